Source: an optimization exercise on an open RTL-to-GDS flow (aim: small area and a short achievable clock period). Production flows keep margins and buffers that such runs may drop. At most, simulation tests tie the RTL to the original design; equivalence was not proved. The runs stand in the order in which they began. Some may have run side by side, so a run need not build on the results above it, and the first need not be the original design. Some runs may be left out. An edit can pass the tests and still lose a function that they never use. For runs 1 to 3, only the layout was checked, not whether the RTL still works. No activity file was given, so power comes from the tool's default toggle rates.

==> design.v <==
module mkbitmanip(CLK,
		  RST_N,
		  mav_putvalue_instr,
		  mav_putvalue_src1,
		  mav_putvalue_src2,
		  mav_putvalue_src3,
		  EN_mav_putvalue,
		  mav_putvalue,
		  RDY_mav_putvalue,
		  mv_scopbusy,
		  RDY_mv_scopbusy);
  input  CLK;
  input  RST_N;
  input  [31 : 0] mav_putvalue_instr;
  input  [31 : 0] mav_putvalue_src1;
  input  [31 : 0] mav_putvalue_src2;
  input  [31 : 0] mav_putvalue_src3;
  input  EN_mav_putvalue;
  output [32 : 0] mav_putvalue;
  output RDY_mav_putvalue;
  output mv_scopbusy;
  output RDY_mv_scopbusy;
  wire [32 : 0] mav_putvalue;
  wire RDY_mav_putvalue, RDY_mv_scopbusy, mv_scopbusy;
  wire CAN_FIRE_mav_putvalue, WILL_FIRE_mav_putvalue;
  reg [31 : 0] CASE_regdest03_0b110000001000010010011_field13_ETC__q4,
	       IF_mav_putvalue_instr_BITS_21_TO_20_66_EQ_0b0__ETC___d2277;
  wire [63 : 0] IF_IF_mav_putvalue_instr_BIT_14_2_THEN_IF_NOT__ETC___d260,
		data__h3408,
		data__h3409,
		data__h3410,
		data__h3411,
		data__h3412,
		inpdata__h3339,
		t__h3414,
		t__h3711,
		t__h3759,
		t__h3807,
		t__h3855,
		t__h3903;
  wire [31 : 0] IF_NOT_mav_putvalue_instr_BITS_14_TO_12_CONCAT_ETC___d2279,
		IF_mav_putvalue_instr_BITS_26_TO_25_65_EQ_0b11_ETC___d2246,
		IF_mav_putvalue_instr_BITS_31_TO_25_CONCAT_mav_ETC___d2264,
		IF_mav_putvalue_instr_BITS_31_TO_25_CONCAT_mav_ETC___d2265,
		IF_mav_putvalue_instr_BITS_31_TO_25_CONCAT_mav_ETC___d2266,
		IF_mav_putvalue_instr_BITS_31_TO_25_EQ_0b10000_ETC___d2272,
		IF_mav_putvalue_instr_BITS_31_TO_25_EQ_0b10000_ETC___d2273,
		IF_mav_putvalue_instr_BITS_31_TO_25_EQ_0b10010_ETC___d2247,
		IF_mav_putvalue_instr_BITS_31_TO_25_EQ_0b10010_ETC___d2259,
		IF_mav_putvalue_instr_BITS_31_TO_25_EQ_0b10010_ETC___d2269,
		IF_mav_putvalue_instr_BITS_31_TO_25_EQ_0b100_9_ETC___d2255,
		IF_mav_putvalue_instr_BITS_31_TO_25_EQ_0b100_9_ETC___d2256,
		IF_mav_putvalue_instr_BITS_31_TO_25_EQ_0b100_9_ETC___d2260,
		IF_mav_putvalue_instr_BITS_31_TO_25_EQ_0b100_9_ETC___d2268,
		IF_mav_putvalue_instr_BITS_31_TO_25_EQ_0b100_9_ETC___d2270,
		IF_mav_putvalue_instr_BITS_31_TO_25_EQ_0b10100_ETC___d2257,
		IF_mav_putvalue_instr_BITS_31_TO_25_EQ_0b101_0_ETC___d2248,
		IF_mav_putvalue_instr_BITS_31_TO_25_EQ_0b101_0_ETC___d2249,
		IF_mav_putvalue_instr_BITS_31_TO_25_EQ_0b101_0_ETC___d2250,
		IF_mav_putvalue_instr_BITS_31_TO_25_EQ_0b11010_ETC___d2258,
		IF_mav_putvalue_instr_BITS_31_TO_26_44_EQ_0b10_ETC___d2251,
		IF_mav_putvalue_instr_BITS_31_TO_26_44_EQ_0b10_ETC___d2252,
		IF_mav_putvalue_instr_BITS_31_TO_26_44_EQ_0b10_ETC___d2253,
		IF_mav_putvalue_instr_BITS_31_TO_26_44_EQ_0b11_ETC___d2254,
		IF_mav_putvalue_instr_BIT_29_04_THEN_IF_mav_pu_ETC___d314,
		IF_mav_putvalue_src2_BITS_27_TO_24_EQ_0_THEN_1_ETC__q3,
		IF_mav_putvalue_src2_BIT_0_05_THEN_IF_mav_putv_ETC___d807,
		IF_mav_putvalue_src2_BIT_10_95_THEN_IF_mav_put_ETC___d1106,
		IF_mav_putvalue_src2_BIT_10_95_THEN_IF_mav_put_ETC___d1957,
		IF_mav_putvalue_src2_BIT_10_95_THEN_IF_mav_put_ETC___d2080,
		IF_mav_putvalue_src2_BIT_10_95_THEN_IF_mav_put_ETC___d2179,
		IF_mav_putvalue_src2_BIT_10_95_THEN_IF_mav_put_ETC___d886,
		IF_mav_putvalue_src2_BIT_11_94_THEN_IF_mav_put_ETC___d1111,
		IF_mav_putvalue_src2_BIT_11_94_THEN_IF_mav_put_ETC___d1961,
		IF_mav_putvalue_src2_BIT_11_94_THEN_IF_mav_put_ETC___d2084,
		IF_mav_putvalue_src2_BIT_11_94_THEN_IF_mav_put_ETC___d2181,
		IF_mav_putvalue_src2_BIT_11_94_THEN_IF_mav_put_ETC___d894,
		IF_mav_putvalue_src2_BIT_12_93_THEN_IF_mav_put_ETC___d1116,
		IF_mav_putvalue_src2_BIT_12_93_THEN_IF_mav_put_ETC___d1965,
		IF_mav_putvalue_src2_BIT_12_93_THEN_IF_mav_put_ETC___d2088,
		IF_mav_putvalue_src2_BIT_12_93_THEN_IF_mav_put_ETC___d2183,
		IF_mav_putvalue_src2_BIT_12_93_THEN_IF_mav_put_ETC___d902,
		IF_mav_putvalue_src2_BIT_13_92_THEN_IF_mav_put_ETC___d1121,
		IF_mav_putvalue_src2_BIT_13_92_THEN_IF_mav_put_ETC___d1969,
		IF_mav_putvalue_src2_BIT_13_92_THEN_IF_mav_put_ETC___d2092,
		IF_mav_putvalue_src2_BIT_13_92_THEN_IF_mav_put_ETC___d2185,
		IF_mav_putvalue_src2_BIT_13_92_THEN_IF_mav_put_ETC___d910,
		IF_mav_putvalue_src2_BIT_14_91_THEN_IF_mav_put_ETC___d1126,
		IF_mav_putvalue_src2_BIT_14_91_THEN_IF_mav_put_ETC___d1973,
		IF_mav_putvalue_src2_BIT_14_91_THEN_IF_mav_put_ETC___d2096,
		IF_mav_putvalue_src2_BIT_14_91_THEN_IF_mav_put_ETC___d2187,
		IF_mav_putvalue_src2_BIT_14_91_THEN_IF_mav_put_ETC___d918,
		IF_mav_putvalue_src2_BIT_15_90_THEN_IF_mav_put_ETC___d1131,
		IF_mav_putvalue_src2_BIT_15_90_THEN_IF_mav_put_ETC___d1977,
		IF_mav_putvalue_src2_BIT_15_90_THEN_IF_mav_put_ETC___d2099,
		IF_mav_putvalue_src2_BIT_15_90_THEN_IF_mav_put_ETC___d2189,
		IF_mav_putvalue_src2_BIT_15_90_THEN_IF_mav_put_ETC___d926,
		IF_mav_putvalue_src2_BIT_16_89_THEN_IF_mav_put_ETC___d1136,
		IF_mav_putvalue_src2_BIT_16_89_THEN_IF_mav_put_ETC___d1980,
		IF_mav_putvalue_src2_BIT_16_89_THEN_IF_mav_put_ETC___d2103,
		IF_mav_putvalue_src2_BIT_16_89_THEN_IF_mav_put_ETC___d2191,
		IF_mav_putvalue_src2_BIT_16_89_THEN_IF_mav_put_ETC___d934,
		IF_mav_putvalue_src2_BIT_17_88_THEN_IF_mav_put_ETC___d1141,
		IF_mav_putvalue_src2_BIT_17_88_THEN_IF_mav_put_ETC___d1984,
		IF_mav_putvalue_src2_BIT_17_88_THEN_IF_mav_put_ETC___d2107,
		IF_mav_putvalue_src2_BIT_17_88_THEN_IF_mav_put_ETC___d2193,
		IF_mav_putvalue_src2_BIT_17_88_THEN_IF_mav_put_ETC___d942,
		IF_mav_putvalue_src2_BIT_18_87_THEN_IF_mav_put_ETC___d1146,
		IF_mav_putvalue_src2_BIT_18_87_THEN_IF_mav_put_ETC___d1988,
		IF_mav_putvalue_src2_BIT_18_87_THEN_IF_mav_put_ETC___d2111,
		IF_mav_putvalue_src2_BIT_18_87_THEN_IF_mav_put_ETC___d2195,
		IF_mav_putvalue_src2_BIT_18_87_THEN_IF_mav_put_ETC___d950,
		IF_mav_putvalue_src2_BIT_19_86_THEN_IF_mav_put_ETC___d1151,
		IF_mav_putvalue_src2_BIT_19_86_THEN_IF_mav_put_ETC___d1992,
		IF_mav_putvalue_src2_BIT_19_86_THEN_IF_mav_put_ETC___d2115,
		IF_mav_putvalue_src2_BIT_19_86_THEN_IF_mav_put_ETC___d2197,
		IF_mav_putvalue_src2_BIT_19_86_THEN_IF_mav_put_ETC___d958,
		IF_mav_putvalue_src2_BIT_1_04_THEN_IF_mav_putv_ETC___d1061,
		IF_mav_putvalue_src2_BIT_1_04_THEN_IF_mav_putv_ETC___d1921,
		IF_mav_putvalue_src2_BIT_1_04_THEN_IF_mav_putv_ETC___d2045,
		IF_mav_putvalue_src2_BIT_1_04_THEN_IF_mav_putv_ETC___d814,
		IF_mav_putvalue_src2_BIT_20_85_THEN_IF_mav_put_ETC___d1156,
		IF_mav_putvalue_src2_BIT_20_85_THEN_IF_mav_put_ETC___d1996,
		IF_mav_putvalue_src2_BIT_20_85_THEN_IF_mav_put_ETC___d2119,
		IF_mav_putvalue_src2_BIT_20_85_THEN_IF_mav_put_ETC___d2199,
		IF_mav_putvalue_src2_BIT_20_85_THEN_IF_mav_put_ETC___d966,
		IF_mav_putvalue_src2_BIT_21_84_THEN_IF_mav_put_ETC___d1161,
		IF_mav_putvalue_src2_BIT_21_84_THEN_IF_mav_put_ETC___d2000,
		IF_mav_putvalue_src2_BIT_21_84_THEN_IF_mav_put_ETC___d2123,
		IF_mav_putvalue_src2_BIT_21_84_THEN_IF_mav_put_ETC___d2201,
		IF_mav_putvalue_src2_BIT_21_84_THEN_IF_mav_put_ETC___d974,
		IF_mav_putvalue_src2_BIT_22_83_THEN_IF_mav_put_ETC___d1166,
		IF_mav_putvalue_src2_BIT_22_83_THEN_IF_mav_put_ETC___d2004,
		IF_mav_putvalue_src2_BIT_22_83_THEN_IF_mav_put_ETC___d2127,
		IF_mav_putvalue_src2_BIT_22_83_THEN_IF_mav_put_ETC___d2203,
		IF_mav_putvalue_src2_BIT_22_83_THEN_IF_mav_put_ETC___d982,
		IF_mav_putvalue_src2_BIT_23_82_THEN_IF_mav_put_ETC___d1171,
		IF_mav_putvalue_src2_BIT_23_82_THEN_IF_mav_put_ETC___d2008,
		IF_mav_putvalue_src2_BIT_23_82_THEN_IF_mav_put_ETC___d2131,
		IF_mav_putvalue_src2_BIT_23_82_THEN_IF_mav_put_ETC___d2205,
		IF_mav_putvalue_src2_BIT_23_82_THEN_IF_mav_put_ETC___d990,
		IF_mav_putvalue_src2_BIT_24_81_THEN_IF_mav_put_ETC___d1176,
		IF_mav_putvalue_src2_BIT_24_81_THEN_IF_mav_put_ETC___d2011,
		IF_mav_putvalue_src2_BIT_24_81_THEN_IF_mav_put_ETC___d2135,
		IF_mav_putvalue_src2_BIT_24_81_THEN_IF_mav_put_ETC___d2207,
		IF_mav_putvalue_src2_BIT_24_81_THEN_IF_mav_put_ETC___d998,
		IF_mav_putvalue_src2_BIT_25_80_THEN_IF_mav_put_ETC___d1006,
		IF_mav_putvalue_src2_BIT_25_80_THEN_IF_mav_put_ETC___d1181,
		IF_mav_putvalue_src2_BIT_25_80_THEN_IF_mav_put_ETC___d2015,
		IF_mav_putvalue_src2_BIT_25_80_THEN_IF_mav_put_ETC___d2139,
		IF_mav_putvalue_src2_BIT_25_80_THEN_IF_mav_put_ETC___d2209,
		IF_mav_putvalue_src2_BIT_26_79_THEN_IF_mav_put_ETC___d1014,
		IF_mav_putvalue_src2_BIT_26_79_THEN_IF_mav_put_ETC___d1186,
		IF_mav_putvalue_src2_BIT_26_79_THEN_IF_mav_put_ETC___d2019,
		IF_mav_putvalue_src2_BIT_26_79_THEN_IF_mav_put_ETC___d2143,
		IF_mav_putvalue_src2_BIT_26_79_THEN_IF_mav_put_ETC___d2211,
		IF_mav_putvalue_src2_BIT_27_78_THEN_IF_mav_put_ETC___d1022,
		IF_mav_putvalue_src2_BIT_27_78_THEN_IF_mav_put_ETC___d1191,
		IF_mav_putvalue_src2_BIT_27_78_THEN_IF_mav_put_ETC___d2023,
		IF_mav_putvalue_src2_BIT_27_78_THEN_IF_mav_put_ETC___d2147,
		IF_mav_putvalue_src2_BIT_27_78_THEN_IF_mav_put_ETC___d2213,
		IF_mav_putvalue_src2_BIT_28_77_THEN_IF_mav_put_ETC___d1030,
		IF_mav_putvalue_src2_BIT_28_77_THEN_IF_mav_put_ETC___d1196,
		IF_mav_putvalue_src2_BIT_28_77_THEN_IF_mav_put_ETC___d2027,
		IF_mav_putvalue_src2_BIT_28_77_THEN_IF_mav_put_ETC___d2151,
		IF_mav_putvalue_src2_BIT_28_77_THEN_IF_mav_put_ETC___d2215,
		IF_mav_putvalue_src2_BIT_29_76_THEN_IF_mav_put_ETC___d1038,
		IF_mav_putvalue_src2_BIT_29_76_THEN_IF_mav_put_ETC___d1201,
		IF_mav_putvalue_src2_BIT_29_76_THEN_IF_mav_put_ETC___d2031,
		IF_mav_putvalue_src2_BIT_29_76_THEN_IF_mav_put_ETC___d2155,
		IF_mav_putvalue_src2_BIT_29_76_THEN_IF_mav_put_ETC___d2217,
		IF_mav_putvalue_src2_BIT_2_03_THEN_IF_mav_putv_ETC___d1066,
		IF_mav_putvalue_src2_BIT_2_03_THEN_IF_mav_putv_ETC___d1925,
		IF_mav_putvalue_src2_BIT_2_03_THEN_IF_mav_putv_ETC___d2049,
		IF_mav_putvalue_src2_BIT_2_03_THEN_IF_mav_putv_ETC___d2163,
		IF_mav_putvalue_src2_BIT_2_03_THEN_IF_mav_putv_ETC___d822,
		IF_mav_putvalue_src2_BIT_30_75_THEN_IF_mav_put_ETC___d1046,
		IF_mav_putvalue_src2_BIT_30_75_THEN_IF_mav_put_ETC___d1206,
		IF_mav_putvalue_src2_BIT_30_75_THEN_IF_mav_put_ETC___d2035,
		IF_mav_putvalue_src2_BIT_30_75_THEN_IF_mav_put_ETC___d2157,
		IF_mav_putvalue_src2_BIT_30_75_THEN_IF_mav_put_ETC___d2219,
		IF_mav_putvalue_src2_BIT_3_02_THEN_IF_mav_putv_ETC___d1071,
		IF_mav_putvalue_src2_BIT_3_02_THEN_IF_mav_putv_ETC___d1929,
		IF_mav_putvalue_src2_BIT_3_02_THEN_IF_mav_putv_ETC___d2053,
		IF_mav_putvalue_src2_BIT_3_02_THEN_IF_mav_putv_ETC___d2165,
		IF_mav_putvalue_src2_BIT_3_02_THEN_IF_mav_putv_ETC___d830,
		IF_mav_putvalue_src2_BIT_4_01_THEN_IF_mav_putv_ETC___d1076,
		IF_mav_putvalue_src2_BIT_4_01_THEN_IF_mav_putv_ETC___d1933,
		IF_mav_putvalue_src2_BIT_4_01_THEN_IF_mav_putv_ETC___d2057,
		IF_mav_putvalue_src2_BIT_4_01_THEN_IF_mav_putv_ETC___d2167,
		IF_mav_putvalue_src2_BIT_4_01_THEN_IF_mav_putv_ETC___d838,
		IF_mav_putvalue_src2_BIT_5_00_THEN_IF_mav_putv_ETC___d1081,
		IF_mav_putvalue_src2_BIT_5_00_THEN_IF_mav_putv_ETC___d1937,
		IF_mav_putvalue_src2_BIT_5_00_THEN_IF_mav_putv_ETC___d2061,
		IF_mav_putvalue_src2_BIT_5_00_THEN_IF_mav_putv_ETC___d2169,
		IF_mav_putvalue_src2_BIT_5_00_THEN_IF_mav_putv_ETC___d846,
		IF_mav_putvalue_src2_BIT_6_99_THEN_IF_mav_putv_ETC___d1086,
		IF_mav_putvalue_src2_BIT_6_99_THEN_IF_mav_putv_ETC___d1941,
		IF_mav_putvalue_src2_BIT_6_99_THEN_IF_mav_putv_ETC___d2065,
		IF_mav_putvalue_src2_BIT_6_99_THEN_IF_mav_putv_ETC___d2171,
		IF_mav_putvalue_src2_BIT_6_99_THEN_IF_mav_putv_ETC___d854,
		IF_mav_putvalue_src2_BIT_7_98_THEN_IF_mav_putv_ETC___d1091,
		IF_mav_putvalue_src2_BIT_7_98_THEN_IF_mav_putv_ETC___d1945,
		IF_mav_putvalue_src2_BIT_7_98_THEN_IF_mav_putv_ETC___d2068,
		IF_mav_putvalue_src2_BIT_7_98_THEN_IF_mav_putv_ETC___d2173,
		IF_mav_putvalue_src2_BIT_7_98_THEN_IF_mav_putv_ETC___d862,
		IF_mav_putvalue_src2_BIT_8_97_THEN_IF_mav_putv_ETC___d1096,
		IF_mav_putvalue_src2_BIT_8_97_THEN_IF_mav_putv_ETC___d1949,
		IF_mav_putvalue_src2_BIT_8_97_THEN_IF_mav_putv_ETC___d2072,
		IF_mav_putvalue_src2_BIT_8_97_THEN_IF_mav_putv_ETC___d2175,
		IF_mav_putvalue_src2_BIT_8_97_THEN_IF_mav_putv_ETC___d870,
		IF_mav_putvalue_src2_BIT_9_96_THEN_IF_mav_putv_ETC___d1101,
		IF_mav_putvalue_src2_BIT_9_96_THEN_IF_mav_putv_ETC___d1953,
		IF_mav_putvalue_src2_BIT_9_96_THEN_IF_mav_putv_ETC___d2076,
		IF_mav_putvalue_src2_BIT_9_96_THEN_IF_mav_putv_ETC___d2177,
		IF_mav_putvalue_src2_BIT_9_96_THEN_IF_mav_putv_ETC___d878,
		_0_CONCAT_0_CONCAT_0_CONCAT_0_CONCAT_0_CONCAT_0_ETC___d405,
		_0_CONCAT_0_CONCAT_0_CONCAT_0_CONCAT_0_CONCAT_0_ETC___d411,
		_0_CONCAT_0_CONCAT_0_CONCAT_0_CONCAT_0_CONCAT_0_ETC___d417,
		_0_CONCAT_0_CONCAT_0_CONCAT_0_CONCAT_0_CONCAT_0_ETC___d424,
		_0_CONCAT_0_CONCAT_0_CONCAT_0_CONCAT_0_CONCAT_0_ETC___d430,
		_0_CONCAT_0_CONCAT_0_CONCAT_0_CONCAT_0_CONCAT_0_ETC___d436,
		_0_CONCAT_0_CONCAT_0_CONCAT_0_CONCAT_0_CONCAT_0_ETC___d442,
		_0_CONCAT_0_CONCAT_0_CONCAT_0_CONCAT_0_CONCAT_0_ETC___d448,
		_0_CONCAT_0_CONCAT_0_CONCAT_0_CONCAT_0_CONCAT_0_ETC___d454,
		_0_CONCAT_0_CONCAT_0_CONCAT_0_CONCAT_0_CONCAT_0_ETC___d460,
		_0_CONCAT_0_CONCAT_0_CONCAT_0_CONCAT_0_CONCAT_0_ETC___d466,
		_0_CONCAT_0_CONCAT_0_CONCAT_0_CONCAT_0_CONCAT_0_ETC___d473,
		_0_CONCAT_0_CONCAT_0_CONCAT_0_CONCAT_0_CONCAT_0_ETC___d479,
		_0_CONCAT_0_CONCAT_0_CONCAT_0_CONCAT_0_CONCAT_0_ETC___d485,
		_0_CONCAT_0_CONCAT_0_CONCAT_0_CONCAT_0_CONCAT_0_ETC___d491,
		_0_CONCAT_0_CONCAT_0_CONCAT_0_CONCAT_0_CONCAT_0_ETC___d497,
		_0_CONCAT_0_CONCAT_0_CONCAT_0_CONCAT_0_CONCAT_0_ETC___d503,
		_0_CONCAT_0_CONCAT_0_CONCAT_0_CONCAT_0_CONCAT_0_ETC___d509,
		_0_CONCAT_0_CONCAT_0_CONCAT_0_CONCAT_0_CONCAT_0_ETC___d515,
		_0_CONCAT_0_CONCAT_0_CONCAT_0_CONCAT_0_CONCAT_0_ETC___d521,
		_0_CONCAT_0_CONCAT_0_CONCAT_0_CONCAT_0_CONCAT_0_ETC___d527,
		_0_CONCAT_0_CONCAT_0_CONCAT_0_CONCAT_0_CONCAT_0_ETC___d533,
		_0_CONCAT_0_CONCAT_0_CONCAT_0_CONCAT_0_CONCAT_0_ETC___d539,
		_0_CONCAT_0_CONCAT_0_CONCAT_0_CONCAT_0_CONCAT_0_ETC___d545,
		_0_CONCAT_0_CONCAT_0_CONCAT_0_CONCAT_0_CONCAT_0_ETC___d551,
		_0_CONCAT_0_CONCAT_0_CONCAT_0_CONCAT_0_CONCAT_0_ETC___d557,
		_0_CONCAT_0_CONCAT_0_CONCAT_0_CONCAT_0_CONCAT_m_ETC___d399,
		_0_CONCAT_0_CONCAT_0_CONCAT_0_CONCAT_mav_putval_ETC___d393,
		_0_CONCAT_0_CONCAT_0_CONCAT_mav_putvalue_src1_B_ETC___d387,
		_0_CONCAT_0_CONCAT_mav_putvalue_src1_BITS_31_TO_ETC___d381,
		_0_CONCAT_mav_putvalue_src1_BITS_31_TO_1_68_69__ETC___d375,
		_theResult_____1__h32267,
		_theResult_____1__h32509,
		_theResult_____1__h32745,
		_theResult_____1__h33012,
		_theResult_____1__h33273,
		_theResult_____1__h3338,
		_theResult_____1__h33525,
		_theResult_____1__h33781,
		_theResult_____1__h34060,
		_theResult_____2__h32266,
		_theResult_____2__h32508,
		_theResult_____2__h32744,
		_theResult_____2__h33011,
		_theResult_____2__h33272,
		_theResult_____2__h33524,
		_theResult_____2__h33780,
		_theResult_____2__h34059,
		_theResult_____3__h32265,
		_theResult_____3__h32507,
		_theResult_____3__h33271,
		_theResult_____3__h33523,
		_theResult____h32264,
		_theResult____h32506,
		_theResult____h32743,
		_theResult____h33010,
		_theResult____h33270,
		_theResult____h33522,
		_theResult____h33779,
		_theResult____h34058,
		_theResult___fst__h25061,
		_theResult___fst__h25112,
		_theResult___fst__h25153,
		_theResult___fst__h25194,
		_theResult___fst__h25235,
		_theResult___fst__h25276,
		_theResult___fst__h25317,
		_theResult___fst__h25358,
		_theResult___fst__h25399,
		_theResult___fst__h25440,
		_theResult___fst__h25481,
		_theResult___fst__h25522,
		_theResult___fst__h25563,
		_theResult___fst__h25604,
		_theResult___fst__h25645,
		_theResult___fst__h25686,
		_theResult___fst__h25727,
		_theResult___fst__h25768,
		_theResult___fst__h25809,
		_theResult___fst__h25850,
		_theResult___fst__h25891,
		_theResult___fst__h25932,
		_theResult___fst__h25973,
		_theResult___fst__h26014,
		_theResult___fst__h26055,
		_theResult___fst__h26096,
		_theResult___fst__h26137,
		_theResult___fst__h26178,
		_theResult___fst__h26219,
		_theResult___fst__h26260,
		_theResult___fst__h26301,
		_theResult___fst__h29128,
		_theResult___fst__h29177,
		_theResult___fst__h29226,
		_theResult___fst__h29275,
		_theResult___fst__h29324,
		_theResult___fst__h29373,
		_theResult___fst__h29422,
		_theResult___fst__h29471,
		_theResult___fst__h29520,
		_theResult___fst__h29569,
		_theResult___fst__h29618,
		_theResult___fst__h29667,
		_theResult___fst__h29716,
		_theResult___fst__h29765,
		_theResult___fst__h29814,
		_theResult___fst__h29863,
		_theResult___fst__h29912,
		_theResult___fst__h29961,
		_theResult___fst__h30010,
		_theResult___fst__h30059,
		_theResult___fst__h30108,
		_theResult___fst__h30157,
		_theResult___fst__h30206,
		_theResult___fst__h30255,
		_theResult___fst__h30304,
		_theResult___fst__h30353,
		_theResult___fst__h30402,
		_theResult___fst__h30451,
		_theResult___fst__h30500,
		_theResult___fst__h30549,
		_theResult___fst__h30598,
		_theResult___fst__h30647,
		data__h39658,
		field1___1__h3327,
		field1___1__h4164,
		field1___1__h4621,
		field1___1__h6358,
		field1__h1075,
		field1__h109,
		field1__h1126,
		field1__h1205,
		field1__h1260,
		field1__h1312,
		field1__h1364,
		field1__h1373,
		field1__h1379,
		field1__h2241,
		field1__h2292,
		field1__h2343,
		field1__h2394,
		field1__h2445,
		field1__h2496,
		field1__h2547,
		field1__h2598,
		field1__h2649,
		field1__h2700,
		field1__h2751,
		field1__h2802,
		field1__h2853,
		field1__h2904,
		field1__h2958,
		field1__h3009,
		field1__h331,
		field1__h382,
		field1__h999,
		len__h39654,
		mask___1__h3967,
		mask__h3337,
		mask__h39657,
		mav_putvalue_src1_BIT_30_02_CONCAT_0_219_CONCA_ETC___d1251,
		off__h39655,
		result__h4403,
		result__h4476,
		result__h4553,
		rs1__h8682,
		rs2__h8683,
		shamt__h39728,
		x___1__h33955,
		x___1__h34234,
		x__h25068,
		x__h26419,
		x__h26467,
		x__h26515,
		x__h26563,
		x__h26611,
		x__h26659,
		x__h26707,
		x__h26755,
		x__h26803,
		x__h26851,
		x__h26899,
		x__h26947,
		x__h26995,
		x__h27043,
		x__h27091,
		x__h27139,
		x__h27187,
		x__h27235,
		x__h27283,
		x__h27331,
		x__h27379,
		x__h27427,
		x__h27475,
		x__h27523,
		x__h27571,
		x__h27619,
		x__h27667,
		x__h27715,
		x__h27763,
		x__h27811,
		x__h32333,
		x__h32363,
		x__h32393,
		x__h32668,
		x__h32687,
		x__h32706,
		x__h32762,
		x__h32808,
		x__h32854,
		x__h33,
		x__h33030,
		x__h33076,
		x__h33122,
		x__h33358,
		x__h33388,
		x__h33418,
		x__h33580,
		x__h33608,
		x__h33636,
		x__h33664,
		x__h33691,
		x__h33817,
		x__h33863,
		x__h33909,
		x__h34097,
		x__h34143,
		x__h34189,
		x__h34662,
		x__h34702,
		x__h34742,
		x__h34782,
		x__h34822,
		x__h34862,
		x__h34902,
		x__h34942,
		x__h34982,
		x__h35022,
		x__h35062,
		x__h35102,
		x__h35142,
		x__h35182,
		x__h35222,
		x__h35262,
		x__h35302,
		x__h35342,
		x__h35382,
		x__h35422,
		x__h35462,
		x__h35502,
		x__h35542,
		x__h35582,
		x__h35622,
		x__h35662,
		x__h35702,
		x__h35742,
		x__h35782,
		x__h35822,
		x__h35862,
		x__h35874,
		x__h36370,
		x__h36410,
		x__h36450,
		x__h36490,
		x__h36530,
		x__h36570,
		x__h36610,
		x__h36650,
		x__h36690,
		x__h36730,
		x__h36770,
		x__h36810,
		x__h36850,
		x__h36890,
		x__h36930,
		x__h36970,
		x__h37010,
		x__h37050,
		x__h37090,
		x__h37130,
		x__h37170,
		x__h37210,
		x__h37250,
		x__h37290,
		x__h37330,
		x__h37370,
		x__h37410,
		x__h37450,
		x__h37490,
		x__h37530,
		x__h37570,
		x__h37582,
		x__h38206,
		x__h38246,
		x__h38286,
		x__h38326,
		x__h38366,
		x__h38406,
		x__h38446,
		x__h38486,
		x__h38526,
		x__h38566,
		x__h38606,
		x__h38646,
		x__h38686,
		x__h38726,
		x__h38766,
		x__h38806,
		x__h38846,
		x__h38886,
		x__h38926,
		x__h38966,
		x__h39006,
		x__h39046,
		x__h39086,
		x__h39126,
		x__h39166,
		x__h39206,
		x__h39246,
		x__h39286,
		x__h39326,
		x__h39366,
		x__h39378,
		x__h39406,
		x__h39669,
		x__h39722,
		x__h39744,
		x__h39889,
		x__h39889_local,
		x__h4402,
		x__h4625,
		x__h6800,
		x__h6816,
		x__h6832,
		x__h6848,
		x__h6864,
		x__h6880,
		x__h6896,
		x__h6912,
		x__h6928,
		x__h6944,
		x__h6960,
		x__h6976,
		x__h6992,
		x__h7008,
		x__h7024,
		x__h7040,
		x__h7056,
		x__h7072,
		x__h7088,
		x__h7104,
		x__h7120,
		x__h7136,
		x__h7152,
		x__h7168,
		x__h7184,
		x__h7200,
		x__h7216,
		x__h7232,
		x__h7248,
		x__h7264,
		x__h7280,
		x__h8406,
		y__h27941,
		y__h27966,
		y__h27991,
		y__h28016,
		y__h28041,
		y__h28066,
		y__h28091,
		y__h28116,
		y__h28141,
		y__h28166,
		y__h28191,
		y__h28216,
		y__h28241,
		y__h28266,
		y__h28291,
		y__h28316,
		y__h28341,
		y__h28366,
		y__h28391,
		y__h28416,
		y__h28441,
		y__h28466,
		y__h28491,
		y__h28516,
		y__h28541,
		y__h28566,
		y__h28591,
		y__h28616,
		y__h28641,
		y__h28666,
		y__h28691,
		y__h32334,
		y__h32364,
		y__h32394,
		y__h32545,
		y__h32571,
		y__h32597,
		y__h32623,
		y__h32669,
		y__h32688,
		y__h32707,
		y__h33359,
		y__h33389,
		y__h33419,
		y__h33581,
		y__h33582,
		y__h33609,
		y__h33610,
		y__h33637,
		y__h33638,
		y__h33665,
		y__h33666,
		y__h33692,
		y__h33693,
		y__h34675,
		y__h34715,
		y__h34755,
		y__h34795,
		y__h34835,
		y__h34875,
		y__h34915,
		y__h34955,
		y__h34995,
		y__h35035,
		y__h35075,
		y__h35115,
		y__h35155,
		y__h35195,
		y__h35235,
		y__h35275,
		y__h35315,
		y__h35355,
		y__h35395,
		y__h35435,
		y__h35475,
		y__h35515,
		y__h35555,
		y__h35595,
		y__h35635,
		y__h35675,
		y__h35715,
		y__h35755,
		y__h35795,
		y__h35835,
		y__h35875,
		y__h38219,
		y__h38259,
		y__h38299,
		y__h38339,
		y__h38379,
		y__h38419,
		y__h38459,
		y__h38499,
		y__h38539,
		y__h38579,
		y__h38619,
		y__h38659,
		y__h38699,
		y__h38739,
		y__h38779,
		y__h38819,
		y__h38859,
		y__h38899,
		y__h38939,
		y__h38979,
		y__h39019,
		y__h39059,
		y__h39099,
		y__h39139,
		y__h39179,
		y__h39219,
		y__h39259,
		y__h39299,
		y__h39339,
		y__h39379,
		y__h39670,
		y__h39877,
		y__h39890,
		y__h39891,
		y__h4496,
		y__h6801,
		y__h6817,
		y__h6833,
		y__h6849,
		y__h6865,
		y__h6881,
		y__h6897,
		y__h6913,
		y__h6929,
		y__h6945,
		y__h6961,
		y__h6977,
		y__h6993,
		y__h7009,
		y__h7025,
		y__h7041,
		y__h7057,
		y__h7073,
		y__h7089,
		y__h7105,
		y__h7121,
		y__h7137,
		y__h7153,
		y__h7169,
		y__h7185,
		y__h7201,
		y__h7217,
		y__h7233,
		y__h7249,
		y__h7265,
		y__h7281,
		y__h7297,
		y__h7304,
		y__h7357,
		y__h7392,
		y__h7427,
		y__h7462,
		y__h7497,
		y__h7532,
		y__h7567,
		y__h7602,
		y__h7637,
		y__h7672,
		y__h7707,
		y__h7742,
		y__h7777,
		y__h7812,
		y__h7847,
		y__h7882,
		y__h7917,
		y__h7952,
		y__h7987,
		y__h8022,
		y__h8057,
		y__h8092,
		y__h8127,
		y__h8162,
		y__h8197,
		y__h8232,
		y__h8267,
		y__h8302,
		y__h8337,
		y__h8372,
		y__h8407;
  wire [21 : 0] regdest__h103;
  wire [17 : 0] x__h1209;
  wire [15 : 0] mav_putvalue_src1_BITS_15_TO_0__q2, rs__h8634;
  wire [9 : 0] x__h254;
  wire [7 : 0] mav_putvalue_src1_BITS_7_TO_0__q1;
  wire [5 : 0] IF_mav_putvalue_instr_BIT_14_2_THEN_IF_NOT_mav_ETC___d217,
	       _theResult_____2__h3336,
	       shamt___1__h3631,
	       shamt__h3335,
	       x__h13442,
	       x__h20124,
	       x__h23461,
	       x__h23478,
	       x__h23490,
	       x__h23502,
	       x__h23514,
	       x__h23526,
	       x__h23538,
	       x__h23550,
	       x__h23562,
	       x__h23574,
	       x__h23586,
	       x__h23598,
	       x__h23610,
	       x__h23622,
	       x__h23634,
	       x__h23646,
	       x__h23658,
	       x__h23670,
	       x__h23682,
	       x__h23694,
	       x__h23706,
	       x__h23718,
	       x__h23730,
	       x__h23742,
	       x__h23754,
	       x__h23766,
	       x__h23778,
	       x__h23790,
	       x__h23802,
	       x__h23814,
	       x__h23826,
	       x__h23838,
	       x__h410,
	       y__h23479,
	       y__h23491,
	       y__h23503,
	       y__h23515,
	       y__h23527,
	       y__h23539,
	       y__h23551,
	       y__h23563,
	       y__h23575,
	       y__h23587,
	       y__h23599,
	       y__h23611,
	       y__h23623,
	       y__h23635,
	       y__h23647,
	       y__h23659,
	       y__h23671,
	       y__h23683,
	       y__h23695,
	       y__h23707,
	       y__h23719,
	       y__h23731,
	       y__h23743,
	       y__h23755,
	       y__h23767,
	       y__h23779,
	       y__h23791,
	       y__h23803,
	       y__h23815,
	       y__h23827,
	       y__h23839;
  wire [4 : 0] IF_mav_putvalue_src2_BIT_10_95_THEN_IF_mav_put_ETC___d888,
	       IF_mav_putvalue_src2_BIT_11_94_THEN_IF_mav_put_ETC___d896,
	       IF_mav_putvalue_src2_BIT_12_93_THEN_IF_mav_put_ETC___d904,
	       IF_mav_putvalue_src2_BIT_13_92_THEN_IF_mav_put_ETC___d912,
	       IF_mav_putvalue_src2_BIT_14_91_THEN_IF_mav_put_ETC___d920,
	       IF_mav_putvalue_src2_BIT_15_90_THEN_IF_mav_put_ETC___d928,
	       IF_mav_putvalue_src2_BIT_16_89_THEN_IF_mav_put_ETC___d936,
	       IF_mav_putvalue_src2_BIT_17_88_THEN_IF_mav_put_ETC___d944,
	       IF_mav_putvalue_src2_BIT_18_87_THEN_IF_mav_put_ETC___d952,
	       IF_mav_putvalue_src2_BIT_19_86_THEN_IF_mav_put_ETC___d960,
	       IF_mav_putvalue_src2_BIT_1_04_THEN_IF_mav_putv_ETC___d816,
	       IF_mav_putvalue_src2_BIT_20_85_THEN_IF_mav_put_ETC___d968,
	       IF_mav_putvalue_src2_BIT_21_84_THEN_IF_mav_put_ETC___d976,
	       IF_mav_putvalue_src2_BIT_22_83_THEN_IF_mav_put_ETC___d984,
	       IF_mav_putvalue_src2_BIT_23_82_THEN_IF_mav_put_ETC___d992,
	       IF_mav_putvalue_src2_BIT_24_81_THEN_IF_mav_put_ETC___d1000,
	       IF_mav_putvalue_src2_BIT_25_80_THEN_IF_mav_put_ETC___d1008,
	       IF_mav_putvalue_src2_BIT_26_79_THEN_IF_mav_put_ETC___d1016,
	       IF_mav_putvalue_src2_BIT_27_78_THEN_IF_mav_put_ETC___d1024,
	       IF_mav_putvalue_src2_BIT_28_77_THEN_IF_mav_put_ETC___d1032,
	       IF_mav_putvalue_src2_BIT_29_76_THEN_IF_mav_put_ETC___d1040,
	       IF_mav_putvalue_src2_BIT_2_03_THEN_IF_mav_putv_ETC___d824,
	       IF_mav_putvalue_src2_BIT_3_02_THEN_IF_mav_putv_ETC___d832,
	       IF_mav_putvalue_src2_BIT_4_01_THEN_IF_mav_putv_ETC___d840,
	       IF_mav_putvalue_src2_BIT_5_00_THEN_IF_mav_putv_ETC___d848,
	       IF_mav_putvalue_src2_BIT_6_99_THEN_IF_mav_putv_ETC___d856,
	       IF_mav_putvalue_src2_BIT_7_98_THEN_IF_mav_putv_ETC___d864,
	       IF_mav_putvalue_src2_BIT_8_97_THEN_IF_mav_putv_ETC___d872,
	       IF_mav_putvalue_src2_BIT_9_96_THEN_IF_mav_putv_ETC___d880,
	       count__h29176,
	       count__h29225,
	       count__h29274,
	       count__h29323,
	       count__h29372,
	       count__h29421,
	       count__h29470,
	       count__h29519,
	       count__h29568,
	       count__h29617,
	       count__h29666,
	       count__h29715,
	       count__h29764,
	       count__h29813,
	       count__h29862,
	       count__h29911,
	       count__h29960,
	       count__h30009,
	       count__h30058,
	       count__h30107,
	       count__h30156,
	       count__h30205,
	       count__h30254,
	       count__h30303,
	       count__h30352,
	       count__h30401,
	       count__h30450,
	       count__h30499,
	       count__h30548,
	       count__h30597,
	       i__h30718,
	       i__h32218,
	       x__h4425;
  wire NOT_mav_putvalue_instr_BITS_14_TO_12_CONCAT_ma_ETC___d339,
       NOT_mav_putvalue_instr_BITS_26_TO_25_65_EQ_0b1_ETC___d359,
       NOT_mav_putvalue_instr_BITS_31_TO_25_CONCAT_ma_ETC___d338,
       NOT_mav_putvalue_instr_BITS_31_TO_25_EQ_0b1000_ETC___d133,
       NOT_mav_putvalue_instr_BITS_31_TO_25_EQ_0b1000_ETC___d196,
       NOT_mav_putvalue_instr_BITS_31_TO_25_EQ_0b1000_ETC___d281,
       NOT_mav_putvalue_instr_BITS_31_TO_25_EQ_0b1000_ETC___d299,
       NOT_mav_putvalue_instr_BITS_31_TO_25_EQ_0b1000_ETC___d365,
       NOT_mav_putvalue_instr_BITS_31_TO_25_EQ_0b1001_ETC___d122,
       NOT_mav_putvalue_instr_BITS_31_TO_25_EQ_0b1001_ETC___d124,
       NOT_mav_putvalue_instr_BITS_31_TO_25_EQ_0b100__ETC___d183,
       NOT_mav_putvalue_instr_BITS_31_TO_25_EQ_0b100__ETC___d194,
       NOT_mav_putvalue_instr_BITS_31_TO_25_EQ_0b100__ETC___d91,
       NOT_mav_putvalue_instr_BITS_31_TO_25_EQ_0b101__ETC___d88,
       mav_putvalue_instr_BITS_26_TO_25_65_EQ_0b11_66_ETC___d2291,
       mav_putvalue_instr_BITS_31_TO_25_CONCAT_mav_pu_ETC___d2320,
       mav_putvalue_instr_BITS_31_TO_25_EQ_0b100000_A_ETC___d2336,
       mav_putvalue_instr_BITS_31_TO_25_EQ_0b10000_9__ETC___d2307,
       mav_putvalue_instr_BITS_31_TO_25_EQ_0b10000_9__ETC___d2331,
       mav_putvalue_instr_BITS_31_TO_25_EQ_0b100100_6_ETC___d2325,
       mav_putvalue_instr_BITS_31_TO_25_EQ_0b100100_6_ETC___d294,
       mav_putvalue_instr_BITS_31_TO_25_EQ_0b100_9_AN_ETC___d2301,
       mav_putvalue_instr_BITS_31_TO_25_EQ_0b101_0_AN_ETC___d2296,
       mav_putvalue_instr_BITS_31_TO_25_EQ_0b110000_8_ETC___d2328,
       mav_putvalue_instr_BITS_31_TO_25_EQ_0b110100_0_ETC___d2313,
       mav_putvalue_instr_BITS_31_TO_27_7_EQ_0b1001_5_ETC___d2316,
       mav_putvalue_instr_BITS_31_TO_27_7_EQ_0b101_15_ETC___d2310,
       x__h4309,
       x__h8685,
       y__h8804;
  assign mav_putvalue =
	     { x__h33,
	       (mav_putvalue_instr[6:0] == 7'b0110011 ||
		mav_putvalue_instr[6:0] == 7'b0010011) &&
	       mav_putvalue_instr_BITS_31_TO_25_EQ_0b100000_A_ETC___d2336 } ;
  assign RDY_mav_putvalue = 1'd1 ;
  assign CAN_FIRE_mav_putvalue = 1'd1 ;
  assign WILL_FIRE_mav_putvalue = EN_mav_putvalue ;
  assign mv_scopbusy = 1'd0 ;
  assign RDY_mv_scopbusy = 1'd1 ;
  assign IF_IF_mav_putvalue_instr_BIT_14_2_THEN_IF_NOT__ETC___d260 =
	     IF_mav_putvalue_instr_BIT_14_2_THEN_IF_NOT_mav_ETC___d217[0] ?
	       t__h3414 :
	       data__h3412 ;
  assign IF_NOT_mav_putvalue_instr_BITS_14_TO_12_CONCAT_ETC___d2279 =
	     NOT_mav_putvalue_instr_BITS_14_TO_12_CONCAT_ma_ETC___d339 ?
	       field1___1__h4621 :
	       (NOT_mav_putvalue_instr_BITS_31_TO_25_EQ_0b1000_ETC___d365 ?
		  IF_mav_putvalue_instr_BITS_21_TO_20_66_EQ_0b0__ETC___d2277 :
		  field1__h109) ;
  assign IF_mav_putvalue_instr_BITS_26_TO_25_65_EQ_0b11_ETC___d2246 =
	     (mav_putvalue_instr[26:25] == 2'b11 &&
	      x__h254 == 10'b0010110011) ?
	       field1__h2958 :
	       field1__h3009 ;
  assign IF_mav_putvalue_instr_BITS_31_TO_25_CONCAT_mav_ETC___d2264 =
	     (x__h1209 == 18'b011000000010001001 &&
	      mav_putvalue_instr[2:0] == 3'b011) ?
	       field1__h1364 :
	       CASE_regdest03_0b110000001000010010011_field13_ETC__q4 ;
  assign IF_mav_putvalue_instr_BITS_31_TO_25_CONCAT_mav_ETC___d2265 =
	     (x__h1209 == 18'b011000000001001001 &&
	      mav_putvalue_instr[2:0] == 3'b011) ?
	       field1__h1312 :
	       IF_mav_putvalue_instr_BITS_31_TO_25_CONCAT_mav_ETC___d2264 ;
  assign IF_mav_putvalue_instr_BITS_31_TO_25_CONCAT_mav_ETC___d2266 =
	     (x__h1209 == 18'b011000000000001001 &&
	      mav_putvalue_instr[2:0] == 3'b011) ?
	       field1__h1260 :
	       IF_mav_putvalue_instr_BITS_31_TO_25_CONCAT_mav_ETC___d2265 ;
  assign IF_mav_putvalue_instr_BITS_31_TO_25_EQ_0b10000_ETC___d2272 =
	     (mav_putvalue_instr[31:25] == 7'b0100000 &&
	      x__h254 == 10'b1000110011) ?
	       field1__h382 :
	       IF_mav_putvalue_instr_BITS_31_TO_25_EQ_0b100_9_ETC___d2270 ;
  assign IF_mav_putvalue_instr_BITS_31_TO_25_EQ_0b10000_ETC___d2273 =
	     (mav_putvalue_instr[31:25] == 7'b0100000 &&
	      x__h254 == 10'b1100110011) ?
	       field1__h331 :
	       IF_mav_putvalue_instr_BITS_31_TO_25_EQ_0b10000_ETC___d2272 ;
  assign IF_mav_putvalue_instr_BITS_31_TO_25_EQ_0b10010_ETC___d2247 =
	     (mav_putvalue_instr[31:25] == 7'b0100100 &&
	      x__h254 == 10'b1110110011) ?
	       field1__h2904 :
	       IF_mav_putvalue_instr_BITS_26_TO_25_65_EQ_0b11_ETC___d2246 ;
  assign IF_mav_putvalue_instr_BITS_31_TO_25_EQ_0b10010_ETC___d2259 =
	     (mav_putvalue_instr[31:25] == 7'b0100100 &&
	      x__h254 == 10'b1100110011) ?
	       field1__h2292 :
	       IF_mav_putvalue_instr_BITS_31_TO_25_EQ_0b11010_ETC___d2258 ;
  assign IF_mav_putvalue_instr_BITS_31_TO_25_EQ_0b10010_ETC___d2269 =
	     (mav_putvalue_instr[31:25] == 7'b0100100 &&
	      x__h410 == 6'b100011 &&
	      mav_putvalue_instr[2:0] == 3'b011) ?
	       field1__h1075 :
	       IF_mav_putvalue_instr_BITS_31_TO_25_EQ_0b100_9_ETC___d2268 ;
  assign IF_mav_putvalue_instr_BITS_31_TO_25_EQ_0b100_9_ETC___d2255 =
	     (mav_putvalue_instr[31:25] == 7'b0000100 &&
	      x__h254 == 10'b1010110011) ?
	       field1__h2496 :
	       IF_mav_putvalue_instr_BITS_31_TO_26_44_EQ_0b11_ETC___d2254 ;
  assign IF_mav_putvalue_instr_BITS_31_TO_25_EQ_0b100_9_ETC___d2256 =
	     (mav_putvalue_instr[31:25] == 7'b0000100 &&
	      x__h254 == 10'b0010110011) ?
	       field1__h2445 :
	       IF_mav_putvalue_instr_BITS_31_TO_25_EQ_0b100_9_ETC___d2255 ;
  assign IF_mav_putvalue_instr_BITS_31_TO_25_EQ_0b100_9_ETC___d2260 =
	     (mav_putvalue_instr[31:25] == 7'b0000100 &&
	      x__h254 == 10'b1100110011) ?
	       field1__h2241 :
	       IF_mav_putvalue_instr_BITS_31_TO_25_EQ_0b10010_ETC___d2259 ;
  assign IF_mav_putvalue_instr_BITS_31_TO_25_EQ_0b100_9_ETC___d2268 =
	     (mav_putvalue_instr[31:25] == 7'b0000100 &&
	      x__h254 == 10'b1110110011) ?
	       field1__h1126 :
	       ((mav_putvalue_instr[31:25] == 7'b0000101 &&
		 mav_putvalue_instr[14] &&
		 mav_putvalue_instr[6:0] == 7'b0110011) ?
		  field1__h1205 :
		  IF_mav_putvalue_instr_BITS_31_TO_25_CONCAT_mav_ETC___d2266) ;
  assign IF_mav_putvalue_instr_BITS_31_TO_25_EQ_0b100_9_ETC___d2270 =
	     (mav_putvalue_instr[31:25] == 7'b0000100 &&
	      x__h410 == 6'b100011 &&
	      mav_putvalue_instr[2:0] == 3'b011) ?
	       field1__h999 :
	       IF_mav_putvalue_instr_BITS_31_TO_25_EQ_0b10010_ETC___d2269 ;
  assign IF_mav_putvalue_instr_BITS_31_TO_25_EQ_0b10100_ETC___d2257 =
	     (mav_putvalue_instr[31:25] == 7'b0010100 &&
	      x__h254 == 10'b1010110011) ?
	       field1__h2394 :
	       IF_mav_putvalue_instr_BITS_31_TO_25_EQ_0b100_9_ETC___d2256 ;
  assign IF_mav_putvalue_instr_BITS_31_TO_25_EQ_0b101_0_ETC___d2248 =
	     (mav_putvalue_instr[31:25] == 7'b0000101 &&
	      x__h254 == 10'b0110110011) ?
	       field1__h2853 :
	       IF_mav_putvalue_instr_BITS_31_TO_25_EQ_0b10010_ETC___d2247 ;
  assign IF_mav_putvalue_instr_BITS_31_TO_25_EQ_0b101_0_ETC___d2249 =
	     (mav_putvalue_instr[31:25] == 7'b0000101 &&
	      x__h254 == 10'b0100110011) ?
	       field1__h2802 :
	       IF_mav_putvalue_instr_BITS_31_TO_25_EQ_0b101_0_ETC___d2248 ;
  assign IF_mav_putvalue_instr_BITS_31_TO_25_EQ_0b101_0_ETC___d2250 =
	     (mav_putvalue_instr[31:25] == 7'b0000101 &&
	      x__h254 == 10'b0010110011) ?
	       field1__h2751 :
	       IF_mav_putvalue_instr_BITS_31_TO_25_EQ_0b101_0_ETC___d2249 ;
  assign IF_mav_putvalue_instr_BITS_31_TO_25_EQ_0b11010_ETC___d2258 =
	     (mav_putvalue_instr[31:25] == 7'b0110100 &&
	      x__h254 == 10'b1010110011) ?
	       field1__h2343 :
	       IF_mav_putvalue_instr_BITS_31_TO_25_EQ_0b10100_ETC___d2257 ;
  assign IF_mav_putvalue_instr_BITS_31_TO_26_44_EQ_0b10_ETC___d2251 =
	     (mav_putvalue_instr[31:26] == 6'b000010 &&
	      x__h254 == 10'b1010010011) ?
	       field1__h2700 :
	       IF_mav_putvalue_instr_BITS_31_TO_25_EQ_0b101_0_ETC___d2250 ;
  assign IF_mav_putvalue_instr_BITS_31_TO_26_44_EQ_0b10_ETC___d2252 =
	     (mav_putvalue_instr[31:26] == 6'b000010 &&
	      x__h254 == 10'b0010010011) ?
	       field1__h2649 :
	       IF_mav_putvalue_instr_BITS_31_TO_26_44_EQ_0b10_ETC___d2251 ;
  assign IF_mav_putvalue_instr_BITS_31_TO_26_44_EQ_0b10_ETC___d2253 =
	     (mav_putvalue_instr[31:26] == 6'b001010 &&
	      x__h254 == 10'b1010010011) ?
	       field1__h2598 :
	       IF_mav_putvalue_instr_BITS_31_TO_26_44_EQ_0b10_ETC___d2252 ;
  assign IF_mav_putvalue_instr_BITS_31_TO_26_44_EQ_0b11_ETC___d2254 =
	     (mav_putvalue_instr[31:26] == 6'b011010 &&
	      x__h254 == 10'b1010010011) ?
	       field1__h2547 :
	       IF_mav_putvalue_instr_BITS_31_TO_26_44_EQ_0b10_ETC___d2253 ;
  assign IF_mav_putvalue_instr_BIT_14_2_THEN_IF_NOT_mav_ETC___d217 =
	     mav_putvalue_instr[14] ?
	       _theResult_____2__h3336 :
	       -_theResult_____2__h3336 ;
  assign IF_mav_putvalue_instr_BIT_29_04_THEN_IF_mav_pu_ETC___d314 =
	     mav_putvalue_instr[29] ?
	       ((mav_putvalue_instr[30:29] == 2'b11) ?
		  result__h4553 :
		  mav_putvalue_src1) :
	       result__h4476 ;
  assign IF_mav_putvalue_src2_BITS_27_TO_24_EQ_0_THEN_1_ETC__q3 =
	     (mav_putvalue_src2[27:24] == 4'd0) ? 32'd16 : len__h39654 ;
  assign IF_mav_putvalue_src2_BIT_0_05_THEN_IF_mav_putv_ETC___d807 =
	     mav_putvalue_src2[0] ? _theResult___fst__h30647 : 32'd0 ;
  assign IF_mav_putvalue_src2_BIT_10_95_THEN_IF_mav_put_ETC___d1106 =
	     mav_putvalue_src2[10] ?
	       _theResult___fst__h30157 :
	       IF_mav_putvalue_src2_BIT_9_96_THEN_IF_mav_putv_ETC___d1101 ;
  assign IF_mav_putvalue_src2_BIT_10_95_THEN_IF_mav_put_ETC___d1957 =
	     mav_putvalue_src2[10] ?
	       x__h35502 :
	       IF_mav_putvalue_src2_BIT_9_96_THEN_IF_mav_putv_ETC___d1953 ;
  assign IF_mav_putvalue_src2_BIT_10_95_THEN_IF_mav_put_ETC___d2080 =
	     mav_putvalue_src2[10] ?
	       x__h37210 :
	       IF_mav_putvalue_src2_BIT_9_96_THEN_IF_mav_putv_ETC___d2076 ;
  assign IF_mav_putvalue_src2_BIT_10_95_THEN_IF_mav_put_ETC___d2179 =
	     mav_putvalue_src2[10] ?
	       x__h39046 :
	       IF_mav_putvalue_src2_BIT_9_96_THEN_IF_mav_putv_ETC___d2177 ;
  assign IF_mav_putvalue_src2_BIT_10_95_THEN_IF_mav_put_ETC___d886 =
	     mav_putvalue_src2[10] ?
	       _theResult___fst__h25932 :
	       IF_mav_putvalue_src2_BIT_9_96_THEN_IF_mav_putv_ETC___d878 ;
  assign IF_mav_putvalue_src2_BIT_10_95_THEN_IF_mav_put_ETC___d888 =
	     mav_putvalue_src2[10] ?
	       count__h30156 :
	       IF_mav_putvalue_src2_BIT_9_96_THEN_IF_mav_putv_ETC___d880 ;
  assign IF_mav_putvalue_src2_BIT_11_94_THEN_IF_mav_put_ETC___d1111 =
	     mav_putvalue_src2[11] ?
	       _theResult___fst__h30108 :
	       IF_mav_putvalue_src2_BIT_10_95_THEN_IF_mav_put_ETC___d1106 ;
  assign IF_mav_putvalue_src2_BIT_11_94_THEN_IF_mav_put_ETC___d1961 =
	     mav_putvalue_src2[11] ?
	       x__h35462 :
	       IF_mav_putvalue_src2_BIT_10_95_THEN_IF_mav_put_ETC___d1957 ;
  assign IF_mav_putvalue_src2_BIT_11_94_THEN_IF_mav_put_ETC___d2084 =
	     mav_putvalue_src2[11] ?
	       x__h37170 :
	       IF_mav_putvalue_src2_BIT_10_95_THEN_IF_mav_put_ETC___d2080 ;
  assign IF_mav_putvalue_src2_BIT_11_94_THEN_IF_mav_put_ETC___d2181 =
	     mav_putvalue_src2[11] ?
	       x__h39006 :
	       IF_mav_putvalue_src2_BIT_10_95_THEN_IF_mav_put_ETC___d2179 ;
  assign IF_mav_putvalue_src2_BIT_11_94_THEN_IF_mav_put_ETC___d894 =
	     mav_putvalue_src2[11] ?
	       _theResult___fst__h25891 :
	       IF_mav_putvalue_src2_BIT_10_95_THEN_IF_mav_put_ETC___d886 ;
  assign IF_mav_putvalue_src2_BIT_11_94_THEN_IF_mav_put_ETC___d896 =
	     mav_putvalue_src2[11] ?
	       count__h30107 :
	       IF_mav_putvalue_src2_BIT_10_95_THEN_IF_mav_put_ETC___d888 ;
  assign IF_mav_putvalue_src2_BIT_12_93_THEN_IF_mav_put_ETC___d1116 =
	     mav_putvalue_src2[12] ?
	       _theResult___fst__h30059 :
	       IF_mav_putvalue_src2_BIT_11_94_THEN_IF_mav_put_ETC___d1111 ;
  assign IF_mav_putvalue_src2_BIT_12_93_THEN_IF_mav_put_ETC___d1965 =
	     mav_putvalue_src2[12] ?
	       x__h35422 :
	       IF_mav_putvalue_src2_BIT_11_94_THEN_IF_mav_put_ETC___d1961 ;
  assign IF_mav_putvalue_src2_BIT_12_93_THEN_IF_mav_put_ETC___d2088 =
	     mav_putvalue_src2[12] ?
	       x__h37130 :
	       IF_mav_putvalue_src2_BIT_11_94_THEN_IF_mav_put_ETC___d2084 ;
  assign IF_mav_putvalue_src2_BIT_12_93_THEN_IF_mav_put_ETC___d2183 =
	     mav_putvalue_src2[12] ?
	       x__h38966 :
	       IF_mav_putvalue_src2_BIT_11_94_THEN_IF_mav_put_ETC___d2181 ;
  assign IF_mav_putvalue_src2_BIT_12_93_THEN_IF_mav_put_ETC___d902 =
	     mav_putvalue_src2[12] ?
	       _theResult___fst__h25850 :
	       IF_mav_putvalue_src2_BIT_11_94_THEN_IF_mav_put_ETC___d894 ;
  assign IF_mav_putvalue_src2_BIT_12_93_THEN_IF_mav_put_ETC___d904 =
	     mav_putvalue_src2[12] ?
	       count__h30058 :
	       IF_mav_putvalue_src2_BIT_11_94_THEN_IF_mav_put_ETC___d896 ;
  assign IF_mav_putvalue_src2_BIT_13_92_THEN_IF_mav_put_ETC___d1121 =
	     mav_putvalue_src2[13] ?
	       _theResult___fst__h30010 :
	       IF_mav_putvalue_src2_BIT_12_93_THEN_IF_mav_put_ETC___d1116 ;
  assign IF_mav_putvalue_src2_BIT_13_92_THEN_IF_mav_put_ETC___d1969 =
	     mav_putvalue_src2[13] ?
	       x__h35382 :
	       IF_mav_putvalue_src2_BIT_12_93_THEN_IF_mav_put_ETC___d1965 ;
  assign IF_mav_putvalue_src2_BIT_13_92_THEN_IF_mav_put_ETC___d2092 =
	     mav_putvalue_src2[13] ?
	       x__h37090 :
	       IF_mav_putvalue_src2_BIT_12_93_THEN_IF_mav_put_ETC___d2088 ;
  assign IF_mav_putvalue_src2_BIT_13_92_THEN_IF_mav_put_ETC___d2185 =
	     mav_putvalue_src2[13] ?
	       x__h38926 :
	       IF_mav_putvalue_src2_BIT_12_93_THEN_IF_mav_put_ETC___d2183 ;
  assign IF_mav_putvalue_src2_BIT_13_92_THEN_IF_mav_put_ETC___d910 =
	     mav_putvalue_src2[13] ?
	       _theResult___fst__h25809 :
	       IF_mav_putvalue_src2_BIT_12_93_THEN_IF_mav_put_ETC___d902 ;
  assign IF_mav_putvalue_src2_BIT_13_92_THEN_IF_mav_put_ETC___d912 =
	     mav_putvalue_src2[13] ?
	       count__h30009 :
	       IF_mav_putvalue_src2_BIT_12_93_THEN_IF_mav_put_ETC___d904 ;
  assign IF_mav_putvalue_src2_BIT_14_91_THEN_IF_mav_put_ETC___d1126 =
	     mav_putvalue_src2[14] ?
	       _theResult___fst__h29961 :
	       IF_mav_putvalue_src2_BIT_13_92_THEN_IF_mav_put_ETC___d1121 ;
  assign IF_mav_putvalue_src2_BIT_14_91_THEN_IF_mav_put_ETC___d1973 =
	     mav_putvalue_src2[14] ?
	       x__h35342 :
	       IF_mav_putvalue_src2_BIT_13_92_THEN_IF_mav_put_ETC___d1969 ;
  assign IF_mav_putvalue_src2_BIT_14_91_THEN_IF_mav_put_ETC___d2096 =
	     mav_putvalue_src2[14] ?
	       x__h37050 :
	       IF_mav_putvalue_src2_BIT_13_92_THEN_IF_mav_put_ETC___d2092 ;
  assign IF_mav_putvalue_src2_BIT_14_91_THEN_IF_mav_put_ETC___d2187 =
	     mav_putvalue_src2[14] ?
	       x__h38886 :
	       IF_mav_putvalue_src2_BIT_13_92_THEN_IF_mav_put_ETC___d2185 ;
  assign IF_mav_putvalue_src2_BIT_14_91_THEN_IF_mav_put_ETC___d918 =
	     mav_putvalue_src2[14] ?
	       _theResult___fst__h25768 :
	       IF_mav_putvalue_src2_BIT_13_92_THEN_IF_mav_put_ETC___d910 ;
  assign IF_mav_putvalue_src2_BIT_14_91_THEN_IF_mav_put_ETC___d920 =
	     mav_putvalue_src2[14] ?
	       count__h29960 :
	       IF_mav_putvalue_src2_BIT_13_92_THEN_IF_mav_put_ETC___d912 ;
  assign IF_mav_putvalue_src2_BIT_15_90_THEN_IF_mav_put_ETC___d1131 =
	     mav_putvalue_src2[15] ?
	       _theResult___fst__h29912 :
	       IF_mav_putvalue_src2_BIT_14_91_THEN_IF_mav_put_ETC___d1126 ;
  assign IF_mav_putvalue_src2_BIT_15_90_THEN_IF_mav_put_ETC___d1977 =
	     mav_putvalue_src2[15] ?
	       x__h35302 :
	       IF_mav_putvalue_src2_BIT_14_91_THEN_IF_mav_put_ETC___d1973 ;
  assign IF_mav_putvalue_src2_BIT_15_90_THEN_IF_mav_put_ETC___d2099 =
	     mav_putvalue_src2[15] ?
	       x__h37010 :
	       IF_mav_putvalue_src2_BIT_14_91_THEN_IF_mav_put_ETC___d2096 ;
  assign IF_mav_putvalue_src2_BIT_15_90_THEN_IF_mav_put_ETC___d2189 =
	     mav_putvalue_src2[15] ?
	       x__h38846 :
	       IF_mav_putvalue_src2_BIT_14_91_THEN_IF_mav_put_ETC___d2187 ;
  assign IF_mav_putvalue_src2_BIT_15_90_THEN_IF_mav_put_ETC___d926 =
	     mav_putvalue_src2[15] ?
	       _theResult___fst__h25727 :
	       IF_mav_putvalue_src2_BIT_14_91_THEN_IF_mav_put_ETC___d918 ;
  assign IF_mav_putvalue_src2_BIT_15_90_THEN_IF_mav_put_ETC___d928 =
	     mav_putvalue_src2[15] ?
	       count__h29911 :
	       IF_mav_putvalue_src2_BIT_14_91_THEN_IF_mav_put_ETC___d920 ;
  assign IF_mav_putvalue_src2_BIT_16_89_THEN_IF_mav_put_ETC___d1136 =
	     mav_putvalue_src2[16] ?
	       _theResult___fst__h29863 :
	       IF_mav_putvalue_src2_BIT_15_90_THEN_IF_mav_put_ETC___d1131 ;
  assign IF_mav_putvalue_src2_BIT_16_89_THEN_IF_mav_put_ETC___d1980 =
	     mav_putvalue_src2[16] ?
	       x__h35262 :
	       IF_mav_putvalue_src2_BIT_15_90_THEN_IF_mav_put_ETC___d1977 ;
  assign IF_mav_putvalue_src2_BIT_16_89_THEN_IF_mav_put_ETC___d2103 =
	     mav_putvalue_src2[16] ?
	       x__h36970 :
	       IF_mav_putvalue_src2_BIT_15_90_THEN_IF_mav_put_ETC___d2099 ;
  assign IF_mav_putvalue_src2_BIT_16_89_THEN_IF_mav_put_ETC___d2191 =
	     mav_putvalue_src2[16] ?
	       x__h38806 :
	       IF_mav_putvalue_src2_BIT_15_90_THEN_IF_mav_put_ETC___d2189 ;
  assign IF_mav_putvalue_src2_BIT_16_89_THEN_IF_mav_put_ETC___d934 =
	     mav_putvalue_src2[16] ?
	       _theResult___fst__h25686 :
	       IF_mav_putvalue_src2_BIT_15_90_THEN_IF_mav_put_ETC___d926 ;
  assign IF_mav_putvalue_src2_BIT_16_89_THEN_IF_mav_put_ETC___d936 =
	     mav_putvalue_src2[16] ?
	       count__h29862 :
	       IF_mav_putvalue_src2_BIT_15_90_THEN_IF_mav_put_ETC___d928 ;
  assign IF_mav_putvalue_src2_BIT_17_88_THEN_IF_mav_put_ETC___d1141 =
	     mav_putvalue_src2[17] ?
	       _theResult___fst__h29814 :
	       IF_mav_putvalue_src2_BIT_16_89_THEN_IF_mav_put_ETC___d1136 ;
  assign IF_mav_putvalue_src2_BIT_17_88_THEN_IF_mav_put_ETC___d1984 =
	     mav_putvalue_src2[17] ?
	       x__h35222 :
	       IF_mav_putvalue_src2_BIT_16_89_THEN_IF_mav_put_ETC___d1980 ;
  assign IF_mav_putvalue_src2_BIT_17_88_THEN_IF_mav_put_ETC___d2107 =
	     mav_putvalue_src2[17] ?
	       x__h36930 :
	       IF_mav_putvalue_src2_BIT_16_89_THEN_IF_mav_put_ETC___d2103 ;
  assign IF_mav_putvalue_src2_BIT_17_88_THEN_IF_mav_put_ETC___d2193 =
	     mav_putvalue_src2[17] ?
	       x__h38766 :
	       IF_mav_putvalue_src2_BIT_16_89_THEN_IF_mav_put_ETC___d2191 ;
  assign IF_mav_putvalue_src2_BIT_17_88_THEN_IF_mav_put_ETC___d942 =
	     mav_putvalue_src2[17] ?
	       _theResult___fst__h25645 :
	       IF_mav_putvalue_src2_BIT_16_89_THEN_IF_mav_put_ETC___d934 ;
  assign IF_mav_putvalue_src2_BIT_17_88_THEN_IF_mav_put_ETC___d944 =
	     mav_putvalue_src2[17] ?
	       count__h29813 :
	       IF_mav_putvalue_src2_BIT_16_89_THEN_IF_mav_put_ETC___d936 ;
  assign IF_mav_putvalue_src2_BIT_18_87_THEN_IF_mav_put_ETC___d1146 =
	     mav_putvalue_src2[18] ?
	       _theResult___fst__h29765 :
	       IF_mav_putvalue_src2_BIT_17_88_THEN_IF_mav_put_ETC___d1141 ;
  assign IF_mav_putvalue_src2_BIT_18_87_THEN_IF_mav_put_ETC___d1988 =
	     mav_putvalue_src2[18] ?
	       x__h35182 :
	       IF_mav_putvalue_src2_BIT_17_88_THEN_IF_mav_put_ETC___d1984 ;
  assign IF_mav_putvalue_src2_BIT_18_87_THEN_IF_mav_put_ETC___d2111 =
	     mav_putvalue_src2[18] ?
	       x__h36890 :
	       IF_mav_putvalue_src2_BIT_17_88_THEN_IF_mav_put_ETC___d2107 ;
  assign IF_mav_putvalue_src2_BIT_18_87_THEN_IF_mav_put_ETC___d2195 =
	     mav_putvalue_src2[18] ?
	       x__h38726 :
	       IF_mav_putvalue_src2_BIT_17_88_THEN_IF_mav_put_ETC___d2193 ;
  assign IF_mav_putvalue_src2_BIT_18_87_THEN_IF_mav_put_ETC___d950 =
	     mav_putvalue_src2[18] ?
	       _theResult___fst__h25604 :
	       IF_mav_putvalue_src2_BIT_17_88_THEN_IF_mav_put_ETC___d942 ;
  assign IF_mav_putvalue_src2_BIT_18_87_THEN_IF_mav_put_ETC___d952 =
	     mav_putvalue_src2[18] ?
	       count__h29764 :
	       IF_mav_putvalue_src2_BIT_17_88_THEN_IF_mav_put_ETC___d944 ;
  assign IF_mav_putvalue_src2_BIT_19_86_THEN_IF_mav_put_ETC___d1151 =
	     mav_putvalue_src2[19] ?
	       _theResult___fst__h29716 :
	       IF_mav_putvalue_src2_BIT_18_87_THEN_IF_mav_put_ETC___d1146 ;
  assign IF_mav_putvalue_src2_BIT_19_86_THEN_IF_mav_put_ETC___d1992 =
	     mav_putvalue_src2[19] ?
	       x__h35142 :
	       IF_mav_putvalue_src2_BIT_18_87_THEN_IF_mav_put_ETC___d1988 ;
  assign IF_mav_putvalue_src2_BIT_19_86_THEN_IF_mav_put_ETC___d2115 =
	     mav_putvalue_src2[19] ?
	       x__h36850 :
	       IF_mav_putvalue_src2_BIT_18_87_THEN_IF_mav_put_ETC___d2111 ;
  assign IF_mav_putvalue_src2_BIT_19_86_THEN_IF_mav_put_ETC___d2197 =
	     mav_putvalue_src2[19] ?
	       x__h38686 :
	       IF_mav_putvalue_src2_BIT_18_87_THEN_IF_mav_put_ETC___d2195 ;
  assign IF_mav_putvalue_src2_BIT_19_86_THEN_IF_mav_put_ETC___d958 =
	     mav_putvalue_src2[19] ?
	       _theResult___fst__h25563 :
	       IF_mav_putvalue_src2_BIT_18_87_THEN_IF_mav_put_ETC___d950 ;
  assign IF_mav_putvalue_src2_BIT_19_86_THEN_IF_mav_put_ETC___d960 =
	     mav_putvalue_src2[19] ?
	       count__h29715 :
	       IF_mav_putvalue_src2_BIT_18_87_THEN_IF_mav_put_ETC___d952 ;
  assign IF_mav_putvalue_src2_BIT_1_04_THEN_IF_mav_putv_ETC___d1061 =
	     mav_putvalue_src2[1] ?
	       _theResult___fst__h30598 :
	       IF_mav_putvalue_src2_BIT_0_05_THEN_IF_mav_putv_ETC___d807 ;
  assign IF_mav_putvalue_src2_BIT_1_04_THEN_IF_mav_putv_ETC___d1921 =
	     mav_putvalue_src2[1] ? x__h35862 : x__h35874 ;
  assign IF_mav_putvalue_src2_BIT_1_04_THEN_IF_mav_putv_ETC___d2045 =
	     mav_putvalue_src2[1] ? x__h37570 : x__h37582 ;
  assign IF_mav_putvalue_src2_BIT_1_04_THEN_IF_mav_putv_ETC___d814 =
	     mav_putvalue_src2[1] ?
	       _theResult___fst__h26301 :
	       IF_mav_putvalue_src2_BIT_0_05_THEN_IF_mav_putv_ETC___d807 ;
  assign IF_mav_putvalue_src2_BIT_1_04_THEN_IF_mav_putv_ETC___d816 =
	     mav_putvalue_src2[1] ? count__h30597 : i__h30718 ;
  assign IF_mav_putvalue_src2_BIT_20_85_THEN_IF_mav_put_ETC___d1156 =
	     mav_putvalue_src2[20] ?
	       _theResult___fst__h29667 :
	       IF_mav_putvalue_src2_BIT_19_86_THEN_IF_mav_put_ETC___d1151 ;
  assign IF_mav_putvalue_src2_BIT_20_85_THEN_IF_mav_put_ETC___d1996 =
	     mav_putvalue_src2[20] ?
	       x__h35102 :
	       IF_mav_putvalue_src2_BIT_19_86_THEN_IF_mav_put_ETC___d1992 ;
  assign IF_mav_putvalue_src2_BIT_20_85_THEN_IF_mav_put_ETC___d2119 =
	     mav_putvalue_src2[20] ?
	       x__h36810 :
	       IF_mav_putvalue_src2_BIT_19_86_THEN_IF_mav_put_ETC___d2115 ;
  assign IF_mav_putvalue_src2_BIT_20_85_THEN_IF_mav_put_ETC___d2199 =
	     mav_putvalue_src2[20] ?
	       x__h38646 :
	       IF_mav_putvalue_src2_BIT_19_86_THEN_IF_mav_put_ETC___d2197 ;
  assign IF_mav_putvalue_src2_BIT_20_85_THEN_IF_mav_put_ETC___d966 =
	     mav_putvalue_src2[20] ?
	       _theResult___fst__h25522 :
	       IF_mav_putvalue_src2_BIT_19_86_THEN_IF_mav_put_ETC___d958 ;
  assign IF_mav_putvalue_src2_BIT_20_85_THEN_IF_mav_put_ETC___d968 =
	     mav_putvalue_src2[20] ?
	       count__h29666 :
	       IF_mav_putvalue_src2_BIT_19_86_THEN_IF_mav_put_ETC___d960 ;
  assign IF_mav_putvalue_src2_BIT_21_84_THEN_IF_mav_put_ETC___d1161 =
	     mav_putvalue_src2[21] ?
	       _theResult___fst__h29618 :
	       IF_mav_putvalue_src2_BIT_20_85_THEN_IF_mav_put_ETC___d1156 ;
  assign IF_mav_putvalue_src2_BIT_21_84_THEN_IF_mav_put_ETC___d2000 =
	     mav_putvalue_src2[21] ?
	       x__h35062 :
	       IF_mav_putvalue_src2_BIT_20_85_THEN_IF_mav_put_ETC___d1996 ;
  assign IF_mav_putvalue_src2_BIT_21_84_THEN_IF_mav_put_ETC___d2123 =
	     mav_putvalue_src2[21] ?
	       x__h36770 :
	       IF_mav_putvalue_src2_BIT_20_85_THEN_IF_mav_put_ETC___d2119 ;
  assign IF_mav_putvalue_src2_BIT_21_84_THEN_IF_mav_put_ETC___d2201 =
	     mav_putvalue_src2[21] ?
	       x__h38606 :
	       IF_mav_putvalue_src2_BIT_20_85_THEN_IF_mav_put_ETC___d2199 ;
  assign IF_mav_putvalue_src2_BIT_21_84_THEN_IF_mav_put_ETC___d974 =
	     mav_putvalue_src2[21] ?
	       _theResult___fst__h25481 :
	       IF_mav_putvalue_src2_BIT_20_85_THEN_IF_mav_put_ETC___d966 ;
  assign IF_mav_putvalue_src2_BIT_21_84_THEN_IF_mav_put_ETC___d976 =
	     mav_putvalue_src2[21] ?
	       count__h29617 :
	       IF_mav_putvalue_src2_BIT_20_85_THEN_IF_mav_put_ETC___d968 ;
  assign IF_mav_putvalue_src2_BIT_22_83_THEN_IF_mav_put_ETC___d1166 =
	     mav_putvalue_src2[22] ?
	       _theResult___fst__h29569 :
	       IF_mav_putvalue_src2_BIT_21_84_THEN_IF_mav_put_ETC___d1161 ;
  assign IF_mav_putvalue_src2_BIT_22_83_THEN_IF_mav_put_ETC___d2004 =
	     mav_putvalue_src2[22] ?
	       x__h35022 :
	       IF_mav_putvalue_src2_BIT_21_84_THEN_IF_mav_put_ETC___d2000 ;
  assign IF_mav_putvalue_src2_BIT_22_83_THEN_IF_mav_put_ETC___d2127 =
	     mav_putvalue_src2[22] ?
	       x__h36730 :
	       IF_mav_putvalue_src2_BIT_21_84_THEN_IF_mav_put_ETC___d2123 ;
  assign IF_mav_putvalue_src2_BIT_22_83_THEN_IF_mav_put_ETC___d2203 =
	     mav_putvalue_src2[22] ?
	       x__h38566 :
	       IF_mav_putvalue_src2_BIT_21_84_THEN_IF_mav_put_ETC___d2201 ;
  assign IF_mav_putvalue_src2_BIT_22_83_THEN_IF_mav_put_ETC___d982 =
	     mav_putvalue_src2[22] ?
	       _theResult___fst__h25440 :
	       IF_mav_putvalue_src2_BIT_21_84_THEN_IF_mav_put_ETC___d974 ;
  assign IF_mav_putvalue_src2_BIT_22_83_THEN_IF_mav_put_ETC___d984 =
	     mav_putvalue_src2[22] ?
	       count__h29568 :
	       IF_mav_putvalue_src2_BIT_21_84_THEN_IF_mav_put_ETC___d976 ;
  assign IF_mav_putvalue_src2_BIT_23_82_THEN_IF_mav_put_ETC___d1171 =
	     mav_putvalue_src2[23] ?
	       _theResult___fst__h29520 :
	       IF_mav_putvalue_src2_BIT_22_83_THEN_IF_mav_put_ETC___d1166 ;
  assign IF_mav_putvalue_src2_BIT_23_82_THEN_IF_mav_put_ETC___d2008 =
	     mav_putvalue_src2[23] ?
	       x__h34982 :
	       IF_mav_putvalue_src2_BIT_22_83_THEN_IF_mav_put_ETC___d2004 ;
  assign IF_mav_putvalue_src2_BIT_23_82_THEN_IF_mav_put_ETC___d2131 =
	     mav_putvalue_src2[23] ?
	       x__h36690 :
	       IF_mav_putvalue_src2_BIT_22_83_THEN_IF_mav_put_ETC___d2127 ;
  assign IF_mav_putvalue_src2_BIT_23_82_THEN_IF_mav_put_ETC___d2205 =
	     mav_putvalue_src2[23] ?
	       x__h38526 :
	       IF_mav_putvalue_src2_BIT_22_83_THEN_IF_mav_put_ETC___d2203 ;
  assign IF_mav_putvalue_src2_BIT_23_82_THEN_IF_mav_put_ETC___d990 =
	     mav_putvalue_src2[23] ?
	       _theResult___fst__h25399 :
	       IF_mav_putvalue_src2_BIT_22_83_THEN_IF_mav_put_ETC___d982 ;
  assign IF_mav_putvalue_src2_BIT_23_82_THEN_IF_mav_put_ETC___d992 =
	     mav_putvalue_src2[23] ?
	       count__h29519 :
	       IF_mav_putvalue_src2_BIT_22_83_THEN_IF_mav_put_ETC___d984 ;
  assign IF_mav_putvalue_src2_BIT_24_81_THEN_IF_mav_put_ETC___d1000 =
	     mav_putvalue_src2[24] ?
	       count__h29470 :
	       IF_mav_putvalue_src2_BIT_23_82_THEN_IF_mav_put_ETC___d992 ;
  assign IF_mav_putvalue_src2_BIT_24_81_THEN_IF_mav_put_ETC___d1176 =
	     mav_putvalue_src2[24] ?
	       _theResult___fst__h29471 :
	       IF_mav_putvalue_src2_BIT_23_82_THEN_IF_mav_put_ETC___d1171 ;
  assign IF_mav_putvalue_src2_BIT_24_81_THEN_IF_mav_put_ETC___d2011 =
	     mav_putvalue_src2[24] ?
	       x__h34942 :
	       IF_mav_putvalue_src2_BIT_23_82_THEN_IF_mav_put_ETC___d2008 ;
  assign IF_mav_putvalue_src2_BIT_24_81_THEN_IF_mav_put_ETC___d2135 =
	     mav_putvalue_src2[24] ?
	       x__h36650 :
	       IF_mav_putvalue_src2_BIT_23_82_THEN_IF_mav_put_ETC___d2131 ;
  assign IF_mav_putvalue_src2_BIT_24_81_THEN_IF_mav_put_ETC___d2207 =
	     mav_putvalue_src2[24] ?
	       x__h38486 :
	       IF_mav_putvalue_src2_BIT_23_82_THEN_IF_mav_put_ETC___d2205 ;
  assign IF_mav_putvalue_src2_BIT_24_81_THEN_IF_mav_put_ETC___d998 =
	     mav_putvalue_src2[24] ?
	       _theResult___fst__h25358 :
	       IF_mav_putvalue_src2_BIT_23_82_THEN_IF_mav_put_ETC___d990 ;
  assign IF_mav_putvalue_src2_BIT_25_80_THEN_IF_mav_put_ETC___d1006 =
	     mav_putvalue_src2[25] ?
	       _theResult___fst__h25317 :
	       IF_mav_putvalue_src2_BIT_24_81_THEN_IF_mav_put_ETC___d998 ;
  assign IF_mav_putvalue_src2_BIT_25_80_THEN_IF_mav_put_ETC___d1008 =
	     mav_putvalue_src2[25] ?
	       count__h29421 :
	       IF_mav_putvalue_src2_BIT_24_81_THEN_IF_mav_put_ETC___d1000 ;
  assign IF_mav_putvalue_src2_BIT_25_80_THEN_IF_mav_put_ETC___d1181 =
	     mav_putvalue_src2[25] ?
	       _theResult___fst__h29422 :
	       IF_mav_putvalue_src2_BIT_24_81_THEN_IF_mav_put_ETC___d1176 ;
  assign IF_mav_putvalue_src2_BIT_25_80_THEN_IF_mav_put_ETC___d2015 =
	     mav_putvalue_src2[25] ?
	       x__h34902 :
	       IF_mav_putvalue_src2_BIT_24_81_THEN_IF_mav_put_ETC___d2011 ;
  assign IF_mav_putvalue_src2_BIT_25_80_THEN_IF_mav_put_ETC___d2139 =
	     mav_putvalue_src2[25] ?
	       x__h36610 :
	       IF_mav_putvalue_src2_BIT_24_81_THEN_IF_mav_put_ETC___d2135 ;
  assign IF_mav_putvalue_src2_BIT_25_80_THEN_IF_mav_put_ETC___d2209 =
	     mav_putvalue_src2[25] ?
	       x__h38446 :
	       IF_mav_putvalue_src2_BIT_24_81_THEN_IF_mav_put_ETC___d2207 ;
  assign IF_mav_putvalue_src2_BIT_26_79_THEN_IF_mav_put_ETC___d1014 =
	     mav_putvalue_src2[26] ?
	       _theResult___fst__h25276 :
	       IF_mav_putvalue_src2_BIT_25_80_THEN_IF_mav_put_ETC___d1006 ;
  assign IF_mav_putvalue_src2_BIT_26_79_THEN_IF_mav_put_ETC___d1016 =
	     mav_putvalue_src2[26] ?
	       count__h29372 :
	       IF_mav_putvalue_src2_BIT_25_80_THEN_IF_mav_put_ETC___d1008 ;
  assign IF_mav_putvalue_src2_BIT_26_79_THEN_IF_mav_put_ETC___d1186 =
	     mav_putvalue_src2[26] ?
	       _theResult___fst__h29373 :
	       IF_mav_putvalue_src2_BIT_25_80_THEN_IF_mav_put_ETC___d1181 ;
  assign IF_mav_putvalue_src2_BIT_26_79_THEN_IF_mav_put_ETC___d2019 =
	     mav_putvalue_src2[26] ?
	       x__h34862 :
	       IF_mav_putvalue_src2_BIT_25_80_THEN_IF_mav_put_ETC___d2015 ;
  assign IF_mav_putvalue_src2_BIT_26_79_THEN_IF_mav_put_ETC___d2143 =
	     mav_putvalue_src2[26] ?
	       x__h36570 :
	       IF_mav_putvalue_src2_BIT_25_80_THEN_IF_mav_put_ETC___d2139 ;
  assign IF_mav_putvalue_src2_BIT_26_79_THEN_IF_mav_put_ETC___d2211 =
	     mav_putvalue_src2[26] ?
	       x__h38406 :
	       IF_mav_putvalue_src2_BIT_25_80_THEN_IF_mav_put_ETC___d2209 ;
  assign IF_mav_putvalue_src2_BIT_27_78_THEN_IF_mav_put_ETC___d1022 =
	     mav_putvalue_src2[27] ?
	       _theResult___fst__h25235 :
	       IF_mav_putvalue_src2_BIT_26_79_THEN_IF_mav_put_ETC___d1014 ;
  assign IF_mav_putvalue_src2_BIT_27_78_THEN_IF_mav_put_ETC___d1024 =
	     mav_putvalue_src2[27] ?
	       count__h29323 :
	       IF_mav_putvalue_src2_BIT_26_79_THEN_IF_mav_put_ETC___d1016 ;
  assign IF_mav_putvalue_src2_BIT_27_78_THEN_IF_mav_put_ETC___d1191 =
	     mav_putvalue_src2[27] ?
	       _theResult___fst__h29324 :
	       IF_mav_putvalue_src2_BIT_26_79_THEN_IF_mav_put_ETC___d1186 ;
  assign IF_mav_putvalue_src2_BIT_27_78_THEN_IF_mav_put_ETC___d2023 =
	     mav_putvalue_src2[27] ?
	       x__h34822 :
	       IF_mav_putvalue_src2_BIT_26_79_THEN_IF_mav_put_ETC___d2019 ;
  assign IF_mav_putvalue_src2_BIT_27_78_THEN_IF_mav_put_ETC___d2147 =
	     mav_putvalue_src2[27] ?
	       x__h36530 :
	       IF_mav_putvalue_src2_BIT_26_79_THEN_IF_mav_put_ETC___d2143 ;
  assign IF_mav_putvalue_src2_BIT_27_78_THEN_IF_mav_put_ETC___d2213 =
	     mav_putvalue_src2[27] ?
	       x__h38366 :
	       IF_mav_putvalue_src2_BIT_26_79_THEN_IF_mav_put_ETC___d2211 ;
  assign IF_mav_putvalue_src2_BIT_28_77_THEN_IF_mav_put_ETC___d1030 =
	     mav_putvalue_src2[28] ?
	       _theResult___fst__h25194 :
	       IF_mav_putvalue_src2_BIT_27_78_THEN_IF_mav_put_ETC___d1022 ;
  assign IF_mav_putvalue_src2_BIT_28_77_THEN_IF_mav_put_ETC___d1032 =
	     mav_putvalue_src2[28] ?
	       count__h29274 :
	       IF_mav_putvalue_src2_BIT_27_78_THEN_IF_mav_put_ETC___d1024 ;
  assign IF_mav_putvalue_src2_BIT_28_77_THEN_IF_mav_put_ETC___d1196 =
	     mav_putvalue_src2[28] ?
	       _theResult___fst__h29275 :
	       IF_mav_putvalue_src2_BIT_27_78_THEN_IF_mav_put_ETC___d1191 ;
  assign IF_mav_putvalue_src2_BIT_28_77_THEN_IF_mav_put_ETC___d2027 =
	     mav_putvalue_src2[28] ?
	       x__h34782 :
	       IF_mav_putvalue_src2_BIT_27_78_THEN_IF_mav_put_ETC___d2023 ;
  assign IF_mav_putvalue_src2_BIT_28_77_THEN_IF_mav_put_ETC___d2151 =
	     mav_putvalue_src2[28] ?
	       x__h36490 :
	       IF_mav_putvalue_src2_BIT_27_78_THEN_IF_mav_put_ETC___d2147 ;
  assign IF_mav_putvalue_src2_BIT_28_77_THEN_IF_mav_put_ETC___d2215 =
	     mav_putvalue_src2[28] ?
	       x__h38326 :
	       IF_mav_putvalue_src2_BIT_27_78_THEN_IF_mav_put_ETC___d2213 ;
  assign IF_mav_putvalue_src2_BIT_29_76_THEN_IF_mav_put_ETC___d1038 =
	     mav_putvalue_src2[29] ?
	       _theResult___fst__h25153 :
	       IF_mav_putvalue_src2_BIT_28_77_THEN_IF_mav_put_ETC___d1030 ;
  assign IF_mav_putvalue_src2_BIT_29_76_THEN_IF_mav_put_ETC___d1040 =
	     mav_putvalue_src2[29] ?
	       count__h29225 :
	       IF_mav_putvalue_src2_BIT_28_77_THEN_IF_mav_put_ETC___d1032 ;
  assign IF_mav_putvalue_src2_BIT_29_76_THEN_IF_mav_put_ETC___d1201 =
	     mav_putvalue_src2[29] ?
	       _theResult___fst__h29226 :
	       IF_mav_putvalue_src2_BIT_28_77_THEN_IF_mav_put_ETC___d1196 ;
  assign IF_mav_putvalue_src2_BIT_29_76_THEN_IF_mav_put_ETC___d2031 =
	     mav_putvalue_src2[29] ?
	       x__h34742 :
	       IF_mav_putvalue_src2_BIT_28_77_THEN_IF_mav_put_ETC___d2027 ;
  assign IF_mav_putvalue_src2_BIT_29_76_THEN_IF_mav_put_ETC___d2155 =
	     mav_putvalue_src2[29] ?
	       x__h36450 :
	       IF_mav_putvalue_src2_BIT_28_77_THEN_IF_mav_put_ETC___d2151 ;
  assign IF_mav_putvalue_src2_BIT_29_76_THEN_IF_mav_put_ETC___d2217 =
	     mav_putvalue_src2[29] ?
	       x__h38286 :
	       IF_mav_putvalue_src2_BIT_28_77_THEN_IF_mav_put_ETC___d2215 ;
  assign IF_mav_putvalue_src2_BIT_2_03_THEN_IF_mav_putv_ETC___d1066 =
	     mav_putvalue_src2[2] ?
	       _theResult___fst__h30549 :
	       IF_mav_putvalue_src2_BIT_1_04_THEN_IF_mav_putv_ETC___d1061 ;
  assign IF_mav_putvalue_src2_BIT_2_03_THEN_IF_mav_putv_ETC___d1925 =
	     mav_putvalue_src2[2] ?
	       x__h35822 :
	       IF_mav_putvalue_src2_BIT_1_04_THEN_IF_mav_putv_ETC___d1921 ;
  assign IF_mav_putvalue_src2_BIT_2_03_THEN_IF_mav_putv_ETC___d2049 =
	     mav_putvalue_src2[2] ?
	       x__h37530 :
	       IF_mav_putvalue_src2_BIT_1_04_THEN_IF_mav_putv_ETC___d2045 ;
  assign IF_mav_putvalue_src2_BIT_2_03_THEN_IF_mav_putv_ETC___d2163 =
	     mav_putvalue_src2[2] ? x__h39366 : x__h39378 ;
  assign IF_mav_putvalue_src2_BIT_2_03_THEN_IF_mav_putv_ETC___d822 =
	     mav_putvalue_src2[2] ?
	       _theResult___fst__h26260 :
	       IF_mav_putvalue_src2_BIT_1_04_THEN_IF_mav_putv_ETC___d814 ;
  assign IF_mav_putvalue_src2_BIT_2_03_THEN_IF_mav_putv_ETC___d824 =
	     mav_putvalue_src2[2] ?
	       count__h30548 :
	       IF_mav_putvalue_src2_BIT_1_04_THEN_IF_mav_putv_ETC___d816 ;
  assign IF_mav_putvalue_src2_BIT_30_75_THEN_IF_mav_put_ETC___d1046 =
	     mav_putvalue_src2[30] ?
	       _theResult___fst__h25112 :
	       IF_mav_putvalue_src2_BIT_29_76_THEN_IF_mav_put_ETC___d1038 ;
  assign IF_mav_putvalue_src2_BIT_30_75_THEN_IF_mav_put_ETC___d1206 =
	     mav_putvalue_src2[30] ?
	       _theResult___fst__h29177 :
	       IF_mav_putvalue_src2_BIT_29_76_THEN_IF_mav_put_ETC___d1201 ;
  assign IF_mav_putvalue_src2_BIT_30_75_THEN_IF_mav_put_ETC___d2035 =
	     mav_putvalue_src2[30] ?
	       x__h34702 :
	       IF_mav_putvalue_src2_BIT_29_76_THEN_IF_mav_put_ETC___d2031 ;
  assign IF_mav_putvalue_src2_BIT_30_75_THEN_IF_mav_put_ETC___d2157 =
	     mav_putvalue_src2[30] ?
	       x__h36410 :
	       IF_mav_putvalue_src2_BIT_29_76_THEN_IF_mav_put_ETC___d2155 ;
  assign IF_mav_putvalue_src2_BIT_30_75_THEN_IF_mav_put_ETC___d2219 =
	     mav_putvalue_src2[30] ?
	       x__h38246 :
	       IF_mav_putvalue_src2_BIT_29_76_THEN_IF_mav_put_ETC___d2217 ;
  assign IF_mav_putvalue_src2_BIT_3_02_THEN_IF_mav_putv_ETC___d1071 =
	     mav_putvalue_src2[3] ?
	       _theResult___fst__h30500 :
	       IF_mav_putvalue_src2_BIT_2_03_THEN_IF_mav_putv_ETC___d1066 ;
  assign IF_mav_putvalue_src2_BIT_3_02_THEN_IF_mav_putv_ETC___d1929 =
	     mav_putvalue_src2[3] ?
	       x__h35782 :
	       IF_mav_putvalue_src2_BIT_2_03_THEN_IF_mav_putv_ETC___d1925 ;
  assign IF_mav_putvalue_src2_BIT_3_02_THEN_IF_mav_putv_ETC___d2053 =
	     mav_putvalue_src2[3] ?
	       x__h37490 :
	       IF_mav_putvalue_src2_BIT_2_03_THEN_IF_mav_putv_ETC___d2049 ;
  assign IF_mav_putvalue_src2_BIT_3_02_THEN_IF_mav_putv_ETC___d2165 =
	     mav_putvalue_src2[3] ?
	       x__h39326 :
	       IF_mav_putvalue_src2_BIT_2_03_THEN_IF_mav_putv_ETC___d2163 ;
  assign IF_mav_putvalue_src2_BIT_3_02_THEN_IF_mav_putv_ETC___d830 =
	     mav_putvalue_src2[3] ?
	       _theResult___fst__h26219 :
	       IF_mav_putvalue_src2_BIT_2_03_THEN_IF_mav_putv_ETC___d822 ;
  assign IF_mav_putvalue_src2_BIT_3_02_THEN_IF_mav_putv_ETC___d832 =
	     mav_putvalue_src2[3] ?
	       count__h30499 :
	       IF_mav_putvalue_src2_BIT_2_03_THEN_IF_mav_putv_ETC___d824 ;
  assign IF_mav_putvalue_src2_BIT_4_01_THEN_IF_mav_putv_ETC___d1076 =
	     mav_putvalue_src2[4] ?
	       _theResult___fst__h30451 :
	       IF_mav_putvalue_src2_BIT_3_02_THEN_IF_mav_putv_ETC___d1071 ;
  assign IF_mav_putvalue_src2_BIT_4_01_THEN_IF_mav_putv_ETC___d1933 =
	     mav_putvalue_src2[4] ?
	       x__h35742 :
	       IF_mav_putvalue_src2_BIT_3_02_THEN_IF_mav_putv_ETC___d1929 ;
  assign IF_mav_putvalue_src2_BIT_4_01_THEN_IF_mav_putv_ETC___d2057 =
	     mav_putvalue_src2[4] ?
	       x__h37450 :
	       IF_mav_putvalue_src2_BIT_3_02_THEN_IF_mav_putv_ETC___d2053 ;
  assign IF_mav_putvalue_src2_BIT_4_01_THEN_IF_mav_putv_ETC___d2167 =
	     mav_putvalue_src2[4] ?
	       x__h39286 :
	       IF_mav_putvalue_src2_BIT_3_02_THEN_IF_mav_putv_ETC___d2165 ;
  assign IF_mav_putvalue_src2_BIT_4_01_THEN_IF_mav_putv_ETC___d838 =
	     mav_putvalue_src2[4] ?
	       _theResult___fst__h26178 :
	       IF_mav_putvalue_src2_BIT_3_02_THEN_IF_mav_putv_ETC___d830 ;
  assign IF_mav_putvalue_src2_BIT_4_01_THEN_IF_mav_putv_ETC___d840 =
	     mav_putvalue_src2[4] ?
	       count__h30450 :
	       IF_mav_putvalue_src2_BIT_3_02_THEN_IF_mav_putv_ETC___d832 ;
  assign IF_mav_putvalue_src2_BIT_5_00_THEN_IF_mav_putv_ETC___d1081 =
	     mav_putvalue_src2[5] ?
	       _theResult___fst__h30402 :
	       IF_mav_putvalue_src2_BIT_4_01_THEN_IF_mav_putv_ETC___d1076 ;
  assign IF_mav_putvalue_src2_BIT_5_00_THEN_IF_mav_putv_ETC___d1937 =
	     mav_putvalue_src2[5] ?
	       x__h35702 :
	       IF_mav_putvalue_src2_BIT_4_01_THEN_IF_mav_putv_ETC___d1933 ;
  assign IF_mav_putvalue_src2_BIT_5_00_THEN_IF_mav_putv_ETC___d2061 =
	     mav_putvalue_src2[5] ?
	       x__h37410 :
	       IF_mav_putvalue_src2_BIT_4_01_THEN_IF_mav_putv_ETC___d2057 ;
  assign IF_mav_putvalue_src2_BIT_5_00_THEN_IF_mav_putv_ETC___d2169 =
	     mav_putvalue_src2[5] ?
	       x__h39246 :
	       IF_mav_putvalue_src2_BIT_4_01_THEN_IF_mav_putv_ETC___d2167 ;
  assign IF_mav_putvalue_src2_BIT_5_00_THEN_IF_mav_putv_ETC___d846 =
	     mav_putvalue_src2[5] ?
	       _theResult___fst__h26137 :
	       IF_mav_putvalue_src2_BIT_4_01_THEN_IF_mav_putv_ETC___d838 ;
  assign IF_mav_putvalue_src2_BIT_5_00_THEN_IF_mav_putv_ETC___d848 =
	     mav_putvalue_src2[5] ?
	       count__h30401 :
	       IF_mav_putvalue_src2_BIT_4_01_THEN_IF_mav_putv_ETC___d840 ;
  assign IF_mav_putvalue_src2_BIT_6_99_THEN_IF_mav_putv_ETC___d1086 =
	     mav_putvalue_src2[6] ?
	       _theResult___fst__h30353 :
	       IF_mav_putvalue_src2_BIT_5_00_THEN_IF_mav_putv_ETC___d1081 ;
  assign IF_mav_putvalue_src2_BIT_6_99_THEN_IF_mav_putv_ETC___d1941 =
	     mav_putvalue_src2[6] ?
	       x__h35662 :
	       IF_mav_putvalue_src2_BIT_5_00_THEN_IF_mav_putv_ETC___d1937 ;
  assign IF_mav_putvalue_src2_BIT_6_99_THEN_IF_mav_putv_ETC___d2065 =
	     mav_putvalue_src2[6] ?
	       x__h37370 :
	       IF_mav_putvalue_src2_BIT_5_00_THEN_IF_mav_putv_ETC___d2061 ;
  assign IF_mav_putvalue_src2_BIT_6_99_THEN_IF_mav_putv_ETC___d2171 =
	     mav_putvalue_src2[6] ?
	       x__h39206 :
	       IF_mav_putvalue_src2_BIT_5_00_THEN_IF_mav_putv_ETC___d2169 ;
  assign IF_mav_putvalue_src2_BIT_6_99_THEN_IF_mav_putv_ETC___d854 =
	     mav_putvalue_src2[6] ?
	       _theResult___fst__h26096 :
	       IF_mav_putvalue_src2_BIT_5_00_THEN_IF_mav_putv_ETC___d846 ;
  assign IF_mav_putvalue_src2_BIT_6_99_THEN_IF_mav_putv_ETC___d856 =
	     mav_putvalue_src2[6] ?
	       count__h30352 :
	       IF_mav_putvalue_src2_BIT_5_00_THEN_IF_mav_putv_ETC___d848 ;
  assign IF_mav_putvalue_src2_BIT_7_98_THEN_IF_mav_putv_ETC___d1091 =
	     mav_putvalue_src2[7] ?
	       _theResult___fst__h30304 :
	       IF_mav_putvalue_src2_BIT_6_99_THEN_IF_mav_putv_ETC___d1086 ;
  assign IF_mav_putvalue_src2_BIT_7_98_THEN_IF_mav_putv_ETC___d1945 =
	     mav_putvalue_src2[7] ?
	       x__h35622 :
	       IF_mav_putvalue_src2_BIT_6_99_THEN_IF_mav_putv_ETC___d1941 ;
  assign IF_mav_putvalue_src2_BIT_7_98_THEN_IF_mav_putv_ETC___d2068 =
	     mav_putvalue_src2[7] ?
	       x__h37330 :
	       IF_mav_putvalue_src2_BIT_6_99_THEN_IF_mav_putv_ETC___d2065 ;
  assign IF_mav_putvalue_src2_BIT_7_98_THEN_IF_mav_putv_ETC___d2173 =
	     mav_putvalue_src2[7] ?
	       x__h39166 :
	       IF_mav_putvalue_src2_BIT_6_99_THEN_IF_mav_putv_ETC___d2171 ;
  assign IF_mav_putvalue_src2_BIT_7_98_THEN_IF_mav_putv_ETC___d862 =
	     mav_putvalue_src2[7] ?
	       _theResult___fst__h26055 :
	       IF_mav_putvalue_src2_BIT_6_99_THEN_IF_mav_putv_ETC___d854 ;
  assign IF_mav_putvalue_src2_BIT_7_98_THEN_IF_mav_putv_ETC___d864 =
	     mav_putvalue_src2[7] ?
	       count__h30303 :
	       IF_mav_putvalue_src2_BIT_6_99_THEN_IF_mav_putv_ETC___d856 ;
  assign IF_mav_putvalue_src2_BIT_8_97_THEN_IF_mav_putv_ETC___d1096 =
	     mav_putvalue_src2[8] ?
	       _theResult___fst__h30255 :
	       IF_mav_putvalue_src2_BIT_7_98_THEN_IF_mav_putv_ETC___d1091 ;
  assign IF_mav_putvalue_src2_BIT_8_97_THEN_IF_mav_putv_ETC___d1949 =
	     mav_putvalue_src2[8] ?
	       x__h35582 :
	       IF_mav_putvalue_src2_BIT_7_98_THEN_IF_mav_putv_ETC___d1945 ;
  assign IF_mav_putvalue_src2_BIT_8_97_THEN_IF_mav_putv_ETC___d2072 =
	     mav_putvalue_src2[8] ?
	       x__h37290 :
	       IF_mav_putvalue_src2_BIT_7_98_THEN_IF_mav_putv_ETC___d2068 ;
  assign IF_mav_putvalue_src2_BIT_8_97_THEN_IF_mav_putv_ETC___d2175 =
	     mav_putvalue_src2[8] ?
	       x__h39126 :
	       IF_mav_putvalue_src2_BIT_7_98_THEN_IF_mav_putv_ETC___d2173 ;
  assign IF_mav_putvalue_src2_BIT_8_97_THEN_IF_mav_putv_ETC___d870 =
	     mav_putvalue_src2[8] ?
	       _theResult___fst__h26014 :
	       IF_mav_putvalue_src2_BIT_7_98_THEN_IF_mav_putv_ETC___d862 ;
  assign IF_mav_putvalue_src2_BIT_8_97_THEN_IF_mav_putv_ETC___d872 =
	     mav_putvalue_src2[8] ?
	       count__h30254 :
	       IF_mav_putvalue_src2_BIT_7_98_THEN_IF_mav_putv_ETC___d864 ;
  assign IF_mav_putvalue_src2_BIT_9_96_THEN_IF_mav_putv_ETC___d1101 =
	     mav_putvalue_src2[9] ?
	       _theResult___fst__h30206 :
	       IF_mav_putvalue_src2_BIT_8_97_THEN_IF_mav_putv_ETC___d1096 ;
  assign IF_mav_putvalue_src2_BIT_9_96_THEN_IF_mav_putv_ETC___d1953 =
	     mav_putvalue_src2[9] ?
	       x__h35542 :
	       IF_mav_putvalue_src2_BIT_8_97_THEN_IF_mav_putv_ETC___d1949 ;
  assign IF_mav_putvalue_src2_BIT_9_96_THEN_IF_mav_putv_ETC___d2076 =
	     mav_putvalue_src2[9] ?
	       x__h37250 :
	       IF_mav_putvalue_src2_BIT_8_97_THEN_IF_mav_putv_ETC___d2072 ;
  assign IF_mav_putvalue_src2_BIT_9_96_THEN_IF_mav_putv_ETC___d2177 =
	     mav_putvalue_src2[9] ?
	       x__h39086 :
	       IF_mav_putvalue_src2_BIT_8_97_THEN_IF_mav_putv_ETC___d2175 ;
  assign IF_mav_putvalue_src2_BIT_9_96_THEN_IF_mav_putv_ETC___d878 =
	     mav_putvalue_src2[9] ?
	       _theResult___fst__h25973 :
	       IF_mav_putvalue_src2_BIT_8_97_THEN_IF_mav_putv_ETC___d870 ;
  assign IF_mav_putvalue_src2_BIT_9_96_THEN_IF_mav_putv_ETC___d880 =
	     mav_putvalue_src2[9] ?
	       count__h30205 :
	       IF_mav_putvalue_src2_BIT_8_97_THEN_IF_mav_putv_ETC___d872 ;
  assign NOT_mav_putvalue_instr_BITS_14_TO_12_CONCAT_ma_ETC___d339 =
	     x__h410 != 6'b001011 &&
	     (mav_putvalue_instr[31:27] != 5'b00100 ||
	      x__h410 != 6'b001001) &&
	     x__h410 != 6'b101011 &&
	     (mav_putvalue_instr[31:27] != 5'b00100 ||
	      x__h410 != 6'b101001) &&
	     (mav_putvalue_instr[31:27] != 5'b01100 ||
	      x__h410 != 6'b101001) &&
	     NOT_mav_putvalue_instr_BITS_31_TO_25_CONCAT_ma_ETC___d338 ;
  assign NOT_mav_putvalue_instr_BITS_26_TO_25_65_EQ_0b1_ETC___d359 =
	     (mav_putvalue_instr[26:25] != 2'b10 ||
	      x__h254 != 10'b0010110011) &&
	     (mav_putvalue_instr[26:25] != 2'b10 ||
	      x__h254 != 10'b1010110011) &&
	     (!mav_putvalue_instr[26] || x__h254 != 10'b1010010011) &&
	     (regdest__h103 == 22'b0110000100000010010011 ||
	      regdest__h103 == 22'b0110000100010010010011 ||
	      regdest__h103 == 22'b0110000100100010010011 ||
	      regdest__h103 == 22'b0110000110000010010011 ||
	      regdest__h103 == 22'b0110000110010010010011 ||
	      regdest__h103 == 22'b0110000110100010010011) ;
  assign NOT_mav_putvalue_instr_BITS_31_TO_25_CONCAT_ma_ETC___d338 =
	     x__h1209 != 18'b011000000000001001 &&
	     x__h1209 != 18'b011000000001001001 &&
	     x__h1209 != 18'b011000000010001001 &&
	     regdest__h103 != 22'b0110000001000010010011 &&
	     regdest__h103 != 22'b0110000001010010010011 &&
	     mav_putvalue_instr[31:25] == 7'b0010000 &&
	     (x__h410 == 6'b010011 || x__h410 == 6'b100011 ||
	      x__h410 == 6'b110011) &&
	     mav_putvalue_instr[2:0] == 3'b011 ;
  assign NOT_mav_putvalue_instr_BITS_31_TO_25_EQ_0b1000_ETC___d133 =
	     mav_putvalue_instr[31:25] != 7'b0010000 ||
	     x__h410 != 6'b010011 && x__h410 != 6'b100011 &&
	     x__h410 != 6'b110011 ||
	     mav_putvalue_instr[2:0] != 3'b011 ;
  assign NOT_mav_putvalue_instr_BITS_31_TO_25_EQ_0b1000_ETC___d196 =
	     (mav_putvalue_instr[31:25] != 7'b0100000 ||
	      x__h254 != 10'b1110110011 && x__h254 != 10'b1100110011 &&
	      x__h254 != 10'b1000110011) &&
	     (mav_putvalue_instr[31:25] == 7'b0010000 &&
	      x__h410 == 6'b001011 &&
	      mav_putvalue_instr[2:0] == 3'b011 ||
	      mav_putvalue_instr[31:27] == 5'b00100 && x__h410 == 6'b001001 &&
	      mav_putvalue_instr[2:0] == 3'b011 ||
	      mav_putvalue_instr[31:25] == 7'b0010000 &&
	      x__h410 == 6'b101011 &&
	      mav_putvalue_instr[2:0] == 3'b011 ||
	      mav_putvalue_instr[31:27] == 5'b00100 && x__h410 == 6'b101001 &&
	      mav_putvalue_instr[2:0] == 3'b011 ||
	      mav_putvalue_instr[31:25] == 7'b0110000 &&
	      x__h410 == 6'b001011 &&
	      mav_putvalue_instr[2:0] == 3'b011 ||
	      mav_putvalue_instr[31:25] == 7'b0110000 &&
	      x__h410 == 6'b101011 &&
	      mav_putvalue_instr[2:0] == 3'b011 ||
	      mav_putvalue_instr[31:27] == 5'b01100 && x__h410 == 6'b101001 &&
	      mav_putvalue_instr[2:0] == 3'b011 ||
	      NOT_mav_putvalue_instr_BITS_31_TO_25_EQ_0b100__ETC___d194) ;
  assign NOT_mav_putvalue_instr_BITS_31_TO_25_EQ_0b1000_ETC___d281 =
	     (mav_putvalue_instr[31:25] != 7'b0010000 ||
	      x__h410 != 6'b001011 ||
	      mav_putvalue_instr[2:0] != 3'b011) &&
	     (mav_putvalue_instr[31:27] != 5'b00100 || x__h410 != 6'b001001 ||
	      mav_putvalue_instr[2:0] != 3'b011) &&
	     (mav_putvalue_instr[31:25] != 7'b0010000 ||
	      x__h410 != 6'b101011 ||
	      mav_putvalue_instr[2:0] != 3'b011) &&
	     (mav_putvalue_instr[31:27] != 5'b00100 || x__h410 != 6'b101001 ||
	      mav_putvalue_instr[2:0] != 3'b011) &&
	     (mav_putvalue_instr[31:25] != 7'b0110000 ||
	      x__h410 != 6'b001011 ||
	      mav_putvalue_instr[2:0] != 3'b011) &&
	     (mav_putvalue_instr[31:25] != 7'b0110000 ||
	      x__h410 != 6'b101011 ||
	      mav_putvalue_instr[2:0] != 3'b011) &&
	     (mav_putvalue_instr[31:27] != 5'b01100 || x__h410 != 6'b101001 ||
	      mav_putvalue_instr[2:0] != 3'b011) ;
  assign NOT_mav_putvalue_instr_BITS_31_TO_25_EQ_0b1000_ETC___d299 =
	     (mav_putvalue_instr[31:25] != 7'b0100000 ||
	      x__h254 != 10'b1110110011 && x__h254 != 10'b1100110011 &&
	      x__h254 != 10'b1000110011) &&
	     NOT_mav_putvalue_instr_BITS_31_TO_25_EQ_0b1000_ETC___d281 &&
	     NOT_mav_putvalue_instr_BITS_31_TO_25_EQ_0b100__ETC___d91 &&
	     (mav_putvalue_instr[31:25] == 7'b0100100 &&
	      x__h410 == 6'b001011 &&
	      mav_putvalue_instr[2:0] == 3'b011 ||
	      mav_putvalue_instr[31:27] == 5'b01001 && x__h410 == 6'b001001 &&
	      mav_putvalue_instr[2:0] == 3'b011 ||
	      mav_putvalue_instr_BITS_31_TO_25_EQ_0b100100_6_ETC___d294) ;
  assign NOT_mav_putvalue_instr_BITS_31_TO_25_EQ_0b1000_ETC___d365 =
	     (mav_putvalue_instr[31:25] != 7'b0100000 ||
	      x__h254 != 10'b1110110011 && x__h254 != 10'b1100110011 &&
	      x__h254 != 10'b1000110011) &&
	     NOT_mav_putvalue_instr_BITS_31_TO_25_EQ_0b1000_ETC___d281 &&
	     NOT_mav_putvalue_instr_BITS_31_TO_25_EQ_0b100__ETC___d91 &&
	     NOT_mav_putvalue_instr_BITS_31_TO_25_EQ_0b1001_ETC___d124 &&
	     NOT_mav_putvalue_instr_BITS_31_TO_25_EQ_0b1000_ETC___d133 &&
	     NOT_mav_putvalue_instr_BITS_31_TO_25_EQ_0b100__ETC___d183 &&
	     NOT_mav_putvalue_instr_BITS_26_TO_25_65_EQ_0b1_ETC___d359 ;
  assign NOT_mav_putvalue_instr_BITS_31_TO_25_EQ_0b1001_ETC___d122 =
	     (mav_putvalue_instr[31:25] != 7'b0100100 ||
	      x__h410 != 6'b101011 ||
	      mav_putvalue_instr[2:0] != 3'b011) &&
	     (mav_putvalue_instr[31:27] != 5'b01001 ||
	      x__h254 != 10'b1010010011) &&
	     (mav_putvalue_instr[31:25] != 7'b0110100 ||
	      x__h410 != 6'b001011 ||
	      mav_putvalue_instr[2:0] != 3'b011) &&
	     (mav_putvalue_instr[31:27] != 5'b01101 || x__h410 != 6'b001001 ||
	      mav_putvalue_instr[2:0] != 3'b011) &&
	     (mav_putvalue_instr[31:25] != 7'b0010100 ||
	      x__h410 != 6'b001011 ||
	      mav_putvalue_instr[2:0] != 3'b011) &&
	     (mav_putvalue_instr[31:27] != 5'b00101 || x__h410 != 6'b001001 ||
	      mav_putvalue_instr[2:0] != 3'b011) ;
  assign NOT_mav_putvalue_instr_BITS_31_TO_25_EQ_0b1001_ETC___d124 =
	     (mav_putvalue_instr[31:25] != 7'b0100100 ||
	      x__h410 != 6'b001011 ||
	      mav_putvalue_instr[2:0] != 3'b011) &&
	     (mav_putvalue_instr[31:27] != 5'b01001 || x__h410 != 6'b001001 ||
	      mav_putvalue_instr[2:0] != 3'b011) &&
	     NOT_mav_putvalue_instr_BITS_31_TO_25_EQ_0b1001_ETC___d122 ;
  assign NOT_mav_putvalue_instr_BITS_31_TO_25_EQ_0b100__ETC___d183 =
	     (mav_putvalue_instr[31:25] != 7'b0000100 ||
	      x__h254 != 10'b1100110011) &&
	     (mav_putvalue_instr[31:25] != 7'b0100100 ||
	      x__h254 != 10'b1100110011) &&
	     (mav_putvalue_instr[31:25] != 7'b0110100 ||
	      x__h254 != 10'b1010110011) &&
	     (mav_putvalue_instr[31:25] != 7'b0010100 ||
	      x__h254 != 10'b1010110011) &&
	     (mav_putvalue_instr[31:25] != 7'b0000100 ||
	      x__h254 != 10'b0010110011) &&
	     (mav_putvalue_instr[31:25] != 7'b0000100 ||
	      x__h254 != 10'b1010110011) &&
	     (mav_putvalue_instr[31:26] != 6'b011010 ||
	      x__h254 != 10'b1010010011) &&
	     (mav_putvalue_instr[31:26] != 6'b001010 ||
	      x__h254 != 10'b1010010011) &&
	     (mav_putvalue_instr[31:26] != 6'b000010 ||
	      x__h254 != 10'b0010010011) &&
	     (mav_putvalue_instr[31:26] != 6'b000010 ||
	      x__h254 != 10'b1010010011) &&
	     (mav_putvalue_instr[31:25] != 7'b0000101 ||
	      x__h254 != 10'b0010110011) &&
	     (mav_putvalue_instr[31:25] != 7'b0000101 ||
	      x__h254 != 10'b0100110011) &&
	     (mav_putvalue_instr[31:25] != 7'b0000101 ||
	      x__h254 != 10'b0110110011) &&
	     (mav_putvalue_instr[31:25] != 7'b0100100 ||
	      x__h254 != 10'b1110110011) &&
	     (mav_putvalue_instr[26:25] != 2'b11 ||
	      x__h254 != 10'b0010110011 && x__h254 != 10'b1010110011) ;
  assign NOT_mav_putvalue_instr_BITS_31_TO_25_EQ_0b100__ETC___d194 =
	     NOT_mav_putvalue_instr_BITS_31_TO_25_EQ_0b100__ETC___d91 &&
	     NOT_mav_putvalue_instr_BITS_31_TO_25_EQ_0b1001_ETC___d124 &&
	     NOT_mav_putvalue_instr_BITS_31_TO_25_EQ_0b1000_ETC___d133 &&
	     NOT_mav_putvalue_instr_BITS_31_TO_25_EQ_0b100__ETC___d183 &&
	     (mav_putvalue_instr[26:25] == 2'b10 &&
	      x__h254 == 10'b0010110011 ||
	      mav_putvalue_instr[26:25] == 2'b10 &&
	      x__h254 == 10'b1010110011 ||
	      mav_putvalue_instr[26] && x__h254 == 10'b1010010011) ;
  assign NOT_mav_putvalue_instr_BITS_31_TO_25_EQ_0b100__ETC___d91 =
	     (mav_putvalue_instr[31:25] != 7'b0000100 ||
	      x__h410 != 6'b100011 ||
	      mav_putvalue_instr[2:0] != 3'b011) &&
	     (mav_putvalue_instr[31:25] != 7'b0100100 ||
	      x__h410 != 6'b100011 ||
	      mav_putvalue_instr[2:0] != 3'b011) &&
	     (mav_putvalue_instr[31:25] != 7'b0000100 ||
	      x__h254 != 10'b1110110011) &&
	     NOT_mav_putvalue_instr_BITS_31_TO_25_EQ_0b101__ETC___d88 ;
  assign NOT_mav_putvalue_instr_BITS_31_TO_25_EQ_0b101__ETC___d88 =
	     (mav_putvalue_instr[31:25] != 7'b0000101 ||
	      !mav_putvalue_instr[14] ||
	      mav_putvalue_instr[6:0] != 7'b0110011) &&
	     (x__h1209 != 18'b011000000000001001 ||
	      mav_putvalue_instr[2:0] != 3'b011) &&
	     (x__h1209 != 18'b011000000001001001 ||
	      mav_putvalue_instr[2:0] != 3'b011) &&
	     (x__h1209 != 18'b011000000010001001 ||
	      mav_putvalue_instr[2:0] != 3'b011) &&
	     regdest__h103 != 22'b0110000001000010010011 &&
	     regdest__h103 != 22'b0110000001010010010011 ;
  assign _0_CONCAT_0_CONCAT_0_CONCAT_0_CONCAT_0_CONCAT_0_ETC___d405 =
	     x__h7216 ^ y__h7217 ;
  assign _0_CONCAT_0_CONCAT_0_CONCAT_0_CONCAT_0_CONCAT_0_ETC___d411 =
	     x__h7200 ^ y__h7201 ;
  assign _0_CONCAT_0_CONCAT_0_CONCAT_0_CONCAT_0_CONCAT_0_ETC___d417 =
	     x__h7184 ^ y__h7185 ;
  assign _0_CONCAT_0_CONCAT_0_CONCAT_0_CONCAT_0_CONCAT_0_ETC___d424 =
	     x__h7168 ^ y__h7169 ;
  assign _0_CONCAT_0_CONCAT_0_CONCAT_0_CONCAT_0_CONCAT_0_ETC___d430 =
	     x__h7152 ^ y__h7153 ;
  assign _0_CONCAT_0_CONCAT_0_CONCAT_0_CONCAT_0_CONCAT_0_ETC___d436 =
	     x__h7136 ^ y__h7137 ;
  assign _0_CONCAT_0_CONCAT_0_CONCAT_0_CONCAT_0_CONCAT_0_ETC___d442 =
	     x__h7120 ^ y__h7121 ;
  assign _0_CONCAT_0_CONCAT_0_CONCAT_0_CONCAT_0_CONCAT_0_ETC___d448 =
	     x__h7104 ^ y__h7105 ;
  assign _0_CONCAT_0_CONCAT_0_CONCAT_0_CONCAT_0_CONCAT_0_ETC___d454 =
	     x__h7088 ^ y__h7089 ;
  assign _0_CONCAT_0_CONCAT_0_CONCAT_0_CONCAT_0_CONCAT_0_ETC___d460 =
	     x__h7072 ^ y__h7073 ;
  assign _0_CONCAT_0_CONCAT_0_CONCAT_0_CONCAT_0_CONCAT_0_ETC___d466 =
	     x__h7056 ^ y__h7057 ;
  assign _0_CONCAT_0_CONCAT_0_CONCAT_0_CONCAT_0_CONCAT_0_ETC___d473 =
	     x__h7040 ^ y__h7041 ;
  assign _0_CONCAT_0_CONCAT_0_CONCAT_0_CONCAT_0_CONCAT_0_ETC___d479 =
	     x__h7024 ^ y__h7025 ;
  assign _0_CONCAT_0_CONCAT_0_CONCAT_0_CONCAT_0_CONCAT_0_ETC___d485 =
	     x__h7008 ^ y__h7009 ;
  assign _0_CONCAT_0_CONCAT_0_CONCAT_0_CONCAT_0_CONCAT_0_ETC___d491 =
	     x__h6992 ^ y__h6993 ;
  assign _0_CONCAT_0_CONCAT_0_CONCAT_0_CONCAT_0_CONCAT_0_ETC___d497 =
	     x__h6976 ^ y__h6977 ;
  assign _0_CONCAT_0_CONCAT_0_CONCAT_0_CONCAT_0_CONCAT_0_ETC___d503 =
	     x__h6960 ^ y__h6961 ;
  assign _0_CONCAT_0_CONCAT_0_CONCAT_0_CONCAT_0_CONCAT_0_ETC___d509 =
	     x__h6944 ^ y__h6945 ;
  assign _0_CONCAT_0_CONCAT_0_CONCAT_0_CONCAT_0_CONCAT_0_ETC___d515 =
	     x__h6928 ^ y__h6929 ;
  assign _0_CONCAT_0_CONCAT_0_CONCAT_0_CONCAT_0_CONCAT_0_ETC___d521 =
	     x__h6912 ^ y__h6913 ;
  assign _0_CONCAT_0_CONCAT_0_CONCAT_0_CONCAT_0_CONCAT_0_ETC___d527 =
	     x__h6896 ^ y__h6897 ;
  assign _0_CONCAT_0_CONCAT_0_CONCAT_0_CONCAT_0_CONCAT_0_ETC___d533 =
	     x__h6880 ^ y__h6881 ;
  assign _0_CONCAT_0_CONCAT_0_CONCAT_0_CONCAT_0_CONCAT_0_ETC___d539 =
	     x__h6864 ^ y__h6865 ;
  assign _0_CONCAT_0_CONCAT_0_CONCAT_0_CONCAT_0_CONCAT_0_ETC___d545 =
	     x__h6848 ^ y__h6849 ;
  assign _0_CONCAT_0_CONCAT_0_CONCAT_0_CONCAT_0_CONCAT_0_ETC___d551 =
	     x__h6832 ^ y__h6833 ;
  assign _0_CONCAT_0_CONCAT_0_CONCAT_0_CONCAT_0_CONCAT_0_ETC___d557 =
	     x__h6816 ^ y__h6817 ;
  assign _0_CONCAT_0_CONCAT_0_CONCAT_0_CONCAT_0_CONCAT_m_ETC___d399 =
	     x__h7232 ^ y__h7233 ;
  assign _0_CONCAT_0_CONCAT_0_CONCAT_0_CONCAT_mav_putval_ETC___d393 =
	     x__h7248 ^ y__h7249 ;
  assign _0_CONCAT_0_CONCAT_0_CONCAT_mav_putvalue_src1_B_ETC___d387 =
	     x__h7264 ^ y__h7265 ;
  assign _0_CONCAT_0_CONCAT_mav_putvalue_src1_BITS_31_TO_ETC___d381 =
	     x__h7280 ^ y__h7281 ;
  assign _0_CONCAT_mav_putvalue_src1_BITS_31_TO_1_68_69__ETC___d375 =
	     y__h38219 ^ y__h7297 ;
  assign _theResult_____1__h32267 =
	     ({ 28'd0, mav_putvalue_src2[3] } == 29'd0) ?
	       _theResult_____2__h32266 :
	       x__h32333 | y__h32334 ;
  assign _theResult_____1__h32509 =
	     ({ 28'd0, mav_putvalue_src2[3] } == 29'd0) ?
	       _theResult_____2__h32508 :
	       _theResult_____2__h32508 | y__h32571 ;
  assign _theResult_____1__h32745 =
	     ({ 30'd0, mav_putvalue_src2[1] } == 31'd0) ?
	       _theResult_____2__h32744 :
	       x__h32808 ;
  assign _theResult_____1__h33012 =
	     ({ 29'd0, mav_putvalue_src2[2] } == 30'd0) ?
	       _theResult_____2__h33011 :
	       x__h33076 ;
  assign _theResult_____1__h33273 =
	     ({ 3'd0, mav_putvalue_instr[23] } == 4'd0) ?
	       _theResult_____2__h33272 :
	       x__h33358 | y__h33359 ;
  assign _theResult_____1__h3338 =
	     (mav_putvalue_instr[26:25] == 2'b10 && mav_putvalue_instr[5] &&
	      !mav_putvalue_instr[14] ||
	      (mav_putvalue_instr[26:25] == 2'b10 && mav_putvalue_instr[5] ||
	       mav_putvalue_instr[26] && !mav_putvalue_instr[5]) &&
	      mav_putvalue_instr[14]) ?
	       mask___1__h3967 :
	       mask__h3337 ;
  assign _theResult_____1__h33525 =
	     ({ 3'd0, mav_putvalue_instr[23] } == 4'd0) ?
	       _theResult_____2__h33524 :
	       x__h33608 | y__h33609 ;
  assign _theResult_____1__h33781 =
	     ({ 4'd0, mav_putvalue_instr[21] } == 5'd0) ?
	       _theResult_____2__h33780 :
	       x__h33863 ;
  assign _theResult_____1__h34060 =
	     ({ 3'd0, mav_putvalue_instr[22] } == 4'd0) ?
	       _theResult_____2__h34059 :
	       x__h34143 ;
  assign _theResult_____2__h32266 =
	     ({ 29'd0, mav_putvalue_src2[2] } == 30'd0) ?
	       _theResult_____3__h32265 :
	       x__h32363 | y__h32364 ;
  assign _theResult_____2__h32508 =
	     ({ 29'd0, mav_putvalue_src2[2] } == 30'd0) ?
	       _theResult_____3__h32507 :
	       _theResult_____3__h32507 | y__h32597 ;
  assign _theResult_____2__h32744 =
	     ({ 29'd0, mav_putvalue_src2[2] } == 30'd0) ?
	       _theResult____h32743 :
	       x__h32854 ;
  assign _theResult_____2__h33011 =
	     ({ 30'd0, mav_putvalue_src2[1] } == 31'd0) ?
	       _theResult____h33010 :
	       x__h33122 ;
  assign _theResult_____2__h33272 =
	     ({ 4'd0, mav_putvalue_instr[22] } == 5'd0) ?
	       _theResult_____3__h33271 :
	       x__h33388 | y__h33389 ;
  assign _theResult_____2__h3336 =
	     (((mav_putvalue_instr[26:25] != 2'b10 ||
		!mav_putvalue_instr[5]) &&
	       (!mav_putvalue_instr[26] || mav_putvalue_instr[5]) ||
	       !mav_putvalue_instr[14]) &&
	      (mav_putvalue_instr[26:25] != 2'b10 || !mav_putvalue_instr[5] ||
	       mav_putvalue_instr[14]) &&
	      !mav_putvalue_instr[3]) ?
	       shamt___1__h3631 :
	       shamt__h3335 ;
  assign _theResult_____2__h33524 =
	     ({ 4'd0, mav_putvalue_instr[22] } == 5'd0) ?
	       _theResult_____3__h33523 :
	       x__h33636 | y__h33637 ;
  assign _theResult_____2__h33780 =
	     ({ 3'd0, mav_putvalue_instr[22] } == 4'd0) ?
	       _theResult____h33779 :
	       x__h33909 ;
  assign _theResult_____2__h34059 =
	     ({ 4'd0, mav_putvalue_instr[21] } == 5'd0) ?
	       _theResult____h34058 :
	       x__h34189 ;
  assign _theResult_____3__h32265 =
	     ({ 30'd0, mav_putvalue_src2[1] } == 31'd0) ?
	       _theResult____h32264 :
	       x__h32393 | y__h32394 ;
  assign _theResult_____3__h32507 =
	     ({ 30'd0, mav_putvalue_src2[1] } == 31'd0) ?
	       _theResult____h32506 :
	       _theResult____h32506 | y__h32623 ;
  assign _theResult_____3__h33271 =
	     ({ 5'd0, mav_putvalue_instr[21] } == 6'd0) ?
	       _theResult____h33270 :
	       x__h33418 | y__h33419 ;
  assign _theResult_____3__h33523 =
	     ({ 5'd0, mav_putvalue_instr[21] } == 6'd0) ?
	       _theResult____h33522 :
	       x__h33664 | y__h33665 ;
  assign _theResult____h32264 =
	     mav_putvalue_src2[0] ?
	       mav_putvalue_src1_BIT_30_02_CONCAT_0_219_CONCA_ETC___d1251 :
	       mav_putvalue_src1 ;
  assign _theResult____h32506 =
	     mav_putvalue_src2[0] ?
	       mav_putvalue_src1 |
	       mav_putvalue_src1_BIT_30_02_CONCAT_0_219_CONCA_ETC___d1251 :
	       mav_putvalue_src1 ;
  assign _theResult____h32743 =
	     ({ 28'd0, mav_putvalue_src2[3] } == 29'd0) ?
	       mav_putvalue_src1 :
	       x___1__h33955 ;
  assign _theResult____h33010 =
	     mav_putvalue_src2[0] ? x___1__h34234 : mav_putvalue_src1 ;
  assign _theResult____h33270 =
	     mav_putvalue_instr[20] ?
	       mav_putvalue_src1_BIT_30_02_CONCAT_0_219_CONCA_ETC___d1251 :
	       mav_putvalue_src1 ;
  assign _theResult____h33522 =
	     mav_putvalue_instr[20] ?
	       x__h33691 | y__h33692 :
	       mav_putvalue_src1 ;
  assign _theResult____h33779 =
	     ({ 2'd0, mav_putvalue_instr[23] } == 3'd0) ?
	       mav_putvalue_src1 :
	       x___1__h33955 ;
  assign _theResult____h34058 =
	     mav_putvalue_instr[20] ? x___1__h34234 : mav_putvalue_src1 ;
  assign _theResult___fst__h25061 =
	     mav_putvalue_src1[31] ?
	       IF_mav_putvalue_src2_BIT_30_75_THEN_IF_mav_put_ETC___d1046 |
	       x__h25068 :
	       IF_mav_putvalue_src2_BIT_30_75_THEN_IF_mav_put_ETC___d1046 &
	       y__h28691 ;
  assign _theResult___fst__h25112 =
	     mav_putvalue_src1[30] ?
	       IF_mav_putvalue_src2_BIT_29_76_THEN_IF_mav_put_ETC___d1038 |
	       x__h26419 :
	       IF_mav_putvalue_src2_BIT_29_76_THEN_IF_mav_put_ETC___d1038 &
	       y__h28666 ;
  assign _theResult___fst__h25153 =
	     mav_putvalue_src1[29] ?
	       IF_mav_putvalue_src2_BIT_28_77_THEN_IF_mav_put_ETC___d1030 |
	       x__h26467 :
	       IF_mav_putvalue_src2_BIT_28_77_THEN_IF_mav_put_ETC___d1030 &
	       y__h28641 ;
  assign _theResult___fst__h25194 =
	     mav_putvalue_src1[28] ?
	       IF_mav_putvalue_src2_BIT_27_78_THEN_IF_mav_put_ETC___d1022 |
	       x__h26515 :
	       IF_mav_putvalue_src2_BIT_27_78_THEN_IF_mav_put_ETC___d1022 &
	       y__h28616 ;
  assign _theResult___fst__h25235 =
	     mav_putvalue_src1[27] ?
	       IF_mav_putvalue_src2_BIT_26_79_THEN_IF_mav_put_ETC___d1014 |
	       x__h26563 :
	       IF_mav_putvalue_src2_BIT_26_79_THEN_IF_mav_put_ETC___d1014 &
	       y__h28591 ;
  assign _theResult___fst__h25276 =
	     mav_putvalue_src1[26] ?
	       IF_mav_putvalue_src2_BIT_25_80_THEN_IF_mav_put_ETC___d1006 |
	       x__h26611 :
	       IF_mav_putvalue_src2_BIT_25_80_THEN_IF_mav_put_ETC___d1006 &
	       y__h28566 ;
  assign _theResult___fst__h25317 =
	     mav_putvalue_src1[25] ?
	       IF_mav_putvalue_src2_BIT_24_81_THEN_IF_mav_put_ETC___d998 |
	       x__h26659 :
	       IF_mav_putvalue_src2_BIT_24_81_THEN_IF_mav_put_ETC___d998 &
	       y__h28541 ;
  assign _theResult___fst__h25358 =
	     mav_putvalue_src1[24] ?
	       IF_mav_putvalue_src2_BIT_23_82_THEN_IF_mav_put_ETC___d990 |
	       x__h26707 :
	       IF_mav_putvalue_src2_BIT_23_82_THEN_IF_mav_put_ETC___d990 &
	       y__h28516 ;
  assign _theResult___fst__h25399 =
	     mav_putvalue_src1[23] ?
	       IF_mav_putvalue_src2_BIT_22_83_THEN_IF_mav_put_ETC___d982 |
	       x__h26755 :
	       IF_mav_putvalue_src2_BIT_22_83_THEN_IF_mav_put_ETC___d982 &
	       y__h28491 ;
  assign _theResult___fst__h25440 =
	     mav_putvalue_src1[22] ?
	       IF_mav_putvalue_src2_BIT_21_84_THEN_IF_mav_put_ETC___d974 |
	       x__h26803 :
	       IF_mav_putvalue_src2_BIT_21_84_THEN_IF_mav_put_ETC___d974 &
	       y__h28466 ;
  assign _theResult___fst__h25481 =
	     mav_putvalue_src1[21] ?
	       IF_mav_putvalue_src2_BIT_20_85_THEN_IF_mav_put_ETC___d966 |
	       x__h26851 :
	       IF_mav_putvalue_src2_BIT_20_85_THEN_IF_mav_put_ETC___d966 &
	       y__h28441 ;
  assign _theResult___fst__h25522 =
	     mav_putvalue_src1[20] ?
	       IF_mav_putvalue_src2_BIT_19_86_THEN_IF_mav_put_ETC___d958 |
	       x__h26899 :
	       IF_mav_putvalue_src2_BIT_19_86_THEN_IF_mav_put_ETC___d958 &
	       y__h28416 ;
  assign _theResult___fst__h25563 =
	     mav_putvalue_src1[19] ?
	       IF_mav_putvalue_src2_BIT_18_87_THEN_IF_mav_put_ETC___d950 |
	       x__h26947 :
	       IF_mav_putvalue_src2_BIT_18_87_THEN_IF_mav_put_ETC___d950 &
	       y__h28391 ;
  assign _theResult___fst__h25604 =
	     mav_putvalue_src1[18] ?
	       IF_mav_putvalue_src2_BIT_17_88_THEN_IF_mav_put_ETC___d942 |
	       x__h26995 :
	       IF_mav_putvalue_src2_BIT_17_88_THEN_IF_mav_put_ETC___d942 &
	       y__h28366 ;
  assign _theResult___fst__h25645 =
	     mav_putvalue_src1[17] ?
	       IF_mav_putvalue_src2_BIT_16_89_THEN_IF_mav_put_ETC___d934 |
	       x__h27043 :
	       IF_mav_putvalue_src2_BIT_16_89_THEN_IF_mav_put_ETC___d934 &
	       y__h28341 ;
  assign _theResult___fst__h25686 =
	     mav_putvalue_src1[16] ?
	       IF_mav_putvalue_src2_BIT_15_90_THEN_IF_mav_put_ETC___d926 |
	       x__h27091 :
	       IF_mav_putvalue_src2_BIT_15_90_THEN_IF_mav_put_ETC___d926 &
	       y__h28316 ;
  assign _theResult___fst__h25727 =
	     mav_putvalue_src1[15] ?
	       IF_mav_putvalue_src2_BIT_14_91_THEN_IF_mav_put_ETC___d918 |
	       x__h27139 :
	       IF_mav_putvalue_src2_BIT_14_91_THEN_IF_mav_put_ETC___d918 &
	       y__h28291 ;
  assign _theResult___fst__h25768 =
	     mav_putvalue_src1[14] ?
	       IF_mav_putvalue_src2_BIT_13_92_THEN_IF_mav_put_ETC___d910 |
	       x__h27187 :
	       IF_mav_putvalue_src2_BIT_13_92_THEN_IF_mav_put_ETC___d910 &
	       y__h28266 ;
  assign _theResult___fst__h25809 =
	     mav_putvalue_src1[13] ?
	       IF_mav_putvalue_src2_BIT_12_93_THEN_IF_mav_put_ETC___d902 |
	       x__h27235 :
	       IF_mav_putvalue_src2_BIT_12_93_THEN_IF_mav_put_ETC___d902 &
	       y__h28241 ;
  assign _theResult___fst__h25850 =
	     mav_putvalue_src1[12] ?
	       IF_mav_putvalue_src2_BIT_11_94_THEN_IF_mav_put_ETC___d894 |
	       x__h27283 :
	       IF_mav_putvalue_src2_BIT_11_94_THEN_IF_mav_put_ETC___d894 &
	       y__h28216 ;
  assign _theResult___fst__h25891 =
	     mav_putvalue_src1[11] ?
	       IF_mav_putvalue_src2_BIT_10_95_THEN_IF_mav_put_ETC___d886 |
	       x__h27331 :
	       IF_mav_putvalue_src2_BIT_10_95_THEN_IF_mav_put_ETC___d886 &
	       y__h28191 ;
  assign _theResult___fst__h25932 =
	     mav_putvalue_src1[10] ?
	       IF_mav_putvalue_src2_BIT_9_96_THEN_IF_mav_putv_ETC___d878 |
	       x__h27379 :
	       IF_mav_putvalue_src2_BIT_9_96_THEN_IF_mav_putv_ETC___d878 &
	       y__h28166 ;
  assign _theResult___fst__h25973 =
	     mav_putvalue_src1[9] ?
	       IF_mav_putvalue_src2_BIT_8_97_THEN_IF_mav_putv_ETC___d870 |
	       x__h27427 :
	       IF_mav_putvalue_src2_BIT_8_97_THEN_IF_mav_putv_ETC___d870 &
	       y__h28141 ;
  assign _theResult___fst__h26014 =
	     mav_putvalue_src1[8] ?
	       IF_mav_putvalue_src2_BIT_7_98_THEN_IF_mav_putv_ETC___d862 |
	       x__h27475 :
	       IF_mav_putvalue_src2_BIT_7_98_THEN_IF_mav_putv_ETC___d862 &
	       y__h28116 ;
  assign _theResult___fst__h26055 =
	     mav_putvalue_src1[7] ?
	       IF_mav_putvalue_src2_BIT_6_99_THEN_IF_mav_putv_ETC___d854 |
	       x__h27523 :
	       IF_mav_putvalue_src2_BIT_6_99_THEN_IF_mav_putv_ETC___d854 &
	       y__h28091 ;
  assign _theResult___fst__h26096 =
	     mav_putvalue_src1[6] ?
	       IF_mav_putvalue_src2_BIT_5_00_THEN_IF_mav_putv_ETC___d846 |
	       x__h27571 :
	       IF_mav_putvalue_src2_BIT_5_00_THEN_IF_mav_putv_ETC___d846 &
	       y__h28066 ;
  assign _theResult___fst__h26137 =
	     mav_putvalue_src1[5] ?
	       IF_mav_putvalue_src2_BIT_4_01_THEN_IF_mav_putv_ETC___d838 |
	       x__h27619 :
	       IF_mav_putvalue_src2_BIT_4_01_THEN_IF_mav_putv_ETC___d838 &
	       y__h28041 ;
  assign _theResult___fst__h26178 =
	     mav_putvalue_src1[4] ?
	       IF_mav_putvalue_src2_BIT_3_02_THEN_IF_mav_putv_ETC___d830 |
	       x__h27667 :
	       IF_mav_putvalue_src2_BIT_3_02_THEN_IF_mav_putv_ETC___d830 &
	       y__h28016 ;
  assign _theResult___fst__h26219 =
	     mav_putvalue_src1[3] ?
	       IF_mav_putvalue_src2_BIT_2_03_THEN_IF_mav_putv_ETC___d822 |
	       x__h27715 :
	       IF_mav_putvalue_src2_BIT_2_03_THEN_IF_mav_putv_ETC___d822 &
	       y__h27991 ;
  assign _theResult___fst__h26260 =
	     mav_putvalue_src1[2] ?
	       IF_mav_putvalue_src2_BIT_1_04_THEN_IF_mav_putv_ETC___d814 |
	       x__h27763 :
	       IF_mav_putvalue_src2_BIT_1_04_THEN_IF_mav_putv_ETC___d814 &
	       y__h27966 ;
  assign _theResult___fst__h26301 =
	     mav_putvalue_src1[1] ?
	       IF_mav_putvalue_src2_BIT_0_05_THEN_IF_mav_putv_ETC___d807 |
	       x__h27811 :
	       IF_mav_putvalue_src2_BIT_0_05_THEN_IF_mav_putv_ETC___d807 &
	       y__h27941 ;
  assign _theResult___fst__h29128 =
	     { mav_putvalue_src1[i__h32218],
	       IF_mav_putvalue_src2_BIT_30_75_THEN_IF_mav_put_ETC___d1206[30:0] } ;
  assign _theResult___fst__h29177 =
	     { IF_mav_putvalue_src2_BIT_29_76_THEN_IF_mav_put_ETC___d1201[31],
	       mav_putvalue_src1[IF_mav_putvalue_src2_BIT_29_76_THEN_IF_mav_put_ETC___d1040],
	       IF_mav_putvalue_src2_BIT_29_76_THEN_IF_mav_put_ETC___d1201[29:0] } ;
  assign _theResult___fst__h29226 =
	     { IF_mav_putvalue_src2_BIT_28_77_THEN_IF_mav_put_ETC___d1196[31:30],
	       mav_putvalue_src1[IF_mav_putvalue_src2_BIT_28_77_THEN_IF_mav_put_ETC___d1032],
	       IF_mav_putvalue_src2_BIT_28_77_THEN_IF_mav_put_ETC___d1196[28:0] } ;
  assign _theResult___fst__h29275 =
	     { IF_mav_putvalue_src2_BIT_27_78_THEN_IF_mav_put_ETC___d1191[31:29],
	       mav_putvalue_src1[IF_mav_putvalue_src2_BIT_27_78_THEN_IF_mav_put_ETC___d1024],
	       IF_mav_putvalue_src2_BIT_27_78_THEN_IF_mav_put_ETC___d1191[27:0] } ;
  assign _theResult___fst__h29324 =
	     { IF_mav_putvalue_src2_BIT_26_79_THEN_IF_mav_put_ETC___d1186[31:28],
	       mav_putvalue_src1[IF_mav_putvalue_src2_BIT_26_79_THEN_IF_mav_put_ETC___d1016],
	       IF_mav_putvalue_src2_BIT_26_79_THEN_IF_mav_put_ETC___d1186[26:0] } ;
  assign _theResult___fst__h29373 =
	     { IF_mav_putvalue_src2_BIT_25_80_THEN_IF_mav_put_ETC___d1181[31:27],
	       mav_putvalue_src1[IF_mav_putvalue_src2_BIT_25_80_THEN_IF_mav_put_ETC___d1008],
	       IF_mav_putvalue_src2_BIT_25_80_THEN_IF_mav_put_ETC___d1181[25:0] } ;
  assign _theResult___fst__h29422 =
	     { IF_mav_putvalue_src2_BIT_24_81_THEN_IF_mav_put_ETC___d1176[31:26],
	       mav_putvalue_src1[IF_mav_putvalue_src2_BIT_24_81_THEN_IF_mav_put_ETC___d1000],
	       IF_mav_putvalue_src2_BIT_24_81_THEN_IF_mav_put_ETC___d1176[24:0] } ;
  assign _theResult___fst__h29471 =
	     { IF_mav_putvalue_src2_BIT_23_82_THEN_IF_mav_put_ETC___d1171[31:25],
	       mav_putvalue_src1[IF_mav_putvalue_src2_BIT_23_82_THEN_IF_mav_put_ETC___d992],
	       IF_mav_putvalue_src2_BIT_23_82_THEN_IF_mav_put_ETC___d1171[23:0] } ;
  assign _theResult___fst__h29520 =
	     { IF_mav_putvalue_src2_BIT_22_83_THEN_IF_mav_put_ETC___d1166[31:24],
	       mav_putvalue_src1[IF_mav_putvalue_src2_BIT_22_83_THEN_IF_mav_put_ETC___d984],
	       IF_mav_putvalue_src2_BIT_22_83_THEN_IF_mav_put_ETC___d1166[22:0] } ;
  assign _theResult___fst__h29569 =
	     { IF_mav_putvalue_src2_BIT_21_84_THEN_IF_mav_put_ETC___d1161[31:23],
	       mav_putvalue_src1[IF_mav_putvalue_src2_BIT_21_84_THEN_IF_mav_put_ETC___d976],
	       IF_mav_putvalue_src2_BIT_21_84_THEN_IF_mav_put_ETC___d1161[21:0] } ;
  assign _theResult___fst__h29618 =
	     { IF_mav_putvalue_src2_BIT_20_85_THEN_IF_mav_put_ETC___d1156[31:22],
	       mav_putvalue_src1[IF_mav_putvalue_src2_BIT_20_85_THEN_IF_mav_put_ETC___d968],
	       IF_mav_putvalue_src2_BIT_20_85_THEN_IF_mav_put_ETC___d1156[20:0] } ;
  assign _theResult___fst__h29667 =
	     { IF_mav_putvalue_src2_BIT_19_86_THEN_IF_mav_put_ETC___d1151[31:21],
	       mav_putvalue_src1[IF_mav_putvalue_src2_BIT_19_86_THEN_IF_mav_put_ETC___d960],
	       IF_mav_putvalue_src2_BIT_19_86_THEN_IF_mav_put_ETC___d1151[19:0] } ;
  assign _theResult___fst__h29716 =
	     { IF_mav_putvalue_src2_BIT_18_87_THEN_IF_mav_put_ETC___d1146[31:20],
	       mav_putvalue_src1[IF_mav_putvalue_src2_BIT_18_87_THEN_IF_mav_put_ETC___d952],
	       IF_mav_putvalue_src2_BIT_18_87_THEN_IF_mav_put_ETC___d1146[18:0] } ;
  assign _theResult___fst__h29765 =
	     { IF_mav_putvalue_src2_BIT_17_88_THEN_IF_mav_put_ETC___d1141[31:19],
	       mav_putvalue_src1[IF_mav_putvalue_src2_BIT_17_88_THEN_IF_mav_put_ETC___d944],
	       IF_mav_putvalue_src2_BIT_17_88_THEN_IF_mav_put_ETC___d1141[17:0] } ;
  assign _theResult___fst__h29814 =
	     { IF_mav_putvalue_src2_BIT_16_89_THEN_IF_mav_put_ETC___d1136[31:18],
	       mav_putvalue_src1[IF_mav_putvalue_src2_BIT_16_89_THEN_IF_mav_put_ETC___d936],
	       IF_mav_putvalue_src2_BIT_16_89_THEN_IF_mav_put_ETC___d1136[16:0] } ;
  assign _theResult___fst__h29863 =
	     { IF_mav_putvalue_src2_BIT_15_90_THEN_IF_mav_put_ETC___d1131[31:17],
	       mav_putvalue_src1[IF_mav_putvalue_src2_BIT_15_90_THEN_IF_mav_put_ETC___d928],
	       IF_mav_putvalue_src2_BIT_15_90_THEN_IF_mav_put_ETC___d1131[15:0] } ;
  assign _theResult___fst__h29912 =
	     { IF_mav_putvalue_src2_BIT_14_91_THEN_IF_mav_put_ETC___d1126[31:16],
	       mav_putvalue_src1[IF_mav_putvalue_src2_BIT_14_91_THEN_IF_mav_put_ETC___d920],
	       IF_mav_putvalue_src2_BIT_14_91_THEN_IF_mav_put_ETC___d1126[14:0] } ;
  assign _theResult___fst__h29961 =
	     { IF_mav_putvalue_src2_BIT_13_92_THEN_IF_mav_put_ETC___d1121[31:15],
	       mav_putvalue_src1[IF_mav_putvalue_src2_BIT_13_92_THEN_IF_mav_put_ETC___d912],
	       IF_mav_putvalue_src2_BIT_13_92_THEN_IF_mav_put_ETC___d1121[13:0] } ;
  assign _theResult___fst__h30010 =
	     { IF_mav_putvalue_src2_BIT_12_93_THEN_IF_mav_put_ETC___d1116[31:14],
	       mav_putvalue_src1[IF_mav_putvalue_src2_BIT_12_93_THEN_IF_mav_put_ETC___d904],
	       IF_mav_putvalue_src2_BIT_12_93_THEN_IF_mav_put_ETC___d1116[12:0] } ;
  assign _theResult___fst__h30059 =
	     { IF_mav_putvalue_src2_BIT_11_94_THEN_IF_mav_put_ETC___d1111[31:13],
	       mav_putvalue_src1[IF_mav_putvalue_src2_BIT_11_94_THEN_IF_mav_put_ETC___d896],
	       IF_mav_putvalue_src2_BIT_11_94_THEN_IF_mav_put_ETC___d1111[11:0] } ;
  assign _theResult___fst__h30108 =
	     { IF_mav_putvalue_src2_BIT_10_95_THEN_IF_mav_put_ETC___d1106[31:12],
	       mav_putvalue_src1[IF_mav_putvalue_src2_BIT_10_95_THEN_IF_mav_put_ETC___d888],
	       IF_mav_putvalue_src2_BIT_10_95_THEN_IF_mav_put_ETC___d1106[10:0] } ;
  assign _theResult___fst__h30157 =
	     { IF_mav_putvalue_src2_BIT_9_96_THEN_IF_mav_putv_ETC___d1101[31:11],
	       mav_putvalue_src1[IF_mav_putvalue_src2_BIT_9_96_THEN_IF_mav_putv_ETC___d880],
	       IF_mav_putvalue_src2_BIT_9_96_THEN_IF_mav_putv_ETC___d1101[9:0] } ;
  assign _theResult___fst__h30206 =
	     { IF_mav_putvalue_src2_BIT_8_97_THEN_IF_mav_putv_ETC___d1096[31:10],
	       mav_putvalue_src1[IF_mav_putvalue_src2_BIT_8_97_THEN_IF_mav_putv_ETC___d872],
	       IF_mav_putvalue_src2_BIT_8_97_THEN_IF_mav_putv_ETC___d1096[8:0] } ;
  assign _theResult___fst__h30255 =
	     { IF_mav_putvalue_src2_BIT_7_98_THEN_IF_mav_putv_ETC___d1091[31:9],
	       mav_putvalue_src1[IF_mav_putvalue_src2_BIT_7_98_THEN_IF_mav_putv_ETC___d864],
	       IF_mav_putvalue_src2_BIT_7_98_THEN_IF_mav_putv_ETC___d1091[7:0] } ;
  assign _theResult___fst__h30304 =
	     { IF_mav_putvalue_src2_BIT_6_99_THEN_IF_mav_putv_ETC___d1086[31:8],
	       mav_putvalue_src1[IF_mav_putvalue_src2_BIT_6_99_THEN_IF_mav_putv_ETC___d856],
	       IF_mav_putvalue_src2_BIT_6_99_THEN_IF_mav_putv_ETC___d1086[6:0] } ;
  assign _theResult___fst__h30353 =
	     { IF_mav_putvalue_src2_BIT_5_00_THEN_IF_mav_putv_ETC___d1081[31:7],
	       mav_putvalue_src1[IF_mav_putvalue_src2_BIT_5_00_THEN_IF_mav_putv_ETC___d848],
	       IF_mav_putvalue_src2_BIT_5_00_THEN_IF_mav_putv_ETC___d1081[5:0] } ;
  assign _theResult___fst__h30402 =
	     { IF_mav_putvalue_src2_BIT_4_01_THEN_IF_mav_putv_ETC___d1076[31:6],
	       mav_putvalue_src1[IF_mav_putvalue_src2_BIT_4_01_THEN_IF_mav_putv_ETC___d840],
	       IF_mav_putvalue_src2_BIT_4_01_THEN_IF_mav_putv_ETC___d1076[4:0] } ;
  assign _theResult___fst__h30451 =
	     { IF_mav_putvalue_src2_BIT_3_02_THEN_IF_mav_putv_ETC___d1071[31:5],
	       mav_putvalue_src1[IF_mav_putvalue_src2_BIT_3_02_THEN_IF_mav_putv_ETC___d832],
	       IF_mav_putvalue_src2_BIT_3_02_THEN_IF_mav_putv_ETC___d1071[3:0] } ;
  assign _theResult___fst__h30500 =
	     { IF_mav_putvalue_src2_BIT_2_03_THEN_IF_mav_putv_ETC___d1066[31:4],
	       mav_putvalue_src1[IF_mav_putvalue_src2_BIT_2_03_THEN_IF_mav_putv_ETC___d824],
	       IF_mav_putvalue_src2_BIT_2_03_THEN_IF_mav_putv_ETC___d1066[2:0] } ;
  assign _theResult___fst__h30549 =
	     { IF_mav_putvalue_src2_BIT_1_04_THEN_IF_mav_putv_ETC___d1061[31:3],
	       mav_putvalue_src1[IF_mav_putvalue_src2_BIT_1_04_THEN_IF_mav_putv_ETC___d816],
	       IF_mav_putvalue_src2_BIT_1_04_THEN_IF_mav_putv_ETC___d1061[1:0] } ;
  assign _theResult___fst__h30598 =
	     { IF_mav_putvalue_src2_BIT_0_05_THEN_IF_mav_putv_ETC___d807[31:2],
	       mav_putvalue_src1[i__h30718],
	       IF_mav_putvalue_src2_BIT_0_05_THEN_IF_mav_putv_ETC___d807[0] } ;
  assign _theResult___fst__h30647 = mav_putvalue_src1[0] ? 32'd1 : 32'd0 ;
  assign count__h29176 =
	     IF_mav_putvalue_src2_BIT_29_76_THEN_IF_mav_put_ETC___d1040 +
	     5'd1 ;
  assign count__h29225 =
	     IF_mav_putvalue_src2_BIT_28_77_THEN_IF_mav_put_ETC___d1032 +
	     5'd1 ;
  assign count__h29274 =
	     IF_mav_putvalue_src2_BIT_27_78_THEN_IF_mav_put_ETC___d1024 +
	     5'd1 ;
  assign count__h29323 =
	     IF_mav_putvalue_src2_BIT_26_79_THEN_IF_mav_put_ETC___d1016 +
	     5'd1 ;
  assign count__h29372 =
	     IF_mav_putvalue_src2_BIT_25_80_THEN_IF_mav_put_ETC___d1008 +
	     5'd1 ;
  assign count__h29421 =
	     IF_mav_putvalue_src2_BIT_24_81_THEN_IF_mav_put_ETC___d1000 +
	     5'd1 ;
  assign count__h29470 =
	     IF_mav_putvalue_src2_BIT_23_82_THEN_IF_mav_put_ETC___d992 +
	     5'd1 ;
  assign count__h29519 =
	     IF_mav_putvalue_src2_BIT_22_83_THEN_IF_mav_put_ETC___d984 +
	     5'd1 ;
  assign count__h29568 =
	     IF_mav_putvalue_src2_BIT_21_84_THEN_IF_mav_put_ETC___d976 +
	     5'd1 ;
  assign count__h29617 =
	     IF_mav_putvalue_src2_BIT_20_85_THEN_IF_mav_put_ETC___d968 +
	     5'd1 ;
  assign count__h29666 =
	     IF_mav_putvalue_src2_BIT_19_86_THEN_IF_mav_put_ETC___d960 +
	     5'd1 ;
  assign count__h29715 =
	     IF_mav_putvalue_src2_BIT_18_87_THEN_IF_mav_put_ETC___d952 +
	     5'd1 ;
  assign count__h29764 =
	     IF_mav_putvalue_src2_BIT_17_88_THEN_IF_mav_put_ETC___d944 +
	     5'd1 ;
  assign count__h29813 =
	     IF_mav_putvalue_src2_BIT_16_89_THEN_IF_mav_put_ETC___d936 +
	     5'd1 ;
  assign count__h29862 =
	     IF_mav_putvalue_src2_BIT_15_90_THEN_IF_mav_put_ETC___d928 +
	     5'd1 ;
  assign count__h29911 =
	     IF_mav_putvalue_src2_BIT_14_91_THEN_IF_mav_put_ETC___d920 +
	     5'd1 ;
  assign count__h29960 =
	     IF_mav_putvalue_src2_BIT_13_92_THEN_IF_mav_put_ETC___d912 +
	     5'd1 ;
  assign count__h30009 =
	     IF_mav_putvalue_src2_BIT_12_93_THEN_IF_mav_put_ETC___d904 +
	     5'd1 ;
  assign count__h30058 =
	     IF_mav_putvalue_src2_BIT_11_94_THEN_IF_mav_put_ETC___d896 +
	     5'd1 ;
  assign count__h30107 =
	     IF_mav_putvalue_src2_BIT_10_95_THEN_IF_mav_put_ETC___d888 +
	     5'd1 ;
  assign count__h30156 =
	     IF_mav_putvalue_src2_BIT_9_96_THEN_IF_mav_putv_ETC___d880 +
	     5'd1 ;
  assign count__h30205 =
	     IF_mav_putvalue_src2_BIT_8_97_THEN_IF_mav_putv_ETC___d872 +
	     5'd1 ;
  assign count__h30254 =
	     IF_mav_putvalue_src2_BIT_7_98_THEN_IF_mav_putv_ETC___d864 +
	     5'd1 ;
  assign count__h30303 =
	     IF_mav_putvalue_src2_BIT_6_99_THEN_IF_mav_putv_ETC___d856 +
	     5'd1 ;
  assign count__h30352 =
	     IF_mav_putvalue_src2_BIT_5_00_THEN_IF_mav_putv_ETC___d848 +
	     5'd1 ;
  assign count__h30401 =
	     IF_mav_putvalue_src2_BIT_4_01_THEN_IF_mav_putv_ETC___d840 +
	     5'd1 ;
  assign count__h30450 =
	     IF_mav_putvalue_src2_BIT_3_02_THEN_IF_mav_putv_ETC___d832 +
	     5'd1 ;
  assign count__h30499 =
	     IF_mav_putvalue_src2_BIT_2_03_THEN_IF_mav_putv_ETC___d824 +
	     5'd1 ;
  assign count__h30548 =
	     IF_mav_putvalue_src2_BIT_1_04_THEN_IF_mav_putv_ETC___d816 +
	     5'd1 ;
  assign count__h30597 = i__h30718 + 5'd1 ;
  assign data__h3408 =
	     IF_mav_putvalue_instr_BIT_14_2_THEN_IF_NOT_mav_ETC___d217[5] ?
	       t__h3903 :
	       inpdata__h3339 ;
  assign data__h3409 =
	     IF_mav_putvalue_instr_BIT_14_2_THEN_IF_NOT_mav_ETC___d217[4] ?
	       t__h3855 :
	       data__h3408 ;
  assign data__h3410 =
	     IF_mav_putvalue_instr_BIT_14_2_THEN_IF_NOT_mav_ETC___d217[3] ?
	       t__h3807 :
	       data__h3409 ;
  assign data__h3411 =
	     IF_mav_putvalue_instr_BIT_14_2_THEN_IF_NOT_mav_ETC___d217[2] ?
	       t__h3759 :
	       data__h3410 ;
  assign data__h3412 =
	     IF_mav_putvalue_instr_BIT_14_2_THEN_IF_NOT_mav_ETC___d217[1] ?
	       t__h3711 :
	       data__h3411 ;
  assign data__h39658 = mav_putvalue_src2 << off__h39655 ;
  assign field1___1__h3327 =
	     mav_putvalue_instr[14] ?
	       IF_IF_mav_putvalue_instr_BIT_14_2_THEN_IF_NOT__ETC___d260[31:0] :
	       IF_IF_mav_putvalue_instr_BIT_14_2_THEN_IF_NOT__ETC___d260[63:32] ;
  assign field1___1__h4164 =
	     mav_putvalue_instr[14] ?
	       { 31'd0, x__h4309 } :
	       (mav_putvalue_instr[30] ?
		  IF_mav_putvalue_instr_BIT_29_04_THEN_IF_mav_pu_ETC___d314 :
		  result__h4403) ;
  assign field1___1__h4621 = x__h4625 + mav_putvalue_src2 ;
  assign field1___1__h6358 = x__h6800 ^ y__h6801 ;
  assign field1__h1075 =
	     { mav_putvalue_src2[31:16], mav_putvalue_src1[31:16] } ;
  assign field1__h109 =
	     (mav_putvalue_instr[31:25] == 7'b0100000 &&
	      x__h254 == 10'b1110110011) ?
	       x__h39889_local :
	       IF_mav_putvalue_instr_BITS_31_TO_25_EQ_0b10000_ETC___d2273 ;
  assign field1__h1126 = { 16'd0, rs__h8634 } ;
  assign field1__h1205 =
	     (x__h8685 ^ mav_putvalue_instr[12]) ?
	       mav_putvalue_src1 :
	       mav_putvalue_src2 ;
  assign field1__h1260 = { 26'd0, x__h13442 } ;
  assign field1__h1312 = { 26'd0, x__h20124 } ;
  assign field1__h1364 = { 26'd0, x__h23461 } ;
  assign field1__h1373 =
	     { {24{mav_putvalue_src1_BITS_7_TO_0__q1[7]}},
	       mav_putvalue_src1_BITS_7_TO_0__q1 } ;
  assign field1__h1379 =
	     { {16{mav_putvalue_src1_BITS_15_TO_0__q2[15]}},
	       mav_putvalue_src1_BITS_15_TO_0__q2 } ;
  assign field1__h2241 =
	     mav_putvalue_src2[31] ?
	       _theResult___fst__h25061 :
	       IF_mav_putvalue_src2_BIT_30_75_THEN_IF_mav_put_ETC___d1046 ;
  assign field1__h2292 =
	     mav_putvalue_src2[31] ?
	       _theResult___fst__h29128 :
	       IF_mav_putvalue_src2_BIT_30_75_THEN_IF_mav_put_ETC___d1206 ;
  assign field1__h2343 =
	     ({ 27'd0, mav_putvalue_src2[4] } == 28'd0) ?
	       _theResult_____1__h32267 :
	       { _theResult_____1__h32267[15:0],
		 _theResult_____1__h32267[31:16] } ;
  assign field1__h2394 =
	     ({ 27'd0, mav_putvalue_src2[4] } == 28'd0) ?
	       _theResult_____1__h32509 :
	       _theResult_____1__h32509 | y__h32545 ;
  assign field1__h2445 =
	     mav_putvalue_src2[0] ? x__h32762 : _theResult_____1__h32745 ;
  assign field1__h2496 =
	     ({ 28'd0, mav_putvalue_src2[3] } == 29'd0) ?
	       _theResult_____1__h33012 :
	       x__h33030 ;
  assign field1__h2547 =
	     ({ 2'd0, mav_putvalue_instr[24] } == 3'd0) ?
	       _theResult_____1__h33273 :
	       { _theResult_____1__h33273[15:0],
		 _theResult_____1__h33273[31:16] } ;
  assign field1__h2598 =
	     ({ 2'd0, mav_putvalue_instr[24] } == 3'd0) ?
	       _theResult_____1__h33525 :
	       x__h33580 | y__h33581 ;
  assign field1__h2649 =
	     mav_putvalue_instr[20] ? x__h33817 : _theResult_____1__h33781 ;
  assign field1__h2700 =
	     ({ 2'd0, mav_putvalue_instr[23] } == 3'd0) ?
	       _theResult_____1__h34060 :
	       x__h34097 ;
  assign field1__h2751 =
	     mav_putvalue_src2[31] ?
	       x__h34662 :
	       IF_mav_putvalue_src2_BIT_30_75_THEN_IF_mav_put_ETC___d2035 ;
  assign field1__h2802 =
	     mav_putvalue_src2[31] ?
	       x__h36370 :
	       IF_mav_putvalue_src2_BIT_30_75_THEN_IF_mav_put_ETC___d2157 ;
  assign field1__h2853 =
	     mav_putvalue_src2[31] ?
	       x__h38206 :
	       IF_mav_putvalue_src2_BIT_30_75_THEN_IF_mav_put_ETC___d2219 ;
  assign field1__h2904 = x__h39669 | y__h39670 ;
  assign field1__h2958 = x__h39889 | y__h39890 ;
  assign field1__h3009 =
	     (mav_putvalue_src2 == 32'd0) ?
	       mav_putvalue_src3 :
	       mav_putvalue_src1 ;
  assign field1__h331 = mav_putvalue_src1 | y__h39891 ;
  assign field1__h382 = mav_putvalue_src1 ^ y__h39891 ;
  assign field1__h999 = { mav_putvalue_src2[15:0], mav_putvalue_src1[15:0] } ;
  assign i__h30718 = mav_putvalue_src2[0] ? 5'd1 : 5'd0 ;
  assign i__h32218 =
	     mav_putvalue_src2[30] ?
	       count__h29176 :
	       IF_mav_putvalue_src2_BIT_29_76_THEN_IF_mav_put_ETC___d1040 ;
  assign inpdata__h3339 =
	     mav_putvalue_instr[14] ?
	       { _theResult_____1__h3338, mav_putvalue_src1 } :
	       { mav_putvalue_src1, _theResult_____1__h3338 } ;
  assign len__h39654 = { 28'd0, mav_putvalue_src2[27:24] } ;
  assign mask___1__h3967 =
	     mav_putvalue_instr[3] ? mav_putvalue_src1 : mav_putvalue_src3 ;
  assign mask__h3337 =
	     mav_putvalue_instr[30] ? mav_putvalue_src1 : 32'hFFFFFFFF ;
  assign mask__h39657 = x__h39722 << off__h39655 ;
  assign mav_putvalue_instr_BITS_26_TO_25_65_EQ_0b11_66_ETC___d2291 =
	     mav_putvalue_instr[26:25] == 2'b11 &&
	     x__h254 == 10'b1010110011 ||
	     mav_putvalue_instr[26:25] == 2'b10 &&
	     x__h254 == 10'b0010110011 ||
	     mav_putvalue_instr[26:25] == 2'b10 &&
	     x__h254 == 10'b1010110011 ||
	     mav_putvalue_instr[26] && x__h254 == 10'b1010010011 ||
	     regdest__h103 == 22'b0110000100000010010011 ||
	     regdest__h103 == 22'b0110000100010010010011 ||
	     regdest__h103 == 22'b0110000100100010010011 ||
	     regdest__h103 == 22'b0110000110000010010011 ||
	     regdest__h103 == 22'b0110000110010010010011 ||
	     regdest__h103 == 22'b0110000110100010010011 ;
  assign mav_putvalue_instr_BITS_31_TO_25_CONCAT_mav_pu_ETC___d2320 =
	     x__h1209 == 18'b011000000010001001 &&
	     mav_putvalue_instr[2:0] == 3'b011 ||
	     regdest__h103 == 22'b0110000001000010010011 ||
	     regdest__h103 == 22'b0110000001010010010011 ||
	     mav_putvalue_instr[31:25] == 7'b0100100 &&
	     x__h410 == 6'b001011 &&
	     mav_putvalue_instr[2:0] == 3'b011 ||
	     mav_putvalue_instr_BITS_31_TO_27_7_EQ_0b1001_5_ETC___d2316 ;
  assign mav_putvalue_instr_BITS_31_TO_25_EQ_0b100000_A_ETC___d2336 =
	     mav_putvalue_instr[31:25] == 7'b0100000 &&
	     x__h254 == 10'b1110110011 ||
	     mav_putvalue_instr[31:25] == 7'b0100000 &&
	     x__h254 == 10'b1100110011 ||
	     mav_putvalue_instr[31:25] == 7'b0100000 &&
	     x__h254 == 10'b1000110011 ||
	     mav_putvalue_instr[31:25] == 7'b0010000 &&
	     x__h410 == 6'b001011 &&
	     mav_putvalue_instr[2:0] == 3'b011 ||
	     mav_putvalue_instr[31:27] == 5'b00100 && x__h410 == 6'b001001 &&
	     mav_putvalue_instr[2:0] == 3'b011 ||
	     mav_putvalue_instr_BITS_31_TO_25_EQ_0b10000_9__ETC___d2331 ;
  assign mav_putvalue_instr_BITS_31_TO_25_EQ_0b10000_9__ETC___d2307 =
	     mav_putvalue_instr[31:25] == 7'b0010000 &&
	     x__h410 == 6'b110011 &&
	     mav_putvalue_instr[2:0] == 3'b011 ||
	     mav_putvalue_instr[31:25] == 7'b0000100 &&
	     x__h254 == 10'b1100110011 ||
	     mav_putvalue_instr[31:25] == 7'b0100100 &&
	     x__h254 == 10'b1100110011 ||
	     mav_putvalue_instr[31:25] == 7'b0110100 &&
	     x__h254 == 10'b1010110011 ||
	     mav_putvalue_instr[31:25] == 7'b0010100 &&
	     x__h254 == 10'b1010110011 ||
	     mav_putvalue_instr[31:25] == 7'b0000100 &&
	     x__h254 == 10'b0010110011 ||
	     mav_putvalue_instr_BITS_31_TO_25_EQ_0b100_9_AN_ETC___d2301 ;
  assign mav_putvalue_instr_BITS_31_TO_25_EQ_0b10000_9__ETC___d2331 =
	     mav_putvalue_instr[31:25] == 7'b0010000 &&
	     x__h410 == 6'b101011 &&
	     mav_putvalue_instr[2:0] == 3'b011 ||
	     mav_putvalue_instr[31:27] == 5'b00100 && x__h410 == 6'b101001 &&
	     mav_putvalue_instr[2:0] == 3'b011 ||
	     mav_putvalue_instr[31:25] == 7'b0110000 &&
	     x__h410 == 6'b001011 &&
	     mav_putvalue_instr[2:0] == 3'b011 ||
	     mav_putvalue_instr_BITS_31_TO_25_EQ_0b110000_8_ETC___d2328 ;
  assign mav_putvalue_instr_BITS_31_TO_25_EQ_0b100100_6_ETC___d2325 =
	     mav_putvalue_instr[31:25] == 7'b0100100 &&
	     x__h410 == 6'b100011 &&
	     mav_putvalue_instr[2:0] == 3'b011 ||
	     mav_putvalue_instr[31:25] == 7'b0000100 &&
	     x__h254 == 10'b1110110011 ||
	     mav_putvalue_instr[31:25] == 7'b0000101 &&
	     mav_putvalue_instr[14] &&
	     mav_putvalue_instr[6:0] == 7'b0110011 ||
	     x__h1209 == 18'b011000000000001001 &&
	     mav_putvalue_instr[2:0] == 3'b011 ||
	     x__h1209 == 18'b011000000001001001 &&
	     mav_putvalue_instr[2:0] == 3'b011 ||
	     mav_putvalue_instr_BITS_31_TO_25_CONCAT_mav_pu_ETC___d2320 ;
  assign mav_putvalue_instr_BITS_31_TO_25_EQ_0b100100_6_ETC___d294 =
	     mav_putvalue_instr[31:25] == 7'b0100100 &&
	     x__h410 == 6'b101011 &&
	     mav_putvalue_instr[2:0] == 3'b011 ||
	     mav_putvalue_instr[31:27] == 5'b01001 &&
	     x__h254 == 10'b1010010011 ||
	     mav_putvalue_instr[31:25] == 7'b0110100 &&
	     x__h410 == 6'b001011 &&
	     mav_putvalue_instr[2:0] == 3'b011 ||
	     mav_putvalue_instr[31:27] == 5'b01101 && x__h410 == 6'b001001 &&
	     mav_putvalue_instr[2:0] == 3'b011 ||
	     mav_putvalue_instr[31:25] == 7'b0010100 &&
	     x__h410 == 6'b001011 &&
	     mav_putvalue_instr[2:0] == 3'b011 ||
	     mav_putvalue_instr[31:27] == 5'b00101 && x__h410 == 6'b001001 &&
	     mav_putvalue_instr[2:0] == 3'b011 ;
  assign mav_putvalue_instr_BITS_31_TO_25_EQ_0b100_9_AN_ETC___d2301 =
	     mav_putvalue_instr[31:25] == 7'b0000100 &&
	     x__h254 == 10'b1010110011 ||
	     mav_putvalue_instr[31:26] == 6'b011010 &&
	     x__h254 == 10'b1010010011 ||
	     mav_putvalue_instr[31:26] == 6'b001010 &&
	     x__h254 == 10'b1010010011 ||
	     mav_putvalue_instr[31:26] == 6'b000010 &&
	     x__h254 == 10'b0010010011 ||
	     mav_putvalue_instr[31:26] == 6'b000010 &&
	     x__h254 == 10'b1010010011 ||
	     mav_putvalue_instr_BITS_31_TO_25_EQ_0b101_0_AN_ETC___d2296 ;
  assign mav_putvalue_instr_BITS_31_TO_25_EQ_0b101_0_AN_ETC___d2296 =
	     mav_putvalue_instr[31:25] == 7'b0000101 &&
	     x__h254 == 10'b0010110011 ||
	     mav_putvalue_instr[31:25] == 7'b0000101 &&
	     x__h254 == 10'b0100110011 ||
	     mav_putvalue_instr[31:25] == 7'b0000101 &&
	     x__h254 == 10'b0110110011 ||
	     mav_putvalue_instr[31:25] == 7'b0100100 &&
	     x__h254 == 10'b1110110011 ||
	     mav_putvalue_instr[26:25] == 2'b11 &&
	     x__h254 == 10'b0010110011 ||
	     mav_putvalue_instr_BITS_26_TO_25_65_EQ_0b11_66_ETC___d2291 ;
  assign mav_putvalue_instr_BITS_31_TO_25_EQ_0b110000_8_ETC___d2328 =
	     mav_putvalue_instr[31:25] == 7'b0110000 &&
	     x__h410 == 6'b101011 &&
	     mav_putvalue_instr[2:0] == 3'b011 ||
	     mav_putvalue_instr[31:27] == 5'b01100 && x__h410 == 6'b101001 &&
	     mav_putvalue_instr[2:0] == 3'b011 ||
	     mav_putvalue_instr[31:25] == 7'b0000100 &&
	     x__h410 == 6'b100011 &&
	     mav_putvalue_instr[2:0] == 3'b011 ||
	     mav_putvalue_instr_BITS_31_TO_25_EQ_0b100100_6_ETC___d2325 ;
  assign mav_putvalue_instr_BITS_31_TO_25_EQ_0b110100_0_ETC___d2313 =
	     mav_putvalue_instr[31:25] == 7'b0110100 &&
	     x__h410 == 6'b001011 &&
	     mav_putvalue_instr[2:0] == 3'b011 ||
	     mav_putvalue_instr[31:27] == 5'b01101 && x__h410 == 6'b001001 &&
	     mav_putvalue_instr[2:0] == 3'b011 ||
	     mav_putvalue_instr[31:25] == 7'b0010100 &&
	     x__h410 == 6'b001011 &&
	     mav_putvalue_instr[2:0] == 3'b011 ||
	     mav_putvalue_instr_BITS_31_TO_27_7_EQ_0b101_15_ETC___d2310 ;
  assign mav_putvalue_instr_BITS_31_TO_27_7_EQ_0b1001_5_ETC___d2316 =
	     mav_putvalue_instr[31:27] == 5'b01001 && x__h410 == 6'b001001 &&
	     mav_putvalue_instr[2:0] == 3'b011 ||
	     mav_putvalue_instr[31:25] == 7'b0100100 &&
	     x__h410 == 6'b101011 &&
	     mav_putvalue_instr[2:0] == 3'b011 ||
	     mav_putvalue_instr[31:27] == 5'b01001 &&
	     x__h254 == 10'b1010010011 ||
	     mav_putvalue_instr_BITS_31_TO_25_EQ_0b110100_0_ETC___d2313 ;
  assign mav_putvalue_instr_BITS_31_TO_27_7_EQ_0b101_15_ETC___d2310 =
	     mav_putvalue_instr[31:27] == 5'b00101 && x__h410 == 6'b001001 &&
	     mav_putvalue_instr[2:0] == 3'b011 ||
	     mav_putvalue_instr[31:25] == 7'b0010000 &&
	     x__h410 == 6'b010011 &&
	     mav_putvalue_instr[2:0] == 3'b011 ||
	     mav_putvalue_instr[31:25] == 7'b0010000 &&
	     x__h410 == 6'b100011 &&
	     mav_putvalue_instr[2:0] == 3'b011 ||
	     mav_putvalue_instr_BITS_31_TO_25_EQ_0b10000_9__ETC___d2307 ;
  assign mav_putvalue_src1_BITS_15_TO_0__q2 = mav_putvalue_src1[15:0] ;
  assign mav_putvalue_src1_BITS_7_TO_0__q1 = mav_putvalue_src1[7:0] ;
  assign mav_putvalue_src1_BIT_30_02_CONCAT_0_219_CONCA_ETC___d1251 =
	     y__h33693 | y__h33692 ;
  assign off__h39655 = { 27'd0, mav_putvalue_src2[20:16] } ;
  assign regdest__h103 =
	     { mav_putvalue_instr[31:20],
	       mav_putvalue_instr[14:12],
	       mav_putvalue_instr[6:0] } ;
  assign result__h4403 = mav_putvalue_src1 | x__h4402 ;
  assign result__h4476 = mav_putvalue_src1 & y__h4496 ;
  assign result__h4553 = (~x__h4309) ? result__h4403 : result__h4476 ;
  assign rs1__h8682 =
	     { mav_putvalue_src1[31] ^ y__h8804, mav_putvalue_src1[30:0] } ;
  assign rs2__h8683 =
	     { mav_putvalue_src2[31] ^ y__h8804, mav_putvalue_src2[30:0] } ;
  assign rs__h8634 = { mav_putvalue_src2[7:0], mav_putvalue_src1[7:0] } ;
  assign shamt___1__h3631 = { 1'b0, shamt__h3335[4:0] } ;
  assign shamt__h3335 =
	     mav_putvalue_instr[5] ?
	       mav_putvalue_src2[5:0] :
	       mav_putvalue_instr[25:20] ;
  assign shamt__h39728 =
	     { 27'd0,
	       IF_mav_putvalue_src2_BITS_27_TO_24_EQ_0_THEN_1_ETC__q3[4:0] } ;
  assign t__h3414 = { data__h3412[0], data__h3412[63:1] } ;
  assign t__h3711 = { data__h3411[1:0], data__h3411[63:2] } ;
  assign t__h3759 = { data__h3410[3:0], data__h3410[63:4] } ;
  assign t__h3807 = { data__h3409[7:0], data__h3409[63:8] } ;
  assign t__h3855 = { data__h3408[15:0], data__h3408[63:16] } ;
  assign t__h3903 = { inpdata__h3339[31:0], inpdata__h3339[63:32] } ;
  assign x___1__h33955 =
	     { { mav_putvalue_src1[31:24], 16'd0 } |
	       { 8'd0, mav_putvalue_src1[15:8], 8'd0 } |
	       { 16'd0, mav_putvalue_src1[23:16] },
	       mav_putvalue_src1[7:0] } ;
  assign x___1__h34234 =
	     { { mav_putvalue_src1[31],
		 2'd0,
		 mav_putvalue_src1[28:27],
		 2'd0,
		 mav_putvalue_src1[24:23],
		 2'd0,
		 mav_putvalue_src1[20:19],
		 2'd0,
		 mav_putvalue_src1[16:15],
		 2'd0,
		 mav_putvalue_src1[12:11],
		 2'd0,
		 mav_putvalue_src1[8:7],
		 2'd0,
		 mav_putvalue_src1[4:3],
		 2'd0 } |
	       { 1'd0,
		 mav_putvalue_src1[29],
		 3'd0,
		 mav_putvalue_src1[25],
		 3'd0,
		 mav_putvalue_src1[21],
		 3'd0,
		 mav_putvalue_src1[17],
		 3'd0,
		 mav_putvalue_src1[13],
		 3'd0,
		 mav_putvalue_src1[9],
		 3'd0,
		 mav_putvalue_src1[5],
		 3'd0,
		 mav_putvalue_src1[1],
		 1'd0 } |
	       { 2'd0,
		 mav_putvalue_src1[30],
		 3'd0,
		 mav_putvalue_src1[26],
		 3'd0,
		 mav_putvalue_src1[22],
		 3'd0,
		 mav_putvalue_src1[18],
		 3'd0,
		 mav_putvalue_src1[14],
		 3'd0,
		 mav_putvalue_src1[10],
		 3'd0,
		 mav_putvalue_src1[6],
		 3'd0,
		 mav_putvalue_src1[2] },
	       mav_putvalue_src1[0] } ;
  assign x__h1209 =
	     { mav_putvalue_instr[31:20],
	       mav_putvalue_instr[14:12],
	       mav_putvalue_instr[6:4] } ;
  assign x__h13442 =
	     mav_putvalue_src1[31] ?
	       6'd0 :
	       (mav_putvalue_src1[30] ?
		  6'd1 :
		  (mav_putvalue_src1[29] ?
		     6'd2 :
		     (mav_putvalue_src1[28] ?
			6'd3 :
			(mav_putvalue_src1[27] ?
			   6'd4 :
			   (mav_putvalue_src1[26] ?
			      6'd5 :
			      (mav_putvalue_src1[25] ?
				 6'd6 :
				 (mav_putvalue_src1[24] ?
				    6'd7 :
				    (mav_putvalue_src1[23] ?
				       6'd8 :
				       (mav_putvalue_src1[22] ?
					  6'd9 :
					  (mav_putvalue_src1[21] ?
					     6'd10 :
					     (mav_putvalue_src1[20] ?
						6'd11 :
						(mav_putvalue_src1[19] ?
						   6'd12 :
						   (mav_putvalue_src1[18] ?
						      6'd13 :
						      (mav_putvalue_src1[17] ?
							 6'd14 :
							 (mav_putvalue_src1[16] ?
							    6'd15 :
							    (mav_putvalue_src1[15] ?
							       6'd16 :
							       (mav_putvalue_src1[14] ?
								  6'd17 :
								  (mav_putvalue_src1[13] ?
								     6'd18 :
								     (mav_putvalue_src1[12] ?
									6'd19 :
									(mav_putvalue_src1[11] ?
									   6'd20 :
									   (mav_putvalue_src1[10] ?
									      6'd21 :
									      (mav_putvalue_src1[9] ?
										 6'd22 :
										 (mav_putvalue_src1[8] ?
										    6'd23 :
										    (mav_putvalue_src1[7] ?
										       6'd24 :
										       (mav_putvalue_src1[6] ?
											  6'd25 :
											  (mav_putvalue_src1[5] ?
											     6'd26 :
											     (mav_putvalue_src1[4] ?
												6'd27 :
												(mav_putvalue_src1[3] ?
												   6'd28 :
												   (mav_putvalue_src1[2] ?
												      6'd29 :
												      (mav_putvalue_src1[1] ?
													 6'd30 :
													 (mav_putvalue_src1[0] ?
													    6'd31 :
													    6'd32))))))))))))))))))))))))))))))) ;
  assign x__h20124 =
	     mav_putvalue_src1[0] ?
	       6'd0 :
	       (mav_putvalue_src1[1] ?
		  6'd1 :
		  (mav_putvalue_src1[2] ?
		     6'd2 :
		     (mav_putvalue_src1[3] ?
			6'd3 :
			(mav_putvalue_src1[4] ?
			   6'd4 :
			   (mav_putvalue_src1[5] ?
			      6'd5 :
			      (mav_putvalue_src1[6] ?
				 6'd6 :
				 (mav_putvalue_src1[7] ?
				    6'd7 :
				    (mav_putvalue_src1[8] ?
				       6'd8 :
				       (mav_putvalue_src1[9] ?
					  6'd9 :
					  (mav_putvalue_src1[10] ?
					     6'd10 :
					     (mav_putvalue_src1[11] ?
						6'd11 :
						(mav_putvalue_src1[12] ?
						   6'd12 :
						   (mav_putvalue_src1[13] ?
						      6'd13 :
						      (mav_putvalue_src1[14] ?
							 6'd14 :
							 (mav_putvalue_src1[15] ?
							    6'd15 :
							    (mav_putvalue_src1[16] ?
							       6'd16 :
							       (mav_putvalue_src1[17] ?
								  6'd17 :
								  (mav_putvalue_src1[18] ?
								     6'd18 :
								     (mav_putvalue_src1[19] ?
									6'd19 :
									(mav_putvalue_src1[20] ?
									   6'd20 :
									   (mav_putvalue_src1[21] ?
									      6'd21 :
									      (mav_putvalue_src1[22] ?
										 6'd22 :
										 (mav_putvalue_src1[23] ?
										    6'd23 :
										    (mav_putvalue_src1[24] ?
										       6'd24 :
										       (mav_putvalue_src1[25] ?
											  6'd25 :
											  (mav_putvalue_src1[26] ?
											     6'd26 :
											     (mav_putvalue_src1[27] ?
												6'd27 :
												(mav_putvalue_src1[28] ?
												   6'd28 :
												   (mav_putvalue_src1[29] ?
												      6'd29 :
												      (mav_putvalue_src1[30] ?
													 6'd30 :
													 (mav_putvalue_src1[31] ?
													    6'd31 :
													    6'd32))))))))))))))))))))))))))))))) ;
  assign x__h23461 = x__h23478 + y__h23479 ;
  assign x__h23478 = x__h23490 + y__h23491 ;
  assign x__h23490 = x__h23502 + y__h23503 ;
  assign x__h23502 = x__h23514 + y__h23515 ;
  assign x__h23514 = x__h23526 + y__h23527 ;
  assign x__h23526 = x__h23538 + y__h23539 ;
  assign x__h23538 = x__h23550 + y__h23551 ;
  assign x__h23550 = x__h23562 + y__h23563 ;
  assign x__h23562 = x__h23574 + y__h23575 ;
  assign x__h23574 = x__h23586 + y__h23587 ;
  assign x__h23586 = x__h23598 + y__h23599 ;
  assign x__h23598 = x__h23610 + y__h23611 ;
  assign x__h23610 = x__h23622 + y__h23623 ;
  assign x__h23622 = x__h23634 + y__h23635 ;
  assign x__h23634 = x__h23646 + y__h23647 ;
  assign x__h23646 = x__h23658 + y__h23659 ;
  assign x__h23658 = x__h23670 + y__h23671 ;
  assign x__h23670 = x__h23682 + y__h23683 ;
  assign x__h23682 = x__h23694 + y__h23695 ;
  assign x__h23694 = x__h23706 + y__h23707 ;
  assign x__h23706 = x__h23718 + y__h23719 ;
  assign x__h23718 = x__h23730 + y__h23731 ;
  assign x__h23730 = x__h23742 + y__h23743 ;
  assign x__h23742 = x__h23754 + y__h23755 ;
  assign x__h23754 = x__h23766 + y__h23767 ;
  assign x__h23766 = x__h23778 + y__h23779 ;
  assign x__h23778 = x__h23790 + y__h23791 ;
  assign x__h23790 = x__h23802 + y__h23803 ;
  assign x__h23802 = x__h23814 + y__h23815 ;
  assign x__h23814 = x__h23826 + y__h23827 ;
  assign x__h23826 = x__h23838 + y__h23839 ;
  assign x__h23838 = { 5'd0, mav_putvalue_src1[31] } ;
  assign x__h25068 = 32'd1 << i__h32218 ;
  assign x__h254 = { mav_putvalue_instr[14:12], mav_putvalue_instr[6:0] } ;
  assign x__h26419 =
	     32'd1 <<
	     IF_mav_putvalue_src2_BIT_29_76_THEN_IF_mav_put_ETC___d1040 ;
  assign x__h26467 =
	     32'd1 <<
	     IF_mav_putvalue_src2_BIT_28_77_THEN_IF_mav_put_ETC___d1032 ;
  assign x__h26515 =
	     32'd1 <<
	     IF_mav_putvalue_src2_BIT_27_78_THEN_IF_mav_put_ETC___d1024 ;
  assign x__h26563 =
	     32'd1 <<
	     IF_mav_putvalue_src2_BIT_26_79_THEN_IF_mav_put_ETC___d1016 ;
  assign x__h26611 =
	     32'd1 <<
	     IF_mav_putvalue_src2_BIT_25_80_THEN_IF_mav_put_ETC___d1008 ;
  assign x__h26659 =
	     32'd1 <<
	     IF_mav_putvalue_src2_BIT_24_81_THEN_IF_mav_put_ETC___d1000 ;
  assign x__h26707 =
	     32'd1 <<
	     IF_mav_putvalue_src2_BIT_23_82_THEN_IF_mav_put_ETC___d992 ;
  assign x__h26755 =
	     32'd1 <<
	     IF_mav_putvalue_src2_BIT_22_83_THEN_IF_mav_put_ETC___d984 ;
  assign x__h26803 =
	     32'd1 <<
	     IF_mav_putvalue_src2_BIT_21_84_THEN_IF_mav_put_ETC___d976 ;
  assign x__h26851 =
	     32'd1 <<
	     IF_mav_putvalue_src2_BIT_20_85_THEN_IF_mav_put_ETC___d968 ;
  assign x__h26899 =
	     32'd1 <<
	     IF_mav_putvalue_src2_BIT_19_86_THEN_IF_mav_put_ETC___d960 ;
  assign x__h26947 =
	     32'd1 <<
	     IF_mav_putvalue_src2_BIT_18_87_THEN_IF_mav_put_ETC___d952 ;
  assign x__h26995 =
	     32'd1 <<
	     IF_mav_putvalue_src2_BIT_17_88_THEN_IF_mav_put_ETC___d944 ;
  assign x__h27043 =
	     32'd1 <<
	     IF_mav_putvalue_src2_BIT_16_89_THEN_IF_mav_put_ETC___d936 ;
  assign x__h27091 =
	     32'd1 <<
	     IF_mav_putvalue_src2_BIT_15_90_THEN_IF_mav_put_ETC___d928 ;
  assign x__h27139 =
	     32'd1 <<
	     IF_mav_putvalue_src2_BIT_14_91_THEN_IF_mav_put_ETC___d920 ;
  assign x__h27187 =
	     32'd1 <<
	     IF_mav_putvalue_src2_BIT_13_92_THEN_IF_mav_put_ETC___d912 ;
  assign x__h27235 =
	     32'd1 <<
	     IF_mav_putvalue_src2_BIT_12_93_THEN_IF_mav_put_ETC___d904 ;
  assign x__h27283 =
	     32'd1 <<
	     IF_mav_putvalue_src2_BIT_11_94_THEN_IF_mav_put_ETC___d896 ;
  assign x__h27331 =
	     32'd1 <<
	     IF_mav_putvalue_src2_BIT_10_95_THEN_IF_mav_put_ETC___d888 ;
  assign x__h27379 =
	     32'd1 <<
	     IF_mav_putvalue_src2_BIT_9_96_THEN_IF_mav_putv_ETC___d880 ;
  assign x__h27427 =
	     32'd1 <<
	     IF_mav_putvalue_src2_BIT_8_97_THEN_IF_mav_putv_ETC___d872 ;
  assign x__h27475 =
	     32'd1 <<
	     IF_mav_putvalue_src2_BIT_7_98_THEN_IF_mav_putv_ETC___d864 ;
  assign x__h27523 =
	     32'd1 <<
	     IF_mav_putvalue_src2_BIT_6_99_THEN_IF_mav_putv_ETC___d856 ;
  assign x__h27571 =
	     32'd1 <<
	     IF_mav_putvalue_src2_BIT_5_00_THEN_IF_mav_putv_ETC___d848 ;
  assign x__h27619 =
	     32'd1 <<
	     IF_mav_putvalue_src2_BIT_4_01_THEN_IF_mav_putv_ETC___d840 ;
  assign x__h27667 =
	     32'd1 <<
	     IF_mav_putvalue_src2_BIT_3_02_THEN_IF_mav_putv_ETC___d832 ;
  assign x__h27715 =
	     32'd1 <<
	     IF_mav_putvalue_src2_BIT_2_03_THEN_IF_mav_putv_ETC___d824 ;
  assign x__h27763 =
	     32'd1 <<
	     IF_mav_putvalue_src2_BIT_1_04_THEN_IF_mav_putv_ETC___d816 ;
  assign x__h27811 = 32'd1 << i__h30718 ;
  assign x__h32333 =
	     { _theResult_____2__h32266[23:16],
	       8'd0,
	       _theResult_____2__h32266[7:0],
	       8'd0 } ;
  assign x__h32363 =
	     { _theResult_____3__h32265[27:24],
	       4'd0,
	       _theResult_____3__h32265[19:16],
	       4'd0,
	       _theResult_____3__h32265[11:8],
	       4'd0,
	       _theResult_____3__h32265[3:0],
	       4'd0 } ;
  assign x__h32393 =
	     { _theResult____h32264[29:28],
	       2'd0,
	       _theResult____h32264[25:24],
	       2'd0,
	       _theResult____h32264[21:20],
	       2'd0,
	       _theResult____h32264[17:16],
	       2'd0,
	       _theResult____h32264[13:12],
	       2'd0,
	       _theResult____h32264[9:8],
	       2'd0,
	       _theResult____h32264[5:4],
	       2'd0,
	       _theResult____h32264[1:0],
	       2'd0 } ;
  assign x__h32668 =
	     { _theResult____h32506[29:28],
	       2'd0,
	       _theResult____h32506[25:24],
	       2'd0,
	       _theResult____h32506[21:20],
	       2'd0,
	       _theResult____h32506[17:16],
	       2'd0,
	       _theResult____h32506[13:12],
	       2'd0,
	       _theResult____h32506[9:8],
	       2'd0,
	       _theResult____h32506[5:4],
	       2'd0,
	       _theResult____h32506[1:0],
	       2'd0 } ;
  assign x__h32687 =
	     { _theResult_____3__h32507[27:24],
	       4'd0,
	       _theResult_____3__h32507[19:16],
	       4'd0,
	       _theResult_____3__h32507[11:8],
	       4'd0,
	       _theResult_____3__h32507[3:0],
	       4'd0 } ;
  assign x__h32706 =
	     { _theResult_____2__h32508[23:16],
	       8'd0,
	       _theResult_____2__h32508[7:0],
	       8'd0 } ;
  assign x__h32762 =
	     { { _theResult_____1__h32745[31],
		 2'd0,
		 _theResult_____1__h32745[28:27],
		 2'd0,
		 _theResult_____1__h32745[24:23],
		 2'd0,
		 _theResult_____1__h32745[20:19],
		 2'd0,
		 _theResult_____1__h32745[16:15],
		 2'd0,
		 _theResult_____1__h32745[12:11],
		 2'd0,
		 _theResult_____1__h32745[8:7],
		 2'd0,
		 _theResult_____1__h32745[4:3],
		 2'd0 } |
	       { 1'd0,
		 _theResult_____1__h32745[29],
		 3'd0,
		 _theResult_____1__h32745[25],
		 3'd0,
		 _theResult_____1__h32745[21],
		 3'd0,
		 _theResult_____1__h32745[17],
		 3'd0,
		 _theResult_____1__h32745[13],
		 3'd0,
		 _theResult_____1__h32745[9],
		 3'd0,
		 _theResult_____1__h32745[5],
		 3'd0,
		 _theResult_____1__h32745[1],
		 1'd0 } |
	       { 2'd0,
		 _theResult_____1__h32745[30],
		 3'd0,
		 _theResult_____1__h32745[26],
		 3'd0,
		 _theResult_____1__h32745[22],
		 3'd0,
		 _theResult_____1__h32745[18],
		 3'd0,
		 _theResult_____1__h32745[14],
		 3'd0,
		 _theResult_____1__h32745[10],
		 3'd0,
		 _theResult_____1__h32745[6],
		 3'd0,
		 _theResult_____1__h32745[2] },
	       _theResult_____1__h32745[0] } ;
  assign x__h32808 =
	     { { _theResult_____2__h32744[31:30],
		 4'd0,
		 _theResult_____2__h32744[25:22],
		 4'd0,
		 _theResult_____2__h32744[17:14],
		 4'd0,
		 _theResult_____2__h32744[9:6],
		 4'd0 } |
	       { 2'd0,
		 _theResult_____2__h32744[27:26],
		 6'd0,
		 _theResult_____2__h32744[19:18],
		 6'd0,
		 _theResult_____2__h32744[11:10],
		 6'd0,
		 _theResult_____2__h32744[3:2],
		 2'd0 } |
	       { 4'd0,
		 _theResult_____2__h32744[29:28],
		 6'd0,
		 _theResult_____2__h32744[21:20],
		 6'd0,
		 _theResult_____2__h32744[13:12],
		 6'd0,
		 _theResult_____2__h32744[5:4] },
	       _theResult_____2__h32744[1:0] } ;
  assign x__h32854 =
	     { { _theResult____h32743[31:28],
		 8'd0,
		 _theResult____h32743[19:12],
		 8'd0 } |
	       { 4'd0,
		 _theResult____h32743[23:20],
		 12'd0,
		 _theResult____h32743[7:4],
		 4'd0 } |
	       { 8'd0,
		 _theResult____h32743[27:24],
		 12'd0,
		 _theResult____h32743[11:8] },
	       _theResult____h32743[3:0] } ;
  assign x__h33 =
	     NOT_mav_putvalue_instr_BITS_31_TO_25_EQ_0b1000_ETC___d196 ?
	       field1___1__h3327 :
	       (NOT_mav_putvalue_instr_BITS_31_TO_25_EQ_0b1000_ETC___d299 ?
		  field1___1__h4164 :
		  IF_NOT_mav_putvalue_instr_BITS_14_TO_12_CONCAT_ETC___d2279) ;
  assign x__h33030 =
	     { { _theResult_____1__h33012[31:24], 16'd0 } |
	       { 8'd0, _theResult_____1__h33012[15:8], 8'd0 } |
	       { 16'd0, _theResult_____1__h33012[23:16] },
	       _theResult_____1__h33012[7:0] } ;
  assign x__h33076 =
	     { { _theResult_____2__h33011[31:28],
		 8'd0,
		 _theResult_____2__h33011[19:12],
		 8'd0 } |
	       { 4'd0,
		 _theResult_____2__h33011[23:20],
		 12'd0,
		 _theResult_____2__h33011[7:4],
		 4'd0 } |
	       { 8'd0,
		 _theResult_____2__h33011[27:24],
		 12'd0,
		 _theResult_____2__h33011[11:8] },
	       _theResult_____2__h33011[3:0] } ;
  assign x__h33122 =
	     { { _theResult____h33010[31:30],
		 4'd0,
		 _theResult____h33010[25:22],
		 4'd0,
		 _theResult____h33010[17:14],
		 4'd0,
		 _theResult____h33010[9:6],
		 4'd0 } |
	       { 2'd0,
		 _theResult____h33010[27:26],
		 6'd0,
		 _theResult____h33010[19:18],
		 6'd0,
		 _theResult____h33010[11:10],
		 6'd0,
		 _theResult____h33010[3:2],
		 2'd0 } |
	       { 4'd0,
		 _theResult____h33010[29:28],
		 6'd0,
		 _theResult____h33010[21:20],
		 6'd0,
		 _theResult____h33010[13:12],
		 6'd0,
		 _theResult____h33010[5:4] },
	       _theResult____h33010[1:0] } ;
  assign x__h33358 =
	     { _theResult_____2__h33272[23:16],
	       8'd0,
	       _theResult_____2__h33272[7:0],
	       8'd0 } ;
  assign x__h33388 =
	     { _theResult_____3__h33271[27:24],
	       4'd0,
	       _theResult_____3__h33271[19:16],
	       4'd0,
	       _theResult_____3__h33271[11:8],
	       4'd0,
	       _theResult_____3__h33271[3:0],
	       4'd0 } ;
  assign x__h33418 =
	     { _theResult____h33270[29:28],
	       2'd0,
	       _theResult____h33270[25:24],
	       2'd0,
	       _theResult____h33270[21:20],
	       2'd0,
	       _theResult____h33270[17:16],
	       2'd0,
	       _theResult____h33270[13:12],
	       2'd0,
	       _theResult____h33270[9:8],
	       2'd0,
	       _theResult____h33270[5:4],
	       2'd0,
	       _theResult____h33270[1:0],
	       2'd0 } ;
  assign x__h33580 = _theResult_____1__h33525 | y__h33582 ;
  assign x__h33608 = _theResult_____2__h33524 | y__h33610 ;
  assign x__h33636 = _theResult_____3__h33523 | y__h33638 ;
  assign x__h33664 = _theResult____h33522 | y__h33666 ;
  assign x__h33691 = mav_putvalue_src1 | y__h33693 ;
  assign x__h33817 =
	     { { _theResult_____1__h33781[31],
		 2'd0,
		 _theResult_____1__h33781[28:27],
		 2'd0,
		 _theResult_____1__h33781[24:23],
		 2'd0,
		 _theResult_____1__h33781[20:19],
		 2'd0,
		 _theResult_____1__h33781[16:15],
		 2'd0,
		 _theResult_____1__h33781[12:11],
		 2'd0,
		 _theResult_____1__h33781[8:7],
		 2'd0,
		 _theResult_____1__h33781[4:3],
		 2'd0 } |
	       { 1'd0,
		 _theResult_____1__h33781[29],
		 3'd0,
		 _theResult_____1__h33781[25],
		 3'd0,
		 _theResult_____1__h33781[21],
		 3'd0,
		 _theResult_____1__h33781[17],
		 3'd0,
		 _theResult_____1__h33781[13],
		 3'd0,
		 _theResult_____1__h33781[9],
		 3'd0,
		 _theResult_____1__h33781[5],
		 3'd0,
		 _theResult_____1__h33781[1],
		 1'd0 } |
	       { 2'd0,
		 _theResult_____1__h33781[30],
		 3'd0,
		 _theResult_____1__h33781[26],
		 3'd0,
		 _theResult_____1__h33781[22],
		 3'd0,
		 _theResult_____1__h33781[18],
		 3'd0,
		 _theResult_____1__h33781[14],
		 3'd0,
		 _theResult_____1__h33781[10],
		 3'd0,
		 _theResult_____1__h33781[6],
		 3'd0,
		 _theResult_____1__h33781[2] },
	       _theResult_____1__h33781[0] } ;
  assign x__h33863 =
	     { { _theResult_____2__h33780[31:30],
		 4'd0,
		 _theResult_____2__h33780[25:22],
		 4'd0,
		 _theResult_____2__h33780[17:14],
		 4'd0,
		 _theResult_____2__h33780[9:6],
		 4'd0 } |
	       { 2'd0,
		 _theResult_____2__h33780[27:26],
		 6'd0,
		 _theResult_____2__h33780[19:18],
		 6'd0,
		 _theResult_____2__h33780[11:10],
		 6'd0,
		 _theResult_____2__h33780[3:2],
		 2'd0 } |
	       { 4'd0,
		 _theResult_____2__h33780[29:28],
		 6'd0,
		 _theResult_____2__h33780[21:20],
		 6'd0,
		 _theResult_____2__h33780[13:12],
		 6'd0,
		 _theResult_____2__h33780[5:4] },
	       _theResult_____2__h33780[1:0] } ;
  assign x__h33909 =
	     { { _theResult____h33779[31:28],
		 8'd0,
		 _theResult____h33779[19:12],
		 8'd0 } |
	       { 4'd0,
		 _theResult____h33779[23:20],
		 12'd0,
		 _theResult____h33779[7:4],
		 4'd0 } |
	       { 8'd0,
		 _theResult____h33779[27:24],
		 12'd0,
		 _theResult____h33779[11:8] },
	       _theResult____h33779[3:0] } ;
  assign x__h34097 =
	     { { _theResult_____1__h34060[31:24], 16'd0 } |
	       { 8'd0, _theResult_____1__h34060[15:8], 8'd0 } |
	       { 16'd0, _theResult_____1__h34060[23:16] },
	       _theResult_____1__h34060[7:0] } ;
  assign x__h34143 =
	     { { _theResult_____2__h34059[31:28],
		 8'd0,
		 _theResult_____2__h34059[19:12],
		 8'd0 } |
	       { 4'd0,
		 _theResult_____2__h34059[23:20],
		 12'd0,
		 _theResult_____2__h34059[7:4],
		 4'd0 } |
	       { 8'd0,
		 _theResult_____2__h34059[27:24],
		 12'd0,
		 _theResult_____2__h34059[11:8] },
	       _theResult_____2__h34059[3:0] } ;
  assign x__h34189 =
	     { { _theResult____h34058[31:30],
		 4'd0,
		 _theResult____h34058[25:22],
		 4'd0,
		 _theResult____h34058[17:14],
		 4'd0,
		 _theResult____h34058[9:6],
		 4'd0 } |
	       { 2'd0,
		 _theResult____h34058[27:26],
		 6'd0,
		 _theResult____h34058[19:18],
		 6'd0,
		 _theResult____h34058[11:10],
		 6'd0,
		 _theResult____h34058[3:2],
		 2'd0 } |
	       { 4'd0,
		 _theResult____h34058[29:28],
		 6'd0,
		 _theResult____h34058[21:20],
		 6'd0,
		 _theResult____h34058[13:12],
		 6'd0,
		 _theResult____h34058[5:4] },
	       _theResult____h34058[1:0] } ;
  assign x__h34662 =
	     IF_mav_putvalue_src2_BIT_30_75_THEN_IF_mav_put_ETC___d2035 ^
	     y__h34675 ;
  assign x__h34702 =
	     IF_mav_putvalue_src2_BIT_29_76_THEN_IF_mav_put_ETC___d2031 ^
	     y__h34715 ;
  assign x__h34742 =
	     IF_mav_putvalue_src2_BIT_28_77_THEN_IF_mav_put_ETC___d2027 ^
	     y__h34755 ;
  assign x__h34782 =
	     IF_mav_putvalue_src2_BIT_27_78_THEN_IF_mav_put_ETC___d2023 ^
	     y__h34795 ;
  assign x__h34822 =
	     IF_mav_putvalue_src2_BIT_26_79_THEN_IF_mav_put_ETC___d2019 ^
	     y__h34835 ;
  assign x__h34862 =
	     IF_mav_putvalue_src2_BIT_25_80_THEN_IF_mav_put_ETC___d2015 ^
	     y__h34875 ;
  assign x__h34902 =
	     IF_mav_putvalue_src2_BIT_24_81_THEN_IF_mav_put_ETC___d2011 ^
	     y__h34915 ;
  assign x__h34942 =
	     IF_mav_putvalue_src2_BIT_23_82_THEN_IF_mav_put_ETC___d2008 ^
	     y__h34955 ;
  assign x__h34982 =
	     IF_mav_putvalue_src2_BIT_22_83_THEN_IF_mav_put_ETC___d2004 ^
	     y__h34995 ;
  assign x__h35022 =
	     IF_mav_putvalue_src2_BIT_21_84_THEN_IF_mav_put_ETC___d2000 ^
	     y__h35035 ;
  assign x__h35062 =
	     IF_mav_putvalue_src2_BIT_20_85_THEN_IF_mav_put_ETC___d1996 ^
	     y__h35075 ;
  assign x__h35102 =
	     IF_mav_putvalue_src2_BIT_19_86_THEN_IF_mav_put_ETC___d1992 ^
	     y__h35115 ;
  assign x__h35142 =
	     IF_mav_putvalue_src2_BIT_18_87_THEN_IF_mav_put_ETC___d1988 ^
	     y__h35155 ;
  assign x__h35182 =
	     IF_mav_putvalue_src2_BIT_17_88_THEN_IF_mav_put_ETC___d1984 ^
	     y__h35195 ;
  assign x__h35222 =
	     IF_mav_putvalue_src2_BIT_16_89_THEN_IF_mav_put_ETC___d1980 ^
	     y__h35235 ;
  assign x__h35262 =
	     IF_mav_putvalue_src2_BIT_15_90_THEN_IF_mav_put_ETC___d1977 ^
	     y__h35275 ;
  assign x__h35302 =
	     IF_mav_putvalue_src2_BIT_14_91_THEN_IF_mav_put_ETC___d1973 ^
	     y__h35315 ;
  assign x__h35342 =
	     IF_mav_putvalue_src2_BIT_13_92_THEN_IF_mav_put_ETC___d1969 ^
	     y__h35355 ;
  assign x__h35382 =
	     IF_mav_putvalue_src2_BIT_12_93_THEN_IF_mav_put_ETC___d1965 ^
	     y__h35395 ;
  assign x__h35422 =
	     IF_mav_putvalue_src2_BIT_11_94_THEN_IF_mav_put_ETC___d1961 ^
	     y__h35435 ;
  assign x__h35462 =
	     IF_mav_putvalue_src2_BIT_10_95_THEN_IF_mav_put_ETC___d1957 ^
	     y__h35475 ;
  assign x__h35502 =
	     IF_mav_putvalue_src2_BIT_9_96_THEN_IF_mav_putv_ETC___d1953 ^
	     y__h35515 ;
  assign x__h35542 =
	     IF_mav_putvalue_src2_BIT_8_97_THEN_IF_mav_putv_ETC___d1949 ^
	     y__h35555 ;
  assign x__h35582 =
	     IF_mav_putvalue_src2_BIT_7_98_THEN_IF_mav_putv_ETC___d1945 ^
	     y__h35595 ;
  assign x__h35622 =
	     IF_mav_putvalue_src2_BIT_6_99_THEN_IF_mav_putv_ETC___d1941 ^
	     y__h35635 ;
  assign x__h35662 =
	     IF_mav_putvalue_src2_BIT_5_00_THEN_IF_mav_putv_ETC___d1937 ^
	     y__h35675 ;
  assign x__h35702 =
	     IF_mav_putvalue_src2_BIT_4_01_THEN_IF_mav_putv_ETC___d1933 ^
	     y__h35715 ;
  assign x__h35742 =
	     IF_mav_putvalue_src2_BIT_3_02_THEN_IF_mav_putv_ETC___d1929 ^
	     y__h35755 ;
  assign x__h35782 =
	     IF_mav_putvalue_src2_BIT_2_03_THEN_IF_mav_putv_ETC___d1925 ^
	     y__h35795 ;
  assign x__h35822 =
	     IF_mav_putvalue_src2_BIT_1_04_THEN_IF_mav_putv_ETC___d1921 ^
	     y__h35835 ;
  assign x__h35862 = x__h35874 ^ y__h35875 ;
  assign x__h35874 = mav_putvalue_src2[0] ? mav_putvalue_src1 : 32'd0 ;
  assign x__h36370 =
	     IF_mav_putvalue_src2_BIT_30_75_THEN_IF_mav_put_ETC___d2157 ^
	     mav_putvalue_src1 ;
  assign x__h36410 =
	     IF_mav_putvalue_src2_BIT_29_76_THEN_IF_mav_put_ETC___d2155 ^
	     y__h38219 ;
  assign x__h36450 =
	     IF_mav_putvalue_src2_BIT_28_77_THEN_IF_mav_put_ETC___d2151 ^
	     y__h38259 ;
  assign x__h36490 =
	     IF_mav_putvalue_src2_BIT_27_78_THEN_IF_mav_put_ETC___d2147 ^
	     y__h38299 ;
  assign x__h36530 =
	     IF_mav_putvalue_src2_BIT_26_79_THEN_IF_mav_put_ETC___d2143 ^
	     y__h38339 ;
  assign x__h36570 =
	     IF_mav_putvalue_src2_BIT_25_80_THEN_IF_mav_put_ETC___d2139 ^
	     y__h38379 ;
  assign x__h36610 =
	     IF_mav_putvalue_src2_BIT_24_81_THEN_IF_mav_put_ETC___d2135 ^
	     y__h38419 ;
  assign x__h36650 =
	     IF_mav_putvalue_src2_BIT_23_82_THEN_IF_mav_put_ETC___d2131 ^
	     y__h38459 ;
  assign x__h36690 =
	     IF_mav_putvalue_src2_BIT_22_83_THEN_IF_mav_put_ETC___d2127 ^
	     y__h38499 ;
  assign x__h36730 =
	     IF_mav_putvalue_src2_BIT_21_84_THEN_IF_mav_put_ETC___d2123 ^
	     y__h38539 ;
  assign x__h36770 =
	     IF_mav_putvalue_src2_BIT_20_85_THEN_IF_mav_put_ETC___d2119 ^
	     y__h38579 ;
  assign x__h36810 =
	     IF_mav_putvalue_src2_BIT_19_86_THEN_IF_mav_put_ETC___d2115 ^
	     y__h38619 ;
  assign x__h36850 =
	     IF_mav_putvalue_src2_BIT_18_87_THEN_IF_mav_put_ETC___d2111 ^
	     y__h38659 ;
  assign x__h36890 =
	     IF_mav_putvalue_src2_BIT_17_88_THEN_IF_mav_put_ETC___d2107 ^
	     y__h38699 ;
  assign x__h36930 =
	     IF_mav_putvalue_src2_BIT_16_89_THEN_IF_mav_put_ETC___d2103 ^
	     y__h38739 ;
  assign x__h36970 =
	     IF_mav_putvalue_src2_BIT_15_90_THEN_IF_mav_put_ETC___d2099 ^
	     y__h38779 ;
  assign x__h37010 =
	     IF_mav_putvalue_src2_BIT_14_91_THEN_IF_mav_put_ETC___d2096 ^
	     y__h38819 ;
  assign x__h37050 =
	     IF_mav_putvalue_src2_BIT_13_92_THEN_IF_mav_put_ETC___d2092 ^
	     y__h38859 ;
  assign x__h37090 =
	     IF_mav_putvalue_src2_BIT_12_93_THEN_IF_mav_put_ETC___d2088 ^
	     y__h38899 ;
  assign x__h37130 =
	     IF_mav_putvalue_src2_BIT_11_94_THEN_IF_mav_put_ETC___d2084 ^
	     y__h38939 ;
  assign x__h37170 =
	     IF_mav_putvalue_src2_BIT_10_95_THEN_IF_mav_put_ETC___d2080 ^
	     y__h38979 ;
  assign x__h37210 =
	     IF_mav_putvalue_src2_BIT_9_96_THEN_IF_mav_putv_ETC___d2076 ^
	     y__h39019 ;
  assign x__h37250 =
	     IF_mav_putvalue_src2_BIT_8_97_THEN_IF_mav_putv_ETC___d2072 ^
	     y__h39059 ;
  assign x__h37290 =
	     IF_mav_putvalue_src2_BIT_7_98_THEN_IF_mav_putv_ETC___d2068 ^
	     y__h39099 ;
  assign x__h37330 =
	     IF_mav_putvalue_src2_BIT_6_99_THEN_IF_mav_putv_ETC___d2065 ^
	     y__h39139 ;
  assign x__h37370 =
	     IF_mav_putvalue_src2_BIT_5_00_THEN_IF_mav_putv_ETC___d2061 ^
	     y__h39179 ;
  assign x__h37410 =
	     IF_mav_putvalue_src2_BIT_4_01_THEN_IF_mav_putv_ETC___d2057 ^
	     y__h39219 ;
  assign x__h37450 =
	     IF_mav_putvalue_src2_BIT_3_02_THEN_IF_mav_putv_ETC___d2053 ^
	     y__h39259 ;
  assign x__h37490 =
	     IF_mav_putvalue_src2_BIT_2_03_THEN_IF_mav_putv_ETC___d2049 ^
	     y__h39299 ;
  assign x__h37530 =
	     IF_mav_putvalue_src2_BIT_1_04_THEN_IF_mav_putv_ETC___d2045 ^
	     y__h39339 ;
  assign x__h37570 = x__h37582 ^ y__h39379 ;
  assign x__h37582 = mav_putvalue_src2[0] ? x__h39406 : 32'd0 ;
  assign x__h38206 =
	     IF_mav_putvalue_src2_BIT_30_75_THEN_IF_mav_put_ETC___d2219 ^
	     y__h38219 ;
  assign x__h38246 =
	     IF_mav_putvalue_src2_BIT_29_76_THEN_IF_mav_put_ETC___d2217 ^
	     y__h38259 ;
  assign x__h38286 =
	     IF_mav_putvalue_src2_BIT_28_77_THEN_IF_mav_put_ETC___d2215 ^
	     y__h38299 ;
  assign x__h38326 =
	     IF_mav_putvalue_src2_BIT_27_78_THEN_IF_mav_put_ETC___d2213 ^
	     y__h38339 ;
  assign x__h38366 =
	     IF_mav_putvalue_src2_BIT_26_79_THEN_IF_mav_put_ETC___d2211 ^
	     y__h38379 ;
  assign x__h38406 =
	     IF_mav_putvalue_src2_BIT_25_80_THEN_IF_mav_put_ETC___d2209 ^
	     y__h38419 ;
  assign x__h38446 =
	     IF_mav_putvalue_src2_BIT_24_81_THEN_IF_mav_put_ETC___d2207 ^
	     y__h38459 ;
  assign x__h38486 =
	     IF_mav_putvalue_src2_BIT_23_82_THEN_IF_mav_put_ETC___d2205 ^
	     y__h38499 ;
  assign x__h38526 =
	     IF_mav_putvalue_src2_BIT_22_83_THEN_IF_mav_put_ETC___d2203 ^
	     y__h38539 ;
  assign x__h38566 =
	     IF_mav_putvalue_src2_BIT_21_84_THEN_IF_mav_put_ETC___d2201 ^
	     y__h38579 ;
  assign x__h38606 =
	     IF_mav_putvalue_src2_BIT_20_85_THEN_IF_mav_put_ETC___d2199 ^
	     y__h38619 ;
  assign x__h38646 =
	     IF_mav_putvalue_src2_BIT_19_86_THEN_IF_mav_put_ETC___d2197 ^
	     y__h38659 ;
  assign x__h38686 =
	     IF_mav_putvalue_src2_BIT_18_87_THEN_IF_mav_put_ETC___d2195 ^
	     y__h38699 ;
  assign x__h38726 =
	     IF_mav_putvalue_src2_BIT_17_88_THEN_IF_mav_put_ETC___d2193 ^
	     y__h38739 ;
  assign x__h38766 =
	     IF_mav_putvalue_src2_BIT_16_89_THEN_IF_mav_put_ETC___d2191 ^
	     y__h38779 ;
  assign x__h38806 =
	     IF_mav_putvalue_src2_BIT_15_90_THEN_IF_mav_put_ETC___d2189 ^
	     y__h38819 ;
  assign x__h38846 =
	     IF_mav_putvalue_src2_BIT_14_91_THEN_IF_mav_put_ETC___d2187 ^
	     y__h38859 ;
  assign x__h38886 =
	     IF_mav_putvalue_src2_BIT_13_92_THEN_IF_mav_put_ETC___d2185 ^
	     y__h38899 ;
  assign x__h38926 =
	     IF_mav_putvalue_src2_BIT_12_93_THEN_IF_mav_put_ETC___d2183 ^
	     y__h38939 ;
  assign x__h38966 =
	     IF_mav_putvalue_src2_BIT_11_94_THEN_IF_mav_put_ETC___d2181 ^
	     y__h38979 ;
  assign x__h39006 =
	     IF_mav_putvalue_src2_BIT_10_95_THEN_IF_mav_put_ETC___d2179 ^
	     y__h39019 ;
  assign x__h39046 =
	     IF_mav_putvalue_src2_BIT_9_96_THEN_IF_mav_putv_ETC___d2177 ^
	     y__h39059 ;
  assign x__h39086 =
	     IF_mav_putvalue_src2_BIT_8_97_THEN_IF_mav_putv_ETC___d2175 ^
	     y__h39099 ;
  assign x__h39126 =
	     IF_mav_putvalue_src2_BIT_7_98_THEN_IF_mav_putv_ETC___d2173 ^
	     y__h39139 ;
  assign x__h39166 =
	     IF_mav_putvalue_src2_BIT_6_99_THEN_IF_mav_putv_ETC___d2171 ^
	     y__h39179 ;
  assign x__h39206 =
	     IF_mav_putvalue_src2_BIT_5_00_THEN_IF_mav_putv_ETC___d2169 ^
	     y__h39219 ;
  assign x__h39246 =
	     IF_mav_putvalue_src2_BIT_4_01_THEN_IF_mav_putv_ETC___d2167 ^
	     y__h39259 ;
  assign x__h39286 =
	     IF_mav_putvalue_src2_BIT_3_02_THEN_IF_mav_putv_ETC___d2165 ^
	     y__h39299 ;
  assign x__h39326 =
	     IF_mav_putvalue_src2_BIT_2_03_THEN_IF_mav_putv_ETC___d2163 ^
	     y__h39339 ;
  assign x__h39366 = x__h39378 ^ y__h39379 ;
  assign x__h39378 = mav_putvalue_src2[1] ? x__h39406 : 32'd0 ;
  assign x__h39406 = { 31'd0, mav_putvalue_src1[31] } ;
  assign x__h39669 = data__h39658 & mask__h39657 ;
  assign x__h39722 = ~x__h39744 ;
  assign x__h39744 = 32'hFFFFFFFF << shamt__h39728 ;
  assign x__h39889 = mav_putvalue_src1 & mav_putvalue_src2 ;
  assign x__h39889_local = mav_putvalue_src1 & (~mav_putvalue_src2) ;
  assign x__h410 = { mav_putvalue_instr[14:12], mav_putvalue_instr[6:4] } ;
  assign x__h4309 = mav_putvalue_src1[x__h4425] ;
  assign x__h4402 = 32'd1 << x__h4425 ;
  assign x__h4425 =
	     mav_putvalue_instr[5] ?
	       mav_putvalue_src2[4:0] :
	       mav_putvalue_instr[24:20] ;
  assign x__h4625 = mav_putvalue_src1 << mav_putvalue_instr[14:13] ;
  assign x__h6800 =
	     { 1'd0,
	       _0_CONCAT_0_CONCAT_0_CONCAT_0_CONCAT_0_CONCAT_0_ETC___d557[31:1] } ;
  assign x__h6816 =
	     { 1'd0,
	       _0_CONCAT_0_CONCAT_0_CONCAT_0_CONCAT_0_CONCAT_0_ETC___d551[31:1] } ;
  assign x__h6832 =
	     { 1'd0,
	       _0_CONCAT_0_CONCAT_0_CONCAT_0_CONCAT_0_CONCAT_0_ETC___d545[31:1] } ;
  assign x__h6848 =
	     { 1'd0,
	       _0_CONCAT_0_CONCAT_0_CONCAT_0_CONCAT_0_CONCAT_0_ETC___d539[31:1] } ;
  assign x__h6864 =
	     { 1'd0,
	       _0_CONCAT_0_CONCAT_0_CONCAT_0_CONCAT_0_CONCAT_0_ETC___d533[31:1] } ;
  assign x__h6880 =
	     { 1'd0,
	       _0_CONCAT_0_CONCAT_0_CONCAT_0_CONCAT_0_CONCAT_0_ETC___d527[31:1] } ;
  assign x__h6896 =
	     { 1'd0,
	       _0_CONCAT_0_CONCAT_0_CONCAT_0_CONCAT_0_CONCAT_0_ETC___d521[31:1] } ;
  assign x__h6912 =
	     { 1'd0,
	       _0_CONCAT_0_CONCAT_0_CONCAT_0_CONCAT_0_CONCAT_0_ETC___d515[31:1] } ;
  assign x__h6928 =
	     { 1'd0,
	       _0_CONCAT_0_CONCAT_0_CONCAT_0_CONCAT_0_CONCAT_0_ETC___d509[31:1] } ;
  assign x__h6944 =
	     { 1'd0,
	       _0_CONCAT_0_CONCAT_0_CONCAT_0_CONCAT_0_CONCAT_0_ETC___d503[31:1] } ;
  assign x__h6960 =
	     { 1'd0,
	       _0_CONCAT_0_CONCAT_0_CONCAT_0_CONCAT_0_CONCAT_0_ETC___d497[31:1] } ;
  assign x__h6976 =
	     { 1'd0,
	       _0_CONCAT_0_CONCAT_0_CONCAT_0_CONCAT_0_CONCAT_0_ETC___d491[31:1] } ;
  assign x__h6992 =
	     { 1'd0,
	       _0_CONCAT_0_CONCAT_0_CONCAT_0_CONCAT_0_CONCAT_0_ETC___d485[31:1] } ;
  assign x__h7008 =
	     { 1'd0,
	       _0_CONCAT_0_CONCAT_0_CONCAT_0_CONCAT_0_CONCAT_0_ETC___d479[31:1] } ;
  assign x__h7024 =
	     { 1'd0,
	       _0_CONCAT_0_CONCAT_0_CONCAT_0_CONCAT_0_CONCAT_0_ETC___d473[31:1] } ;
  assign x__h7040 =
	     { 1'd0,
	       _0_CONCAT_0_CONCAT_0_CONCAT_0_CONCAT_0_CONCAT_0_ETC___d466[31:1] } ;
  assign x__h7056 =
	     { 1'd0,
	       _0_CONCAT_0_CONCAT_0_CONCAT_0_CONCAT_0_CONCAT_0_ETC___d460[31:1] } ;
  assign x__h7072 =
	     { 1'd0,
	       _0_CONCAT_0_CONCAT_0_CONCAT_0_CONCAT_0_CONCAT_0_ETC___d454[31:1] } ;
  assign x__h7088 =
	     { 1'd0,
	       _0_CONCAT_0_CONCAT_0_CONCAT_0_CONCAT_0_CONCAT_0_ETC___d448[31:1] } ;
  assign x__h7104 =
	     { 1'd0,
	       _0_CONCAT_0_CONCAT_0_CONCAT_0_CONCAT_0_CONCAT_0_ETC___d442[31:1] } ;
  assign x__h7120 =
	     { 1'd0,
	       _0_CONCAT_0_CONCAT_0_CONCAT_0_CONCAT_0_CONCAT_0_ETC___d436[31:1] } ;
  assign x__h7136 =
	     { 1'd0,
	       _0_CONCAT_0_CONCAT_0_CONCAT_0_CONCAT_0_CONCAT_0_ETC___d430[31:1] } ;
  assign x__h7152 =
	     { 1'd0,
	       _0_CONCAT_0_CONCAT_0_CONCAT_0_CONCAT_0_CONCAT_0_ETC___d424[31:1] } ;
  assign x__h7168 =
	     { 1'd0,
	       _0_CONCAT_0_CONCAT_0_CONCAT_0_CONCAT_0_CONCAT_0_ETC___d417[31:1] } ;
  assign x__h7184 =
	     { 1'd0,
	       _0_CONCAT_0_CONCAT_0_CONCAT_0_CONCAT_0_CONCAT_0_ETC___d411[31:1] } ;
  assign x__h7200 =
	     { 1'd0,
	       _0_CONCAT_0_CONCAT_0_CONCAT_0_CONCAT_0_CONCAT_0_ETC___d405[31:1] } ;
  assign x__h7216 =
	     { 1'd0,
	       _0_CONCAT_0_CONCAT_0_CONCAT_0_CONCAT_0_CONCAT_m_ETC___d399[31:1] } ;
  assign x__h7232 =
	     { 1'd0,
	       _0_CONCAT_0_CONCAT_0_CONCAT_0_CONCAT_mav_putval_ETC___d393[31:1] } ;
  assign x__h7248 =
	     { 1'd0,
	       _0_CONCAT_0_CONCAT_0_CONCAT_mav_putvalue_src1_B_ETC___d387[31:1] } ;
  assign x__h7264 =
	     { 1'd0,
	       _0_CONCAT_0_CONCAT_mav_putvalue_src1_BITS_31_TO_ETC___d381[31:1] } ;
  assign x__h7280 =
	     { 1'd0,
	       _0_CONCAT_mav_putvalue_src1_BITS_31_TO_1_68_69__ETC___d375[31:1] } ;
  assign x__h8406 = mav_putvalue_instr[23] ? 32'h82F63B78 : 32'hEDB88320 ;
  assign x__h8685 = rs1__h8682 < rs2__h8683 ;
  assign y__h23479 = { 5'd0, mav_putvalue_src1[0] } ;
  assign y__h23491 = { 5'd0, mav_putvalue_src1[1] } ;
  assign y__h23503 = { 5'd0, mav_putvalue_src1[2] } ;
  assign y__h23515 = { 5'd0, mav_putvalue_src1[3] } ;
  assign y__h23527 = { 5'd0, mav_putvalue_src1[4] } ;
  assign y__h23539 = { 5'd0, mav_putvalue_src1[5] } ;
  assign y__h23551 = { 5'd0, mav_putvalue_src1[6] } ;
  assign y__h23563 = { 5'd0, mav_putvalue_src1[7] } ;
  assign y__h23575 = { 5'd0, mav_putvalue_src1[8] } ;
  assign y__h23587 = { 5'd0, mav_putvalue_src1[9] } ;
  assign y__h23599 = { 5'd0, mav_putvalue_src1[10] } ;
  assign y__h23611 = { 5'd0, mav_putvalue_src1[11] } ;
  assign y__h23623 = { 5'd0, mav_putvalue_src1[12] } ;
  assign y__h23635 = { 5'd0, mav_putvalue_src1[13] } ;
  assign y__h23647 = { 5'd0, mav_putvalue_src1[14] } ;
  assign y__h23659 = { 5'd0, mav_putvalue_src1[15] } ;
  assign y__h23671 = { 5'd0, mav_putvalue_src1[16] } ;
  assign y__h23683 = { 5'd0, mav_putvalue_src1[17] } ;
  assign y__h23695 = { 5'd0, mav_putvalue_src1[18] } ;
  assign y__h23707 = { 5'd0, mav_putvalue_src1[19] } ;
  assign y__h23719 = { 5'd0, mav_putvalue_src1[20] } ;
  assign y__h23731 = { 5'd0, mav_putvalue_src1[21] } ;
  assign y__h23743 = { 5'd0, mav_putvalue_src1[22] } ;
  assign y__h23755 = { 5'd0, mav_putvalue_src1[23] } ;
  assign y__h23767 = { 5'd0, mav_putvalue_src1[24] } ;
  assign y__h23779 = { 5'd0, mav_putvalue_src1[25] } ;
  assign y__h23791 = { 5'd0, mav_putvalue_src1[26] } ;
  assign y__h23803 = { 5'd0, mav_putvalue_src1[27] } ;
  assign y__h23815 = { 5'd0, mav_putvalue_src1[28] } ;
  assign y__h23827 = { 5'd0, mav_putvalue_src1[29] } ;
  assign y__h23839 = { 5'd0, mav_putvalue_src1[30] } ;
  assign y__h27941 = ~x__h27811 ;
  assign y__h27966 = ~x__h27763 ;
  assign y__h27991 = ~x__h27715 ;
  assign y__h28016 = ~x__h27667 ;
  assign y__h28041 = ~x__h27619 ;
  assign y__h28066 = ~x__h27571 ;
  assign y__h28091 = ~x__h27523 ;
  assign y__h28116 = ~x__h27475 ;
  assign y__h28141 = ~x__h27427 ;
  assign y__h28166 = ~x__h27379 ;
  assign y__h28191 = ~x__h27331 ;
  assign y__h28216 = ~x__h27283 ;
  assign y__h28241 = ~x__h27235 ;
  assign y__h28266 = ~x__h27187 ;
  assign y__h28291 = ~x__h27139 ;
  assign y__h28316 = ~x__h27091 ;
  assign y__h28341 = ~x__h27043 ;
  assign y__h28366 = ~x__h26995 ;
  assign y__h28391 = ~x__h26947 ;
  assign y__h28416 = ~x__h26899 ;
  assign y__h28441 = ~x__h26851 ;
  assign y__h28466 = ~x__h26803 ;
  assign y__h28491 = ~x__h26755 ;
  assign y__h28516 = ~x__h26707 ;
  assign y__h28541 = ~x__h26659 ;
  assign y__h28566 = ~x__h26611 ;
  assign y__h28591 = ~x__h26563 ;
  assign y__h28616 = ~x__h26515 ;
  assign y__h28641 = ~x__h26467 ;
  assign y__h28666 = ~x__h26419 ;
  assign y__h28691 = ~x__h25068 ;
  assign y__h32334 =
	     { 8'd0,
	       _theResult_____2__h32266[31:24],
	       8'd0,
	       _theResult_____2__h32266[15:8] } ;
  assign y__h32364 =
	     { 4'd0,
	       _theResult_____3__h32265[31:28],
	       4'd0,
	       _theResult_____3__h32265[23:20],
	       4'd0,
	       _theResult_____3__h32265[15:12],
	       4'd0,
	       _theResult_____3__h32265[7:4] } ;
  assign y__h32394 =
	     { 2'd0,
	       _theResult____h32264[31:30],
	       2'd0,
	       _theResult____h32264[27:26],
	       2'd0,
	       _theResult____h32264[23:22],
	       2'd0,
	       _theResult____h32264[19:18],
	       2'd0,
	       _theResult____h32264[15:14],
	       2'd0,
	       _theResult____h32264[11:10],
	       2'd0,
	       _theResult____h32264[7:6],
	       2'd0,
	       _theResult____h32264[3:2] } ;
  assign y__h32545 =
	     { _theResult_____1__h32509[15:0],
	       _theResult_____1__h32509[31:16] } ;
  assign y__h32571 = x__h32706 | y__h32707 ;
  assign y__h32597 = x__h32687 | y__h32688 ;
  assign y__h32623 = x__h32668 | y__h32669 ;
  assign y__h32669 =
	     { 2'd0,
	       _theResult____h32506[31:30],
	       2'd0,
	       _theResult____h32506[27:26],
	       2'd0,
	       _theResult____h32506[23:22],
	       2'd0,
	       _theResult____h32506[19:18],
	       2'd0,
	       _theResult____h32506[15:14],
	       2'd0,
	       _theResult____h32506[11:10],
	       2'd0,
	       _theResult____h32506[7:6],
	       2'd0,
	       _theResult____h32506[3:2] } ;
  assign y__h32688 =
	     { 4'd0,
	       _theResult_____3__h32507[31:28],
	       4'd0,
	       _theResult_____3__h32507[23:20],
	       4'd0,
	       _theResult_____3__h32507[15:12],
	       4'd0,
	       _theResult_____3__h32507[7:4] } ;
  assign y__h32707 =
	     { 8'd0,
	       _theResult_____2__h32508[31:24],
	       8'd0,
	       _theResult_____2__h32508[15:8] } ;
  assign y__h33359 =
	     { 8'd0,
	       _theResult_____2__h33272[31:24],
	       8'd0,
	       _theResult_____2__h33272[15:8] } ;
  assign y__h33389 =
	     { 4'd0,
	       _theResult_____3__h33271[31:28],
	       4'd0,
	       _theResult_____3__h33271[23:20],
	       4'd0,
	       _theResult_____3__h33271[15:12],
	       4'd0,
	       _theResult_____3__h33271[7:4] } ;
  assign y__h33419 =
	     { 2'd0,
	       _theResult____h33270[31:30],
	       2'd0,
	       _theResult____h33270[27:26],
	       2'd0,
	       _theResult____h33270[23:22],
	       2'd0,
	       _theResult____h33270[19:18],
	       2'd0,
	       _theResult____h33270[15:14],
	       2'd0,
	       _theResult____h33270[11:10],
	       2'd0,
	       _theResult____h33270[7:6],
	       2'd0,
	       _theResult____h33270[3:2] } ;
  assign y__h33581 = { 16'd0, _theResult_____1__h33525[31:16] } ;
  assign y__h33582 = { _theResult_____1__h33525[15:0], 16'd0 } ;
  assign y__h33609 =
	     { 8'd0,
	       _theResult_____2__h33524[31:24],
	       8'd0,
	       _theResult_____2__h33524[15:8] } ;
  assign y__h33610 =
	     { _theResult_____2__h33524[23:16],
	       8'd0,
	       _theResult_____2__h33524[7:0],
	       8'd0 } ;
  assign y__h33637 =
	     { 4'd0,
	       _theResult_____3__h33523[31:28],
	       4'd0,
	       _theResult_____3__h33523[23:20],
	       4'd0,
	       _theResult_____3__h33523[15:12],
	       4'd0,
	       _theResult_____3__h33523[7:4] } ;
  assign y__h33638 =
	     { _theResult_____3__h33523[27:24],
	       4'd0,
	       _theResult_____3__h33523[19:16],
	       4'd0,
	       _theResult_____3__h33523[11:8],
	       4'd0,
	       _theResult_____3__h33523[3:0],
	       4'd0 } ;
  assign y__h33665 =
	     { 2'd0,
	       _theResult____h33522[31:30],
	       2'd0,
	       _theResult____h33522[27:26],
	       2'd0,
	       _theResult____h33522[23:22],
	       2'd0,
	       _theResult____h33522[19:18],
	       2'd0,
	       _theResult____h33522[15:14],
	       2'd0,
	       _theResult____h33522[11:10],
	       2'd0,
	       _theResult____h33522[7:6],
	       2'd0,
	       _theResult____h33522[3:2] } ;
  assign y__h33666 =
	     { _theResult____h33522[29:28],
	       2'd0,
	       _theResult____h33522[25:24],
	       2'd0,
	       _theResult____h33522[21:20],
	       2'd0,
	       _theResult____h33522[17:16],
	       2'd0,
	       _theResult____h33522[13:12],
	       2'd0,
	       _theResult____h33522[9:8],
	       2'd0,
	       _theResult____h33522[5:4],
	       2'd0,
	       _theResult____h33522[1:0],
	       2'd0 } ;
  assign y__h33692 =
	     { 1'd0,
	       mav_putvalue_src1[31],
	       1'd0,
	       mav_putvalue_src1[29],
	       1'd0,
	       mav_putvalue_src1[27],
	       1'd0,
	       mav_putvalue_src1[25],
	       1'd0,
	       mav_putvalue_src1[23],
	       1'd0,
	       mav_putvalue_src1[21],
	       1'd0,
	       mav_putvalue_src1[19],
	       1'd0,
	       mav_putvalue_src1[17],
	       1'd0,
	       mav_putvalue_src1[15],
	       1'd0,
	       mav_putvalue_src1[13],
	       1'd0,
	       mav_putvalue_src1[11],
	       1'd0,
	       mav_putvalue_src1[9],
	       1'd0,
	       mav_putvalue_src1[7],
	       1'd0,
	       mav_putvalue_src1[5],
	       1'd0,
	       mav_putvalue_src1[3],
	       1'd0,
	       mav_putvalue_src1[1] } ;
  assign y__h33693 =
	     { mav_putvalue_src1[30],
	       1'd0,
	       mav_putvalue_src1[28],
	       1'd0,
	       mav_putvalue_src1[26],
	       1'd0,
	       mav_putvalue_src1[24],
	       1'd0,
	       mav_putvalue_src1[22],
	       1'd0,
	       mav_putvalue_src1[20],
	       1'd0,
	       mav_putvalue_src1[18],
	       1'd0,
	       mav_putvalue_src1[16],
	       1'd0,
	       mav_putvalue_src1[14],
	       1'd0,
	       mav_putvalue_src1[12],
	       1'd0,
	       mav_putvalue_src1[10],
	       1'd0,
	       mav_putvalue_src1[8],
	       1'd0,
	       mav_putvalue_src1[6],
	       1'd0,
	       mav_putvalue_src1[4],
	       1'd0,
	       mav_putvalue_src1[2],
	       1'd0,
	       mav_putvalue_src1[0],
	       1'd0 } ;
  assign y__h34675 = { mav_putvalue_src1[0], 31'd0 } ;
  assign y__h34715 = { mav_putvalue_src1[1:0], 30'd0 } ;
  assign y__h34755 = { mav_putvalue_src1[2:0], 29'd0 } ;
  assign y__h34795 = { mav_putvalue_src1[3:0], 28'd0 } ;
  assign y__h34835 = { mav_putvalue_src1[4:0], 27'd0 } ;
  assign y__h34875 = { mav_putvalue_src1[5:0], 26'd0 } ;
  assign y__h34915 = { mav_putvalue_src1[6:0], 25'd0 } ;
  assign y__h34955 = { mav_putvalue_src1[7:0], 24'd0 } ;
  assign y__h34995 = { mav_putvalue_src1[8:0], 23'd0 } ;
  assign y__h35035 = { mav_putvalue_src1[9:0], 22'd0 } ;
  assign y__h35075 = { mav_putvalue_src1[10:0], 21'd0 } ;
  assign y__h35115 = { mav_putvalue_src1[11:0], 20'd0 } ;
  assign y__h35155 = { mav_putvalue_src1[12:0], 19'd0 } ;
  assign y__h35195 = { mav_putvalue_src1[13:0], 18'd0 } ;
  assign y__h35235 = { mav_putvalue_src1[14:0], 17'd0 } ;
  assign y__h35275 = { mav_putvalue_src1[15:0], 16'd0 } ;
  assign y__h35315 = { mav_putvalue_src1[16:0], 15'd0 } ;
  assign y__h35355 = { mav_putvalue_src1[17:0], 14'd0 } ;
  assign y__h35395 = { mav_putvalue_src1[18:0], 13'd0 } ;
  assign y__h35435 = { mav_putvalue_src1[19:0], 12'd0 } ;
  assign y__h35475 = { mav_putvalue_src1[20:0], 11'd0 } ;
  assign y__h35515 = { mav_putvalue_src1[21:0], 10'd0 } ;
  assign y__h35555 = { mav_putvalue_src1[22:0], 9'd0 } ;
  assign y__h35595 = { mav_putvalue_src1[23:0], 8'd0 } ;
  assign y__h35635 = { mav_putvalue_src1[24:0], 7'd0 } ;
  assign y__h35675 = { mav_putvalue_src1[25:0], 6'd0 } ;
  assign y__h35715 = { mav_putvalue_src1[26:0], 5'd0 } ;
  assign y__h35755 = { mav_putvalue_src1[27:0], 4'd0 } ;
  assign y__h35795 = { mav_putvalue_src1[28:0], 3'd0 } ;
  assign y__h35835 = { mav_putvalue_src1[29:0], 2'd0 } ;
  assign y__h35875 = { mav_putvalue_src1[30:0], 1'd0 } ;
  assign y__h38219 = { 1'd0, mav_putvalue_src1[31:1] } ;
  assign y__h38259 = { 2'd0, mav_putvalue_src1[31:2] } ;
  assign y__h38299 = { 3'd0, mav_putvalue_src1[31:3] } ;
  assign y__h38339 = { 4'd0, mav_putvalue_src1[31:4] } ;
  assign y__h38379 = { 5'd0, mav_putvalue_src1[31:5] } ;
  assign y__h38419 = { 6'd0, mav_putvalue_src1[31:6] } ;
  assign y__h38459 = { 7'd0, mav_putvalue_src1[31:7] } ;
  assign y__h38499 = { 8'd0, mav_putvalue_src1[31:8] } ;
  assign y__h38539 = { 9'd0, mav_putvalue_src1[31:9] } ;
  assign y__h38579 = { 10'd0, mav_putvalue_src1[31:10] } ;
  assign y__h38619 = { 11'd0, mav_putvalue_src1[31:11] } ;
  assign y__h38659 = { 12'd0, mav_putvalue_src1[31:12] } ;
  assign y__h38699 = { 13'd0, mav_putvalue_src1[31:13] } ;
  assign y__h38739 = { 14'd0, mav_putvalue_src1[31:14] } ;
  assign y__h38779 = { 15'd0, mav_putvalue_src1[31:15] } ;
  assign y__h38819 = { 16'd0, mav_putvalue_src1[31:16] } ;
  assign y__h38859 = { 17'd0, mav_putvalue_src1[31:17] } ;
  assign y__h38899 = { 18'd0, mav_putvalue_src1[31:18] } ;
  assign y__h38939 = { 19'd0, mav_putvalue_src1[31:19] } ;
  assign y__h38979 = { 20'd0, mav_putvalue_src1[31:20] } ;
  assign y__h39019 = { 21'd0, mav_putvalue_src1[31:21] } ;
  assign y__h39059 = { 22'd0, mav_putvalue_src1[31:22] } ;
  assign y__h39099 = { 23'd0, mav_putvalue_src1[31:23] } ;
  assign y__h39139 = { 24'd0, mav_putvalue_src1[31:24] } ;
  assign y__h39179 = { 25'd0, mav_putvalue_src1[31:25] } ;
  assign y__h39219 = { 26'd0, mav_putvalue_src1[31:26] } ;
  assign y__h39259 = { 27'd0, mav_putvalue_src1[31:27] } ;
  assign y__h39299 = { 28'd0, mav_putvalue_src1[31:28] } ;
  assign y__h39339 = { 29'd0, mav_putvalue_src1[31:29] } ;
  assign y__h39379 = { 30'd0, mav_putvalue_src1[31:30] } ;
  assign y__h39670 = mav_putvalue_src1 & y__h39877 ;
  assign y__h39877 = ~mask__h39657 ;
  assign y__h39890 = mav_putvalue_src3 & y__h39891 ;
  assign y__h39891 = ~mav_putvalue_src2 ;
  assign y__h4496 = ~x__h4402 ;
  assign y__h6801 = x__h8406 & y__h8407 ;
  assign y__h6817 = x__h8406 & y__h8372 ;
  assign y__h6833 = x__h8406 & y__h8337 ;
  assign y__h6849 = x__h8406 & y__h8302 ;
  assign y__h6865 = x__h8406 & y__h8267 ;
  assign y__h6881 = x__h8406 & y__h8232 ;
  assign y__h6897 = x__h8406 & y__h8197 ;
  assign y__h6913 = x__h8406 & y__h8162 ;
  assign y__h6929 = x__h8406 & y__h8127 ;
  assign y__h6945 = x__h8406 & y__h8092 ;
  assign y__h6961 = x__h8406 & y__h8057 ;
  assign y__h6977 = x__h8406 & y__h8022 ;
  assign y__h6993 = x__h8406 & y__h7987 ;
  assign y__h7009 = x__h8406 & y__h7952 ;
  assign y__h7025 = x__h8406 & y__h7917 ;
  assign y__h7041 = x__h8406 & y__h7882 ;
  assign y__h7057 = x__h8406 & y__h7847 ;
  assign y__h7073 = x__h8406 & y__h7812 ;
  assign y__h7089 = x__h8406 & y__h7777 ;
  assign y__h7105 = x__h8406 & y__h7742 ;
  assign y__h7121 = x__h8406 & y__h7707 ;
  assign y__h7137 = x__h8406 & y__h7672 ;
  assign y__h7153 = x__h8406 & y__h7637 ;
  assign y__h7169 = x__h8406 & y__h7602 ;
  assign y__h7185 = x__h8406 & y__h7567 ;
  assign y__h7201 = x__h8406 & y__h7532 ;
  assign y__h7217 = x__h8406 & y__h7497 ;
  assign y__h7233 = x__h8406 & y__h7462 ;
  assign y__h7249 = x__h8406 & y__h7427 ;
  assign y__h7265 = x__h8406 & y__h7392 ;
  assign y__h7281 = x__h8406 & y__h7357 ;
  assign y__h7297 = x__h8406 & y__h7304 ;
  assign y__h7304 = {32{mav_putvalue_src1[0]}} ;
  assign y__h7357 =
	     {32{_0_CONCAT_mav_putvalue_src1_BITS_31_TO_1_68_69__ETC___d375[0]}} ;
  assign y__h7392 =
	     {32{_0_CONCAT_0_CONCAT_mav_putvalue_src1_BITS_31_TO_ETC___d381[0]}} ;
  assign y__h7427 =
	     {32{_0_CONCAT_0_CONCAT_0_CONCAT_mav_putvalue_src1_B_ETC___d387[0]}} ;
  assign y__h7462 =
	     {32{_0_CONCAT_0_CONCAT_0_CONCAT_0_CONCAT_mav_putval_ETC___d393[0]}} ;
  assign y__h7497 =
	     {32{_0_CONCAT_0_CONCAT_0_CONCAT_0_CONCAT_0_CONCAT_m_ETC___d399[0]}} ;
  assign y__h7532 =
	     {32{_0_CONCAT_0_CONCAT_0_CONCAT_0_CONCAT_0_CONCAT_0_ETC___d405[0]}} ;
  assign y__h7567 =
	     {32{_0_CONCAT_0_CONCAT_0_CONCAT_0_CONCAT_0_CONCAT_0_ETC___d411[0]}} ;
  assign y__h7602 =
	     {32{_0_CONCAT_0_CONCAT_0_CONCAT_0_CONCAT_0_CONCAT_0_ETC___d417[0]}} ;
  assign y__h7637 =
	     {32{_0_CONCAT_0_CONCAT_0_CONCAT_0_CONCAT_0_CONCAT_0_ETC___d424[0]}} ;
  assign y__h7672 =
	     {32{_0_CONCAT_0_CONCAT_0_CONCAT_0_CONCAT_0_CONCAT_0_ETC___d430[0]}} ;
  assign y__h7707 =
	     {32{_0_CONCAT_0_CONCAT_0_CONCAT_0_CONCAT_0_CONCAT_0_ETC___d436[0]}} ;
  assign y__h7742 =
	     {32{_0_CONCAT_0_CONCAT_0_CONCAT_0_CONCAT_0_CONCAT_0_ETC___d442[0]}} ;
  assign y__h7777 =
	     {32{_0_CONCAT_0_CONCAT_0_CONCAT_0_CONCAT_0_CONCAT_0_ETC___d448[0]}} ;
  assign y__h7812 =
	     {32{_0_CONCAT_0_CONCAT_0_CONCAT_0_CONCAT_0_CONCAT_0_ETC___d454[0]}} ;
  assign y__h7847 =
	     {32{_0_CONCAT_0_CONCAT_0_CONCAT_0_CONCAT_0_CONCAT_0_ETC___d460[0]}} ;
  assign y__h7882 =
	     {32{_0_CONCAT_0_CONCAT_0_CONCAT_0_CONCAT_0_CONCAT_0_ETC___d466[0]}} ;
  assign y__h7917 =
	     {32{_0_CONCAT_0_CONCAT_0_CONCAT_0_CONCAT_0_CONCAT_0_ETC___d473[0]}} ;
  assign y__h7952 =
	     {32{_0_CONCAT_0_CONCAT_0_CONCAT_0_CONCAT_0_CONCAT_0_ETC___d479[0]}} ;
  assign y__h7987 =
	     {32{_0_CONCAT_0_CONCAT_0_CONCAT_0_CONCAT_0_CONCAT_0_ETC___d485[0]}} ;
  assign y__h8022 =
	     {32{_0_CONCAT_0_CONCAT_0_CONCAT_0_CONCAT_0_CONCAT_0_ETC___d491[0]}} ;
  assign y__h8057 =
	     {32{_0_CONCAT_0_CONCAT_0_CONCAT_0_CONCAT_0_CONCAT_0_ETC___d497[0]}} ;
  assign y__h8092 =
	     {32{_0_CONCAT_0_CONCAT_0_CONCAT_0_CONCAT_0_CONCAT_0_ETC___d503[0]}} ;
  assign y__h8127 =
	     {32{_0_CONCAT_0_CONCAT_0_CONCAT_0_CONCAT_0_CONCAT_0_ETC___d509[0]}} ;
  assign y__h8162 =
	     {32{_0_CONCAT_0_CONCAT_0_CONCAT_0_CONCAT_0_CONCAT_0_ETC___d515[0]}} ;
  assign y__h8197 =
	     {32{_0_CONCAT_0_CONCAT_0_CONCAT_0_CONCAT_0_CONCAT_0_ETC___d521[0]}} ;
  assign y__h8232 =
	     {32{_0_CONCAT_0_CONCAT_0_CONCAT_0_CONCAT_0_CONCAT_0_ETC___d527[0]}} ;
  assign y__h8267 =
	     {32{_0_CONCAT_0_CONCAT_0_CONCAT_0_CONCAT_0_CONCAT_0_ETC___d533[0]}} ;
  assign y__h8302 =
	     {32{_0_CONCAT_0_CONCAT_0_CONCAT_0_CONCAT_0_CONCAT_0_ETC___d539[0]}} ;
  assign y__h8337 =
	     {32{_0_CONCAT_0_CONCAT_0_CONCAT_0_CONCAT_0_CONCAT_0_ETC___d545[0]}} ;
  assign y__h8372 =
	     {32{_0_CONCAT_0_CONCAT_0_CONCAT_0_CONCAT_0_CONCAT_0_ETC___d551[0]}} ;
  assign y__h8407 =
	     {32{_0_CONCAT_0_CONCAT_0_CONCAT_0_CONCAT_0_CONCAT_0_ETC___d557[0]}} ;
  assign y__h8804 = ~mav_putvalue_instr[13] ;
  always@(regdest__h103 or
	  IF_mav_putvalue_instr_BITS_31_TO_25_EQ_0b100_9_ETC___d2260 or
	  field1__h1373 or field1__h1379)
  begin
    case (regdest__h103)
      22'b0110000001000010010011:
	  CASE_regdest03_0b110000001000010010011_field13_ETC__q4 =
	      field1__h1373;
      22'b0110000001010010010011:
	  CASE_regdest03_0b110000001000010010011_field13_ETC__q4 =
	      field1__h1379;
      default: CASE_regdest03_0b110000001000010010011_field13_ETC__q4 =
		   IF_mav_putvalue_instr_BITS_31_TO_25_EQ_0b100_9_ETC___d2260;
    endcase
  end
  always@(mav_putvalue_instr or
	  field1__h109 or
	  _0_CONCAT_0_CONCAT_0_CONCAT_0_CONCAT_0_CONCAT_0_ETC___d417 or
	  _0_CONCAT_0_CONCAT_0_CONCAT_0_CONCAT_0_CONCAT_0_ETC___d466 or
	  field1___1__h6358)
  begin
    case (mav_putvalue_instr[21:20])
      2'b0:
	  IF_mav_putvalue_instr_BITS_21_TO_20_66_EQ_0b0__ETC___d2277 =
	      _0_CONCAT_0_CONCAT_0_CONCAT_0_CONCAT_0_CONCAT_0_ETC___d417;
      2'b01:
	  IF_mav_putvalue_instr_BITS_21_TO_20_66_EQ_0b0__ETC___d2277 =
	      _0_CONCAT_0_CONCAT_0_CONCAT_0_CONCAT_0_CONCAT_0_ETC___d466;
      2'b10:
	  IF_mav_putvalue_instr_BITS_21_TO_20_66_EQ_0b0__ETC___d2277 =
	      field1___1__h6358;
      2'd3:
	  IF_mav_putvalue_instr_BITS_21_TO_20_66_EQ_0b0__ETC___d2277 =
	      field1__h109;
    endcase
  end
endmodule   
module bitmanip_pipe(CLK,
                     RST_N,
                     mav_putvalue_instr,
                     mav_putvalue_src1,
                     mav_putvalue_src2,
                     mav_putvalue_src3,
                     EN_mav_putvalue,
                     mav_putvalue,
                     RDY_mav_putvalue,
                     mv_scopbusy,
                     RDY_mv_scopbusy);
  input  CLK;
  input  RST_N;
  input  [31 : 0] mav_putvalue_instr;
  input  [31 : 0] mav_putvalue_src1;
  input  [31 : 0] mav_putvalue_src2;
  input  [31 : 0] mav_putvalue_src3;
  input  EN_mav_putvalue;
  output [32 : 0] mav_putvalue;
  output RDY_mav_putvalue;
  output mv_scopbusy;
  output RDY_mv_scopbusy;
  reg [32 : 0] result_q;
  wire [32 : 0] result_d;
  wire rdy_put, busy, rdy_busy;
  mkbitmanip u_bitmanip(.CLK(CLK),
                        .RST_N(RST_N),
                        .mav_putvalue_instr(mav_putvalue_instr),
                        .mav_putvalue_src1(mav_putvalue_src1),
                        .mav_putvalue_src2(mav_putvalue_src2),
                        .mav_putvalue_src3(mav_putvalue_src3),
                        .EN_mav_putvalue(EN_mav_putvalue),
                        .mav_putvalue(result_d),
                        .RDY_mav_putvalue(rdy_put),
                        .mv_scopbusy(busy),
                        .RDY_mv_scopbusy(rdy_busy));
  always @(posedge CLK) begin
    result_q <= result_d;
  end
  assign mav_putvalue     = result_q;
  assign RDY_mav_putvalue = rdy_put;
  assign mv_scopbusy      = busy;
  assign RDY_mv_scopbusy  = rdy_busy;
endmodule
==> run.sh <==
#!/bin/bash
# synth_recipe.tcl (not shown) runs the flow's synth.tcl, then flattens the netlist and writes it again
# the make line also repeats each setting of config.mk as NAME=value (left out here)
make -C /OpenROAD-flow-scripts/flow DESIGN_CONFIG=/design/flow/config.mk WORK_HOME=/design/flow/orfs CLKGATE_MAP_FILE= SYNTH_SCRIPT=/design/flow/synth_recipe.tcl finish
==> config.mk <==
export PLATFORM = sky130hd
export DESIGN_NAME = bitmanip_pipe
export DESIGN_NICKNAME = bitmanip_pipe
export VERILOG_FILES = /design/flow/design.v
export SDC_FILE = /design/flow/constraint.sdc
export NUM_CORES = 8
export LEC_CHECK = 0
export CAP_MARGIN = 30
export CORE_MARGIN = 2
export CORE_UTILIZATION = 40
export SLEW_MARGIN = 30
==> constraint.sdc <==
create_clock -name core_clock -period 26.0 [get_ports {CLK}]
set_input_delay 5.2000 -clock core_clock [delete_from_list [all_inputs] [get_ports {CLK}]]
set_output_delay 5.2000 -clock core_clock [all_outputs]
set_load 0.01 [all_outputs]
==> results of run 1 <==
worst paths after layout:
kind | startpoint | to | slack [ns] | cells past startpoint
worst max-delay path | mav_putvalue_src2[0] | result_q[32]$_DFF_P_ | 0.67 | 104
worst min-delay path | mav_putvalue_src1[23] | result_q[8]$_DFF_P_ | 5.58 | 3
final cells by class:
| cell class | instances | area share |
|---|---|---|
| multi-input combinational | 10700 | 0.875 |
| clock buffer | 6 | 0.00154 |
| sequential | 33 | 0.00790 |
| timing repair buffer | 665 | 0.0638 |
| clock inverter | 2 | 0.000120 |
| antenna | 106 | 0.00317 |
| tap | 2542 | 0.0380 |
| inverter | 234 | 0.0106 |
logic make-up (layout without fill, tap and decap cells):
kind of cell / count (synthesis) / after routing
compound gates: 3549 / 3549
xor+xnor: 1622 / 1622
fa+ha+maj: 297 / 297
buf+inv: 1448 / 907
flops: 33 / 33
mux: 847 / 847
other cells: 2 / 109
simple gates: 4361 / 4361
critical path, delay by kind of cell:
family                   cells  cell delay [ns]
XOR/XNOR                     1             0.17
buffers and inverters       10             1.71
AND/OR/NAND/NOR             30             4.06
AO/OA/AOI/OAI               35             6.21
multiplexers                 3             0.87
adder cells (fa/ha/maj)     25             7.20
placed cells by master, fill, tap and decap left out, drive strengths merged, types with 109 or more instances in the layout:
cell type  instances
nand2           2260
mux2i            532
mux2             109
a31oi            160
nor3             265
inv              193
a211oi           206
nand3            326
buf              584
o21ai            907
o22ai            211
xnor2           1229
and2             126
mux4             206
a21oi            864
ha               269
nor2             944
xor2             342
o211ai           234
layer usage:
| layer | global-route usage | share of wire | vias up |
|---|---|---|---|
| met2 | 0.741 | 0.39 | 10400 |
| met5 | 0 | 0.00045 | - |
| met3 | 0.215 | 0.16 | 2831 |
| met1 | 0.667 | 0.36 | 50900 |
| met4 | 0.399 | 0.094 | 36 |
| li1 | - | - | 42800 |
timing repair:
action / in CTS / in global routing
hold buffers: 0 / 0
setup buffers: 0 / 17
setup endpoints to repair: 0 / 32
resized for setup: 0 / 26
metrics by stage:
step | std cells | util | hold WS, ns
after floorplan | 12200 | - | 5.38
after global placement | 14100 | 0.425 | 5.89
after detailed placement | 14100 | 0.426 | 5.84
after CTS | 14100 | 0.426 | 5.52
after global routing | 14200 | 0.429 | 5.56
final | 14300 | 0.430 | 5.58
==> impl_metrics.csv, run 1 <==
group,metric,value,unit
outcome,status,"no timing/DRC/antenna violations",
place,dp_slack,0.00141,ns
logic_synthesis,ys_types,121,
place,dpl_cell_area,82800,µm²
place,io_buffers,151,
clock_network,ctsHtreeMaxLevel,2,
setup_path,path_max_fanout,18,
grt,grt.total_usage,0.538,
setup_path,crit_path_end_kind,"register",
cells_and_area,seq_area,661,µm²
setup_path,path_class,"in -> reg",
route,avgRoutedWirePerCell,39.6,µm
logic_synthesis,seq_area_frac_synth,0.00844,
logic_synthesis,synth_edf_count,0,
route,drt_iter0_drc,20700,
setup_path,crit_path_start_kind,"input pin",
grt,overflow,0,
route,vias_per_cell,7.50,
logic_synthesis,synth_compound_area_frac,0.293,
timing,tightest_slew,1.29,ns
min_path,hp-class,"in -> reg",
cells_and_area,largest_reg_flops,33,
die,fp.coreArea,195000,µm²
timing,hold_violations,0,
die,die_area,199000,µm²
timing,clock.fmax,0.0395,GHz
logic_synthesis,synthSimpleGateAreaFrac,0.239,
logic_synthesis,yosys-top-cells-area,"xnor2_1, nand2_1, mux2i_1",
route,drcViolationCount,0,
grt,grt_pass1_vias,94400,
logic_synthesis,netlist_area,78300,µm²
route,num_vias,107000,
setup_path,critPathSlowestCell,"a222oi_1",
place,post-dp-hpwl,408,mm
clock_network,cts_buffers,5,
setup_path,crit_top_cell,"ha_1",
route,ant_nets,0,
cells_and_area,regMostFlops,"result_q",
setup_path,crit_path_max_incr_delay,0.43,ns
logic_synthesis,synthTopCellsByCount,"nand2_1, xnor2_1, nor2_1",
clock_network,cts.clk_slew.worst_paths,0.07,ns
timing,setup_ws,0.668,ns
timing,drv_slew,0,
logic_synthesis,synth_top_family_by_area,"compound AO/OA/AOI/OAI gates",
cells_and_area,drive_above_1_share,0.105,
cells_and_area,nets,12000,
timing,setup_tns,0,ns
grt,grt_antenna_before_repair,103,
logic_synthesis,yosys_register_bits,33,
clock_network,cts_tree,"built",
run,maxCapViolations,0,
logic_synthesis,synth_fa_ha_area_frac,0.0498,
timing,final_period_minus_worst_setup_slack,25.33,ns
grt,grt_max_degree,137,
place,place.gp.congestion,1.13,
timing,finalCritPeriodShare,0.974,
logic_synthesis,async_flop_share,0,
cells_and_area,postLayoutCellArea,83600,µm²
die,num_rows,162,
route,wirelength,565,mm
route,firstDrtPassIters,10,
clock_network,root_buffer,"clkbuf_16",
die,io_pins,167,
logic_synthesis,synth.largest_area_cell,"xnor2_1",
logic_synthesis,synth_xor_area_frac,0.196,
clock_network,clock_path_buffers,2,
cells_and_area,area_delta_synth_final,6.84,%
logic_synthesis,synth_cells,12200,
die,die_h,446,µm
grt,grt_pass1_wl,766,mm
logic_synthesis,synth_top_area_frac,0.134,
logic_synthesis,synthFlopType,"dfxtp_1",
cells_and_area,fillers,20700,
setup_path,cp.arrival,25.55,ns
cells_and_area,multi_input_area,73200,µm²
logic_synthesis,synth.most_common_cell,"nand2_1",
timing,maxSlewHeadroom,0.138,
die,die_x,446,µm
logic_synthesis,synth_area_per_cell,6.44,µm²
setup_path,worst_ep_required_time,26.22,ns
cells_and_area,reg_top3,"result_q: 33 flops",
logic_synthesis,yosysWarnings,2,
timing,finalSetupViolCount,0,
die,start_util,0.402,
logic_synthesis,synthMuxAreaShare,0.143,
clock_network,clock-sinks,33,
Power of run 1 is left out: the tool's default activity adds up to more than one toggle a clock period on the data nets, which glitch-free logic cannot reach.
==> inputs of run 2 (changes only) <==
==> design.v (replaced) <==
module mkbitmanip(CLK,
		  RST_N,
		  mav_putvalue_instr,
		  mav_putvalue_src1,
		  mav_putvalue_src2,
		  mav_putvalue_src3,
		  EN_mav_putvalue,
		  mav_putvalue,
		  RDY_mav_putvalue,
		  mv_scopbusy,
		  RDY_mv_scopbusy);
  input  CLK;
  input  RST_N;
  input  [31 : 0] mav_putvalue_instr;
  input  [31 : 0] mav_putvalue_src1;
  input  [31 : 0] mav_putvalue_src2;
  input  [31 : 0] mav_putvalue_src3;
  input  EN_mav_putvalue;
  output [32 : 0] mav_putvalue;
  output RDY_mav_putvalue;
  output mv_scopbusy;
  output RDY_mv_scopbusy;
  assign RDY_mav_putvalue = 1'b1;
  assign mv_scopbusy      = 1'b0;
  assign RDY_mv_scopbusy  = 1'b1;
  wire [31:0] in = mav_putvalue_instr;
  wire [31:0] a  = mav_putvalue_src1;
  wire [31:0] b  = mav_putvalue_src2;
  wire [31:0] c  = mav_putvalue_src3;
  integer q, j;
  wire [2:0] f3 = in[14:12];
  wire [6:0] f7 = in[31:25];
  wire isOP  = in[6:0] == 7'b0110011;
  wire isIMM = in[6:0] == 7'b0010011;
  wire f3_001 = f3 == 3'b001;
  wire f3_101 = f3 == 3'b101;
  wire d_andn   = isOP & f7 == 7'b0100000 & f3 == 3'b111;
  wire d_orn    = isOP & f7 == 7'b0100000 & f3 == 3'b110;
  wire d_xnor   = isOP & f7 == 7'b0100000 & f3 == 3'b100;
  wire d_slo    = isOP & f7 == 7'b0010000 & f3_001;
  wire d_sro    = isOP & f7 == 7'b0010000 & f3_101;
  wire d_shadd  = isOP & f7 == 7'b0010000 & (f3 == 3'b010 | f3 == 3'b100 | f3 == 3'b110);
  wire d_rol    = isOP & f7 == 7'b0110000 & f3_001;
  wire d_ror    = isOP & f7 == 7'b0110000 & f3_101;
  wire d_pack   = isOP & f7 == 7'b0000100 & f3 == 3'b100;
  wire d_bext   = isOP & f7 == 7'b0000100 & f3 == 3'b110;
  wire d_packh  = isOP & f7 == 7'b0000100 & f3 == 3'b111;
  wire d_shfl   = isOP & f7 == 7'b0000100 & f3_001;
  wire d_unshfl = isOP & f7 == 7'b0000100 & f3_101;
  wire d_packu  = isOP & f7 == 7'b0100100 & f3 == 3'b100;
  wire d_sbclr  = isOP & f7 == 7'b0100100 & f3_001;
  wire d_sbext  = isOP & f7 == 7'b0100100 & f3_101;
  wire d_bdep   = isOP & f7 == 7'b0100100 & f3 == 3'b110;
  wire d_bfp    = isOP & f7 == 7'b0100100 & f3 == 3'b111;
  wire d_minmax = isOP & f7 == 7'b0000101 & f3[2];
  wire d_clmul  = isOP & f7 == 7'b0000101 & (f3 == 3'b001 | f3 == 3'b010 | f3 == 3'b011);
  wire d_sbinv  = isOP & f7 == 7'b0110100 & f3_001;
  wire d_grev   = isOP & f7 == 7'b0110100 & f3_101;
  wire d_sbset  = isOP & f7 == 7'b0010100 & f3_001;
  wire d_gorc   = isOP & f7 == 7'b0010100 & f3_101;
  wire d_cmix   = isOP & in[26:25] == 2'b11 & f3_001;
  wire d_cmov   = isOP & in[26:25] == 2'b11 & f3_101;
  wire d_fsl    = isOP & in[26:25] == 2'b10 & f3_001;
  wire d_fsr    = isOP & in[26:25] == 2'b10 & f3_101;
  wire d_sloi    = isIMM & in[31:27] == 5'b00100 & f3_001;
  wire d_sroi    = isIMM & in[31:27] == 5'b00100 & f3_101;
  wire d_rori    = isIMM & in[31:27] == 5'b01100 & f3_101;
  wire d_sbclri  = isIMM & in[31:27] == 5'b01001 & f3_001;
  wire d_sbexti  = isIMM & in[31:27] == 5'b01001 & f3_101;
  wire d_sbinvi  = isIMM & in[31:27] == 5'b01101 & f3_001;
  wire d_sbseti  = isIMM & in[31:27] == 5'b00101 & f3_001;
  wire d_grevi   = isIMM & in[31:26] == 6'b011010 & f3_101;
  wire d_gorci   = isIMM & in[31:26] == 6'b001010 & f3_101;
  wire d_shfli   = isIMM & in[31:26] == 6'b000010 & f3_001;
  wire d_unshfli = isIMM & in[31:26] == 6'b000010 & f3_101;
  wire d_fsri    = isIMM & in[26] & f3_101;
  wire [11:0] u12 = in[31:20];
  wire d_unary_ok = isIMM & f3_001 &
       (u12 == 12'h600 | u12 == 12'h601 | u12 == 12'h602 |
        u12 == 12'h604 | u12 == 12'h605 |
        u12 == 12'h610 | u12 == 12'h611 | u12 == 12'h612 |
        u12 == 12'h618 | u12 == 12'h619 | u12 == 12'h61a);
  wire s_cnt  = isIMM & f3_001 & (u12 == 12'h600 | u12 == 12'h601 | u12 == 12'h602);
  wire s_sext = isIMM & f3_001 & (u12 == 12'h604 | u12 == 12'h605);
  wire s_crc  = isIMM & f3_001 & (u12 == 12'h610 | u12 == 12'h611 | u12 == 12'h612 |
                                  u12 == 12'h618 | u12 == 12'h619 | u12 == 12'h61a);
  wire d_sbx   = d_sbclr | d_sbset | d_sbinv | d_sbclri | d_sbseti | d_sbinvi;
  wire d_sbe   = d_sbext | d_sbexti;
  wire d_grv   = d_grev | d_grevi;
  wire d_gor   = d_gorc | d_gorci;
  wire d_shf   = d_shfl | d_unshfl | d_shfli | d_unshfli;
  wire d_fun_r = (d_fsl | d_fsr) & ~(d_sbclr | d_sbset | d_sbinv | d_sbext |
                                     d_grev | d_gorc | d_shfl | d_unshfl);
  wire d_shift = d_slo | d_sro | d_rol | d_ror | d_sloi | d_sroi | d_rori |
                 d_fun_r | (d_fsri & ~d_sbexti);
  wire valid = d_andn | d_orn | d_xnor | d_slo | d_sro | d_shadd | d_rol | d_ror |
               d_pack | d_bext | d_packh | d_shfl | d_unshfl | d_packu | d_sbclr |
               d_sbext | d_bdep | d_bfp | d_minmax | d_clmul | d_sbinv | d_grev |
               d_sbset | d_gorc | d_cmix | d_cmov | d_fsl | d_fsr |
               d_sloi | d_sroi | d_rori | d_sbclri | d_sbexti | d_sbinvi | d_sbseti |
               d_grevi | d_gorci | d_shfli | d_unshfli | d_fsri | d_unary_ok;
  wire [5:0] amt = in[5] ? b[5:0] : in[25:20];
  reg [1:0] c2 [0:15];
  reg [2:0] c4 [0:7];
  reg [3:0] c8 [0:3];
  reg [4:0] c16;
  reg [4:0] P [0:31];     
  always @* begin
    for (q = 0; q < 16; q = q + 1) c2[q] = b[2*q] + b[2*q+1];
    for (q = 0; q < 8; q = q + 1)  c4[q] = c2[2*q] + c2[2*q+1];
    for (q = 0; q < 4; q = q + 1)  c8[q] = c4[2*q] + c4[2*q+1];
    c16 = c8[0] + c8[1];
    for (q = 0; q < 32; q = q + 1) P[q] = 5'd0;
    P[2]  = c2[0];
    P[4]  = c4[0];
    P[6]  = c4[0] + c2[2];
    P[8]  = c8[0];
    P[10] = c8[0] + c2[4];
    P[12] = c8[0] + c4[2];
    P[14] = P[12] + c2[6];
    P[16] = c16;
    P[18] = c16 + c2[8];
    P[20] = c16 + c4[4];
    P[22] = P[20] + c2[10];
    P[24] = c16 + c8[2];
    P[26] = P[24] + c2[12];
    P[28] = P[24] + c4[6];
    P[30] = P[28] + c2[14];
    for (q = 0; q < 16; q = q + 1) P[2*q+1] = P[2*q] + b[2*q];
  end
  wire [79:0] xns;    
  genvar gj, gn;
  generate
    for (gj = 1; gj <= 5; gj = gj + 1) begin : g_xns
      localparam integer K = 1 << (gj - 1);
      for (gn = 0; gn < 16; gn = gn + 1) begin : g_n
        localparam integer BB = gn / K;
        localparam integer PP = gn % K;
        wire [4:0] Mv = P[BB * 2 * K + K] & (2 * K - 1);
        assign xns[(gj-1)*16 + gn] = Mv[gj-1] ^ (PP < (Mv & (K - 1)));
      end
    end
  endgenerate
  wire funnel = in[5] ? (in[26:25] == 2'b10) : (in[26] & in[14]);
  wire left   = ~in[14];
  wire [4:0] sa = amt[4:0];
  wire a5 = funnel & amt[5];
  wire [31:0] R = funnel ? c : (in[30] ? a : 32'hFFFFFFFF);
  reg  [31:0] th, w;
  always @* begin
    for (q = 0; q < 32; q = q + 1) th[q] = q >= sa;
    for (q = 0; q < 32; q = q + 1)
      w[q] = ((left ? th[31-q] : th[q]) ^ a5) ? a[q] : R[q];
  end
  wire m_bext = d_bext;
  wire m_bfp  = d_bfp;
  wire m_grev = d_grv;
  wire m_gorc = d_gor;
  wire m_plain = d_sbe | d_grv | d_gor;
  wire [31:0] z = m_bfp ? b : m_bext ? (a & b) : m_plain ? a : w;
  wire [4:0] r = m_bfp ? b[20:16] : (left ? sa : (5'd0 - sa));
  wire [191:0] st;
  assign st[31:0] = z;
  generate
    for (gj = 1; gj <= 5; gj = gj + 1) begin : g_pu
      localparam integer K = 1 << (gj - 1);
      for (gn = 0; gn < 16; gn = gn + 1) begin : g_n
        localparam integer BB = gn / K;
        localparam integer PP = gn % K;
        localparam integer LO = BB * 2 * K + PP;
        localparam integer HI = LO + K;
        wire rns = ~r[gj-1] ^ (PP < (r & (K - 1)));
        wire xb  = xns[(gj-1)*16 + gn];
        wire kp  = m_gorc ? 1'b1 : m_grev ? ~sa[gj-1] : m_bext ? xb : rns;
        wire xc  = (m_gorc | m_grev) ? sa[gj-1] : m_bext ? ~xb : ~rns;
        assign st[gj*32 + LO] = (st[(gj-1)*32 + LO] & kp) | (st[(gj-1)*32 + HI] & xc);
        assign st[gj*32 + HI] = (st[(gj-1)*32 + HI] & kp) | (st[(gj-1)*32 + LO] & xc);
      end
    end
  endgenerate
  wire [31:0] net = st[191:160];
  wire [4:0] off = b[20:16];
  wire [4:0] len = (b[27:24] == 4'd0) ? 5'd16 : {1'b0, b[27:24]};
  wire [5:0] eoff = off + len;
  reg  [31:0] bmask;
  always @* for (q = 0; q < 32; q = q + 1) bmask[q] = (q >= off) & (q < eoff);
  wire [191:0] dt;
  assign dt[191:160] = a;
  generate
    for (gj = 5; gj >= 1; gj = gj - 1) begin : g_dep
      localparam integer K = 1 << (gj - 1);
      for (gn = 0; gn < 16; gn = gn + 1) begin : g_n
        localparam integer BB = gn / K;
        localparam integer PP = gn % K;
        localparam integer LO = BB * 2 * K + PP;
        localparam integer HI = LO + K;
        wire xb = xns[(gj-1)*16 + gn];
        assign dt[(gj-1)*32 + LO] = xb ? dt[gj*32 + LO] : dt[gj*32 + HI];
        assign dt[(gj-1)*32 + HI] = xb ? dt[gj*32 + HI] : dt[gj*32 + LO];
      end
    end
  endgenerate
  wire [31:0] bdep = dt[31:0] & b;
  function [31:0] shst;
    input [31:0] x;
    input [31:0] ml;
    input [31:0] mr;
    input integer n;
    shst = (x & ~(ml | mr)) | ((x << n) & ml) | ((x >> n) & mr);
  endfunction
  wire [31:0] sh0 = a;
  wire [31:0] sh1 = amt[3] ? shst(sh0, 32'h00ff0000, 32'h0000ff00, 8) : sh0;
  wire [31:0] sh2 = amt[2] ? shst(sh1, 32'h0f000f00, 32'h00f000f0, 4) : sh1;
  wire [31:0] sh3 = amt[1] ? shst(sh2, 32'h30303030, 32'h0c0c0c0c, 2) : sh2;
  wire [31:0] sh4 = amt[0] ? shst(sh3, 32'h44444444, 32'h22222222, 1) : sh3;
  wire [31:0] us1 = amt[0] ? shst(a,   32'h44444444, 32'h22222222, 1) : a;
  wire [31:0] us2 = amt[1] ? shst(us1, 32'h30303030, 32'h0c0c0c0c, 2) : us1;
  wire [31:0] us3 = amt[2] ? shst(us2, 32'h0f000f00, 32'h00f000f0, 4) : us2;
  wire [31:0] us4 = amt[3] ? shst(us3, 32'h00ff0000, 32'h0000ff00, 8) : us3;
  wire [31:0] shf = in[14] ? us4 : sh4;
  reg [31:0] pre, suf, t;
  reg [5:0] cnt;
  always @* begin
    pre[0] = a[0];
    for (q = 1; q < 32; q = q + 1) pre[q] = pre[q-1] | a[q];
    suf[31] = a[31];
    for (q = 30; q >= 0; q = q - 1) suf[q] = suf[q+1] | a[q];
    t = in[21] ? a : (in[20] ? ~pre : ~suf);
    cnt = 6'd0;
    for (q = 0; q < 32; q = q + 1) cnt = cnt + t[q];
  end
  function [31:0] crcf;
    input [31:0] x;
    input [31:0] poly;
    integer i;
    begin
      crcf = x;
      for (i = 0; i < 32; i = i + 1)
        crcf = (crcf >> 1) ^ (crcf[0] ? poly : 32'd0);
    end
  endfunction
  wire [31:0] cv = in[21] ? a : (in[20] ? {a[15:0], 16'd0} : {a[7:0], 24'd0});
  wire [31:0] cs = in[21] ? 32'd0 : (in[20] ? {16'd0, a[31:16]} : {8'd0, a[31:8]});
  wire [31:0] crc = cs ^ (in[23] ? crcf(cv, 32'h82F63B78) : crcf(cv, 32'hEDB88320));
  wire rv = f3[1];
  reg [31:0] ca, cb, cl, clr;
  always @* begin
    for (q = 0; q < 32; q = q + 1) begin
      ca[q] = rv ? a[31-q] : a[q];
      cb[q] = rv ? b[31-q] : b[q];
    end
    for (q = 0; q < 32; q = q + 1) begin
      cl[q] = 1'b0;
      for (j = 0; j <= q; j = j + 1) cl[q] = cl[q] ^ (ca[j] & cb[q-j]);
    end
    for (q = 0; q < 32; q = q + 1) clr[q] = cl[31-q];
  end
  wire [31:0] clm = ~rv ? cl : (f3[0] ? {1'b0, clr[31:1]} : clr);
  wire [31:0] shadd = (a << in[14:13]) + b;
  wire lt = {a[31] ^ ~in[13], a[30:0]} < {b[31] ^ ~in[13], b[30:0]};
  wire [31:0] minmax = (lt ^ in[12]) ? a : b;
  wire [31:0] oh = 32'd1 << sa;
  wire [31:0] sbx = in[30] ? (in[29] ? (a ^ oh) : (a & ~oh)) : (a | oh);
  wire [31:0] logic_r = (f3 == 3'b111) ? (a & ~b) : (f3 == 3'b110) ? (a | ~b) : ~(a ^ b);
  wire [31:0] cmix = (a & b) | (c & ~b);
  wire [31:0] cmov = (b == 32'd0) ? c : a;
  wire [31:0] pack  = {b[15:0], a[15:0]};
  wire [31:0] packu = {b[31:16], a[31:16]};
  wire [31:0] packh = {16'd0, b[7:0], a[7:0]};
  wire [31:0] sext  = in[20] ? {{16{a[15]}}, a[15:0]} : {{24{a[7]}}, a[7:0]};
  wire [31:0] res =
      ({32{d_andn | d_orn | d_xnor}} & logic_r) |
      ({32{d_shift | d_grv | d_gor | d_bext}} & net) |
      ({32{d_sbe}} & {31'd0, net[0]}) |
      ({32{d_bfp}} & ((net & bmask) | (a & ~bmask))) |
      ({32{d_bdep}} & bdep) |
      ({32{d_shf}} & shf) |
      ({32{s_cnt}} & {26'd0, cnt}) |
      ({32{s_crc}} & crc) |
      ({32{s_sext}} & sext) |
      ({32{d_clmul}} & clm) |
      ({32{d_shadd}} & shadd) |
      ({32{d_minmax}} & minmax) |
      ({32{d_sbx}} & sbx) |
      ({32{d_cmix}} & cmix) |
      ({32{d_cmov}} & cmov) |
      ({32{d_pack}} & pack) |
      ({32{d_packu}} & packu) |
      ({32{d_packh}} & packh);
  assign mav_putvalue = {res, valid};
endmodule
module bitmanip_pipe(CLK,
                     RST_N,
                     mav_putvalue_instr,
                     mav_putvalue_src1,
                     mav_putvalue_src2,
                     mav_putvalue_src3,
                     EN_mav_putvalue,
                     mav_putvalue,
                     RDY_mav_putvalue,
                     mv_scopbusy,
                     RDY_mv_scopbusy);
  input  CLK;
  input  RST_N;
  input  [31 : 0] mav_putvalue_instr;
  input  [31 : 0] mav_putvalue_src1;
  input  [31 : 0] mav_putvalue_src2;
  input  [31 : 0] mav_putvalue_src3;
  input  EN_mav_putvalue;
  output [32 : 0] mav_putvalue;
  output RDY_mav_putvalue;
  output mv_scopbusy;
  output RDY_mv_scopbusy;
  reg [32 : 0] result_q;
  wire [32 : 0] result_d;
  wire rdy_put, busy, rdy_busy;
  mkbitmanip u_bitmanip(.CLK(CLK),
                        .RST_N(RST_N),
                        .mav_putvalue_instr(mav_putvalue_instr),
                        .mav_putvalue_src1(mav_putvalue_src1),
                        .mav_putvalue_src2(mav_putvalue_src2),
                        .mav_putvalue_src3(mav_putvalue_src3),
                        .EN_mav_putvalue(EN_mav_putvalue),
                        .mav_putvalue(result_d),
                        .RDY_mav_putvalue(rdy_put),
                        .mv_scopbusy(busy),
                        .RDY_mv_scopbusy(rdy_busy));
  always @(posedge CLK) begin
    result_q <= result_d;
  end
  assign mav_putvalue     = result_q;
  assign RDY_mav_putvalue = rdy_put;
  assign mv_scopbusy      = busy;
  assign RDY_mv_scopbusy  = rdy_busy;
endmodule
==> run 2 against run 1 <==
- via count fell by 54%
- count of clock-buffer cells in the layout is 1 lower
- sequential share of layout area grew 0.73 points
- final cell count fell by 50%
==> impl_metrics.csv, run 2 <==
group,metric,value,unit
logic_synthesis,async_flop_share,0,
timing,hold_violations,0,
cells_and_area,drive_above_1_share,0.0778,
clock_network,cts.hold.buffers_added,0,
cells_and_area,final_common_cell,"nor2_1",
logic_synthesis,yosys_register_bits,33,
timing,setup_tns,0,ns
cells_and_area,area_delta_synth_final,8.80,%
logic_synthesis,synth.largest_area_cell,"xnor2_1",
logic_synthesis,seq_area_frac_synth,0.0165,
die,die_h,320,µm
timing,finalCritPeriodShare,0.628,
route,firstDrtPassIters,8,
logic_synthesis,netlist_area,40000,µm²
clock_network,clock_path_buffers,2,
setup_path,cp.arrival,16.37,ns
setup_path,path_max_fanout,7,
grt,overflow,0,
setup_path,critPathSlowestCell,"o311ai_0",
logic_synthesis,ys_types,92,
place,post-dp-hpwl,190,mm
logic_synthesis,synthSimpleGateAreaFrac,0.181,
logic_synthesis,synth_xor_area_frac,0.283,
setup_path,cpLargestDelayFamily,"adder cells",
logic_synthesis,synth_compound_area_frac,0.265,
timing,finalSetupViolCount,0,
grt,grt_antenna_before_repair,46,
clock_network,ctsHtreeMaxLevel,2,
logic_synthesis,synthFlopType,"dfxtp_1",
place,place.gp.congestion,1.09,
logic_synthesis,yosys-top-cells-area,"xnor2_1, nor2_1, ha_1",
cells_and_area,reg_top3,"result_q: 33 flops",
logic_synthesis,synth_edf_count,0,
die,die_x,320,µm
timing,clock.fmax,0.0613,GHz
setup_path,crit_path_end_kind,"register",
grt,grt_pass1_wl,358,mm
route,drt_iter0_drc,8993,
clock_network,root_buffer,"clkbuf_16",
clock_network,post_cts_buffers,0,
setup_path,critPathCapture,"result_q[17]$_DFF_P_",
logic_synthesis,synth_top_family_by_area,"XOR/XNOR gates",
grt,grt_pass1_vias,44300,
route,ant_nets,0,
die,fp.coreArea,98700,µm²
clock_network,cts_buffers,5,
setup_path,crit_top_cell,"fa_1",
cells_and_area,final_cell_mix,"nor2_1, xnor2_1, a21oi_1, nand2_1, o21ai_0",
timing,drv_slew,0,
setup_path,cp.depth,27,
timing,maxSlewHeadroom,0.177,
clock_network,clock-sinks,33,
die,io_pins,167,
run,maxCapViolations,0,
route,drcViolationCount,0,
setup_path,crit_path_start_kind,"input pin",
setup_path,worst_ep_required_time,26.05,ns
clock_network,cts_tree,"built",
logic_synthesis,synthTopCellsByCount,"nor2_1, xnor2_1, a21oi_1",
route,avgRoutedWirePerCell,37.0,µm
setup_path,crit_path_max_incr_delay,0.95,ns
cells_and_area,largest_reg_flops,33,
route,wirelength,263,mm
grt,grt_max_degree,83,
logic_synthesis,synth_top_area_frac,0.185,
grt,grt.total_usage,0.493,
setup_path,critPathBufInv,8,
logic_synthesis,synth_fa_ha_area_frac,0.108,
setup_path,crit_path_start,"mav_putvalue_src2[0]",
timing,tightest_slew,1.23,ns
die,die_area,103000,µm²
setup_path,path_class,"in -> reg",
clock_network,cts-resized-gates,0,
logic_synthesis,synth_area_per_cell,6.78,µm²
cells_and_area,nets,6258,
logic_synthesis,yosysWarnings,6,
logic_synthesis,synth_cells,5897,
min_path,hp-class,"in -> reg",
timing,final_period_minus_worst_setup_slack,16.32,ns
die,start_util,0.405,
logic_synthesis,synthMuxAreaShare,0.0849,
clock_network,cts.clk_slew.worst_paths,0.07,ns
outcome,status,"no timing/DRC/antenna violations",
route,num_vias,49400,
die,num_rows,115,
place,io_buffers,151,
cells_and_area,regMostFlops,"result_q",
timing,rsz0062_at_grt,"no",
logic_synthesis,synth.most_common_cell,"nor2_1",
route,vias_per_cell,6.93,
[run 2: cell types whose count changed in the layout (fill, tap and decap cells not counted), sizes merged, moves of 205 or more]
cell	delta
xnor2	-375
a21oi	-414
nand3	-228
mux4	-205
o21ai	-500
buf	-322
nand2	-1832
mux2i	-275
[run 2: layer usage]
metal | wire length [µm] | GRT usage
met2 | 102000 | 0.683
met3 | 38100 | 0.190
met1 | 96200 | 0.602
met5 | 264 | 0.00426
met4 | 26900 | 0.399
[run 2: area by class of cell]
type,count,area [µm²]
fill,10300,55200
multi-input combinational,5214,37200
timing repair buffer,386,3140
tap,1287,1610
sequential,33,661
inverter,170,638
clock buffer,5,125
antenna,32,80.1
clock inverter,3,65.1
[run 2: how the worst min path moves through the flow]
stage | startpoint | endpoint | slack [ns] | cells after the start
2_1_floorplan | mav_putvalue_src3[30] | result_q[31]$_DFF_P_ | 5.48 | 4
3_3_place_gp | result_q[21]$_DFF_P_ | mav_putvalue[21] | 5.94 | 1
3_5_place_dp | result_q[21]$_DFF_P_ | mav_putvalue[21] | 5.94 | 1
4_1_cts | mav_putvalue_src1[6] | result_q[7]$_DFF_P_ | 5.86 | 6
5_1_grt | mav_putvalue_src1[6] | result_q[7]$_DFF_P_ | 5.91 | 6
6_report | mav_putvalue_src1[7] | result_q[8]$_DFF_P_ | 5.91 | 4
[run 2: stage by stage]
| step | cell area (µm²) | setup slack, ns | std cells | hold slack [ns] | util |
|---|---|---|---|---|---|
| 6_report | 43500 | 9.68 | 7130 | 5.91 | 0.441 |
| 5_1_grt | 43400 | 9.44 | 7103 | 5.91 | 0.440 |
| 4_1_cts | 43400 | 9.88 | 7092 | 5.86 | 0.439 |
| 3_5_place_dp | 43200 | 9.54 | 7084 | 5.94 | 0.437 |
| 3_3_place_gp | 43100 | 9.66 | 7084 | 5.94 | 0.437 |
| 2_1_floorplan | 40000 | 11.94 | 5898 | 5.48 | - |
[run 2: kinds of logic (layout without fill, tap and decap cells)]
kind of cell,after synthesis,in the layout
other cells,2,35
mux,328,328
fa+ha+maj,317,317
flops,33,33
simple gates,1715,1715
xor+xnor,1210,1210
compound gates,1641,1641
buf+inv,651,564
[run 2: worst min-delay path, cell delays in order]
cell and delay (ns):
buf_2 0.56, o21ai_0 0.20, nand2_1 0.08, a2111o_1 0.14
Power of run 2 is left out for the same reason.
==> inputs of run 3 (changes only) <==
--- a/config.mk
+++ b/config.mk
@@ -5,6 +5,7 @@
 export SDC_FILE = /design/flow/constraint.sdc
 export NUM_CORES = 8
 export LEC_CHECK = 0
+export ABC_AREA = 1
 export CAP_MARGIN = 30
 export CORE_MARGIN = 2
 export CORE_UTILIZATION = 40
==> run 3 against run 2 <==
- via count grew 16%
- core utilization shrank 0.26 points
- critical path depth grew 16
- first-iteration DRC count grew 15%
- area after synthesis grew 6.4%
- fmax grew 1.8%
- sequential share of layout area shrank 0.088 points
- non-clock buffer count shrank 8
==> impl_metrics.csv, run 3 <==
group,metric,value,unit
clock_network,cts-resized-gates,0,
cells_and_area,nets,8023,
grt,grt_max_degree,160,
timing,whs,5.77,ns
outcome,status,"no timing/DRC/antenna violations",
setup_path,crit_path_max_incr_delay,0.72,ns
timing,hold_violations,0,
logic_synthesis,synthFlopType,"dfxtp_1",
cells_and_area,multi_input_area,38000,µm²
logic_synthesis,synth_area_per_cell,5.60,µm²
cells_and_area,seq_area,661,µm²
logic_synthesis,netlist_area,42600,µm²
timing,setup_tns,0,ns
die,num_rows,119,
clock_network,root_buffer,"clkbuf_16",
clock_network,cts_tree,"built",
die,die_h,330,µm
grt,grt.total_usage,0.507,
cells_and_area,area_delta_synth_final,8.52,%
cells_and_area,fillers,11600,
setup_path,crit_top_cell,"fa_1",
setup_path,crit_path_start,"mav_putvalue_src1[2]",
setup_path,cp.arrival,16.16,ns
cells_and_area,regMostFlops,"result_q",
logic_synthesis,yosys-top-cells-area,"nand2_1, xor2_1, o21ai_0",
timing,rsz0062_at_grt,"no",
route,vias_per_cell,6.36,
clock_network,clock-sinks,33,
route,drcViolationCount,0,
logic_synthesis,ys_types,86,
clock_network,ctsHtreeMaxLevel,2,
die,start_util,0.404,
clock_network,cts_buffers,5,
timing,final_period_minus_worst_setup_slack,16.04,ns
logic_synthesis,synth.largest_area_cell,"nand2_1",
timing,finalCritPeriodShare,0.617,
grt,grt_antenna_before_repair,28,
route,firstDrtPassIters,21,
grt,grt_pass1_wl,389,mm
place,place.gp.congestion,1.12,
logic_synthesis,yosysWarnings,6,
run,maxCapViolations,0,
min_path,hp-start,"mav_putvalue_instr[21]",
setup_path,crit_path_end_kind,"register",
place,dp_cells,8959,
setup_path,path_class,"in -> reg",
place,dp_slack,10.17,ns
cells_and_area,final_common_cell,"nand2_1",
die,io_pins,167,
setup_path,critPathSlowestCell,"inv_2",
cells_and_area,drive_above_1_share,0.0702,
logic_synthesis,synth_top_area_frac,0.219,
cells_and_area,largest_reg_flops,33,
cells_and_area,final_cell_mix,"nand2_1, o21ai_0, inv_1, xor2_1, xnor2_1",
route,ant_nets,0,
route,wirelength,289,mm
place,post-dp-hpwl,218,mm
clock_network,cts.clk_slew.worst_paths,0.06,ns
clock_network,post_cts_buffers,0,
timing,drv_slew,0,
cells_and_area,reg_top3,"result_q: 33 flops",
cells_and_area,fin_cells,8987,
timing,maxSlewHeadroom,0.217,
min_path,hp-class,"in -> reg",
logic_synthesis,async_flop_share,0,
timing,tightest_slew,1.16,ns
timing,clock.fmax,0.0624,GHz
die,die_x,330,µm
timing,setup_ws,9.96,ns
route,drt_iter0_drc,10400,
logic_synthesis,synth_cells,7602,
setup_path,crit_path_start_kind,"input pin",
grt,overflow,0,
route,num_vias,57200,
grt,grt_pass1_vias,48400,
die,fp.coreArea,105000,µm²
route,avgRoutedWirePerCell,32.1,µm
logic_synthesis,synth_edf_count,0,
logic_synthesis,synthTopCellsByCount,"nand2_1, o21ai_0, inv_1",
die,die_area,109000,µm²
timing,finalSetupViolCount,0,
clock_network,cts.hold.buffers_added,0,
clock_network,clock_path_buffers,2,
logic_synthesis,yosys_register_bits,33,
logic_synthesis,seq_area_frac_synth,0.0155,
setup_path,worst_ep_required_time,26.12,ns
setup_path,path_max_fanout,20,
place,io_buffers,151,
logic_synthesis,synth.most_common_cell,"nand2_1",
-- run 3: cell types whose count changed after synthesis, sizes merged, moves of 43 or more --
cell,before,now
mux2,70,0
clkbuf,407,344
a21oi,450,357
nor2,914,416
xor2,317,543
inv,156,616
a211oi,65,17
nand3,98,415
nand2,428,2592
mux2i,257,18
nor2b,53,0
o21ai,407,825
a32oi,52,9
xnor2,854,423
-- run 3: final timing paths --
path | depth (start not counted) | end
max | 43 | result_q[5]$_DFF_P_
min | 5 | result_q[19]$_DFF_P_
-- run 3: worst max-delay path: cells and delay by family --
family	cells	cell delay, ns
simple gates	20	3.31
compound gates	7	1.53
fa+ha+maj	9	4.27
buf+inv	6	1.67
xor+xnor	1	0.10
-- run 3: cells by family after synthesis --
| group | Yosys count | share of synthesized area |
|---|---|---|
| AOI/OAI and AO/OA | 1633 | 0.223 |
| xor gates and xnor gates | 967 | 0.210 |
| adders and majority gates | 317 | 0.101 |
| buffers and inverters | 1044 | 0.0970 |
| DFF | 33 | 0.0155 |
| muxes | 18 | 0.00423 |
| other | 2 | 0.000176 |
| and+or+nand+nor | 3588 | 0.348 |
-- run 3: cell type report --
class,count,share of cell area
Tap cell,1391,0.0377
Multi-Input combinational cell,6526,0.822
Timing Repair Buffer,378,0.0698
Sequential cell,33,0.0143
Clock buffer,6,0.00301
Clock inverter,2,0.000813
Inverter,631,0.0517
Antenna cell,20,0.00108
-- run 3: metal layers --
| layer | up-vias | track usage | wire (µm) |
|---|---|---|---|
| met3 | 1002 | 0.221 | 48300 |
| met4 | 20 | 0.300 | 21800 |
| li1 | 24900 | - | - |
| met2 | 4715 | 0.647 | 104000 |
| met5 | - | 0.00957 | 256 |
| met1 | 26600 | 0.687 | 114000 |
-- run 3: stage by stage --
stage	utilization	instance area, µm²
after detailed placement	0.436	45900
after global routing	0.438	46200
after CTS	0.438	46100
after floorplan	-	42600
after global placement	0.436	45900
final	0.438	46200
Power of run 3 is not shown: the default activity estimate is doubtful for this run.
==> inputs of run 4 (changes only) <==
==> design.v (replaced) <==
module mkbitmanip(CLK,
		  RST_N,
		  mav_putvalue_instr,
		  mav_putvalue_src1,
		  mav_putvalue_src2,
		  mav_putvalue_src3,
		  EN_mav_putvalue,
		  mav_putvalue,
		  RDY_mav_putvalue,
		  mv_scopbusy,
		  RDY_mv_scopbusy);
  input  CLK;
  input  RST_N;
  input  [31 : 0] mav_putvalue_instr;
  input  [31 : 0] mav_putvalue_src1;
  input  [31 : 0] mav_putvalue_src2;
  input  [31 : 0] mav_putvalue_src3;
  input  EN_mav_putvalue;
  output [32 : 0] mav_putvalue;
  output RDY_mav_putvalue;
  output mv_scopbusy;
  output RDY_mv_scopbusy;
  assign RDY_mav_putvalue = 1'b1;
  assign mv_scopbusy      = 1'b0;
  assign RDY_mv_scopbusy  = 1'b1;
  wire [31:0] in = mav_putvalue_instr;
  wire [31:0] a  = mav_putvalue_src1;
  wire [31:0] b  = mav_putvalue_src2;
  wire [31:0] c  = mav_putvalue_src3;
  wire [2:0] f3 = in[14:12];
  wire [6:0] f7 = in[31:25];
  wire isOP  = in[6:0] == 7'b0110011;
  wire isIMM = in[6:0] == 7'b0010011;
  wire f3_001 = f3 == 3'b001;
  wire f3_101 = f3 == 3'b101;
  wire d_andn   = isOP & f7 == 7'b0100000 & f3 == 3'b111;
  wire d_orn    = isOP & f7 == 7'b0100000 & f3 == 3'b110;
  wire d_xnor   = isOP & f7 == 7'b0100000 & f3 == 3'b100;
  wire d_slo    = isOP & f7 == 7'b0010000 & f3_001;
  wire d_sro    = isOP & f7 == 7'b0010000 & f3_101;
  wire d_shadd  = isOP & f7 == 7'b0010000 & (f3 == 3'b010 | f3 == 3'b100 | f3 == 3'b110);
  wire d_rol    = isOP & f7 == 7'b0110000 & f3_001;
  wire d_ror    = isOP & f7 == 7'b0110000 & f3_101;
  wire d_pack   = isOP & f7 == 7'b0000100 & f3 == 3'b100;
  wire d_bext   = isOP & f7 == 7'b0000100 & f3 == 3'b110;
  wire d_packh  = isOP & f7 == 7'b0000100 & f3 == 3'b111;
  wire d_shfl   = isOP & f7 == 7'b0000100 & f3_001;
  wire d_unshfl = isOP & f7 == 7'b0000100 & f3_101;
  wire d_packu  = isOP & f7 == 7'b0100100 & f3 == 3'b100;
  wire d_sbclr  = isOP & f7 == 7'b0100100 & f3_001;
  wire d_sbext  = isOP & f7 == 7'b0100100 & f3_101;
  wire d_bdep   = isOP & f7 == 7'b0100100 & f3 == 3'b110;
  wire d_bfp    = isOP & f7 == 7'b0100100 & f3 == 3'b111;
  wire d_minmax = isOP & f7 == 7'b0000101 & f3[2];
  wire d_clmul  = isOP & f7 == 7'b0000101 & (f3 == 3'b001 | f3 == 3'b010 | f3 == 3'b011);
  wire d_sbinv  = isOP & f7 == 7'b0110100 & f3_001;
  wire d_grev   = isOP & f7 == 7'b0110100 & f3_101;
  wire d_sbset  = isOP & f7 == 7'b0010100 & f3_001;
  wire d_gorc   = isOP & f7 == 7'b0010100 & f3_101;
  wire d_cmix   = isOP & in[26:25] == 2'b11 & f3_001;
  wire d_cmov   = isOP & in[26:25] == 2'b11 & f3_101;
  wire d_fsl    = isOP & in[26:25] == 2'b10 & f3_001;
  wire d_fsr    = isOP & in[26:25] == 2'b10 & f3_101;
  wire d_sloi    = isIMM & in[31:27] == 5'b00100 & f3_001;
  wire d_sroi    = isIMM & in[31:27] == 5'b00100 & f3_101;
  wire d_rori    = isIMM & in[31:27] == 5'b01100 & f3_101;
  wire d_sbclri  = isIMM & in[31:27] == 5'b01001 & f3_001;
  wire d_sbexti  = isIMM & in[31:27] == 5'b01001 & f3_101;
  wire d_sbinvi  = isIMM & in[31:27] == 5'b01101 & f3_001;
  wire d_sbseti  = isIMM & in[31:27] == 5'b00101 & f3_001;
  wire d_grevi   = isIMM & in[31:26] == 6'b011010 & f3_101;
  wire d_gorci   = isIMM & in[31:26] == 6'b001010 & f3_101;
  wire d_shfli   = isIMM & in[31:26] == 6'b000010 & f3_001;
  wire d_unshfli = isIMM & in[31:26] == 6'b000010 & f3_101;
  wire d_fsri    = isIMM & in[26] & f3_101;
  wire [11:0] u12 = in[31:20];
  wire s_cnt  = isIMM & f3_001 & (u12 == 12'h600 | u12 == 12'h601 | u12 == 12'h602);
  wire s_sext = isIMM & f3_001 & (u12 == 12'h604 | u12 == 12'h605);
  wire s_crc  = isIMM & f3_001 & (u12 == 12'h610 | u12 == 12'h611 | u12 == 12'h612 |
                                  u12 == 12'h618 | u12 == 12'h619 | u12 == 12'h61a);
  wire d_sbx   = d_sbclr | d_sbset | d_sbinv | d_sbclri | d_sbseti | d_sbinvi;
  wire d_sbe   = d_sbext | d_sbexti;
  wire d_grv   = d_grev | d_grevi;
  wire d_gor   = d_gorc | d_gorci;
  wire d_shf   = d_shfl | d_unshfl | d_shfli | d_unshfli;
  wire d_fun_r = (d_fsl | d_fsr) & ~(d_sbclr | d_sbset | d_sbinv | d_sbext |
                                     d_grev | d_gorc | d_shfl | d_unshfl);
  wire d_shift = d_slo | d_sro | d_rol | d_ror | d_sloi | d_sroi | d_rori |
                 d_fun_r | (d_fsri & ~d_sbexti);
  wire valid = d_andn | d_orn | d_xnor | d_slo | d_sro | d_shadd | d_rol | d_ror |
               d_pack | d_bext | d_packh | d_shfl | d_unshfl | d_packu | d_sbclr |
               d_sbext | d_bdep | d_bfp | d_minmax | d_clmul | d_sbinv | d_grev |
               d_sbset | d_gorc | d_cmix | d_cmov | d_fsl | d_fsr |
               d_sloi | d_sroi | d_rori | d_sbclri | d_sbexti | d_sbinvi | d_sbseti |
               d_grevi | d_gorci | d_shfli | d_unshfli | d_fsri | s_cnt | s_sext | s_crc;
  wire [5:0] amt = in[5] ? b[5:0] : in[25:20];
  wire [31:0] pu_y;
  bm_pu u_pu(.a(a), .b(b), .c(c), .in(in), .amt(amt),
             .d_bfp(d_bfp), .d_bext(d_bext), .d_bdep(d_bdep),
             .d_plain(d_sbe | d_grv | d_gor), .d_grv(d_grv), .d_gor(d_gor),
             .y(pu_y));
  wire [31:0] shf;
  bm_shf u_shf(.a(a), .amt(amt[3:0]), .un(in[14]), .y(shf));
  wire [5:0] cnt;
  bm_cnt u_cnt(.a(a), .sel(in[21:20]), .y(cnt));
  wire [31:0] crc;
  bm_crc u_crc(.a(a), .sel({in[23], in[21:20]}), .y(crc));
  wire [31:0] clm;
  bm_clm u_clm(.a(a), .b(b), .f3(f3[1:0]), .y(clm));
  wire [31:0] shadd;
  bm_add u_add(.a(a), .b(b), .sh(in[14:13]), .y(shadd));
  wire [31:0] minmax;
  bm_minmax u_mm(.a(a), .b(b), .f3(f3[1:0]), .y(minmax));
  wire [31:0] sbx;
  bm_sbx u_sbx(.a(a), .sa(amt[4:0]), .op(in[30:29]), .y(sbx));
  wire [31:0] logic_r = (f3 == 3'b111) ? (a & ~b) : (f3 == 3'b110) ? (a | ~b) : ~(a ^ b);
  wire [31:0] cmix = (a & b) | (c & ~b);
  wire [31:0] cmov = (b == 32'd0) ? c : a;
  wire [31:0] pack  = {b[15:0], a[15:0]};
  wire [31:0] packu = {b[31:16], a[31:16]};
  wire [31:0] packh = {16'd0, b[7:0], a[7:0]};
  wire [31:0] sext  = in[20] ? {{16{a[15]}}, a[15:0]} : {{24{a[7]}}, a[7:0]};
  wire [31:0] res =
      ({32{d_andn | d_orn | d_xnor}} & logic_r) |
      ({32{d_shift | d_grv | d_gor | d_bext | d_bdep | d_bfp}} & pu_y) |
      ({32{d_sbe}} & {31'd0, pu_y[0]}) |
      ({32{d_shf}} & shf) |
      ({32{s_cnt}} & {26'd0, cnt}) |
      ({32{s_crc}} & crc) |
      ({32{s_sext}} & sext) |
      ({32{d_clmul}} & clm) |
      ({32{d_shadd}} & shadd) |
      ({32{d_minmax}} & minmax) |
      ({32{d_sbx}} & sbx) |
      ({32{d_cmix}} & cmix) |
      ({32{d_cmov}} & cmov) |
      ({32{d_pack}} & pack) |
      ({32{d_packu}} & packu) |
      ({32{d_packh}} & packh);
  assign mav_putvalue = {res, valid};
endmodule
module bm_pu(input [31:0] a, input [31:0] b, input [31:0] c, input [31:0] in,
             input [5:0] amt, input d_bfp, input d_bext, input d_bdep,
             input d_plain, input d_grv, input d_gor, output [31:0] y);
  integer q;
  wire [4:0] sa = amt[4:0];
  wire [79:0] ns;
  bm_pfx u_pfx(.m(b), .ns(ns));
  wire funnel = in[5] ? (in[26:25] == 2'b10) : (in[26] & in[14]);
  wire left   = ~in[14];
  wire a5 = funnel & amt[5];
  wire [31:0] R = funnel ? c : (in[30] ? a : 32'hFFFFFFFF);
  reg  [31:0] th, w;
  always @* begin
    for (q = 0; q < 32; q = q + 1) th[q] = q >= sa;
    for (q = 0; q < 32; q = q + 1)
      w[q] = ((left ? th[31-q] : th[q]) ^ a5) ? a[q] : R[q];
  end
  wire [31:0] a_rho;
  assign a_rho = {a[31], a[15], a[23], a[7], a[27], a[11], a[19], a[3], a[29], a[13], a[21], a[5], a[25], a[9], a[17], a[1], a[30], a[14], a[22], a[6], a[26], a[10], a[18], a[2], a[28], a[12], a[20], a[4], a[24], a[8], a[16], a[0]};
  wire [31:0] z = d_bfp ? b : d_bext ? (a & b) : d_bdep ? a_rho : d_plain ? a : w;
  wire [4:0] r = d_bfp ? b[20:16] : (left ? sa : (5'd0 - sa));
  wire [3:0] md = {d_gor, d_grv, d_bdep, d_bext};
  wire [191:0] st;
  assign st[31:0] = z;
  bm_pu_cell #(.J(1), .P(0)) u_s1_0(.l(st[0]), .h(st[1]), .xb(ns[0]), .xd(ns[64]), .r(r), .sa(sa), .md(md), .yl(st[32]), .yh(st[33]));
  bm_pu_cell #(.J(1), .P(0)) u_s1_1(.l(st[2]), .h(st[3]), .xb(ns[1]), .xd(ns[72]), .r(r), .sa(sa), .md(md), .yl(st[34]), .yh(st[35]));
  bm_pu_cell #(.J(1), .P(0)) u_s1_2(.l(st[4]), .h(st[5]), .xb(ns[2]), .xd(ns[68]), .r(r), .sa(sa), .md(md), .yl(st[36]), .yh(st[37]));
  bm_pu_cell #(.J(1), .P(0)) u_s1_3(.l(st[6]), .h(st[7]), .xb(ns[3]), .xd(ns[76]), .r(r), .sa(sa), .md(md), .yl(st[38]), .yh(st[39]));
  bm_pu_cell #(.J(1), .P(0)) u_s1_4(.l(st[8]), .h(st[9]), .xb(ns[4]), .xd(ns[66]), .r(r), .sa(sa), .md(md), .yl(st[40]), .yh(st[41]));
  bm_pu_cell #(.J(1), .P(0)) u_s1_5(.l(st[10]), .h(st[11]), .xb(ns[5]), .xd(ns[74]), .r(r), .sa(sa), .md(md), .yl(st[42]), .yh(st[43]));
  bm_pu_cell #(.J(1), .P(0)) u_s1_6(.l(st[12]), .h(st[13]), .xb(ns[6]), .xd(ns[70]), .r(r), .sa(sa), .md(md), .yl(st[44]), .yh(st[45]));
  bm_pu_cell #(.J(1), .P(0)) u_s1_7(.l(st[14]), .h(st[15]), .xb(ns[7]), .xd(ns[78]), .r(r), .sa(sa), .md(md), .yl(st[46]), .yh(st[47]));
  bm_pu_cell #(.J(1), .P(0)) u_s1_8(.l(st[16]), .h(st[17]), .xb(ns[8]), .xd(ns[65]), .r(r), .sa(sa), .md(md), .yl(st[48]), .yh(st[49]));
  bm_pu_cell #(.J(1), .P(0)) u_s1_9(.l(st[18]), .h(st[19]), .xb(ns[9]), .xd(ns[73]), .r(r), .sa(sa), .md(md), .yl(st[50]), .yh(st[51]));
  bm_pu_cell #(.J(1), .P(0)) u_s1_10(.l(st[20]), .h(st[21]), .xb(ns[10]), .xd(ns[69]), .r(r), .sa(sa), .md(md), .yl(st[52]), .yh(st[53]));
  bm_pu_cell #(.J(1), .P(0)) u_s1_11(.l(st[22]), .h(st[23]), .xb(ns[11]), .xd(ns[77]), .r(r), .sa(sa), .md(md), .yl(st[54]), .yh(st[55]));
  bm_pu_cell #(.J(1), .P(0)) u_s1_12(.l(st[24]), .h(st[25]), .xb(ns[12]), .xd(ns[67]), .r(r), .sa(sa), .md(md), .yl(st[56]), .yh(st[57]));
  bm_pu_cell #(.J(1), .P(0)) u_s1_13(.l(st[26]), .h(st[27]), .xb(ns[13]), .xd(ns[75]), .r(r), .sa(sa), .md(md), .yl(st[58]), .yh(st[59]));
  bm_pu_cell #(.J(1), .P(0)) u_s1_14(.l(st[28]), .h(st[29]), .xb(ns[14]), .xd(ns[71]), .r(r), .sa(sa), .md(md), .yl(st[60]), .yh(st[61]));
  bm_pu_cell #(.J(1), .P(0)) u_s1_15(.l(st[30]), .h(st[31]), .xb(ns[15]), .xd(ns[79]), .r(r), .sa(sa), .md(md), .yl(st[62]), .yh(st[63]));
  bm_pu_cell #(.J(2), .P(0)) u_s2_0(.l(st[32]), .h(st[34]), .xb(ns[16]), .xd(ns[48]), .r(r), .sa(sa), .md(md), .yl(st[64]), .yh(st[66]));
  bm_pu_cell #(.J(2), .P(1)) u_s2_1(.l(st[33]), .h(st[35]), .xb(ns[17]), .xd(ns[56]), .r(r), .sa(sa), .md(md), .yl(st[65]), .yh(st[67]));
  bm_pu_cell #(.J(2), .P(0)) u_s2_2(.l(st[36]), .h(st[38]), .xb(ns[18]), .xd(ns[52]), .r(r), .sa(sa), .md(md), .yl(st[68]), .yh(st[70]));
  bm_pu_cell #(.J(2), .P(1)) u_s2_3(.l(st[37]), .h(st[39]), .xb(ns[19]), .xd(ns[60]), .r(r), .sa(sa), .md(md), .yl(st[69]), .yh(st[71]));
  bm_pu_cell #(.J(2), .P(0)) u_s2_4(.l(st[40]), .h(st[42]), .xb(ns[20]), .xd(ns[50]), .r(r), .sa(sa), .md(md), .yl(st[72]), .yh(st[74]));
  bm_pu_cell #(.J(2), .P(1)) u_s2_5(.l(st[41]), .h(st[43]), .xb(ns[21]), .xd(ns[58]), .r(r), .sa(sa), .md(md), .yl(st[73]), .yh(st[75]));
  bm_pu_cell #(.J(2), .P(0)) u_s2_6(.l(st[44]), .h(st[46]), .xb(ns[22]), .xd(ns[54]), .r(r), .sa(sa), .md(md), .yl(st[76]), .yh(st[78]));
  bm_pu_cell #(.J(2), .P(1)) u_s2_7(.l(st[45]), .h(st[47]), .xb(ns[23]), .xd(ns[62]), .r(r), .sa(sa), .md(md), .yl(st[77]), .yh(st[79]));
  bm_pu_cell #(.J(2), .P(0)) u_s2_8(.l(st[48]), .h(st[50]), .xb(ns[24]), .xd(ns[49]), .r(r), .sa(sa), .md(md), .yl(st[80]), .yh(st[82]));
  bm_pu_cell #(.J(2), .P(1)) u_s2_9(.l(st[49]), .h(st[51]), .xb(ns[25]), .xd(ns[57]), .r(r), .sa(sa), .md(md), .yl(st[81]), .yh(st[83]));
  bm_pu_cell #(.J(2), .P(0)) u_s2_10(.l(st[52]), .h(st[54]), .xb(ns[26]), .xd(ns[53]), .r(r), .sa(sa), .md(md), .yl(st[84]), .yh(st[86]));
  bm_pu_cell #(.J(2), .P(1)) u_s2_11(.l(st[53]), .h(st[55]), .xb(ns[27]), .xd(ns[61]), .r(r), .sa(sa), .md(md), .yl(st[85]), .yh(st[87]));
  bm_pu_cell #(.J(2), .P(0)) u_s2_12(.l(st[56]), .h(st[58]), .xb(ns[28]), .xd(ns[51]), .r(r), .sa(sa), .md(md), .yl(st[88]), .yh(st[90]));
  bm_pu_cell #(.J(2), .P(1)) u_s2_13(.l(st[57]), .h(st[59]), .xb(ns[29]), .xd(ns[59]), .r(r), .sa(sa), .md(md), .yl(st[89]), .yh(st[91]));
  bm_pu_cell #(.J(2), .P(0)) u_s2_14(.l(st[60]), .h(st[62]), .xb(ns[30]), .xd(ns[55]), .r(r), .sa(sa), .md(md), .yl(st[92]), .yh(st[94]));
  bm_pu_cell #(.J(2), .P(1)) u_s2_15(.l(st[61]), .h(st[63]), .xb(ns[31]), .xd(ns[63]), .r(r), .sa(sa), .md(md), .yl(st[93]), .yh(st[95]));
  bm_pu_cell #(.J(3), .P(0)) u_s3_0(.l(st[64]), .h(st[68]), .xb(ns[32]), .xd(ns[32]), .r(r), .sa(sa), .md(md), .yl(st[96]), .yh(st[100]));
  bm_pu_cell #(.J(3), .P(1)) u_s3_1(.l(st[65]), .h(st[69]), .xb(ns[33]), .xd(ns[40]), .r(r), .sa(sa), .md(md), .yl(st[97]), .yh(st[101]));
  bm_pu_cell #(.J(3), .P(2)) u_s3_2(.l(st[66]), .h(st[70]), .xb(ns[34]), .xd(ns[36]), .r(r), .sa(sa), .md(md), .yl(st[98]), .yh(st[102]));
  bm_pu_cell #(.J(3), .P(3)) u_s3_3(.l(st[67]), .h(st[71]), .xb(ns[35]), .xd(ns[44]), .r(r), .sa(sa), .md(md), .yl(st[99]), .yh(st[103]));
  bm_pu_cell #(.J(3), .P(0)) u_s3_4(.l(st[72]), .h(st[76]), .xb(ns[36]), .xd(ns[34]), .r(r), .sa(sa), .md(md), .yl(st[104]), .yh(st[108]));
  bm_pu_cell #(.J(3), .P(1)) u_s3_5(.l(st[73]), .h(st[77]), .xb(ns[37]), .xd(ns[42]), .r(r), .sa(sa), .md(md), .yl(st[105]), .yh(st[109]));
  bm_pu_cell #(.J(3), .P(2)) u_s3_6(.l(st[74]), .h(st[78]), .xb(ns[38]), .xd(ns[38]), .r(r), .sa(sa), .md(md), .yl(st[106]), .yh(st[110]));
  bm_pu_cell #(.J(3), .P(3)) u_s3_7(.l(st[75]), .h(st[79]), .xb(ns[39]), .xd(ns[46]), .r(r), .sa(sa), .md(md), .yl(st[107]), .yh(st[111]));
  bm_pu_cell #(.J(3), .P(0)) u_s3_8(.l(st[80]), .h(st[84]), .xb(ns[40]), .xd(ns[33]), .r(r), .sa(sa), .md(md), .yl(st[112]), .yh(st[116]));
  bm_pu_cell #(.J(3), .P(1)) u_s3_9(.l(st[81]), .h(st[85]), .xb(ns[41]), .xd(ns[41]), .r(r), .sa(sa), .md(md), .yl(st[113]), .yh(st[117]));
  bm_pu_cell #(.J(3), .P(2)) u_s3_10(.l(st[82]), .h(st[86]), .xb(ns[42]), .xd(ns[37]), .r(r), .sa(sa), .md(md), .yl(st[114]), .yh(st[118]));
  bm_pu_cell #(.J(3), .P(3)) u_s3_11(.l(st[83]), .h(st[87]), .xb(ns[43]), .xd(ns[45]), .r(r), .sa(sa), .md(md), .yl(st[115]), .yh(st[119]));
  bm_pu_cell #(.J(3), .P(0)) u_s3_12(.l(st[88]), .h(st[92]), .xb(ns[44]), .xd(ns[35]), .r(r), .sa(sa), .md(md), .yl(st[120]), .yh(st[124]));
  bm_pu_cell #(.J(3), .P(1)) u_s3_13(.l(st[89]), .h(st[93]), .xb(ns[45]), .xd(ns[43]), .r(r), .sa(sa), .md(md), .yl(st[121]), .yh(st[125]));
  bm_pu_cell #(.J(3), .P(2)) u_s3_14(.l(st[90]), .h(st[94]), .xb(ns[46]), .xd(ns[39]), .r(r), .sa(sa), .md(md), .yl(st[122]), .yh(st[126]));
  bm_pu_cell #(.J(3), .P(3)) u_s3_15(.l(st[91]), .h(st[95]), .xb(ns[47]), .xd(ns[47]), .r(r), .sa(sa), .md(md), .yl(st[123]), .yh(st[127]));
  bm_pu_cell #(.J(4), .P(0)) u_s4_0(.l(st[96]), .h(st[104]), .xb(ns[48]), .xd(ns[16]), .r(r), .sa(sa), .md(md), .yl(st[128]), .yh(st[136]));
  bm_pu_cell #(.J(4), .P(1)) u_s4_1(.l(st[97]), .h(st[105]), .xb(ns[49]), .xd(ns[24]), .r(r), .sa(sa), .md(md), .yl(st[129]), .yh(st[137]));
  bm_pu_cell #(.J(4), .P(2)) u_s4_2(.l(st[98]), .h(st[106]), .xb(ns[50]), .xd(ns[20]), .r(r), .sa(sa), .md(md), .yl(st[130]), .yh(st[138]));
  bm_pu_cell #(.J(4), .P(3)) u_s4_3(.l(st[99]), .h(st[107]), .xb(ns[51]), .xd(ns[28]), .r(r), .sa(sa), .md(md), .yl(st[131]), .yh(st[139]));
  bm_pu_cell #(.J(4), .P(4)) u_s4_4(.l(st[100]), .h(st[108]), .xb(ns[52]), .xd(ns[18]), .r(r), .sa(sa), .md(md), .yl(st[132]), .yh(st[140]));
  bm_pu_cell #(.J(4), .P(5)) u_s4_5(.l(st[101]), .h(st[109]), .xb(ns[53]), .xd(ns[26]), .r(r), .sa(sa), .md(md), .yl(st[133]), .yh(st[141]));
  bm_pu_cell #(.J(4), .P(6)) u_s4_6(.l(st[102]), .h(st[110]), .xb(ns[54]), .xd(ns[22]), .r(r), .sa(sa), .md(md), .yl(st[134]), .yh(st[142]));
  bm_pu_cell #(.J(4), .P(7)) u_s4_7(.l(st[103]), .h(st[111]), .xb(ns[55]), .xd(ns[30]), .r(r), .sa(sa), .md(md), .yl(st[135]), .yh(st[143]));
  bm_pu_cell #(.J(4), .P(0)) u_s4_8(.l(st[112]), .h(st[120]), .xb(ns[56]), .xd(ns[17]), .r(r), .sa(sa), .md(md), .yl(st[144]), .yh(st[152]));
  bm_pu_cell #(.J(4), .P(1)) u_s4_9(.l(st[113]), .h(st[121]), .xb(ns[57]), .xd(ns[25]), .r(r), .sa(sa), .md(md), .yl(st[145]), .yh(st[153]));
  bm_pu_cell #(.J(4), .P(2)) u_s4_10(.l(st[114]), .h(st[122]), .xb(ns[58]), .xd(ns[21]), .r(r), .sa(sa), .md(md), .yl(st[146]), .yh(st[154]));
  bm_pu_cell #(.J(4), .P(3)) u_s4_11(.l(st[115]), .h(st[123]), .xb(ns[59]), .xd(ns[29]), .r(r), .sa(sa), .md(md), .yl(st[147]), .yh(st[155]));
  bm_pu_cell #(.J(4), .P(4)) u_s4_12(.l(st[116]), .h(st[124]), .xb(ns[60]), .xd(ns[19]), .r(r), .sa(sa), .md(md), .yl(st[148]), .yh(st[156]));
  bm_pu_cell #(.J(4), .P(5)) u_s4_13(.l(st[117]), .h(st[125]), .xb(ns[61]), .xd(ns[27]), .r(r), .sa(sa), .md(md), .yl(st[149]), .yh(st[157]));
  bm_pu_cell #(.J(4), .P(6)) u_s4_14(.l(st[118]), .h(st[126]), .xb(ns[62]), .xd(ns[23]), .r(r), .sa(sa), .md(md), .yl(st[150]), .yh(st[158]));
  bm_pu_cell #(.J(4), .P(7)) u_s4_15(.l(st[119]), .h(st[127]), .xb(ns[63]), .xd(ns[31]), .r(r), .sa(sa), .md(md), .yl(st[151]), .yh(st[159]));
  bm_pu_cell #(.J(5), .P(0)) u_s5_0(.l(st[128]), .h(st[144]), .xb(ns[64]), .xd(ns[0]), .r(r), .sa(sa), .md(md), .yl(st[160]), .yh(st[176]));
  bm_pu_cell #(.J(5), .P(1)) u_s5_1(.l(st[129]), .h(st[145]), .xb(ns[65]), .xd(ns[8]), .r(r), .sa(sa), .md(md), .yl(st[161]), .yh(st[177]));
  bm_pu_cell #(.J(5), .P(2)) u_s5_2(.l(st[130]), .h(st[146]), .xb(ns[66]), .xd(ns[4]), .r(r), .sa(sa), .md(md), .yl(st[162]), .yh(st[178]));
  bm_pu_cell #(.J(5), .P(3)) u_s5_3(.l(st[131]), .h(st[147]), .xb(ns[67]), .xd(ns[12]), .r(r), .sa(sa), .md(md), .yl(st[163]), .yh(st[179]));
  bm_pu_cell #(.J(5), .P(4)) u_s5_4(.l(st[132]), .h(st[148]), .xb(ns[68]), .xd(ns[2]), .r(r), .sa(sa), .md(md), .yl(st[164]), .yh(st[180]));
  bm_pu_cell #(.J(5), .P(5)) u_s5_5(.l(st[133]), .h(st[149]), .xb(ns[69]), .xd(ns[10]), .r(r), .sa(sa), .md(md), .yl(st[165]), .yh(st[181]));
  bm_pu_cell #(.J(5), .P(6)) u_s5_6(.l(st[134]), .h(st[150]), .xb(ns[70]), .xd(ns[6]), .r(r), .sa(sa), .md(md), .yl(st[166]), .yh(st[182]));
  bm_pu_cell #(.J(5), .P(7)) u_s5_7(.l(st[135]), .h(st[151]), .xb(ns[71]), .xd(ns[14]), .r(r), .sa(sa), .md(md), .yl(st[167]), .yh(st[183]));
  bm_pu_cell #(.J(5), .P(8)) u_s5_8(.l(st[136]), .h(st[152]), .xb(ns[72]), .xd(ns[1]), .r(r), .sa(sa), .md(md), .yl(st[168]), .yh(st[184]));
  bm_pu_cell #(.J(5), .P(9)) u_s5_9(.l(st[137]), .h(st[153]), .xb(ns[73]), .xd(ns[9]), .r(r), .sa(sa), .md(md), .yl(st[169]), .yh(st[185]));
  bm_pu_cell #(.J(5), .P(10)) u_s5_10(.l(st[138]), .h(st[154]), .xb(ns[74]), .xd(ns[5]), .r(r), .sa(sa), .md(md), .yl(st[170]), .yh(st[186]));
  bm_pu_cell #(.J(5), .P(11)) u_s5_11(.l(st[139]), .h(st[155]), .xb(ns[75]), .xd(ns[13]), .r(r), .sa(sa), .md(md), .yl(st[171]), .yh(st[187]));
  bm_pu_cell #(.J(5), .P(12)) u_s5_12(.l(st[140]), .h(st[156]), .xb(ns[76]), .xd(ns[3]), .r(r), .sa(sa), .md(md), .yl(st[172]), .yh(st[188]));
  bm_pu_cell #(.J(5), .P(13)) u_s5_13(.l(st[141]), .h(st[157]), .xb(ns[77]), .xd(ns[11]), .r(r), .sa(sa), .md(md), .yl(st[173]), .yh(st[189]));
  bm_pu_cell #(.J(5), .P(14)) u_s5_14(.l(st[142]), .h(st[158]), .xb(ns[78]), .xd(ns[7]), .r(r), .sa(sa), .md(md), .yl(st[174]), .yh(st[190]));
  bm_pu_cell #(.J(5), .P(15)) u_s5_15(.l(st[143]), .h(st[159]), .xb(ns[79]), .xd(ns[15]), .r(r), .sa(sa), .md(md), .yl(st[175]), .yh(st[191]));
  wire [31:0] net = st[191:160];
  wire [31:0] net_rho;
  assign net_rho = {net[31], net[15], net[23], net[7], net[27], net[11], net[19], net[3], net[29], net[13], net[21], net[5], net[25], net[9], net[17], net[1], net[30], net[14], net[22], net[6], net[26], net[10], net[18], net[2], net[28], net[12], net[20], net[4], net[24], net[8], net[16], net[0]};
  wire [4:0] off = b[20:16];
  wire [4:0] len = (b[27:24] == 4'd0) ? 5'd16 : {1'b0, b[27:24]};
  wire [5:0] eoff = off + len;
  reg  [31:0] bmask;
  always @* for (q = 0; q < 32; q = q + 1) bmask[q] = (q >= off) & (q < eoff);
  assign y = d_bdep ? (net_rho & b) : d_bfp ? ((net & bmask) | (a & ~bmask)) : net;
endmodule
module bm_pu_cell #(parameter integer J = 1, parameter integer P = 0)
  (input l, input h, input xb, input xd, input [4:0] r, input [4:0] sa,
   input [3:0] md, output yl, output yh);
  localparam integer K = 1 << (J - 1);
  wire rns = ~r[J-1] ^ (P < (r & (K - 1)));
  wire nsw = md[0] ? xb : md[1] ? xd : rns;
  wire kp  = md[3] ? 1'b1 : md[2] ? ~sa[J-1] : nsw;
  wire xc  = (md[3] | md[2]) ? sa[J-1] : ~nsw;
  assign yl = (l & kp) | (h & xc);
  assign yh = (h & kp) | (l & xc);
endmodule
module bm_shf(input [31:0] a, input [3:0] amt, input un, output [31:0] y);
  function [31:0] shst;
    input [31:0] x;
    input [31:0] ml;
    input [31:0] mr;
    input integer n;
    shst = (x & ~(ml | mr)) | ((x << n) & ml) | ((x >> n) & mr);
  endfunction
  wire [31:0] sh1 = amt[3] ? shst(a,   32'h00ff0000, 32'h0000ff00, 8) : a;
  wire [31:0] sh2 = amt[2] ? shst(sh1, 32'h0f000f00, 32'h00f000f0, 4) : sh1;
  wire [31:0] sh3 = amt[1] ? shst(sh2, 32'h30303030, 32'h0c0c0c0c, 2) : sh2;
  wire [31:0] sh4 = amt[0] ? shst(sh3, 32'h44444444, 32'h22222222, 1) : sh3;
  wire [31:0] us1 = amt[0] ? shst(a,   32'h44444444, 32'h22222222, 1) : a;
  wire [31:0] us2 = amt[1] ? shst(us1, 32'h30303030, 32'h0c0c0c0c, 2) : us1;
  wire [31:0] us3 = amt[2] ? shst(us2, 32'h0f000f00, 32'h00f000f0, 4) : us2;
  wire [31:0] us4 = amt[3] ? shst(us3, 32'h00ff0000, 32'h0000ff00, 8) : us3;
  assign y = un ? us4 : sh4;
endmodule
module bm_cnt(input [31:0] a, input [1:0] sel, output [5:0] y);
  function [5:0] lzc32;
    input [31:0] x;
    reg [7:0] v4;
    reg [15:0] c4;
    reg [3:0] v8;
    reg [11:0] c8;
    reg [1:0] v16;
    reg [7:0] c16;
    integer i;
    begin
      for (i = 0; i < 8; i = i + 1) begin
        v4[i] = |x[4*i +: 4];
        c4[2*i +: 2] = x[4*i+3] ? 2'd0 : x[4*i+2] ? 2'd1 : x[4*i+1] ? 2'd2 : 2'd3;
      end
      for (i = 0; i < 4; i = i + 1) begin
        v8[i] = v4[2*i+1] | v4[2*i];
        c8[3*i +: 3] = v4[2*i+1] ? {1'b0, c4[2*(2*i+1) +: 2]} : {1'b1, c4[2*(2*i) +: 2]};
      end
      for (i = 0; i < 2; i = i + 1) begin
        v16[i] = v8[2*i+1] | v8[2*i];
        c16[4*i +: 4] = v8[2*i+1] ? {1'b0, c8[3*(2*i+1) +: 3]} : {1'b1, c8[3*(2*i) +: 3]};
      end
      lzc32 = ~(v16[1] | v16[0]) ? 6'd32 :
              v16[1] ? {2'b00, c16[7:4]} : {2'b01, c16[3:0]};
    end
  endfunction
  integer q;
  reg [31:0] arev;
  always @* for (q = 0; q < 32; q = q + 1) arev[q] = a[31-q];
  wire [5:0] clz = lzc32(a);
  wire [5:0] ctz = lzc32(arev);
  wire [5:0] pcnt;
  bm_pop32 u_pop(.x(a), .y(pcnt));
  assign y = sel[1] ? pcnt : sel[0] ? ctz : clz;
endmodule
module bm_crc(input [31:0] a, input [2:0] sel, output [31:0] y);
  function [31:0] crcf;
    input [31:0] x;
    input [31:0] poly;
    integer i;
    begin
      crcf = x;
      for (i = 0; i < 32; i = i + 1)
        crcf = (crcf >> 1) ^ (crcf[0] ? poly : 32'd0);
    end
  endfunction
  wire [31:0] cv = sel[1] ? a : (sel[0] ? {a[15:0], 16'd0} : {a[7:0], 24'd0});
  wire [31:0] cs = sel[1] ? 32'd0 : (sel[0] ? {16'd0, a[31:16]} : {8'd0, a[31:8]});
  assign y = cs ^ (sel[2] ? crcf(cv, 32'h82F63B78) : crcf(cv, 32'hEDB88320));
endmodule
module bm_clm(input [31:0] a, input [31:0] b, input [1:0] f3, output [31:0] y);
  integer q, j;
  wire rv = f3[1];
  reg [31:0] ca, cb, cl, clr;
  always @* begin
    for (q = 0; q < 32; q = q + 1) begin
      ca[q] = rv ? a[31-q] : a[q];
      cb[q] = rv ? b[31-q] : b[q];
    end
    for (q = 0; q < 32; q = q + 1) begin
      cl[q] = 1'b0;
      for (j = 0; j <= q; j = j + 1) cl[q] = cl[q] ^ (ca[j] & cb[q-j]);
    end
    for (q = 0; q < 32; q = q + 1) clr[q] = cl[31-q];
  end
  assign y = ~rv ? cl : (f3[0] ? {1'b0, clr[31:1]} : clr);
endmodule
module bm_add(input [31:0] a, input [31:0] b, input [1:0] sh, output [31:0] y);
  assign y = (a << sh) + b;
endmodule
module bm_minmax(input [31:0] a, input [31:0] b, input [1:0] f3, output [31:0] y);
  wire lt = {a[31] ^ ~f3[1], a[30:0]} < {b[31] ^ ~f3[1], b[30:0]};
  assign y = (lt ^ f3[0]) ? a : b;
endmodule
module bm_sbx(input [31:0] a, input [4:0] sa, input [1:0] op, output [31:0] y);
  wire [31:0] oh = 32'd1 << sa;
  assign y = op[1] ? (op[0] ? (a ^ oh) : (a & ~oh)) : (a | oh);
endmodule
module bm_pfx(input [31:0] m, output [79:0] ns);
  wire q1 = m[0] ^ m[1];
  wire q2 = m[0] & m[1];
  wire q3 = m[2] ^ m[3];
  wire q4 = m[2] & m[3];
  wire q5 = m[4] ^ m[5];
  wire q6 = m[4] & m[5];
  wire q7 = m[6] ^ m[7];
  wire q8 = m[6] & m[7];
  wire q9 = m[8] ^ m[9];
  wire q10 = m[8] & m[9];
  wire q11 = m[10] ^ m[11];
  wire q12 = m[10] & m[11];
  wire q13 = m[12] ^ m[13];
  wire q14 = m[12] & m[13];
  wire q15 = m[14] ^ m[15];
  wire q16 = m[14] & m[15];
  wire q17 = m[16] ^ m[17];
  wire q18 = m[16] & m[17];
  wire q19 = m[18] ^ m[19];
  wire q20 = m[18] & m[19];
  wire q21 = m[20] ^ m[21];
  wire q22 = m[20] & m[21];
  wire q23 = m[22] ^ m[23];
  wire q24 = m[22] & m[23];
  wire q25 = m[24] ^ m[25];
  wire q26 = m[24] & m[25];
  wire q27 = m[26] ^ m[27];
  wire q28 = m[26] & m[27];
  wire q29 = m[28] ^ m[29];
  wire q30 = m[28] & m[29];
  wire q31 = m[30] ^ m[31];
  wire q32 = m[30] & m[31];
  wire q33 = q1 ^ q3;
  wire q34 = q1 & q3;
  wire q35 = q2 ^ q4 ^ q34;
  wire q36 = (q2 & q4) | (q34 & (q2 ^ q4));
  wire q37 = q5 ^ q7;
  wire q38 = q5 & q7;
  wire q39 = q6 ^ q8 ^ q38;
  wire q40 = (q6 & q8) | (q38 & (q6 ^ q8));
  wire q41 = q11 ^ q9;
  wire q42 = q11 & q9;
  wire q43 = q10 ^ q12 ^ q42;
  wire q44 = (q10 & q12) | (q42 & (q10 ^ q12));
  wire q45 = q13 ^ q15;
  wire q46 = q13 & q15;
  wire q47 = q14 ^ q16 ^ q46;
  wire q48 = (q14 & q16) | (q46 & (q14 ^ q16));
  wire q49 = q17 ^ q19;
  wire q50 = q17 & q19;
  wire q51 = q18 ^ q20 ^ q50;
  wire q52 = (q18 & q20) | (q50 & (q18 ^ q20));
  wire q53 = q21 ^ q23;
  wire q54 = q21 & q23;
  wire q55 = q22 ^ q24 ^ q54;
  wire q56 = (q22 & q24) | (q54 & (q22 ^ q24));
  wire q57 = q25 ^ q27;
  wire q58 = q25 & q27;
  wire q59 = q26 ^ q28 ^ q58;
  wire q60 = (q26 & q28) | (q58 & (q26 ^ q28));
  wire q61 = q29 ^ q31;
  wire q62 = q29 & q31;
  wire q63 = q30 ^ q32 ^ q62;
  wire q64 = (q30 & q32) | (q62 & (q30 ^ q32));
  wire q65 = q33 ^ q37;
  wire q66 = q33 & q37;
  wire q67 = q66 ^ q35 ^ q39;
  wire q68 = (q66 & q35) | (q39 & (q66 ^ q35));
  wire q69 = q36 ^ q40 ^ q68;
  wire q70 = (q36 & q40) | (q68 & (q36 ^ q40));
  wire q71 = q41 ^ q45;
  wire q72 = q41 & q45;
  wire q73 = q72 ^ q43 ^ q47;
  wire q74 = (q72 & q43) | (q47 & (q72 ^ q43));
  wire q75 = q44 ^ q48 ^ q74;
  wire q76 = (q44 & q48) | (q74 & (q44 ^ q48));
  wire q77 = q49 ^ q53;
  wire q78 = q49 & q53;
  wire q79 = q78 ^ q51 ^ q55;
  wire q80 = (q78 & q51) | (q55 & (q78 ^ q51));
  wire q81 = q52 ^ q56 ^ q80;
  wire q82 = (q52 & q56) | (q80 & (q52 ^ q56));
  wire q83 = q57 ^ q61;
  wire q84 = q57 & q61;
  wire q85 = q84 ^ q59 ^ q63;
  wire q86 = (q84 & q59) | (q63 & (q84 ^ q59));
  wire q87 = q60 ^ q64 ^ q86;
  wire q88 = (q60 & q64) | (q86 & (q60 ^ q64));
  wire q89 = q65 ^ q71;
  wire q90 = q65 & q71;
  wire q91 = q90 ^ q67 ^ q73;
  wire q92 = (q90 & q67) | (q73 & (q90 ^ q67));
  wire q93 = q69 ^ q75 ^ q92;
  wire q94 = (q69 & q75) | (q92 & (q69 ^ q75));
  wire q95 = q70 ^ q76 ^ q94;
  wire q96 = (q70 & q76) | (q94 & (q70 ^ q76));
  wire q97 = m[2] ^ q1;
  wire q98 = m[4] ^ q33;
  wire q99 = q5 ^ q33;
  wire q100 = q5 & q33;
  wire q101 = q6 ^ q100 ^ q35;
  wire q102 = m[6] ^ q5 ^ q33;
  wire q103 = m[8] ^ q65;
  wire q104 = q9 ^ q65;
  wire q105 = q9 & q65;
  wire q106 = q10 ^ q105 ^ q67;
  wire q107 = m[10] ^ q9 ^ q65;
  wire q108 = q41 ^ q65;
  wire q109 = q41 & q65;
  wire q110 = q109 ^ q43 ^ q67;
  wire q111 = (q109 & q43) | (q67 & (q109 ^ q43));
  wire q112 = q44 ^ q111 ^ q69;
  wire q113 = m[12] ^ q41 ^ q65;
  wire q114 = q13 ^ q41 ^ q65;
  wire q115 = (q13 & q41) | (q65 & (q13 ^ q41));
  wire q116 = q14 ^ q43 ^ q115;
  wire q117 = q67 ^ q116;
  wire q118 = m[14] ^ q13 ^ q41;
  wire q119 = q65 ^ q118;
  wire q120 = m[16] ^ q89;
  wire q121 = q17 ^ q89;
  wire q122 = q17 & q89;
  wire q123 = q18 ^ q122 ^ q91;
  wire q124 = m[18] ^ q17 ^ q89;
  wire q125 = q49 ^ q89;
  wire q126 = q49 & q89;
  wire q127 = q51 ^ q126 ^ q91;
  wire q128 = (q51 & q126) | (q91 & (q51 ^ q126));
  wire q129 = q52 ^ q128 ^ q93;
  wire q130 = m[20] ^ q49 ^ q89;
  wire q131 = q21 ^ q49 ^ q89;
  wire q132 = (q21 & q49) | (q89 & (q21 ^ q49));
  wire q133 = q22 ^ q51 ^ q132;
  wire q134 = q133 ^ q91;
  wire q135 = m[22] ^ q21 ^ q49;
  wire q136 = q135 ^ q89;
  wire q137 = q77 ^ q89;
  wire q138 = q77 & q89;
  wire q139 = q138 ^ q79 ^ q91;
  wire q140 = (q138 & q79) | (q91 & (q138 ^ q79));
  wire q141 = q81 ^ q140 ^ q93;
  wire q142 = (q81 & q140) | (q93 & (q81 ^ q140));
  wire q143 = q82 ^ q142 ^ q95;
  wire q144 = m[24] ^ q77 ^ q89;
  wire q145 = q25 ^ q77 ^ q89;
  wire q146 = (q25 & q77) | (q89 & (q25 ^ q77));
  wire q147 = q26 ^ q146 ^ q79;
  wire q148 = q147 ^ q91;
  wire q149 = m[26] ^ q25 ^ q77;
  wire q150 = q89 ^ q149;
  wire q151 = q57 ^ q77 ^ q89;
  wire q152 = (q57 & q77) | (q89 & (q57 ^ q77));
  wire q153 = q59 ^ q152 ^ q79;
  wire q154 = (q59 & q152) | (q79 & (q59 ^ q152));
  wire q155 = q153 ^ q91;
  wire q156 = q153 & q91;
  wire q157 = q60 ^ q154 ^ q81;
  wire q158 = q156 ^ q157 ^ q93;
  wire q159 = m[28] ^ q57 ^ q77;
  wire q160 = q89 ^ q159;
  wire q161 = q29 ^ q57 ^ q77;
  wire q162 = (q29 & q57) | (q77 & (q29 ^ q57));
  wire q163 = q89 ^ q161;
  wire q164 = q89 & q161;
  wire q165 = q30 ^ q59 ^ q162;
  wire q166 = q164 ^ q79 ^ q165;
  wire q167 = q91 ^ q166;
  wire q168 = m[30] ^ q29 ^ q57;
  wire q169 = q77 ^ q168 ^ q89;
  wire [0:0] M1_0 = {m[0]};
  wire [0:0] M1_1 = {q97};
  wire [0:0] M1_2 = {q98};
  wire [0:0] M1_3 = {q102};
  wire [0:0] M1_4 = {q103};
  wire [0:0] M1_5 = {q107};
  wire [0:0] M1_6 = {q113};
  wire [0:0] M1_7 = {q119};
  wire [0:0] M1_8 = {q120};
  wire [0:0] M1_9 = {q124};
  wire [0:0] M1_10 = {q130};
  wire [0:0] M1_11 = {q136};
  wire [0:0] M1_12 = {q144};
  wire [0:0] M1_13 = {q150};
  wire [0:0] M1_14 = {q160};
  wire [0:0] M1_15 = {q169};
  wire [1:0] M2_0 = {q2, q1};
  wire [1:0] M2_1 = {q101, q99};
  wire [1:0] M2_2 = {q106, q104};
  wire [1:0] M2_3 = {q117, q114};
  wire [1:0] M2_4 = {q123, q121};
  wire [1:0] M2_5 = {q134, q131};
  wire [1:0] M2_6 = {q148, q145};
  wire [1:0] M2_7 = {q167, q163};
  wire [2:0] M3_0 = {q36, q35, q33};
  wire [2:0] M3_1 = {q112, q110, q108};
  wire [2:0] M3_2 = {q129, q127, q125};
  wire [2:0] M3_3 = {q158, q155, q151};
  wire [3:0] M4_0 = {q70, q69, q67, q65};
  wire [3:0] M4_1 = {q143, q141, q139, q137};
  wire [4:0] M5_0 = {q96, q95, q93, q91, q89};
  assign ns[0] = M1_0[0];
  assign ns[1] = M1_1[0];
  assign ns[2] = M1_2[0];
  assign ns[3] = M1_3[0];
  assign ns[4] = M1_4[0];
  assign ns[5] = M1_5[0];
  assign ns[6] = M1_6[0];
  assign ns[7] = M1_7[0];
  assign ns[8] = M1_8[0];
  assign ns[9] = M1_9[0];
  assign ns[10] = M1_10[0];
  assign ns[11] = M1_11[0];
  assign ns[12] = M1_12[0];
  assign ns[13] = M1_13[0];
  assign ns[14] = M1_14[0];
  assign ns[15] = M1_15[0];
  assign ns[16] = M2_0[1] ^ (0 < M2_0[0:0]);
  assign ns[17] = M2_0[1] ^ (1 < M2_0[0:0]);
  assign ns[18] = M2_1[1] ^ (0 < M2_1[0:0]);
  assign ns[19] = M2_1[1] ^ (1 < M2_1[0:0]);
  assign ns[20] = M2_2[1] ^ (0 < M2_2[0:0]);
  assign ns[21] = M2_2[1] ^ (1 < M2_2[0:0]);
  assign ns[22] = M2_3[1] ^ (0 < M2_3[0:0]);
  assign ns[23] = M2_3[1] ^ (1 < M2_3[0:0]);
  assign ns[24] = M2_4[1] ^ (0 < M2_4[0:0]);
  assign ns[25] = M2_4[1] ^ (1 < M2_4[0:0]);
  assign ns[26] = M2_5[1] ^ (0 < M2_5[0:0]);
  assign ns[27] = M2_5[1] ^ (1 < M2_5[0:0]);
  assign ns[28] = M2_6[1] ^ (0 < M2_6[0:0]);
  assign ns[29] = M2_6[1] ^ (1 < M2_6[0:0]);
  assign ns[30] = M2_7[1] ^ (0 < M2_7[0:0]);
  assign ns[31] = M2_7[1] ^ (1 < M2_7[0:0]);
  assign ns[32] = M3_0[2] ^ (0 < M3_0[1:0]);
  assign ns[33] = M3_0[2] ^ (1 < M3_0[1:0]);
  assign ns[34] = M3_0[2] ^ (2 < M3_0[1:0]);
  assign ns[35] = M3_0[2] ^ (3 < M3_0[1:0]);
  assign ns[36] = M3_1[2] ^ (0 < M3_1[1:0]);
  assign ns[37] = M3_1[2] ^ (1 < M3_1[1:0]);
  assign ns[38] = M3_1[2] ^ (2 < M3_1[1:0]);
  assign ns[39] = M3_1[2] ^ (3 < M3_1[1:0]);
  assign ns[40] = M3_2[2] ^ (0 < M3_2[1:0]);
  assign ns[41] = M3_2[2] ^ (1 < M3_2[1:0]);
  assign ns[42] = M3_2[2] ^ (2 < M3_2[1:0]);
  assign ns[43] = M3_2[2] ^ (3 < M3_2[1:0]);
  assign ns[44] = M3_3[2] ^ (0 < M3_3[1:0]);
  assign ns[45] = M3_3[2] ^ (1 < M3_3[1:0]);
  assign ns[46] = M3_3[2] ^ (2 < M3_3[1:0]);
  assign ns[47] = M3_3[2] ^ (3 < M3_3[1:0]);
  assign ns[48] = M4_0[3] ^ (0 < M4_0[2:0]);
  assign ns[49] = M4_0[3] ^ (1 < M4_0[2:0]);
  assign ns[50] = M4_0[3] ^ (2 < M4_0[2:0]);
  assign ns[51] = M4_0[3] ^ (3 < M4_0[2:0]);
  assign ns[52] = M4_0[3] ^ (4 < M4_0[2:0]);
  assign ns[53] = M4_0[3] ^ (5 < M4_0[2:0]);
  assign ns[54] = M4_0[3] ^ (6 < M4_0[2:0]);
  assign ns[55] = M4_0[3] ^ (7 < M4_0[2:0]);
  assign ns[56] = M4_1[3] ^ (0 < M4_1[2:0]);
  assign ns[57] = M4_1[3] ^ (1 < M4_1[2:0]);
  assign ns[58] = M4_1[3] ^ (2 < M4_1[2:0]);
  assign ns[59] = M4_1[3] ^ (3 < M4_1[2:0]);
  assign ns[60] = M4_1[3] ^ (4 < M4_1[2:0]);
  assign ns[61] = M4_1[3] ^ (5 < M4_1[2:0]);
  assign ns[62] = M4_1[3] ^ (6 < M4_1[2:0]);
  assign ns[63] = M4_1[3] ^ (7 < M4_1[2:0]);
  assign ns[64] = M5_0[4] ^ (0 < M5_0[3:0]);
  assign ns[65] = M5_0[4] ^ (1 < M5_0[3:0]);
  assign ns[66] = M5_0[4] ^ (2 < M5_0[3:0]);
  assign ns[67] = M5_0[4] ^ (3 < M5_0[3:0]);
  assign ns[68] = M5_0[4] ^ (4 < M5_0[3:0]);
  assign ns[69] = M5_0[4] ^ (5 < M5_0[3:0]);
  assign ns[70] = M5_0[4] ^ (6 < M5_0[3:0]);
  assign ns[71] = M5_0[4] ^ (7 < M5_0[3:0]);
  assign ns[72] = M5_0[4] ^ (8 < M5_0[3:0]);
  assign ns[73] = M5_0[4] ^ (9 < M5_0[3:0]);
  assign ns[74] = M5_0[4] ^ (10 < M5_0[3:0]);
  assign ns[75] = M5_0[4] ^ (11 < M5_0[3:0]);
  assign ns[76] = M5_0[4] ^ (12 < M5_0[3:0]);
  assign ns[77] = M5_0[4] ^ (13 < M5_0[3:0]);
  assign ns[78] = M5_0[4] ^ (14 < M5_0[3:0]);
  assign ns[79] = M5_0[4] ^ (15 < M5_0[3:0]);
endmodule
module bm_pop32(input [31:0] x, output [5:0] y);
  wire t1 = x[0] ^ x[10] ^ x[11];
  wire t2 = (x[0] & x[10]) | (x[11] & (x[0] ^ x[10]));
  wire t3 = x[12] ^ x[13] ^ x[14];
  wire t4 = (x[12] & x[13]) | (x[14] & (x[12] ^ x[13]));
  wire t5 = x[15] ^ x[16] ^ x[17];
  wire t6 = (x[15] & x[16]) | (x[17] & (x[15] ^ x[16]));
  wire t7 = x[18] ^ x[19] ^ x[1];
  wire t8 = (x[18] & x[19]) | (x[1] & (x[18] ^ x[19]));
  wire t9 = x[20] ^ x[21] ^ x[22];
  wire t10 = (x[20] & x[21]) | (x[22] & (x[20] ^ x[21]));
  wire t11 = x[23] ^ x[24] ^ x[25];
  wire t12 = (x[23] & x[24]) | (x[25] & (x[23] ^ x[24]));
  wire t13 = x[26] ^ x[27] ^ x[28];
  wire t14 = (x[26] & x[27]) | (x[28] & (x[26] ^ x[27]));
  wire t15 = x[29] ^ x[2] ^ x[30];
  wire t16 = (x[29] & x[2]) | (x[30] & (x[29] ^ x[2]));
  wire t17 = x[31] ^ x[3] ^ x[4];
  wire t18 = (x[31] & x[3]) | (x[4] & (x[31] ^ x[3]));
  wire t19 = x[5] ^ x[6] ^ x[7];
  wire t20 = (x[5] & x[6]) | (x[7] & (x[5] ^ x[6]));
  wire t21 = x[8] ^ x[9] ^ t1;
  wire t22 = (x[8] & x[9]) | (t1 & (x[8] ^ x[9]));
  wire t23 = t11 ^ t13 ^ t15;
  wire t24 = (t11 & t13) | (t15 & (t11 ^ t13));
  wire t25 = t17 ^ t19 ^ t3;
  wire t26 = (t17 & t19) | (t3 & (t17 ^ t19));
  wire t27 = t5 ^ t7 ^ t9;
  wire t28 = (t5 & t7) | (t9 & (t5 ^ t7));
  wire t29 = t21 ^ t23 ^ t25;
  wire t30 = (t21 & t23) | (t25 & (t21 ^ t23));
  wire t31 = t27 ^ t29;
  wire t32 = t27 & t29;
  wire t33 = t10 ^ t12 ^ t14;
  wire t34 = (t10 & t12) | (t14 & (t10 ^ t12));
  wire t35 = t16 ^ t18 ^ t2;
  wire t36 = (t16 & t18) | (t2 & (t16 ^ t18));
  wire t37 = t20 ^ t4 ^ t6;
  wire t38 = (t20 & t4) | (t6 & (t20 ^ t4));
  wire t39 = t8 ^ t22 ^ t24;
  wire t40 = (t8 & t22) | (t24 & (t8 ^ t22));
  wire t41 = t26 ^ t28 ^ t33;
  wire t42 = (t26 & t28) | (t33 & (t26 ^ t28));
  wire t43 = t35 ^ t37 ^ t30;
  wire t44 = (t35 & t37) | (t30 & (t35 ^ t37));
  wire t45 = t39 ^ t41 ^ t32;
  wire t46 = (t39 & t41) | (t32 & (t39 ^ t41));
  wire t47 = t43 ^ t45;
  wire t48 = t43 & t45;
  wire t49 = t34 ^ t36 ^ t38;
  wire t50 = (t34 & t36) | (t38 & (t34 ^ t36));
  wire t51 = t40 ^ t42 ^ t49;
  wire t52 = (t40 & t42) | (t49 & (t40 ^ t42));
  wire t53 = t44 ^ t51 ^ t46;
  wire t54 = (t44 & t51) | (t46 & (t44 ^ t51));
  wire t55 = t48 ^ t53;
  wire t56 = t48 & t53;
  wire t57 = t50 ^ t52 ^ t54;
  wire t58 = (t50 & t52) | (t54 & (t50 ^ t52));
  wire t59 = t56 ^ t57;
  wire t60 = t56 & t57;
  wire t61 = t58 ^ t60;
  wire t62 = t58 & t60;
  assign y = {t62, t61, t59, t55, t47, t31};
endmodule
module bitmanip_pipe(CLK,
                     RST_N,
                     mav_putvalue_instr,
                     mav_putvalue_src1,
                     mav_putvalue_src2,
                     mav_putvalue_src3,
                     EN_mav_putvalue,
                     mav_putvalue,
                     RDY_mav_putvalue,
                     mv_scopbusy,
                     RDY_mv_scopbusy);
  input  CLK;
  input  RST_N;
  input  [31 : 0] mav_putvalue_instr;
  input  [31 : 0] mav_putvalue_src1;
  input  [31 : 0] mav_putvalue_src2;
  input  [31 : 0] mav_putvalue_src3;
  input  EN_mav_putvalue;
  output [32 : 0] mav_putvalue;
  output RDY_mav_putvalue;
  output mv_scopbusy;
  output RDY_mv_scopbusy;
  reg [32 : 0] result_q;
  wire [32 : 0] result_d;
  wire rdy_put, busy, rdy_busy;
  mkbitmanip u_bitmanip(.CLK(CLK),
                        .RST_N(RST_N),
                        .mav_putvalue_instr(mav_putvalue_instr),
                        .mav_putvalue_src1(mav_putvalue_src1),
                        .mav_putvalue_src2(mav_putvalue_src2),
                        .mav_putvalue_src3(mav_putvalue_src3),
                        .EN_mav_putvalue(EN_mav_putvalue),
                        .mav_putvalue(result_d),
                        .RDY_mav_putvalue(rdy_put),
                        .mv_scopbusy(busy),
                        .RDY_mv_scopbusy(rdy_busy));
  always @(posedge CLK) begin
    result_q <= result_d;
  end
  assign mav_putvalue     = result_q;
  assign RDY_mav_putvalue = rdy_put;
  assign mv_scopbusy      = busy;
  assign RDY_mv_scopbusy  = rdy_busy;
endmodule
--- a/config.mk
+++ b/config.mk
@@ -5,7 +5,6 @@
 export SDC_FILE = /design/flow/constraint.sdc
 export NUM_CORES = 8
 export LEC_CHECK = 0
-export ABC_AREA = 1
 export CAP_MARGIN = 30
 export CORE_MARGIN = 2
 export CORE_UTILIZATION = 40
==> run 4 against run 3 <==
- still clean on timing, DRC and antenna
- design area down 5.9%
- sequential share of layout area is 0.090 points higher
- die area shrank 6.0%
- worst setup slack better by 0.98 ns
- critical path depth is 17 lower
- fmax rose by 6.5%
- count of clock-buffer cells in the layout shrank 1
- worst hold slack got worse by 0.10 ns
- routed wire length down 12%
- final cell count down 20%
- largest cell class unchanged
- highest routed layer unchanged
==> impl_metrics.csv, run 4 <==
group,metric,value,unit
outcome,status,"no timing/DRC/antenna violations",
cells_and_area,final_cell_mix,"nor2_1, xnor2_1, a21oi_1, nand2_1, o21ai_0",
die,die_x,320,µm
clock_network,root_buffer,"clkbuf_16",
die,die_area,103000,µm²
cells_and_area,area_delta_synth_final,8.69,%
timing,drv_slew,0,
cells_and_area,reg_top3,"result_q: 33 flops",
timing,hold_violations,0,
route,drcViolationCount,0,
place,io_buffers,151,
timing,finalCritPeriodShare,0.579,
cells_and_area,drive_above_1_share,0.0764,
logic_synthesis,netlist_area,40000,µm²
run,maxCapViolations,0,
setup_path,path_max_fanout,11,
clock_network,cts.clk_slew.worst_paths,0.07,ns
logic_synthesis,synth_top_area_frac,0.191,
clock_network,post_cts_buffers,0,
logic_synthesis,yosys-top-cells-area,"xnor2_1, nor2_1, ha_1",
logic_synthesis,yosysWarnings,6,
route,firstDrtPassIters,7,
setup_path,crit_path_max_incr_delay,0.82,ns
setup_path,path_class,"in -> reg",
logic_synthesis,seq_area_frac_synth,0.0165,
grt,grt_pass1_vias,44100,
route,wirelength,254,mm
timing,setup_tns,0,ns
logic_synthesis,synth_cells,5942,
timing,clock.fmax,0.0664,GHz
logic_synthesis,synth.largest_area_cell,"xnor2_1",
route,ant_nets,0,
die,start_util,0.405,
logic_synthesis,synth_edf_count,0,
route,num_vias,48500,
timing,finalSetupViolCount,0,
logic_synthesis,synth_area_per_cell,6.73,µm²
logic_synthesis,yosys_register_bits,33,
cells_and_area,final_common_cell,"nor2_1",
min_path,min_delay_path_depth,3,
die,die_h,320,µm
grt,overflow,0,
setup_path,crit_top_cell,"fa_1",
place,place.gp.congestion,1.08,
cells_and_area,regMostFlops,"result_q",
logic_synthesis,async_flop_share,0,
clock_network,cts-resized-gates,0,
grt,grt_max_degree,91,
cells_and_area,largest_reg_flops,33,
die,num_rows,115,
min_path,hp-start,"mav_putvalue_src1[6]",
grt,grt.total_usage,0.476,
setup_path,critPathSlowestCell,"a221oi_1",
logic_synthesis,ys_types,97,
setup_path,crit_path_end_kind,"register",
die,fp.coreArea,98700,µm²
clock_network,cts.hold.buffers_added,0,
timing,maxSlewHeadroom,0.222,
clock_network,ctsHtreeMaxLevel,2,
route,vias_per_cell,6.78,
route,drt_iter0_drc,8252,
timing,final_period_minus_worst_setup_slack,15.05,ns
setup_path,worst_ep_required_time,26.15,ns
clock_network,clock-sinks,33,
min_path,hp-class,"in -> reg",
grt,grt_antenna_before_repair,19,
cells_and_area,nets,6328,
logic_synthesis,synthTopCellsByCount,"nor2_1, xnor2_1, a21oi_1",
clock_network,cts_buffers,5,
timing,tightest_slew,1.16,ns
setup_path,crit_path_start_kind,"input pin",
logic_synthesis,synthFlopType,"dfxtp_1",
setup_path,crit_path_start,"mav_putvalue_src2[11]",
clock_network,clock_path_buffers,2,
die,io_pins,167,
place,post-dp-hpwl,185,mm
timing,rsz0062_at_grt,"no",
clock_network,cts_tree,"built",
grt,grt_pass1_wl,349,mm
setup_path,cp.arrival,15.20,ns
logic_synthesis,synth.most_common_cell,"nor2_1",
route,avgRoutedWirePerCell,35.5,µm
-- run 4: routing by layer --
metal  up-vias  routed length [µm]  track usage
li1      20600                   -            -
met1     23000               95100        0.600
met2      3942              102000        0.689
met3      1024               34200        0.137
met4        20               22800        0.342
met5         -                 193      0.00615
-- run 4: worst paths after layout --
kind,end
setup / recovery,result_q[18]$_DFF_P_
hold / removal,result_q[7]$_DFF_P_
-- run 4: worst max-delay path: cells and delay by family --
kind	cells	cell delay, ns
AO/OA/AOI/OAI	9	3.88
XOR/XNOR	3	1.12
adder cells (fa/ha/maj)	7	3.31
buffers and inverters	6	1.52
multiplexers	1	0.16
-- run 4: logic make-up (layout without fill, tap and decap cells) --
kind of cell    Yosys count  count (layout)  synth area share
compound gates         1640            1640             0.261
xor+xnor               1213            1213             0.289
flops                    33              33            0.0165
mux                     208             208            0.0540
fa+ha+maj               335             335             0.116
simple gates           1887            1887             0.204
other cells               2              14          0.000188
buf+inv                 624             544            0.0604
-- run 4: area by class of cell --
type	instances	area, µm²
Antenna cell	11	27.5
Clock buffer	5	125
Clock inverter	3	17.5
Fill cell	10400	55200
Inverter	146	548
Multi-Input combinational cell	5286	37200
Sequential cell	33	661
Tap cell	1287	1610
Timing Repair Buffer	390	3240
-- run 4: through the flow --
step / utilization / std cells / hold slack, ns / cell area (µm²) / setup WS, ns
2_1_floorplan: - / 5943 / 5.41 / 40000 / 13.68
6_report: 0.440 / 7161 / 5.66 / 43500 / 10.95
5_1_grt: 0.440 / 7150 / 5.66 / 43400 / 10.77
3_3_place_gp: 0.438 / 7140 / 5.94 / 43200 / 10.93
4_1_cts: 0.439 / 7148 / 5.61 / 43400 / 11.33
3_5_place_dp: 0.438 / 7140 / 5.94 / 43200 / 11.00
Power of run 4 is not shown: default switching activity piles up to over one toggle a cycle in this logic, so the estimate is an artifact.
==> inputs of run 5 (changes only) <==
==> design.v (replaced) <==
module mkbitmanip(CLK,
		  RST_N,
		  mav_putvalue_instr,
		  mav_putvalue_src1,
		  mav_putvalue_src2,
		  mav_putvalue_src3,
		  EN_mav_putvalue,
		  mav_putvalue,
		  RDY_mav_putvalue,
		  mv_scopbusy,
		  RDY_mv_scopbusy);
  input  CLK;
  input  RST_N;
  input  [31 : 0] mav_putvalue_instr;
  input  [31 : 0] mav_putvalue_src1;
  input  [31 : 0] mav_putvalue_src2;
  input  [31 : 0] mav_putvalue_src3;
  input  EN_mav_putvalue;
  output [32 : 0] mav_putvalue;
  output RDY_mav_putvalue;
  output mv_scopbusy;
  output RDY_mv_scopbusy;
  assign RDY_mav_putvalue = 1'b1;
  assign mv_scopbusy      = 1'b0;
  assign RDY_mv_scopbusy  = 1'b1;
  wire [31:0] in = mav_putvalue_instr;
  wire [31:0] a  = mav_putvalue_src1;
  wire [31:0] b  = mav_putvalue_src2;
  wire [31:0] c  = mav_putvalue_src3;
  wire [2:0] f3 = in[14:12];
  wire [6:0] f7 = in[31:25];
  wire isOP  = in[6:0] == 7'b0110011;
  wire isIMM = in[6:0] == 7'b0010011;
  wire f3_001 = f3 == 3'b001;
  wire f3_101 = f3 == 3'b101;
  wire d_andn   = isOP & f7 == 7'b0100000 & f3 == 3'b111;
  wire d_orn    = isOP & f7 == 7'b0100000 & f3 == 3'b110;
  wire d_xnor   = isOP & f7 == 7'b0100000 & f3 == 3'b100;
  wire d_slo    = isOP & f7 == 7'b0010000 & f3_001;
  wire d_sro    = isOP & f7 == 7'b0010000 & f3_101;
  wire d_shadd  = isOP & f7 == 7'b0010000 & (f3 == 3'b010 | f3 == 3'b100 | f3 == 3'b110);
  wire d_rol    = isOP & f7 == 7'b0110000 & f3_001;
  wire d_ror    = isOP & f7 == 7'b0110000 & f3_101;
  wire d_pack   = isOP & f7 == 7'b0000100 & f3 == 3'b100;
  wire d_bext   = isOP & f7 == 7'b0000100 & f3 == 3'b110;
  wire d_packh  = isOP & f7 == 7'b0000100 & f3 == 3'b111;
  wire d_shfl   = isOP & f7 == 7'b0000100 & f3_001;
  wire d_unshfl = isOP & f7 == 7'b0000100 & f3_101;
  wire d_packu  = isOP & f7 == 7'b0100100 & f3 == 3'b100;
  wire d_sbclr  = isOP & f7 == 7'b0100100 & f3_001;
  wire d_sbext  = isOP & f7 == 7'b0100100 & f3_101;
  wire d_bdep   = isOP & f7 == 7'b0100100 & f3 == 3'b110;
  wire d_bfp    = isOP & f7 == 7'b0100100 & f3 == 3'b111;
  wire d_minmax = isOP & f7 == 7'b0000101 & f3[2];
  wire d_clmul  = isOP & f7 == 7'b0000101 & (f3 == 3'b001 | f3 == 3'b010 | f3 == 3'b011);
  wire d_sbinv  = isOP & f7 == 7'b0110100 & f3_001;
  wire d_grev   = isOP & f7 == 7'b0110100 & f3_101;
  wire d_sbset  = isOP & f7 == 7'b0010100 & f3_001;
  wire d_gorc   = isOP & f7 == 7'b0010100 & f3_101;
  wire d_cmix   = isOP & in[26:25] == 2'b11 & f3_001;
  wire d_cmov   = isOP & in[26:25] == 2'b11 & f3_101;
  wire d_fsl    = isOP & in[26:25] == 2'b10 & f3_001;
  wire d_fsr    = isOP & in[26:25] == 2'b10 & f3_101;
  wire d_sloi    = isIMM & in[31:27] == 5'b00100 & f3_001;
  wire d_sroi    = isIMM & in[31:27] == 5'b00100 & f3_101;
  wire d_rori    = isIMM & in[31:27] == 5'b01100 & f3_101;
  wire d_sbclri  = isIMM & in[31:27] == 5'b01001 & f3_001;
  wire d_sbexti  = isIMM & in[31:27] == 5'b01001 & f3_101;
  wire d_sbinvi  = isIMM & in[31:27] == 5'b01101 & f3_001;
  wire d_sbseti  = isIMM & in[31:27] == 5'b00101 & f3_001;
  wire d_grevi   = isIMM & in[31:26] == 6'b011010 & f3_101;
  wire d_gorci   = isIMM & in[31:26] == 6'b001010 & f3_101;
  wire d_shfli   = isIMM & in[31:26] == 6'b000010 & f3_001;
  wire d_unshfli = isIMM & in[31:26] == 6'b000010 & f3_101;
  wire d_fsri    = isIMM & in[26] & f3_101;
  wire [11:0] u12 = in[31:20];
  wire s_cnt  = isIMM & f3_001 & (u12 == 12'h600 | u12 == 12'h601 | u12 == 12'h602);
  wire s_sext = isIMM & f3_001 & (u12 == 12'h604 | u12 == 12'h605);
  wire s_crc  = isIMM & f3_001 & (u12 == 12'h610 | u12 == 12'h611 | u12 == 12'h612 |
                                  u12 == 12'h618 | u12 == 12'h619 | u12 == 12'h61a);
  wire d_sbx   = d_sbclr | d_sbset | d_sbinv | d_sbclri | d_sbseti | d_sbinvi;
  wire d_sbe   = d_sbext | d_sbexti;
  wire d_grv   = d_grev | d_grevi;
  wire d_gor   = d_gorc | d_gorci;
  wire d_shf   = d_shfl | d_unshfl | d_shfli | d_unshfli;
  wire d_fun_r = (d_fsl | d_fsr) & ~(d_sbclr | d_sbset | d_sbinv | d_sbext |
                                     d_grev | d_gorc | d_shfl | d_unshfl);
  wire d_shift = d_slo | d_sro | d_rol | d_ror | d_sloi | d_sroi | d_rori |
                 d_fun_r | (d_fsri & ~d_sbexti);
  wire valid = d_andn | d_orn | d_xnor | d_slo | d_sro | d_shadd | d_rol | d_ror |
               d_pack | d_bext | d_packh | d_shfl | d_unshfl | d_packu | d_sbclr |
               d_sbext | d_bdep | d_bfp | d_minmax | d_clmul | d_sbinv | d_grev |
               d_sbset | d_gorc | d_cmix | d_cmov | d_fsl | d_fsr |
               d_sloi | d_sroi | d_rori | d_sbclri | d_sbexti | d_sbinvi | d_sbseti |
               d_grevi | d_gorci | d_shfli | d_unshfli | d_fsri | s_cnt | s_sext | s_crc;
  wire [5:0] amt = in[5] ? b[5:0] : in[25:20];
  wire [31:0] pu_y;
  bm_pu u_pu(.a(a), .b(b), .c(c), .in(in), .amt(amt),
             .d_bfp(d_bfp), .d_bext(d_bext), .d_bdep(d_bdep),
             .d_plain(d_sbe | d_grv | d_gor), .d_grv(d_grv), .d_gor(d_gor),
             .y(pu_y));
  wire [31:0] shf;
  bm_shf u_shf(.a(a), .amt(amt[3:0]), .un(in[14]), .y(shf));
  wire [5:0] cnt;
  bm_cnt u_cnt(.a(a), .sel(in[21:20]), .y(cnt));
  wire [31:0] crc;
  bm_crc u_crc(.a(a), .sel({in[23], in[21:20]}), .y(crc));
  wire [31:0] clm;
  bm_clm u_clm(.a(a), .b(b), .f3(f3[1:0]), .y(clm));
  wire [31:0] shadd;
  bm_add u_add(.a(a), .b(b), .sh(in[14:13]), .y(shadd));
  wire [31:0] minmax;
  bm_minmax u_mm(.a(a), .b(b), .f3(f3[1:0]), .y(minmax));
  wire [31:0] sbx;
  bm_sbx u_sbx(.a(a), .sa(amt[4:0]), .op(in[30:29]), .y(sbx));
  wire [31:0] logic_r = (f3 == 3'b111) ? (a & ~b) : (f3 == 3'b110) ? (a | ~b) : ~(a ^ b);
  wire [31:0] cmix = (a & b) | (c & ~b);
  wire [31:0] cmov = (b == 32'd0) ? c : a;
  wire [31:0] pack  = {b[15:0], a[15:0]};
  wire [31:0] packu = {b[31:16], a[31:16]};
  wire [31:0] packh = {16'd0, b[7:0], a[7:0]};
  wire [31:0] sext  = in[20] ? {{16{a[15]}}, a[15:0]} : {{24{a[7]}}, a[7:0]};
  wire [31:0] res =
      ({32{d_andn | d_orn | d_xnor}} & logic_r) |
      ({32{d_shift | d_grv | d_gor | d_bext | d_bdep | d_bfp}} & pu_y) |
      ({32{d_sbe}} & {31'd0, pu_y[0]}) |
      ({32{d_shf}} & shf) |
      ({32{s_cnt}} & {26'd0, cnt}) |
      ({32{s_crc}} & crc) |
      ({32{s_sext}} & sext) |
      ({32{d_clmul}} & clm) |
      ({32{d_shadd}} & shadd) |
      ({32{d_minmax}} & minmax) |
      ({32{d_sbx}} & sbx) |
      ({32{d_cmix}} & cmix) |
      ({32{d_cmov}} & cmov) |
      ({32{d_pack}} & pack) |
      ({32{d_packu}} & packu) |
      ({32{d_packh}} & packh);
  assign mav_putvalue = {res, valid};
endmodule
module bm_pu(input [31:0] a, input [31:0] b, input [31:0] c, input [31:0] in,
             input [5:0] amt, input d_bfp, input d_bext, input d_bdep,
             input d_plain, input d_grv, input d_gor, output [31:0] y);
  function geqc;
    input [5:0] x;
    input integer C;
    integer i;
    begin
      geqc = 1'b1;
      for (i = 0; i < 6; i = i + 1)
        geqc = ((C >> i) & 1) ? (x[i] & geqc) : (x[i] | geqc);
    end
  endfunction
  integer q;
  wire [4:0] sa = amt[4:0];
  wire [79:0] ns;
  bm_pfx u_pfx(.m(b), .ns(ns));
  wire funnel = in[5] ? (in[26:25] == 2'b10) : (in[26] & in[14]);
  wire left   = ~in[14];
  wire a5 = funnel & amt[5];
  wire [31:0] R = funnel ? c : (in[30] ? a : 32'hFFFFFFFF);
  reg  [31:0] th, w;
  always @* begin
    for (q = 0; q < 32; q = q + 1) th[q] = ~geqc({1'b0, sa}, q + 1);
    for (q = 0; q < 32; q = q + 1)
      w[q] = ((left ? th[31-q] : th[q]) ^ a5) ? a[q] : R[q];
  end
  wire [31:0] a_rho;
  assign a_rho = {a[31], a[15], a[23], a[7], a[27], a[11], a[19], a[3], a[29], a[13], a[21], a[5], a[25], a[9], a[17], a[1], a[30], a[14], a[22], a[6], a[26], a[10], a[18], a[2], a[28], a[12], a[20], a[4], a[24], a[8], a[16], a[0]};
  wire [31:0] z = d_bfp ? b : d_bext ? (a & b) : d_bdep ? a_rho : d_plain ? a : w;
  wire [4:0] nsa = {sa[4] ^ |sa[3:0], sa[3] ^ |sa[2:0], sa[2] ^ |sa[1:0], sa[1] ^ sa[0], sa[0]};
  wire [4:0] r = d_bfp ? b[20:16] : (left ? sa : nsa);
  wire gg = d_grv | d_gor;
  wire [30:0] rc;    
  genvar gj, gp;
  generate
    for (gj = 1; gj <= 5; gj = gj + 1) begin : g_rc
      localparam integer K = 1 << (gj - 1);
      for (gp = 0; gp < K; gp = gp + 1) begin : g_p
        wire [5:0] rm = {1'b0, r} & (K - 1);
        wire rns = ~r[gj-1] ^ geqc(rm, gp + 1);
        assign rc[K - 1 + gp] = gg ? ~sa[gj-1] : rns;
      end
    end
  endgenerate
  wire [1:0] md = {d_bdep, d_bext};
  wire [191:0] st;
  assign st[31:0] = z;
  bm_pu_cell u_s1_0(.l(st[0]), .h(st[1]), .xb(ns[0]), .xd(ns[64]), .rc(rc[0]), .md(md), .gor(d_gor), .yl(st[32]), .yh(st[33]));
  bm_pu_cell u_s1_1(.l(st[2]), .h(st[3]), .xb(ns[1]), .xd(ns[72]), .rc(rc[0]), .md(md), .gor(d_gor), .yl(st[34]), .yh(st[35]));
  bm_pu_cell u_s1_2(.l(st[4]), .h(st[5]), .xb(ns[2]), .xd(ns[68]), .rc(rc[0]), .md(md), .gor(d_gor), .yl(st[36]), .yh(st[37]));
  bm_pu_cell u_s1_3(.l(st[6]), .h(st[7]), .xb(ns[3]), .xd(ns[76]), .rc(rc[0]), .md(md), .gor(d_gor), .yl(st[38]), .yh(st[39]));
  bm_pu_cell u_s1_4(.l(st[8]), .h(st[9]), .xb(ns[4]), .xd(ns[66]), .rc(rc[0]), .md(md), .gor(d_gor), .yl(st[40]), .yh(st[41]));
  bm_pu_cell u_s1_5(.l(st[10]), .h(st[11]), .xb(ns[5]), .xd(ns[74]), .rc(rc[0]), .md(md), .gor(d_gor), .yl(st[42]), .yh(st[43]));
  bm_pu_cell u_s1_6(.l(st[12]), .h(st[13]), .xb(ns[6]), .xd(ns[70]), .rc(rc[0]), .md(md), .gor(d_gor), .yl(st[44]), .yh(st[45]));
  bm_pu_cell u_s1_7(.l(st[14]), .h(st[15]), .xb(ns[7]), .xd(ns[78]), .rc(rc[0]), .md(md), .gor(d_gor), .yl(st[46]), .yh(st[47]));
  bm_pu_cell u_s1_8(.l(st[16]), .h(st[17]), .xb(ns[8]), .xd(ns[65]), .rc(rc[0]), .md(md), .gor(d_gor), .yl(st[48]), .yh(st[49]));
  bm_pu_cell u_s1_9(.l(st[18]), .h(st[19]), .xb(ns[9]), .xd(ns[73]), .rc(rc[0]), .md(md), .gor(d_gor), .yl(st[50]), .yh(st[51]));
  bm_pu_cell u_s1_10(.l(st[20]), .h(st[21]), .xb(ns[10]), .xd(ns[69]), .rc(rc[0]), .md(md), .gor(d_gor), .yl(st[52]), .yh(st[53]));
  bm_pu_cell u_s1_11(.l(st[22]), .h(st[23]), .xb(ns[11]), .xd(ns[77]), .rc(rc[0]), .md(md), .gor(d_gor), .yl(st[54]), .yh(st[55]));
  bm_pu_cell u_s1_12(.l(st[24]), .h(st[25]), .xb(ns[12]), .xd(ns[67]), .rc(rc[0]), .md(md), .gor(d_gor), .yl(st[56]), .yh(st[57]));
  bm_pu_cell u_s1_13(.l(st[26]), .h(st[27]), .xb(ns[13]), .xd(ns[75]), .rc(rc[0]), .md(md), .gor(d_gor), .yl(st[58]), .yh(st[59]));
  bm_pu_cell u_s1_14(.l(st[28]), .h(st[29]), .xb(ns[14]), .xd(ns[71]), .rc(rc[0]), .md(md), .gor(d_gor), .yl(st[60]), .yh(st[61]));
  bm_pu_cell u_s1_15(.l(st[30]), .h(st[31]), .xb(ns[15]), .xd(ns[79]), .rc(rc[0]), .md(md), .gor(d_gor), .yl(st[62]), .yh(st[63]));
  bm_pu_cell u_s2_0(.l(st[32]), .h(st[34]), .xb(ns[16]), .xd(ns[48]), .rc(rc[1]), .md(md), .gor(d_gor), .yl(st[64]), .yh(st[66]));
  bm_pu_cell u_s2_1(.l(st[33]), .h(st[35]), .xb(ns[17]), .xd(ns[56]), .rc(rc[2]), .md(md), .gor(d_gor), .yl(st[65]), .yh(st[67]));
  bm_pu_cell u_s2_2(.l(st[36]), .h(st[38]), .xb(ns[18]), .xd(ns[52]), .rc(rc[1]), .md(md), .gor(d_gor), .yl(st[68]), .yh(st[70]));
  bm_pu_cell u_s2_3(.l(st[37]), .h(st[39]), .xb(ns[19]), .xd(ns[60]), .rc(rc[2]), .md(md), .gor(d_gor), .yl(st[69]), .yh(st[71]));
  bm_pu_cell u_s2_4(.l(st[40]), .h(st[42]), .xb(ns[20]), .xd(ns[50]), .rc(rc[1]), .md(md), .gor(d_gor), .yl(st[72]), .yh(st[74]));
  bm_pu_cell u_s2_5(.l(st[41]), .h(st[43]), .xb(ns[21]), .xd(ns[58]), .rc(rc[2]), .md(md), .gor(d_gor), .yl(st[73]), .yh(st[75]));
  bm_pu_cell u_s2_6(.l(st[44]), .h(st[46]), .xb(ns[22]), .xd(ns[54]), .rc(rc[1]), .md(md), .gor(d_gor), .yl(st[76]), .yh(st[78]));
  bm_pu_cell u_s2_7(.l(st[45]), .h(st[47]), .xb(ns[23]), .xd(ns[62]), .rc(rc[2]), .md(md), .gor(d_gor), .yl(st[77]), .yh(st[79]));
  bm_pu_cell u_s2_8(.l(st[48]), .h(st[50]), .xb(ns[24]), .xd(ns[49]), .rc(rc[1]), .md(md), .gor(d_gor), .yl(st[80]), .yh(st[82]));
  bm_pu_cell u_s2_9(.l(st[49]), .h(st[51]), .xb(ns[25]), .xd(ns[57]), .rc(rc[2]), .md(md), .gor(d_gor), .yl(st[81]), .yh(st[83]));
  bm_pu_cell u_s2_10(.l(st[52]), .h(st[54]), .xb(ns[26]), .xd(ns[53]), .rc(rc[1]), .md(md), .gor(d_gor), .yl(st[84]), .yh(st[86]));
  bm_pu_cell u_s2_11(.l(st[53]), .h(st[55]), .xb(ns[27]), .xd(ns[61]), .rc(rc[2]), .md(md), .gor(d_gor), .yl(st[85]), .yh(st[87]));
  bm_pu_cell u_s2_12(.l(st[56]), .h(st[58]), .xb(ns[28]), .xd(ns[51]), .rc(rc[1]), .md(md), .gor(d_gor), .yl(st[88]), .yh(st[90]));
  bm_pu_cell u_s2_13(.l(st[57]), .h(st[59]), .xb(ns[29]), .xd(ns[59]), .rc(rc[2]), .md(md), .gor(d_gor), .yl(st[89]), .yh(st[91]));
  bm_pu_cell u_s2_14(.l(st[60]), .h(st[62]), .xb(ns[30]), .xd(ns[55]), .rc(rc[1]), .md(md), .gor(d_gor), .yl(st[92]), .yh(st[94]));
  bm_pu_cell u_s2_15(.l(st[61]), .h(st[63]), .xb(ns[31]), .xd(ns[63]), .rc(rc[2]), .md(md), .gor(d_gor), .yl(st[93]), .yh(st[95]));
  bm_pu_cell u_s3_0(.l(st[64]), .h(st[68]), .xb(ns[32]), .xd(ns[32]), .rc(rc[3]), .md(md), .gor(d_gor), .yl(st[96]), .yh(st[100]));
  bm_pu_cell u_s3_1(.l(st[65]), .h(st[69]), .xb(ns[33]), .xd(ns[40]), .rc(rc[4]), .md(md), .gor(d_gor), .yl(st[97]), .yh(st[101]));
  bm_pu_cell u_s3_2(.l(st[66]), .h(st[70]), .xb(ns[34]), .xd(ns[36]), .rc(rc[5]), .md(md), .gor(d_gor), .yl(st[98]), .yh(st[102]));
  bm_pu_cell u_s3_3(.l(st[67]), .h(st[71]), .xb(ns[35]), .xd(ns[44]), .rc(rc[6]), .md(md), .gor(d_gor), .yl(st[99]), .yh(st[103]));
  bm_pu_cell u_s3_4(.l(st[72]), .h(st[76]), .xb(ns[36]), .xd(ns[34]), .rc(rc[3]), .md(md), .gor(d_gor), .yl(st[104]), .yh(st[108]));
  bm_pu_cell u_s3_5(.l(st[73]), .h(st[77]), .xb(ns[37]), .xd(ns[42]), .rc(rc[4]), .md(md), .gor(d_gor), .yl(st[105]), .yh(st[109]));
  bm_pu_cell u_s3_6(.l(st[74]), .h(st[78]), .xb(ns[38]), .xd(ns[38]), .rc(rc[5]), .md(md), .gor(d_gor), .yl(st[106]), .yh(st[110]));
  bm_pu_cell u_s3_7(.l(st[75]), .h(st[79]), .xb(ns[39]), .xd(ns[46]), .rc(rc[6]), .md(md), .gor(d_gor), .yl(st[107]), .yh(st[111]));
  bm_pu_cell u_s3_8(.l(st[80]), .h(st[84]), .xb(ns[40]), .xd(ns[33]), .rc(rc[3]), .md(md), .gor(d_gor), .yl(st[112]), .yh(st[116]));
  bm_pu_cell u_s3_9(.l(st[81]), .h(st[85]), .xb(ns[41]), .xd(ns[41]), .rc(rc[4]), .md(md), .gor(d_gor), .yl(st[113]), .yh(st[117]));
  bm_pu_cell u_s3_10(.l(st[82]), .h(st[86]), .xb(ns[42]), .xd(ns[37]), .rc(rc[5]), .md(md), .gor(d_gor), .yl(st[114]), .yh(st[118]));
  bm_pu_cell u_s3_11(.l(st[83]), .h(st[87]), .xb(ns[43]), .xd(ns[45]), .rc(rc[6]), .md(md), .gor(d_gor), .yl(st[115]), .yh(st[119]));
  bm_pu_cell u_s3_12(.l(st[88]), .h(st[92]), .xb(ns[44]), .xd(ns[35]), .rc(rc[3]), .md(md), .gor(d_gor), .yl(st[120]), .yh(st[124]));
  bm_pu_cell u_s3_13(.l(st[89]), .h(st[93]), .xb(ns[45]), .xd(ns[43]), .rc(rc[4]), .md(md), .gor(d_gor), .yl(st[121]), .yh(st[125]));
  bm_pu_cell u_s3_14(.l(st[90]), .h(st[94]), .xb(ns[46]), .xd(ns[39]), .rc(rc[5]), .md(md), .gor(d_gor), .yl(st[122]), .yh(st[126]));
  bm_pu_cell u_s3_15(.l(st[91]), .h(st[95]), .xb(ns[47]), .xd(ns[47]), .rc(rc[6]), .md(md), .gor(d_gor), .yl(st[123]), .yh(st[127]));
  bm_pu_cell u_s4_0(.l(st[96]), .h(st[104]), .xb(ns[48]), .xd(ns[16]), .rc(rc[7]), .md(md), .gor(d_gor), .yl(st[128]), .yh(st[136]));
  bm_pu_cell u_s4_1(.l(st[97]), .h(st[105]), .xb(ns[49]), .xd(ns[24]), .rc(rc[8]), .md(md), .gor(d_gor), .yl(st[129]), .yh(st[137]));
  bm_pu_cell u_s4_2(.l(st[98]), .h(st[106]), .xb(ns[50]), .xd(ns[20]), .rc(rc[9]), .md(md), .gor(d_gor), .yl(st[130]), .yh(st[138]));
  bm_pu_cell u_s4_3(.l(st[99]), .h(st[107]), .xb(ns[51]), .xd(ns[28]), .rc(rc[10]), .md(md), .gor(d_gor), .yl(st[131]), .yh(st[139]));
  bm_pu_cell u_s4_4(.l(st[100]), .h(st[108]), .xb(ns[52]), .xd(ns[18]), .rc(rc[11]), .md(md), .gor(d_gor), .yl(st[132]), .yh(st[140]));
  bm_pu_cell u_s4_5(.l(st[101]), .h(st[109]), .xb(ns[53]), .xd(ns[26]), .rc(rc[12]), .md(md), .gor(d_gor), .yl(st[133]), .yh(st[141]));
  bm_pu_cell u_s4_6(.l(st[102]), .h(st[110]), .xb(ns[54]), .xd(ns[22]), .rc(rc[13]), .md(md), .gor(d_gor), .yl(st[134]), .yh(st[142]));
  bm_pu_cell u_s4_7(.l(st[103]), .h(st[111]), .xb(ns[55]), .xd(ns[30]), .rc(rc[14]), .md(md), .gor(d_gor), .yl(st[135]), .yh(st[143]));
  bm_pu_cell u_s4_8(.l(st[112]), .h(st[120]), .xb(ns[56]), .xd(ns[17]), .rc(rc[7]), .md(md), .gor(d_gor), .yl(st[144]), .yh(st[152]));
  bm_pu_cell u_s4_9(.l(st[113]), .h(st[121]), .xb(ns[57]), .xd(ns[25]), .rc(rc[8]), .md(md), .gor(d_gor), .yl(st[145]), .yh(st[153]));
  bm_pu_cell u_s4_10(.l(st[114]), .h(st[122]), .xb(ns[58]), .xd(ns[21]), .rc(rc[9]), .md(md), .gor(d_gor), .yl(st[146]), .yh(st[154]));
  bm_pu_cell u_s4_11(.l(st[115]), .h(st[123]), .xb(ns[59]), .xd(ns[29]), .rc(rc[10]), .md(md), .gor(d_gor), .yl(st[147]), .yh(st[155]));
  bm_pu_cell u_s4_12(.l(st[116]), .h(st[124]), .xb(ns[60]), .xd(ns[19]), .rc(rc[11]), .md(md), .gor(d_gor), .yl(st[148]), .yh(st[156]));
  bm_pu_cell u_s4_13(.l(st[117]), .h(st[125]), .xb(ns[61]), .xd(ns[27]), .rc(rc[12]), .md(md), .gor(d_gor), .yl(st[149]), .yh(st[157]));
  bm_pu_cell u_s4_14(.l(st[118]), .h(st[126]), .xb(ns[62]), .xd(ns[23]), .rc(rc[13]), .md(md), .gor(d_gor), .yl(st[150]), .yh(st[158]));
  bm_pu_cell u_s4_15(.l(st[119]), .h(st[127]), .xb(ns[63]), .xd(ns[31]), .rc(rc[14]), .md(md), .gor(d_gor), .yl(st[151]), .yh(st[159]));
  bm_pu_cell u_s5_0(.l(st[128]), .h(st[144]), .xb(ns[64]), .xd(ns[0]), .rc(rc[15]), .md(md), .gor(d_gor), .yl(st[160]), .yh(st[176]));
  bm_pu_cell u_s5_1(.l(st[129]), .h(st[145]), .xb(ns[65]), .xd(ns[8]), .rc(rc[16]), .md(md), .gor(d_gor), .yl(st[161]), .yh(st[177]));
  bm_pu_cell u_s5_2(.l(st[130]), .h(st[146]), .xb(ns[66]), .xd(ns[4]), .rc(rc[17]), .md(md), .gor(d_gor), .yl(st[162]), .yh(st[178]));
  bm_pu_cell u_s5_3(.l(st[131]), .h(st[147]), .xb(ns[67]), .xd(ns[12]), .rc(rc[18]), .md(md), .gor(d_gor), .yl(st[163]), .yh(st[179]));
  bm_pu_cell u_s5_4(.l(st[132]), .h(st[148]), .xb(ns[68]), .xd(ns[2]), .rc(rc[19]), .md(md), .gor(d_gor), .yl(st[164]), .yh(st[180]));
  bm_pu_cell u_s5_5(.l(st[133]), .h(st[149]), .xb(ns[69]), .xd(ns[10]), .rc(rc[20]), .md(md), .gor(d_gor), .yl(st[165]), .yh(st[181]));
  bm_pu_cell u_s5_6(.l(st[134]), .h(st[150]), .xb(ns[70]), .xd(ns[6]), .rc(rc[21]), .md(md), .gor(d_gor), .yl(st[166]), .yh(st[182]));
  bm_pu_cell u_s5_7(.l(st[135]), .h(st[151]), .xb(ns[71]), .xd(ns[14]), .rc(rc[22]), .md(md), .gor(d_gor), .yl(st[167]), .yh(st[183]));
  bm_pu_cell u_s5_8(.l(st[136]), .h(st[152]), .xb(ns[72]), .xd(ns[1]), .rc(rc[23]), .md(md), .gor(d_gor), .yl(st[168]), .yh(st[184]));
  bm_pu_cell u_s5_9(.l(st[137]), .h(st[153]), .xb(ns[73]), .xd(ns[9]), .rc(rc[24]), .md(md), .gor(d_gor), .yl(st[169]), .yh(st[185]));
  bm_pu_cell u_s5_10(.l(st[138]), .h(st[154]), .xb(ns[74]), .xd(ns[5]), .rc(rc[25]), .md(md), .gor(d_gor), .yl(st[170]), .yh(st[186]));
  bm_pu_cell u_s5_11(.l(st[139]), .h(st[155]), .xb(ns[75]), .xd(ns[13]), .rc(rc[26]), .md(md), .gor(d_gor), .yl(st[171]), .yh(st[187]));
  bm_pu_cell u_s5_12(.l(st[140]), .h(st[156]), .xb(ns[76]), .xd(ns[3]), .rc(rc[27]), .md(md), .gor(d_gor), .yl(st[172]), .yh(st[188]));
  bm_pu_cell u_s5_13(.l(st[141]), .h(st[157]), .xb(ns[77]), .xd(ns[11]), .rc(rc[28]), .md(md), .gor(d_gor), .yl(st[173]), .yh(st[189]));
  bm_pu_cell u_s5_14(.l(st[142]), .h(st[158]), .xb(ns[78]), .xd(ns[7]), .rc(rc[29]), .md(md), .gor(d_gor), .yl(st[174]), .yh(st[190]));
  bm_pu_cell u_s5_15(.l(st[143]), .h(st[159]), .xb(ns[79]), .xd(ns[15]), .rc(rc[30]), .md(md), .gor(d_gor), .yl(st[175]), .yh(st[191]));
  wire [31:0] net = st[191:160];
  wire [31:0] net_rho;
  assign net_rho = {net[31], net[15], net[23], net[7], net[27], net[11], net[19], net[3], net[29], net[13], net[21], net[5], net[25], net[9], net[17], net[1], net[30], net[14], net[22], net[6], net[26], net[10], net[18], net[2], net[28], net[12], net[20], net[4], net[24], net[8], net[16], net[0]};
  wire [4:0] off = b[20:16];
  wire [4:0] len = (b[27:24] == 4'd0) ? 5'd16 : {1'b0, b[27:24]};
  wire [5:0] eoff = off + len;
  reg  [31:0] bmask;
  always @* for (q = 0; q < 32; q = q + 1) bmask[q] = ~geqc({1'b0, off}, q + 1) & geqc(eoff, q + 1);
  assign y = d_bdep ? (net_rho & b) : d_bfp ? ((net & bmask) | (a & ~bmask)) : net;
endmodule
module bm_pu_cell(input l, input h, input xb, input xd, input rc,
                  input [1:0] md, input gor, output yl, output yh);
  wire nsw = md[0] ? xb : md[1] ? xd : rc;
  wire kp  = nsw | gor;
  wire xc  = ~nsw;
  assign yl = (l & kp) | (h & xc);
  assign yh = (h & kp) | (l & xc);
endmodule
module bm_shf(input [31:0] a, input [3:0] amt, input un, output [31:0] y);
  function [31:0] shst;
    input [31:0] x;
    input [31:0] ml;
    input [31:0] mr;
    input integer n;
    shst = (x & ~(ml | mr)) | ((x << n) & ml) | ((x >> n) & mr);
  endfunction
  wire [31:0] sh1 = amt[3] ? shst(a,   32'h00ff0000, 32'h0000ff00, 8) : a;
  wire [31:0] sh2 = amt[2] ? shst(sh1, 32'h0f000f00, 32'h00f000f0, 4) : sh1;
  wire [31:0] sh3 = amt[1] ? shst(sh2, 32'h30303030, 32'h0c0c0c0c, 2) : sh2;
  wire [31:0] sh4 = amt[0] ? shst(sh3, 32'h44444444, 32'h22222222, 1) : sh3;
  wire [31:0] us1 = amt[0] ? shst(a,   32'h44444444, 32'h22222222, 1) : a;
  wire [31:0] us2 = amt[1] ? shst(us1, 32'h30303030, 32'h0c0c0c0c, 2) : us1;
  wire [31:0] us3 = amt[2] ? shst(us2, 32'h0f000f00, 32'h00f000f0, 4) : us2;
  wire [31:0] us4 = amt[3] ? shst(us3, 32'h00ff0000, 32'h0000ff00, 8) : us3;
  assign y = un ? us4 : sh4;
endmodule
module bm_cnt(input [31:0] a, input [1:0] sel, output [5:0] y);
  function [5:0] lzc32;
    input [31:0] x;
    reg [7:0] v4;
    reg [15:0] c4;
    reg [3:0] v8;
    reg [11:0] c8;
    reg [1:0] v16;
    reg [7:0] c16;
    integer i;
    begin
      for (i = 0; i < 8; i = i + 1) begin
        v4[i] = |x[4*i +: 4];
        c4[2*i +: 2] = x[4*i+3] ? 2'd0 : x[4*i+2] ? 2'd1 : x[4*i+1] ? 2'd2 : 2'd3;
      end
      for (i = 0; i < 4; i = i + 1) begin
        v8[i] = v4[2*i+1] | v4[2*i];
        c8[3*i +: 3] = v4[2*i+1] ? {1'b0, c4[2*(2*i+1) +: 2]} : {1'b1, c4[2*(2*i) +: 2]};
      end
      for (i = 0; i < 2; i = i + 1) begin
        v16[i] = v8[2*i+1] | v8[2*i];
        c16[4*i +: 4] = v8[2*i+1] ? {1'b0, c8[3*(2*i+1) +: 3]} : {1'b1, c8[3*(2*i) +: 3]};
      end
      lzc32 = ~(v16[1] | v16[0]) ? 6'd32 :
              v16[1] ? {2'b00, c16[7:4]} : {2'b01, c16[3:0]};
    end
  endfunction
  integer q;
  reg [31:0] arev;
  always @* for (q = 0; q < 32; q = q + 1) arev[q] = a[31-q];
  wire [5:0] clz = lzc32(a);
  wire [5:0] ctz = lzc32(arev);
  wire [5:0] pcnt;
  bm_pop32 u_pop(.x(a), .y(pcnt));
  assign y = sel[1] ? pcnt : sel[0] ? ctz : clz;
endmodule
module bm_crc(input [31:0] a, input [2:0] sel, output [31:0] y);
  function [31:0] crcf;
    input [31:0] x;
    input [31:0] poly;
    integer i;
    begin
      crcf = x;
      for (i = 0; i < 32; i = i + 1)
        crcf = (crcf >> 1) ^ (crcf[0] ? poly : 32'd0);
    end
  endfunction
  wire [31:0] cv = sel[1] ? a : (sel[0] ? {a[15:0], 16'd0} : {a[7:0], 24'd0});
  wire [31:0] cs = sel[1] ? 32'd0 : (sel[0] ? {16'd0, a[31:16]} : {8'd0, a[31:8]});
  assign y = cs ^ (sel[2] ? crcf(cv, 32'h82F63B78) : crcf(cv, 32'hEDB88320));
endmodule
module bm_clm(input [31:0] a, input [31:0] b, input [1:0] f3, output [31:0] y);
  integer q, j;
  wire rv = f3[1];
  reg [31:0] ca, cb, cl, clr;
  always @* begin
    for (q = 0; q < 32; q = q + 1) begin
      ca[q] = rv ? a[31-q] : a[q];
      cb[q] = rv ? b[31-q] : b[q];
    end
    for (q = 0; q < 32; q = q + 1) begin
      cl[q] = 1'b0;
      for (j = 0; j <= q; j = j + 1) cl[q] = cl[q] ^ (ca[j] & cb[q-j]);
    end
    for (q = 0; q < 32; q = q + 1) clr[q] = cl[31-q];
  end
  assign y = ~rv ? cl : (f3[0] ? {1'b0, clr[31:1]} : clr);
endmodule
module bm_add(input [31:0] a, input [31:0] b, input [1:0] sh, output [31:0] y);
  assign y = (a << sh) + b;
endmodule
module bm_minmax(input [31:0] a, input [31:0] b, input [1:0] f3, output [31:0] y);
  wire lt = {a[31] ^ ~f3[1], a[30:0]} < {b[31] ^ ~f3[1], b[30:0]};
  assign y = (lt ^ f3[0]) ? a : b;
endmodule
module bm_sbx(input [31:0] a, input [4:0] sa, input [1:0] op, output [31:0] y);
  wire [31:0] oh = 32'd1 << sa;
  assign y = op[1] ? (op[0] ? (a ^ oh) : (a & ~oh)) : (a | oh);
endmodule
module bm_pfx(input [31:0] m, output [79:0] ns);
  wire s1 = m[0] | m[1];
  wire s2 = m[0] & m[1];
  wire s3 = m[2] | m[3];
  wire s4 = m[2] & m[3];
  wire s5 = s1 | s3;
  wire s6 = s1 & s3;
  wire s7 = s2 | s4;
  wire s8 = s2 & s4;
  wire s9 = s7 | s6;
  wire s10 = s7 & s6;
  wire s11 = m[4] | m[5];
  wire s12 = m[4] & m[5];
  wire s13 = m[6] | m[7];
  wire s14 = m[6] & m[7];
  wire s15 = s11 | s13;
  wire s16 = s11 & s13;
  wire s17 = s12 | s14;
  wire s18 = s12 & s14;
  wire s19 = s17 | s16;
  wire s20 = s17 & s16;
  wire s21 = m[8] | m[9];
  wire s22 = m[8] & m[9];
  wire s23 = m[10] | m[11];
  wire s24 = m[10] & m[11];
  wire s25 = s21 | s23;
  wire s26 = s21 & s23;
  wire s27 = s22 | s24;
  wire s28 = s22 & s24;
  wire s29 = s27 | s26;
  wire s30 = s27 & s26;
  wire s31 = m[12] | m[13];
  wire s32 = m[12] & m[13];
  wire s33 = m[14] | m[15];
  wire s34 = m[14] & m[15];
  wire s35 = s31 | s33;
  wire s36 = s31 & s33;
  wire s37 = s32 | s34;
  wire s38 = s32 & s34;
  wire s39 = s37 | s36;
  wire s40 = s37 & s36;
  wire s41 = m[16] | m[17];
  wire s42 = m[16] & m[17];
  wire s43 = m[18] | m[19];
  wire s44 = m[18] & m[19];
  wire s45 = s41 | s43;
  wire s46 = s41 & s43;
  wire s47 = s42 | s44;
  wire s48 = s42 & s44;
  wire s49 = s47 | s46;
  wire s50 = s47 & s46;
  wire s51 = m[20] | m[21];
  wire s52 = m[20] & m[21];
  wire s53 = m[22] | m[23];
  wire s54 = m[22] & m[23];
  wire s55 = s51 | s53;
  wire s56 = s51 & s53;
  wire s57 = s52 | s54;
  wire s58 = s52 & s54;
  wire s59 = s57 | s56;
  wire s60 = s57 & s56;
  wire s61 = m[24] | m[25];
  wire s62 = m[24] & m[25];
  wire s63 = m[26] | m[27];
  wire s64 = m[26] & m[27];
  wire s65 = s61 | s63;
  wire s66 = s61 & s63;
  wire s67 = s62 | s64;
  wire s68 = s62 & s64;
  wire s69 = s67 | s66;
  wire s70 = s67 & s66;
  wire s71 = s5 | s15;
  wire s72 = s5 & s15;
  wire s73 = s10 | s20;
  wire s74 = s10 & s20;
  wire s75 = s73 | s72;
  wire s76 = s73 & s72;
  wire s77 = s9 | s19;
  wire s78 = s9 & s19;
  wire s79 = s8 | s18;
  wire s80 = s8 & s18;
  wire s81 = s79 | s78;
  wire s82 = s79 & s78;
  wire s83 = s77 | s75;
  wire s84 = s77 & s75;
  wire s85 = s81 | s76;
  wire s86 = s81 & s76;
  wire s87 = s82 | s74;
  wire s88 = s82 & s74;
  wire s89 = s25 | s35;
  wire s90 = s25 & s35;
  wire s91 = s30 | s40;
  wire s92 = s30 & s40;
  wire s93 = s91 | s90;
  wire s94 = s91 & s90;
  wire s95 = s29 | s39;
  wire s96 = s29 & s39;
  wire s97 = s28 | s38;
  wire s98 = s28 & s38;
  wire s99 = s97 | s96;
  wire s100 = s97 & s96;
  wire s101 = s95 | s93;
  wire s102 = s95 & s93;
  wire s103 = s99 | s94;
  wire s104 = s99 & s94;
  wire s105 = s100 | s92;
  wire s106 = s100 & s92;
  wire s107 = s71 | s89;
  wire s108 = s71 & s89;
  wire s109 = s86 | s104;
  wire s110 = s86 & s104;
  wire s111 = s109 | s108;
  wire s112 = s109 & s108;
  wire s113 = s84 | s102;
  wire s114 = s84 & s102;
  wire s115 = s88 | s106;
  wire s116 = s88 & s106;
  wire s117 = s115 | s114;
  wire s118 = s115 & s114;
  wire s119 = s113 | s111;
  wire s120 = s113 & s111;
  wire s121 = s117 | s112;
  wire s122 = s117 & s112;
  wire s123 = s118 | s110;
  wire s124 = s118 & s110;
  wire s125 = s83 | s101;
  wire s126 = s83 & s101;
  wire s127 = s87 | s105;
  wire s128 = s87 & s105;
  wire s129 = s127 | s126;
  wire s130 = s127 & s126;
  wire s131 = s85 | s103;
  wire s132 = s85 & s103;
  wire s133 = s80 | s98;
  wire s134 = s80 & s98;
  wire s135 = s133 | s132;
  wire s136 = s133 & s132;
  wire s137 = s131 | s129;
  wire s138 = s131 & s129;
  wire s139 = s135 | s130;
  wire s140 = s135 & s130;
  wire s141 = s136 | s128;
  wire s142 = s136 & s128;
  wire s143 = s125 | s119;
  wire s144 = s125 & s119;
  wire s145 = s137 | s120;
  wire s146 = s137 & s120;
  wire s147 = s138 | s121;
  wire s148 = s138 & s121;
  wire s149 = s139 | s122;
  wire s150 = s139 & s122;
  wire s151 = s140 | s123;
  wire s152 = s140 & s123;
  wire s153 = s141 | s124;
  wire s154 = s141 & s124;
  wire s155 = s142 | s116;
  wire s156 = s142 & s116;
  wire s157 = s45 | s55;
  wire s158 = s45 & s55;
  wire s159 = s50 | s60;
  wire s160 = s50 & s60;
  wire s161 = s159 | s158;
  wire s162 = s159 & s158;
  wire s163 = s49 | s59;
  wire s164 = s49 & s59;
  wire s165 = s48 | s58;
  wire s166 = s48 & s58;
  wire s167 = s165 | s164;
  wire s168 = s165 & s164;
  wire s169 = s163 | s161;
  wire s170 = s163 & s161;
  wire s171 = s167 | s162;
  wire s172 = s167 & s162;
  wire s173 = s168 | s160;
  wire s174 = s168 & s160;
  wire s175 = s107 | s157;
  wire s176 = s107 & s157;
  wire s177 = s150 | s176;
  wire s178 = s150 & s176;
  wire s179 = s146 | s172;
  wire s180 = s146 & s172;
  wire s181 = s154 | s180;
  wire s182 = s154 & s180;
  wire s183 = s179 | s177;
  wire s184 = s179 & s177;
  wire s185 = s181 | s178;
  wire s186 = s181 & s178;
  wire s187 = s144 | s170;
  wire s188 = s144 & s170;
  wire s189 = s152 | s188;
  wire s190 = s152 & s188;
  wire s191 = s148 | s174;
  wire s192 = s148 & s174;
  wire s193 = s156 | s192;
  wire s194 = s156 & s192;
  wire s195 = s191 | s189;
  wire s196 = s191 & s189;
  wire s197 = s193 | s190;
  wire s198 = s193 & s190;
  wire s199 = s187 | s183;
  wire s200 = s187 & s183;
  wire s201 = s195 | s184;
  wire s202 = s195 & s184;
  wire s203 = s196 | s185;
  wire s204 = s196 & s185;
  wire s205 = s197 | s186;
  wire s206 = s197 & s186;
  wire s207 = s198 | s182;
  wire s208 = s198 & s182;
  wire s209 = s143 | s169;
  wire s210 = s143 & s169;
  wire s211 = s151 | s210;
  wire s212 = s151 & s210;
  wire s213 = s147 | s173;
  wire s214 = s147 & s173;
  wire s215 = s155 | s214;
  wire s216 = s155 & s214;
  wire s217 = s213 | s211;
  wire s218 = s213 & s211;
  wire s219 = s215 | s212;
  wire s220 = s215 & s212;
  wire s221 = s145 | s171;
  wire s222 = s145 & s171;
  wire s223 = s153 | s222;
  wire s224 = s153 & s222;
  wire s225 = s149 | s166;
  wire s226 = s149 & s166;
  wire s227 = s134 | s226;
  wire s228 = s134 & s226;
  wire s229 = s225 | s223;
  wire s230 = s225 & s223;
  wire s231 = s227 | s224;
  wire s232 = s227 & s224;
  wire s233 = s221 | s217;
  wire s234 = s221 & s217;
  wire s235 = s229 | s218;
  wire s236 = s229 & s218;
  wire s237 = s230 | s219;
  wire s238 = s230 & s219;
  wire s239 = s231 | s220;
  wire s240 = s231 & s220;
  wire s241 = s232 | s216;
  wire s242 = s232 & s216;
  wire s243 = s209 | s199;
  wire s244 = s209 & s199;
  wire s245 = s233 | s200;
  wire s246 = s233 & s200;
  wire s247 = s234 | s201;
  wire s248 = s234 & s201;
  wire s249 = s235 | s202;
  wire s250 = s235 & s202;
  wire s251 = s236 | s203;
  wire s252 = s236 & s203;
  wire s253 = s237 | s204;
  wire s254 = s237 & s204;
  wire s255 = s238 | s205;
  wire s256 = s238 & s205;
  wire s257 = s239 | s206;
  wire s258 = s239 & s206;
  wire s259 = s240 | s207;
  wire s260 = s240 & s207;
  wire s261 = s241 | s208;
  wire s262 = s241 & s208;
  wire s263 = s242 | s194;
  wire s264 = s242 & s194;
  wire s265 = s71 | s25;
  wire s266 = s71 & s25;
  wire s267 = s86 | s266;
  wire s268 = s86 & s266;
  wire s269 = s84 | s30;
  wire s270 = s84 & s30;
  wire s271 = s88 | s270;
  wire s272 = s88 & s270;
  wire s273 = s269 | s267;
  wire s274 = s269 & s267;
  wire s275 = s271 | s268;
  wire s276 = s271 & s268;
  wire s277 = s83 | s29;
  wire s278 = s83 & s29;
  wire s279 = s87 | s278;
  wire s280 = s87 & s278;
  wire s281 = s85 | s28;
  wire s282 = s85 & s28;
  wire s283 = s80 | s282;
  wire s284 = s80 & s282;
  wire s285 = s281 | s279;
  wire s286 = s281 & s279;
  wire s287 = s283 | s280;
  wire s288 = s283 & s280;
  wire s289 = s277 | s273;
  wire s290 = s277 & s273;
  wire s291 = s285 | s274;
  wire s292 = s285 & s274;
  wire s293 = s286 | s275;
  wire s294 = s286 & s275;
  wire s295 = s287 | s276;
  wire s296 = s287 & s276;
  wire s297 = s288 | s272;
  wire s298 = s288 & s272;
  wire s299 = s107 | s45;
  wire s300 = s107 & s45;
  wire s301 = s150 | s300;
  wire s302 = s150 & s300;
  wire s303 = s146 | s301;
  wire s304 = s146 & s301;
  wire s305 = s154 | s302;
  wire s306 = s154 & s302;
  wire s307 = s144 | s50;
  wire s308 = s144 & s50;
  wire s309 = s152 | s308;
  wire s310 = s152 & s308;
  wire s311 = s148 | s309;
  wire s312 = s148 & s309;
  wire s313 = s156 | s310;
  wire s314 = s156 & s310;
  wire s315 = s307 | s303;
  wire s316 = s307 & s303;
  wire s317 = s311 | s304;
  wire s318 = s311 & s304;
  wire s319 = s312 | s305;
  wire s320 = s312 & s305;
  wire s321 = s313 | s306;
  wire s322 = s313 & s306;
  wire s323 = s143 | s49;
  wire s324 = s143 & s49;
  wire s325 = s151 | s324;
  wire s326 = s151 & s324;
  wire s327 = s147 | s325;
  wire s328 = s147 & s325;
  wire s329 = s155 | s326;
  wire s330 = s155 & s326;
  wire s331 = s145 | s48;
  wire s332 = s145 & s48;
  wire s333 = s153 | s332;
  wire s334 = s153 & s332;
  wire s335 = s149 | s333;
  wire s336 = s149 & s333;
  wire s337 = s134 | s334;
  wire s338 = s134 & s334;
  wire s339 = s331 | s327;
  wire s340 = s331 & s327;
  wire s341 = s335 | s328;
  wire s342 = s335 & s328;
  wire s343 = s336 | s329;
  wire s344 = s336 & s329;
  wire s345 = s337 | s330;
  wire s346 = s337 & s330;
  wire s347 = s323 | s315;
  wire s348 = s323 & s315;
  wire s349 = s339 | s316;
  wire s350 = s339 & s316;
  wire s351 = s340 | s317;
  wire s352 = s340 & s317;
  wire s353 = s341 | s318;
  wire s354 = s341 & s318;
  wire s355 = s342 | s319;
  wire s356 = s342 & s319;
  wire s357 = s343 | s320;
  wire s358 = s343 & s320;
  wire s359 = s344 | s321;
  wire s360 = s344 & s321;
  wire s361 = s345 | s322;
  wire s362 = s345 & s322;
  wire s363 = s346 | s314;
  wire s364 = s346 & s314;
  wire s365 = s175 | s65;
  wire s366 = s175 & s65;
  wire s367 = s258 | s366;
  wire s368 = s258 & s366;
  wire s369 = s250 | s367;
  wire s370 = s250 & s367;
  wire s371 = s246 | s369;
  wire s372 = s246 & s369;
  wire s373 = s254 | s370;
  wire s374 = s254 & s370;
  wire s375 = s262 | s368;
  wire s376 = s262 & s368;
  wire s377 = s244 | s70;
  wire s378 = s244 & s70;
  wire s379 = s260 | s378;
  wire s380 = s260 & s378;
  wire s381 = s252 | s379;
  wire s382 = s252 & s379;
  wire s383 = s248 | s381;
  wire s384 = s248 & s381;
  wire s385 = s256 | s382;
  wire s386 = s256 & s382;
  wire s387 = s264 | s380;
  wire s388 = s264 & s380;
  wire s389 = s377 | s371;
  wire s390 = s377 & s371;
  wire s391 = s383 | s372;
  wire s392 = s383 & s372;
  wire s393 = s384 | s373;
  wire s394 = s384 & s373;
  wire s395 = s385 | s374;
  wire s396 = s385 & s374;
  wire s397 = s386 | s375;
  wire s398 = s386 & s375;
  wire s399 = s387 | s376;
  wire s400 = s387 & s376;
  wire s401 = s243 | s69;
  wire s402 = s243 & s69;
  wire s403 = s259 | s402;
  wire s404 = s259 & s402;
  wire s405 = s251 | s403;
  wire s406 = s251 & s403;
  wire s407 = s247 | s405;
  wire s408 = s247 & s405;
  wire s409 = s255 | s406;
  wire s410 = s255 & s406;
  wire s411 = s263 | s404;
  wire s412 = s263 & s404;
  wire s413 = s245 | s68;
  wire s414 = s245 & s68;
  wire s415 = s261 | s414;
  wire s416 = s261 & s414;
  wire s417 = s253 | s415;
  wire s418 = s253 & s415;
  wire s419 = s249 | s417;
  wire s420 = s249 & s417;
  wire s421 = s257 | s418;
  wire s422 = s257 & s418;
  wire s423 = s228 | s416;
  wire s424 = s228 & s416;
  wire s425 = s413 | s407;
  wire s426 = s413 & s407;
  wire s427 = s419 | s408;
  wire s428 = s419 & s408;
  wire s429 = s420 | s409;
  wire s430 = s420 & s409;
  wire s431 = s421 | s410;
  wire s432 = s421 & s410;
  wire s433 = s422 | s411;
  wire s434 = s422 & s411;
  wire s435 = s423 | s412;
  wire s436 = s423 & s412;
  wire s437 = s401 | s389;
  wire s438 = s401 & s389;
  wire s439 = s425 | s390;
  wire s440 = s425 & s390;
  wire s441 = s426 | s391;
  wire s442 = s426 & s391;
  wire s443 = s427 | s392;
  wire s444 = s427 & s392;
  wire s445 = s428 | s393;
  wire s446 = s428 & s393;
  wire s447 = s429 | s394;
  wire s448 = s429 & s394;
  wire s449 = s430 | s395;
  wire s450 = s430 & s395;
  wire s451 = s431 | s396;
  wire s452 = s431 & s396;
  wire s453 = s432 | s397;
  wire s454 = s432 & s397;
  wire s455 = s433 | s398;
  wire s456 = s433 & s398;
  wire s457 = s434 | s399;
  wire s458 = s434 & s399;
  wire s459 = s435 | s400;
  wire s460 = s435 & s400;
  wire s461 = s436 | s388;
  wire s462 = s436 & s388;
  wire pa0_0 = (m[0] ^ m[1]);
  wire pb0_0 = (m[0] & m[1]);
  wire pa1_0 = (m[2] ^ m[3]);
  wire pb1_0 = (m[2] & m[3]);
  wire pa2_0 = (m[4] ^ m[5]);
  wire pb2_0 = (m[4] & m[5]);
  wire pa3_0 = (m[6] ^ m[7]);
  wire pb3_0 = (m[6] & m[7]);
  wire pa4_0 = (m[8] ^ m[9]);
  wire pb4_0 = (m[8] & m[9]);
  wire pa5_0 = (m[10] ^ m[11]);
  wire pb5_0 = (m[10] & m[11]);
  wire pa6_0 = (m[12] ^ m[13]);
  wire pb6_0 = (m[12] & m[13]);
  wire pa7_0 = (m[14] ^ m[15]);
  wire pb7_0 = (m[14] & m[15]);
  wire pa8_0 = (m[16] ^ m[17]);
  wire pb8_0 = (m[16] & m[17]);
  wire pa9_0 = (m[18] ^ m[19]);
  wire pb9_0 = (m[18] & m[19]);
  wire pa10_0 = (m[20] ^ m[21]);
  wire pb10_0 = (m[20] & m[21]);
  wire pa11_0 = (m[22] ^ m[23]);
  wire pb11_0 = (m[22] & m[23]);
  wire pa12_0 = (m[24] ^ m[25]);
  wire pb12_0 = (m[24] & m[25]);
  wire pa13_0 = (m[26] ^ m[27]);
  wire pb13_0 = (m[26] & m[27]);
  wire pa14_0 = (m[28] ^ m[29]);
  wire pb14_0 = (m[28] & m[29]);
  wire pa15_0 = (m[30] ^ m[31]);
  wire pb15_0 = (m[30] & m[31]);
  wire pa1_1 = pa0_0 ^ pa1_0;
  wire pb1_1 = pb0_0 ^ pb1_0 ^ (pa0_0 & pa1_0);
  wire pa3_1 = pa2_0 ^ pa3_0;
  wire pb3_1 = pb2_0 ^ pb3_0 ^ (pa2_0 & pa3_0);
  wire pa5_1 = pa4_0 ^ pa5_0;
  wire pb5_1 = pb4_0 ^ pb5_0 ^ (pa4_0 & pa5_0);
  wire pa7_1 = pa6_0 ^ pa7_0;
  wire pb7_1 = pb6_0 ^ pb7_0 ^ (pa6_0 & pa7_0);
  wire pa9_1 = pa8_0 ^ pa9_0;
  wire pb9_1 = pb8_0 ^ pb9_0 ^ (pa8_0 & pa9_0);
  wire pa11_1 = pa10_0 ^ pa11_0;
  wire pb11_1 = pb10_0 ^ pb11_0 ^ (pa10_0 & pa11_0);
  wire pa13_1 = pa12_0 ^ pa13_0;
  wire pb13_1 = pb12_0 ^ pb13_0 ^ (pa12_0 & pa13_0);
  wire pa15_1 = pa14_0 ^ pa15_0;
  wire pb15_1 = pb14_0 ^ pb15_0 ^ (pa14_0 & pa15_0);
  wire pa2_2 = pa1_1 ^ pa2_0;
  wire pb2_2 = pb1_1 ^ pb2_0 ^ (pa1_1 & pa2_0);
  wire pa3_2 = pa1_1 ^ pa3_1;
  wire pb3_2 = pb1_1 ^ pb3_1 ^ (pa1_1 & pa3_1);
  wire pa6_2 = pa5_1 ^ pa6_0;
  wire pb6_2 = pb5_1 ^ pb6_0 ^ (pa5_1 & pa6_0);
  wire pa7_2 = pa5_1 ^ pa7_1;
  wire pb7_2 = pb5_1 ^ pb7_1 ^ (pa5_1 & pa7_1);
  wire pa10_2 = pa9_1 ^ pa10_0;
  wire pb10_2 = pb9_1 ^ pb10_0 ^ (pa9_1 & pa10_0);
  wire pa11_2 = pa9_1 ^ pa11_1;
  wire pb11_2 = pb9_1 ^ pb11_1 ^ (pa9_1 & pa11_1);
  wire pa14_2 = pa13_1 ^ pa14_0;
  wire pb14_2 = pb13_1 ^ pb14_0 ^ (pa13_1 & pa14_0);
  wire pa15_2 = pa13_1 ^ pa15_1;
  wire pb15_2 = pb13_1 ^ pb15_1 ^ (pa13_1 & pa15_1);
  wire pa4_3 = pa3_2 ^ pa4_0;
  wire pb4_3 = pb3_2 ^ pb4_0 ^ (pa3_2 & pa4_0);
  wire pa5_3 = pa3_2 ^ pa5_1;
  wire pb5_3 = pb3_2 ^ pb5_1 ^ (pa3_2 & pa5_1);
  wire pa6_3 = pa3_2 ^ pa6_2;
  wire pb6_3 = pb3_2 ^ pb6_2 ^ (pa3_2 & pa6_2);
  wire pa7_3 = pa3_2 ^ pa7_2;
  wire pb7_3 = pb3_2 ^ pb7_2 ^ (pa3_2 & pa7_2);
  wire pa12_3 = pa11_2 ^ pa12_0;
  wire pb12_3 = pb11_2 ^ pb12_0 ^ (pa11_2 & pa12_0);
  wire pa13_3 = pa11_2 ^ pa13_1;
  wire pb13_3 = pb11_2 ^ pb13_1 ^ (pa11_2 & pa13_1);
  wire pa14_3 = pa11_2 ^ pa14_2;
  wire pb14_3 = pb11_2 ^ pb14_2 ^ (pa11_2 & pa14_2);
  wire pa15_3 = pa11_2 ^ pa15_2;
  wire pb15_3 = pb11_2 ^ pb15_2 ^ (pa11_2 & pa15_2);
  wire pa8_4 = pa7_3 ^ pa8_0;
  wire pb8_4 = pb7_3 ^ pb8_0 ^ (pa7_3 & pa8_0);
  wire pa9_4 = pa7_3 ^ pa9_1;
  wire pb9_4 = pb7_3 ^ pb9_1 ^ (pa7_3 & pa9_1);
  wire pa10_4 = pa7_3 ^ pa10_2;
  wire pb10_4 = pb7_3 ^ pb10_2 ^ (pa7_3 & pa10_2);
  wire pa11_4 = pa7_3 ^ pa11_2;
  wire pb11_4 = pb7_3 ^ pb11_2 ^ (pa7_3 & pa11_2);
  wire pa12_4 = pa7_3 ^ pa12_3;
  wire pb12_4 = pb7_3 ^ pb12_3 ^ (pa7_3 & pa12_3);
  wire pa13_4 = pa7_3 ^ pa13_3;
  wire pb13_4 = pb7_3 ^ pb13_3 ^ (pa7_3 & pa13_3);
  wire pa14_4 = pa7_3 ^ pa14_3;
  wire pb14_4 = pb7_3 ^ pb14_3 ^ (pa7_3 & pa14_3);
  wire pa15_4 = pa7_3 ^ pa15_3;
  wire pb15_4 = pb7_3 ^ pb15_3 ^ (pa7_3 & pa15_3);
  assign ns[0] = m[0];
  assign ns[1] = pa0_0 ^ m[2];
  assign ns[2] = pa1_1 ^ m[4];
  assign ns[3] = pa2_2 ^ m[6];
  assign ns[4] = pa3_2 ^ m[8];
  assign ns[5] = pa4_3 ^ m[10];
  assign ns[6] = pa5_3 ^ m[12];
  assign ns[7] = pa6_3 ^ m[14];
  assign ns[8] = pa7_3 ^ m[16];
  assign ns[9] = pa8_4 ^ m[18];
  assign ns[10] = pa9_4 ^ m[20];
  assign ns[11] = pa10_4 ^ m[22];
  assign ns[12] = pa11_4 ^ m[24];
  assign ns[13] = pa12_4 ^ m[26];
  assign ns[14] = pa13_4 ^ m[28];
  assign ns[15] = pa14_4 ^ m[30];
  assign ns[16] = pb0_0 ^ pa0_0;
  assign ns[17] = pb0_0;
  assign ns[18] = pb2_2 ^ pa2_2;
  assign ns[19] = pb2_2;
  assign ns[20] = pb4_3 ^ pa4_3;
  assign ns[21] = pb4_3;
  assign ns[22] = pb6_3 ^ pa6_3;
  assign ns[23] = pb6_3;
  assign ns[24] = pb8_4 ^ pa8_4;
  assign ns[25] = pb8_4;
  assign ns[26] = pb10_4 ^ pa10_4;
  assign ns[27] = pb10_4;
  assign ns[28] = pb12_4 ^ pa12_4;
  assign ns[29] = pb12_4;
  assign ns[30] = pb14_4 ^ pa14_4;
  assign ns[31] = pb14_4;
  assign ns[32] = s5;
  assign ns[33] = s9;
  assign ns[34] = s10;
  assign ns[35] = s8;
  assign ns[36] = (s265 & ~s292) | s296;
  assign ns[37] = (s289 & ~s293) | s297;
  assign ns[38] = (s290 & ~s294) | s298;
  assign ns[39] = (s291 & ~s295) | s284;
  assign ns[40] = (s299 & ~s350) | (s354 & ~s358) | s362;
  assign ns[41] = (s347 & ~s351) | (s355 & ~s359) | s363;
  assign ns[42] = (s348 & ~s352) | (s356 & ~s360) | s364;
  assign ns[43] = (s349 & ~s353) | (s357 & ~s361) | s338;
  assign ns[44] = (s365 & ~s440) | (s444 & ~s448) | (s452 & ~s456) | s460;
  assign ns[45] = (s437 & ~s441) | (s445 & ~s449) | (s453 & ~s457) | s461;
  assign ns[46] = (s438 & ~s442) | (s446 & ~s450) | (s454 & ~s458) | s462;
  assign ns[47] = (s439 & ~s443) | (s447 & ~s451) | (s455 & ~s459) | s424;
  assign ns[48] = s71;
  assign ns[49] = s83;
  assign ns[50] = s84;
  assign ns[51] = s85;
  assign ns[52] = s86;
  assign ns[53] = s87;
  assign ns[54] = s88;
  assign ns[55] = s80;
  assign ns[56] = (s175 & ~s250) | s258;
  assign ns[57] = (s243 & ~s251) | s259;
  assign ns[58] = (s244 & ~s252) | s260;
  assign ns[59] = (s245 & ~s253) | s261;
  assign ns[60] = (s246 & ~s254) | s262;
  assign ns[61] = (s247 & ~s255) | s263;
  assign ns[62] = (s248 & ~s256) | s264;
  assign ns[63] = (s249 & ~s257) | s228;
  assign ns[64] = s107;
  assign ns[65] = s143;
  assign ns[66] = s144;
  assign ns[67] = s145;
  assign ns[68] = s146;
  assign ns[69] = s147;
  assign ns[70] = s148;
  assign ns[71] = s149;
  assign ns[72] = s150;
  assign ns[73] = s151;
  assign ns[74] = s152;
  assign ns[75] = s153;
  assign ns[76] = s154;
  assign ns[77] = s155;
  assign ns[78] = s156;
  assign ns[79] = s134;
endmodule
module bm_pop32(input [31:0] x, output [5:0] y);
  wire t1 = x[0] ^ x[10] ^ x[11];
  wire t2 = (x[0] & x[10]) | (x[11] & (x[0] ^ x[10]));
  wire t3 = x[12] ^ x[13] ^ x[14];
  wire t4 = (x[12] & x[13]) | (x[14] & (x[12] ^ x[13]));
  wire t5 = x[15] ^ x[16] ^ x[17];
  wire t6 = (x[15] & x[16]) | (x[17] & (x[15] ^ x[16]));
  wire t7 = x[18] ^ x[19] ^ x[1];
  wire t8 = (x[18] & x[19]) | (x[1] & (x[18] ^ x[19]));
  wire t9 = x[20] ^ x[21] ^ x[22];
  wire t10 = (x[20] & x[21]) | (x[22] & (x[20] ^ x[21]));
  wire t11 = x[23] ^ x[24] ^ x[25];
  wire t12 = (x[23] & x[24]) | (x[25] & (x[23] ^ x[24]));
  wire t13 = x[26] ^ x[27] ^ x[28];
  wire t14 = (x[26] & x[27]) | (x[28] & (x[26] ^ x[27]));
  wire t15 = x[29] ^ x[2] ^ x[30];
  wire t16 = (x[29] & x[2]) | (x[30] & (x[29] ^ x[2]));
  wire t17 = x[31] ^ x[3] ^ x[4];
  wire t18 = (x[31] & x[3]) | (x[4] & (x[31] ^ x[3]));
  wire t19 = x[5] ^ x[6] ^ x[7];
  wire t20 = (x[5] & x[6]) | (x[7] & (x[5] ^ x[6]));
  wire t21 = x[8] ^ x[9] ^ t1;
  wire t22 = (x[8] & x[9]) | (t1 & (x[8] ^ x[9]));
  wire t23 = t11 ^ t13 ^ t15;
  wire t24 = (t11 & t13) | (t15 & (t11 ^ t13));
  wire t25 = t17 ^ t19 ^ t3;
  wire t26 = (t17 & t19) | (t3 & (t17 ^ t19));
  wire t27 = t5 ^ t7 ^ t9;
  wire t28 = (t5 & t7) | (t9 & (t5 ^ t7));
  wire t29 = t21 ^ t23 ^ t25;
  wire t30 = (t21 & t23) | (t25 & (t21 ^ t23));
  wire t31 = t27 ^ t29;
  wire t32 = t27 & t29;
  wire t33 = t10 ^ t12 ^ t14;
  wire t34 = (t10 & t12) | (t14 & (t10 ^ t12));
  wire t35 = t16 ^ t18 ^ t2;
  wire t36 = (t16 & t18) | (t2 & (t16 ^ t18));
  wire t37 = t20 ^ t4 ^ t6;
  wire t38 = (t20 & t4) | (t6 & (t20 ^ t4));
  wire t39 = t8 ^ t22 ^ t24;
  wire t40 = (t8 & t22) | (t24 & (t8 ^ t22));
  wire t41 = t26 ^ t28 ^ t33;
  wire t42 = (t26 & t28) | (t33 & (t26 ^ t28));
  wire t43 = t35 ^ t37 ^ t30;
  wire t44 = (t35 & t37) | (t30 & (t35 ^ t37));
  wire t45 = t39 ^ t41 ^ t32;
  wire t46 = (t39 & t41) | (t32 & (t39 ^ t41));
  wire t47 = t43 ^ t45;
  wire t48 = t43 & t45;
  wire t49 = t34 ^ t36 ^ t38;
  wire t50 = (t34 & t36) | (t38 & (t34 ^ t36));
  wire t51 = t40 ^ t42 ^ t49;
  wire t52 = (t40 & t42) | (t49 & (t40 ^ t42));
  wire t53 = t44 ^ t51 ^ t46;
  wire t54 = (t44 & t51) | (t46 & (t44 ^ t51));
  wire t55 = t48 ^ t53;
  wire t56 = t48 & t53;
  wire t57 = t50 ^ t52 ^ t54;
  wire t58 = (t50 & t52) | (t54 & (t50 ^ t52));
  wire t59 = t56 ^ t57;
  wire t60 = t56 & t57;
  wire t61 = t58 ^ t60;
  wire t62 = t58 & t60;
  assign y = {t62, t61, t59, t55, t47, t31};
endmodule
module bitmanip_pipe(CLK,
                     RST_N,
                     mav_putvalue_instr,
                     mav_putvalue_src1,
                     mav_putvalue_src2,
                     mav_putvalue_src3,
                     EN_mav_putvalue,
                     mav_putvalue,
                     RDY_mav_putvalue,
                     mv_scopbusy,
                     RDY_mv_scopbusy);
  input  CLK;
  input  RST_N;
  input  [31 : 0] mav_putvalue_instr;
  input  [31 : 0] mav_putvalue_src1;
  input  [31 : 0] mav_putvalue_src2;
  input  [31 : 0] mav_putvalue_src3;
  input  EN_mav_putvalue;
  output [32 : 0] mav_putvalue;
  output RDY_mav_putvalue;
  output mv_scopbusy;
  output RDY_mv_scopbusy;
  reg [32 : 0] result_q;
  wire [32 : 0] result_d;
  wire rdy_put, busy, rdy_busy;
  mkbitmanip u_bitmanip(.CLK(CLK),
                        .RST_N(RST_N),
                        .mav_putvalue_instr(mav_putvalue_instr),
                        .mav_putvalue_src1(mav_putvalue_src1),
                        .mav_putvalue_src2(mav_putvalue_src2),
                        .mav_putvalue_src3(mav_putvalue_src3),
                        .EN_mav_putvalue(EN_mav_putvalue),
                        .mav_putvalue(result_d),
                        .RDY_mav_putvalue(rdy_put),
                        .mv_scopbusy(busy),
                        .RDY_mv_scopbusy(rdy_busy));
  always @(posedge CLK) begin
    result_q <= result_d;
  end
  assign mav_putvalue     = result_q;
  assign RDY_mav_putvalue = rdy_put;
  assign mv_scopbusy      = busy;
  assign RDY_mv_scopbusy  = rdy_busy;
endmodule
==> flow/run.sh (new file) <==
#!/bin/bash
# Own layout flow: the standard ORFS flow (standard.sh, unchanged synthesis,
# floorplan, placement, CTS and routing), with the timing repair steps asked to
# reach more setup slack than the clock needs, on the worst 10% of endpoints,
# so that the achieved clock period shrinks.  The design's clock period and
# I/O constraints are used unchanged.
set -euo pipefail
bash standard.sh SETUP_SLACK_MARGIN=14 TNS_END_PERCENT=10 finish > standard_flow.log 2>&1
==> standard.sh (new file) <==
#!/bin/bash
# synth_recipe.tcl (not shown) runs the flow's synth.tcl, then flattens the netlist and writes it again
# the make line also repeats each setting of config.mk as NAME=value (left out here)
make -C /OpenROAD-flow-scripts/flow DESIGN_CONFIG=/design/flow/config.mk WORK_HOME=/design/flow/orfs CLKGATE_MAP_FILE= SYNTH_SCRIPT=/design/flow/synth_recipe.tcl "${@:-finish}"
removed: run.sh
==> run 5 against run 4 <==
- synthesized cell count fell by 1.0%
- fmax rose by 23%
- worst setup slack improved by 2.9 ns
- critical path depth fell by 4
- area after synthesis rose by 1.2%
- sequential cell count did not move
- via count rose by 0.89%
- largest cell class unchanged
- sequential share of layout area barely moved
- first-iteration DRC count fell by 1.8%
- die area rose by 1.2%
==> impl_metrics.csv, run 5 <==
group,metric,value,unit
outcome,status,"no timing/DRC/antenna violations",
setup_path,crit_path_start,"mav_putvalue_src2[25]",
setup_path,worst_ep_required_time,26.07,ns
die,die_x,322,µm
clock_network,root_buffer,"clkbuf_16",
logic_synthesis,synthTopCellsByCount,"nor2_1, xnor2_1, a21oi_1",
route,num_vias,49000,
grt,grt_pass1_vias,43700,
setup_path,critPathSlowestCell,"clkdlybuf4s50_1",
logic_synthesis,synthFlopType,"dfxtp_1",
cells_and_area,largest_reg_flops,33,
timing,drv_slew,0,
timing,rsz0062_at_grt,"yes",
timing,hold_violations,0,
cells_and_area,drive_above_1_share,0.103,
logic_synthesis,synth_top_area_frac,0.177,
cells_and_area,area_delta_synth_final,10.7,%
min_path,hp-class,"in -> reg",
clock_network,clock_path_buffers,2,
die,die_h,322,µm
grt,grt.total_usage,0.445,
cells_and_area,reg_top3,"result_q: 33 flops",
die,io_pins,167,
logic_synthesis,netlist_area,40500,µm²
timing,clock.fmax,0.0820,GHz
setup_path,crit_path_start_kind,"input pin",
die,die_area,104000,µm²
grt,grt_antenna_before_repair,19,
setup_path,cp.depth,22,
setup_path,cpLargestDelayFamily,"compound AO/OA/AOI/OAI gates",
timing,finalCritPeriodShare,0.469,
logic_synthesis,synth.most_common_cell,"nor2_1",
logic_synthesis,yosys_register_bits,33,
cells_and_area,nets,6301,
logic_synthesis,ys_types,112,
timing,setup_ws,13.81,ns
setup_path,crit_chain,"clkdlybuf4s50_1 > inv_1 > ha_1 > ha_1 > ha_1 > ha_1 > ha_1 > xnor2_1 > xnor2_1 > xnor2_1 > xnor2_1 > xnor2_1 > o221a_2 > nand2_1 > a21oi_1 > or2_2 > inv_1 > o22ai_1 > a21oi_1 > o22ai_1 > a311oi_1 > o221ai_1",
grt,grt_max_degree,178,
logic_synthesis,synth.largest_area_cell,"xnor2_1",
die,start_util,0.404,
setup_path,path_max_fanout,11,
setup_path,crit_path_max_incr_delay,1.25,ns
grt,use_met2,0.638,
route,wirelength,241,mm
setup_path,cp.arrival,12.27,ns
logic_synthesis,yosys-top-cells-area,"xnor2_1, ha_1, nor2_1",
min_path,hold_end,"result_q[1]$_DFF_P_",
grt,busiest_layer,"met2",
logic_synthesis,synth_edf_count,0,
place,place.gp.congestion,1.10,
timing,setup_tns,0,ns
clock_network,ctsHtreeMaxLevel,2,
route,ant_nets,0,
route,drt_iter0_drc,8107,
die,num_rows,116,
cells_and_area,final_cell_mix,"nor2_1, xnor2_1, a21oi_1, nand2_1, ha_1",
place,post-dp-hpwl,174,mm
route,drcViolationCount,0,
cells_and_area,regMostFlops,"result_q",
place,io_buffers,151,
grt,grt_use_met1,0.567,
die,fp.coreArea,100000,µm²
min_path,min_delay_path_depth,6,
clock_network,clock-sinks,33,
clock_network,cts_tree,"built",
logic_synthesis,yosysWarnings,6,
clock_network,cts.clk_slew.worst_paths,0.08,ns
cells_and_area,fin_util,0.447,
timing,final_period_minus_worst_setup_slack,12.19,ns
run,maxCapViolations,0,
grt,use_met3,0.129,
logic_synthesis,synth_area_per_cell,6.88,µm²
logic_synthesis,async_flop_share,0,
setup_path,critPathBufInv,3,
setup_path,crit_path_end_kind,"register",
logic_synthesis,seq_area_frac_synth,0.0163,
setup_path,path_class,"in -> reg",
route,avgRoutedWirePerCell,33.8,µm
min_path,hp-start,"mav_putvalue_instr[13]",
clock_network,cts_buffers,5,
place,dp_slack,12.20,ns
route,vias_per_cell,6.86,
logic_synthesis,synth_cells,5881,
cells_and_area,final_common_cell,"nor2_1",
grt,overflow,0,
timing,maxSlewHeadroom,0.201,
timing,finalSetupViolCount,0,
timing,tightest_slew,1.19,ns
grt,grt_pass1_wl,334,mm
route,firstDrtPassIters,10,
-- run 5: layout make-up --
class / instances / area, µm²
well taps: 1298 / 1620
multi-input cells: 5242 / 38400
inverters: 151 / 604
clock buffers: 6 / 129
clock inverters: 2 / 10.0
repair buffers: 393 / 3340
fillers: 10400 / 55300
flip-flops and latches: 33 / 661
diodes: 13 / 32.5
-- run 5: what timing repair did --
action,CTS,global route
hold endpoints to repair,0,0
pin swaps,9,7
resized for setup,87,68
setup buffers,13,13
setup endpoints to repair,32,31
hold buffers,0,0
-- run 5: logic make-up after synthesis --
logic type	share of synthesized area
other	0.000186
buffers and inverters	0.0580
flip-flops	0.0163
XOR/XNOR	0.279
AND/OR/NAND/NOR	0.195
AO/OA/AOI/OAI	0.279
adder cells (fa/ha/maj)	0.112
multiplexers	0.0606
-- run 5: per-layer routing --
layer | wire length, µm | vias up
met5 | 86 | -
met4 | 21600 | 14
met3 | 32600 | 1027
met2 | 95800 | 3909
met1 | 91000 | 23200
li1 | - | 20800
-- run 5: how the worst max path moves through the flow --
stage                           end  slack, ns
5_1_grt        result_q[21]$_DFF_P_      13.90
2_1_floorplan  result_q[31]$_DFF_P_      14.36
6_report        result_q[2]$_DFF_P_      13.81
3_3_place_gp   result_q[14]$_DFF_P_      12.00
4_1_cts        result_q[21]$_DFF_P_      13.98
3_5_place_dp   result_q[14]$_DFF_P_      12.20
-- run 5: through the flow --
stage	hold slack, ns	area, µm²	cells
4_1_cts	5.60	44300	7112
6_report	5.66	44800	7138
2_1_floorplan	5.35	40500	5882
5_1_grt	5.67	44800	7126
3_5_place_dp	5.92	43700	7091
3_3_place_gp	5.94	43600	7090
-- run 5: worst min-delay path, stage by stage --
cell       delay (ns)
buf_6            0.21
a21oi_1          0.10
nor2_1           0.08
a2111oi_0        0.07
o21ai_0          0.08
a211o_1          0.18
Power of run 5 is left out for the same reason.
## Run 6: large edit since run 5, in outline
design.v: 1133 -> 2627 lines; modules unchanged: 7
  mkbitmanip: edited, 141 -> 138 lines
  bm_sbx: edited, 4 -> 12 lines
  bm_crc: edited, 15 -> 399 lines, not shown
  bm_clm: edited, 17 -> 1032 lines, shown in part
  bm_add: edited, 3 -> 97 lines
  removed: bm_minmax
==> module mkbitmanip, changes in run 6 <==
@@ -107,35 +107,32 @@
   bm_crc u_crc(.a(a), .sel({in[23], in[21:20]}), .y(crc));
   wire [31:0] clm;
   bm_clm u_clm(.a(a), .b(b), .f3(f3[1:0]), .y(clm));
-  wire [31:0] shadd;
-  bm_add u_add(.a(a), .b(b), .sh(in[14:13]), .y(shadd));
-  wire [31:0] minmax;
-  bm_minmax u_mm(.a(a), .b(b), .f3(f3[1:0]), .y(minmax));
+  wire [31:0] sum, minmax;
+  bm_add u_add(.a(a), .b(b), .sh(in[14:13]), .cmp(in[25]), .sgn(~in[13]), .mx(in[12]),
+               .sum(sum), .mm(minmax));
   wire [31:0] sbx;
   bm_sbx u_sbx(.a(a), .sa(amt[4:0]), .op(in[30:29]), .y(sbx));
-  wire [31:0] logic_r = (f3 == 3'b111) ? (a & ~b) : (f3 == 3'b110) ? (a | ~b) : ~(a ^ b);
-  wire [31:0] cmix = (a & b) | (c & ~b);
-  wire [31:0] cmov = (b == 32'd0) ? c : a;
-  wire [31:0] pack  = {b[15:0], a[15:0]};
-  wire [31:0] packu = {b[31:16], a[31:16]};
-  wire [31:0] packh = {16'd0, b[7:0], a[7:0]};
-  wire [31:0] sext  = in[20] ? {{16{a[15]}}, a[15:0]} : {{24{a[7]}}, a[7:0]};
+  wire [31:0] lg = (f3 == 3'b111) ? (a & ~b) : (f3 == 3'b110) ? (a | ~b) : ~(a ^ b);
+  wire bz = (b == 32'd0);
+  wire [31:0] sA = {32{d_cmov & ~bz}} | ({32{d_cmix}} & b);
+  wire [31:0] m3 = d_minmax ? minmax : ((sA & a) | (~sA & c));
+  wire sxb = s_sext & ~in[20];
+  wire sgn = in[20] ? a[15] : a[7];
+  wire [7:0]  pk0 = d_packu ? a[23:16] : a[7:0];
+  wire [7:0]  pk1 = d_packu ? a[31:24] : d_packh ? b[7:0] : sxb ? {8{a[7]}} : a[15:8];
+  wire [15:0] pk2 = d_packu ? b[31:16] : d_pack ? b[15:0] : s_sext ? {16{sgn}} : 16'd0;
+  wire [31:0] pk = {pk2, pk1, pk0};
   wire [31:0] res =
-      ({32{d_andn | d_orn | d_xnor}} & logic_r) |
+      ({32{d_andn | d_orn | d_xnor}} & lg) |
       ({32{d_shift | d_grv | d_gor | d_bext | d_bdep | d_bfp}} & pu_y) |
       ({32{d_sbe}} & {31'd0, pu_y[0]}) |
       ({32{d_shf}} & shf) |
       ({32{s_cnt}} & {26'd0, cnt}) |
       ({32{s_crc}} & crc) |
-      ({32{s_sext}} & sext) |
       ({32{d_clmul}} & clm) |
-      ({32{d_shadd}} & shadd) |
-      ({32{d_minmax}} & minmax) |
-      ({32{d_sbx}} & sbx) |
-      ({32{d_cmix}} & cmix) |
-      ({32{d_cmov}} & cmov) |
-      ({32{d_pack}} & pack) |
-      ({32{d_packu}} & packu) |
-      ({32{d_packh}} & packh);
+      ({32{d_shadd}} & sum) |
+      ({32{d_minmax | d_cmov | d_cmix}} & m3) |
+      ({32{d_pack | d_packu | d_packh | s_sext}} & pk) |
+      ({32{d_sbx}} & sbx);
   assign mav_putvalue = {res, valid};
 endmodule
==> module bm_sbx as of run 6 <==
module bm_sbx(input [31:0] a, input [4:0] sa, input [1:0] op, output [31:0] y);
  wire [3:0] d0 = {sa[1:0] == 2'd3, sa[1:0] == 2'd2, sa[1:0] == 2'd1, sa[1:0] == 2'd0};
  wire [7:0] d1 = {sa[4:2] == 3'd7, sa[4:2] == 3'd6, sa[4:2] == 3'd5, sa[4:2] == 3'd4,
                   sa[4:2] == 3'd3, sa[4:2] == 3'd2, sa[4:2] == 3'd1, sa[4:2] == 3'd0};
  genvar i;
  generate
    for (i = 0; i < 32; i = i + 1) begin : g_b
      wire oh = d0[i % 4] & d1[i / 4];
      assign y[i] = oh ? (op[1] ? (op[0] & ~a[i]) : 1'b1) : a[i];
    end
  endgenerate
endmodule
==> module bm_clm, changes in run 6, first 44 of 1046 lines <==
@@ -1,17 +1,1032 @@
 module bm_clm(input [31:0] a, input [31:0] b, input [1:0] f3, output [31:0] y);
-  integer q, j;
   wire rv = f3[1];
-  reg [31:0] ca, cb, cl, clr;
-  always @* begin
-    for (q = 0; q < 32; q = q + 1) begin
-      ca[q] = rv ? a[31-q] : a[q];
-      cb[q] = rv ? b[31-q] : b[q];
-    end
-    for (q = 0; q < 32; q = q + 1) begin
-      cl[q] = 1'b0;
-      for (j = 0; j <= q; j = j + 1) cl[q] = cl[q] ^ (ca[j] & cb[q-j]);
-    end
-    for (q = 0; q < 32; q = q + 1) clr[q] = cl[31-q];
-  end
+  wire [31:0] ca = rv ? {a[0], a[1], a[2], a[3], a[4], a[5], a[6], a[7], a[8], a[9], a[10], a[11], a[12], a[13], a[14], a[15], a[16], a[17], a[18], a[19], a[20], a[21], a[22], a[23], a[24], a[25], a[26], a[27], a[28], a[29], a[30], a[31]} : a;
+  wire [31:0] cb = rv ? {b[0], b[1], b[2], b[3], b[4], b[5], b[6], b[7], b[8], b[9], b[10], b[11], b[12], b[13], b[14], b[15], b[16], b[17], b[18], b[19], b[20], b[21], b[22], b[23], b[24], b[25], b[26], b[27], b[28], b[29], b[30], b[31]} : b;
+  wire pp0_0 = ca[0] & cb[0];
+  wire pp1_0 = ca[0] & cb[1];
+  wire pp1_1 = ca[1] & cb[0];
+  wire cx1 = pp1_0 ^ pp1_1;
+  wire pp2_0 = ca[0] & cb[2];
+  wire pp2_1 = ca[1] & cb[1];
+  wire pp2_2 = ca[2] & cb[0];
+  wire cx2 = pp2_0 ^ pp2_1;
+  wire cx3 = cx2 ^ pp2_2;
+  wire pp3_0 = ca[0] & cb[3];
+  wire pp3_1 = ca[1] & cb[2];
+  wire pp3_2 = ca[2] & cb[1];
+  wire pp3_3 = ca[3] & cb[0];
+  wire cx4 = pp3_0 ^ pp3_1;
+  wire cx5 = pp3_2 ^ pp3_3;
+  wire cx6 = cx4 ^ cx5;
+  wire pp4_0 = ca[0] & cb[4];
+  wire pp4_1 = ca[1] & cb[3];
+  wire pp4_2 = ca[2] & cb[2];
+  wire pp4_3 = ca[3] & cb[1];
+  wire pp4_4 = ca[4] & cb[0];
+  wire cx7 = pp4_0 ^ pp4_1;
+  wire cx8 = pp4_2 ^ pp4_3;
+  wire cx9 = cx7 ^ cx8;
+  wire cx10 = cx9 ^ pp4_4;
+  wire pp5_0 = ca[0] & cb[5];
==> module bm_add as of run 6 <==
module bm_add(input [31:0] a, input [31:0] b, input [1:0] sh, input cmp,
              input sgn, input mx, output [31:0] sum, output [31:0] mm);
  wire [31:0] as = sh[1] ? (sh[0] ? {a[28:0], 3'd0} : {a[29:0], 2'd0})
                         : (sh[0] ? {a[30:0], 1'd0} : a);
  wire [31:0] A = cmp ? {a[31] ^ sgn, a[30:0]} : as;
  wire [31:0] B = cmp ? ~{b[31] ^ sgn, b[30:0]} : b;
  wire [31:0] pg = A ^ B;
  wire [31:0] gg = A & B;
  wire bg1 = gg[0] | (pg[0] & cmp);
  wire bg2 = gg[2] | (pg[2] & gg[1]);
  wire bp2 = pg[2] & pg[1];
  wire bg3 = gg[4] | (pg[4] & gg[3]);
  wire bp3 = pg[4] & pg[3];
  wire bg4 = gg[6] | (pg[6] & gg[5]);
  wire bp4 = pg[6] & pg[5];
  wire bg5 = gg[8] | (pg[8] & gg[7]);
  wire bp5 = pg[8] & pg[7];
  wire bg6 = gg[10] | (pg[10] & gg[9]);
  wire bp6 = pg[10] & pg[9];
  wire bg7 = gg[12] | (pg[12] & gg[11]);
  wire bp7 = pg[12] & pg[11];
  wire bg8 = gg[14] | (pg[14] & gg[13]);
  wire bp8 = pg[14] & pg[13];
  wire bg9 = gg[16] | (pg[16] & gg[15]);
  wire bp9 = pg[16] & pg[15];
  wire bg10 = gg[18] | (pg[18] & gg[17]);
  wire bp10 = pg[18] & pg[17];
  wire bg11 = gg[20] | (pg[20] & gg[19]);
  wire bp11 = pg[20] & pg[19];
  wire bg12 = gg[22] | (pg[22] & gg[21]);
  wire bp12 = pg[22] & pg[21];
  wire bg13 = gg[24] | (pg[24] & gg[23]);
  wire bp13 = pg[24] & pg[23];
  wire bg14 = gg[26] | (pg[26] & gg[25]);
  wire bp14 = pg[26] & pg[25];
  wire bg15 = gg[28] | (pg[28] & gg[27]);
  wire bp15 = pg[28] & pg[27];
  wire bg16 = gg[30] | (pg[30] & gg[29]);
  wire bp16 = pg[30] & pg[29];
  wire bg17 = bg2 | (bp2 & bg1);
  wire bg18 = bg4 | (bp4 & bg3);
  wire bp18 = bp4 & bp3;
  wire bg19 = bg6 | (bp6 & bg5);
  wire bp19 = bp6 & bp5;
  wire bg20 = bg8 | (bp8 & bg7);
  wire bp20 = bp8 & bp7;
  wire bg21 = bg10 | (bp10 & bg9);
  wire bp21 = bp10 & bp9;
  wire bg22 = bg12 | (bp12 & bg11);
  wire bp22 = bp12 & bp11;
  wire bg23 = bg14 | (bp14 & bg13);
  wire bp23 = bp14 & bp13;
  wire bg24 = bg16 | (bp16 & bg15);
  wire bp24 = bp16 & bp15;
  wire bg25 = bg18 | (bp18 & bg17);
  wire bg26 = bg20 | (bp20 & bg19);
  wire bp26 = bp20 & bp19;
  wire bg27 = bg22 | (bp22 & bg21);
  wire bp27 = bp22 & bp21;
  wire bg28 = bg24 | (bp24 & bg23);
  wire bp28 = bp24 & bp23;
  wire bg29 = bg26 | (bp26 & bg25);
  wire bg30 = bg28 | (bp28 & bg27);
  wire bp30 = bp28 & bp27;
  wire bg31 = bg30 | (bp30 & bg29);
  wire bg32 = bg27 | (bp27 & bg29);
  wire bg33 = bg19 | (bp19 & bg25);
  wire bg34 = bg21 | (bp21 & bg29);
  wire bg35 = bg23 | (bp23 & bg32);
  wire bg36 = bg3 | (bp3 & bg17);
  wire bg37 = bg5 | (bp5 & bg25);
  wire bg38 = bg7 | (bp7 & bg33);
  wire bg39 = bg9 | (bp9 & bg29);
  wire bg40 = bg11 | (bp11 & bg34);
  wire bg41 = bg13 | (bp13 & bg32);
  wire bg42 = bg15 | (bp15 & bg35);
  wire bg43 = gg[1] | (pg[1] & bg1);
  wire bg44 = gg[3] | (pg[3] & bg17);
  wire bg45 = gg[5] | (pg[5] & bg36);
  wire bg46 = gg[7] | (pg[7] & bg25);
  wire bg47 = gg[9] | (pg[9] & bg37);
  wire bg48 = gg[11] | (pg[11] & bg33);
  wire bg49 = gg[13] | (pg[13] & bg38);
  wire bg50 = gg[15] | (pg[15] & bg29);
  wire bg51 = gg[17] | (pg[17] & bg39);
  wire bg52 = gg[19] | (pg[19] & bg34);
  wire bg53 = gg[21] | (pg[21] & bg40);
  wire bg54 = gg[23] | (pg[23] & bg32);
  wire bg55 = gg[25] | (pg[25] & bg41);
  wire bg56 = gg[27] | (pg[27] & bg35);
  wire bg57 = gg[29] | (pg[29] & bg42);
  wire bg58 = gg[31] | (pg[31] & bg31);
  wire [32:0] cy = {bg58, bg31, bg57, bg42, bg56, bg35, bg55, bg41, bg54, bg32, bg53, bg40, bg52, bg34, bg51, bg39, bg50, bg29, bg49, bg38, bg48, bg33, bg47, bg37, bg46, bg25, bg45, bg36, bg44, bg17, bg43, bg1, cmp};
  assign sum = pg ^ cy[31:0];
  wire lt = ~cy[32];
  assign mm = (lt ^ mx) ? a : b;
endmodule
==> flow/run.sh (replaced) <==
#!/bin/bash
# Own layout flow: the standard ORFS flow (standard.sh) with
#  - synthesis without full/half-adder cell extraction (ADDER_MAP_FILE empty),
#    so ABC maps the XOR/majority logic itself; registers are unchanged,
#  - port buffers of type buf_2 instead of the default delay-buffer cell,
#  - timing repair asked to reach more setup slack than the clock needs, so
#    that the achieved clock period shrinks.
# The design's clock period and I/O constraints are used unchanged.
set -euo pipefail
bash standard.sh ADDER_MAP_FILE= SETUP_SLACK_MARGIN=16 \
  "BUFFER_PORTS_ARGS=-buffer_cell sky130_fd_sc_hd__buf_2" finish > standard_flow.log 2>&1
--- a/config.mk
+++ b/config.mk
@@ -7,5 +7,6 @@
 export LEC_CHECK = 0
 export CAP_MARGIN = 30
 export CORE_MARGIN = 2
-export CORE_UTILIZATION = 40
+export CORE_UTILIZATION = 75
 export SLEW_MARGIN = 30
+export TNS_END_PERCENT = 10
==> run 6 against run 5 <==
- the run now fails in global routing
- synthesized cell count increased by 1.6%
- area after synthesis decreased by 7.7%
==> impl_metrics.csv, run 6 <==
group,metric,value,unit
die,num_rows,81,
logic_synthesis,synthFlopType,"dfxtp_1",
logic_synthesis,synth_fa_ha_area_frac,0.0121,
logic_synthesis,synth_xor_area_frac,0.281,
place,place.gp.congestion,1.31,
logic_synthesis,synthSimpleGateAreaFrac,0.238,
place,io_buffers,151,
logic_synthesis,ys_types,118,
logic_synthesis,async_flop_share,0,
grt,grt_max_degree,76,
logic_synthesis,synth_compound_area_frac,0.320,
logic_synthesis,synthTopCellsByCount,"nor2_1, xnor2_1, nand2_1",
logic_synthesis,synth_edf_count,0,
clock_network,ctsHtreeMaxLevel,2,
grt,grt_pass1_wl,366,mm
logic_synthesis,synthMuxAreaShare,0.0665,
outcome,status,"did not finish",
die,die_h,227,µm
logic_synthesis,synth_top_family_by_area,"compound AO/OA/AOI/OAI gates",
logic_synthesis,netlist_area,37300,µm²
die,die_x,227,µm
logic_synthesis,seq_area_frac_synth,0.0177,
outcome,lastStage,"global routing",
grt,overflow,1048,
logic_synthesis,yosysWarnings,4,
outcome,stop_error,"[ERROR GRT-0116] Global routing finished with congestion. Check the congestion regions in the DRC Viewer.",
clock_network,clock-sinks,33,
clock_network,cts_buffers,5,
logic_synthesis,synth_cells,5975,
clock_network,root_buffer,"clkbuf_16",
grt,grt_pass1_vias,56800,
die,io_pins,167,
logic_synthesis,yosys-top-cells-area,"xnor2_1, nor2_1, xor2_1",
clock_network,clock_path_buffers,2,
logic_synthesis,synth_area_per_cell,6.25,µm²
place,post-dp-hpwl,139,mm
die,start_util,0.761,
logic_synthesis,synth.largest_area_cell,"xnor2_1",
grt,grt.total_usage,0.930,
logic_synthesis,synth_top_area_frac,0.207,
logic_synthesis,yosys_register_bits,33,
logic_synthesis,synth.most_common_cell,"nor2_1",
run 6: cell count changes after synthesis, sizes merged, moves of 58 or more:
cell    change
o21ai     +147
clkbuf     +58
inv        -65
nand2      +84
nor2       +91
ha        -316
run 6: through the flow:
step           cell area, µm²  utilization  instances  setup slack (ns)  hold WS, ns
2_1_floorplan           37300            -       5976             16.02         5.48
3_3_place_gp            38400        0.783       6431             13.70         5.59
3_5_place_dp            38400        0.784       6431             13.58         5.59
4_1_cts                 41700        0.851       6555             15.84         5.39
run 6: what timing repair did:
item                       CTS
hold buffers                 0
resized for setup          408
setup endpoints to repair   32
cloned                      12
setup buffers              104
pin swaps                   94
run 6: kinds of logic after synthesis:
group,after synthesis
compound gates,1826
fa+ha+maj,45
simple gates,2029
buf+inv,625
other cells,2
mux,236
flops,33
xor+xnor,1179
run 6: worst max-delay path by stage:
| stage | to | cells after the start | from | slack, ns |
|---|---|---|---|---|
| after CTS | result_q[19]$_DFF_P_ | 19 | mav_putvalue_src2[17] | 15.84 |
| after detailed placement | result_q[17]$_DFF_P_ | 21 | mav_putvalue_instr[14] | 13.58 |
| after global placement | result_q[17]$_DFF_P_ | 17 | mav_putvalue_instr[14] | 13.70 |
| after floorplan | result_q[29]$_DFF_P_ | 19 | mav_putvalue_src2[2] | 16.02 |
run 6: per-layer routing:
metal | GRT overflow | track usage
met1 | 104 | 0.914
met2 | 478 | 1.02
met5 | 17 | 0.705
met3 | 121 | 0.865
met4 | 328 | 0.947
==> run 7: too many edits to list; what changed since run 6 <==
design.v: 2627 -> 2310 lines; modules unchanged: 8
  mkbitmanip: edited, 138 -> 149 lines
  bm_pfx: edited, 640 -> 408 lines, not shown
  bm_crc: edited, 399 -> 399 lines, not shown
  bm_clm: edited, 1032 -> 936 lines, shown in part
==> module mkbitmanip as of run 7 <==
module mkbitmanip(CLK,
		  RST_N,
		  mav_putvalue_instr,
		  mav_putvalue_src1,
		  mav_putvalue_src2,
		  mav_putvalue_src3,
		  EN_mav_putvalue,
		  mav_putvalue,
		  RDY_mav_putvalue,
		  mv_scopbusy,
		  RDY_mv_scopbusy);
  input  CLK;
  input  RST_N;
  input  [31 : 0] mav_putvalue_instr;
  input  [31 : 0] mav_putvalue_src1;
  input  [31 : 0] mav_putvalue_src2;
  input  [31 : 0] mav_putvalue_src3;
  input  EN_mav_putvalue;
  output [32 : 0] mav_putvalue;
  output RDY_mav_putvalue;
  output mv_scopbusy;
  output RDY_mv_scopbusy;
  assign RDY_mav_putvalue = 1'b1;
  assign mv_scopbusy      = 1'b0;
  assign RDY_mv_scopbusy  = 1'b1;
  wire [31:0] in = mav_putvalue_instr;
  wire [31:0] a  = mav_putvalue_src1;
  wire [31:0] b  = mav_putvalue_src2;
  wire [31:0] c  = mav_putvalue_src3;
  wire [2:0] f3 = in[14:12];
  wire [6:0] f7 = in[31:25];
  wire isOP  = in[6:0] == 7'b0110011;
  wire isIMM = in[6:0] == 7'b0010011;
  wire f3_001 = f3 == 3'b001;
  wire f3_101 = f3 == 3'b101;
  wire d_andn   = isOP & f7 == 7'b0100000 & f3 == 3'b111;
  wire d_orn    = isOP & f7 == 7'b0100000 & f3 == 3'b110;
  wire d_xnor   = isOP & f7 == 7'b0100000 & f3 == 3'b100;
  wire d_slo    = isOP & f7 == 7'b0010000 & f3_001;
  wire d_sro    = isOP & f7 == 7'b0010000 & f3_101;
  wire d_shadd  = isOP & f7 == 7'b0010000 & (f3 == 3'b010 | f3 == 3'b100 | f3 == 3'b110);
  wire d_rol    = isOP & f7 == 7'b0110000 & f3_001;
  wire d_ror    = isOP & f7 == 7'b0110000 & f3_101;
  wire d_pack   = isOP & f7 == 7'b0000100 & f3 == 3'b100;
  wire d_bext   = isOP & f7 == 7'b0000100 & f3 == 3'b110;
  wire d_packh  = isOP & f7 == 7'b0000100 & f3 == 3'b111;
  wire d_shfl   = isOP & f7 == 7'b0000100 & f3_001;
  wire d_unshfl = isOP & f7 == 7'b0000100 & f3_101;
  wire d_packu  = isOP & f7 == 7'b0100100 & f3 == 3'b100;
  wire d_sbclr  = isOP & f7 == 7'b0100100 & f3_001;
  wire d_sbext  = isOP & f7 == 7'b0100100 & f3_101;
  wire d_bdep   = isOP & f7 == 7'b0100100 & f3 == 3'b110;
  wire d_bfp    = isOP & f7 == 7'b0100100 & f3 == 3'b111;
  wire d_minmax = isOP & f7 == 7'b0000101 & f3[2];
  wire d_clmul  = isOP & f7 == 7'b0000101 & (f3 == 3'b001 | f3 == 3'b010 | f3 == 3'b011);
  wire d_sbinv  = isOP & f7 == 7'b0110100 & f3_001;
  wire d_grev   = isOP & f7 == 7'b0110100 & f3_101;
  wire d_sbset  = isOP & f7 == 7'b0010100 & f3_001;
  wire d_gorc   = isOP & f7 == 7'b0010100 & f3_101;
  wire d_cmix   = isOP & in[26:25] == 2'b11 & f3_001;
  wire d_cmov   = isOP & in[26:25] == 2'b11 & f3_101;
  wire d_fsl    = isOP & in[26:25] == 2'b10 & f3_001;
  wire d_fsr    = isOP & in[26:25] == 2'b10 & f3_101;
  wire d_sloi    = isIMM & in[31:27] == 5'b00100 & f3_001;
  wire d_sroi    = isIMM & in[31:27] == 5'b00100 & f3_101;
  wire d_rori    = isIMM & in[31:27] == 5'b01100 & f3_101;
  wire d_sbclri  = isIMM & in[31:27] == 5'b01001 & f3_001;
  wire d_sbexti  = isIMM & in[31:27] == 5'b01001 & f3_101;
  wire d_sbinvi  = isIMM & in[31:27] == 5'b01101 & f3_001;
  wire d_sbseti  = isIMM & in[31:27] == 5'b00101 & f3_001;
  wire d_grevi   = isIMM & in[31:26] == 6'b011010 & f3_101;
  wire d_gorci   = isIMM & in[31:26] == 6'b001010 & f3_101;
  wire d_shfli   = isIMM & in[31:26] == 6'b000010 & f3_001;
  wire d_unshfli = isIMM & in[31:26] == 6'b000010 & f3_101;
  wire d_fsri    = isIMM & in[26] & f3_101;
  wire [11:0] u12 = in[31:20];
  wire v_cnt  = isIMM & f3_001 & (u12 == 12'h600 | u12 == 12'h601 | u12 == 12'h602);
  wire v_sext = isIMM & f3_001 & (u12 == 12'h604 | u12 == 12'h605);
  wire v_crc  = isIMM & f3_001 & (u12 == 12'h610 | u12 == 12'h611 | u12 == 12'h612 |
                                  u12 == 12'h618 | u12 == 12'h619 | u12 == 12'h61a);
  wire valid = d_andn | d_orn | d_xnor | d_slo | d_sro | d_shadd | d_rol | d_ror |
               d_pack | d_bext | d_packh | d_shfl | d_unshfl | d_packu | d_sbclr |
               d_sbext | d_bdep | d_bfp | d_minmax | d_clmul | d_sbinv | d_grev |
               d_sbset | d_gorc | d_cmix | d_cmov | d_fsl | d_fsr |
               d_sloi | d_sroi | d_rori | d_sbclri | d_sbexti | d_sbinvi | d_sbseti |
               d_grevi | d_gorci | d_shfli | d_unshfli | d_fsri | v_cnt | v_sext | v_crc;
  wire s_pu = (in[29] & ~in[26] & in[14] & in[12]) | (~in[30] & ~in[27] & ~in[5]) | (in[26] & ~in[25] & in[5]) | (in[28] & ~in[5]) | (in[27] & ~in[25] & in[13] & ~in[12]) | (in[30] & in[27] & in[13]) | (~in[27] & ~in[26] & ~in[14] & ~in[13] & in[5]) | (in[29] & in[14] & ~in[5]) | (in[31] & ~in[5]) | (~in[27] & in[26] & ~in[5]) | (~in[30] & ~in[29] & in[26] & ~in[5]);
  wire s_sbe = (~in[31] & in[30] & ~in[29] & ~in[28] & in[27] & in[14] & ~in[5]) | (in[30] & ~in[29] & ~in[26] & in[14] & ~in[13] & in[12]);
  wire s_lg = (~in[29] & ~in[27] & ~in[26]);
  wire s_add = (in[29] & ~in[12]);
  wire s_sbx = (in[29] & in[27] & ~in[14] & ~in[5]) | (in[30] & ~in[29] & ~in[26] & ~in[14]) | (in[29] & in[27] & ~in[26] & ~in[14]) | (in[30] & ~in[29] & ~in[14] & ~in[5]);
  wire s_m3 = (in[25] & in[14] & in[5]) | (in[26] & in[25] & in[5]);
  wire s_cnt = (in[30] & ~in[27] & ~in[24] & ~in[22] & ~in[14] & ~in[5]);
  wire s_pk = (in[30] & ~in[27] & in[22] & ~in[14] & ~in[5]) | (in[27] & ~in[25] & ~in[13] & ~in[12]) | (~in[30] & ~in[25] & in[13] & in[12]);
  wire s_crc = (in[30] & ~in[27] & in[24] & ~in[14] & ~in[5]);
  wire s_clm = (~in[26] & in[25] & ~in[14] & in[5]);
  wire s_shf = (~in[30] & ~in[29] & ~in[26] & ~in[25] & ~in[13] & in[12]) | (~in[30] & ~in[29] & ~in[26] & ~in[5]);
  wire m_bfp = (in[13] & in[12]);
  wire m_bext = (~in[30] & ~in[12]);
  wire m_bdep = (in[30] & ~in[12]);
  wire m_plain = (in[27] & ~in[26] & ~in[13]) | (~in[31] & in[30] & ~in[29] & ~in[28] & in[27] & ~in[5]);
  wire m_gg = (in[29] & in[27] & ~in[26]);
  wire m_gor = (~in[30] & in[27] & ~in[26] & in[12]);
  wire [5:0] amt = in[5] ? b[5:0] : in[25:20];
  wire [31:0] pu_y;
  bm_pu u_pu(.a(a), .b(b), .c(c), .in(in), .amt(amt),
             .d_bfp(m_bfp), .d_bext(m_bext), .d_bdep(m_bdep),
             .d_plain(m_plain), .d_grv(m_gg), .d_gor(m_gor),
             .y(pu_y));
  wire [31:0] shf;
  bm_shf u_shf(.a(a), .amt(amt[3:0]), .un(in[14]), .y(shf));
  wire [5:0] cnt;
  bm_cnt u_cnt(.a(a), .sel(in[21:20]), .y(cnt));
  wire [31:0] crc;
  bm_crc u_crc(.a(a), .sel({in[23], in[21:20]}), .y(crc));
  wire [31:0] clm;
  bm_clm u_clm(.a(a), .b(b), .f3(f3[1:0]), .y(clm));
  wire [31:0] sum, minmax;
  bm_add u_add(.a(a), .b(b), .sh(in[14:13]), .cmp(in[25]), .sgn(~in[13]), .mx(in[12]),
               .sum(sum), .mm(minmax));
  wire [31:0] sbx;
  bm_sbx u_sbx(.a(a), .sa(amt[4:0]), .op(in[30:29]), .y(sbx));
  wire [31:0] lg = (f3 == 3'b111) ? (a & ~b) : (f3 == 3'b110) ? (a | ~b) : ~(a ^ b);
  wire bz = (b == 32'd0);
  wire [31:0] sA = {32{in[14] & ~bz}} | ({32{~in[14]}} & b);
  wire [31:0] m3 = ~in[26] ? minmax : ((sA & a) | (~sA & c));
  wire k_sext = ~in[5];
  wire k_packu = in[30] & in[5];
  wire k_packh = in[12] & in[5];
  wire sxb = k_sext & ~in[20];
  wire sgn = in[20] ? a[15] : a[7];
  wire [7:0]  pk0 = k_packu ? a[23:16] : a[7:0];
  wire [7:0]  pk1 = k_packu ? a[31:24] : k_packh ? b[7:0] : sxb ? {8{a[7]}} : a[15:8];
  wire [15:0] pk2 = k_packu ? b[31:16] : k_packh ? 16'd0 : k_sext ? {16{sgn}} : b[15:0];
  wire [31:0] pk = {pk2, pk1, pk0};
  wire [31:0] fast =
      ({32{s_lg}} & lg) |
      ({32{s_shf}} & shf) |
      ({32{s_add}} & sum) |
      ({32{s_m3}} & m3) |
      ({32{s_pk}} & pk) |
      ({32{s_sbx}} & sbx);
  wire [31:0] r4 = s_cnt ? {26'd0, cnt} : fast;
  wire [31:0] r3 = s_crc ? crc : r4;
  wire [31:0] r2 = s_sbe ? {31'd0, pu_y[0]} : r3;
  wire [31:0] r1 = s_pu ? pu_y : r2;
  wire [31:0] res = s_clm ? clm : r1;
  assign mav_putvalue = {res, valid};
endmodule
==> module bm_clm as of run 7, first 39 of 936 lines <==
module bm_clm(input [31:0] a, input [31:0] b, input [1:0] f3, output [31:0] y);
  wire rv = f3[1];
  wire [31:0] ca = rv ? {a[0], a[1], a[2], a[3], a[4], a[5], a[6], a[7], a[8], a[9], a[10], a[11], a[12], a[13], a[14], a[15], a[16], a[17], a[18], a[19], a[20], a[21], a[22], a[23], a[24], a[25], a[26], a[27], a[28], a[29], a[30], a[31]} : a;
  wire [31:0] cb = rv ? {b[0], b[1], b[2], b[3], b[4], b[5], b[6], b[7], b[8], b[9], b[10], b[11], b[12], b[13], b[14], b[15], b[16], b[17], b[18], b[19], b[20], b[21], b[22], b[23], b[24], b[25], b[26], b[27], b[28], b[29], b[30], b[31]} : b;
  wire [7:0] sa = ca[7:0] ^ ca[15:8];
  wire [7:0] sb = cb[7:0] ^ cb[15:8];
  wire p_ca0_cb0 = ca[0] & cb[0];
  wire p_ca0_cb1 = ca[0] & cb[1];
  wire p_ca1_cb0 = ca[1] & cb[0];
  wire kl_1 = p_ca0_cb1 ^ p_ca1_cb0;
  wire p_ca0_cb2 = ca[0] & cb[2];
  wire p_ca1_cb1 = ca[1] & cb[1];
  wire p_ca2_cb0 = ca[2] & cb[0];
  wire kl_2 = p_ca0_cb2 ^ p_ca1_cb1;
  wire kl_3 = p_ca2_cb0 ^ kl_2;
  wire p_ca0_cb3 = ca[0] & cb[3];
  wire p_ca1_cb2 = ca[1] & cb[2];
  wire p_ca2_cb1 = ca[2] & cb[1];
  wire p_ca3_cb0 = ca[3] & cb[0];
  wire kl_4 = p_ca0_cb3 ^ p_ca1_cb2;
  wire kl_5 = p_ca2_cb1 ^ p_ca3_cb0;
  wire kl_6 = kl_4 ^ kl_5;
  wire p_ca0_cb4 = ca[0] & cb[4];
  wire p_ca1_cb3 = ca[1] & cb[3];
  wire p_ca2_cb2 = ca[2] & cb[2];
  wire p_ca3_cb1 = ca[3] & cb[1];
  wire p_ca4_cb0 = ca[4] & cb[0];
  wire kl_7 = p_ca0_cb4 ^ p_ca1_cb3;
  wire kl_8 = p_ca2_cb2 ^ p_ca3_cb1;
  wire kl_9 = p_ca4_cb0 ^ kl_7;
  wire kl_10 = kl_8 ^ kl_9;
  wire p_ca0_cb5 = ca[0] & cb[5];
  wire p_ca1_cb4 = ca[1] & cb[4];
  wire p_ca2_cb3 = ca[2] & cb[3];
  wire p_ca3_cb2 = ca[3] & cb[2];
  wire p_ca4_cb1 = ca[4] & cb[1];
  wire p_ca5_cb0 = ca[5] & cb[0];
  wire kl_11 = p_ca0_cb5 ^ p_ca1_cb4;
  wire kl_12 = p_ca2_cb3 ^ p_ca3_cb2;
==> flow/run.sh (replaced) <==
#!/bin/bash
# Own layout flow: the standard ORFS flow (standard.sh), run in two parts,
# with
#  - synthesis without full/half-adder cell extraction (ADDER_MAP_FILE empty),
#    so ABC maps the XOR/majority logic itself; registers are unchanged,
#  - port buffers of type buf_2 instead of the default delay-buffer cell,
#  - timing repair asked for more setup slack than the clock needs (17 ns up
#    to CTS, 16.6 ns after global routing), so that the achieved clock period
#    shrinks.
# The design's clock period and I/O constraints are used unchanged.
set -euo pipefail
B="BUFFER_PORTS_ARGS=-buffer_cell sky130_fd_sc_hd__buf_2"
bash standard.sh ADDER_MAP_FILE= SETUP_SLACK_MARGIN=17 "$B" cts > flow_to_cts.log 2>&1
bash standard.sh ADDER_MAP_FILE= SETUP_SLACK_MARGIN=16.6 "$B" finish > flow_finish.log 2>&1
--- a/config.mk
+++ b/config.mk
@@ -5,8 +5,9 @@
 export SDC_FILE = /design/flow/constraint.sdc
 export NUM_CORES = 8
 export LEC_CHECK = 0
-export CAP_MARGIN = 30
+export ABC_AREA = 1
+export CAP_MARGIN = 20
 export CORE_MARGIN = 2
-export CORE_UTILIZATION = 75
-export SLEW_MARGIN = 30
+export CORE_UTILIZATION = 45
+export SLEW_MARGIN = 20
 export TNS_END_PERCENT = 10
==> run 7 against run 6 <==
- now clean on timing, DRC and antenna
- area after synthesis fell by 7.6%
- synthesized cell count rose by 9.9%
==> impl_metrics.csv, run 7 <==
group,metric,value,unit
die,die_h,281,µm
run,maxCapViolations,0,
die,start_util,0.455,
setup_path,path_class,"in -> reg",
cells_and_area,nets,6738,
timing,hold_violations,0,
cells_and_area,reg_top3,"result_q: 33 flops",
clock_network,root_buffer,"clkbuf_16",
cells_and_area,area_delta_synth_final,15.9,%
grt,grt_pass1_wl,332,mm
route,ant_nets,0,
logic_synthesis,synth_area_per_cell,5.26,µm²
setup_path,cpLargestDelayFamily,"compound AO/OA/AOI/OAI gates",
timing,finalSetupViolCount,0,
grt,grt_antenna_before_repair,36,
route,wirelength,240,mm
logic_synthesis,synth_compound_area_frac,0.254,
logic_synthesis,synthSimpleGateAreaFrac,0.377,
timing,whs,5.32,ns
cells_and_area,final_common_cell,"nand2_1",
cells_and_area,largest_reg_flops,33,
cells_and_area,fillers,8163,
timing,finalCritPeriodShare,0.379,
logic_synthesis,synth_fa_ha_area_frac,0,
route,avgRoutedWirePerCell,31.3,µm
place,dp_slack,14.40,ns
die,io_pins,167,
logic_synthesis,netlist_area,34500,µm²
timing,maxSlewHeadroom,0.0922,
route,drcViolationCount,0,
logic_synthesis,ys_types,74,
die,die_area,78900,µm²
place,post-dp-hpwl,166,mm
logic_synthesis,synth_top_area_frac,0.251,
setup_path,cp.depth,11,
clock_network,cts.clk_slew.worst_paths,0.08,ns
clock_network,clock-sinks,33,
logic_synthesis,yosys-top-cells-area,"nand2_1, xor2_1, xnor2_1",
pwr,fin_total_pwr,2.32,mW
pwr,p_leak,18.2,nW
place,dpl_cell_area,36000,µm²
timing,setup_tns,0,ns
place,io_buffers,151,
logic_synthesis,seq_area_frac_synth,0.0191,
logic_synthesis,synthFlopType,"dfxtp_1",
place,place.gp.congestion,1.14,
logic_synthesis,synth_xor_area_frac,0.245,
route,num_vias,51100,
logic_synthesis,synth.largest_area_cell,"nand2_1",
logic_synthesis,async_flop_share,0,
setup_path,critPathCapture,"result_q[10]$_DFF_P_",
logic_synthesis,yosysWarnings,5,
min_path,hp-class,"in -> reg",
grt,grt.total_usage,0.588,
clock_network,clock_path_buffers,2,
setup_path,crit_chain,"buf_2 > inv_1 > nand2_1 > inv_1 > buf_4 > o21ai_0 > o2111ai_1 > a21oi_1 > nand3_1 > a21oi_2 > a21oi_1",
die,num_rows,101,
logic_synthesis,synth.most_common_cell,"nand2_1",
logic_synthesis,synthMuxAreaShare,0.000580,
route,firstDrtPassIters,13,
route,drt_iter0_drc,9754,
clock_network,cts_buffers,5,
setup_path,crit_path_start_kind,"input pin",
logic_synthesis,synth_edf_count,0,
clock_network,cts_tree,"built",
clock_network,cts.hold.buffers_added,0,
grt,grt_pass1_vias,44500,
timing,clock.fmax,0.102,GHz
cells_and_area,regMostFlops,"result_q",
clock_network,ctsHtreeMaxLevel,2,
pwr,vdd_drop_max,0.0336,mV
setup_path,critPathBufInv,4,
grt,grt_max_degree,72,
logic_synthesis,synth_cells,6569,
timing,tightest_slew,1.33,ns
setup_path,critPathSlowestCell,"nand2_1",
logic_synthesis,yosys_register_bits,33,
timing,setup_ws,16.15,ns
setup_path,crit_path_start,"mav_putvalue_instr[29]",
setup_path,path_max_fanout,29,
timing,rsz0062_at_grt,"yes",
cells_and_area,postLayoutCellArea,40000,µm²
cells_and_area,final_cell_mix,"nand2_1, o21ai_0, xor2_1, xnor2_1, nor2_1",
timing,final_period_minus_worst_setup_slack,9.85,ns
setup_path,crit_path_max_incr_delay,0.84,ns
grt,overflow,0,
setup_path,crit_path_end_kind,"register",
timing,drv_slew,0,
logic_synthesis,synth_top_family_by_area,"simple AND/OR/NAND/NOR gates",
die,die_x,281,µm
route,vias_per_cell,6.67,
cells_and_area,drive_above_1_share,0.143,
setup_path,cp.arrival,9.98,ns
pwr,powerDensity,57.9,nW/µm²
setup_path,worst_ep_required_time,26.13,ns
logic_synthesis,synthTopCellsByCount,"nand2_1, o21ai_0, xor2_1",
outcome,status,"no timing/DRC/antenna violations",
die,fp.coreArea,75900,µm²
-- run 7: repair_timing --
action,in CTS,in global routing
pin swaps,57,17
cloned,26,1
hold endpoints to repair,0,0
resized for setup,477,110
buffers inserted,108,8
endpoints found under the setup margin,32,32
-- run 7: final cells by class --
| class | instances | area [µm²] | share of cell area |
|---|---|---|---|
| multi-input combinational | 5663 | 31800 | 0.796 |
| timing repair buffer | 449 | 4100 | 0.103 |
| inverter | 453 | 1890 | 0.0473 |
| tap | 1030 | 1290 | 0.0322 |
| sequential | 33 | 661 | 0.0165 |
| clock buffer | 5 | 125 | 0.00313 |
| antenna | 30 | 75.1 | 0.00188 |
| clock inverter | 3 | 17.5 | 0.000438 |
| timing repair inverter | 2 | 12.5 | 0.000313 |
-- run 7: worst min path at each step --
stage	start	slack [ns]	cells after the start	to
after floorplan	mav_putvalue_instr[1]	5.34	2	result_q[0]$_DFF_P_
after global placement	mav_putvalue_instr[2]	5.60	4	result_q[0]$_DFF_P_
after detailed placement	result_q[20]$_DFF_P_	5.59	1	mav_putvalue[20]
after CTS	mav_putvalue_instr[2]	5.28	4	result_q[0]$_DFF_P_
after global routing	mav_putvalue_instr[4]	5.29	3	result_q[0]$_DFF_P_
final	mav_putvalue_instr[2]	5.32	4	result_q[0]$_DFF_P_
-- run 7: kinds of logic (layout without fill, tap and decap cells) --
| logic type | count (synthesis) | count (layout) |
|---|---|---|
| muxes | 2 | 2 |
| and+or+nand+nor | 3208 | 3213 |
| xor gates and xnor gates | 951 | 951 |
| other | 2 | 33 |
| buffers and inverters | 879 | 912 |
| DFF | 33 | 33 |
| AOI/OAI and AO/OA | 1494 | 1494 |
-- run 7: per-layer routing --
metal  GRT usage  wire, µm
met1       0.687     82100
met2       0.780     87400
met3       0.307     42000
met4       0.480     27800
met5      0.0607       789
-- run 7: where the power goes --
group          switching, mW  internal (mW)
Sequential            0.0129         0.0715
Clock                 0.0277         0.0352
Combinational           1.49          0.681
-- run 7: stage by stage --
stage	utilization	instances
floorplan	-	6570
global placement	0.474	7487
detailed placement	0.474	7487
CTS	0.519	7629
global route	0.526	7644
finish	0.527	7668
==> inputs of run 8 (changes only) <==
--- a/design.v
+++ b/design.v
@@ -108,7 +108,9 @@
              .d_plain(m_plain), .d_grv(m_gg), .d_gor(m_gor),
              .y(pu_y));
   wire [31:0] shf;
-  bm_shf u_shf(.a(a), .amt(amt[3:0]), .un(in[14]), .y(shf));
+  wire [31:0] a_rho;
+  assign a_rho = {a[31], a[15], a[23], a[7], a[27], a[11], a[19], a[3], a[29], a[13], a[21], a[5], a[25], a[9], a[17], a[1], a[30], a[14], a[22], a[6], a[26], a[10], a[18], a[2], a[28], a[12], a[20], a[4], a[24], a[8], a[16], a[0]};
+  bm_shf u_shf(.a(a), .a_rho(a_rho), .amt(amt[3:0]), .un(in[14]), .y(shf));
   wire [5:0] cnt;
   bm_cnt u_cnt(.a(a), .sel(in[21:20]), .y(cnt));
   wire [31:0] crc;
@@ -293,7 +295,7 @@
   assign yl = (l & kp) | (h & xc);
   assign yh = (h & kp) | (l & xc);
 endmodule
-module bm_shf(input [31:0] a, input [3:0] amt, input un, output [31:0] y);
+module bm_shf(input [31:0] a, input [31:0] a_rho, input [3:0] amt, input un, output [31:0] y);
   function [31:0] shst;
     input [31:0] x;
     input [31:0] ml;
@@ -301,15 +303,15 @@
     input integer n;
     shst = (x & ~(ml | mr)) | ((x << n) & ml) | ((x >> n) & mr);
   endfunction
-  wire [31:0] sh1 = amt[3] ? shst(a,   32'h00ff0000, 32'h0000ff00, 8) : a;
-  wire [31:0] sh2 = amt[2] ? shst(sh1, 32'h0f000f00, 32'h00f000f0, 4) : sh1;
-  wire [31:0] sh3 = amt[1] ? shst(sh2, 32'h30303030, 32'h0c0c0c0c, 2) : sh2;
-  wire [31:0] sh4 = amt[0] ? shst(sh3, 32'h44444444, 32'h22222222, 1) : sh3;
-  wire [31:0] us1 = amt[0] ? shst(a,   32'h44444444, 32'h22222222, 1) : a;
-  wire [31:0] us2 = amt[1] ? shst(us1, 32'h30303030, 32'h0c0c0c0c, 2) : us1;
-  wire [31:0] us3 = amt[2] ? shst(us2, 32'h0f000f00, 32'h00f000f0, 4) : us2;
-  wire [31:0] us4 = amt[3] ? shst(us3, 32'h00ff0000, 32'h0000ff00, 8) : us3;
-  assign y = un ? us4 : sh4;
+  wire [3:0] c = un ? {amt[0], amt[1], amt[2], amt[3]} : amt;
+  wire [31:0] x0 = un ? a_rho : a;
+  wire [31:0] sh1 = c[3] ? shst(x0,  32'h00ff0000, 32'h0000ff00, 8) : x0;
+  wire [31:0] sh2 = c[2] ? shst(sh1, 32'h0f000f00, 32'h00f000f0, 4) : sh1;
+  wire [31:0] sh3 = c[1] ? shst(sh2, 32'h30303030, 32'h0c0c0c0c, 2) : sh2;
+  wire [31:0] sh4 = c[0] ? shst(sh3, 32'h44444444, 32'h22222222, 1) : sh3;
+  wire [31:0] sh4_rho;
+  assign sh4_rho = {sh4[31], sh4[15], sh4[23], sh4[7], sh4[27], sh4[11], sh4[19], sh4[3], sh4[29], sh4[13], sh4[21], sh4[5], sh4[25], sh4[9], sh4[17], sh4[1], sh4[30], sh4[14], sh4[22], sh4[6], sh4[26], sh4[10], sh4[18], sh4[2], sh4[28], sh4[12], sh4[20], sh4[4], sh4[24], sh4[8], sh4[16], sh4[0]};
+  assign y = un ? sh4_rho : sh4;
 endmodule
 module bm_cnt(input [31:0] a, input [1:0] sel, output [5:0] y);
   function [5:0] lzc32;
--- a/flow/run.sh
+++ b/flow/run.sh
@@ -7,8 +7,26 @@
 #  - timing repair asked for more setup slack than the clock needs (17 ns up
 #    to CTS, 16.6 ns after global routing), so that the achieved clock period
 #    shrinks.
+# If the detailed router leaves design-rule violations at the first core
+# utilization, the whole layout is made again at a lower one.
 # The design's clock period and I/O constraints are used unchanged.
-set -euo pipefail
+set -uo pipefail
 B="BUFFER_PORTS_ARGS=-buffer_cell sky130_fd_sc_hd__buf_2"
-bash standard.sh ADDER_MAP_FILE= SETUP_SLACK_MARGIN=17 "$B" cts > flow_to_cts.log 2>&1
-bash standard.sh ADDER_MAP_FILE= SETUP_SLACK_MARGIN=16.6 "$B" finish > flow_finish.log 2>&1
+attempt() {
+  local u=$1
+  rm -f out/final.def
+  if [ -d orfs ]; then mv orfs "orfs_before_u$u"; fi
+  bash standard.sh ADDER_MAP_FILE= SETUP_SLACK_MARGIN=17 CORE_UTILIZATION=$u "$B" cts \
+    > "flow_u${u}_to_cts.log" 2>&1 || return 1
+  bash standard.sh ADDER_MAP_FILE= SETUP_SLACK_MARGIN=16.6 CORE_UTILIZATION=$u "$B" finish \
+    > "flow_u${u}_finish.log" 2>&1 || return 1
+  python3 - > "flow_u${u}_drc_check.log" 2>&1 <<'PY' || return 1
+import glob, json, sys
+f = glob.glob("orfs/logs/*/bitmanip_pipe/base/5_2_route.json")
+n = json.load(open(f[0])).get("detailedroute__route__drc_errors", 1) if f else 1
+print("detailed route violations:", n)
+sys.exit(0 if n == 0 else 1)
+PY
+  [ -f out/final.def ]
+}
+attempt 40 || attempt 35 || attempt 30
--- a/config.mk
+++ b/config.mk
@@ -8,6 +8,6 @@
 export ABC_AREA = 1
 export CAP_MARGIN = 20
 export CORE_MARGIN = 2
-export CORE_UTILIZATION = 45
+export CORE_UTILIZATION = 40
 export SLEW_MARGIN = 20
 export TNS_END_PERCENT = 10
==> run 8 against run 7 <==
- critical endpoint is now result_q[26]$_DFF_P_
- core utilization down 7.8 points
- still clean on timing, DRC and antenna
- via count down 3.4%
- worst setup slack better by 0.30 ns
- critical path depth up 8
- power down 4.4%
==> impl_metrics.csv, run 8 <==
group,metric,value,unit
outcome,status,"no timing/DRC/antenna violations",
logic_synthesis,yosysWarnings,5,
cells_and_area,nets,6641,
min_path,hp-class,"in -> reg",
timing,clock.fmax,0.105,GHz
route,vias_per_cell,6.43,
grt,grt_antenna_before_repair,29,
place,dp_slack,14.64,ns
grt,overflow,0,
die,fp.coreArea,86500,µm²
logic_synthesis,yosys-top-cells-area,"nand2_1, xor2_1, xnor2_1",
timing,setup_ws,16.45,ns
setup_path,crit_path_start_kind,"input pin",
run,maxCapViolations,0,
grt,grt_max_degree,76,
cells_and_area,reg_top3,"result_q: 33 flops",
pwr,powerDensity,57.0,nW/µm²
timing,finalSetupViolCount,0,
logic_synthesis,yosys_register_bits,33,
setup_path,cp.arrival,9.70,ns
clock_network,cts.hold.buffers_added,0,
cells_and_area,final_common_cell,"nand2_1",
clock_network,clock_path_buffers,2,
cells_and_area,seq_area,661,µm²
logic_synthesis,synth_cells,6528,
cells_and_area,largest_reg_flops,33,
route,ant_nets,0,
clock_network,ctsHtreeMaxLevel,2,
pwr,p_leak,17.8,nW
pwr,vdd_drop_max,0.0322,mV
setup_path,path_class,"in -> reg",
clock_network,root_buffer,"clkbuf_16",
die,die_h,299,µm
pwr,fin_total_pwr,2.22,mW
place,place.gp.congestion,1.14,
grt,grt_pass1_vias,42900,
timing,finalCritPeriodShare,0.367,
logic_synthesis,synthFlopType,"dfxtp_1",
cells_and_area,final_cell_mix,"nand2_1, o21ai_0, xor2_1, xnor2_1, inv_1",
route,avgRoutedWirePerCell,30.0,µm
setup_path,path_max_fanout,42,
logic_synthesis,ys_types,84,
cells_and_area,multi_input_area,31200,µm²
logic_synthesis,synthTopCellsByCount,"nand2_1, o21ai_0, xor2_1",
timing,setup_tns,0,ns
logic_synthesis,synth_edf_count,0,
route,wirelength,231,mm
place,post-dp-hpwl,162,mm
logic_synthesis,netlist_area,34800,µm²
cells_and_area,area_delta_synth_final,11.6,%
grt,grt.total_usage,0.490,
route,firstDrtPassIters,13,
die,start_util,0.402,
timing,final_period_minus_worst_setup_slack,9.55,ns
die,die_area,89400,µm²
die,num_rows,108,
die,io_pins,167,
setup_path,crit_path_end_kind,"register",
timing,tightest_slew,1.33,ns
logic_synthesis,async_flop_share,0,
logic_synthesis,synth_area_per_cell,5.33,µm²
timing,hold_violations,0,
timing,rsz0062_at_grt,"yes",
logic_synthesis,seq_area_frac_synth,0.0190,
logic_synthesis,synth.largest_area_cell,"nand2_1",
cells_and_area,regMostFlops,"result_q",
timing,whs,5.52,ns
grt,grt_pass1_wl,317,mm
cells_and_area,fillers,9641,
clock_network,cts.clk_slew.worst_paths,0.05,ns
logic_synthesis,synth.most_common_cell,"nand2_1",
setup_path,worst_ep_required_time,26.15,ns
route,num_vias,49400,
clock_network,clock-sinks,33,
clock_network,cts_buffers,5,
route,drcViolationCount,0,
logic_synthesis,synth_top_area_frac,0.250,
cells_and_area,drive_above_1_share,0.122,
route,drt_iter0_drc,9003,
timing,drv_slew,0,
die,die_x,299,µm
timing,maxSlewHeadroom,0.101,
place,io_buffers,151,
clock_network,cts_tree,"built",
-- run 8: cell types whose count changed after synthesis, moves of 14 or more --
cell / previous run / this run
xnor2_1: 366 / 405
nor2_1: 382 / 364
inv_1: 377 / 393
a31oi_1: 40 / 57
o21ai_0: 613 / 576
buf_6: 10 / 30
clkbuf_1: 282 / 247
o211ai_1: 126 / 144
xor2_1: 571 / 530
inv_2: 60 / 46
-- run 8: routing by layer --
layer | track usage | vias up | routed length [µm]
met1 | 0.588 | 22500 | 81200
met4 | 0.391 | 12 | 24600
met3 | 0.213 | 1307 | 37100
met5 | 0.0164 | - | 257
li1 | - | 21200 | -
met2 | 0.673 | 4375 | 87400
-- run 8: cell families after synthesis --
family,synth area share
AOI/OAI and AO/OA,0.244
xor gates and xnor gates,0.247
buffers and inverters,0.110
DFF,0.0190
muxes,0.00201
other,0.000216
and+or+nand+nor,0.377
-- run 8: where the power goes --
part / switching (mW) / internal (mW)
clock network: 0.0246 / 0.0351
registers: 0.00951 / 0.0711
logic: 1.42 / 0.657
-- run 8: final timing paths --
| check | start | to | slack, ns | depth (start not counted) |
|---|---|---|---|---|
| min | mav_putvalue_src2[8] | result_q[9]$_DFF_P_ | 5.52 | 5 |
| max | mav_putvalue_instr[23] | result_q[26]$_DFF_P_ | 16.45 | 19 |
-- run 8: what timing repair did --
action | 4_1_cts | 5_1_grt
resized for setup | 373 | 41
hold endpoints to repair | 0 | 0
gates cloned | 19 | 1
pin swaps | 29 | 8
setup buffers | 59 | 4
setup endpoints to repair | 32 | 28
-- run 8: metrics by stage --
| step | cell area [µm²] | utilization | std cells |
|---|---|---|---|
| floorplan | 34800 | - | 6529 |
| global placement | 36100 | 0.418 | 7574 |
| detailed placement | 36100 | 0.418 | 7574 |
| CTS | 38600 | 0.446 | 7660 |
| global route | 38800 | 0.449 | 7670 |
| finish | 38900 | 0.449 | 7687 |
-- run 8: worst max-delay path, cell delays in order --
cell	delay (ns)
buf_2	0.08
clkbuf_8	0.33
o21ai_0	0.15
buf_4	0.22
inv_1	0.22
nand2_1	0.17
nor2_1	0.32
inv_1	0.19
o311ai_0	1.02
nand3_1	0.42
a31oi_1	0.43
o21ai_0	0.14
o21bai_1	0.18
nand2_1	0.09
nand2_1	0.06
nand3_1	0.19
nand2_1	0.08
nand2_1	0.06
nand2_1	0.11
-- run 8: final cells by class --
class	instances	share of cell area
inverter	461	0.0488
timing repair buffer	379	0.0879
tap	1155	0.0372
clock inverter	3	0.000451
sequential	33	0.0170
antenna	21	0.00135
clock buffer	5	0.00322
multi-input combinational	5628	0.804
timing repair inverter	2	0.000386
==> inputs of run 9 (changes only) <==
--- a/design.v
+++ b/design.v
@@ -101,6 +101,20 @@
   wire m_plain = (in[27] & ~in[26] & ~in[13]) | (~in[31] & in[30] & ~in[29] & ~in[28] & in[27] & ~in[5]);
   wire m_gg = (in[29] & in[27] & ~in[26]);
   wire m_gor = (~in[30] & in[27] & ~in[26] & in[12]);
+  wire k_andn = (in[30] & in[13] & in[12]);
+  wire k_orn = (~in[25] & in[13] & ~in[12]);
+  wire k_xnor = (~in[27] & ~in[13] & ~in[12]);
+  wire k_mm = (~in[26] & in[25] & in[5]);
+  wire k_cmov = (in[26] & in[14]);
+  wire k_cmix = (in[25] & ~in[14] & in[5]);
+  wire k_pack = (~in[30] & ~in[25] & ~in[12]);
+  wire k_packu = (in[30] & in[27] & ~in[12]);
+  wire k_packh = (~in[30] & ~in[25] & in[13]);
+  wire k_sextb = (~in[27] & ~in[20] & ~in[5]);
+  wire k_sexth = (~in[27] & in[20] & ~in[5]);
+  wire k_sbset = (~in[30] & ~in[5]) | (~in[30] & in[29] & ~in[25]);
+  wire k_sbclr = (~in[29] & ~in[5]) | (~in[29] & ~in[25] & ~in[14]);
+  wire k_sbinv = (in[30] & in[29] & in[27] & ~in[5]) | (in[30] & in[29] & ~in[25] & in[5]);
   wire [5:0] amt = in[5] ? b[5:0] : in[25:20];
   wire [31:0] pu_y;
   bm_pu u_pu(.a(a), .b(b), .c(c), .in(in), .amt(amt),
@@ -117,31 +131,45 @@
   bm_crc u_crc(.a(a), .sel({in[23], in[21:20]}), .y(crc));
   wire [31:0] clm;
   bm_clm u_clm(.a(a), .b(b), .f3(f3[1:0]), .y(clm));
-  wire [31:0] sum, minmax;
-  bm_add u_add(.a(a), .b(b), .sh(in[14:13]), .cmp(in[25]), .sgn(~in[13]), .mx(in[12]),
-               .sum(sum), .mm(minmax));
-  wire [31:0] sbx;
-  bm_sbx u_sbx(.a(a), .sa(amt[4:0]), .op(in[30:29]), .y(sbx));
-  wire [31:0] lg = (f3 == 3'b111) ? (a & ~b) : (f3 == 3'b110) ? (a | ~b) : ~(a ^ b);
+  wire [31:0] sum;
+  wire lt;
+  bm_add u_add(.a(a), .b(b), .sh(in[14:13]), .cmp(in[25]), .sgn(~in[13]),
+               .sum(sum), .lt(lt));
   wire bz = (b == 32'd0);
-  wire [31:0] sA = {32{in[14] & ~bz}} | ({32{~in[14]}} & b);
-  wire [31:0] m3 = ~in[26] ? minmax : ((sA & a) | (~sA & c));
-  wire k_sext = ~in[5];
-  wire k_packu = in[30] & in[5];
-  wire k_packh = in[12] & in[5];
-  wire sxb = k_sext & ~in[20];
-  wire sgn = in[20] ? a[15] : a[7];
-  wire [7:0]  pk0 = k_packu ? a[23:16] : a[7:0];
-  wire [7:0]  pk1 = k_packu ? a[31:24] : k_packh ? b[7:0] : sxb ? {8{a[7]}} : a[15:8];
-  wire [15:0] pk2 = k_packu ? b[31:16] : k_packh ? 16'd0 : k_sext ? {16{sgn}} : b[15:0];
-  wire [31:0] pk = {pk2, pk1, pk0};
+  wire sel = lt ^ in[12];
+  wire [3:0] d0 = {amt[1:0] == 2'd3, amt[1:0] == 2'd2, amt[1:0] == 2'd1, amt[1:0] == 2'd0};
+  wire [7:0] d1 = {amt[4:2] == 3'd7, amt[4:2] == 3'd6, amt[4:2] == 3'd5, amt[4:2] == 3'd4,
+                   amt[4:2] == 3'd3, amt[4:2] == 3'd2, amt[4:2] == 3'd1, amt[4:2] == 3'd0};
+  wire k_pk = k_pack | k_packu | k_packh | k_sextb | k_sexth;
+  wire t11 = ~(k_andn | k_sbclr | k_sbinv);
+  wire T10 = k_andn | k_orn | (k_mm & sel) | (k_cmov & ~bz) | k_pk | k_sbset | k_sbclr | k_sbinv;
+  wire T01 = (k_mm & ~sel) | (k_cmov & bz) | k_sbset | k_sbinv;
+  wire t00 = k_orn | k_xnor;
+  wire k_qb = k_andn | k_orn | k_xnor | k_mm;
+  wire k_qc = k_cmov | k_cmix;
+  wire k_qo = k_sbset | k_sbclr | k_sbinv;
+  integer q;
+  reg [31:0] su;
+  reg P, Q, t10, t01;
+  always @* begin
+    for (q = 0; q < 32; q = q + 1) begin
+      if (q < 8)
+        P = k_packu ? a[q+16] : a[q];
+      else if (q < 16)
+        P = k_packu ? a[q+16] : k_packh ? b[q-8] : k_sextb ? a[7] : a[q];
+      else
+        P = k_packu ? b[q] : k_pack ? b[q-16] : k_packh ? 1'b0 :
+            k_sextb ? a[7] : k_sexth ? a[15] : a[q];
+      Q = (k_qb & b[q]) | (k_qc & c[q]) | (k_qo & d0[q % 4] & d1[q / 4]);
+      t10 = T10 | (k_cmix & b[q]);
+      t01 = T01 | (k_cmix & ~b[q]);
+      su[q] = (P & Q & t11) | (P & ~Q & t10) | (~P & Q & t01) | (~P & ~Q & t00);
+    end
+  end
   wire [31:0] fast =
-      ({32{s_lg}} & lg) |
       ({32{s_shf}} & shf) |
       ({32{s_add}} & sum) |
-      ({32{s_m3}} & m3) |
-      ({32{s_pk}} & pk) |
-      ({32{s_sbx}} & sbx);
+      ({32{s_lg | s_m3 | s_pk | s_sbx}} & su);
   wire [31:0] r4 = s_cnt ? {26'd0, cnt} : fast;
   wire [31:0] r3 = s_crc ? crc : r4;
   wire [31:0] r2 = s_sbe ? {31'd0, pu_y[0]} : r3;
@@ -349,18 +377,6 @@
   bm_pop32 u_pop(.x(a), .y(pcnt));
   assign y = sel[1] ? pcnt : sel[0] ? ctz : clz;
 endmodule
-module bm_sbx(input [31:0] a, input [4:0] sa, input [1:0] op, output [31:0] y);
-  wire [3:0] d0 = {sa[1:0] == 2'd3, sa[1:0] == 2'd2, sa[1:0] == 2'd1, sa[1:0] == 2'd0};
-  wire [7:0] d1 = {sa[4:2] == 3'd7, sa[4:2] == 3'd6, sa[4:2] == 3'd5, sa[4:2] == 3'd4,
-                   sa[4:2] == 3'd3, sa[4:2] == 3'd2, sa[4:2] == 3'd1, sa[4:2] == 3'd0};
-  genvar i;
-  generate
-    for (i = 0; i < 32; i = i + 1) begin : g_b
-      wire oh = d0[i % 4] & d1[i / 4];
-      assign y[i] = oh ? (op[1] ? (op[0] & ~a[i]) : 1'b1) : a[i];
-    end
-  endgenerate
-endmodule
 module bm_pfx(input [31:0] m, output [79:0] ns);
   function geqc;
     input [5:0] x;
@@ -2170,7 +2186,7 @@
   assign y = ~rv ? cl : (f3[0] ? {1'b0, clr[31:1]} : clr);
 endmodule
 module bm_add(input [31:0] a, input [31:0] b, input [1:0] sh, input cmp,
-              input sgn, input mx, output [31:0] sum, output [31:0] mm);
+              input sgn, output [31:0] sum, output lt);
   wire [31:0] as = sh[1] ? (sh[0] ? {a[28:0], 3'd0} : {a[29:0], 2'd0})
                          : (sh[0] ? {a[30:0], 1'd0} : a);
   wire [31:0] A = cmp ? {a[31] ^ sgn, a[30:0]} : as;
@@ -2263,8 +2279,7 @@
   wire bg58 = gg[31] | (pg[31] & bg31);
   wire [32:0] cy = {bg58, bg31, bg57, bg42, bg56, bg35, bg55, bg41, bg54, bg32, bg53, bg40, bg52, bg34, bg51, bg39, bg50, bg29, bg49, bg38, bg48, bg33, bg47, bg37, bg46, bg25, bg45, bg36, bg44, bg17, bg43, bg1, cmp};
   assign sum = pg ^ cy[31:0];
-  wire lt = ~cy[32];
-  assign mm = (lt ^ mx) ? a : b;
+  assign lt = ~cy[32];
 endmodule
 module bitmanip_pipe(CLK,
                      RST_N,
==> flow/run.sh (replaced) <==
#!/bin/bash
# Own layout flow: the standard ORFS flow (standard.sh), run in two parts,
# with
#  - synthesis without full/half-adder cell extraction (ADDER_MAP_FILE empty),
#    so ABC maps the XOR/majority logic itself; registers are unchanged,
#  - port buffers of type buf_2 instead of the default delay-buffer cell,
set -uo pipefail
B="BUFFER_PORTS_ARGS=-buffer_cell sky130_fd_sc_hd__buf_2"
attempt() {
  local u=$1
  rm -f out/final.def
  if [ -d orfs ]; then mv orfs "orfs_before_u$u"; fi
  bash standard.sh ADDER_MAP_FILE= SETUP_SLACK_MARGIN=17 SKIP_GATE_CLONING=1 CORE_UTILIZATION=$u "$B" cts \
    > "flow_u${u}_to_cts.log" 2>&1 || return 1
  bash standard.sh ADDER_MAP_FILE= SETUP_SLACK_MARGIN=16.6 SKIP_GATE_CLONING=1 CORE_UTILIZATION=$u "$B" finish \
    > "flow_u${u}_finish.log" 2>&1 || return 1
  python3 - > "flow_u${u}_drc_check.log" 2>&1 <<'PY' || return 1
import glob, json, sys
f = glob.glob("orfs/logs/*/bitmanip_pipe/base/5_2_route.json")
n = json.load(open(f[0])).get("detailedroute__route__drc_errors", 1) if f else 1
print("detailed route violations:", n)
sys.exit(0 if n == 0 else 1)
PY
  [ -f out/final.def ]
}
attempt 40 || attempt 35 || attempt 30
==> run 9 against run 8 <==
- power increased by 0.21%
- worst hold slack improved by 0.015 ns
- area after synthesis decreased by 0.35%
- synthesized cell count increased by 0.80%
- critical path depth increased by 4
- critical path type unchanged
- highest routed layer unchanged
==> impl_metrics.csv, run 9 <==
group,metric,value,unit
setup_path,critPathSlowestCell,"a221oi_1",
logic_synthesis,ys_types,82,
timing,setup_ws,16.61,ns
grt,grt_pass1_wl,300,mm
logic_synthesis,synth.largest_area_cell,"nand2_1",
timing,rsz0062_at_grt,"yes",
setup_path,cp.arrival,9.54,ns
die,die_area,89100,µm²
route,drt_iter0_drc,7718,
timing,setup_tns,0,ns
route,ant_nets,0,
logic_synthesis,yosysWarnings,6,
cells_and_area,nets,6715,
setup_path,cpLargestDelayFamily,"buffers and inverters",
die,die_x,298,µm
logic_synthesis,yosys_register_bits,33,
die,io_pins,167,
logic_synthesis,seq_area_frac_synth,0.0190,
outcome,status,"no timing/DRC/antenna violations",
timing,finalSetupViolCount,0,
route,vias_per_cell,6.13,
die,die_h,298,µm
logic_synthesis,synth_cells,6580,
pwr,p_leak,18.2,nW
cells_and_area,final_common_cell,"nand2_1",
setup_path,crit_chain,"buf_16 > buf_16 > buf_16 > clkinvlp_4 > nor2_2 > buf_6 > nand2_1 > o21ai_2 > buf_4 > nor3_2 > buf_4 > nor2_1 > a221oi_1 > inv_1 > o21ai_0 > o21bai_1 > nand2_1 > nand2_1 > nand3_1 > nand3_1 > nand2_1 > nand3_1 > nand2_1",
grt,grt_max_degree,81,
clock_network,cts_tree,"built",
pwr,p_int,0.769,mW
grt,grt_pass1_vias,42400,
cells_and_area,largest_reg_flops,33,
cells_and_area,area_delta_synth_final,10.7,%
logic_synthesis,netlist_area,34700,µm²
grt,overflow,0,
timing,clock.fmax,0.106,GHz
clock_network,cts_buffers,5,
clock_network,cts.clk_slew.worst_paths,0.05,ns
timing,final_period_minus_worst_setup_slack,9.39,ns
route,wirelength,215,mm
cells_and_area,reg_top3,"result_q: 33 flops",
clock_network,clock-sinks,33,
setup_path,crit_path_end_kind,"register",
setup_path,cp.depth,23,
setup_path,critPathCapture,"result_q[1]$_DFF_P_",
min_path,hp-class,"in -> reg",
setup_path,path_max_fanout,33,
timing,whs,5.54,ns
place,dp_slack,13.93,ns
pwr,sw_frac_of_total,0.653,
pwr,powerDensity,57.8,nW/µm²
setup_path,crit_path_max_incr_delay,0.62,ns
clock_network,ctsHtreeMaxLevel,2,
setup_path,crit_path_start,"mav_putvalue_instr[13]",
setup_path,path_class,"in -> reg",
timing,finalCritPeriodShare,0.361,
cells_and_area,multi_input_area,30900,µm²
cells_and_area,seq_area,661,µm²
setup_path,worst_ep_required_time,26.15,ns
pwr,seqPwrFrac,0.035,
logic_synthesis,synthFlopType,"dfxtp_1",
run,maxCapViolations,0,
timing,drv_slew,0,
logic_synthesis,synthTopCellsByCount,"nand2_1, o21ai_0, xor2_1",
route,drcViolationCount,0,
logic_synthesis,synth.most_common_cell,"nand2_1",
place,io_buffers,151,
setup_path,crit_path_start_kind,"input pin",
route,num_vias,47500,
timing,maxSlewHeadroom,0.189,
route,avgRoutedWirePerCell,27.7,µm
pwr,vdd_drop_max,0.0433,mV
cells_and_area,final_cell_mix,"nand2_1, xor2_1, o21ai_0, inv_1, nor2_1",
cells_and_area,drive_above_1_share,0.121,
clock_network,root_buffer,"clkbuf_16",
die,fp.coreArea,85500,µm²
pwr,p_switching,1.45,mW
setup_path,critPathBufInv,8,
place,post-dp-hpwl,158,mm
logic_synthesis,synth_area_per_cell,5.27,µm²
logic_synthesis,async_flop_share,0,
die,num_rows,107,
place,place.gp.congestion,1.09,
route,firstDrtPassIters,12,
clock_network,clock_path_buffers,2,
cells_and_area,fillers,9607,
pwr,power_frac_clock,0.026,
logic_synthesis,yosys-top-cells-area,"nand2_1, xor2_1, xnor2_1",
setup_path,crit_top_cell,"nand2_1",
logic_synthesis,synth_edf_count,0,
grt,grt_antenna_before_repair,22,
pwr,comb_power_share,0.939,
die,start_util,0.405,
timing,hold_violations,0,
cells_and_area,regMostFlops,"result_q",
timing,tightest_slew,1.21,ns
grt,grt.total_usage,0.459,
logic_synthesis,synth_top_area_frac,0.278,
## run 9: changes by cell type after synthesis, sizes merged, moves of 11 or more
| cell | before | now |
|---|---|---|
| a211oi | 12 | 1 |
| a21oi | 331 | 283 |
| a31oi | 59 | 33 |
| buf | 151 | 135 |
| clkbuf | 257 | 243 |
| nand2 | 2389 | 2646 |
| nand3 | 339 | 301 |
| o2111ai | 15 | 3 |
| o211ai | 145 | 108 |
| o21bai | 7 | 33 |
| o22ai | 51 | 63 |
| xnor2 | 408 | 350 |
| xor2 | 549 | 592 |
## run 9: cell families after synthesis
group | count (synthesis) | synth area share
adder cells (fa/ha/maj) | 1 | 0.000289
multiplexers | 3 | 0.000866
buffers and inverters | 845 | 0.111
other | 2 | 0.000217
XOR/XNOR | 942 | 0.242
AND/OR/NAND/NOR | 3418 | 0.402
AO/OA/AOI/OAI | 1336 | 0.225
flip-flops | 33 | 0.0190
## run 9: power groups by stage
stage	combinational [mW]	clock, mW	sequential [mW]
floorplan	1.35	0	0.0900
global placement	1.91	0	0.0786
detailed placement	1.93	0	0.0789
CTS	1.99	0.0589	0.0778
global route	2.22	0.0610	0.0794
finish	2.08	0.0580	0.0773
## run 9: layout make-up
cell class	instances	share of cell area
diodes	15	0.000978
clock buffers	6	0.00336
repair buffers	376	0.0834
clock inverters	2	0.000261
inverters	465	0.0514
well taps	1144	0.0373
flip-flops and latches	33	0.0172
multi-input cells	5703	0.806
## run 9: worst min-delay path: stages
cell	delay [ns]
buf_12	0.15
nand3_1	0.10
nand2_1	0.05
nand2_1	0.05
nand2_1	0.09
nand2_1	0.08
nand2_1	0.04
## run 9: timing repair
action | 4_1_cts | 5_1_grt
hold buffers | 0 | 0
hold endpoints to repair | 0 | 0
cloned | 0 | 0
endpoints found under the setup margin | 32 | 32
pin swaps | 28 | 15
gates resized for setup | 360 | 77
buffers inserted | 59 | 20
## run 9: how the worst min path moves through the flow
| stage | slack (ns) | to | start | depth (start not counted) |
|---|---|---|---|---|
| 2_1_floorplan | 5.39 | result_q[0]$_DFF_P_ | mav_putvalue_instr[6] | 3 |
| 3_3_place_gp | 5.59 | mav_putvalue[10] | result_q[10]$_DFF_P_ | 1 |
| 3_5_place_dp | 5.59 | mav_putvalue[31] | result_q[31]$_DFF_P_ | 1 |
| 4_1_cts | 5.52 | result_q[16]$_DFF_P_ | mav_putvalue_src2[15] | 7 |
| 5_1_grt | 5.58 | result_q[16]$_DFF_P_ | mav_putvalue_src2[15] | 7 |
| 6_report | 5.54 | result_q[16]$_DFF_P_ | mav_putvalue_src2[15] | 7 |
## run 9: per-layer routing
layer | routed length [µm] | part of all wire | GRT usage | vias up
met5 | 464 | 0.0022 | 0.0143 | -
met4 | 22200 | 0.10 | 0.379 | 24
met3 | 32000 | 0.15 | 0.174 | 1122
met2 | 82300 | 0.38 | 0.636 | 3697
met1 | 77500 | 0.36 | 0.556 | 21500
li1 | - | - | - | 21200
## run 9: through the flow
| stage | cells | power (mW) | utilization | cell area (µm²) |
|---|---|---|---|---|
| floorplan | 6581 | 1.44 | - | 34700 |
| detailed placement | 7642 | 2.01 | 0.421 | 36000 |
| CTS | 7709 | 2.12 | 0.443 | 37900 |
| finish | 7744 | 2.22 | 0.449 | 38400 |
| global placement | 7642 | 1.99 | 0.421 | 36000 |
| global route | 7735 | 2.36 | 0.448 | 38400 |
==> inputs of run 10 (changes only) <==
--- a/design.v
+++ b/design.v
@@ -166,15 +166,13 @@
       su[q] = (P & Q & t11) | (P & ~Q & t10) | (~P & Q & t01) | (~P & ~Q & t00);
     end
   end
-  wire [31:0] fast =
-      ({32{s_shf}} & shf) |
-      ({32{s_add}} & sum) |
-      ({32{s_lg | s_m3 | s_pk | s_sbx}} & su);
-  wire [31:0] r4 = s_cnt ? {26'd0, cnt} : fast;
-  wire [31:0] r3 = s_crc ? crc : r4;
-  wire [31:0] r2 = s_sbe ? {31'd0, pu_y[0]} : r3;
-  wire [31:0] r1 = s_pu ? pu_y : r2;
-  wire [31:0] res = s_clm ? clm : r1;
+  wire [31:0] r6 = s_sbe ? {31'd0, pu_y[0]} : shf;
+  wire [31:0] r5 = s_cnt ? {26'd0, cnt} : r6;
+  wire [31:0] r4 = s_crc ? crc : r5;
+  wire [31:0] r3 = s_pu ? pu_y : r4;
+  wire [31:0] r2 = s_clm ? clm : r3;
+  wire [31:0] r1 = (s_lg | s_m3 | s_pk | s_sbx) ? su : r2;
+  wire [31:0] res = s_add ? sum : r1;
   assign mav_putvalue = {res, valid};
 endmodule
 module bm_pu(input [31:0] a, input [31:0] b, input [31:0] c, input [31:0] in,
==> run 10 against run 9 <==
- sequential cell count stayed put
- critical path depth rose by 4
- non-clock buffer count fell by 45
==> impl_metrics.csv, run 10 <==
group,metric,value,unit
place,dpl_cell_area,35200,µm²
timing,finalCritPeriodShare,0.364,
route,wirelength,214,mm
route,drt_iter0_drc,7568,
timing,hold_violations,0,
setup_path,cp.arrival,9.68,ns
outcome,status,"no timing/DRC/antenna violations",
setup_path,crit_path_max_incr_delay,0.40,ns
clock_network,cts.hold.buffers_added,0,
cells_and_area,drive_above_1_share,0.128,
setup_path,cpLargestDelayFamily,"simple AND/OR/NAND/NOR gates",
place,io_buffers,151,
grt,grt_use_met1,0.564,
route,avgRoutedWirePerCell,28.7,µm
die,die_x,295,µm
clock_network,root_buffer,"clkbuf_16",
timing,setup_tns,0,ns
logic_synthesis,seq_area_frac_synth,0.0195,
cells_and_area,nets,6416,
min_path,hp-class,"in -> reg",
min_path,min_delay_path_depth,4,
pwr,powerDensity,59.7,nW/µm²
place,dp_cells,7340,
timing,clock.fmax,0.106,GHz
timing,maxSlewHeadroom,0.133,
place,place.gp.congestion,1.16,
logic_synthesis,synthMuxAreaShare,0.00118,
logic_synthesis,synth_xor_area_frac,0.264,
pwr,p_leak,17.1,nW
route,drcViolationCount,0,
logic_synthesis,synthSimpleGateAreaFrac,0.376,
grt,use_met2,0.655,
logic_synthesis,synth_fa_ha_area_frac,0,
clock_network,ctsHtreeMaxLevel,2,
cells_and_area,largest_reg_flops,33,
timing,final_period_minus_worst_setup_slack,9.46,ns
die,io_pins,167,
logic_synthesis,yosys-top-cells-area,"nand2_1, xor2_1, xnor2_1",
cells_and_area,fin_cells,7443,
logic_synthesis,yosysWarnings,6,
pwr,vdd_drop_max,0.0321,mV
logic_synthesis,synth_edf_count,0,
timing,finalSetupViolCount,0,
grt,grt_max_degree,84,
route,vias_per_cell,6.23,
logic_synthesis,synthFlopType,"dfxtp_1",
grt,grt_pass1_vias,40600,
logic_synthesis,synth_top_family_by_area,"simple AND/OR/NAND/NOR gates",
setup_path,critPathSlowestCell,"o21ai_0",
logic_synthesis,netlist_area,33800,µm²
logic_synthesis,synthTopCellsByCount,"nand2_1, xor2_1, o21ai_0",
logic_synthesis,yosys_register_bits,33,
die,start_util,0.404,
timing,rsz0062_at_grt,"yes",
logic_synthesis,synth_area_per_cell,5.35,µm²
die,fp.coreArea,83700,µm²
clock_network,cts_tree,"built",
clock_network,clock-sinks,33,
grt,grt_pass1_wl,295,mm
die,num_rows,106,
setup_path,worst_ep_required_time,26.21,ns
setup_path,path_class,"in -> reg",
timing,drv_slew,0,
setup_path,cp.depth,27,
grt,use_met3,0.183,
timing,tightest_slew,1.29,ns
grt,busiest_layer,"met2",
place,post-dp-hpwl,156,mm
logic_synthesis,synth_compound_area_frac,0.239,
setup_path,crit_path_start,"mav_putvalue_instr[13]",
setup_path,critPathBufInv,6,
cells_and_area,final_common_cell,"nand2_1",
setup_path,critPathCapture,"result_q[7]$_DFF_P_",
cells_and_area,postLayoutCellArea,37600,µm²
die,die_area,86900,µm²
clock_network,cts.clk_slew.worst_paths,0.06,ns
grt,grt.total_usage,0.470,
setup_path,crit_path_start_kind,"input pin",
timing,whs,5.50,ns
cells_and_area,reg_top3,"result_q: 33 flops",
route,firstDrtPassIters,9,
cells_and_area,regMostFlops,"result_q",
cells_and_area,area_delta_synth_final,11.2,%
cells_and_area,final_cell_mix,"nand2_1, xor2_1, o21ai_0, xnor2_1, inv_1",
logic_synthesis,synth.largest_area_cell,"nand2_1",
setup_path,crit_top_cell,"nand2_1",
die,die_h,295,µm
grt,grt_antenna_before_repair,21,
run,maxCapViolations,0,
logic_synthesis,synth_cells,6324,
cells_and_area,fillers,9289,
route,ant_nets,0,
cells_and_area,fin_util,0.449,
logic_synthesis,async_flop_share,0,
grt,overflow,0,
setup_path,crit_path_end_kind,"register",
logic_synthesis,ys_types,76,
clock_network,cts_buffers,5,
logic_synthesis,synth_top_area_frac,0.256,
route,num_vias,46300,
logic_synthesis,synth.most_common_cell,"nand2_1",
clock_network,clock_path_buffers,2,
setup_path,path_max_fanout,38,
[run 10: cell count changes in the layout (fill, tap and decap cells not counted), moves of 17 or more]
cell      delta
nand2_1    -253
inv_1       -68
nor2_1      -56
o21ai_0     -55
inv_2       +46
xnor2_1     +44
a21oi_1     +28
o221ai_1    +24
o21ai_1     +19
a31oi_1     +17
buf_6       -17
[run 10: layout make-up]
class                      instances  area [µm²]  area share
inverter                         432        1860      0.0495
multi-input combinational       5482       30800       0.818
clock buffer                       5         125     0.00333
tap                             1134        1420      0.0377
antenna                           23        57.6     0.00153
sequential                        33         661      0.0176
timing repair buffer             331        2690      0.0715
clock inverter                     3        17.5    0.000466
[run 10: cells by family (layout without fill, tap and decap cells)]
kind of cell              Yosys count  in the layout
AOI/OAI and AO/OA                1370           1370
xor gates and xnor gates          992            992
buffers and inverters             810            771
DFF                                33             33
muxes                               4              4
other                               2             26
and+or+nand+nor                  3113           3113
[run 10: report_power, final]
group | switching [mW] | leakage, nW | internal, mW | total [mW]
clock | 0.0244 | 0.0697 | 0.0352 | 0.0595
sequential | 0.00431 | 0.278 | 0.0662 | 0.0705
combinational | 1.44 | 16.8 | 0.674 | 2.12
total | 1.47 | 17.1 | 0.776 | 2.25
[run 10: layer usage]
layer | wire length [µm] | part of all wire
met1 | 76400 | 0.36
met2 | 82600 | 0.39
met3 | 31900 | 0.15
met4 | 22500 | 0.11
met5 | 138 | 0.00065
[run 10: per-stage QoR]
| step | worst slack (ns) | total power, mW |
|---|---|---|
| floorplan | 17.88 | 1.43 |
| global placement | 15.01 | 1.99 |
| detailed placement | 15.01 | 2.01 |
| CTS | 16.95 | 2.14 |
| global route | 16.49 | 2.36 |
| finish | 16.54 | 2.25 |
[run 10: worst min path at each step]
stage                                     start                   to  slack, ns
after global placement      result_q[7]$_DFF_P_      mav_putvalue[7]       5.60
after CTS                  mav_putvalue_src2[0]  result_q[1]$_DFF_P_       5.48
after floorplan           mav_putvalue_instr[6]  result_q[0]$_DFF_P_       5.38
after detailed placement    result_q[7]$_DFF_P_      mav_putvalue[7]       5.59
after global routing      mav_putvalue_instr[6]  result_q[0]$_DFF_P_       5.47
final                      mav_putvalue_src2[0]  result_q[1]$_DFF_P_       5.50
[run 10: what timing repair did]
| item | 4_1_cts | 5_1_grt |
|---|---|---|
| endpoints found under the setup margin | 32 | 31 |
| resized for setup | 354 | 18 |
| gates cloned | 0 | 0 |
| pin swaps | 31 | 3 |
| buffers inserted | 64 | 8 |
==> inputs of run 11 (changes only) <==
==> run.sh (new file) <==
#!/bin/bash
# synth_recipe.tcl (not shown) runs the flow's synth.tcl, then flattens the netlist and writes it again
# the make line also repeats each setting of config.mk as NAME=value (left out here)
make -C /OpenROAD-flow-scripts/flow DESIGN_CONFIG=/design/flow/config.mk WORK_HOME=/design/flow/orfs CLKGATE_MAP_FILE= SYNTH_SCRIPT=/design/flow/synth_recipe.tcl finish
--- a/config.mk
+++ b/config.mk
@@ -9,5 +9,6 @@
 export CAP_MARGIN = 20
 export CORE_MARGIN = 2
 export CORE_UTILIZATION = 40
+export SETUP_SLACK_MARGIN = 5
 export SLEW_MARGIN = 20
 export TNS_END_PERCENT = 10
removed: flow/run.sh
removed: standard.sh
==> run 11 against run 10 <==
- final cell count shrank 0.43%
- core utilization shrank 0.69 points
- routed wire length grew 3.0%
- sequential power grew 2%
- largest cell class unchanged
- global-route usage grew 0.41 points
- critical endpoint is now result_q[6]$_DFF_P_
- still clean
- power grew 11%
==> impl_metrics.csv, run 11 <==
group,metric,value,unit
logic_synthesis,netlist_area,34500,µm²
logic_synthesis,synthTopCellsByCount,"nand2_1, o21ai_0, xor2_1",
timing,final_period_minus_worst_setup_slack,15.61,ns
die,num_rows,107,
pwr,vdd_drop_max,0.0651,mV
clock_network,cts.hold.buffers_added,0,
route,num_vias,45500,
setup_path,crit_path_max_incr_delay,0.89,ns
logic_synthesis,synth.largest_area_cell,"nand2_1",
pwr,p_switching,1.63,mW
clock_network,clock-sinks,33,
pwr,p_leak,17.7,nW
timing,hold_violations,0,
clock_network,cts_buffers,5,
timing,finalSetupViolCount,0,
pwr,comb_power_share,0.938,
route,ant_nets,0,
setup_path,crit_top_cell,"inv_1",
grt,grt.total_usage,0.475,
clock_network,cts-resized-gates,0,
logic_synthesis,synth_top_area_frac,0.245,
cells_and_area,regMostFlops,"result_q",
setup_path,cp.arrival,15.81,ns
die,die_area,88700,µm²
timing,drv_slew,0,
setup_path,path_class,"in -> reg",
logic_synthesis,synth_cells,6263,
route,drcViolationCount,0,
grt,grt_max_degree,81,
clock_network,root_buffer,"clkbuf_16",
route,avgRoutedWirePerCell,29.7,µm
run,maxCapViolations,0,
pwr,sw_frac_of_total,0.658,
die,die_x,298,µm
route,firstDrtPassIters,8,
setup_path,crit_path_end_kind,"register",
setup_path,crit_path_start_kind,"input pin",
logic_synthesis,yosys-top-cells-area,"nand2_1, xor2_1, xnor2_1",
cells_and_area,largest_reg_flops,33,
logic_synthesis,ys_types,70,
grt,overflow,0,
logic_synthesis,synth_edf_count,0,
logic_synthesis,yosysWarnings,6,
logic_synthesis,synth_area_per_cell,5.52,µm²
grt,grt_pass1_wl,303,mm
clock_network,ctsHtreeMaxLevel,2,
timing,clock.fmax,0.0641,GHz
logic_synthesis,synth.most_common_cell,"nand2_1",
pwr,seqPwrFrac,0.029,
grt,grt_pass1_vias,39900,
route,vias_per_cell,6.14,
place,post-dp-hpwl,167,mm
cells_and_area,fillers,9648,
pwr,powerDensity,65.7,nW/µm²
die,fp.coreArea,85400,µm²
setup_path,critPathSlowestCell,"clkinv_1",
timing,rsz0062_at_grt,"no",
clock_network,post_cts_buffers,0,
grt,grt_antenna_before_repair,22,
timing,tightest_slew,1.20,ns
die,start_util,0.404,
cells_and_area,final_common_cell,"nand2_1",
clock_network,cts_tree,"built",
setup_path,path_max_fanout,34,
route,wirelength,220,mm
setup_path,critPathCapture,"result_q[6]$_DFF_P_",
timing,finalCritPeriodShare,0.600,
pwr,power_frac_clock,0.033,
timing,maxSlewHeadroom,0.188,
cells_and_area,drive_above_1_share,0.0542,
logic_synthesis,synthFlopType,"dfxtp_1",
place,io_buffers,151,
cells_and_area,nets,6579,
clock_network,cts.clk_slew.worst_paths,0.09,ns
cells_and_area,reg_top3,"result_q: 33 flops",
die,die_h,298,µm
pwr,p_int,0.850,mW
route,drt_iter0_drc,7354,
setup_path,worst_ep_required_time,26.20,ns
place,place.gp.congestion,1.11,
cells_and_area,area_delta_synth_final,9.39,%
die,io_pins,167,
timing,setup_tns,0,ns
min_path,hp-class,"in -> reg",
logic_synthesis,seq_area_frac_synth,0.0191,
logic_synthesis,async_flop_share,0,
place,dpl_cell_area,37600,µm²
outcome,status,"no timing/DRC/antenna violations",
cells_and_area,postLayoutCellArea,37800,µm²
logic_synthesis,yosys_register_bits,33,
cells_and_area,final_cell_mix,"nand2_1, o21ai_0, xor2_1, inv_1, xnor2_1",
setup_path,crit_path_start,"mav_putvalue_instr[14]",
clock_network,clock_path_buffers,2,
run 11: cell types whose count changed in the layout (fill, tap and decap cells not counted), sizes merged, moves of 47 or more:
cell           before   now
fa                  0    48
inv               402   482
nand2            2375  2263
nand3             319   272
xor2              595   504
ha                  0   149
buf               330   196
clkdlybuf4s50       0   147
run 11: how the worst min path moves through the flow:
stage / start / end / depth (start not counted)
2_1_floorplan: mav_putvalue_instr[6] / result_q[0]$_DFF_P_ / 1
3_3_place_gp: mav_putvalue_instr[4] / result_q[0]$_DFF_P_ / 3
3_5_place_dp: mav_putvalue_instr[4] / result_q[0]$_DFF_P_ / 3
4_1_cts: mav_putvalue_instr[4] / result_q[0]$_DFF_P_ / 3
5_1_grt: mav_putvalue_instr[6] / result_q[0]$_DFF_P_ / 2
6_report: mav_putvalue_instr[4] / result_q[0]$_DFF_P_ / 3
run 11: power groups by stage:
stage / registers (mW) / clock network (mW) / logic, mW
floorplan: 0.0811 / 0 / 1.45
CTS: 0.0720 / 0.0829 / 2.24
global route: 0.0737 / 0.0844 / 2.46
finish: 0.0718 / 0.0818 / 2.33
global placement: 0.0731 / 0 / 2.22
detailed placement: 0.0732 / 0 / 2.23
run 11: layout make-up:
class / instances / area, µm² / area share
Inverter: 502 / 1890 / 0.0499
Sequential cell: 33 / 661 / 0.0175
Tap cell: 1144 / 1430 / 0.0379
Clock inverter: 3 / 46.3 / 0.00123
Antenna cell: 15 / 37.5 / 0.000993
Clock buffer: 5 / 125 / 0.00331
Timing Repair Buffer: 343 / 2940 / 0.0777
Multi-Input combinational cell: 5366 / 30700 / 0.811
run 11: per-stage QoR:
step / cells / util / power (mW) / hold WS [ns] / worst slack [ns]
floorplan: 6264 / - / 1.53 / 5.30 / 15.40
global placement: 7387 / 0.440 / 2.29 / 5.84 / 10.77
detailed placement: 7387 / 0.440 / 2.30 / 5.84 / 10.81
CTS: 7395 / 0.442 / 2.39 / 5.48 / 11.12
global route: 7396 / 0.442 / 2.62 / 5.51 / 10.38
finish: 7411 / 0.442 / 2.48 / 5.47 / 10.39
run 11: cells by family after synthesis:
logic type               Yosys count  share of synthesized area
other                              2                   0.000217
adder cells (fa/ha/maj)          197                     0.0818
multiplexers                       5                    0.00145
flip-flops                        33                     0.0191
buffers and inverters            865                     0.0969
AND/OR/NAND/NOR                 2959                      0.340
AO/OA/AOI/OAI                   1257                      0.214
XOR/XNOR                         945                      0.247
run 11: per-layer routing:
layer / global-route usage / wire length, µm / share of wire / up-vias
met5: 0.000541 / 131 / 0.00060 / -
met4: 0.293 / 17200 / 0.078 / 20
met3: 0.141 / 29600 / 0.13 / 829
met2: 0.675 / 86600 / 0.39 / 3403
met1: 0.623 / 86300 / 0.39 / 21100
li1: - / - / - / 20200
run 11: critical path: cells and delay by family:
kind / cells / cell delay [ns]
AO/OA/AOI/OAI: 10 / 3.70
buffers and inverters: 8 / 2.72
AND/OR/NAND/NOR: 7 / 2.20
multiplexers: 1 / 0.71
adder cells (fa/ha/maj): 2 / 0.60
XOR/XNOR: 1 / 0.58
==> inputs of run 12 (changes only) <==
--- a/config.mk
+++ b/config.mk
@@ -5,7 +5,7 @@
 export SDC_FILE = /design/flow/constraint.sdc
 export NUM_CORES = 8
 export LEC_CHECK = 0
-export ABC_AREA = 1
+export ABC_AREA = 0
 export CAP_MARGIN = 20
 export CORE_MARGIN = 2
 export CORE_UTILIZATION = 40
==> run 12 against run 11 <==
- the layout now fails its checks (capacitance limit, slew limit)
- area after synthesis grew 7.8%
- critical path depth grew 6
- sequential power grew 9.7%
- non-clock buffer count grew 31
- via count grew 0.73%
- final cell count shrank 8.4%
- clock power shrank 17%
- sequential share of layout area shrank 0.11 points
- die area grew 7.7%
- first-iteration DRC count grew 3.2%
- count of clock-buffer cells in the layout is the same
- global-route usage shrank 2.6 points
- critical path type unchanged
==> impl_metrics.csv, run 12 <==
group,metric,value,unit
outcome,status,"finished with violations",
outcome,failed_checks,"capacitance limit, slew limit",
cells_and_area,largest_reg_flops,33,
setup_path,worst_ep_required_time,26.08,ns
setup_path,path_max_fanout,64,
route,ant_nets,0,
clock_network,cts.clk_slew.worst_paths,0.06,ns
min_path,min_delay_path_depth,3,
min_path,hold_end,"result_q[0]$_DFF_P_",
timing,hold_violations,0,
min_path,hp-start,"mav_putvalue_instr[0]",
die,fp.coreArea,91900,µm²
setup_path,cp.arrival,15.59,ns
setup_path,path_class,"in -> reg",
route,firstDrtPassIters,14,
route,wirelength,223,mm
logic_synthesis,synthFlopType,"dfxtp_1",
pwr,p_leak,15.5,nW
clock_network,cts-resized-gates,0,
grt,grt_max_degree,79,
logic_synthesis,seq_area_frac_synth,0.0177,
clock_network,cts.hold.buffers_added,0,
cells_and_area,drive_above_1_share,0.0791,
die,io_pins,167,
cells_and_area,final_cell_mix,"nor2_1, xnor2_1, nand2_1, a21oi_1, o21ai_0",
die,die_h,309,µm
logic_synthesis,async_flop_share,0,
logic_synthesis,synth_cells,5630,
pwr,vdd_drop_max,0.0436,mV
place,io_buffers,151,
grt,grt_pass1_vias,40600,
die,start_util,0.405,
grt,overflow,0,
cells_and_area,final_common_cell,"nor2_1",
clock_network,root_buffer,"clkbuf_16",
logic_synthesis,ys_types,124,
setup_path,critPathSlowestCell,"o31ai_1",
min_path,hp-class,"in -> reg",
logic_synthesis,yosys_register_bits,33,
logic_synthesis,synth.largest_area_cell,"xnor2_1",
timing,rsz0062_at_grt,"no",
place,post-dp-hpwl,164,mm
route,vias_per_cell,6.75,
clock_network,cts_buffers,5,
grt,grt_antenna_before_repair,16,
timing,clock.fmax,0.0645,GHz
timing,finalSetupViolCount,0,
setup_path,crit_path_start_kind,"input pin",
logic_synthesis,yosys-top-cells-area,"xnor2_1, nor2_1, xor2_1",
setup_path,crit_path_end_kind,"register",
logic_synthesis,yosysWarnings,6,
logic_synthesis,synth.most_common_cell,"nor2_1",
timing,tightest_slew,1.49,ns
setup_path,crit_top_cell,"a21oi_1",
clock_network,ctsHtreeMaxLevel,2,
run,maxCapViolations,1,
clock_network,post_cts_buffers,0,
logic_synthesis,synth_edf_count,0,
pwr,fin_total_pwr,3.07,mW
timing,final_period_minus_worst_setup_slack,15.51,ns
die,num_rows,111,
cells_and_area,regMostFlops,"result_q",
grt,grt_pass1_wl,309,mm
pwr,powerDensity,76.0,nW/µm²
logic_synthesis,synthTopCellsByCount,"nor2_1, xnor2_1, nand2_1",
cells_and_area,nets,5863,
clock_network,cts_tree,"built",
clock_network,clock-sinks,33,
cells_and_area,reg_top3,"result_q: 33 flops",
timing,whs,5.47,ns
route,drcViolationCount,0,
timing,drv_slew,1,
die,die_area,95600,µm²
timing,finalCritPeriodShare,0.596,
timing,setup_tns,0,ns
place,place.gp.congestion,1.09,
route,drt_iter0_drc,7588,
grt,grt.total_usage,0.449,
logic_synthesis,synth_area_per_cell,6.62,µm²
clock_network,clock_path_buffers,2,
route,num_vias,45900,
route,avgRoutedWirePerCell,32.9,µm
setup_path,crit_path_max_incr_delay,0.74,ns
logic_synthesis,netlist_area,37300,µm²
cells_and_area,area_delta_synth_final,8.41,%
timing,maxSlewHeadroom,-0.00453,
logic_synthesis,synth_top_area_frac,0.182,
die,die_x,309,µm
[run 12: report_power, final]
| group | switching (mW) | total [mW] | leakage, nW | internal, mW |
|---|---|---|---|---|
| Combinational | 1.83 | 2.92 | 15.2 | 1.09 |
| Clock | 0.0227 | 0.0680 | 0.0801 | 0.0453 |
| Sequential | 0.00816 | 0.0788 | 0.278 | 0.0707 |
| Total | 1.86 | 3.07 | 15.5 | 1.21 |
[run 12: logic make-up (layout without fill, tap and decap cells)]
kind of cell,Yosys count,after routing,synth area share
other cells,2,15,0.000202
fa+ha+maj,200,200,0.0766
compound gates,1648,1648,0.296
simple gates,1799,1799,0.208
mux,245,245,0.0773
xor+xnor,1067,1067,0.258
buf+inv,636,541,0.0673
flops,33,33,0.0177
[run 12: worst max-delay path, delay by kind of cell]
kind	cells	cell delay, ns
AOI/OAI and AO/OA	17	5.05
adders and majority gates	2	0.89
buffers and inverters	5	2.35
muxes	1	0.33
and+or+nand+nor	10	1.65
[run 12: layout make-up]
type / instances / area (µm²)
Antenna cell: 12 / 30.0
Clock buffer: 5 / 125
Clock inverter: 3 / 46.3
Fill cell: 9738 / 51600
Inverter: 159 / 597
Multi-Input combinational cell: 4962 / 34200
Sequential cell: 33 / 661
Tap cell: 1243 / 1560
Timing Repair Buffer: 374 / 3130
[run 12: per-layer routing]
| metal | wire [µm] | up-vias | track usage |
|---|---|---|---|
| met1 | 85500 | 21600 | 0.584 |
| met2 | 86500 | 3767 | 0.625 |
| met5 | 453 | - | 0.00859 |
| li1 | - | 19600 | - |
| met3 | 33700 | 875 | 0.164 |
| met4 | 17300 | 22 | 0.270 |
[run 12: worst max-delay path by stage]
| stage | startpoint | endpoint | cells after the start |
|---|---|---|---|
| CTS | mav_putvalue_src2[3] | result_q[28]$_DFF_P_ | 29 |
| global placement | mav_putvalue_src2[3] | result_q[28]$_DFF_P_ | 29 |
| detailed placement | mav_putvalue_src2[3] | result_q[28]$_DFF_P_ | 29 |
| floorplan | mav_putvalue_instr[14] | result_q[20]$_DFF_P_ | 39 |
| global route | mav_putvalue_instr[13] | result_q[6]$_DFF_P_ | 35 |
| finish | mav_putvalue_instr[13] | result_q[6]$_DFF_P_ | 35 |
[run 12: stage by stage]
step           utilization  setup slack [ns]  area (µm²)  cells
4_1_cts              0.439             11.06       40300   6775
5_1_grt              0.439             10.37       40400   6780
3_3_place_gp         0.437             10.85       40100   6765
6_report             0.439             10.49       40400   6791
3_5_place_dp         0.437             10.80       40100   6767
2_1_floorplan            -             12.45       37300   5631

==> what the ideal ports hide <==
Ports are ideal in the flow. The routed layouts listed here were re-timed in OpenROAD.
Step 1, drivers: a clkbuf_16 drives CLK and a buf_2 each remaining input, both assumed.
Step 2 also shifts input and output timing later by t, the mid clock arrival at the registers, as if the neighbouring blocks saw the same clock.
Slacks: no drivers / after step 1 / after step 2; pairs: no drivers / after step 1.
| run | shift t [ns] | slack for setup (ns) | clock arrival spread, ns | worst register clock-pin slew, ns |
|---|---|---|---|---|
| run 1 | 0.346 | 0.668 / 0.638 / 0.292 | 0.010 / 0.010 | 0.07 / 0.07 |
| run 2 | 0.392 | 9.680 / 9.708 / 9.317 | 0.022 / 0.023 | 0.09 / 0.09 |
| run 3 | 0.364 | 9.965 / 10.000 / 9.635 | 0.007 / 0.007 | 0.06 / 0.06 |
| run 4 | 0.400 | 10.947 / 10.975 / 10.575 | 0.047 / 0.048 | 0.11 / 0.11 |
| run 5 | 0.345 | 13.806 / 13.821 / 13.476 | 0.027 / 0.027 | 0.08 / 0.08 |
| run 7 | 0.333 | 16.149 / 16.168 / 15.835 | 0.019 / 0.019 | 0.08 / 0.08 |
| run 8 | 0.327 | 16.450 / 16.446 / 16.119 | 0.015 / 0.016 | 0.07 / 0.07 |
| run 9 | 0.327 | 16.607 / 16.584 / 16.257 | 0.003 / 0.003 | 0.05 / 0.05 |
| run 10 | 0.324 | 16.535 / 16.451 / 16.127 | 0.014 / 0.013 | 0.07 / 0.07 |
| run 11 | 0.387 | 10.394 / 10.433 / 10.046 | 0.028 / 0.028 | 0.09 / 0.09 |
| run 12 | 0.317 | 10.492 / 10.495 / 10.178 | 0.010 / 0.010 | 0.06 / 0.06 |
The setup slack of run 10, which loses most, moves by -0.084 ns with the drivers and by -0.408 ns with both steps.
